Source: an optimization exercise on an open RTL-to-GDS flow (aim: small area and a short achievable clock period). Production flows keep margins and buffers that such runs may drop.
RTL that was checked went through simulation tests only; none was proved equivalent to the original.
Runs are listed by start time; runs that overlapped did not see each other's results, and the first one shown may already differ from the original design.
Some runs may be left out. An edit can pass the tests and still lose a function that they never use.
Only the layout flow was run in runs 4 to 7, 10, 12, 13, 18, 24, 25 and 29; the RTL was not checked for function there.

## design.v

```verilog
module Correlation_32(
    input [31:0] Num_1,
    input [31:0] Num_2,
    input [31:0] Num_3,
    input [31:0] Num_4,
    input [31:0] Num_5,
    input [31:0] Num_6,
    input [31:0] Num_7,
    input [31:0] Num_8,
    input [31:0] Num_9,
    input [31:0] Num_10,
    input [31:0] Num_11,
    input [31:0] Num_12,
    input [31:0] Num_13,
    input [31:0] Num_14,
    input [31:0] Num_15,
    input [31:0] Num_16,
    input [31:0] Target_Num,
    input Clock,
    input Reset,
    output reg [3:0] Out_4
    );
	 reg [5:0] corr_memory[14:0];
	 reg [5:0] max;
	 reg [3:0] best;
	 integer i;
	 always @(*) begin
			corr_memory[0] = Correlation_Func(Num_1,Target_Num);
			corr_memory[1] = Correlation_Func(Num_2,Target_Num);
			corr_memory[2] = Correlation_Func(Num_3,Target_Num);
			corr_memory[3] = Correlation_Func(Num_4,Target_Num);
			corr_memory[4] = Correlation_Func(Num_5,Target_Num);
			corr_memory[5] = Correlation_Func(Num_6,Target_Num);
			corr_memory[6] = Correlation_Func(Num_7,Target_Num);
			corr_memory[7] = Correlation_Func(Num_8,Target_Num);
			corr_memory[8] = Correlation_Func(Num_9,Target_Num);
			corr_memory[9] = Correlation_Func(Num_10,Target_Num);
			corr_memory[10] = Correlation_Func(Num_11,Target_Num);
			corr_memory[11] = Correlation_Func(Num_12,Target_Num);
			corr_memory[12] = Correlation_Func(Num_13,Target_Num);
			corr_memory[13] = Correlation_Func(Num_14,Target_Num);
			corr_memory[14] = Correlation_Func(Num_15,Target_Num);
			max = Correlation_Func(Num_16,Target_Num);
			best = 15;
			for(i=14;i>=0;i=i-1) begin
				if(corr_memory[i]>=max) begin
					max = corr_memory[i];
					best = i;
				end
			end
	 end
	 always @(posedge Clock or posedge Reset) begin
		if(Reset) begin
			Out_4<=0;
		end
		else begin
			Out_4<=best;
		end
	 end
	 function [5:0] Correlation_Func;
		input [31:0] Num;		
		input [31:0] Target;
		reg [5:0] i;
		begin
			Correlation_Func=0;
			for (i=0;i<32;i=i+1)
				Correlation_Func=Correlation_Func+(Num[i]==Target[i]);
		end
	endfunction
endmodule
```

## run.sh

```bash
#!/bin/bash
# synth_recipe.tcl (not shown) runs the flow's synth.tcl, then flattens the netlist and writes it again
# the make line also repeats each setting of config.mk as NAME=value (left out here)
make -C /OpenROAD-flow-scripts/flow DESIGN_CONFIG=/design/flow/config.mk WORK_HOME=/design/flow/orfs CLKGATE_MAP_FILE= SYNTH_SCRIPT=/design/flow/synth_recipe.tcl finish
```

## config.mk

```make
export PLATFORM = sky130hd
export DESIGN_NAME = Correlation_32
export DESIGN_NICKNAME = Correlation_32
export VERILOG_FILES = /design/flow/design.v
export SDC_FILE = /design/flow/constraint.sdc
export NUM_CORES = 4
export LEC_CHECK = 0
export CAP_MARGIN = 20
export CORE_MARGIN = 2
export CORE_UTILIZATION = 40
export SLEW_MARGIN = 20
```

## constraint.sdc

```tcl
create_clock -name core_clock -period 50.0 [get_ports {Clock}]
set_input_delay 10.0000 -clock core_clock [delete_from_list [all_inputs] [get_ports {Clock}]]
set_output_delay 10.0000 -clock core_clock [all_outputs]
set_load 0.01 [all_outputs]
```

==> flow_summary_export.csv, run 1 <==
group,metric,value,unit
timing,max_freq,0.02262,GHz
global_route,antenna_found_initial,7,
finish,final_common_cell,"clkdlybuf4s50_1",
synth,synth_cell_type_count,110,
setup_path,start_kind,"primary input",
drt,drc_errors,0,
clock_tree,cts.htree.levels,1,
clock_tree,postCtsSetupBuffers,0,
setup_path,endpoint_kind,"flip-flop",
die,core,51200,um^2
drt,drt-total-wl,83.03,mm
finish,nets,3778,
setup_path,worst-path-buf-inv,7,
clock_tree,path_clk_slew,30,ps
synth,synth_edf_count,0,
drt,wire_per_inst,24.68,um
timing,fin_tns_setup,0,ps
global_route,grt.overflow.total,0,
clock_tree,cts_sinks,4,
clock_tree,cts_root_buf,"clkbuf_16",
synth,synth_cells,2168,
synth,yosysSeqAreaShare,0.004841,
job,max_cap_violations,0,
clock_tree,clockBufferDepth,2,
place,portBuffers,549,
setup_path,critPathCapture,"Out_4[3]",
setup_path,critPathSlowestCell,"fa_1",
setup_path,cp.depth,155,
finish,final_cell_mix,"clkdlybuf4s50_1 (549), fa_1 (384), inv_1 (365)",
drt,firstDrtPassIters,5,
global_route,busiest_layer,"met2",
clock_tree,post_cts_resized,0,
place,dp_hpwl,72.31,mm
global_route,grt_usage,0.3086,
synth,synth.ff_latch_count,4,
timing,fin_crit_sh,0.8840,
timing,setup_violations,0,
drt,antenna_left,0,
drt,drt-initial-drc-count,1088,
die,rows,83,
synth,postSynth.asyncResetShare,1.000,
die,initial_utilization,0.4039,
timing,finalCriticalPeriod,44200,ps
finish,largest_reg_flops,4,
clock_tree,hold_buffers,0,
die,ios,550,
synth,syn_nets,3262,
hold_path,worstHoldPathType,"in -> async",
global_route,use_met2,0.5217,
synth,netlist_area,20680,um^2
setup_path,cp.required,50150,ps
setup_path,cpMostUsedCell,"a21oi_1",
setup_path,startpoint,"Target_Num[15]",
timing,max_slew_margin,0.2476,
setup_path,path_class,"in -> reg",
global_route,grt_pass1_vias,18860,
global_route,grt_pass1_wl,120.0,mm
global_route,use_met3,0.05450,
synth,yosysTopAreaCellShare,0.3718,
setup_path,cp_max_fo,16,
finish,fill_cells,4684,
die,dieHeight,231.4,um
global_route,grt_start_max_net_pins,17,
finish,syn2layout_area_growth,30.80,%
die,fp.dieW,231.4,um
global_route,met1_usage,0.4168,
timing,drv_slew,0,
place,place_congestion,1.004,
clock_tree,cts_tree,"yes",
die,die_area,53530,um^2
setup_path,cpPeakStageDelay,560,ps
finish,top_regs,"Out_4 x4",
timing,tightest_slew,1119,ps
drt,vias,17270,
synth,ys.warnings.count,2,
timing,hold_viol_final,0,
timing,rsz0062_at_grt,"false",
setup_path,cp.arrival,44350,ps
drt,viasPerCell,5.135,
synth,synth.largest_area_cell,"fa_1",
finish,top_register,"Out_4",
run_status,status,"no timing/DRC/antenna violations",
synth,synth_area_leaders,"fa_1 (37%), xor2_1 (12%), xnor2_1 (12%)",
clock_tree,cts_buffers,3,
finish,final_layout_size_suffix_gt1_frac,0.05481,
synth,syn-mean-instance-area,9.538,um^2
setup_path,crit_family,"compound AO/OA/AOI/OAI gates",
synth,ys.flop_type,"dfrtp_1",
==> metrics by stage <==
step | util | instance area (um^2) | worst slack (ps) | std cells | hold slack, ps
5_1_grt | 0.5282 | 27040 | 3100 | 3363 | 10010
3_5_place_dp | 0.5267 | 26970 | 5944 | 3359 | 10230
2_1_floorplan | - | 20680 | 9369 | 2168 | 9766
3_3_place_gp | 0.5267 | 26970 | 6727 | 3359 | 10230
6_report | 0.5283 | 27050 | 5798 | 3364 | 9975
4_1_cts | 0.5282 | 27040 | 6079 | 3362 | 9991
==> per-layer routing <==
metal	routed length [um]	share of wire
met5	8	0.000096
met3	6375	0.077
met2	39430	0.47
met1	35590	0.43
met4	1626	0.020
==> cells in the mapped netlist, drive strengths merged, types with 7 or more instances <==
cell / count
a31oi: 15
o31ai: 10
a21o: 45
nand2: 62
nand4: 7
a211oi: 18
xnor2: 278
a21oi: 92
nand2b: 19
and3: 9
mux2i: 9
nor2: 52
nor2b: 17
nor3: 9
or2: 18
buf: 13
inv: 365
mux2: 19
and2: 12
o21a: 22
o21ai: 48
ha: 164
xor2: 291
clkbuf: 59
fa: 384
a221oi: 8
nand3: 15
maj3: 7
==> how the worst min path moves through the flow <==
stage                     startpoint  endpoint  slack, ps
after floorplan                Reset  Out_4[0]       9770
after global placement         Reset  Out_4[0]      10230
after detailed placement       Reset  Out_4[0]      10230
after CTS                      Reset  Out_4[0]       9990
after global routing           Reset  Out_4[0]      10010
final                          Reset  Out_4[0]       9980
==> layout make-up <==
cell class	count	area, um^2	area share
inverter	365	1370	0.05065
clock buffer	3	75.07	0.002776
timing repair buffer	583	5751	0.2126
multi-input combinational	1727	18900	0.6986
sequential	4	100.1	0.003701
tap	680	850.8	0.03146
antenna	2	5.005	0.0001850
==> cells by family after synthesis <==
kind of cell             Yosys count  share of synthesized area
XOR/XNOR                         569                     0.2410
buffers and inverters            437                    0.08138
flip-flops                         4                   0.004841
adder cells (fa/ha/maj)          555                     0.4745
AND/OR/NAND/NOR                  244                    0.06426
AO/OA/AOI/OAI                    331                     0.1186
multiplexers                      28                    0.01543
Power of run 1 is left out: the tool's default activity adds up to more than one toggle a clock period on the data nets, which glitch-free logic cannot reach.
==> run 2: changes to the inputs <==
==> design.v (replaced) <==
module Correlation_32(
    input [31:0] Num_1,
    input [31:0] Num_2,
    input [31:0] Num_3,
    input [31:0] Num_4,
    input [31:0] Num_5,
    input [31:0] Num_6,
    input [31:0] Num_7,
    input [31:0] Num_8,
    input [31:0] Num_9,
    input [31:0] Num_10,
    input [31:0] Num_11,
    input [31:0] Num_12,
    input [31:0] Num_13,
    input [31:0] Num_14,
    input [31:0] Num_15,
    input [31:0] Num_16,
    input [31:0] Target_Num,
    input Clock,
    input Reset,
    output reg [3:0] Out_4
    );
  wire [31:0] num [0:15];
  assign num[0] = Num_1;   assign num[1] = Num_2;   assign num[2] = Num_3;   assign num[3] = Num_4;
  assign num[4] = Num_5;   assign num[5] = Num_6;   assign num[6] = Num_7;   assign num[7] = Num_8;
  assign num[8] = Num_9;   assign num[9] = Num_10;  assign num[10] = Num_11; assign num[11] = Num_12;
  assign num[12] = Num_13; assign num[13] = Num_14; assign num[14] = Num_15; assign num[15] = Num_16;
  wire [5:0] d0 [0:15];
  wire [31:0] x0 = num[0] ^ Target_Num;
  wire p0_s0, p0_c0;
  wire p0_s1, p0_c1;
  wire p0_s2, p0_c2;
  wire p0_s3, p0_c3;
  wire p0_s4, p0_c4;
  wire p0_s5, p0_c5;
  wire p0_s6, p0_c6;
  wire p0_s7, p0_c7;
  wire p0_s8, p0_c8;
  wire p0_s9, p0_c9;
  wire p0_s10, p0_c10;
  wire p0_s11, p0_c11;
  wire p0_s12, p0_c12;
  wire p0_s13, p0_c13;
  wire p0_s14, p0_c14;
  wire p0_s15, p0_c15;
  wire p0_s16, p0_c16;
  wire p0_s17, p0_c17;
  wire p0_s18, p0_c18;
  wire p0_s19, p0_c19;
  wire p0_s20, p0_c20;
  wire p0_s21, p0_c21;
  wire p0_s22, p0_c22;
  wire p0_s23, p0_c23;
  wire p0_s24, p0_c24;
  wire p0_s25, p0_c25;
  wire p0_s26, p0_c26;
  wire p0_s27, p0_c27;
  wire p0_s28, p0_c28;
  wire p0_s29, p0_c29;
  wire p0_s30, p0_c30;
  corr32_fa p0_u_s0 (.a(x0[0]), .b(x0[10]), .c(x0[11]), .s(p0_s0), .co(p0_c0));
  corr32_fa p0_u_s1 (.a(x0[12]), .b(x0[13]), .c(x0[14]), .s(p0_s1), .co(p0_c1));
  corr32_fa p0_u_s2 (.a(x0[15]), .b(x0[16]), .c(x0[17]), .s(p0_s2), .co(p0_c2));
  corr32_fa p0_u_s3 (.a(x0[18]), .b(x0[19]), .c(x0[1]), .s(p0_s3), .co(p0_c3));
  corr32_fa p0_u_s4 (.a(x0[20]), .b(x0[21]), .c(x0[22]), .s(p0_s4), .co(p0_c4));
  corr32_fa p0_u_s5 (.a(x0[23]), .b(x0[24]), .c(x0[25]), .s(p0_s5), .co(p0_c5));
  corr32_fa p0_u_s6 (.a(x0[26]), .b(x0[27]), .c(x0[28]), .s(p0_s6), .co(p0_c6));
  corr32_fa p0_u_s7 (.a(x0[29]), .b(x0[2]), .c(x0[30]), .s(p0_s7), .co(p0_c7));
  corr32_fa p0_u_s8 (.a(x0[31]), .b(x0[3]), .c(x0[4]), .s(p0_s8), .co(p0_c8));
  corr32_fa p0_u_s9 (.a(x0[5]), .b(x0[6]), .c(x0[7]), .s(p0_s9), .co(p0_c9));
  corr32_fa p0_u_s10 (.a(x0[8]), .b(x0[9]), .c(p0_s0), .s(p0_s10), .co(p0_c10));
  corr32_fa p0_u_s11 (.a(p0_s1), .b(p0_s2), .c(p0_s3), .s(p0_s11), .co(p0_c11));
  corr32_fa p0_u_s12 (.a(p0_s4), .b(p0_s5), .c(p0_s6), .s(p0_s12), .co(p0_c12));
  corr32_fa p0_u_s13 (.a(p0_s7), .b(p0_s8), .c(p0_s9), .s(p0_s13), .co(p0_c13));
  corr32_fa p0_u_s14 (.a(p0_s10), .b(p0_s11), .c(p0_s12), .s(p0_s14), .co(p0_c14));
  corr32_ha p0_u_s15 (.a(p0_s13), .b(p0_s14), .s(p0_s15), .co(p0_c15));
  corr32_fa p0_u_s16 (.a(p0_c0), .b(p0_c1), .c(p0_c2), .s(p0_s16), .co(p0_c16));
  corr32_fa p0_u_s17 (.a(p0_c3), .b(p0_c4), .c(p0_c5), .s(p0_s17), .co(p0_c17));
  corr32_fa p0_u_s18 (.a(p0_c6), .b(p0_c7), .c(p0_c8), .s(p0_s18), .co(p0_c18));
  corr32_fa p0_u_s19 (.a(p0_c9), .b(p0_c10), .c(p0_c11), .s(p0_s19), .co(p0_c19));
  corr32_fa p0_u_s20 (.a(p0_c12), .b(p0_c13), .c(p0_s16), .s(p0_s20), .co(p0_c20));
  corr32_fa p0_u_s21 (.a(p0_s17), .b(p0_s18), .c(p0_c14), .s(p0_s21), .co(p0_c21));
  corr32_fa p0_u_s22 (.a(p0_s19), .b(p0_s20), .c(p0_c15), .s(p0_s22), .co(p0_c22));
  corr32_ha p0_u_s23 (.a(p0_s21), .b(p0_s22), .s(p0_s23), .co(p0_c23));
  corr32_fa p0_u_s24 (.a(p0_c16), .b(p0_c17), .c(p0_c18), .s(p0_s24), .co(p0_c24));
  corr32_fa p0_u_s25 (.a(p0_c19), .b(p0_c20), .c(p0_s24), .s(p0_s25), .co(p0_c25));
  corr32_fa p0_u_s26 (.a(p0_c21), .b(p0_s25), .c(p0_c22), .s(p0_s26), .co(p0_c26));
  corr32_ha p0_u_s27 (.a(p0_c23), .b(p0_s26), .s(p0_s27), .co(p0_c27));
  corr32_fa p0_u_s28 (.a(p0_c24), .b(p0_c25), .c(p0_c26), .s(p0_s28), .co(p0_c28));
  corr32_ha p0_u_s29 (.a(p0_c27), .b(p0_s28), .s(p0_s29), .co(p0_c29));
  corr32_ha p0_u_s30 (.a(p0_c28), .b(p0_c29), .s(p0_s30), .co(p0_c30));
  assign d0[0] = {p0_c30, p0_s30, p0_s29, p0_s27, p0_s23, p0_s15};
  wire [31:0] x1 = num[1] ^ Target_Num;
  wire p1_s0, p1_c0;
  wire p1_s1, p1_c1;
  wire p1_s2, p1_c2;
  wire p1_s3, p1_c3;
  wire p1_s4, p1_c4;
  wire p1_s5, p1_c5;
  wire p1_s6, p1_c6;
  wire p1_s7, p1_c7;
  wire p1_s8, p1_c8;
  wire p1_s9, p1_c9;
  wire p1_s10, p1_c10;
  wire p1_s11, p1_c11;
  wire p1_s12, p1_c12;
  wire p1_s13, p1_c13;
  wire p1_s14, p1_c14;
  wire p1_s15, p1_c15;
  wire p1_s16, p1_c16;
  wire p1_s17, p1_c17;
  wire p1_s18, p1_c18;
  wire p1_s19, p1_c19;
  wire p1_s20, p1_c20;
  wire p1_s21, p1_c21;
  wire p1_s22, p1_c22;
  wire p1_s23, p1_c23;
  wire p1_s24, p1_c24;
  wire p1_s25, p1_c25;
  wire p1_s26, p1_c26;
  wire p1_s27, p1_c27;
  wire p1_s28, p1_c28;
  wire p1_s29, p1_c29;
  wire p1_s30, p1_c30;
  corr32_fa p1_u_s0 (.a(x1[0]), .b(x1[10]), .c(x1[11]), .s(p1_s0), .co(p1_c0));
  corr32_fa p1_u_s1 (.a(x1[12]), .b(x1[13]), .c(x1[14]), .s(p1_s1), .co(p1_c1));
  corr32_fa p1_u_s2 (.a(x1[15]), .b(x1[16]), .c(x1[17]), .s(p1_s2), .co(p1_c2));
  corr32_fa p1_u_s3 (.a(x1[18]), .b(x1[19]), .c(x1[1]), .s(p1_s3), .co(p1_c3));
  corr32_fa p1_u_s4 (.a(x1[20]), .b(x1[21]), .c(x1[22]), .s(p1_s4), .co(p1_c4));
  corr32_fa p1_u_s5 (.a(x1[23]), .b(x1[24]), .c(x1[25]), .s(p1_s5), .co(p1_c5));
  corr32_fa p1_u_s6 (.a(x1[26]), .b(x1[27]), .c(x1[28]), .s(p1_s6), .co(p1_c6));
  corr32_fa p1_u_s7 (.a(x1[29]), .b(x1[2]), .c(x1[30]), .s(p1_s7), .co(p1_c7));
  corr32_fa p1_u_s8 (.a(x1[31]), .b(x1[3]), .c(x1[4]), .s(p1_s8), .co(p1_c8));
  corr32_fa p1_u_s9 (.a(x1[5]), .b(x1[6]), .c(x1[7]), .s(p1_s9), .co(p1_c9));
  corr32_fa p1_u_s10 (.a(x1[8]), .b(x1[9]), .c(p1_s0), .s(p1_s10), .co(p1_c10));
  corr32_fa p1_u_s11 (.a(p1_s1), .b(p1_s2), .c(p1_s3), .s(p1_s11), .co(p1_c11));
  corr32_fa p1_u_s12 (.a(p1_s4), .b(p1_s5), .c(p1_s6), .s(p1_s12), .co(p1_c12));
  corr32_fa p1_u_s13 (.a(p1_s7), .b(p1_s8), .c(p1_s9), .s(p1_s13), .co(p1_c13));
  corr32_fa p1_u_s14 (.a(p1_s10), .b(p1_s11), .c(p1_s12), .s(p1_s14), .co(p1_c14));
  corr32_ha p1_u_s15 (.a(p1_s13), .b(p1_s14), .s(p1_s15), .co(p1_c15));
  corr32_fa p1_u_s16 (.a(p1_c0), .b(p1_c1), .c(p1_c2), .s(p1_s16), .co(p1_c16));
  corr32_fa p1_u_s17 (.a(p1_c3), .b(p1_c4), .c(p1_c5), .s(p1_s17), .co(p1_c17));
  corr32_fa p1_u_s18 (.a(p1_c6), .b(p1_c7), .c(p1_c8), .s(p1_s18), .co(p1_c18));
  corr32_fa p1_u_s19 (.a(p1_c9), .b(p1_c10), .c(p1_c11), .s(p1_s19), .co(p1_c19));
  corr32_fa p1_u_s20 (.a(p1_c12), .b(p1_c13), .c(p1_s16), .s(p1_s20), .co(p1_c20));
  corr32_fa p1_u_s21 (.a(p1_s17), .b(p1_s18), .c(p1_c14), .s(p1_s21), .co(p1_c21));
  corr32_fa p1_u_s22 (.a(p1_s19), .b(p1_s20), .c(p1_c15), .s(p1_s22), .co(p1_c22));
  corr32_ha p1_u_s23 (.a(p1_s21), .b(p1_s22), .s(p1_s23), .co(p1_c23));
  corr32_fa p1_u_s24 (.a(p1_c16), .b(p1_c17), .c(p1_c18), .s(p1_s24), .co(p1_c24));
  corr32_fa p1_u_s25 (.a(p1_c19), .b(p1_c20), .c(p1_s24), .s(p1_s25), .co(p1_c25));
  corr32_fa p1_u_s26 (.a(p1_c21), .b(p1_s25), .c(p1_c22), .s(p1_s26), .co(p1_c26));
  corr32_ha p1_u_s27 (.a(p1_c23), .b(p1_s26), .s(p1_s27), .co(p1_c27));
  corr32_fa p1_u_s28 (.a(p1_c24), .b(p1_c25), .c(p1_c26), .s(p1_s28), .co(p1_c28));
  corr32_ha p1_u_s29 (.a(p1_c27), .b(p1_s28), .s(p1_s29), .co(p1_c29));
  corr32_ha p1_u_s30 (.a(p1_c28), .b(p1_c29), .s(p1_s30), .co(p1_c30));
  assign d0[1] = {p1_c30, p1_s30, p1_s29, p1_s27, p1_s23, p1_s15};
  wire [31:0] x2 = num[2] ^ Target_Num;
  wire p2_s0, p2_c0;
  wire p2_s1, p2_c1;
  wire p2_s2, p2_c2;
  wire p2_s3, p2_c3;
  wire p2_s4, p2_c4;
  wire p2_s5, p2_c5;
  wire p2_s6, p2_c6;
  wire p2_s7, p2_c7;
  wire p2_s8, p2_c8;
  wire p2_s9, p2_c9;
  wire p2_s10, p2_c10;
  wire p2_s11, p2_c11;
  wire p2_s12, p2_c12;
  wire p2_s13, p2_c13;
  wire p2_s14, p2_c14;
  wire p2_s15, p2_c15;
  wire p2_s16, p2_c16;
  wire p2_s17, p2_c17;
  wire p2_s18, p2_c18;
  wire p2_s19, p2_c19;
  wire p2_s20, p2_c20;
  wire p2_s21, p2_c21;
  wire p2_s22, p2_c22;
  wire p2_s23, p2_c23;
  wire p2_s24, p2_c24;
  wire p2_s25, p2_c25;
  wire p2_s26, p2_c26;
  wire p2_s27, p2_c27;
  wire p2_s28, p2_c28;
  wire p2_s29, p2_c29;
  wire p2_s30, p2_c30;
  corr32_fa p2_u_s0 (.a(x2[0]), .b(x2[10]), .c(x2[11]), .s(p2_s0), .co(p2_c0));
  corr32_fa p2_u_s1 (.a(x2[12]), .b(x2[13]), .c(x2[14]), .s(p2_s1), .co(p2_c1));
  corr32_fa p2_u_s2 (.a(x2[15]), .b(x2[16]), .c(x2[17]), .s(p2_s2), .co(p2_c2));
  corr32_fa p2_u_s3 (.a(x2[18]), .b(x2[19]), .c(x2[1]), .s(p2_s3), .co(p2_c3));
  corr32_fa p2_u_s4 (.a(x2[20]), .b(x2[21]), .c(x2[22]), .s(p2_s4), .co(p2_c4));
  corr32_fa p2_u_s5 (.a(x2[23]), .b(x2[24]), .c(x2[25]), .s(p2_s5), .co(p2_c5));
  corr32_fa p2_u_s6 (.a(x2[26]), .b(x2[27]), .c(x2[28]), .s(p2_s6), .co(p2_c6));
  corr32_fa p2_u_s7 (.a(x2[29]), .b(x2[2]), .c(x2[30]), .s(p2_s7), .co(p2_c7));
  corr32_fa p2_u_s8 (.a(x2[31]), .b(x2[3]), .c(x2[4]), .s(p2_s8), .co(p2_c8));
  corr32_fa p2_u_s9 (.a(x2[5]), .b(x2[6]), .c(x2[7]), .s(p2_s9), .co(p2_c9));
  corr32_fa p2_u_s10 (.a(x2[8]), .b(x2[9]), .c(p2_s0), .s(p2_s10), .co(p2_c10));
  corr32_fa p2_u_s11 (.a(p2_s1), .b(p2_s2), .c(p2_s3), .s(p2_s11), .co(p2_c11));
  corr32_fa p2_u_s12 (.a(p2_s4), .b(p2_s5), .c(p2_s6), .s(p2_s12), .co(p2_c12));
  corr32_fa p2_u_s13 (.a(p2_s7), .b(p2_s8), .c(p2_s9), .s(p2_s13), .co(p2_c13));
  corr32_fa p2_u_s14 (.a(p2_s10), .b(p2_s11), .c(p2_s12), .s(p2_s14), .co(p2_c14));
  corr32_ha p2_u_s15 (.a(p2_s13), .b(p2_s14), .s(p2_s15), .co(p2_c15));
  corr32_fa p2_u_s16 (.a(p2_c0), .b(p2_c1), .c(p2_c2), .s(p2_s16), .co(p2_c16));
  corr32_fa p2_u_s17 (.a(p2_c3), .b(p2_c4), .c(p2_c5), .s(p2_s17), .co(p2_c17));
  corr32_fa p2_u_s18 (.a(p2_c6), .b(p2_c7), .c(p2_c8), .s(p2_s18), .co(p2_c18));
  corr32_fa p2_u_s19 (.a(p2_c9), .b(p2_c10), .c(p2_c11), .s(p2_s19), .co(p2_c19));
  corr32_fa p2_u_s20 (.a(p2_c12), .b(p2_c13), .c(p2_s16), .s(p2_s20), .co(p2_c20));
  corr32_fa p2_u_s21 (.a(p2_s17), .b(p2_s18), .c(p2_c14), .s(p2_s21), .co(p2_c21));
  corr32_fa p2_u_s22 (.a(p2_s19), .b(p2_s20), .c(p2_c15), .s(p2_s22), .co(p2_c22));
  corr32_ha p2_u_s23 (.a(p2_s21), .b(p2_s22), .s(p2_s23), .co(p2_c23));
  corr32_fa p2_u_s24 (.a(p2_c16), .b(p2_c17), .c(p2_c18), .s(p2_s24), .co(p2_c24));
  corr32_fa p2_u_s25 (.a(p2_c19), .b(p2_c20), .c(p2_s24), .s(p2_s25), .co(p2_c25));
  corr32_fa p2_u_s26 (.a(p2_c21), .b(p2_s25), .c(p2_c22), .s(p2_s26), .co(p2_c26));
  corr32_ha p2_u_s27 (.a(p2_c23), .b(p2_s26), .s(p2_s27), .co(p2_c27));
  corr32_fa p2_u_s28 (.a(p2_c24), .b(p2_c25), .c(p2_c26), .s(p2_s28), .co(p2_c28));
  corr32_ha p2_u_s29 (.a(p2_c27), .b(p2_s28), .s(p2_s29), .co(p2_c29));
  corr32_ha p2_u_s30 (.a(p2_c28), .b(p2_c29), .s(p2_s30), .co(p2_c30));
  assign d0[2] = {p2_c30, p2_s30, p2_s29, p2_s27, p2_s23, p2_s15};
  wire [31:0] x3 = num[3] ^ Target_Num;
  wire p3_s0, p3_c0;
  wire p3_s1, p3_c1;
  wire p3_s2, p3_c2;
  wire p3_s3, p3_c3;
  wire p3_s4, p3_c4;
  wire p3_s5, p3_c5;
  wire p3_s6, p3_c6;
  wire p3_s7, p3_c7;
  wire p3_s8, p3_c8;
  wire p3_s9, p3_c9;
  wire p3_s10, p3_c10;
  wire p3_s11, p3_c11;
  wire p3_s12, p3_c12;
  wire p3_s13, p3_c13;
  wire p3_s14, p3_c14;
  wire p3_s15, p3_c15;
  wire p3_s16, p3_c16;
  wire p3_s17, p3_c17;
  wire p3_s18, p3_c18;
  wire p3_s19, p3_c19;
  wire p3_s20, p3_c20;
  wire p3_s21, p3_c21;
  wire p3_s22, p3_c22;
  wire p3_s23, p3_c23;
  wire p3_s24, p3_c24;
  wire p3_s25, p3_c25;
  wire p3_s26, p3_c26;
  wire p3_s27, p3_c27;
  wire p3_s28, p3_c28;
  wire p3_s29, p3_c29;
  wire p3_s30, p3_c30;
  corr32_fa p3_u_s0 (.a(x3[0]), .b(x3[10]), .c(x3[11]), .s(p3_s0), .co(p3_c0));
  corr32_fa p3_u_s1 (.a(x3[12]), .b(x3[13]), .c(x3[14]), .s(p3_s1), .co(p3_c1));
  corr32_fa p3_u_s2 (.a(x3[15]), .b(x3[16]), .c(x3[17]), .s(p3_s2), .co(p3_c2));
  corr32_fa p3_u_s3 (.a(x3[18]), .b(x3[19]), .c(x3[1]), .s(p3_s3), .co(p3_c3));
  corr32_fa p3_u_s4 (.a(x3[20]), .b(x3[21]), .c(x3[22]), .s(p3_s4), .co(p3_c4));
  corr32_fa p3_u_s5 (.a(x3[23]), .b(x3[24]), .c(x3[25]), .s(p3_s5), .co(p3_c5));
  corr32_fa p3_u_s6 (.a(x3[26]), .b(x3[27]), .c(x3[28]), .s(p3_s6), .co(p3_c6));
  corr32_fa p3_u_s7 (.a(x3[29]), .b(x3[2]), .c(x3[30]), .s(p3_s7), .co(p3_c7));
  corr32_fa p3_u_s8 (.a(x3[31]), .b(x3[3]), .c(x3[4]), .s(p3_s8), .co(p3_c8));
  corr32_fa p3_u_s9 (.a(x3[5]), .b(x3[6]), .c(x3[7]), .s(p3_s9), .co(p3_c9));
  corr32_fa p3_u_s10 (.a(x3[8]), .b(x3[9]), .c(p3_s0), .s(p3_s10), .co(p3_c10));
  corr32_fa p3_u_s11 (.a(p3_s1), .b(p3_s2), .c(p3_s3), .s(p3_s11), .co(p3_c11));
  corr32_fa p3_u_s12 (.a(p3_s4), .b(p3_s5), .c(p3_s6), .s(p3_s12), .co(p3_c12));
  corr32_fa p3_u_s13 (.a(p3_s7), .b(p3_s8), .c(p3_s9), .s(p3_s13), .co(p3_c13));
  corr32_fa p3_u_s14 (.a(p3_s10), .b(p3_s11), .c(p3_s12), .s(p3_s14), .co(p3_c14));
  corr32_ha p3_u_s15 (.a(p3_s13), .b(p3_s14), .s(p3_s15), .co(p3_c15));
  corr32_fa p3_u_s16 (.a(p3_c0), .b(p3_c1), .c(p3_c2), .s(p3_s16), .co(p3_c16));
  corr32_fa p3_u_s17 (.a(p3_c3), .b(p3_c4), .c(p3_c5), .s(p3_s17), .co(p3_c17));
  corr32_fa p3_u_s18 (.a(p3_c6), .b(p3_c7), .c(p3_c8), .s(p3_s18), .co(p3_c18));
  corr32_fa p3_u_s19 (.a(p3_c9), .b(p3_c10), .c(p3_c11), .s(p3_s19), .co(p3_c19));
  corr32_fa p3_u_s20 (.a(p3_c12), .b(p3_c13), .c(p3_s16), .s(p3_s20), .co(p3_c20));
  corr32_fa p3_u_s21 (.a(p3_s17), .b(p3_s18), .c(p3_c14), .s(p3_s21), .co(p3_c21));
  corr32_fa p3_u_s22 (.a(p3_s19), .b(p3_s20), .c(p3_c15), .s(p3_s22), .co(p3_c22));
  corr32_ha p3_u_s23 (.a(p3_s21), .b(p3_s22), .s(p3_s23), .co(p3_c23));
  corr32_fa p3_u_s24 (.a(p3_c16), .b(p3_c17), .c(p3_c18), .s(p3_s24), .co(p3_c24));
  corr32_fa p3_u_s25 (.a(p3_c19), .b(p3_c20), .c(p3_s24), .s(p3_s25), .co(p3_c25));
  corr32_fa p3_u_s26 (.a(p3_c21), .b(p3_s25), .c(p3_c22), .s(p3_s26), .co(p3_c26));
  corr32_ha p3_u_s27 (.a(p3_c23), .b(p3_s26), .s(p3_s27), .co(p3_c27));
  corr32_fa p3_u_s28 (.a(p3_c24), .b(p3_c25), .c(p3_c26), .s(p3_s28), .co(p3_c28));
  corr32_ha p3_u_s29 (.a(p3_c27), .b(p3_s28), .s(p3_s29), .co(p3_c29));
  corr32_ha p3_u_s30 (.a(p3_c28), .b(p3_c29), .s(p3_s30), .co(p3_c30));
  assign d0[3] = {p3_c30, p3_s30, p3_s29, p3_s27, p3_s23, p3_s15};
  wire [31:0] x4 = num[4] ^ Target_Num;
  wire p4_s0, p4_c0;
  wire p4_s1, p4_c1;
  wire p4_s2, p4_c2;
  wire p4_s3, p4_c3;
  wire p4_s4, p4_c4;
  wire p4_s5, p4_c5;
  wire p4_s6, p4_c6;
  wire p4_s7, p4_c7;
  wire p4_s8, p4_c8;
  wire p4_s9, p4_c9;
  wire p4_s10, p4_c10;
  wire p4_s11, p4_c11;
  wire p4_s12, p4_c12;
  wire p4_s13, p4_c13;
  wire p4_s14, p4_c14;
  wire p4_s15, p4_c15;
  wire p4_s16, p4_c16;
  wire p4_s17, p4_c17;
  wire p4_s18, p4_c18;
  wire p4_s19, p4_c19;
  wire p4_s20, p4_c20;
  wire p4_s21, p4_c21;
  wire p4_s22, p4_c22;
  wire p4_s23, p4_c23;
  wire p4_s24, p4_c24;
  wire p4_s25, p4_c25;
  wire p4_s26, p4_c26;
  wire p4_s27, p4_c27;
  wire p4_s28, p4_c28;
  wire p4_s29, p4_c29;
  wire p4_s30, p4_c30;
  corr32_fa p4_u_s0 (.a(x4[0]), .b(x4[10]), .c(x4[11]), .s(p4_s0), .co(p4_c0));
  corr32_fa p4_u_s1 (.a(x4[12]), .b(x4[13]), .c(x4[14]), .s(p4_s1), .co(p4_c1));
  corr32_fa p4_u_s2 (.a(x4[15]), .b(x4[16]), .c(x4[17]), .s(p4_s2), .co(p4_c2));
  corr32_fa p4_u_s3 (.a(x4[18]), .b(x4[19]), .c(x4[1]), .s(p4_s3), .co(p4_c3));
  corr32_fa p4_u_s4 (.a(x4[20]), .b(x4[21]), .c(x4[22]), .s(p4_s4), .co(p4_c4));
  corr32_fa p4_u_s5 (.a(x4[23]), .b(x4[24]), .c(x4[25]), .s(p4_s5), .co(p4_c5));
  corr32_fa p4_u_s6 (.a(x4[26]), .b(x4[27]), .c(x4[28]), .s(p4_s6), .co(p4_c6));
  corr32_fa p4_u_s7 (.a(x4[29]), .b(x4[2]), .c(x4[30]), .s(p4_s7), .co(p4_c7));
  corr32_fa p4_u_s8 (.a(x4[31]), .b(x4[3]), .c(x4[4]), .s(p4_s8), .co(p4_c8));
  corr32_fa p4_u_s9 (.a(x4[5]), .b(x4[6]), .c(x4[7]), .s(p4_s9), .co(p4_c9));
  corr32_fa p4_u_s10 (.a(x4[8]), .b(x4[9]), .c(p4_s0), .s(p4_s10), .co(p4_c10));
  corr32_fa p4_u_s11 (.a(p4_s1), .b(p4_s2), .c(p4_s3), .s(p4_s11), .co(p4_c11));
  corr32_fa p4_u_s12 (.a(p4_s4), .b(p4_s5), .c(p4_s6), .s(p4_s12), .co(p4_c12));
  corr32_fa p4_u_s13 (.a(p4_s7), .b(p4_s8), .c(p4_s9), .s(p4_s13), .co(p4_c13));
  corr32_fa p4_u_s14 (.a(p4_s10), .b(p4_s11), .c(p4_s12), .s(p4_s14), .co(p4_c14));
  corr32_ha p4_u_s15 (.a(p4_s13), .b(p4_s14), .s(p4_s15), .co(p4_c15));
  corr32_fa p4_u_s16 (.a(p4_c0), .b(p4_c1), .c(p4_c2), .s(p4_s16), .co(p4_c16));
  corr32_fa p4_u_s17 (.a(p4_c3), .b(p4_c4), .c(p4_c5), .s(p4_s17), .co(p4_c17));
  corr32_fa p4_u_s18 (.a(p4_c6), .b(p4_c7), .c(p4_c8), .s(p4_s18), .co(p4_c18));
  corr32_fa p4_u_s19 (.a(p4_c9), .b(p4_c10), .c(p4_c11), .s(p4_s19), .co(p4_c19));
  corr32_fa p4_u_s20 (.a(p4_c12), .b(p4_c13), .c(p4_s16), .s(p4_s20), .co(p4_c20));
  corr32_fa p4_u_s21 (.a(p4_s17), .b(p4_s18), .c(p4_c14), .s(p4_s21), .co(p4_c21));
  corr32_fa p4_u_s22 (.a(p4_s19), .b(p4_s20), .c(p4_c15), .s(p4_s22), .co(p4_c22));
  corr32_ha p4_u_s23 (.a(p4_s21), .b(p4_s22), .s(p4_s23), .co(p4_c23));
  corr32_fa p4_u_s24 (.a(p4_c16), .b(p4_c17), .c(p4_c18), .s(p4_s24), .co(p4_c24));
  corr32_fa p4_u_s25 (.a(p4_c19), .b(p4_c20), .c(p4_s24), .s(p4_s25), .co(p4_c25));
  corr32_fa p4_u_s26 (.a(p4_c21), .b(p4_s25), .c(p4_c22), .s(p4_s26), .co(p4_c26));
  corr32_ha p4_u_s27 (.a(p4_c23), .b(p4_s26), .s(p4_s27), .co(p4_c27));
  corr32_fa p4_u_s28 (.a(p4_c24), .b(p4_c25), .c(p4_c26), .s(p4_s28), .co(p4_c28));
  corr32_ha p4_u_s29 (.a(p4_c27), .b(p4_s28), .s(p4_s29), .co(p4_c29));
  corr32_ha p4_u_s30 (.a(p4_c28), .b(p4_c29), .s(p4_s30), .co(p4_c30));
  assign d0[4] = {p4_c30, p4_s30, p4_s29, p4_s27, p4_s23, p4_s15};
  wire [31:0] x5 = num[5] ^ Target_Num;
  wire p5_s0, p5_c0;
  wire p5_s1, p5_c1;
  wire p5_s2, p5_c2;
  wire p5_s3, p5_c3;
  wire p5_s4, p5_c4;
  wire p5_s5, p5_c5;
  wire p5_s6, p5_c6;
  wire p5_s7, p5_c7;
  wire p5_s8, p5_c8;
  wire p5_s9, p5_c9;
  wire p5_s10, p5_c10;
  wire p5_s11, p5_c11;
  wire p5_s12, p5_c12;
  wire p5_s13, p5_c13;
  wire p5_s14, p5_c14;
  wire p5_s15, p5_c15;
  wire p5_s16, p5_c16;
  wire p5_s17, p5_c17;
  wire p5_s18, p5_c18;
  wire p5_s19, p5_c19;
  wire p5_s20, p5_c20;
  wire p5_s21, p5_c21;
  wire p5_s22, p5_c22;
  wire p5_s23, p5_c23;
  wire p5_s24, p5_c24;
  wire p5_s25, p5_c25;
  wire p5_s26, p5_c26;
  wire p5_s27, p5_c27;
  wire p5_s28, p5_c28;
  wire p5_s29, p5_c29;
  wire p5_s30, p5_c30;
  corr32_fa p5_u_s0 (.a(x5[0]), .b(x5[10]), .c(x5[11]), .s(p5_s0), .co(p5_c0));
  corr32_fa p5_u_s1 (.a(x5[12]), .b(x5[13]), .c(x5[14]), .s(p5_s1), .co(p5_c1));
  corr32_fa p5_u_s2 (.a(x5[15]), .b(x5[16]), .c(x5[17]), .s(p5_s2), .co(p5_c2));
  corr32_fa p5_u_s3 (.a(x5[18]), .b(x5[19]), .c(x5[1]), .s(p5_s3), .co(p5_c3));
  corr32_fa p5_u_s4 (.a(x5[20]), .b(x5[21]), .c(x5[22]), .s(p5_s4), .co(p5_c4));
  corr32_fa p5_u_s5 (.a(x5[23]), .b(x5[24]), .c(x5[25]), .s(p5_s5), .co(p5_c5));
  corr32_fa p5_u_s6 (.a(x5[26]), .b(x5[27]), .c(x5[28]), .s(p5_s6), .co(p5_c6));
  corr32_fa p5_u_s7 (.a(x5[29]), .b(x5[2]), .c(x5[30]), .s(p5_s7), .co(p5_c7));
  corr32_fa p5_u_s8 (.a(x5[31]), .b(x5[3]), .c(x5[4]), .s(p5_s8), .co(p5_c8));
  corr32_fa p5_u_s9 (.a(x5[5]), .b(x5[6]), .c(x5[7]), .s(p5_s9), .co(p5_c9));
  corr32_fa p5_u_s10 (.a(x5[8]), .b(x5[9]), .c(p5_s0), .s(p5_s10), .co(p5_c10));
  corr32_fa p5_u_s11 (.a(p5_s1), .b(p5_s2), .c(p5_s3), .s(p5_s11), .co(p5_c11));
  corr32_fa p5_u_s12 (.a(p5_s4), .b(p5_s5), .c(p5_s6), .s(p5_s12), .co(p5_c12));
  corr32_fa p5_u_s13 (.a(p5_s7), .b(p5_s8), .c(p5_s9), .s(p5_s13), .co(p5_c13));
  corr32_fa p5_u_s14 (.a(p5_s10), .b(p5_s11), .c(p5_s12), .s(p5_s14), .co(p5_c14));
  corr32_ha p5_u_s15 (.a(p5_s13), .b(p5_s14), .s(p5_s15), .co(p5_c15));
  corr32_fa p5_u_s16 (.a(p5_c0), .b(p5_c1), .c(p5_c2), .s(p5_s16), .co(p5_c16));
  corr32_fa p5_u_s17 (.a(p5_c3), .b(p5_c4), .c(p5_c5), .s(p5_s17), .co(p5_c17));
  corr32_fa p5_u_s18 (.a(p5_c6), .b(p5_c7), .c(p5_c8), .s(p5_s18), .co(p5_c18));
  corr32_fa p5_u_s19 (.a(p5_c9), .b(p5_c10), .c(p5_c11), .s(p5_s19), .co(p5_c19));
  corr32_fa p5_u_s20 (.a(p5_c12), .b(p5_c13), .c(p5_s16), .s(p5_s20), .co(p5_c20));
  corr32_fa p5_u_s21 (.a(p5_s17), .b(p5_s18), .c(p5_c14), .s(p5_s21), .co(p5_c21));
  corr32_fa p5_u_s22 (.a(p5_s19), .b(p5_s20), .c(p5_c15), .s(p5_s22), .co(p5_c22));
  corr32_ha p5_u_s23 (.a(p5_s21), .b(p5_s22), .s(p5_s23), .co(p5_c23));
  corr32_fa p5_u_s24 (.a(p5_c16), .b(p5_c17), .c(p5_c18), .s(p5_s24), .co(p5_c24));
  corr32_fa p5_u_s25 (.a(p5_c19), .b(p5_c20), .c(p5_s24), .s(p5_s25), .co(p5_c25));
  corr32_fa p5_u_s26 (.a(p5_c21), .b(p5_s25), .c(p5_c22), .s(p5_s26), .co(p5_c26));
  corr32_ha p5_u_s27 (.a(p5_c23), .b(p5_s26), .s(p5_s27), .co(p5_c27));
  corr32_fa p5_u_s28 (.a(p5_c24), .b(p5_c25), .c(p5_c26), .s(p5_s28), .co(p5_c28));
  corr32_ha p5_u_s29 (.a(p5_c27), .b(p5_s28), .s(p5_s29), .co(p5_c29));
  corr32_ha p5_u_s30 (.a(p5_c28), .b(p5_c29), .s(p5_s30), .co(p5_c30));
  assign d0[5] = {p5_c30, p5_s30, p5_s29, p5_s27, p5_s23, p5_s15};
  wire [31:0] x6 = num[6] ^ Target_Num;
  wire p6_s0, p6_c0;
  wire p6_s1, p6_c1;
  wire p6_s2, p6_c2;
  wire p6_s3, p6_c3;
  wire p6_s4, p6_c4;
  wire p6_s5, p6_c5;
  wire p6_s6, p6_c6;
  wire p6_s7, p6_c7;
  wire p6_s8, p6_c8;
  wire p6_s9, p6_c9;
  wire p6_s10, p6_c10;
  wire p6_s11, p6_c11;
  wire p6_s12, p6_c12;
  wire p6_s13, p6_c13;
  wire p6_s14, p6_c14;
  wire p6_s15, p6_c15;
  wire p6_s16, p6_c16;
  wire p6_s17, p6_c17;
  wire p6_s18, p6_c18;
  wire p6_s19, p6_c19;
  wire p6_s20, p6_c20;
  wire p6_s21, p6_c21;
  wire p6_s22, p6_c22;
  wire p6_s23, p6_c23;
  wire p6_s24, p6_c24;
  wire p6_s25, p6_c25;
  wire p6_s26, p6_c26;
  wire p6_s27, p6_c27;
  wire p6_s28, p6_c28;
  wire p6_s29, p6_c29;
  wire p6_s30, p6_c30;
  corr32_fa p6_u_s0 (.a(x6[0]), .b(x6[10]), .c(x6[11]), .s(p6_s0), .co(p6_c0));
  corr32_fa p6_u_s1 (.a(x6[12]), .b(x6[13]), .c(x6[14]), .s(p6_s1), .co(p6_c1));
  corr32_fa p6_u_s2 (.a(x6[15]), .b(x6[16]), .c(x6[17]), .s(p6_s2), .co(p6_c2));
  corr32_fa p6_u_s3 (.a(x6[18]), .b(x6[19]), .c(x6[1]), .s(p6_s3), .co(p6_c3));
  corr32_fa p6_u_s4 (.a(x6[20]), .b(x6[21]), .c(x6[22]), .s(p6_s4), .co(p6_c4));
  corr32_fa p6_u_s5 (.a(x6[23]), .b(x6[24]), .c(x6[25]), .s(p6_s5), .co(p6_c5));
  corr32_fa p6_u_s6 (.a(x6[26]), .b(x6[27]), .c(x6[28]), .s(p6_s6), .co(p6_c6));
  corr32_fa p6_u_s7 (.a(x6[29]), .b(x6[2]), .c(x6[30]), .s(p6_s7), .co(p6_c7));
  corr32_fa p6_u_s8 (.a(x6[31]), .b(x6[3]), .c(x6[4]), .s(p6_s8), .co(p6_c8));
  corr32_fa p6_u_s9 (.a(x6[5]), .b(x6[6]), .c(x6[7]), .s(p6_s9), .co(p6_c9));
  corr32_fa p6_u_s10 (.a(x6[8]), .b(x6[9]), .c(p6_s0), .s(p6_s10), .co(p6_c10));
  corr32_fa p6_u_s11 (.a(p6_s1), .b(p6_s2), .c(p6_s3), .s(p6_s11), .co(p6_c11));
  corr32_fa p6_u_s12 (.a(p6_s4), .b(p6_s5), .c(p6_s6), .s(p6_s12), .co(p6_c12));
  corr32_fa p6_u_s13 (.a(p6_s7), .b(p6_s8), .c(p6_s9), .s(p6_s13), .co(p6_c13));
  corr32_fa p6_u_s14 (.a(p6_s10), .b(p6_s11), .c(p6_s12), .s(p6_s14), .co(p6_c14));
  corr32_ha p6_u_s15 (.a(p6_s13), .b(p6_s14), .s(p6_s15), .co(p6_c15));
  corr32_fa p6_u_s16 (.a(p6_c0), .b(p6_c1), .c(p6_c2), .s(p6_s16), .co(p6_c16));
  corr32_fa p6_u_s17 (.a(p6_c3), .b(p6_c4), .c(p6_c5), .s(p6_s17), .co(p6_c17));
  corr32_fa p6_u_s18 (.a(p6_c6), .b(p6_c7), .c(p6_c8), .s(p6_s18), .co(p6_c18));
  corr32_fa p6_u_s19 (.a(p6_c9), .b(p6_c10), .c(p6_c11), .s(p6_s19), .co(p6_c19));
  corr32_fa p6_u_s20 (.a(p6_c12), .b(p6_c13), .c(p6_s16), .s(p6_s20), .co(p6_c20));
  corr32_fa p6_u_s21 (.a(p6_s17), .b(p6_s18), .c(p6_c14), .s(p6_s21), .co(p6_c21));
  corr32_fa p6_u_s22 (.a(p6_s19), .b(p6_s20), .c(p6_c15), .s(p6_s22), .co(p6_c22));
  corr32_ha p6_u_s23 (.a(p6_s21), .b(p6_s22), .s(p6_s23), .co(p6_c23));
  corr32_fa p6_u_s24 (.a(p6_c16), .b(p6_c17), .c(p6_c18), .s(p6_s24), .co(p6_c24));
  corr32_fa p6_u_s25 (.a(p6_c19), .b(p6_c20), .c(p6_s24), .s(p6_s25), .co(p6_c25));
  corr32_fa p6_u_s26 (.a(p6_c21), .b(p6_s25), .c(p6_c22), .s(p6_s26), .co(p6_c26));
  corr32_ha p6_u_s27 (.a(p6_c23), .b(p6_s26), .s(p6_s27), .co(p6_c27));
  corr32_fa p6_u_s28 (.a(p6_c24), .b(p6_c25), .c(p6_c26), .s(p6_s28), .co(p6_c28));
  corr32_ha p6_u_s29 (.a(p6_c27), .b(p6_s28), .s(p6_s29), .co(p6_c29));
  corr32_ha p6_u_s30 (.a(p6_c28), .b(p6_c29), .s(p6_s30), .co(p6_c30));
  assign d0[6] = {p6_c30, p6_s30, p6_s29, p6_s27, p6_s23, p6_s15};
  wire [31:0] x7 = num[7] ^ Target_Num;
  wire p7_s0, p7_c0;
  wire p7_s1, p7_c1;
  wire p7_s2, p7_c2;
  wire p7_s3, p7_c3;
  wire p7_s4, p7_c4;
  wire p7_s5, p7_c5;
  wire p7_s6, p7_c6;
  wire p7_s7, p7_c7;
  wire p7_s8, p7_c8;
  wire p7_s9, p7_c9;
  wire p7_s10, p7_c10;
  wire p7_s11, p7_c11;
  wire p7_s12, p7_c12;
  wire p7_s13, p7_c13;
  wire p7_s14, p7_c14;
  wire p7_s15, p7_c15;
  wire p7_s16, p7_c16;
  wire p7_s17, p7_c17;
  wire p7_s18, p7_c18;
  wire p7_s19, p7_c19;
  wire p7_s20, p7_c20;
  wire p7_s21, p7_c21;
  wire p7_s22, p7_c22;
  wire p7_s23, p7_c23;
  wire p7_s24, p7_c24;
  wire p7_s25, p7_c25;
  wire p7_s26, p7_c26;
  wire p7_s27, p7_c27;
  wire p7_s28, p7_c28;
  wire p7_s29, p7_c29;
  wire p7_s30, p7_c30;
  corr32_fa p7_u_s0 (.a(x7[0]), .b(x7[10]), .c(x7[11]), .s(p7_s0), .co(p7_c0));
  corr32_fa p7_u_s1 (.a(x7[12]), .b(x7[13]), .c(x7[14]), .s(p7_s1), .co(p7_c1));
  corr32_fa p7_u_s2 (.a(x7[15]), .b(x7[16]), .c(x7[17]), .s(p7_s2), .co(p7_c2));
  corr32_fa p7_u_s3 (.a(x7[18]), .b(x7[19]), .c(x7[1]), .s(p7_s3), .co(p7_c3));
  corr32_fa p7_u_s4 (.a(x7[20]), .b(x7[21]), .c(x7[22]), .s(p7_s4), .co(p7_c4));
  corr32_fa p7_u_s5 (.a(x7[23]), .b(x7[24]), .c(x7[25]), .s(p7_s5), .co(p7_c5));
  corr32_fa p7_u_s6 (.a(x7[26]), .b(x7[27]), .c(x7[28]), .s(p7_s6), .co(p7_c6));
  corr32_fa p7_u_s7 (.a(x7[29]), .b(x7[2]), .c(x7[30]), .s(p7_s7), .co(p7_c7));
  corr32_fa p7_u_s8 (.a(x7[31]), .b(x7[3]), .c(x7[4]), .s(p7_s8), .co(p7_c8));
  corr32_fa p7_u_s9 (.a(x7[5]), .b(x7[6]), .c(x7[7]), .s(p7_s9), .co(p7_c9));
  corr32_fa p7_u_s10 (.a(x7[8]), .b(x7[9]), .c(p7_s0), .s(p7_s10), .co(p7_c10));
  corr32_fa p7_u_s11 (.a(p7_s1), .b(p7_s2), .c(p7_s3), .s(p7_s11), .co(p7_c11));
  corr32_fa p7_u_s12 (.a(p7_s4), .b(p7_s5), .c(p7_s6), .s(p7_s12), .co(p7_c12));
  corr32_fa p7_u_s13 (.a(p7_s7), .b(p7_s8), .c(p7_s9), .s(p7_s13), .co(p7_c13));
  corr32_fa p7_u_s14 (.a(p7_s10), .b(p7_s11), .c(p7_s12), .s(p7_s14), .co(p7_c14));
  corr32_ha p7_u_s15 (.a(p7_s13), .b(p7_s14), .s(p7_s15), .co(p7_c15));
  corr32_fa p7_u_s16 (.a(p7_c0), .b(p7_c1), .c(p7_c2), .s(p7_s16), .co(p7_c16));
  corr32_fa p7_u_s17 (.a(p7_c3), .b(p7_c4), .c(p7_c5), .s(p7_s17), .co(p7_c17));
  corr32_fa p7_u_s18 (.a(p7_c6), .b(p7_c7), .c(p7_c8), .s(p7_s18), .co(p7_c18));
  corr32_fa p7_u_s19 (.a(p7_c9), .b(p7_c10), .c(p7_c11), .s(p7_s19), .co(p7_c19));
  corr32_fa p7_u_s20 (.a(p7_c12), .b(p7_c13), .c(p7_s16), .s(p7_s20), .co(p7_c20));
  corr32_fa p7_u_s21 (.a(p7_s17), .b(p7_s18), .c(p7_c14), .s(p7_s21), .co(p7_c21));
  corr32_fa p7_u_s22 (.a(p7_s19), .b(p7_s20), .c(p7_c15), .s(p7_s22), .co(p7_c22));
  corr32_ha p7_u_s23 (.a(p7_s21), .b(p7_s22), .s(p7_s23), .co(p7_c23));
  corr32_fa p7_u_s24 (.a(p7_c16), .b(p7_c17), .c(p7_c18), .s(p7_s24), .co(p7_c24));
  corr32_fa p7_u_s25 (.a(p7_c19), .b(p7_c20), .c(p7_s24), .s(p7_s25), .co(p7_c25));
  corr32_fa p7_u_s26 (.a(p7_c21), .b(p7_s25), .c(p7_c22), .s(p7_s26), .co(p7_c26));
  corr32_ha p7_u_s27 (.a(p7_c23), .b(p7_s26), .s(p7_s27), .co(p7_c27));
  corr32_fa p7_u_s28 (.a(p7_c24), .b(p7_c25), .c(p7_c26), .s(p7_s28), .co(p7_c28));
  corr32_ha p7_u_s29 (.a(p7_c27), .b(p7_s28), .s(p7_s29), .co(p7_c29));
  corr32_ha p7_u_s30 (.a(p7_c28), .b(p7_c29), .s(p7_s30), .co(p7_c30));
  assign d0[7] = {p7_c30, p7_s30, p7_s29, p7_s27, p7_s23, p7_s15};
  wire [31:0] x8 = num[8] ^ Target_Num;
  wire p8_s0, p8_c0;
  wire p8_s1, p8_c1;
  wire p8_s2, p8_c2;
  wire p8_s3, p8_c3;
  wire p8_s4, p8_c4;
  wire p8_s5, p8_c5;
  wire p8_s6, p8_c6;
  wire p8_s7, p8_c7;
  wire p8_s8, p8_c8;
  wire p8_s9, p8_c9;
  wire p8_s10, p8_c10;
  wire p8_s11, p8_c11;
  wire p8_s12, p8_c12;
  wire p8_s13, p8_c13;
  wire p8_s14, p8_c14;
  wire p8_s15, p8_c15;
  wire p8_s16, p8_c16;
  wire p8_s17, p8_c17;
  wire p8_s18, p8_c18;
  wire p8_s19, p8_c19;
  wire p8_s20, p8_c20;
  wire p8_s21, p8_c21;
  wire p8_s22, p8_c22;
  wire p8_s23, p8_c23;
  wire p8_s24, p8_c24;
  wire p8_s25, p8_c25;
  wire p8_s26, p8_c26;
  wire p8_s27, p8_c27;
  wire p8_s28, p8_c28;
  wire p8_s29, p8_c29;
  wire p8_s30, p8_c30;
  corr32_fa p8_u_s0 (.a(x8[0]), .b(x8[10]), .c(x8[11]), .s(p8_s0), .co(p8_c0));
  corr32_fa p8_u_s1 (.a(x8[12]), .b(x8[13]), .c(x8[14]), .s(p8_s1), .co(p8_c1));
  corr32_fa p8_u_s2 (.a(x8[15]), .b(x8[16]), .c(x8[17]), .s(p8_s2), .co(p8_c2));
  corr32_fa p8_u_s3 (.a(x8[18]), .b(x8[19]), .c(x8[1]), .s(p8_s3), .co(p8_c3));
  corr32_fa p8_u_s4 (.a(x8[20]), .b(x8[21]), .c(x8[22]), .s(p8_s4), .co(p8_c4));
  corr32_fa p8_u_s5 (.a(x8[23]), .b(x8[24]), .c(x8[25]), .s(p8_s5), .co(p8_c5));
  corr32_fa p8_u_s6 (.a(x8[26]), .b(x8[27]), .c(x8[28]), .s(p8_s6), .co(p8_c6));
  corr32_fa p8_u_s7 (.a(x8[29]), .b(x8[2]), .c(x8[30]), .s(p8_s7), .co(p8_c7));
  corr32_fa p8_u_s8 (.a(x8[31]), .b(x8[3]), .c(x8[4]), .s(p8_s8), .co(p8_c8));
  corr32_fa p8_u_s9 (.a(x8[5]), .b(x8[6]), .c(x8[7]), .s(p8_s9), .co(p8_c9));
  corr32_fa p8_u_s10 (.a(x8[8]), .b(x8[9]), .c(p8_s0), .s(p8_s10), .co(p8_c10));
  corr32_fa p8_u_s11 (.a(p8_s1), .b(p8_s2), .c(p8_s3), .s(p8_s11), .co(p8_c11));
  corr32_fa p8_u_s12 (.a(p8_s4), .b(p8_s5), .c(p8_s6), .s(p8_s12), .co(p8_c12));
  corr32_fa p8_u_s13 (.a(p8_s7), .b(p8_s8), .c(p8_s9), .s(p8_s13), .co(p8_c13));
  corr32_fa p8_u_s14 (.a(p8_s10), .b(p8_s11), .c(p8_s12), .s(p8_s14), .co(p8_c14));
  corr32_ha p8_u_s15 (.a(p8_s13), .b(p8_s14), .s(p8_s15), .co(p8_c15));
  corr32_fa p8_u_s16 (.a(p8_c0), .b(p8_c1), .c(p8_c2), .s(p8_s16), .co(p8_c16));
  corr32_fa p8_u_s17 (.a(p8_c3), .b(p8_c4), .c(p8_c5), .s(p8_s17), .co(p8_c17));
  corr32_fa p8_u_s18 (.a(p8_c6), .b(p8_c7), .c(p8_c8), .s(p8_s18), .co(p8_c18));
  corr32_fa p8_u_s19 (.a(p8_c9), .b(p8_c10), .c(p8_c11), .s(p8_s19), .co(p8_c19));
  corr32_fa p8_u_s20 (.a(p8_c12), .b(p8_c13), .c(p8_s16), .s(p8_s20), .co(p8_c20));
  corr32_fa p8_u_s21 (.a(p8_s17), .b(p8_s18), .c(p8_c14), .s(p8_s21), .co(p8_c21));
  corr32_fa p8_u_s22 (.a(p8_s19), .b(p8_s20), .c(p8_c15), .s(p8_s22), .co(p8_c22));
  corr32_ha p8_u_s23 (.a(p8_s21), .b(p8_s22), .s(p8_s23), .co(p8_c23));
  corr32_fa p8_u_s24 (.a(p8_c16), .b(p8_c17), .c(p8_c18), .s(p8_s24), .co(p8_c24));
  corr32_fa p8_u_s25 (.a(p8_c19), .b(p8_c20), .c(p8_s24), .s(p8_s25), .co(p8_c25));
  corr32_fa p8_u_s26 (.a(p8_c21), .b(p8_s25), .c(p8_c22), .s(p8_s26), .co(p8_c26));
  corr32_ha p8_u_s27 (.a(p8_c23), .b(p8_s26), .s(p8_s27), .co(p8_c27));
  corr32_fa p8_u_s28 (.a(p8_c24), .b(p8_c25), .c(p8_c26), .s(p8_s28), .co(p8_c28));
  corr32_ha p8_u_s29 (.a(p8_c27), .b(p8_s28), .s(p8_s29), .co(p8_c29));
  corr32_ha p8_u_s30 (.a(p8_c28), .b(p8_c29), .s(p8_s30), .co(p8_c30));
  assign d0[8] = {p8_c30, p8_s30, p8_s29, p8_s27, p8_s23, p8_s15};
  wire [31:0] x9 = num[9] ^ Target_Num;
  wire p9_s0, p9_c0;
  wire p9_s1, p9_c1;
  wire p9_s2, p9_c2;
  wire p9_s3, p9_c3;
  wire p9_s4, p9_c4;
  wire p9_s5, p9_c5;
  wire p9_s6, p9_c6;
  wire p9_s7, p9_c7;
  wire p9_s8, p9_c8;
  wire p9_s9, p9_c9;
  wire p9_s10, p9_c10;
  wire p9_s11, p9_c11;
  wire p9_s12, p9_c12;
  wire p9_s13, p9_c13;
  wire p9_s14, p9_c14;
  wire p9_s15, p9_c15;
  wire p9_s16, p9_c16;
  wire p9_s17, p9_c17;
  wire p9_s18, p9_c18;
  wire p9_s19, p9_c19;
  wire p9_s20, p9_c20;
  wire p9_s21, p9_c21;
  wire p9_s22, p9_c22;
  wire p9_s23, p9_c23;
  wire p9_s24, p9_c24;
  wire p9_s25, p9_c25;
  wire p9_s26, p9_c26;
  wire p9_s27, p9_c27;
  wire p9_s28, p9_c28;
  wire p9_s29, p9_c29;
  wire p9_s30, p9_c30;
  corr32_fa p9_u_s0 (.a(x9[0]), .b(x9[10]), .c(x9[11]), .s(p9_s0), .co(p9_c0));
  corr32_fa p9_u_s1 (.a(x9[12]), .b(x9[13]), .c(x9[14]), .s(p9_s1), .co(p9_c1));
  corr32_fa p9_u_s2 (.a(x9[15]), .b(x9[16]), .c(x9[17]), .s(p9_s2), .co(p9_c2));
  corr32_fa p9_u_s3 (.a(x9[18]), .b(x9[19]), .c(x9[1]), .s(p9_s3), .co(p9_c3));
  corr32_fa p9_u_s4 (.a(x9[20]), .b(x9[21]), .c(x9[22]), .s(p9_s4), .co(p9_c4));
  corr32_fa p9_u_s5 (.a(x9[23]), .b(x9[24]), .c(x9[25]), .s(p9_s5), .co(p9_c5));
  corr32_fa p9_u_s6 (.a(x9[26]), .b(x9[27]), .c(x9[28]), .s(p9_s6), .co(p9_c6));
  corr32_fa p9_u_s7 (.a(x9[29]), .b(x9[2]), .c(x9[30]), .s(p9_s7), .co(p9_c7));
  corr32_fa p9_u_s8 (.a(x9[31]), .b(x9[3]), .c(x9[4]), .s(p9_s8), .co(p9_c8));
  corr32_fa p9_u_s9 (.a(x9[5]), .b(x9[6]), .c(x9[7]), .s(p9_s9), .co(p9_c9));
  corr32_fa p9_u_s10 (.a(x9[8]), .b(x9[9]), .c(p9_s0), .s(p9_s10), .co(p9_c10));
  corr32_fa p9_u_s11 (.a(p9_s1), .b(p9_s2), .c(p9_s3), .s(p9_s11), .co(p9_c11));
  corr32_fa p9_u_s12 (.a(p9_s4), .b(p9_s5), .c(p9_s6), .s(p9_s12), .co(p9_c12));
  corr32_fa p9_u_s13 (.a(p9_s7), .b(p9_s8), .c(p9_s9), .s(p9_s13), .co(p9_c13));
  corr32_fa p9_u_s14 (.a(p9_s10), .b(p9_s11), .c(p9_s12), .s(p9_s14), .co(p9_c14));
  corr32_ha p9_u_s15 (.a(p9_s13), .b(p9_s14), .s(p9_s15), .co(p9_c15));
  corr32_fa p9_u_s16 (.a(p9_c0), .b(p9_c1), .c(p9_c2), .s(p9_s16), .co(p9_c16));
  corr32_fa p9_u_s17 (.a(p9_c3), .b(p9_c4), .c(p9_c5), .s(p9_s17), .co(p9_c17));
  corr32_fa p9_u_s18 (.a(p9_c6), .b(p9_c7), .c(p9_c8), .s(p9_s18), .co(p9_c18));
  corr32_fa p9_u_s19 (.a(p9_c9), .b(p9_c10), .c(p9_c11), .s(p9_s19), .co(p9_c19));
  corr32_fa p9_u_s20 (.a(p9_c12), .b(p9_c13), .c(p9_s16), .s(p9_s20), .co(p9_c20));
  corr32_fa p9_u_s21 (.a(p9_s17), .b(p9_s18), .c(p9_c14), .s(p9_s21), .co(p9_c21));
  corr32_fa p9_u_s22 (.a(p9_s19), .b(p9_s20), .c(p9_c15), .s(p9_s22), .co(p9_c22));
  corr32_ha p9_u_s23 (.a(p9_s21), .b(p9_s22), .s(p9_s23), .co(p9_c23));
  corr32_fa p9_u_s24 (.a(p9_c16), .b(p9_c17), .c(p9_c18), .s(p9_s24), .co(p9_c24));
  corr32_fa p9_u_s25 (.a(p9_c19), .b(p9_c20), .c(p9_s24), .s(p9_s25), .co(p9_c25));
  corr32_fa p9_u_s26 (.a(p9_c21), .b(p9_s25), .c(p9_c22), .s(p9_s26), .co(p9_c26));
  corr32_ha p9_u_s27 (.a(p9_c23), .b(p9_s26), .s(p9_s27), .co(p9_c27));
  corr32_fa p9_u_s28 (.a(p9_c24), .b(p9_c25), .c(p9_c26), .s(p9_s28), .co(p9_c28));
  corr32_ha p9_u_s29 (.a(p9_c27), .b(p9_s28), .s(p9_s29), .co(p9_c29));
  corr32_ha p9_u_s30 (.a(p9_c28), .b(p9_c29), .s(p9_s30), .co(p9_c30));
  assign d0[9] = {p9_c30, p9_s30, p9_s29, p9_s27, p9_s23, p9_s15};
  wire [31:0] x10 = num[10] ^ Target_Num;
  wire p10_s0, p10_c0;
  wire p10_s1, p10_c1;
  wire p10_s2, p10_c2;
  wire p10_s3, p10_c3;
  wire p10_s4, p10_c4;
  wire p10_s5, p10_c5;
  wire p10_s6, p10_c6;
  wire p10_s7, p10_c7;
  wire p10_s8, p10_c8;
  wire p10_s9, p10_c9;
  wire p10_s10, p10_c10;
  wire p10_s11, p10_c11;
  wire p10_s12, p10_c12;
  wire p10_s13, p10_c13;
  wire p10_s14, p10_c14;
  wire p10_s15, p10_c15;
  wire p10_s16, p10_c16;
  wire p10_s17, p10_c17;
  wire p10_s18, p10_c18;
  wire p10_s19, p10_c19;
  wire p10_s20, p10_c20;
  wire p10_s21, p10_c21;
  wire p10_s22, p10_c22;
  wire p10_s23, p10_c23;
  wire p10_s24, p10_c24;
  wire p10_s25, p10_c25;
  wire p10_s26, p10_c26;
  wire p10_s27, p10_c27;
  wire p10_s28, p10_c28;
  wire p10_s29, p10_c29;
  wire p10_s30, p10_c30;
  corr32_fa p10_u_s0 (.a(x10[0]), .b(x10[10]), .c(x10[11]), .s(p10_s0), .co(p10_c0));
  corr32_fa p10_u_s1 (.a(x10[12]), .b(x10[13]), .c(x10[14]), .s(p10_s1), .co(p10_c1));
  corr32_fa p10_u_s2 (.a(x10[15]), .b(x10[16]), .c(x10[17]), .s(p10_s2), .co(p10_c2));
  corr32_fa p10_u_s3 (.a(x10[18]), .b(x10[19]), .c(x10[1]), .s(p10_s3), .co(p10_c3));
  corr32_fa p10_u_s4 (.a(x10[20]), .b(x10[21]), .c(x10[22]), .s(p10_s4), .co(p10_c4));
  corr32_fa p10_u_s5 (.a(x10[23]), .b(x10[24]), .c(x10[25]), .s(p10_s5), .co(p10_c5));
  corr32_fa p10_u_s6 (.a(x10[26]), .b(x10[27]), .c(x10[28]), .s(p10_s6), .co(p10_c6));
  corr32_fa p10_u_s7 (.a(x10[29]), .b(x10[2]), .c(x10[30]), .s(p10_s7), .co(p10_c7));
  corr32_fa p10_u_s8 (.a(x10[31]), .b(x10[3]), .c(x10[4]), .s(p10_s8), .co(p10_c8));
  corr32_fa p10_u_s9 (.a(x10[5]), .b(x10[6]), .c(x10[7]), .s(p10_s9), .co(p10_c9));
  corr32_fa p10_u_s10 (.a(x10[8]), .b(x10[9]), .c(p10_s0), .s(p10_s10), .co(p10_c10));
  corr32_fa p10_u_s11 (.a(p10_s1), .b(p10_s2), .c(p10_s3), .s(p10_s11), .co(p10_c11));
  corr32_fa p10_u_s12 (.a(p10_s4), .b(p10_s5), .c(p10_s6), .s(p10_s12), .co(p10_c12));
  corr32_fa p10_u_s13 (.a(p10_s7), .b(p10_s8), .c(p10_s9), .s(p10_s13), .co(p10_c13));
  corr32_fa p10_u_s14 (.a(p10_s10), .b(p10_s11), .c(p10_s12), .s(p10_s14), .co(p10_c14));
  corr32_ha p10_u_s15 (.a(p10_s13), .b(p10_s14), .s(p10_s15), .co(p10_c15));
  corr32_fa p10_u_s16 (.a(p10_c0), .b(p10_c1), .c(p10_c2), .s(p10_s16), .co(p10_c16));
  corr32_fa p10_u_s17 (.a(p10_c3), .b(p10_c4), .c(p10_c5), .s(p10_s17), .co(p10_c17));
  corr32_fa p10_u_s18 (.a(p10_c6), .b(p10_c7), .c(p10_c8), .s(p10_s18), .co(p10_c18));
  corr32_fa p10_u_s19 (.a(p10_c9), .b(p10_c10), .c(p10_c11), .s(p10_s19), .co(p10_c19));
  corr32_fa p10_u_s20 (.a(p10_c12), .b(p10_c13), .c(p10_s16), .s(p10_s20), .co(p10_c20));
  corr32_fa p10_u_s21 (.a(p10_s17), .b(p10_s18), .c(p10_c14), .s(p10_s21), .co(p10_c21));
  corr32_fa p10_u_s22 (.a(p10_s19), .b(p10_s20), .c(p10_c15), .s(p10_s22), .co(p10_c22));
  corr32_ha p10_u_s23 (.a(p10_s21), .b(p10_s22), .s(p10_s23), .co(p10_c23));
  corr32_fa p10_u_s24 (.a(p10_c16), .b(p10_c17), .c(p10_c18), .s(p10_s24), .co(p10_c24));
  corr32_fa p10_u_s25 (.a(p10_c19), .b(p10_c20), .c(p10_s24), .s(p10_s25), .co(p10_c25));
  corr32_fa p10_u_s26 (.a(p10_c21), .b(p10_s25), .c(p10_c22), .s(p10_s26), .co(p10_c26));
  corr32_ha p10_u_s27 (.a(p10_c23), .b(p10_s26), .s(p10_s27), .co(p10_c27));
  corr32_fa p10_u_s28 (.a(p10_c24), .b(p10_c25), .c(p10_c26), .s(p10_s28), .co(p10_c28));
  corr32_ha p10_u_s29 (.a(p10_c27), .b(p10_s28), .s(p10_s29), .co(p10_c29));
  corr32_ha p10_u_s30 (.a(p10_c28), .b(p10_c29), .s(p10_s30), .co(p10_c30));
  assign d0[10] = {p10_c30, p10_s30, p10_s29, p10_s27, p10_s23, p10_s15};
  wire [31:0] x11 = num[11] ^ Target_Num;
  wire p11_s0, p11_c0;
  wire p11_s1, p11_c1;
  wire p11_s2, p11_c2;
  wire p11_s3, p11_c3;
  wire p11_s4, p11_c4;
  wire p11_s5, p11_c5;
  wire p11_s6, p11_c6;
  wire p11_s7, p11_c7;
  wire p11_s8, p11_c8;
  wire p11_s9, p11_c9;
  wire p11_s10, p11_c10;
  wire p11_s11, p11_c11;
  wire p11_s12, p11_c12;
  wire p11_s13, p11_c13;
  wire p11_s14, p11_c14;
  wire p11_s15, p11_c15;
  wire p11_s16, p11_c16;
  wire p11_s17, p11_c17;
  wire p11_s18, p11_c18;
  wire p11_s19, p11_c19;
  wire p11_s20, p11_c20;
  wire p11_s21, p11_c21;
  wire p11_s22, p11_c22;
  wire p11_s23, p11_c23;
  wire p11_s24, p11_c24;
  wire p11_s25, p11_c25;
  wire p11_s26, p11_c26;
  wire p11_s27, p11_c27;
  wire p11_s28, p11_c28;
  wire p11_s29, p11_c29;
  wire p11_s30, p11_c30;
  corr32_fa p11_u_s0 (.a(x11[0]), .b(x11[10]), .c(x11[11]), .s(p11_s0), .co(p11_c0));
  corr32_fa p11_u_s1 (.a(x11[12]), .b(x11[13]), .c(x11[14]), .s(p11_s1), .co(p11_c1));
  corr32_fa p11_u_s2 (.a(x11[15]), .b(x11[16]), .c(x11[17]), .s(p11_s2), .co(p11_c2));
  corr32_fa p11_u_s3 (.a(x11[18]), .b(x11[19]), .c(x11[1]), .s(p11_s3), .co(p11_c3));
  corr32_fa p11_u_s4 (.a(x11[20]), .b(x11[21]), .c(x11[22]), .s(p11_s4), .co(p11_c4));
  corr32_fa p11_u_s5 (.a(x11[23]), .b(x11[24]), .c(x11[25]), .s(p11_s5), .co(p11_c5));
  corr32_fa p11_u_s6 (.a(x11[26]), .b(x11[27]), .c(x11[28]), .s(p11_s6), .co(p11_c6));
  corr32_fa p11_u_s7 (.a(x11[29]), .b(x11[2]), .c(x11[30]), .s(p11_s7), .co(p11_c7));
  corr32_fa p11_u_s8 (.a(x11[31]), .b(x11[3]), .c(x11[4]), .s(p11_s8), .co(p11_c8));
  corr32_fa p11_u_s9 (.a(x11[5]), .b(x11[6]), .c(x11[7]), .s(p11_s9), .co(p11_c9));
  corr32_fa p11_u_s10 (.a(x11[8]), .b(x11[9]), .c(p11_s0), .s(p11_s10), .co(p11_c10));
  corr32_fa p11_u_s11 (.a(p11_s1), .b(p11_s2), .c(p11_s3), .s(p11_s11), .co(p11_c11));
  corr32_fa p11_u_s12 (.a(p11_s4), .b(p11_s5), .c(p11_s6), .s(p11_s12), .co(p11_c12));
  corr32_fa p11_u_s13 (.a(p11_s7), .b(p11_s8), .c(p11_s9), .s(p11_s13), .co(p11_c13));
  corr32_fa p11_u_s14 (.a(p11_s10), .b(p11_s11), .c(p11_s12), .s(p11_s14), .co(p11_c14));
  corr32_ha p11_u_s15 (.a(p11_s13), .b(p11_s14), .s(p11_s15), .co(p11_c15));
  corr32_fa p11_u_s16 (.a(p11_c0), .b(p11_c1), .c(p11_c2), .s(p11_s16), .co(p11_c16));
  corr32_fa p11_u_s17 (.a(p11_c3), .b(p11_c4), .c(p11_c5), .s(p11_s17), .co(p11_c17));
  corr32_fa p11_u_s18 (.a(p11_c6), .b(p11_c7), .c(p11_c8), .s(p11_s18), .co(p11_c18));
  corr32_fa p11_u_s19 (.a(p11_c9), .b(p11_c10), .c(p11_c11), .s(p11_s19), .co(p11_c19));
  corr32_fa p11_u_s20 (.a(p11_c12), .b(p11_c13), .c(p11_s16), .s(p11_s20), .co(p11_c20));
  corr32_fa p11_u_s21 (.a(p11_s17), .b(p11_s18), .c(p11_c14), .s(p11_s21), .co(p11_c21));
  corr32_fa p11_u_s22 (.a(p11_s19), .b(p11_s20), .c(p11_c15), .s(p11_s22), .co(p11_c22));
  corr32_ha p11_u_s23 (.a(p11_s21), .b(p11_s22), .s(p11_s23), .co(p11_c23));
  corr32_fa p11_u_s24 (.a(p11_c16), .b(p11_c17), .c(p11_c18), .s(p11_s24), .co(p11_c24));
  corr32_fa p11_u_s25 (.a(p11_c19), .b(p11_c20), .c(p11_s24), .s(p11_s25), .co(p11_c25));
  corr32_fa p11_u_s26 (.a(p11_c21), .b(p11_s25), .c(p11_c22), .s(p11_s26), .co(p11_c26));
  corr32_ha p11_u_s27 (.a(p11_c23), .b(p11_s26), .s(p11_s27), .co(p11_c27));
  corr32_fa p11_u_s28 (.a(p11_c24), .b(p11_c25), .c(p11_c26), .s(p11_s28), .co(p11_c28));
  corr32_ha p11_u_s29 (.a(p11_c27), .b(p11_s28), .s(p11_s29), .co(p11_c29));
  corr32_ha p11_u_s30 (.a(p11_c28), .b(p11_c29), .s(p11_s30), .co(p11_c30));
  assign d0[11] = {p11_c30, p11_s30, p11_s29, p11_s27, p11_s23, p11_s15};
  wire [31:0] x12 = num[12] ^ Target_Num;
  wire p12_s0, p12_c0;
  wire p12_s1, p12_c1;
  wire p12_s2, p12_c2;
  wire p12_s3, p12_c3;
  wire p12_s4, p12_c4;
  wire p12_s5, p12_c5;
  wire p12_s6, p12_c6;
  wire p12_s7, p12_c7;
  wire p12_s8, p12_c8;
  wire p12_s9, p12_c9;
  wire p12_s10, p12_c10;
  wire p12_s11, p12_c11;
  wire p12_s12, p12_c12;
  wire p12_s13, p12_c13;
  wire p12_s14, p12_c14;
  wire p12_s15, p12_c15;
  wire p12_s16, p12_c16;
  wire p12_s17, p12_c17;
  wire p12_s18, p12_c18;
  wire p12_s19, p12_c19;
  wire p12_s20, p12_c20;
  wire p12_s21, p12_c21;
  wire p12_s22, p12_c22;
  wire p12_s23, p12_c23;
  wire p12_s24, p12_c24;
  wire p12_s25, p12_c25;
  wire p12_s26, p12_c26;
  wire p12_s27, p12_c27;
  wire p12_s28, p12_c28;
  wire p12_s29, p12_c29;
  wire p12_s30, p12_c30;
  corr32_fa p12_u_s0 (.a(x12[0]), .b(x12[10]), .c(x12[11]), .s(p12_s0), .co(p12_c0));
  corr32_fa p12_u_s1 (.a(x12[12]), .b(x12[13]), .c(x12[14]), .s(p12_s1), .co(p12_c1));
  corr32_fa p12_u_s2 (.a(x12[15]), .b(x12[16]), .c(x12[17]), .s(p12_s2), .co(p12_c2));
  corr32_fa p12_u_s3 (.a(x12[18]), .b(x12[19]), .c(x12[1]), .s(p12_s3), .co(p12_c3));
  corr32_fa p12_u_s4 (.a(x12[20]), .b(x12[21]), .c(x12[22]), .s(p12_s4), .co(p12_c4));
  corr32_fa p12_u_s5 (.a(x12[23]), .b(x12[24]), .c(x12[25]), .s(p12_s5), .co(p12_c5));
  corr32_fa p12_u_s6 (.a(x12[26]), .b(x12[27]), .c(x12[28]), .s(p12_s6), .co(p12_c6));
  corr32_fa p12_u_s7 (.a(x12[29]), .b(x12[2]), .c(x12[30]), .s(p12_s7), .co(p12_c7));
  corr32_fa p12_u_s8 (.a(x12[31]), .b(x12[3]), .c(x12[4]), .s(p12_s8), .co(p12_c8));
  corr32_fa p12_u_s9 (.a(x12[5]), .b(x12[6]), .c(x12[7]), .s(p12_s9), .co(p12_c9));
  corr32_fa p12_u_s10 (.a(x12[8]), .b(x12[9]), .c(p12_s0), .s(p12_s10), .co(p12_c10));
  corr32_fa p12_u_s11 (.a(p12_s1), .b(p12_s2), .c(p12_s3), .s(p12_s11), .co(p12_c11));
  corr32_fa p12_u_s12 (.a(p12_s4), .b(p12_s5), .c(p12_s6), .s(p12_s12), .co(p12_c12));
  corr32_fa p12_u_s13 (.a(p12_s7), .b(p12_s8), .c(p12_s9), .s(p12_s13), .co(p12_c13));
  corr32_fa p12_u_s14 (.a(p12_s10), .b(p12_s11), .c(p12_s12), .s(p12_s14), .co(p12_c14));
  corr32_ha p12_u_s15 (.a(p12_s13), .b(p12_s14), .s(p12_s15), .co(p12_c15));
  corr32_fa p12_u_s16 (.a(p12_c0), .b(p12_c1), .c(p12_c2), .s(p12_s16), .co(p12_c16));
  corr32_fa p12_u_s17 (.a(p12_c3), .b(p12_c4), .c(p12_c5), .s(p12_s17), .co(p12_c17));
  corr32_fa p12_u_s18 (.a(p12_c6), .b(p12_c7), .c(p12_c8), .s(p12_s18), .co(p12_c18));
  corr32_fa p12_u_s19 (.a(p12_c9), .b(p12_c10), .c(p12_c11), .s(p12_s19), .co(p12_c19));
  corr32_fa p12_u_s20 (.a(p12_c12), .b(p12_c13), .c(p12_s16), .s(p12_s20), .co(p12_c20));
  corr32_fa p12_u_s21 (.a(p12_s17), .b(p12_s18), .c(p12_c14), .s(p12_s21), .co(p12_c21));
  corr32_fa p12_u_s22 (.a(p12_s19), .b(p12_s20), .c(p12_c15), .s(p12_s22), .co(p12_c22));
  corr32_ha p12_u_s23 (.a(p12_s21), .b(p12_s22), .s(p12_s23), .co(p12_c23));
  corr32_fa p12_u_s24 (.a(p12_c16), .b(p12_c17), .c(p12_c18), .s(p12_s24), .co(p12_c24));
  corr32_fa p12_u_s25 (.a(p12_c19), .b(p12_c20), .c(p12_s24), .s(p12_s25), .co(p12_c25));
  corr32_fa p12_u_s26 (.a(p12_c21), .b(p12_s25), .c(p12_c22), .s(p12_s26), .co(p12_c26));
  corr32_ha p12_u_s27 (.a(p12_c23), .b(p12_s26), .s(p12_s27), .co(p12_c27));
  corr32_fa p12_u_s28 (.a(p12_c24), .b(p12_c25), .c(p12_c26), .s(p12_s28), .co(p12_c28));
  corr32_ha p12_u_s29 (.a(p12_c27), .b(p12_s28), .s(p12_s29), .co(p12_c29));
  corr32_ha p12_u_s30 (.a(p12_c28), .b(p12_c29), .s(p12_s30), .co(p12_c30));
  assign d0[12] = {p12_c30, p12_s30, p12_s29, p12_s27, p12_s23, p12_s15};
  wire [31:0] x13 = num[13] ^ Target_Num;
  wire p13_s0, p13_c0;
  wire p13_s1, p13_c1;
  wire p13_s2, p13_c2;
  wire p13_s3, p13_c3;
  wire p13_s4, p13_c4;
  wire p13_s5, p13_c5;
  wire p13_s6, p13_c6;
  wire p13_s7, p13_c7;
  wire p13_s8, p13_c8;
  wire p13_s9, p13_c9;
  wire p13_s10, p13_c10;
  wire p13_s11, p13_c11;
  wire p13_s12, p13_c12;
  wire p13_s13, p13_c13;
  wire p13_s14, p13_c14;
  wire p13_s15, p13_c15;
  wire p13_s16, p13_c16;
  wire p13_s17, p13_c17;
  wire p13_s18, p13_c18;
  wire p13_s19, p13_c19;
  wire p13_s20, p13_c20;
  wire p13_s21, p13_c21;
  wire p13_s22, p13_c22;
  wire p13_s23, p13_c23;
  wire p13_s24, p13_c24;
  wire p13_s25, p13_c25;
  wire p13_s26, p13_c26;
  wire p13_s27, p13_c27;
  wire p13_s28, p13_c28;
  wire p13_s29, p13_c29;
  wire p13_s30, p13_c30;
  corr32_fa p13_u_s0 (.a(x13[0]), .b(x13[10]), .c(x13[11]), .s(p13_s0), .co(p13_c0));
  corr32_fa p13_u_s1 (.a(x13[12]), .b(x13[13]), .c(x13[14]), .s(p13_s1), .co(p13_c1));
  corr32_fa p13_u_s2 (.a(x13[15]), .b(x13[16]), .c(x13[17]), .s(p13_s2), .co(p13_c2));
  corr32_fa p13_u_s3 (.a(x13[18]), .b(x13[19]), .c(x13[1]), .s(p13_s3), .co(p13_c3));
  corr32_fa p13_u_s4 (.a(x13[20]), .b(x13[21]), .c(x13[22]), .s(p13_s4), .co(p13_c4));
  corr32_fa p13_u_s5 (.a(x13[23]), .b(x13[24]), .c(x13[25]), .s(p13_s5), .co(p13_c5));
  corr32_fa p13_u_s6 (.a(x13[26]), .b(x13[27]), .c(x13[28]), .s(p13_s6), .co(p13_c6));
  corr32_fa p13_u_s7 (.a(x13[29]), .b(x13[2]), .c(x13[30]), .s(p13_s7), .co(p13_c7));
  corr32_fa p13_u_s8 (.a(x13[31]), .b(x13[3]), .c(x13[4]), .s(p13_s8), .co(p13_c8));
  corr32_fa p13_u_s9 (.a(x13[5]), .b(x13[6]), .c(x13[7]), .s(p13_s9), .co(p13_c9));
  corr32_fa p13_u_s10 (.a(x13[8]), .b(x13[9]), .c(p13_s0), .s(p13_s10), .co(p13_c10));
  corr32_fa p13_u_s11 (.a(p13_s1), .b(p13_s2), .c(p13_s3), .s(p13_s11), .co(p13_c11));
  corr32_fa p13_u_s12 (.a(p13_s4), .b(p13_s5), .c(p13_s6), .s(p13_s12), .co(p13_c12));
  corr32_fa p13_u_s13 (.a(p13_s7), .b(p13_s8), .c(p13_s9), .s(p13_s13), .co(p13_c13));
  corr32_fa p13_u_s14 (.a(p13_s10), .b(p13_s11), .c(p13_s12), .s(p13_s14), .co(p13_c14));
  corr32_ha p13_u_s15 (.a(p13_s13), .b(p13_s14), .s(p13_s15), .co(p13_c15));
  corr32_fa p13_u_s16 (.a(p13_c0), .b(p13_c1), .c(p13_c2), .s(p13_s16), .co(p13_c16));
  corr32_fa p13_u_s17 (.a(p13_c3), .b(p13_c4), .c(p13_c5), .s(p13_s17), .co(p13_c17));
  corr32_fa p13_u_s18 (.a(p13_c6), .b(p13_c7), .c(p13_c8), .s(p13_s18), .co(p13_c18));
  corr32_fa p13_u_s19 (.a(p13_c9), .b(p13_c10), .c(p13_c11), .s(p13_s19), .co(p13_c19));
  corr32_fa p13_u_s20 (.a(p13_c12), .b(p13_c13), .c(p13_s16), .s(p13_s20), .co(p13_c20));
  corr32_fa p13_u_s21 (.a(p13_s17), .b(p13_s18), .c(p13_c14), .s(p13_s21), .co(p13_c21));
  corr32_fa p13_u_s22 (.a(p13_s19), .b(p13_s20), .c(p13_c15), .s(p13_s22), .co(p13_c22));
  corr32_ha p13_u_s23 (.a(p13_s21), .b(p13_s22), .s(p13_s23), .co(p13_c23));
  corr32_fa p13_u_s24 (.a(p13_c16), .b(p13_c17), .c(p13_c18), .s(p13_s24), .co(p13_c24));
  corr32_fa p13_u_s25 (.a(p13_c19), .b(p13_c20), .c(p13_s24), .s(p13_s25), .co(p13_c25));
  corr32_fa p13_u_s26 (.a(p13_c21), .b(p13_s25), .c(p13_c22), .s(p13_s26), .co(p13_c26));
  corr32_ha p13_u_s27 (.a(p13_c23), .b(p13_s26), .s(p13_s27), .co(p13_c27));
  corr32_fa p13_u_s28 (.a(p13_c24), .b(p13_c25), .c(p13_c26), .s(p13_s28), .co(p13_c28));
  corr32_ha p13_u_s29 (.a(p13_c27), .b(p13_s28), .s(p13_s29), .co(p13_c29));
  corr32_ha p13_u_s30 (.a(p13_c28), .b(p13_c29), .s(p13_s30), .co(p13_c30));
  assign d0[13] = {p13_c30, p13_s30, p13_s29, p13_s27, p13_s23, p13_s15};
  wire [31:0] x14 = num[14] ^ Target_Num;
  wire p14_s0, p14_c0;
  wire p14_s1, p14_c1;
  wire p14_s2, p14_c2;
  wire p14_s3, p14_c3;
  wire p14_s4, p14_c4;
  wire p14_s5, p14_c5;
  wire p14_s6, p14_c6;
  wire p14_s7, p14_c7;
  wire p14_s8, p14_c8;
  wire p14_s9, p14_c9;
  wire p14_s10, p14_c10;
  wire p14_s11, p14_c11;
  wire p14_s12, p14_c12;
  wire p14_s13, p14_c13;
  wire p14_s14, p14_c14;
  wire p14_s15, p14_c15;
  wire p14_s16, p14_c16;
  wire p14_s17, p14_c17;
  wire p14_s18, p14_c18;
  wire p14_s19, p14_c19;
  wire p14_s20, p14_c20;
  wire p14_s21, p14_c21;
  wire p14_s22, p14_c22;
  wire p14_s23, p14_c23;
  wire p14_s24, p14_c24;
  wire p14_s25, p14_c25;
  wire p14_s26, p14_c26;
  wire p14_s27, p14_c27;
  wire p14_s28, p14_c28;
  wire p14_s29, p14_c29;
  wire p14_s30, p14_c30;
  corr32_fa p14_u_s0 (.a(x14[0]), .b(x14[10]), .c(x14[11]), .s(p14_s0), .co(p14_c0));
  corr32_fa p14_u_s1 (.a(x14[12]), .b(x14[13]), .c(x14[14]), .s(p14_s1), .co(p14_c1));
  corr32_fa p14_u_s2 (.a(x14[15]), .b(x14[16]), .c(x14[17]), .s(p14_s2), .co(p14_c2));
  corr32_fa p14_u_s3 (.a(x14[18]), .b(x14[19]), .c(x14[1]), .s(p14_s3), .co(p14_c3));
  corr32_fa p14_u_s4 (.a(x14[20]), .b(x14[21]), .c(x14[22]), .s(p14_s4), .co(p14_c4));
  corr32_fa p14_u_s5 (.a(x14[23]), .b(x14[24]), .c(x14[25]), .s(p14_s5), .co(p14_c5));
  corr32_fa p14_u_s6 (.a(x14[26]), .b(x14[27]), .c(x14[28]), .s(p14_s6), .co(p14_c6));
  corr32_fa p14_u_s7 (.a(x14[29]), .b(x14[2]), .c(x14[30]), .s(p14_s7), .co(p14_c7));
  corr32_fa p14_u_s8 (.a(x14[31]), .b(x14[3]), .c(x14[4]), .s(p14_s8), .co(p14_c8));
  corr32_fa p14_u_s9 (.a(x14[5]), .b(x14[6]), .c(x14[7]), .s(p14_s9), .co(p14_c9));
  corr32_fa p14_u_s10 (.a(x14[8]), .b(x14[9]), .c(p14_s0), .s(p14_s10), .co(p14_c10));
  corr32_fa p14_u_s11 (.a(p14_s1), .b(p14_s2), .c(p14_s3), .s(p14_s11), .co(p14_c11));
  corr32_fa p14_u_s12 (.a(p14_s4), .b(p14_s5), .c(p14_s6), .s(p14_s12), .co(p14_c12));
  corr32_fa p14_u_s13 (.a(p14_s7), .b(p14_s8), .c(p14_s9), .s(p14_s13), .co(p14_c13));
  corr32_fa p14_u_s14 (.a(p14_s10), .b(p14_s11), .c(p14_s12), .s(p14_s14), .co(p14_c14));
  corr32_ha p14_u_s15 (.a(p14_s13), .b(p14_s14), .s(p14_s15), .co(p14_c15));
  corr32_fa p14_u_s16 (.a(p14_c0), .b(p14_c1), .c(p14_c2), .s(p14_s16), .co(p14_c16));
  corr32_fa p14_u_s17 (.a(p14_c3), .b(p14_c4), .c(p14_c5), .s(p14_s17), .co(p14_c17));
  corr32_fa p14_u_s18 (.a(p14_c6), .b(p14_c7), .c(p14_c8), .s(p14_s18), .co(p14_c18));
  corr32_fa p14_u_s19 (.a(p14_c9), .b(p14_c10), .c(p14_c11), .s(p14_s19), .co(p14_c19));
  corr32_fa p14_u_s20 (.a(p14_c12), .b(p14_c13), .c(p14_s16), .s(p14_s20), .co(p14_c20));
  corr32_fa p14_u_s21 (.a(p14_s17), .b(p14_s18), .c(p14_c14), .s(p14_s21), .co(p14_c21));
  corr32_fa p14_u_s22 (.a(p14_s19), .b(p14_s20), .c(p14_c15), .s(p14_s22), .co(p14_c22));
  corr32_ha p14_u_s23 (.a(p14_s21), .b(p14_s22), .s(p14_s23), .co(p14_c23));
  corr32_fa p14_u_s24 (.a(p14_c16), .b(p14_c17), .c(p14_c18), .s(p14_s24), .co(p14_c24));
  corr32_fa p14_u_s25 (.a(p14_c19), .b(p14_c20), .c(p14_s24), .s(p14_s25), .co(p14_c25));
  corr32_fa p14_u_s26 (.a(p14_c21), .b(p14_s25), .c(p14_c22), .s(p14_s26), .co(p14_c26));
  corr32_ha p14_u_s27 (.a(p14_c23), .b(p14_s26), .s(p14_s27), .co(p14_c27));
  corr32_fa p14_u_s28 (.a(p14_c24), .b(p14_c25), .c(p14_c26), .s(p14_s28), .co(p14_c28));
  corr32_ha p14_u_s29 (.a(p14_c27), .b(p14_s28), .s(p14_s29), .co(p14_c29));
  corr32_ha p14_u_s30 (.a(p14_c28), .b(p14_c29), .s(p14_s30), .co(p14_c30));
  assign d0[14] = {p14_c30, p14_s30, p14_s29, p14_s27, p14_s23, p14_s15};
  wire [31:0] x15 = num[15] ^ Target_Num;
  wire p15_s0, p15_c0;
  wire p15_s1, p15_c1;
  wire p15_s2, p15_c2;
  wire p15_s3, p15_c3;
  wire p15_s4, p15_c4;
  wire p15_s5, p15_c5;
  wire p15_s6, p15_c6;
  wire p15_s7, p15_c7;
  wire p15_s8, p15_c8;
  wire p15_s9, p15_c9;
  wire p15_s10, p15_c10;
  wire p15_s11, p15_c11;
  wire p15_s12, p15_c12;
  wire p15_s13, p15_c13;
  wire p15_s14, p15_c14;
  wire p15_s15, p15_c15;
  wire p15_s16, p15_c16;
  wire p15_s17, p15_c17;
  wire p15_s18, p15_c18;
  wire p15_s19, p15_c19;
  wire p15_s20, p15_c20;
  wire p15_s21, p15_c21;
  wire p15_s22, p15_c22;
  wire p15_s23, p15_c23;
  wire p15_s24, p15_c24;
  wire p15_s25, p15_c25;
  wire p15_s26, p15_c26;
  wire p15_s27, p15_c27;
  wire p15_s28, p15_c28;
  wire p15_s29, p15_c29;
  wire p15_s30, p15_c30;
  corr32_fa p15_u_s0 (.a(x15[0]), .b(x15[10]), .c(x15[11]), .s(p15_s0), .co(p15_c0));
  corr32_fa p15_u_s1 (.a(x15[12]), .b(x15[13]), .c(x15[14]), .s(p15_s1), .co(p15_c1));
  corr32_fa p15_u_s2 (.a(x15[15]), .b(x15[16]), .c(x15[17]), .s(p15_s2), .co(p15_c2));
  corr32_fa p15_u_s3 (.a(x15[18]), .b(x15[19]), .c(x15[1]), .s(p15_s3), .co(p15_c3));
  corr32_fa p15_u_s4 (.a(x15[20]), .b(x15[21]), .c(x15[22]), .s(p15_s4), .co(p15_c4));
  corr32_fa p15_u_s5 (.a(x15[23]), .b(x15[24]), .c(x15[25]), .s(p15_s5), .co(p15_c5));
  corr32_fa p15_u_s6 (.a(x15[26]), .b(x15[27]), .c(x15[28]), .s(p15_s6), .co(p15_c6));
  corr32_fa p15_u_s7 (.a(x15[29]), .b(x15[2]), .c(x15[30]), .s(p15_s7), .co(p15_c7));
  corr32_fa p15_u_s8 (.a(x15[31]), .b(x15[3]), .c(x15[4]), .s(p15_s8), .co(p15_c8));
  corr32_fa p15_u_s9 (.a(x15[5]), .b(x15[6]), .c(x15[7]), .s(p15_s9), .co(p15_c9));
  corr32_fa p15_u_s10 (.a(x15[8]), .b(x15[9]), .c(p15_s0), .s(p15_s10), .co(p15_c10));
  corr32_fa p15_u_s11 (.a(p15_s1), .b(p15_s2), .c(p15_s3), .s(p15_s11), .co(p15_c11));
  corr32_fa p15_u_s12 (.a(p15_s4), .b(p15_s5), .c(p15_s6), .s(p15_s12), .co(p15_c12));
  corr32_fa p15_u_s13 (.a(p15_s7), .b(p15_s8), .c(p15_s9), .s(p15_s13), .co(p15_c13));
  corr32_fa p15_u_s14 (.a(p15_s10), .b(p15_s11), .c(p15_s12), .s(p15_s14), .co(p15_c14));
  corr32_ha p15_u_s15 (.a(p15_s13), .b(p15_s14), .s(p15_s15), .co(p15_c15));
  corr32_fa p15_u_s16 (.a(p15_c0), .b(p15_c1), .c(p15_c2), .s(p15_s16), .co(p15_c16));
  corr32_fa p15_u_s17 (.a(p15_c3), .b(p15_c4), .c(p15_c5), .s(p15_s17), .co(p15_c17));
  corr32_fa p15_u_s18 (.a(p15_c6), .b(p15_c7), .c(p15_c8), .s(p15_s18), .co(p15_c18));
  corr32_fa p15_u_s19 (.a(p15_c9), .b(p15_c10), .c(p15_c11), .s(p15_s19), .co(p15_c19));
  corr32_fa p15_u_s20 (.a(p15_c12), .b(p15_c13), .c(p15_s16), .s(p15_s20), .co(p15_c20));
  corr32_fa p15_u_s21 (.a(p15_s17), .b(p15_s18), .c(p15_c14), .s(p15_s21), .co(p15_c21));
  corr32_fa p15_u_s22 (.a(p15_s19), .b(p15_s20), .c(p15_c15), .s(p15_s22), .co(p15_c22));
  corr32_ha p15_u_s23 (.a(p15_s21), .b(p15_s22), .s(p15_s23), .co(p15_c23));
  corr32_fa p15_u_s24 (.a(p15_c16), .b(p15_c17), .c(p15_c18), .s(p15_s24), .co(p15_c24));
  corr32_fa p15_u_s25 (.a(p15_c19), .b(p15_c20), .c(p15_s24), .s(p15_s25), .co(p15_c25));
  corr32_fa p15_u_s26 (.a(p15_c21), .b(p15_s25), .c(p15_c22), .s(p15_s26), .co(p15_c26));
  corr32_ha p15_u_s27 (.a(p15_c23), .b(p15_s26), .s(p15_s27), .co(p15_c27));
  corr32_fa p15_u_s28 (.a(p15_c24), .b(p15_c25), .c(p15_c26), .s(p15_s28), .co(p15_c28));
  corr32_ha p15_u_s29 (.a(p15_c27), .b(p15_s28), .s(p15_s29), .co(p15_c29));
  corr32_ha p15_u_s30 (.a(p15_c28), .b(p15_c29), .s(p15_s30), .co(p15_c30));
  assign d0[15] = {p15_c30, p15_s30, p15_s29, p15_s27, p15_s23, p15_s15};
  genvar k;
  wire [5:0] d1 [0:7];
  wire       i1 [0:7];
  generate
    for (k = 0; k < 8; k = k + 1) begin : g_l1
      assign i1[k] = d0[2*k+1] < d0[2*k];
      assign d1[k] = i1[k] ? d0[2*k+1] : d0[2*k];
    end
  endgenerate
  wire [5:0] d2 [0:3];
  wire [1:0] i2 [0:3];
  generate
    for (k = 0; k < 4; k = k + 1) begin : g_l2
      wire s = d1[2*k+1] < d1[2*k];
      assign i2[k] = s ? {1'b1, i1[2*k+1]} : {1'b0, i1[2*k]};
      assign d2[k] = s ? d1[2*k+1] : d1[2*k];
    end
  endgenerate
  wire [5:0] d3 [0:1];
  wire [2:0] i3 [0:1];
  generate
    for (k = 0; k < 2; k = k + 1) begin : g_l3
      wire s = d2[2*k+1] < d2[2*k];
      assign i3[k] = s ? {1'b1, i2[2*k+1]} : {1'b0, i2[2*k]};
      assign d3[k] = s ? d2[2*k+1] : d2[2*k];
    end
  endgenerate
  wire s4 = d3[1] < d3[0];
  wire [3:0] best = s4 ? {1'b1, i3[1]} : {1'b0, i3[0]};
  always @(posedge Clock or posedge Reset) begin
    if (Reset)
      Out_4 <= 4'd0;
    else
      Out_4 <= best;
  end
endmodule
module corr32_fa(input a, input b, input c, output s, output co);
  assign s = a ^ b ^ c;
  assign co = (a & b) | (c & (a | b));
endmodule
module corr32_ha(input a, input b, output s, output co);
  assign s = a ^ b;
  assign co = a & b;
endmodule
--- a/config.mk
+++ b/config.mk
@@ -11 +11,3 @@
 export SLEW_MARGIN = 20
+export SYNTH_HIERARCHICAL = 1
+export SYNTH_MINIMUM_KEEP_SIZE = 0
==> run 2 against run 1 <==
Net effect:
- cell count shrank 26%
- area after synthesis shrank 17%
- sequential share of layout area grew 0.067 points
- synthesized cell count shrank 32%
- count of clock-buffer cells in the layout is the same
- non-clock buffer count shrank 31
- largest cell class unchanged
- highest routed layer unchanged
==> flow_summary_export.csv, run 2 <==
group,metric,value,unit
run_status,status,"no timing/DRC/antenna violations",
drt,drt-initial-drc-count,707,
finish,syn2layout_area_growth,34.21,%
place,portBuffers,549,
finish,largest_reg_flops,4,
die,ios,550,
clock_tree,postCtsSetupBuffers,0,
setup_path,cp.arrival,20310,ps
setup_path,cpPeakStageDelay,730,ps
timing,fin_crit_sh,0.4045,
setup_path,critPathSlowestCell,"buf_2",
clock_tree,clockBufferDepth,2,
global_route,grt_pass1_vias,15020,
die,rows,75,
drt,drc_errors,0,
synth,synth_cell_type_count,47,
timing,max_freq,0.04944,GHz
drt,viasPerCell,5.220,
die,initial_utilization,0.4061,
die,fp.dieW,210.6,um
drt,firstDrtPassIters,5,
finish,final_layout_size_suffix_gt1_frac,0.03482,
synth,syn-mean-instance-area,11.62,um^2
synth,syn_nets,2582,
synth,synth.ff_latch_count,4,
clock_tree,post_cts_resized,0,
finish,top_register,"Out_4",
clock_tree,cts_root_buf,"clkbuf_16",
setup_path,path_class,"in -> reg",
drt,drt-total-wl,71.13,mm
global_route,grt.overflow.total,0,
global_route,grt_pass1_wl,100.8,mm
timing,fin_tns_setup,0,ps
synth,yosys-top-cells-count,"xor2_1 (514), fa_1 (416), ha_1 (151)",
synth,ys.flop_type,"dfrtp_1",
drt,antenna_left,0,
synth,synth.largest_area_cell,"fa_1",
synth,synth_cells,1469,
synth,postSynth.asyncResetShare,1.000,
timing,hold_viol_final,0,
timing,drv_slew,0,
global_route,antenna_found_initial,7,
timing,finalCriticalPeriod,20230,ps
synth,yosysTopAreaCellShare,0.4878,
finish,fill_cells,3750,
clock_tree,cts_tree,"yes",
setup_path,cp.required,50080,ps
clock_tree,cts_sinks,4,
timing,tightest_slew,981.1,ps
timing,max_slew_margin,0.3459,
finish,final_cell_mix,"clkdlybuf4s50_1 (517), xor2_1 (514), fa_1 (416)",
finish,top_regs,"Out_4 x4",
synth,synth_area_leaders,"fa_1 (49%), xor2_1 (26%), ha_1 (11%)",
die,core,42040,um^2
finish,nets,3068,
place,place_congestion,0.9352,
global_route,grt_start_max_net_pins,17,
synth,ys.warnings.count,7,
global_route,grt_usage,0.3231,
synth,synth_edf_count,0,
synth,yosysSeqAreaShare,0.005863,
timing,rsz0062_at_grt,"false",
timing,setup_violations,0,
drt,wire_per_inst,28.52,um
drt,vias,13020,
clock_tree,cts_buffers,3,
place,dp_hpwl,59.58,mm
clock_tree,path_clk_slew,30,ps
clock_tree,cts.htree.levels,1,
clock_tree,hold_buffers,0,
die,dieHeight,210.6,um
setup_path,start_kind,"primary input",
finish,final_common_cell,"clkdlybuf4s50_1",
setup_path,cpMostUsedCell,"ha_1",
synth,netlist_area,17070,um^2
hold_path,worstHoldPathType,"in -> async",
die,die_area,44350,um^2
job,max_cap_violations,0,
synth,synth_most_common_cell,"xor2_1",
setup_path,endpoint_kind,"flip-flop",
setup_path,cp_max_fo,16,
## run 2: cell types whose count changed in the layout (fill, tap and decap cells not counted), sizes merged, moves of 26 or more
cell,before,now
inv,365,59
xnor2,278,0
xor2,291,514
a21oi,92,45
nand2,62,19
a21o,45,13
clkdlybuf4s50,549,517
fa,384,416
o21ai,48,19
mux2i,9,35
## run 2: cells by family after synthesis
kind of cell,count (synthesis),synth area share
AND/OR/NAND/NOR,79,0.02169
AO/OA/AOI/OAI,123,0.04947
buffers and inverters,130,0.02887
flip-flops,4,0.005863
adder cells (fa/ha/maj),567,0.5985
XOR/XNOR,514,0.2637
multiplexers,52,0.03195
## run 2: Yosys stat by module, one instance, submodules excluded
module | cell area [um^2] | flops+latches | cells inside
corr32_ha | 12.51 | 0 | 1
Correlation_32 | 7744 | 4 | 973
corr32_fa | 20.02 | 0 | 1
## run 2: area by class of cell
| cell class | instances | area (um^2) | share of cell area |
|---|---|---|---|
| Multi-Input combinational cell | 1335 | 16480 | 0.7192 |
| Sequential cell | 4 | 100.1 | 0.004368 |
| Antenna cell | 2 | 5.005 | 0.0002184 |
| Inverter | 59 | 221.5 | 0.009665 |
| Tap cell | 539 | 674.4 | 0.02943 |
| Clock buffer | 3 | 75.07 | 0.003276 |
| Timing Repair Buffer | 552 | 5358 | 0.2338 |
## run 2: worst max-delay path by stage
stage,depth (start not counted),startpoint,slack [ps],endpoint
finish,32,Target_Num[23],29770,Out_4[2]
global route,33,Target_Num[23],29150,Out_4[2]
CTS,32,Target_Num[14],29800,Out_4[2]
detailed placement,32,Target_Num[14],29570,Out_4[0]
global placement,32,Target_Num[23],29690,Out_4[2]
floorplan,35,Target_Num[13],30440,Out_4[2]
## run 2: worst max-delay path: cells and delay by family
family,cells,cell delay (ps)
AO/OA/AOI/OAI,12,3550
adder cells (fa/ha/maj),13,4720
multiplexers,3,900
XOR/XNOR,1,210
AND/OR/NAND/NOR,1,160
buffers and inverters,2,780
## run 2: routing by layer
| layer | global-route usage | wire length, um | vias to the layer above | share of wire |
|---|---|---|---|---|
| met1 | 0.4090 | 27700 | 6591 | 0.39 |
| met4 | 0.1105 | 2748 | 6 | 0.039 |
| met5 | 0 | 41 | - | 0.00058 |
| met2 | 0.5598 | 35360 | 643 | 0.50 |
| met3 | 0.05483 | 5280 | 115 | 0.074 |
| li1 | - | - | 5663 | - |
## run 2: metrics by stage
| step | cell area (um^2) | hold WS [ps] | utilization | setup WS [ps] | cells |
|---|---|---|---|---|---|
| 3_3_place_gp | 22830 | 10220 | 0.5431 | 29690 | 2489 |
| 5_1_grt | 22910 | 10000 | 0.5450 | 29150 | 2494 |
| 4_1_cts | 22910 | 9996 | 0.5449 | 29800 | 2492 |
| 2_1_floorplan | 17070 | 9766 | - | 30440 | 1469 |
| 6_report | 22910 | 9984 | 0.5450 | 29770 | 2494 |
| 3_5_place_dp | 22830 | 10230 | 0.5431 | 29570 | 2489 |
Power of run 2 is left out for the same reason.
==> run 3: changes to the inputs <==
==> flow/run.sh (new file) <==
#!/bin/bash
# Standard ORFS layout (standard.sh), with the port buffers made from the
# smallest buffer cell instead of the default choice.
set -euo pipefail
export BUFFER_PORTS_ARGS="-buffer_cell sky130_fd_sc_hd__buf_1"
bash standard.sh > standard.log 2>&1
==> standard.sh (new file) <==
#!/bin/bash
# synth_recipe.tcl (not shown) runs the flow's synth.tcl, then flattens the netlist and writes it again
# the make line also repeats each setting of config.mk as NAME=value (left out here)
make -C /OpenROAD-flow-scripts/flow DESIGN_CONFIG=/design/flow/config.mk WORK_HOME=/design/flow/orfs CLKGATE_MAP_FILE= SYNTH_SCRIPT=/design/flow/synth_recipe.tcl "${@:-finish}"
removed: run.sh
==> run 3 against run 2 <==
Net effect:
- still clean
- non-clock buffer count grew 17
- design area decreased by 14%
- global-route usage shrank 2.4 points
- worst setup slack worse by 68 ps
- hold slack worse by 300 ps
- sequential share of layout area up 0.069 points
==> flow_summary_export.csv, run 3 <==
group,metric,value,unit
drt,wl_met2,32.21,mm
synth,yosys-top-cells-count,"xor2_1 (514), fa_1 (416), ha_1 (151)",
finish,largest_reg_flops,4,
clock_tree,hold_buffers,0,
drt,drt-initial-drc-count,1028,
finish,finish.utilization,0.4711,
timing,rsz0062_at_grt,"false",
place,dp_hpwl,55.10,mm
synth,ys.warnings.count,7,
die,rows,75,
finish,final_common_cell,"buf_1",
finish,seqCellArea,100.1,um^2
drt,drt-total-wl,65.72,mm
drt,wl_met3,4.813,mm
synth,synth_area_leaders,"fa_1 (49%), xor2_1 (26%), ha_1 (11%)",
timing,tightest_slew,996.4,ps
hold_path,worstHoldPathType,"in -> async",
synth,yosysSeqAreaShare,0.005863,
place,dp_slack,29570,ps
setup_path,cpPeakStageDelay,710,ps
clock_tree,postCtsSetupBuffers,0,
drt,firstDrtPassIters,5,
drt,wire_per_inst,26.18,um
place,portBuffers,549,
setup_path,cpMostUsedCell,"ha_1",
timing,drv_slew,0,
die,core,42040,um^2
finish,final_layout_size_suffix_gt1_frac,0.04315,
synth,netlist_area,17070,um^2
setup_path,path_class,"in -> reg",
timing,setup_violations,0,
synth,synth_edf_count,0,
finish,fill_cells,3984,
synth,syn-mean-instance-area,11.62,um^2
global_route,grt.overflow.total,0,
clock_tree,cts_sinks,4,
finish,top_regs,"Out_4 x4",
drt,antenna_left,0,
timing,fin_tns_setup,0,ps
global_route,grt_pass1_wl,95.32,mm
clock_tree,clockBufferDepth,2,
die,ios,550,
drt,viasPerCell,5.273,
job,max_cap_violations,0,
synth,synth_cell_type_count,47,
global_route,grt_usage,0.2992,
clock_tree,cts_buffers,3,
finish,multiInputGateArea,16480,um^2
drt,vias,13240,
global_route,grt_start_max_net_pins,17,
synth,synth_cells,1469,
drt,dr.max_layer_used,"met5",
synth,postSynth.asyncResetShare,1.000,
synth,ys.flop_type,"dfrtp_1",
die,initial_utilization,0.4061,
finish,nets,3085,
synth,synth_most_common_cell,"xor2_1",
synth,yosysTopAreaCellShare,0.4878,
setup_path,cp.arrival,20380,ps
setup_path,endpoint_kind,"flip-flop",
setup_path,critPathSlowestCell,"clkbuf_2",
synth,synth.largest_area_cell,"fa_1",
finish,final_cell_mix,"buf_1 (517), xor2_1 (514), fa_1 (416)",
clock_tree,cts_root_buf,"clkbuf_16",
finish,top_register,"Out_4",
global_route,antenna_found_initial,2,
finish,syn2layout_area_growth,16.00,%
drt,wl_met1,25.44,mm
timing,final.setup.worst_slack,29700,ps
place,place_congestion,0.9870,
die,dieHeight,210.6,um
timing,max_freq,0.04927,GHz
synth,syn_nets,2582,
drt,drc_errors,0,
clock_tree,post_cts_resized,0,
timing,finalCriticalPeriod,20300,ps
setup_path,start_kind,"primary input",
setup_path,cp.required,50080,ps
die,die_area,44350,um^2
die,fp.dieW,210.6,um
timing,fin_crit_sh,0.4059,
clock_tree,cts.htree.levels,1,
global_route,grt_pass1_vias,15220,
clock_tree,cts_tree,"yes",
timing,max_slew_margin,0.3357,
clock_tree,path_clk_slew,30,ps
synth,synth.ff_latch_count,4,
timing,hold_viol_final,0,
setup_path,cp_max_fo,16,
run_status,status,"no timing/DRC/antenna violations",
-- run 3: cell counts after synthesis --
Identical to the previous run, type by type.
-- run 3: critical path: cells and delay by family --
kind            cells  cell delay [ps]
simple gates        2              250
xor+xnor            1              210
mux                 3              900
buf+inv             2              760
compound gates     12             3610
fa+ha+maj          13             4600
-- run 3: stage by stage --
stage | area, um^2 | hold slack (ps) | cells
6_report | 19800 | 9689 | 2510
5_1_grt | 19800 | 9714 | 2510
4_1_cts | 19800 | 9723 | 2509
3_5_place_dp | 19730 | 9958 | 2506
3_3_place_gp | 19730 | 9961 | 2506
2_1_floorplan | 17070 | 9766 | 1469
-- run 3: cell families after synthesis --
| group | synth area share |
|---|---|
| fa+ha+maj | 0.5985 |
| xor+xnor | 0.2637 |
| buf+inv | 0.02887 |
| compound gates | 0.04947 |
| simple gates | 0.02169 |
| mux | 0.03195 |
| flops | 0.005863 |
-- run 3: worst paths after layout --
check | to | slack, ps | depth (start not counted) | startpoint
min in group core_clock | Out_4[1] | 10750 | 1 | Out_4[1]
max in group asynchronous | Out_4[0] | 40160 | 2 | Reset
worst min-delay path | Out_4[2] | 9690 | 2 | Reset
worst max-delay path | Out_4[2] | 29700 | 33 | Target_Num[20]
-- run 3: per-module statistics from Yosys (local to each module, per instance) --
module / times used / cells / flip-flops and latches / cell area (um^2)
Correlation_32: 1 / 973 / 4 / 7744
corr32_fa: 416 / 1 / 0 / 20.02
corr32_ha: 80 / 1 / 0 / 12.51
-- run 3: layer usage --
| layer | global-route usage | vias up |
|---|---|---|
| li1 | - | 5691 |
| met1 | 0.3781 | 6695 |
| met2 | 0.5090 | 711 |
| met3 | 0.04633 | 136 |
| met4 | 0.1311 | 2 |
| met5 | 0 | - |
-- run 3: final cells by class --
cell class | instances | share of cell area
well taps | 539 | 0.03405
clock buffers | 3 | 0.003791
multi-input cells | 1335 | 0.8321
inverters | 59 | 0.01118
flip-flops and latches | 4 | 0.005054
diodes | 1 | 0.0001264
repair buffers | 569 | 0.1137
Power of run 3 is left out for the same reason.
## Run 4: large edit since run 3, in outline
design.v: 1096 -> 1092 lines; modules unchanged: 2
  Correlation_32: edited, 1088 -> 1084 lines, shown in part
==> module Correlation_32 as of run 4, first 61 of 1084 lines <==
module Correlation_32(
    input [31:0] Num_1,
    input [31:0] Num_2,
    input [31:0] Num_3,
    input [31:0] Num_4,
    input [31:0] Num_5,
    input [31:0] Num_6,
    input [31:0] Num_7,
    input [31:0] Num_8,
    input [31:0] Num_9,
    input [31:0] Num_10,
    input [31:0] Num_11,
    input [31:0] Num_12,
    input [31:0] Num_13,
    input [31:0] Num_14,
    input [31:0] Num_15,
    input [31:0] Num_16,
    input [31:0] Target_Num,
    input Clock,
    input Reset,
    output reg [3:0] Out_4
    );
  wire [31:0] num [0:15];
  assign num[0] = Num_1;   assign num[1] = Num_2;   assign num[2] = Num_3;   assign num[3] = Num_4;
  assign num[4] = Num_5;   assign num[5] = Num_6;   assign num[6] = Num_7;   assign num[7] = Num_8;
  assign num[8] = Num_9;   assign num[9] = Num_10;  assign num[10] = Num_11; assign num[11] = Num_12;
  assign num[12] = Num_13; assign num[13] = Num_14; assign num[14] = Num_15; assign num[15] = Num_16;
  wire [5:0] d0 [0:15];
  wire [31:0] x0 = num[0] ^ Target_Num;
  wire p0_s0, p0_c0;
  wire p0_s1, p0_c1;
  wire p0_s2, p0_c2;
  wire p0_s3, p0_c3;
  wire p0_s4, p0_c4;
  wire p0_s5, p0_c5;
  wire p0_s6, p0_c6;
  wire p0_s7, p0_c7;
  wire p0_s8, p0_c8;
  wire p0_s9, p0_c9;
  wire p0_s10, p0_c10;
  wire p0_s11, p0_c11;
  wire p0_s12, p0_c12;
  wire p0_s13, p0_c13;
  wire p0_s14, p0_c14;
  wire p0_s15, p0_c15;
  wire p0_s16, p0_c16;
  wire p0_s17, p0_c17;
  wire p0_s18, p0_c18;
  wire p0_s19, p0_c19;
  wire p0_s20, p0_c20;
  wire p0_s21, p0_c21;
  wire p0_s22, p0_c22;
  wire p0_s23, p0_c23;
  wire p0_s24, p0_c24;
  wire p0_s25, p0_c25;
  wire p0_s26, p0_c26;
  wire p0_s27, p0_c27;
  wire p0_s28, p0_c28;
  wire p0_s29, p0_c29;
  wire p0_s30, p0_c30;
  corr32_fa u_p0_1 (.a(x0[0]), .b(x0[10]), .c(x0[11]), .s(p0_s0), .co(p0_c0));
==> flow/run.sh (replaced) <==
#!/bin/bash
# Standard ORFS layout (standard.sh), with the port buffers made from the
# smallest buffer cell, and timing repair aiming for 0 ns of setup slack.
set -euo pipefail
export BUFFER_PORTS_ARGS="-buffer_cell sky130_fd_sc_hd__buf_1"
export SETUP_SLACK_MARGIN=0
bash standard.sh > standard.log 2>&1
==> run 4 against run 3 <==
Net effect:
- area after synthesis grew 8.8%
- cell count rose by 7.5%
- core utilization down 0.56 points
- critical path depth shrank 8
- critical endpoint is now Out_4[0]
- sequential cell count stayed put
- maximum frequency is 12% higher
- sequential share of layout area is essentially flat
- non-clock buffer count fell by 20
- wire length grew 13%
==> flow_summary_export.csv, run 4 <==
group,metric,value,unit
clock_tree,clockBufferDepth,2,
synth,netlist_area,18570,um^2
timing,setup_violations,0,
timing,max_freq,0.05512,GHz
setup_path,endpoint_kind,"flip-flop",
global_route,grt.overflow.total,0,
die,die_area,48160,um^2
synth,ys.flop_type,"dfrtp_1",
timing,fin_crit_sh,0.3628,
clock_tree,hold_buffers,0,
synth,synth_cells,1615,
drt,antenna_left,0,
synth,synth.ff_latch_count,4,
synth,synth_cell_type_count,77,
finish,fill_cells,4381,
finish,final_cell_mix,"buf_1 (517), xor2_1 (512), fa_1 (416)",
synth,synth_edf_count,0,
timing,max_slew_margin,0.2421,
synth,postSynth.asyncResetShare,1.000,
global_route,grt_pass1_wl,105.2,mm
setup_path,cp.required,50080,ps
setup_path,path_class,"in -> reg",
die,fp.dieW,219.4,um
job,max_cap_violations,0,
drt,drt-total-wl,74.50,mm
synth,yosys-top-cells-count,"xor2_1 (512), fa_1 (416), ha_1 (227)",
die,initial_utilization,0.4074,
finish,top_register,"Out_4",
synth,ys.warnings.count,7,
drt,drt-initial-drc-count,1218,
timing,hold_viol_final,0,
finish,finish.utilization,0.4654,
global_route,grt_usage,0.3074,
place,place_congestion,0.9938,
finish,final_common_cell,"buf_1",
synth,syn-mean-instance-area,11.50,um^2
setup_path,cp_max_fo,16,
drt,vias,14690,
synth,synth_area_leaders,"fa_1 (45%), xor2_1 (24%), ha_1 (15%)",
place,dp_hpwl,60.42,mm
finish,top_regs,"Out_4 x4",
clock_tree,post_cts_resized,0,
setup_path,start_kind,"primary input",
drt,viasPerCell,5.442,
clock_tree,postCtsSetupBuffers,0,
global_route,antenna_found_initial,2,
finish,syn2layout_area_growth,14.25,%
global_route,grt_start_max_net_pins,17,
timing,fin_tns_setup,0,ps
die,dieHeight,219.4,um
hold_path,worstHoldPathType,"in -> async",
die,rows,78,
clock_tree,cts_root_buf,"clkbuf_16",
synth,syn_nets,2804,
drt,drc_errors,0,
timing,drv_slew,0,
clock_tree,cts_buffers,3,
synth,synth.largest_area_cell,"fa_1",
die,ios,550,
clock_tree,cts.htree.levels,1,
clock_tree,cts_sinks,4,
synth,yosysSeqAreaShare,0.005391,
place,portBuffers,549,
drt,firstDrtPassIters,5,
timing,finalCriticalPeriod,18140,ps
timing,tightest_slew,1137,ps
finish,final_layout_size_suffix_gt1_frac,0.03337,
run_status,status,"no timing/DRC/antenna violations",
clock_tree,path_clk_slew,30,ps
synth,synth_most_common_cell,"xor2_1",
clock_tree,cts_tree,"yes",
setup_path,cp.arrival,18230,ps
finish,largest_reg_flops,4,
timing,rsz0062_at_grt,"false",
die,core,45580,um^2
finish,nets,3289,
global_route,grt_pass1_vias,16530,
synth,yosysTopAreaCellShare,0.4485,
drt,wire_per_inst,27.60,um
run 4: cell types whose count changed in the layout (fill, tap and decap cells not counted), sizes merged, moves of 8 or more:
cell	change
inv	+13
mux2	-17
a222oi	+9
nand2b	+15
ha	+76
nor2	-27
nand2	+11
buf	-20
a22o	+12
mux2i	-35
a211oi	+8
run 4: routing by layer:
| layer | GRT usage | routed length (um) | share of wire | vias up |
|---|---|---|---|---|
| li1 | - | - | - | 6333 |
| met1 | 0.3914 | 29620 | 0.40 | 7405 |
| met2 | 0.5204 | 35750 | 0.48 | 816 |
| met3 | 0.05669 | 6102 | 0.082 | 131 |
| met4 | 0.1119 | 3008 | 0.040 | 2 |
| met5 | 0 | 13 | 0.00017 | - |
run 4: area by class of cell:
class,instances,area (um^2),share of cell area
diodes,1,2.502,0.0001180
clock buffers,3,75.07,0.003539
inverters,72,270.3,0.01274
multi-input cells,1470,17910,0.8445
flip-flops and latches,4,100.1,0.004719
well taps,600,750.7,0.03539
repair buffers,549,2101,0.09903
run 4: logic make-up after synthesis:
| family | Yosys count | share of synthesized area |
|---|---|---|
| fa+ha+maj | 644 | 0.6021 |
| flops | 4 | 0.005391 |
| compound gates | 190 | 0.08020 |
| xor+xnor | 512 | 0.2415 |
| buf+inv | 141 | 0.02979 |
| simple gates | 124 | 0.04097 |
run 4: stage by stage:
stage,cell area [um^2],hold slack (ps),worst slack [ps],instances
after floorplan,18570,9766,32490,1615
after global placement,21140,9890,31910,2695
after detailed placement,21140,9890,31750,2695
after CTS,21210,9656,31940,2698
after global routing,21210,9665,31500,2699
final,21210,9647,31860,2699
run 4: Yosys stat by module, one instance, submodules excluded:
module,area [um^2],cells
Correlation_32,9238,1119
corr32_fa,20.02,1
corr32_ha,12.51,1
run 4: path summary, 6_finish.rpt:
| path | from | end |
|---|---|---|
| max | Target_Num[0] | Out_4[0] |
| min | Reset | Out_4[3] |
| max in group asynchronous | Reset | Out_4[0] |
| min in group core_clock | Out_4[2] | Out_4[2] |
run 4: critical path, cell delays in order:
cell	delay [ps]
clkbuf_2	780
xor2_1	200
fa_1	660
fa_1	480
fa_1	490
ha_1	200
fa_1	390
fa_1	400
fa_1	440
ha_1	190
ha_1	350
inv_1	90
ha_1	310
nand4_1	90
o221ai_1	170
a211oi_1	700
a222oi_1	270
nand2_1	250
ha_1	290
a21o_1	160
a21o_1	160
a221oi_1	420
a21boi_0	250
a32oi_1	290
o211ai_2	130
Power of run 4 is left out for the same reason.
==> run 5: changes to the inputs <==
==> flow/run.sh (replaced) <==
#!/bin/bash
# Standard ORFS layout (standard.sh), with the port buffers made from the
# smallest buffer cell, and timing repair aiming for 32 ns of setup slack.
set -euo pipefail
export BUFFER_PORTS_ARGS="-buffer_cell sky130_fd_sc_hd__buf_1"
export SETUP_SLACK_MARGIN=32
bash standard.sh > standard.log 2>&1
==> run 5 against run 4 <==
Net effect:
- critical path depth increased by 1
- synthesized cell count unchanged
- first-iteration DRC count decreased by 3.7%
- worst setup slack improved by 440 ps
- via count increased by 0.20%
- core utilization increased by 0.31 points
- wire length increased by 0.19%
- design area increased by 0.66%
==> flow_summary_export.csv, run 5 <==
group,metric,value,unit
run_status,status,"no timing/DRC/antenna violations",
synth,synth_area_leaders,"fa_1 (45%), xor2_1 (24%), ha_1 (15%)",
clock_tree,cts_sinks,4,
clock_tree,cts.htree.levels,1,
die,ios,550,
finish,fill_cells,4381,
synth,synth.ff_latch_count,4,
clock_tree,cts_tree,"yes",
synth,syn-mean-instance-area,11.50,um^2
synth,yosysSeqAreaShare,0.005391,
drt,vias,14720,
global_route,grt_usage,0.3077,
die,die_area,48160,um^2
synth,netlist_area,18570,um^2
finish,final_layout_size_suffix_gt1_frac,0.03575,
timing,finalCriticalPeriod,17700,ps
timing,fin_crit_sh,0.3540,
die,fp.dieW,219.4,um
die,initial_utilization,0.4074,
drt,viasPerCell,5.452,
synth,ys.flop_type,"dfrtp_1",
timing,setup_violations,0,
setup_path,cp_max_fo,16,
setup_path,cpPeakStageDelay,610,ps
finish,fin_area,21350,um^2
setup_path,cp.required,50080,ps
clock_tree,clockBufferDepth,2,
drt,drt-total-wl,74.64,mm
finish,final_cell_mix,"buf_1 (517), xor2_1 (511), fa_1 (416)",
global_route,grt.overflow.total,0,
place,portBuffers,549,
synth,synth_cells,1615,
synth,yosysTopAreaCellShare,0.4485,
drt,firstDrtPassIters,7,
synth,ys.warnings.count,7,
place,placement.cell_area,21140,um^2
global_route,grt_start_max_net_pins,17,
synth,synth.largest_area_cell,"fa_1",
timing,tightest_slew,1069,ps
finish,top_register,"Out_4",
setup_path,endpoint_kind,"flip-flop",
place,place_congestion,0.9938,
timing,rsz0062_at_grt,"false",
finish,top_regs,"Out_4 x4",
timing,hold_viol_final,0,
synth,synth_edf_count,0,
synth,synth_cell_type_count,77,
synth,postSynth.asyncResetShare,1.000,
timing,max_slew_margin,0.2872,
drt,drt-initial-drc-count,1173,
global_route,grt_pass1_wl,105.3,mm
synth,synth_most_common_cell,"xor2_1",
finish,nets,3289,
setup_path,critPathSlowestCell,"fa_1",
global_route,antenna_found_initial,2,
clock_tree,hold_buffers,0,
place,dp_hpwl,60.42,mm
die,dieHeight,219.4,um
finish,final_common_cell,"buf_1",
job,max_cap_violations,0,
clock_tree,path_clk_slew,30,ps
setup_path,start_kind,"primary input",
global_route,grt_pass1_vias,16520,
timing,final.setup.worst_slack,32300,ps
drt,wire_per_inst,27.66,um
drt,drc_errors,0,
place,dp_slack,31750,ps
die,core,45580,um^2
drt,antenna_left,0,
clock_tree,cts_buffers,3,
finish,syn2layout_area_growth,15.01,%
die,rows,78,
finish,largest_reg_flops,4,
timing,fin_tns_setup,0,ps
synth,yosys-top-cells-count,"xor2_1 (512), fa_1 (416), ha_1 (227)",
synth,syn_nets,2804,
timing,max_freq,0.05650,GHz
timing,drv_slew,0,
clock_tree,cts_root_buf,"clkbuf_16",
setup_path,cpMostUsedCell,"fa_1",
setup_path,cp.arrival,17780,ps
hold_path,worstHoldPathType,"in -> async",
setup_path,path_class,"in -> reg",
timing,whs,9648,ps
run 5: cell families after synthesis:
kind of cell	synth area share
flip-flops	0.005391
AO/OA/AOI/OAI	0.08020
XOR/XNOR	0.2415
adder cells (fa/ha/maj)	0.6021
buffers and inverters	0.02979
AND/OR/NAND/NOR	0.04097
run 5: path summary, 6_finish.rpt:
kind / start / to
hold / removal: Reset / Out_4[3]
setup / recovery: Target_Num[17] / Out_4[0]
max in group asynchronous: Reset / Out_4[0]
min in group core_clock: Out_4[1] / Out_4[1]
run 5: area by class of cell:
class                   instances  area (um^2)  share of cell area
well taps                     600        750.7             0.03516
inverters                      72        270.3             0.01266
flip-flops and latches          4        100.1            0.004688
multi-input cells            1470        17940              0.8404
diodes                          1        2.502           0.0001172
repair buffers                549         2210              0.1035
clock buffers                   3        75.07            0.003516
run 5: critical path, delay by kind of cell:
family / cells / cell delay, ps
buffers and inverters: 2 / 490
XOR/XNOR: 1 / 230
AO/OA/AOI/OAI: 10 / 2260
AND/OR/NAND/NOR: 2 / 540
adder cells (fa/ha/maj): 11 / 4170
run 5: modules after synthesis, one instance, submodules excluded:
| module | cells inside | cell area [um^2] | times used | flops+latches |
|---|---|---|---|---|
| Correlation_32 | 1119 | 9238 | 1 | 4 |
| corr32_fa | 1 | 20.02 | 416 | 0 |
| corr32_ha | 1 | 12.51 | 80 | 0 |
run 5: stage by stage:
step	std cells	utilization
after floorplan	1615	-
after global placement	2695	0.4637
after detailed placement	2695	0.4637
after CTS	2698	0.4656
after global routing	2699	0.4685
final	2699	0.4685
run 5: layer usage:
| layer | track usage | routed length, um |
|---|---|---|
| met2 | 0.5203 | 35760 |
| met5 | 0 | 13 |
| met4 | 0.1126 | 3131 |
| met3 | 0.05572 | 5900 |
| met1 | 0.3930 | 29840 |
run 5: timing repair:
action,CTS,global route
endpoints found under the setup margin,2,4
gates cloned,0,0
gates resized for setup,4,82
buffers inserted,0,0
Power of run 5 is left out for the same reason.
==> run 6: changes to the inputs <==
==> flow/run.sh (replaced) <==
#!/bin/bash
# Standard ORFS layout (standard.sh), with the port buffers made from the
# smallest buffer cell, and timing repair aiming for 34 ns of setup slack.
set -euo pipefail
export BUFFER_PORTS_ARGS="-buffer_cell sky130_fd_sc_hd__buf_1"
export SETUP_SLACK_MARGIN=34
bash standard.sh > standard.log 2>&1
==> run 6 against run 5 <==
Net effect:
- cell count is 1.9% higher
- design area is 11% higher
- global-route usage is 1.6 points higher
- synthesized cell count did not move
- area after synthesis is the same
- sequential share of layout area about the same
- critical path depth grew 4
- non-clock buffer count increased by 52
- first-iteration DRC count down 13%
==> flow_summary_export.csv, run 6 <==
group,metric,value,unit
run_status,status,"no timing/DRC/antenna violations",
clock_tree,cts_root_buf,"clkbuf_16",
drt,firstDrtPassIters,9,
drt,wl_met1,28.29,mm
timing,hold_viol_final,0,
timing,finalCriticalPeriod,17050,ps
drt,wire_per_inst,28.52,um
place,portBuffers,549,
die,rows,78,
global_route,grt_start_max_net_pins,17,
finish,final_common_cell,"buf_1",
synth,synth_cell_type_count,77,
timing,fin_tns_setup,0,ps
drt,wl_met2,39.24,mm
synth,synth_area_leaders,"fa_1 (45%), xor2_1 (24%), ha_1 (15%)",
global_route,grt_pass1_wl,110.8,mm
finish,syn2layout_area_growth,28.00,%
setup_path,cp.arrival,17140,ps
synth,synth.largest_area_cell,"fa_1",
timing,rsz0062_at_grt,"true",
finish,top_register,"Out_4",
clock_tree,clockBufferDepth,2,
setup_path,cp.required,50090,ps
synth,synth_most_common_cell,"xor2_1",
synth,yosysSeqAreaShare,0.005391,
setup_path,crit_family,"adder cells",
place,dp_hpwl,66.53,mm
synth,yosysTopAreaCellShare,0.4485,
finish,nets,3341,
global_route,antenna_found_initial,1,
timing,setup_violations,0,
die,core,45580,um^2
clock_tree,cts_buffers,3,
synth,ys.flop_type,"dfrtp_1",
setup_path,endpoint_kind,"flip-flop",
finish,final_layout_size_suffix_gt1_frac,0.1614,
drt,antenna_left,0,
setup_path,start_kind,"primary input",
global_route,grt_usage,0.3239,
drt,drt-initial-drc-count,1019,
setup_path,cpPeakStageDelay,550,ps
finish,fill_cells,4101,
finish,largest_reg_flops,4,
hold_path,worstHoldPathType,"in -> async",
die,dieHeight,219.4,um
synth,postSynth.asyncResetShare,1.000,
global_route,grt_pass1_vias,17250,
synth,syn_nets,2804,
timing,max_slew_margin,0.6273,
die,die_area,48160,um^2
clock_tree,cts_sinks,4,
synth,synth_edf_count,0,
drt,viasPerCell,5.479,
timing,max_freq,0.05864,GHz
finish,seqCellArea,100.1,um^2
die,initial_utilization,0.4074,
setup_path,path_class,"in -> reg",
setup_path,worst-path-buf-inv,6,
timing,drv_slew,0,
synth,syn-mean-instance-area,11.50,um^2
finish,multiInputGateArea,19500,um^2
synth,ys.warnings.count,7,
setup_path,critPathSlowestCell,"fa_1",
clock_tree,cts_tree,"yes",
finish,top_regs,"Out_4 x4",
clock_tree,path_clk_slew,30,ps
die,fp.dieW,219.4,um
drt,drt-total-wl,78.47,mm
drt,vias,15070,
die,ios,550,
global_route,grt.overflow.total,0,
synth,synth.ff_latch_count,4,
finish,final_cell_mix,"buf_1 (517), xor2_1 (431), fa_1 (379)",
synth,netlist_area,18570,um^2
timing,tightest_slew,554.4,ps
job,max_cap_violations,0,
timing,fin_crit_sh,0.3411,
synth,yosys-top-cells-count,"xor2_1 (512), fa_1 (416), ha_1 (227)",
drt,wl_met3,5.837,mm
clock_tree,cts.htree.levels,1,
setup_path,cp_max_fo,6,
drt,dr.max_layer_used,"met4",
drt,drc_errors,0,
place,place_congestion,0.9961,
synth,synth_cells,1615,
==> run 6: routing by layer <==
layer,global-route usage,vias to the layer above
met4,0.1856,0
met3,0.05710,184
li1,-,6377
met2,0.5606,831
met5,0,-
met1,0.3774,7680
==> run 6: worst max path at each step <==
stage / from / cells past startpoint / endpoint
floorplan: Target_Num[2] / 27 / Out_4[1]
global placement: Target_Num[26] / 24 / Out_4[1]
detailed placement: Target_Num[26] / 26 / Out_4[0]
CTS: Target_Num[11] / 28 / Out_4[0]
global route: Target_Num[27] / 29 / Out_4[0]
finish: Target_Num[27] / 30 / Out_4[0]
==> run 6: logic make-up (layout without fill, tap and decap cells) <==
logic type,count (synthesis),in the layout,synth area share
compound gates,190,190,0.08020
xor+xnor,512,512,0.2415
fa+ha+maj,644,644,0.6021
buf+inv,141,676,0.02979
flops,4,4,0.005391
other cells,0,1,0
simple gates,124,124,0.04097
==> run 6: modules after synthesis (local to each module, per instance) <==
module / cells / cell area [um^2] / flip-flops and latches
corr32_ha: 1 / 12.51 / 0
corr32_fa: 1 / 20.02 / 0
Correlation_32: 1119 / 9238 / 4
==> run 6: cell type report <==
class | count | share of cell area
multi-input combinational | 1470 | 0.8204
timing repair buffer | 601 | 0.1292
tap | 600 | 0.03159
inverter | 72 | 0.01137
sequential | 4 | 0.004212
clock buffer | 3 | 0.003159
antenna | 1 | 0.0001053
==> run 6: stage by stage <==
stage          setup WS (ps)  std cells  utilization  cell area (um^2)  hold slack (ps)
3_5_place_dp           31910       2700       0.4776             21770             9907
6_report               32950       2751       0.5214             23770             9661
4_1_cts                33060       2740       0.5129             23380             9674
3_3_place_gp           32150       2700       0.4776             21770             9896
2_1_floorplan          33300       1615            -             19810             9766
5_1_grt                32740       2751       0.5214             23770             9681
==> run 6: what timing repair did <==
item                       CTS  global route
cloned                       2             0
gates resized for setup    211            38
setup endpoints to repair    4             4
hold buffers                 0             0
setup buffers               35            10
pin swaps                   62            32
Power of run 6 is left out for the same reason.
==> run 7: changes to the inputs <==
==> flow/run.sh (replaced) <==
#!/bin/bash
# Standard ORFS layout (standard.sh), with the port buffers made from the
# smallest buffer cell, and timing repair aiming for 36 ns of setup slack.
set -euo pipefail
export BUFFER_PORTS_ARGS="-buffer_cell sky130_fd_sc_hd__buf_1"
export SETUP_SLACK_MARGIN=36
bash standard.sh > standard.log 2>&1
==> run 7 against run 6 <==
Net effect:
- wire length stayed put
- area after synthesis stayed put
- critical endpoint unchanged
- hold slack stayed put
- core utilization stayed put
- first-iteration DRC count stayed put
- cell count stayed put
- non-clock buffer count stayed put
- global-route usage stayed put
- design area stayed put
- still clean on timing, DRC and antenna
- sequential share of layout area stayed put
- largest cell class unchanged
- sequential cell count stayed put
- die area stayed put
==> flow_summary_export.csv, run 7 <==
group,metric,value,unit
run_status,status,"no timing/DRC/antenna violations",
synth,synth_edf_count,0,
drt,vias,15070,
setup_path,cp.required,50090,ps
drt,antenna_left,0,
global_route,grt.overflow.total,0,
drt,drt-total-wl,78.47,mm
setup_path,cp_max_fo,6,
setup_path,endpoint_kind,"flip-flop",
die,core,45580,um^2
setup_path,path_class,"in -> reg",
place,dp_hpwl,66.53,mm
synth,synth.largest_area_cell,"fa_1",
setup_path,critPathSlowestCell,"fa_1",
timing,fin_tns_setup,0,ps
clock_tree,clockBufferDepth,2,
synth,yosysTopAreaCellShare,0.4485,
timing,fin_crit_sh,0.3411,
finish,final_common_cell,"buf_1",
timing,rsz0062_at_grt,"true",
finish,top_regs,"Out_4 x4",
clock_tree,path_clk_slew,30,ps
finish,nets,3341,
global_route,antenna_found_initial,1,
clock_tree,cts_buffers,3,
die,fp.dieW,219.4,um
synth,yosysSeqAreaShare,0.005391,
timing,max_slew_margin,0.6273,
die,ios,550,
synth,yosys-top-cells-count,"xor2_1 (512), fa_1 (416), ha_1 (227)",
finish,syn2layout_area_growth,28.00,%
job,max_cap_violations,0,
die,initial_utilization,0.4074,
timing,finalCriticalPeriod,17050,ps
synth,syn_nets,2804,
drt,drt-initial-drc-count,1019,
place,portBuffers,549,
global_route,grt_pass1_vias,17250,
hold_path,worstHoldPathType,"in -> async",
synth,synth_area_leaders,"fa_1 (45%), xor2_1 (24%), ha_1 (15%)",
timing,whs,9661,ps
setup_path,startpoint,"Target_Num[27]",
setup_path,start_kind,"primary input",
synth,synth.ff_latch_count,4,
synth,synth_most_common_cell,"xor2_1",
finish,largest_reg_flops,4,
synth,synth_cells,1615,
synth,syn-mean-instance-area,11.50,um^2
synth,netlist_area,18570,um^2
finish,final_layout_size_suffix_gt1_frac,0.1614,
clock_tree,cts_tree,"yes",
finish,top_register,"Out_4",
synth,postSynth.asyncResetShare,1.000,
die,die_area,48160,um^2
timing,drv_slew,0,
global_route,grt_start_max_net_pins,17,
die,rows,78,
clock_tree,cts_sinks,4,
setup_path,cpPeakStageDelay,550,ps
timing,max_freq,0.05864,GHz
finish,fill_cells,4101,
timing,hold_viol_final,0,
timing,tightest_slew,554.4,ps
setup_path,crit_family,"adder cells",
drt,wire_per_inst,28.52,um
drt,firstDrtPassIters,9,
timing,setup_violations,0,
setup_path,cp.arrival,17140,ps
synth,ys.warnings.count,7,
synth,ys.flop_type,"dfrtp_1",
finish,final_cell_mix,"buf_1 (517), xor2_1 (431), fa_1 (379)",
die,dieHeight,219.4,um
place,place_congestion,0.9961,
clock_tree,cts.htree.levels,1,
clock_tree,cts_root_buf,"clkbuf_16",
synth,synth_cell_type_count,77,
setup_path,worst-path-buf-inv,6,
drt,viasPerCell,5.479,
finish,finish.utilization,0.5214,
global_route,grt_usage,0.3239,
global_route,grt_pass1_wl,110.8,mm
drt,drc_errors,0,
run 7: cell counts after synthesis:
Identical to the previous run, type by type.
run 7: layer usage:
| metal | vias up | global-route usage | routed length [um] |
|---|---|---|---|
| met5 | - | 0 | 0 |
| met4 | 0 | 0.1856 | 5098 |
| met3 | 184 | 0.05710 | 5837 |
| met2 | 831 | 0.5606 | 39240 |
| met1 | 7680 | 0.3774 | 28290 |
| li1 | 6377 | - | - |
run 7: logic make-up after synthesis:
family | Yosys count | synth area share
xor+xnor | 512 | 0.2415
flops | 4 | 0.005391
fa+ha+maj | 644 | 0.6021
simple gates | 124 | 0.04097
buf+inv | 141 | 0.02979
compound gates | 190 | 0.08020
run 7: final timing paths:
check,slack (ps),to,depth (start not counted)
setup / recovery,32950,Out_4[0],30
max in group asynchronous,40170,Out_4[3],2
min in group core_clock,10750,Out_4[2],1
hold / removal,9660,Out_4[1],2
run 7: modules after synthesis, one instance, submodules excluded:
module          cells  times used
corr32_fa           1         416
corr32_ha           1          80
Correlation_32   1119           1
run 7: cell type report:
cell class / count / area, um^2 / area share
diodes: 1 / 2.502 / 0.0001053
inverters: 72 / 270.3 / 0.01137
multi-input cells: 1470 / 19500 / 0.8204
well taps: 600 / 750.7 / 0.03159
flip-flops and latches: 4 / 100.1 / 0.004212
clock buffers: 3 / 75.07 / 0.003159
repair buffers: 601 / 3070 / 0.1292
run 7: repair_timing:
item                                    in CTS  in global routing
buffers inserted                            35                 10
pin swaps                                   62                 32
endpoints found under the setup margin       4                  4
hold buffers                                 0                  0
gates cloned                                 2                  0
resized for setup                          211                 38
run 7: stage by stage:
stage          instance area (um^2)  instances  setup slack (ps)
2_1_floorplan                 19810       1615             33300
3_3_place_gp                  21770       2700             32150
3_5_place_dp                  21770       2700             31910
4_1_cts                       23380       2740             33060
5_1_grt                       23770       2751             32740
6_report                      23770       2751             32950
Power of run 7 is left out for the same reason.
==> run 8: changes to the inputs <==
--- a/design.v
+++ b/design.v
@@ -1052,27 +1052,309 @@
   assign d0[15] = {p15_c30, p15_s30, p15_s29, p15_s27, p15_s23, p15_s15};
-  wire [5:0] d1 [0:3];
-  wire [1:0] i1 [0:3];
-  genvar g;
-  generate
-    for (g = 0; g < 4; g = g + 1) begin : g_l1
-      wire [5:0] a = d0[4*g], b = d0[4*g+1], c = d0[4*g+2], d = d0[4*g+3];
-      wire ba = b < a, ca = c < a, da = d < a, cb = c < b, db = d < b, dc = d < c;
-      wire [3:0] w;
-      assign w[0] = ~ba & ~ca & ~da;
-      assign w[1] = ba & ~cb & ~db;
-      assign w[2] = ca & cb & ~dc;
-      assign w[3] = da & db & dc;
-      assign i1[g] = {w[2] | w[3], w[1] | w[3]};
-      assign d1[g] = ({6{w[0]}} & a) | ({6{w[1]}} & b) | ({6{w[2]}} & c) | ({6{w[3]}} & d);
-    end
-  endgenerate
-  wire ba = d1[1] < d1[0], ca = d1[2] < d1[0], da = d1[3] < d1[0];
-  wire cb = d1[2] < d1[1], db = d1[3] < d1[1], dc = d1[3] < d1[2];
-  wire [3:0] w2;
-  assign w2[0] = ~ba & ~ca & ~da;
-  assign w2[1] = ba & ~cb & ~db;
-  assign w2[2] = ca & cb & ~dc;
-  assign w2[3] = da & db & dc;
-  wire [3:0] best = {w2[2] | w2[3], w2[1] | w2[3],
-                     ({2{w2[0]}} & i1[0]) | ({2{w2[1]}} & i1[1]) | ({2{w2[2]}} & i1[2]) | ({2{w2[3]}} & i1[3])};
+  wire [5:0] m0_na = ~d0[0];
+  wire [6:0] m0_c;   
+  assign m0_c[1] = d0[1][0] | m0_na[0];
+  corr32_maj u_m0_1 (.a(d0[1][1]), .b(m0_na[1]), .c(m0_c[1]), .y(m0_c[2]));
+  corr32_maj u_m0_2 (.a(d0[1][2]), .b(m0_na[2]), .c(m0_c[2]), .y(m0_c[3]));
+  corr32_maj u_m0_3 (.a(d0[1][3]), .b(m0_na[3]), .c(m0_c[3]), .y(m0_c[4]));
+  corr32_maj u_m0_4 (.a(d0[1][4]), .b(m0_na[4]), .c(m0_c[4]), .y(m0_c[5]));
+  corr32_maj u_m0_5 (.a(d0[1][5]), .b(m0_na[5]), .c(m0_c[5]), .y(m0_c[6]));
+  wire q1_0_lt10 = ~m0_c[6];
+  wire [5:0] m1_na = ~d0[0];
+  wire [6:0] m1_c;   
+  assign m1_c[1] = d0[2][0] | m1_na[0];
+  corr32_maj u_m1_1 (.a(d0[2][1]), .b(m1_na[1]), .c(m1_c[1]), .y(m1_c[2]));
+  corr32_maj u_m1_2 (.a(d0[2][2]), .b(m1_na[2]), .c(m1_c[2]), .y(m1_c[3]));
+  corr32_maj u_m1_3 (.a(d0[2][3]), .b(m1_na[3]), .c(m1_c[3]), .y(m1_c[4]));
+  corr32_maj u_m1_4 (.a(d0[2][4]), .b(m1_na[4]), .c(m1_c[4]), .y(m1_c[5]));
+  corr32_maj u_m1_5 (.a(d0[2][5]), .b(m1_na[5]), .c(m1_c[5]), .y(m1_c[6]));
+  wire q1_0_lt20 = ~m1_c[6];
+  wire [5:0] m2_na = ~d0[1];
+  wire [6:0] m2_c;   
+  assign m2_c[1] = d0[2][0] | m2_na[0];
+  corr32_maj u_m2_1 (.a(d0[2][1]), .b(m2_na[1]), .c(m2_c[1]), .y(m2_c[2]));
+  corr32_maj u_m2_2 (.a(d0[2][2]), .b(m2_na[2]), .c(m2_c[2]), .y(m2_c[3]));
+  corr32_maj u_m2_3 (.a(d0[2][3]), .b(m2_na[3]), .c(m2_c[3]), .y(m2_c[4]));
+  corr32_maj u_m2_4 (.a(d0[2][4]), .b(m2_na[4]), .c(m2_c[4]), .y(m2_c[5]));
+  corr32_maj u_m2_5 (.a(d0[2][5]), .b(m2_na[5]), .c(m2_c[5]), .y(m2_c[6]));
+  wire q1_0_lt21 = ~m2_c[6];
+  wire [5:0] m3_na = ~d0[0];
+  wire [6:0] m3_c;   
+  assign m3_c[1] = d0[3][0] | m3_na[0];
+  corr32_maj u_m3_1 (.a(d0[3][1]), .b(m3_na[1]), .c(m3_c[1]), .y(m3_c[2]));
+  corr32_maj u_m3_2 (.a(d0[3][2]), .b(m3_na[2]), .c(m3_c[2]), .y(m3_c[3]));
+  corr32_maj u_m3_3 (.a(d0[3][3]), .b(m3_na[3]), .c(m3_c[3]), .y(m3_c[4]));
+  corr32_maj u_m3_4 (.a(d0[3][4]), .b(m3_na[4]), .c(m3_c[4]), .y(m3_c[5]));
+  corr32_maj u_m3_5 (.a(d0[3][5]), .b(m3_na[5]), .c(m3_c[5]), .y(m3_c[6]));
+  wire q1_0_lt30 = ~m3_c[6];
+  wire [5:0] m4_na = ~d0[1];
+  wire [6:0] m4_c;   
+  assign m4_c[1] = d0[3][0] | m4_na[0];
+  corr32_maj u_m4_1 (.a(d0[3][1]), .b(m4_na[1]), .c(m4_c[1]), .y(m4_c[2]));
+  corr32_maj u_m4_2 (.a(d0[3][2]), .b(m4_na[2]), .c(m4_c[2]), .y(m4_c[3]));
+  corr32_maj u_m4_3 (.a(d0[3][3]), .b(m4_na[3]), .c(m4_c[3]), .y(m4_c[4]));
+  corr32_maj u_m4_4 (.a(d0[3][4]), .b(m4_na[4]), .c(m4_c[4]), .y(m4_c[5]));
+  corr32_maj u_m4_5 (.a(d0[3][5]), .b(m4_na[5]), .c(m4_c[5]), .y(m4_c[6]));
+  wire q1_0_lt31 = ~m4_c[6];
+  wire [5:0] m5_na = ~d0[2];
+  wire [6:0] m5_c;   
+  assign m5_c[1] = d0[3][0] | m5_na[0];
+  corr32_maj u_m5_1 (.a(d0[3][1]), .b(m5_na[1]), .c(m5_c[1]), .y(m5_c[2]));
+  corr32_maj u_m5_2 (.a(d0[3][2]), .b(m5_na[2]), .c(m5_c[2]), .y(m5_c[3]));
+  corr32_maj u_m5_3 (.a(d0[3][3]), .b(m5_na[3]), .c(m5_c[3]), .y(m5_c[4]));
+  corr32_maj u_m5_4 (.a(d0[3][4]), .b(m5_na[4]), .c(m5_c[4]), .y(m5_c[5]));
+  corr32_maj u_m5_5 (.a(d0[3][5]), .b(m5_na[5]), .c(m5_c[5]), .y(m5_c[6]));
+  wire q1_0_lt32 = ~m5_c[6];
+  wire q1_0_w0 = ~q1_0_lt10 & ~q1_0_lt20 & ~q1_0_lt30;
+  wire q1_0_w1 = q1_0_lt10 & ~q1_0_lt21 & ~q1_0_lt31;
+  wire q1_0_w2 = q1_0_lt20 & q1_0_lt21 & ~q1_0_lt32;
+  wire q1_0_w3 = q1_0_lt30 & q1_0_lt31 & q1_0_lt32;
+  wire i1_0_0 = (q1_0_w2 | q1_0_w3);
+  wire i1_0_1 = (q1_0_w1 | q1_0_w3);
+  wire [5:0] v1_0 = ({6{q1_0_w0}} & d0[0]) | ({6{q1_0_w1}} & d0[1]) | ({6{q1_0_w2}} & d0[2]) | ({6{q1_0_w3}} & d0[3]);
+  wire [5:0] m6_na = ~d0[4];
+  wire [6:0] m6_c;   
+  assign m6_c[1] = d0[5][0] | m6_na[0];
+  corr32_maj u_m6_1 (.a(d0[5][1]), .b(m6_na[1]), .c(m6_c[1]), .y(m6_c[2]));
+  corr32_maj u_m6_2 (.a(d0[5][2]), .b(m6_na[2]), .c(m6_c[2]), .y(m6_c[3]));
+  corr32_maj u_m6_3 (.a(d0[5][3]), .b(m6_na[3]), .c(m6_c[3]), .y(m6_c[4]));
+  corr32_maj u_m6_4 (.a(d0[5][4]), .b(m6_na[4]), .c(m6_c[4]), .y(m6_c[5]));
+  corr32_maj u_m6_5 (.a(d0[5][5]), .b(m6_na[5]), .c(m6_c[5]), .y(m6_c[6]));
+  wire q1_1_lt10 = ~m6_c[6];
+  wire [5:0] m7_na = ~d0[4];
+  wire [6:0] m7_c;   
+  assign m7_c[1] = d0[6][0] | m7_na[0];
+  corr32_maj u_m7_1 (.a(d0[6][1]), .b(m7_na[1]), .c(m7_c[1]), .y(m7_c[2]));
+  corr32_maj u_m7_2 (.a(d0[6][2]), .b(m7_na[2]), .c(m7_c[2]), .y(m7_c[3]));
+  corr32_maj u_m7_3 (.a(d0[6][3]), .b(m7_na[3]), .c(m7_c[3]), .y(m7_c[4]));
+  corr32_maj u_m7_4 (.a(d0[6][4]), .b(m7_na[4]), .c(m7_c[4]), .y(m7_c[5]));
+  corr32_maj u_m7_5 (.a(d0[6][5]), .b(m7_na[5]), .c(m7_c[5]), .y(m7_c[6]));
+  wire q1_1_lt20 = ~m7_c[6];
+  wire [5:0] m8_na = ~d0[5];
+  wire [6:0] m8_c;   
+  assign m8_c[1] = d0[6][0] | m8_na[0];
+  corr32_maj u_m8_1 (.a(d0[6][1]), .b(m8_na[1]), .c(m8_c[1]), .y(m8_c[2]));
+  corr32_maj u_m8_2 (.a(d0[6][2]), .b(m8_na[2]), .c(m8_c[2]), .y(m8_c[3]));
+  corr32_maj u_m8_3 (.a(d0[6][3]), .b(m8_na[3]), .c(m8_c[3]), .y(m8_c[4]));
+  corr32_maj u_m8_4 (.a(d0[6][4]), .b(m8_na[4]), .c(m8_c[4]), .y(m8_c[5]));
+  corr32_maj u_m8_5 (.a(d0[6][5]), .b(m8_na[5]), .c(m8_c[5]), .y(m8_c[6]));
+  wire q1_1_lt21 = ~m8_c[6];
+  wire [5:0] m9_na = ~d0[4];
+  wire [6:0] m9_c;   
+  assign m9_c[1] = d0[7][0] | m9_na[0];
+  corr32_maj u_m9_1 (.a(d0[7][1]), .b(m9_na[1]), .c(m9_c[1]), .y(m9_c[2]));
+  corr32_maj u_m9_2 (.a(d0[7][2]), .b(m9_na[2]), .c(m9_c[2]), .y(m9_c[3]));
+  corr32_maj u_m9_3 (.a(d0[7][3]), .b(m9_na[3]), .c(m9_c[3]), .y(m9_c[4]));
+  corr32_maj u_m9_4 (.a(d0[7][4]), .b(m9_na[4]), .c(m9_c[4]), .y(m9_c[5]));
+  corr32_maj u_m9_5 (.a(d0[7][5]), .b(m9_na[5]), .c(m9_c[5]), .y(m9_c[6]));
+  wire q1_1_lt30 = ~m9_c[6];
+  wire [5:0] m10_na = ~d0[5];
+  wire [6:0] m10_c;   
+  assign m10_c[1] = d0[7][0] | m10_na[0];
+  corr32_maj u_m10_1 (.a(d0[7][1]), .b(m10_na[1]), .c(m10_c[1]), .y(m10_c[2]));
+  corr32_maj u_m10_2 (.a(d0[7][2]), .b(m10_na[2]), .c(m10_c[2]), .y(m10_c[3]));
+  corr32_maj u_m10_3 (.a(d0[7][3]), .b(m10_na[3]), .c(m10_c[3]), .y(m10_c[4]));
+  corr32_maj u_m10_4 (.a(d0[7][4]), .b(m10_na[4]), .c(m10_c[4]), .y(m10_c[5]));
+  corr32_maj u_m10_5 (.a(d0[7][5]), .b(m10_na[5]), .c(m10_c[5]), .y(m10_c[6]));
+  wire q1_1_lt31 = ~m10_c[6];
+  wire [5:0] m11_na = ~d0[6];
+  wire [6:0] m11_c;   
+  assign m11_c[1] = d0[7][0] | m11_na[0];
+  corr32_maj u_m11_1 (.a(d0[7][1]), .b(m11_na[1]), .c(m11_c[1]), .y(m11_c[2]));
+  corr32_maj u_m11_2 (.a(d0[7][2]), .b(m11_na[2]), .c(m11_c[2]), .y(m11_c[3]));
+  corr32_maj u_m11_3 (.a(d0[7][3]), .b(m11_na[3]), .c(m11_c[3]), .y(m11_c[4]));
+  corr32_maj u_m11_4 (.a(d0[7][4]), .b(m11_na[4]), .c(m11_c[4]), .y(m11_c[5]));
+  corr32_maj u_m11_5 (.a(d0[7][5]), .b(m11_na[5]), .c(m11_c[5]), .y(m11_c[6]));
+  wire q1_1_lt32 = ~m11_c[6];
+  wire q1_1_w0 = ~q1_1_lt10 & ~q1_1_lt20 & ~q1_1_lt30;
+  wire q1_1_w1 = q1_1_lt10 & ~q1_1_lt21 & ~q1_1_lt31;
+  wire q1_1_w2 = q1_1_lt20 & q1_1_lt21 & ~q1_1_lt32;
+  wire q1_1_w3 = q1_1_lt30 & q1_1_lt31 & q1_1_lt32;
+  wire i1_1_0 = (q1_1_w2 | q1_1_w3);
+  wire i1_1_1 = (q1_1_w1 | q1_1_w3);
+  wire [5:0] v1_1 = ({6{q1_1_w0}} & d0[4]) | ({6{q1_1_w1}} & d0[5]) | ({6{q1_1_w2}} & d0[6]) | ({6{q1_1_w3}} & d0[7]);
+  wire [5:0] m12_na = ~d0[8];
+  wire [6:0] m12_c;   
+  assign m12_c[1] = d0[9][0] | m12_na[0];
+  corr32_maj u_m12_1 (.a(d0[9][1]), .b(m12_na[1]), .c(m12_c[1]), .y(m12_c[2]));
+  corr32_maj u_m12_2 (.a(d0[9][2]), .b(m12_na[2]), .c(m12_c[2]), .y(m12_c[3]));
+  corr32_maj u_m12_3 (.a(d0[9][3]), .b(m12_na[3]), .c(m12_c[3]), .y(m12_c[4]));
+  corr32_maj u_m12_4 (.a(d0[9][4]), .b(m12_na[4]), .c(m12_c[4]), .y(m12_c[5]));
+  corr32_maj u_m12_5 (.a(d0[9][5]), .b(m12_na[5]), .c(m12_c[5]), .y(m12_c[6]));
+  wire q1_2_lt10 = ~m12_c[6];
+  wire [5:0] m13_na = ~d0[8];
+  wire [6:0] m13_c;   
+  assign m13_c[1] = d0[10][0] | m13_na[0];
+  corr32_maj u_m13_1 (.a(d0[10][1]), .b(m13_na[1]), .c(m13_c[1]), .y(m13_c[2]));
+  corr32_maj u_m13_2 (.a(d0[10][2]), .b(m13_na[2]), .c(m13_c[2]), .y(m13_c[3]));
+  corr32_maj u_m13_3 (.a(d0[10][3]), .b(m13_na[3]), .c(m13_c[3]), .y(m13_c[4]));
+  corr32_maj u_m13_4 (.a(d0[10][4]), .b(m13_na[4]), .c(m13_c[4]), .y(m13_c[5]));
+  corr32_maj u_m13_5 (.a(d0[10][5]), .b(m13_na[5]), .c(m13_c[5]), .y(m13_c[6]));
+  wire q1_2_lt20 = ~m13_c[6];
+  wire [5:0] m14_na = ~d0[9];
+  wire [6:0] m14_c;   
+  assign m14_c[1] = d0[10][0] | m14_na[0];
+  corr32_maj u_m14_1 (.a(d0[10][1]), .b(m14_na[1]), .c(m14_c[1]), .y(m14_c[2]));
+  corr32_maj u_m14_2 (.a(d0[10][2]), .b(m14_na[2]), .c(m14_c[2]), .y(m14_c[3]));
+  corr32_maj u_m14_3 (.a(d0[10][3]), .b(m14_na[3]), .c(m14_c[3]), .y(m14_c[4]));
+  corr32_maj u_m14_4 (.a(d0[10][4]), .b(m14_na[4]), .c(m14_c[4]), .y(m14_c[5]));
+  corr32_maj u_m14_5 (.a(d0[10][5]), .b(m14_na[5]), .c(m14_c[5]), .y(m14_c[6]));
+  wire q1_2_lt21 = ~m14_c[6];
+  wire [5:0] m15_na = ~d0[8];
+  wire [6:0] m15_c;   
+  assign m15_c[1] = d0[11][0] | m15_na[0];
+  corr32_maj u_m15_1 (.a(d0[11][1]), .b(m15_na[1]), .c(m15_c[1]), .y(m15_c[2]));
+  corr32_maj u_m15_2 (.a(d0[11][2]), .b(m15_na[2]), .c(m15_c[2]), .y(m15_c[3]));
+  corr32_maj u_m15_3 (.a(d0[11][3]), .b(m15_na[3]), .c(m15_c[3]), .y(m15_c[4]));
+  corr32_maj u_m15_4 (.a(d0[11][4]), .b(m15_na[4]), .c(m15_c[4]), .y(m15_c[5]));
+  corr32_maj u_m15_5 (.a(d0[11][5]), .b(m15_na[5]), .c(m15_c[5]), .y(m15_c[6]));
+  wire q1_2_lt30 = ~m15_c[6];
+  wire [5:0] m16_na = ~d0[9];
+  wire [6:0] m16_c;   
+  assign m16_c[1] = d0[11][0] | m16_na[0];
+  corr32_maj u_m16_1 (.a(d0[11][1]), .b(m16_na[1]), .c(m16_c[1]), .y(m16_c[2]));
+  corr32_maj u_m16_2 (.a(d0[11][2]), .b(m16_na[2]), .c(m16_c[2]), .y(m16_c[3]));
+  corr32_maj u_m16_3 (.a(d0[11][3]), .b(m16_na[3]), .c(m16_c[3]), .y(m16_c[4]));
+  corr32_maj u_m16_4 (.a(d0[11][4]), .b(m16_na[4]), .c(m16_c[4]), .y(m16_c[5]));
+  corr32_maj u_m16_5 (.a(d0[11][5]), .b(m16_na[5]), .c(m16_c[5]), .y(m16_c[6]));
+  wire q1_2_lt31 = ~m16_c[6];
+  wire [5:0] m17_na = ~d0[10];
+  wire [6:0] m17_c;   
+  assign m17_c[1] = d0[11][0] | m17_na[0];
+  corr32_maj u_m17_1 (.a(d0[11][1]), .b(m17_na[1]), .c(m17_c[1]), .y(m17_c[2]));
+  corr32_maj u_m17_2 (.a(d0[11][2]), .b(m17_na[2]), .c(m17_c[2]), .y(m17_c[3]));
+  corr32_maj u_m17_3 (.a(d0[11][3]), .b(m17_na[3]), .c(m17_c[3]), .y(m17_c[4]));
+  corr32_maj u_m17_4 (.a(d0[11][4]), .b(m17_na[4]), .c(m17_c[4]), .y(m17_c[5]));
+  corr32_maj u_m17_5 (.a(d0[11][5]), .b(m17_na[5]), .c(m17_c[5]), .y(m17_c[6]));
+  wire q1_2_lt32 = ~m17_c[6];
+  wire q1_2_w0 = ~q1_2_lt10 & ~q1_2_lt20 & ~q1_2_lt30;
+  wire q1_2_w1 = q1_2_lt10 & ~q1_2_lt21 & ~q1_2_lt31;
+  wire q1_2_w2 = q1_2_lt20 & q1_2_lt21 & ~q1_2_lt32;
+  wire q1_2_w3 = q1_2_lt30 & q1_2_lt31 & q1_2_lt32;
+  wire i1_2_0 = (q1_2_w2 | q1_2_w3);
+  wire i1_2_1 = (q1_2_w1 | q1_2_w3);
+  wire [5:0] v1_2 = ({6{q1_2_w0}} & d0[8]) | ({6{q1_2_w1}} & d0[9]) | ({6{q1_2_w2}} & d0[10]) | ({6{q1_2_w3}} & d0[11]);
+  wire [5:0] m18_na = ~d0[12];
+  wire [6:0] m18_c;   
+  assign m18_c[1] = d0[13][0] | m18_na[0];
+  corr32_maj u_m18_1 (.a(d0[13][1]), .b(m18_na[1]), .c(m18_c[1]), .y(m18_c[2]));
+  corr32_maj u_m18_2 (.a(d0[13][2]), .b(m18_na[2]), .c(m18_c[2]), .y(m18_c[3]));
+  corr32_maj u_m18_3 (.a(d0[13][3]), .b(m18_na[3]), .c(m18_c[3]), .y(m18_c[4]));
+  corr32_maj u_m18_4 (.a(d0[13][4]), .b(m18_na[4]), .c(m18_c[4]), .y(m18_c[5]));
+  corr32_maj u_m18_5 (.a(d0[13][5]), .b(m18_na[5]), .c(m18_c[5]), .y(m18_c[6]));
+  wire q1_3_lt10 = ~m18_c[6];
+  wire [5:0] m19_na = ~d0[12];
+  wire [6:0] m19_c;   
+  assign m19_c[1] = d0[14][0] | m19_na[0];
+  corr32_maj u_m19_1 (.a(d0[14][1]), .b(m19_na[1]), .c(m19_c[1]), .y(m19_c[2]));
+  corr32_maj u_m19_2 (.a(d0[14][2]), .b(m19_na[2]), .c(m19_c[2]), .y(m19_c[3]));
+  corr32_maj u_m19_3 (.a(d0[14][3]), .b(m19_na[3]), .c(m19_c[3]), .y(m19_c[4]));
+  corr32_maj u_m19_4 (.a(d0[14][4]), .b(m19_na[4]), .c(m19_c[4]), .y(m19_c[5]));
+  corr32_maj u_m19_5 (.a(d0[14][5]), .b(m19_na[5]), .c(m19_c[5]), .y(m19_c[6]));
+  wire q1_3_lt20 = ~m19_c[6];
+  wire [5:0] m20_na = ~d0[13];
+  wire [6:0] m20_c;   
+  assign m20_c[1] = d0[14][0] | m20_na[0];
+  corr32_maj u_m20_1 (.a(d0[14][1]), .b(m20_na[1]), .c(m20_c[1]), .y(m20_c[2]));
+  corr32_maj u_m20_2 (.a(d0[14][2]), .b(m20_na[2]), .c(m20_c[2]), .y(m20_c[3]));
+  corr32_maj u_m20_3 (.a(d0[14][3]), .b(m20_na[3]), .c(m20_c[3]), .y(m20_c[4]));
+  corr32_maj u_m20_4 (.a(d0[14][4]), .b(m20_na[4]), .c(m20_c[4]), .y(m20_c[5]));
+  corr32_maj u_m20_5 (.a(d0[14][5]), .b(m20_na[5]), .c(m20_c[5]), .y(m20_c[6]));
+  wire q1_3_lt21 = ~m20_c[6];
+  wire [5:0] m21_na = ~d0[12];
+  wire [6:0] m21_c;   
+  assign m21_c[1] = d0[15][0] | m21_na[0];
+  corr32_maj u_m21_1 (.a(d0[15][1]), .b(m21_na[1]), .c(m21_c[1]), .y(m21_c[2]));
+  corr32_maj u_m21_2 (.a(d0[15][2]), .b(m21_na[2]), .c(m21_c[2]), .y(m21_c[3]));
+  corr32_maj u_m21_3 (.a(d0[15][3]), .b(m21_na[3]), .c(m21_c[3]), .y(m21_c[4]));
+  corr32_maj u_m21_4 (.a(d0[15][4]), .b(m21_na[4]), .c(m21_c[4]), .y(m21_c[5]));
+  corr32_maj u_m21_5 (.a(d0[15][5]), .b(m21_na[5]), .c(m21_c[5]), .y(m21_c[6]));
+  wire q1_3_lt30 = ~m21_c[6];
+  wire [5:0] m22_na = ~d0[13];
+  wire [6:0] m22_c;   
+  assign m22_c[1] = d0[15][0] | m22_na[0];
+  corr32_maj u_m22_1 (.a(d0[15][1]), .b(m22_na[1]), .c(m22_c[1]), .y(m22_c[2]));
+  corr32_maj u_m22_2 (.a(d0[15][2]), .b(m22_na[2]), .c(m22_c[2]), .y(m22_c[3]));
+  corr32_maj u_m22_3 (.a(d0[15][3]), .b(m22_na[3]), .c(m22_c[3]), .y(m22_c[4]));
+  corr32_maj u_m22_4 (.a(d0[15][4]), .b(m22_na[4]), .c(m22_c[4]), .y(m22_c[5]));
+  corr32_maj u_m22_5 (.a(d0[15][5]), .b(m22_na[5]), .c(m22_c[5]), .y(m22_c[6]));
+  wire q1_3_lt31 = ~m22_c[6];
+  wire [5:0] m23_na = ~d0[14];
+  wire [6:0] m23_c;   
+  assign m23_c[1] = d0[15][0] | m23_na[0];
+  corr32_maj u_m23_1 (.a(d0[15][1]), .b(m23_na[1]), .c(m23_c[1]), .y(m23_c[2]));
+  corr32_maj u_m23_2 (.a(d0[15][2]), .b(m23_na[2]), .c(m23_c[2]), .y(m23_c[3]));
+  corr32_maj u_m23_3 (.a(d0[15][3]), .b(m23_na[3]), .c(m23_c[3]), .y(m23_c[4]));
+  corr32_maj u_m23_4 (.a(d0[15][4]), .b(m23_na[4]), .c(m23_c[4]), .y(m23_c[5]));
+  corr32_maj u_m23_5 (.a(d0[15][5]), .b(m23_na[5]), .c(m23_c[5]), .y(m23_c[6]));
+  wire q1_3_lt32 = ~m23_c[6];
+  wire q1_3_w0 = ~q1_3_lt10 & ~q1_3_lt20 & ~q1_3_lt30;
+  wire q1_3_w1 = q1_3_lt10 & ~q1_3_lt21 & ~q1_3_lt31;
+  wire q1_3_w2 = q1_3_lt20 & q1_3_lt21 & ~q1_3_lt32;
+  wire q1_3_w3 = q1_3_lt30 & q1_3_lt31 & q1_3_lt32;
+  wire i1_3_0 = (q1_3_w2 | q1_3_w3);
+  wire i1_3_1 = (q1_3_w1 | q1_3_w3);
+  wire [5:0] v1_3 = ({6{q1_3_w0}} & d0[12]) | ({6{q1_3_w1}} & d0[13]) | ({6{q1_3_w2}} & d0[14]) | ({6{q1_3_w3}} & d0[15]);
+  wire [5:0] m24_na = ~v1_0;
+  wire [6:0] m24_c;   
+  assign m24_c[1] = v1_1[0] | m24_na[0];
+  corr32_maj u_m24_1 (.a(v1_1[1]), .b(m24_na[1]), .c(m24_c[1]), .y(m24_c[2]));
+  corr32_maj u_m24_2 (.a(v1_1[2]), .b(m24_na[2]), .c(m24_c[2]), .y(m24_c[3]));
+  corr32_maj u_m24_3 (.a(v1_1[3]), .b(m24_na[3]), .c(m24_c[3]), .y(m24_c[4]));
+  corr32_maj u_m24_4 (.a(v1_1[4]), .b(m24_na[4]), .c(m24_c[4]), .y(m24_c[5]));
+  corr32_maj u_m24_5 (.a(v1_1[5]), .b(m24_na[5]), .c(m24_c[5]), .y(m24_c[6]));
+  wire q2_0_lt10 = ~m24_c[6];
+  wire [5:0] m25_na = ~v1_0;
+  wire [6:0] m25_c;   
+  assign m25_c[1] = v1_2[0] | m25_na[0];
+  corr32_maj u_m25_1 (.a(v1_2[1]), .b(m25_na[1]), .c(m25_c[1]), .y(m25_c[2]));
+  corr32_maj u_m25_2 (.a(v1_2[2]), .b(m25_na[2]), .c(m25_c[2]), .y(m25_c[3]));
+  corr32_maj u_m25_3 (.a(v1_2[3]), .b(m25_na[3]), .c(m25_c[3]), .y(m25_c[4]));
+  corr32_maj u_m25_4 (.a(v1_2[4]), .b(m25_na[4]), .c(m25_c[4]), .y(m25_c[5]));
+  corr32_maj u_m25_5 (.a(v1_2[5]), .b(m25_na[5]), .c(m25_c[5]), .y(m25_c[6]));
+  wire q2_0_lt20 = ~m25_c[6];
+  wire [5:0] m26_na = ~v1_1;
+  wire [6:0] m26_c;   
+  assign m26_c[1] = v1_2[0] | m26_na[0];
+  corr32_maj u_m26_1 (.a(v1_2[1]), .b(m26_na[1]), .c(m26_c[1]), .y(m26_c[2]));
+  corr32_maj u_m26_2 (.a(v1_2[2]), .b(m26_na[2]), .c(m26_c[2]), .y(m26_c[3]));
+  corr32_maj u_m26_3 (.a(v1_2[3]), .b(m26_na[3]), .c(m26_c[3]), .y(m26_c[4]));
+  corr32_maj u_m26_4 (.a(v1_2[4]), .b(m26_na[4]), .c(m26_c[4]), .y(m26_c[5]));
+  corr32_maj u_m26_5 (.a(v1_2[5]), .b(m26_na[5]), .c(m26_c[5]), .y(m26_c[6]));
+  wire q2_0_lt21 = ~m26_c[6];
+  wire [5:0] m27_na = ~v1_0;
+  wire [6:0] m27_c;   
+  assign m27_c[1] = v1_3[0] | m27_na[0];
+  corr32_maj u_m27_1 (.a(v1_3[1]), .b(m27_na[1]), .c(m27_c[1]), .y(m27_c[2]));
+  corr32_maj u_m27_2 (.a(v1_3[2]), .b(m27_na[2]), .c(m27_c[2]), .y(m27_c[3]));
+  corr32_maj u_m27_3 (.a(v1_3[3]), .b(m27_na[3]), .c(m27_c[3]), .y(m27_c[4]));
+  corr32_maj u_m27_4 (.a(v1_3[4]), .b(m27_na[4]), .c(m27_c[4]), .y(m27_c[5]));
+  corr32_maj u_m27_5 (.a(v1_3[5]), .b(m27_na[5]), .c(m27_c[5]), .y(m27_c[6]));
+  wire q2_0_lt30 = ~m27_c[6];
+  wire [5:0] m28_na = ~v1_1;
+  wire [6:0] m28_c;   
+  assign m28_c[1] = v1_3[0] | m28_na[0];
+  corr32_maj u_m28_1 (.a(v1_3[1]), .b(m28_na[1]), .c(m28_c[1]), .y(m28_c[2]));
+  corr32_maj u_m28_2 (.a(v1_3[2]), .b(m28_na[2]), .c(m28_c[2]), .y(m28_c[3]));
+  corr32_maj u_m28_3 (.a(v1_3[3]), .b(m28_na[3]), .c(m28_c[3]), .y(m28_c[4]));
+  corr32_maj u_m28_4 (.a(v1_3[4]), .b(m28_na[4]), .c(m28_c[4]), .y(m28_c[5]));
+  corr32_maj u_m28_5 (.a(v1_3[5]), .b(m28_na[5]), .c(m28_c[5]), .y(m28_c[6]));
+  wire q2_0_lt31 = ~m28_c[6];
+  wire [5:0] m29_na = ~v1_2;
+  wire [6:0] m29_c;   
+  assign m29_c[1] = v1_3[0] | m29_na[0];
+  corr32_maj u_m29_1 (.a(v1_3[1]), .b(m29_na[1]), .c(m29_c[1]), .y(m29_c[2]));
+  corr32_maj u_m29_2 (.a(v1_3[2]), .b(m29_na[2]), .c(m29_c[2]), .y(m29_c[3]));
+  corr32_maj u_m29_3 (.a(v1_3[3]), .b(m29_na[3]), .c(m29_c[3]), .y(m29_c[4]));
+  corr32_maj u_m29_4 (.a(v1_3[4]), .b(m29_na[4]), .c(m29_c[4]), .y(m29_c[5]));
+  corr32_maj u_m29_5 (.a(v1_3[5]), .b(m29_na[5]), .c(m29_c[5]), .y(m29_c[6]));
+  wire q2_0_lt32 = ~m29_c[6];
+  wire q2_0_w0 = ~q2_0_lt10 & ~q2_0_lt20 & ~q2_0_lt30;
+  wire q2_0_w1 = q2_0_lt10 & ~q2_0_lt21 & ~q2_0_lt31;
+  wire q2_0_w2 = q2_0_lt20 & q2_0_lt21 & ~q2_0_lt32;
+  wire q2_0_w3 = q2_0_lt30 & q2_0_lt31 & q2_0_lt32;
+  wire i2_0_0 = (q2_0_w2 | q2_0_w3);
+  wire i2_0_1 = (q2_0_w1 | q2_0_w3);
+  wire i2_0_2 = ((q2_0_w0 & i1_0_0) | (q2_0_w1 & i1_1_0) | (q2_0_w2 & i1_2_0) | (q2_0_w3 & i1_3_0));
+  wire i2_0_3 = ((q2_0_w0 & i1_0_1) | (q2_0_w1 & i1_1_1) | (q2_0_w2 & i1_2_1) | (q2_0_w3 & i1_3_1));
+  wire [3:0] best = {i2_0_0, i2_0_1, i2_0_2, i2_0_3};
   always @(posedge Clock or posedge Reset) begin
@@ -1088,2 +1370,5 @@
 endmodule
+module corr32_maj(input a, input b, input c, output y);
+  assign y = (a & b) | (c & (a | b));
+endmodule
 module corr32_ha(input a, input b, output s, output co);
==> flow/run.sh (replaced) <==
#!/bin/bash
# Standard ORFS layout (standard.sh), with the port buffers made from the
# smallest buffer cell, and timing repair aiming for 33 ns of setup slack.
set -euo pipefail
export BUFFER_PORTS_ARGS="-buffer_cell sky130_fd_sc_hd__buf_1"
export SETUP_SLACK_MARGIN=33
bash standard.sh > standard.log 2>&1
==> run 8 against run 7 <==
Net effect:
- via count is 11% lower
- area after synthesis down 7.1%
- critical path depth decreased by 7
- wire length is 6.0% lower
- core utilization shrank 0.47 points
- non-clock buffer count decreased by 7
- hold slack better by 27 ps
- synthesized cell count fell by 12%
- design area shrank 7.0%
- cell count down 9.0%
- sequential cell count unchanged
- largest cell class unchanged
==> flow_summary_export.csv, run 8 <==
group,metric,value,unit
global_route,grt_start_max_net_pins,17,
synth,synth_edf_count,0,
clock_tree,cts_sinks,4,
finish,top_regs,"Out_4 x4",
setup_path,worstPathCellList,"clkbuf_16 -> xor2_1 -> fa_1 -> fa_1 -> fa_1 -> ha_1 -> fa_1 -> fa_2 -> ha_1 -> maj3_2 -> maj3_2 -> maj3_2 -> maj3_2 -> and4b_1 -> nor4_4 -> nand2b_1 -> maj3_2 -> maj3_2 -> maj3_2 -> maj3_2 -> maj3_2 -> nor3b_2 -> or2_2",
synth,synth.ff_latch_count,4,
clock_tree,cts.htree.levels,1,
finish,final_layout_size_suffix_gt1_frac,0.2340,
synth,netlist_area,17240,um^2
finish,largest_reg_flops,4,
clock_tree,cts_root_buf,"clkbuf_16",
timing,tightest_slew,920.8,ps
global_route,grt_pass1_vias,15390,
timing,max_slew_margin,0.3814,
synth,synth_cell_type_count,38,
clock_tree,path_clk_slew,30,ps
clock_tree,clockBufferDepth,2,
synth,yosysSeqAreaShare,0.005805,
finish,nets,3001,
global_route,grt.overflow.total,0,
finish,syn2layout_area_growth,28.23,%
finish,final_common_cell,"buf_1",
timing,max_freq,0.05765,GHz
setup_path,cpPeakStageDelay,540,ps
global_route,grt_pass1_wl,101.1,mm
clock_tree,hold_buffers,0,
finish,final_cell_mix,"buf_1 (516), xor2_1 (400), fa_1 (370)",
synth,synth.largest_area_cell,"fa_1",
setup_path,start_kind,"primary input",
die,rows,76,
setup_path,path_class,"in -> reg",
synth,ys.warnings.count,7,
setup_path,endpoint_kind,"flip-flop",
synth,postSynth.asyncResetShare,1.000,
die,die_area,44780,um^2
drt,drt-initial-drc-count,966,
clock_tree,cts_tree,"yes",
finish,top_register,"Out_4",
synth,yosys-top-cells-count,"xor2_1 (512), fa_1 (416), maj3_2 (150)",
run_status,status,"no timing/DRC/antenna violations",
place,place_congestion,0.9294,
drt,firstDrtPassIters,5,
setup_path,cp_max_fo,16,
timing,fin_tns_setup,0,ps
die,ios,550,
setup_path,cp.arrival,17440,ps
synth,synth_most_common_cell,"xor2_1",
drt,drt-total-wl,73.73,mm
die,dieHeight,211.6,um
finish,antennaDiodeCount,0,
timing,fin_crit_sh,0.3469,
drt,vias,13470,
hold_path,worstHoldPathType,"in -> async",
place,dp_hpwl,57.85,mm
drt,viasPerCell,5.381,
timing,whs,9687,ps
timing,drv_slew,0,
setup_path,cpMostUsedCell,"maj3_2",
synth,synth_cells,1429,
drt,wire_per_inst,29.46,um
die,core,42790,um^2
timing,hold_viol_final,0,
drt,antenna_left,0,
setup_path,critPathSlowestCell,"fa_1",
synth,ys.flop_type,"dfrtp_1",
synth,yosysTopAreaCellShare,0.4830,
place,portBuffers,549,
global_route,grt_usage,0.3226,
timing,setup_violations,0,
job,max_cap_violations,0,
synth,syn-mean-instance-area,12.07,um^2
global_route,antenna_found_initial,2,
die,initial_utilization,0.4030,
clock_tree,cts_buffers,3,
timing,finalCriticalPeriod,17350,ps
die,fp.dieW,211.6,um
drt,drc_errors,0,
synth,syn_nets,2471,
timing,rsz0062_at_grt,"true",
synth,synth_area_leaders,"fa_1 (48%), xor2_1 (26%), maj3_2 (9.8%)",
setup_path,cp.required,50100,ps
[run 8: changes by cell type after synthesis, sizes merged, moves of 10 or more]
| cell | previous run | this run |
|---|---|---|
| a21o | 14 | 0 |
| ha | 227 | 80 |
| maj3 | 1 | 150 |
| a2111oi | 10 | 0 |
| inv | 72 | 61 |
| clkbuf | 52 | 2 |
| buf | 17 | 67 |
| o21ai | 26 | 8 |
| a21oi | 40 | 0 |
| o211ai | 10 | 0 |
| nand2 | 30 | 9 |
[run 8: critical path: cells and delay by family]
family | cells | cell delay, ps
and+or+nand+nor | 5 | 1180
buffers and inverters | 1 | 240
adders and majority gates | 16 | 5700
xor gates and xnor gates | 1 | 280
[run 8: layout make-up]
type	count	area, um^2
Timing Repair Buffer	594	3063
Tap cell	546	683.2
Fill cell	3866	20680
Clock buffer	3	75.07
Multi-Input combinational cell	1295	17960
Sequential cell	4	100.1
Inverter	61	229.0
[run 8: modules after synthesis (local to each module, per instance)]
module | cell area, um^2 | flops+latches | copies in the design | cells inside
Correlation_32 | 6225 | 4 | 1 | 783
corr32_fa | 20.02 | 0 | 416 | 1
corr32_ha | 12.51 | 0 | 80 | 1
corr32_maj | 11.26 | 0 | 150 | 1
[run 8: cells by family (layout without fill, tap and decap cells)]
family          count (synthesis)  after routing  synth area share
flops                           4              4          0.005805
fa+ha+maj                     646            646            0.6390
buf+inv                       130            658           0.03367
compound gates                 58             58           0.02801
simple gates                   79             79           0.03345
xor+xnor                      512            512            0.2601
[run 8: repair_timing]
item,4_1_cts,5_1_grt
buffers inserted,18,13
endpoints found under the setup margin,4,4
pin swaps,61,67
gates cloned,8,4
resized for setup,175,66
[run 8: worst max-delay path by stage]
stage,startpoint,endpoint,cells past startpoint
floorplan,Target_Num[27],Out_4[2],25
global placement,Target_Num[12],Out_4[0],24
detailed placement,Target_Num[12],Out_4[0],24
CTS,Target_Num[18],Out_4[0],25
global route,Target_Num[28],Out_4[0],25
finish,Target_Num[24],Out_4[3],23
[run 8: per-stage QoR]
stage	instances	util	worst slack, ps	instance area [um^2]
2_1_floorplan	1429	-	32780	18120
3_3_place_gp	2457	0.4713	31680	20170
3_5_place_dp	2457	0.4713	31640	20170
4_1_cts	2486	0.5032	32660	21530
5_1_grt	2503	0.5167	32450	22110
6_report	2503	0.5167	32650	22110
[run 8: metal layers]
metal / vias up / wire length (um) / global-route usage
met5: - / 126 / 0
met4: 6 / 2473 / 0.1071
met3: 103 / 5728 / 0.05711
met2: 747 / 37380 / 0.5734
met1: 7066 / 28020 / 0.3962
li1: 5547 / - / -
Power of run 8 is left out for the same reason.
==> run 9: changes to the inputs <==
==> flow/run.sh (replaced) <==
#!/bin/bash
# Standard ORFS layout (standard.sh), with the port buffers made from the
# smallest buffer cell, and timing repair aiming for 32 ns of setup slack.
set -euo pipefail
export BUFFER_PORTS_ARGS="-buffer_cell sky130_fd_sc_hd__buf_1"
export SETUP_SLACK_MARGIN=32
bash standard.sh > standard.log 2>&1
==> run 9 against run 8 <==
Net effect:
- worst setup slack lost 420 ps
- cell count down 1.4%
- core utilization down 4.7 points
- die area unchanged
==> flow_summary_export.csv, run 9 <==
group,metric,value,unit
synth,ys.warnings.count,7,
clock_tree,cts_tree,"yes",
drt,viasPerCell,5.298,
synth,synth_edf_count,0,
clock_tree,cts.htree.levels,1,
place,portBuffers,549,
synth,synthSimpleGateAreaFrac,0.03345,
clock_tree,cts_sinks,4,
die,ios,550,
synth,netlist_area,17240,um^2
synth,synth_cells,1429,
setup_path,crit_family,"adder cells",
finish,instances_no_fill,2468,
synth,synth_most_common_cell,"xor2_1",
finish,final_common_cell,"buf_1",
timing,fin_crit_sh,0.3554,
synth,synth.ff_latch_count,4,
die,fp.dieW,211.6,um
drt,antenna_left,0,
synth,synth_cell_type_count,38,
setup_path,critPathSlowestCell,"fa_1",
synth,ys.flop_type,"dfrtp_1",
finish,nets,2965,
die,core,42790,um^2
place,place_congestion,1.002,
die,initial_utilization,0.4030,
synth,synthXorXnorAreaFrac,0.2601,
drt,drt-initial-drc-count,729,
timing,max_freq,0.05628,GHz
synth,yosys-top-cells-count,"xor2_1 (512), fa_1 (416), maj3_2 (150)",
global_route,grt_usage,0.3025,
setup_path,start_kind,"primary input",
synth,synth_mux_area_frac,0,
job,max_cap_violations,0,
run_status,status,"no timing/DRC/antenna violations",
setup_path,worst-path-buf-inv,3,
hold_path,worstHoldPathType,"in -> async",
timing,drv_slew,0,
place,dp_hpwl,55.29,mm
setup_path,cpPeakStageDelay,550,ps
synth,syn-mean-instance-area,12.07,um^2
synth,synth_area_leaders,"fa_1 (48%), xor2_1 (26%), maj3_2 (9.8%)",
synth,yosysSeqAreaShare,0.005805,
synth,yosysTopAreaCellShare,0.4830,
timing,finalCriticalPeriod,17770,ps
clock_tree,cts_buffers,3,
die,rows,76,
place,dp_cells,2464,
clock_tree,postCtsSetupBuffers,0,
clock_tree,path_clk_slew,30,ps
clock_tree,cts_root_buf,"clkbuf_16",
global_route,antenna_found_initial,1,
synth,syn_nets,2471,
timing,rsz0062_at_grt,"false",
setup_path,cp_max_fo,16,
synth,synthAdderAreaFrac,0.6390,
finish,top_register,"Out_4",
finish,syn2layout_area_growth,16.54,%
synth,synth_top_family_by_area,"adder cells",
global_route,grt.overflow.total,0,
drt,drc_errors,0,
drt,drt-total-wl,67.43,mm
global_route,grt_start_max_net_pins,17,
timing,fin_tns_setup,0,ps
clock_tree,hold_buffers,0,
synth,synth-compound-area-share,0.02801,
setup_path,path_class,"in -> reg",
finish,final_cell_mix,"buf_1 (517), xor2_1 (503), fa_1 (416)",
global_route,grt_pass1_vias,14870,
die,dieHeight,211.6,um
timing,max_slew_margin,0.2953,
timing,setup_violations,0,
finish,top_regs,"Out_4 x4",
setup_path,cpMostUsedCell,"maj3_2",
drt,vias,13080,
timing,hold_viol_final,0,
synth,postSynth.asyncResetShare,1.000,
finish,largest_reg_flops,4,
clock_tree,clockBufferDepth,2,
setup_path,cp.required,50100,ps
die,die_area,44780,um^2
synth,synth.largest_area_cell,"fa_1",
drt,wire_per_inst,27.32,um
setup_path,cp.arrival,17870,ps
setup_path,endpoint_kind,"flip-flop",
global_route,grt_pass1_wl,95.91,mm
finish,final_layout_size_suffix_gt1_frac,0.1150,
drt,firstDrtPassIters,5,
timing,tightest_slew,1057,ps
==> run 9: cell types whose count changed in the layout (fill, tap and decap cells not counted), sizes merged <==
| cell | delta |
|---|---|
| clkbuf | -26 |
| buf | -10 |
| diode | +1 |
==> run 9: Yosys stat by module (local to each module, per instance) <==
module / cell area, um^2 / times used / flops+latches / cells
corr32_fa: 20.02 / 416 / 0 / 1
Correlation_32: 6225 / 1 / 4 / 783
corr32_maj: 11.26 / 150 / 0 / 1
corr32_ha: 12.51 / 80 / 0 / 1
==> run 9: worst paths after layout <==
path                            end  cells past startpoint            from  slack [ps]
worst max-delay path       Out_4[2]                     25  Target_Num[19]       32230
worst min-delay path       Out_4[2]                      2           Reset        9690
max in group asynchronous  Out_4[1]                      2           Reset       40120
min in group core_clock    Out_4[0]                      1        Out_4[0]       10760
==> run 9: per-stage QoR <==
step	utilization	area [um^2]	worst slack [ps]	hold WS [ps]
2_1_floorplan	-	17240	32420	9766
3_3_place_gp	0.4614	19740	31530	9917
3_5_place_dp	0.4614	19740	31380	9919
4_1_cts	0.4651	19900	32000	9688
5_1_grt	0.4696	20100	32020	9702
6_report	0.4696	20100	32230	9691
==> run 9: metal layers <==
| metal | vias to the layer above | global-route usage | wire length, um |
|---|---|---|---|
| met4 | 0 | 0.1489 | 3959 |
| met2 | 703 | 0.4975 | 31870 |
| met1 | 6655 | 0.3830 | 26170 |
| li1 | 5572 | - | - |
| met5 | - | 0 | 0 |
| met3 | 145 | 0.05741 | 5427 |
==> run 9: kinds of logic (layout without fill, tap and decap cells) <==
| logic type | after synthesis | after routing |
|---|---|---|
| fa+ha+maj | 646 | 646 |
| flops | 4 | 4 |
| other cells | 0 | 1 |
| xor+xnor | 512 | 512 |
| compound gates | 58 | 58 |
| buf+inv | 130 | 622 |
| simple gates | 79 | 79 |
==> run 9: area by class of cell <==
| cell class | instances | area (um^2) |
|---|---|---|
| repair buffers | 558 | 2331 |
| diodes | 1 | 2.502 |
| inverters | 61 | 229.0 |
| multi-input cells | 1295 | 16670 |
| clock buffers | 3 | 75.07 |
| well taps | 546 | 683.2 |
| fillers | 4065 | 22700 |
| flip-flops and latches | 4 | 100.1 |
==> run 9: repair_timing <==
item                       4_1_cts  5_1_grt
setup endpoints to repair        4        4
resized for setup               28       63
gates cloned                     0        0
Power of run 9 is left out for the same reason.
==> run 10: changes to the inputs <==
--- a/design.v
+++ b/design.v
@@ -1297,3 +1297,4 @@
   wire [5:0] m24_na = ~v1_0;
-  wire [6:0] m24_c;   
+  wire [3:1] m24_c;   
+  wire [6:4] m24_c0, m24_c1;   
   assign m24_c[1] = v1_1[0] | m24_na[0];
@@ -1301,8 +1302,12 @@
   corr32_maj u_m24_2 (.a(v1_1[2]), .b(m24_na[2]), .c(m24_c[2]), .y(m24_c[3]));
-  corr32_maj u_m24_3 (.a(v1_1[3]), .b(m24_na[3]), .c(m24_c[3]), .y(m24_c[4]));
-  corr32_maj u_m24_4 (.a(v1_1[4]), .b(m24_na[4]), .c(m24_c[4]), .y(m24_c[5]));
-  corr32_maj u_m24_5 (.a(v1_1[5]), .b(m24_na[5]), .c(m24_c[5]), .y(m24_c[6]));
-  wire q2_0_lt10 = ~m24_c[6];
+  assign m24_c0[4] = v1_1[3] & m24_na[3];
+  assign m24_c1[4] = v1_1[3] | m24_na[3];
+  corr32_maj u_m24_4_0 (.a(v1_1[4]), .b(m24_na[4]), .c(m24_c0[4]), .y(m24_c0[5]));
+  corr32_maj u_m24_4_1 (.a(v1_1[4]), .b(m24_na[4]), .c(m24_c1[4]), .y(m24_c1[5]));
+  corr32_maj u_m24_5_0 (.a(v1_1[5]), .b(m24_na[5]), .c(m24_c0[5]), .y(m24_c0[6]));
+  corr32_maj u_m24_5_1 (.a(v1_1[5]), .b(m24_na[5]), .c(m24_c1[5]), .y(m24_c1[6]));
+  wire q2_0_lt10 = ~(m24_c[3] ? m24_c1[6] : m24_c0[6]);
   wire [5:0] m25_na = ~v1_0;
-  wire [6:0] m25_c;   
+  wire [3:1] m25_c;   
+  wire [6:4] m25_c0, m25_c1;   
   assign m25_c[1] = v1_2[0] | m25_na[0];
@@ -1310,8 +1315,12 @@
   corr32_maj u_m25_2 (.a(v1_2[2]), .b(m25_na[2]), .c(m25_c[2]), .y(m25_c[3]));
-  corr32_maj u_m25_3 (.a(v1_2[3]), .b(m25_na[3]), .c(m25_c[3]), .y(m25_c[4]));
-  corr32_maj u_m25_4 (.a(v1_2[4]), .b(m25_na[4]), .c(m25_c[4]), .y(m25_c[5]));
-  corr32_maj u_m25_5 (.a(v1_2[5]), .b(m25_na[5]), .c(m25_c[5]), .y(m25_c[6]));
-  wire q2_0_lt20 = ~m25_c[6];
+  assign m25_c0[4] = v1_2[3] & m25_na[3];
+  assign m25_c1[4] = v1_2[3] | m25_na[3];
+  corr32_maj u_m25_4_0 (.a(v1_2[4]), .b(m25_na[4]), .c(m25_c0[4]), .y(m25_c0[5]));
+  corr32_maj u_m25_4_1 (.a(v1_2[4]), .b(m25_na[4]), .c(m25_c1[4]), .y(m25_c1[5]));
+  corr32_maj u_m25_5_0 (.a(v1_2[5]), .b(m25_na[5]), .c(m25_c0[5]), .y(m25_c0[6]));
+  corr32_maj u_m25_5_1 (.a(v1_2[5]), .b(m25_na[5]), .c(m25_c1[5]), .y(m25_c1[6]));
+  wire q2_0_lt20 = ~(m25_c[3] ? m25_c1[6] : m25_c0[6]);
   wire [5:0] m26_na = ~v1_1;
-  wire [6:0] m26_c;   
+  wire [3:1] m26_c;   
+  wire [6:4] m26_c0, m26_c1;   
   assign m26_c[1] = v1_2[0] | m26_na[0];
@@ -1319,8 +1328,12 @@
   corr32_maj u_m26_2 (.a(v1_2[2]), .b(m26_na[2]), .c(m26_c[2]), .y(m26_c[3]));
-  corr32_maj u_m26_3 (.a(v1_2[3]), .b(m26_na[3]), .c(m26_c[3]), .y(m26_c[4]));
-  corr32_maj u_m26_4 (.a(v1_2[4]), .b(m26_na[4]), .c(m26_c[4]), .y(m26_c[5]));
-  corr32_maj u_m26_5 (.a(v1_2[5]), .b(m26_na[5]), .c(m26_c[5]), .y(m26_c[6]));
-  wire q2_0_lt21 = ~m26_c[6];
+  assign m26_c0[4] = v1_2[3] & m26_na[3];
+  assign m26_c1[4] = v1_2[3] | m26_na[3];
+  corr32_maj u_m26_4_0 (.a(v1_2[4]), .b(m26_na[4]), .c(m26_c0[4]), .y(m26_c0[5]));
+  corr32_maj u_m26_4_1 (.a(v1_2[4]), .b(m26_na[4]), .c(m26_c1[4]), .y(m26_c1[5]));
+  corr32_maj u_m26_5_0 (.a(v1_2[5]), .b(m26_na[5]), .c(m26_c0[5]), .y(m26_c0[6]));
+  corr32_maj u_m26_5_1 (.a(v1_2[5]), .b(m26_na[5]), .c(m26_c1[5]), .y(m26_c1[6]));
+  wire q2_0_lt21 = ~(m26_c[3] ? m26_c1[6] : m26_c0[6]);
   wire [5:0] m27_na = ~v1_0;
-  wire [6:0] m27_c;   
+  wire [3:1] m27_c;   
+  wire [6:4] m27_c0, m27_c1;   
   assign m27_c[1] = v1_3[0] | m27_na[0];
@@ -1328,8 +1341,12 @@
   corr32_maj u_m27_2 (.a(v1_3[2]), .b(m27_na[2]), .c(m27_c[2]), .y(m27_c[3]));
-  corr32_maj u_m27_3 (.a(v1_3[3]), .b(m27_na[3]), .c(m27_c[3]), .y(m27_c[4]));
-  corr32_maj u_m27_4 (.a(v1_3[4]), .b(m27_na[4]), .c(m27_c[4]), .y(m27_c[5]));
-  corr32_maj u_m27_5 (.a(v1_3[5]), .b(m27_na[5]), .c(m27_c[5]), .y(m27_c[6]));
-  wire q2_0_lt30 = ~m27_c[6];
+  assign m27_c0[4] = v1_3[3] & m27_na[3];
+  assign m27_c1[4] = v1_3[3] | m27_na[3];
+  corr32_maj u_m27_4_0 (.a(v1_3[4]), .b(m27_na[4]), .c(m27_c0[4]), .y(m27_c0[5]));
+  corr32_maj u_m27_4_1 (.a(v1_3[4]), .b(m27_na[4]), .c(m27_c1[4]), .y(m27_c1[5]));
+  corr32_maj u_m27_5_0 (.a(v1_3[5]), .b(m27_na[5]), .c(m27_c0[5]), .y(m27_c0[6]));
+  corr32_maj u_m27_5_1 (.a(v1_3[5]), .b(m27_na[5]), .c(m27_c1[5]), .y(m27_c1[6]));
+  wire q2_0_lt30 = ~(m27_c[3] ? m27_c1[6] : m27_c0[6]);
   wire [5:0] m28_na = ~v1_1;
-  wire [6:0] m28_c;   
+  wire [3:1] m28_c;   
+  wire [6:4] m28_c0, m28_c1;   
   assign m28_c[1] = v1_3[0] | m28_na[0];
@@ -1337,8 +1354,12 @@
   corr32_maj u_m28_2 (.a(v1_3[2]), .b(m28_na[2]), .c(m28_c[2]), .y(m28_c[3]));
-  corr32_maj u_m28_3 (.a(v1_3[3]), .b(m28_na[3]), .c(m28_c[3]), .y(m28_c[4]));
-  corr32_maj u_m28_4 (.a(v1_3[4]), .b(m28_na[4]), .c(m28_c[4]), .y(m28_c[5]));
-  corr32_maj u_m28_5 (.a(v1_3[5]), .b(m28_na[5]), .c(m28_c[5]), .y(m28_c[6]));
-  wire q2_0_lt31 = ~m28_c[6];
+  assign m28_c0[4] = v1_3[3] & m28_na[3];
+  assign m28_c1[4] = v1_3[3] | m28_na[3];
+  corr32_maj u_m28_4_0 (.a(v1_3[4]), .b(m28_na[4]), .c(m28_c0[4]), .y(m28_c0[5]));
+  corr32_maj u_m28_4_1 (.a(v1_3[4]), .b(m28_na[4]), .c(m28_c1[4]), .y(m28_c1[5]));
+  corr32_maj u_m28_5_0 (.a(v1_3[5]), .b(m28_na[5]), .c(m28_c0[5]), .y(m28_c0[6]));
+  corr32_maj u_m28_5_1 (.a(v1_3[5]), .b(m28_na[5]), .c(m28_c1[5]), .y(m28_c1[6]));
+  wire q2_0_lt31 = ~(m28_c[3] ? m28_c1[6] : m28_c0[6]);
   wire [5:0] m29_na = ~v1_2;
-  wire [6:0] m29_c;   
+  wire [3:1] m29_c;   
+  wire [6:4] m29_c0, m29_c1;   
   assign m29_c[1] = v1_3[0] | m29_na[0];
@@ -1346,6 +1367,9 @@
   corr32_maj u_m29_2 (.a(v1_3[2]), .b(m29_na[2]), .c(m29_c[2]), .y(m29_c[3]));
-  corr32_maj u_m29_3 (.a(v1_3[3]), .b(m29_na[3]), .c(m29_c[3]), .y(m29_c[4]));
-  corr32_maj u_m29_4 (.a(v1_3[4]), .b(m29_na[4]), .c(m29_c[4]), .y(m29_c[5]));
-  corr32_maj u_m29_5 (.a(v1_3[5]), .b(m29_na[5]), .c(m29_c[5]), .y(m29_c[6]));
-  wire q2_0_lt32 = ~m29_c[6];
+  assign m29_c0[4] = v1_3[3] & m29_na[3];
+  assign m29_c1[4] = v1_3[3] | m29_na[3];
+  corr32_maj u_m29_4_0 (.a(v1_3[4]), .b(m29_na[4]), .c(m29_c0[4]), .y(m29_c0[5]));
+  corr32_maj u_m29_4_1 (.a(v1_3[4]), .b(m29_na[4]), .c(m29_c1[4]), .y(m29_c1[5]));
+  corr32_maj u_m29_5_0 (.a(v1_3[5]), .b(m29_na[5]), .c(m29_c0[5]), .y(m29_c0[6]));
+  corr32_maj u_m29_5_1 (.a(v1_3[5]), .b(m29_na[5]), .c(m29_c1[5]), .y(m29_c1[6]));
+  wire q2_0_lt32 = ~(m29_c[3] ? m29_c1[6] : m29_c0[6]);
   wire q2_0_w0 = ~q2_0_lt10 & ~q2_0_lt20 & ~q2_0_lt30;
--- a/config.mk
+++ b/config.mk
@@ -9,3 +9,3 @@
 export CORE_MARGIN = 2
-export CORE_UTILIZATION = 40
+export CORE_UTILIZATION = 60
 export SLEW_MARGIN = 20
==> run 10 against run 9 <==
Net effect:
- still clean on timing, DRC and antenna
- via count up 4.2%
- sequential cell count is the same
- sequential share of layout area about the same
- count of clock-buffer cells in the layout unchanged
- area after synthesis rose by 1.7%
- critical path depth decreased by 3
- hold slack worse by 15 ps
- cell count is 5.2% lower
- synthesized cell count increased by 2.2%
- highest routed layer unchanged
==> flow_summary_export.csv, run 10 <==
group,metric,value,unit
global_route,grt_pass1_wl,89.32,mm
synth,synth_area_leaders,"fa_1 (47%), xor2_1 (26%), maj3_2 (10%)",
clock_tree,postCtsSetupBuffers,0,
setup_path,cp.required,50130,ps
finish,final_common_cell,"buf_1",
synth,synth.ff_latch_count,4,
finish,largest_reg_flops,4,
timing,fin_crit_sh,0.3573,
synth,yosys-top-cells-count,"xor2_1 (512), fa_1 (416), maj3_2 (156)",
synth,synth_most_common_cell,"xor2_1",
clock_tree,path_clk_slew,30,ps
finish,final_cell_mix,"buf_1 (517), xor2_1 (512), fa_1 (416)",
synth,synth_cell_type_count,42,
clock_tree,post_cts_resized,0,
setup_path,path_class,"in -> reg",
global_route,antenna_found_initial,2,
finish,syn2layout_area_growth,13.74,%
run_status,status,"no timing/DRC/antenna violations",
place,portBuffers,549,
setup_path,worstPathCellList,"clkbuf_2 -> xor2_1 -> fa_1 -> fa_1 -> fa_1 -> ha_1 -> fa_1 -> fa_1 -> fa_1 -> ha_1 -> inv_1 -> maj3_2 -> maj3_2 -> maj3_2 -> and4_1 -> nor4_2 -> nand2b_1 -> maj3_2 -> maj3_2 -> mux2_4 -> or3_4 -> o2111ai_1",
synth,postSynth.asyncResetShare,1.000,
drt,drt-total-wl,61.02,mm
global_route,grt.overflow.total,0,
clock_tree,cts_sinks,4,
finish,final_layout_size_suffix_gt1_frac,0.1100,
timing,hold_viol_final,0,
clock_tree,cts_tree,"yes",
drt,vias,13620,
setup_path,cpPeakStageDelay,640,ps
timing,max_slew_margin,0.3165,
setup_path,critPathSlowestCell,"nor4_2",
synth,synth.largest_area_cell,"fa_1",
place,place_congestion,0.9790,
setup_path,endpoint_kind,"flip-flop",
timing,setup_violations,0,
finish,top_register,"Out_4",
timing,fin_tns_setup,0,ps
drt,wire_per_inst,26.08,um
die,dieHeight,175.0,um
global_route,grt_start_max_net_pins,17,
finish,fill_cells,2196,
finish,nets,2998,
drt,drc_errors,0,
finish,multiInputGateArea,16890,um^2
place,dp_hpwl,50.37,mm
die,initial_utilization,0.6109,
hold_path,worstHoldPathType,"in -> async",
synth,yosysTopAreaCellShare,0.4750,
synth,synth_edf_count,0,
timing,rsz0062_at_grt,"false",
timing,finalCriticalPeriod,17870,ps
synth,syn_nets,2503,
drt,viasPerCell,5.821,
synth,netlist_area,17530,um^2
clock_tree,cts_buffers,3,
job,max_cap_violations,0,
global_route,grt_usage,0.4008,
die,rows,62,
die,ios,550,
clock_tree,hold_buffers,0,
drt,firstDrtPassIters,5,
die,die_area,30610,um^2
timing,tightest_slew,1025,ps
drt,antenna_left,0,
synth,syn-mean-instance-area,12.00,um^2
setup_path,cp_max_fo,16,
die,core,28700,um^2
synth,synth_cells,1461,
setup_path,cp.arrival,18000,ps
drt,drt-initial-drc-count,994,
timing,max_freq,0.05597,GHz
finish,seqCellArea,100.1,um^2
synth,ys.flop_type,"dfrtp_1",
clock_tree,clockBufferDepth,2,
finish,top_regs,"Out_4 x4",
synth,yosysSeqAreaShare,0.005709,
global_route,grt_pass1_vias,15270,
setup_path,cpMostUsedCell,"fa_1",
clock_tree,cts.htree.levels,1,
clock_tree,cts_root_buf,"clkbuf_16",
die,fp.dieW,175.0,um
setup_path,start_kind,"primary input",
timing,drv_slew,0,
synth,ys.warnings.count,7,
==> run 10: how the worst max path moves through the flow <==
stage	start	endpoint	slack (ps)	depth (start not counted)
6_report	Target_Num[1]	Out_4[1]	32130	22
5_1_grt	Target_Num[1]	Out_4[1]	32010	22
4_1_cts	Target_Num[12]	Out_4[1]	32110	22
3_5_place_dp	Target_Num[1]	Out_4[1]	31900	22
3_3_place_gp	Target_Num[0]	Out_4[0]	31970	22
2_1_floorplan	Target_Num[13]	Out_4[0]	32920	22
==> run 10: final cells by class <==
class / instances / area share
Inverter: 61 / 0.01148
Clock buffer: 3 / 0.003764
Antenna cell: 2 / 0.0002509
Multi-Input combinational cell: 1330 / 0.8471
Sequential cell: 4 / 0.005019
Timing Repair Buffer: 556 / 0.1083
Tap cell: 384 / 0.02409
==> run 10: kinds of logic (layout without fill, tap and decap cells) <==
| kind of cell | count (synthesis) | count (layout) | share of synthesized area |
|---|---|---|---|
| XOR/XNOR | 512 | 512 | 0.2557 |
| buffers and inverters | 127 | 620 | 0.03175 |
| AND/OR/NAND/NOR | 109 | 109 | 0.04460 |
| flip-flops | 4 | 4 | 0.005709 |
| adder cells (fa/ha/maj) | 652 | 652 | 0.6322 |
| multiplexers | 9 | 9 | 0.005994 |
| AO/OA/AOI/OAI | 48 | 48 | 0.02398 |
| other | 0 | 2 | 0 |
==> run 10: worst max-delay path, delay by kind of cell <==
family | cells | cell delay (ps)
fa+ha+maj | 13 | 4910
simple gates | 4 | 1400
buf+inv | 2 | 650
xor+xnor | 1 | 510
mux | 1 | 280
compound gates | 1 | 210
==> run 10: routing by layer <==
| layer | vias to the layer above | track usage | part of all wire |
|---|---|---|---|
| met5 | - | 0 | 0 |
| met4 | 0 | 0.1753 | 0.052 |
| met3 | 189 | 0.09182 | 0.096 |
| met2 | 842 | 0.6874 | 0.49 |
| met1 | 6862 | 0.4853 | 0.36 |
| li1 | 5729 | - | - |
==> run 10: modules after synthesis (local to each module, per instance) <==
module / cells / flip-flops and latches
Correlation_32: 809 / 4
corr32_maj: 1 / 0
corr32_ha: 1 / 0
corr32_fa: 1 / 0
==> run 10: per-stage QoR <==
| step | worst slack, ps | area, um^2 | instances | util | hold slack (ps) |
|---|---|---|---|---|---|
| global route | 32010 | 19940 | 2340 | 0.6949 | 9682 |
| CTS | 32110 | 19920 | 2338 | 0.6939 | 9677 |
| finish | 32130 | 19940 | 2340 | 0.6949 | 9676 |
| detailed placement | 31900 | 19840 | 2335 | 0.6912 | 9910 |
| floorplan | 32920 | 17530 | 1461 | - | 9766 |
| global placement | 31970 | 19840 | 2335 | 0.6912 | 9908 |
Power of run 10 is left out for the same reason.
==> run 11: changes to the inputs <==
--- a/design.v
+++ b/design.v
@@ -1397,2 +1397,8 @@
 endmodule
+module corr32_aoi(input a, input b, input c, output y);
+  assign y = ~((a & b) | c);
+endmodule
+module corr32_oai(input a, input b, input c, output y);
+  assign y = ~((a | b) & c);
+endmodule
 module corr32_ha(input a, input b, output s, output co);
==> flow/run.sh (replaced) <==
#!/bin/bash
# Standard ORFS layout (standard.sh), with the port buffers made from the
# smallest buffer cell, and timing repair aiming for 32.5 ns of setup slack.
set -euo pipefail
export BUFFER_PORTS_ARGS="-buffer_cell sky130_fd_sc_hd__buf_1"
export SETUP_SLACK_MARGIN=32.5
bash standard.sh > standard.log 2>&1
--- a/config.mk
+++ b/config.mk
@@ -9,3 +9,3 @@
 export CORE_MARGIN = 2
-export CORE_UTILIZATION = 60
+export CORE_UTILIZATION = 40
 export SLEW_MARGIN = 20
==> run 11 against run 10 <==
Net effect:
- core utilization down 22 points
- worst setup slack better by 540 ps
- critical endpoint unchanged
- still clean
- critical path depth unchanged
- synthesized cell count unchanged
- critical path type unchanged
==> flow_summary_export.csv, run 11 <==
group,metric,value,unit
die,dieHeight,213.4,um
synth,synthXorXnorAreaFrac,0.2557,
die,ios,550,
setup_path,endpoint_kind,"flip-flop",
job,max_cap_violations,0,
clock_tree,cts_sinks,4,
drt,drc_errors,0,
finish,final_layout_size_suffix_gt1_frac,0.1150,
timing,max_slew_margin,0.2390,
place,dp_hpwl,55.75,mm
global_route,grt.overflow.total,0,
synth,syn_nets,2503,
setup_path,cpPeakStageDelay,620,ps
synth,synth.ff_latch_count,4,
synth,synth.largest_area_cell,"fa_1",
setup_path,cp.depth,22,
synth,synth_edf_count,0,
drt,wire_per_inst,26.01,um
place,portBuffers,549,
setup_path,critPathCapture,"Out_4[1]",
synth,synth_most_common_cell,"xor2_1",
setup_path,cp.arrival,17460,ps
timing,fin_crit_sh,0.3465,
setup_path,start_kind,"primary input",
clock_tree,hold_buffers,0,
finish,syn2layout_area_growth,16.60,%
synth,netlist_area,17530,um^2
synth,yosys-top-cells-count,"xor2_1 (512), fa_1 (416), maj3_2 (156)",
setup_path,path_class,"in -> reg",
setup_path,critPathSlowestCell,"or4b_2",
timing,tightest_slew,1142,ps
timing,setup_violations,0,
synth,synth_top_family_by_area,"adder cells",
setup_path,cp_max_fo,16,
timing,max_freq,0.05771,GHz
timing,hold_viol_final,0,
finish,top_regs,"Out_4 x4",
global_route,grt_pass1_vias,15250,
finish,final_common_cell,"buf_1",
synth,syn-mean-instance-area,12.00,um^2
clock_tree,cts_tree,"yes",
synth,ys.flop_type,"dfrtp_1",
drt,drt-total-wl,65.91,mm
synth,yosysTopAreaCellShare,0.4750,
drt,firstDrtPassIters,6,
clock_tree,cts_buffers,3,
synth,synth_cells,1461,
die,fp.dieW,213.4,um
synth,synth-compound-area-share,0.02398,
timing,rsz0062_at_grt,"false",
synth,synth_cell_type_count,42,
setup_path,worst-path-buf-inv,2,
setup_path,startpoint,"Target_Num[22]",
drt,drt-initial-drc-count,806,
synth,synthSimpleGateAreaFrac,0.04460,
synth,synth_mux_area_frac,0.005994,
global_route,grt_usage,0.2891,
setup_path,crit_family,"adder cells",
global_route,grt_pass1_wl,94.30,mm
die,initial_utilization,0.4062,
synth,synthAdderAreaFrac,0.6322,
timing,fin_tns_setup,0,ps
finish,nets,2992,
clock_tree,clockBufferDepth,2,
timing,finalCriticalPeriod,17330,ps
drt,vias,13200,
setup_path,worstPathCellList,"buf_6 -> xor2_1 -> fa_1 -> fa_1 -> fa_1 -> ha_1 -> fa_1 -> fa_1 -> fa_1 -> ha_1 -> inv_1 -> maj3_2 -> maj3_2 -> maj3_2 -> or4b_2 -> nand4_1 -> nand2_1 -> maj3_2 -> maj3_2 -> mux2_4 -> or3_4 -> o2111ai_1",
global_route,grt_start_max_net_pins,17,
finish,top_register,"Out_4",
synth,postSynth.asyncResetShare,1.000,
drt,viasPerCell,5.209,
die,die_area,45530,um^2
setup_path,cpMostUsedCell,"fa_1",
hold_path,worstHoldPathType,"in -> async",
clock_tree,cts_root_buf,"clkbuf_16",
timing,drv_slew,0,
clock_tree,path_clk_slew,30,ps
drt,antenna_left,0,
setup_path,cp.required,50130,ps
global_route,antenna_found_initial,0,
run_status,status,"no timing/DRC/antenna violations",
die,core,43170,um^2
synth,yosysSeqAreaShare,0.005709,
finish,largest_reg_flops,4,
clock_tree,cts.htree.levels,1,
synth,ys.warnings.count,7,
finish,final_cell_mix,"buf_1 (517), xor2_1 (506), fa_1 (415)",
place,place_congestion,0.9583,
synth,synth_area_leaders,"fa_1 (47%), xor2_1 (26%), maj3_2 (10%)",
die,rows,76,
[run 11: cell counts after synthesis]
Identical to the previous run, type by type.
[run 11: timing repair]
item                       in CTS  in global routing
cloned                          0                  0
setup buffers                   0                  1
gates resized for setup        38                 60
pin swaps                       0                  2
setup endpoints to repair       4                  4
[run 11: metrics by stage]
step / instance area [um^2] / setup WS (ps) / utilization / hold WS, ps / cells
after floorplan: 17530 / 32920 / - / 9766 / 1461
after global placement: 20040 / 31950 / 0.4642 / 9901 / 2529
after detailed placement: 20040 / 31760 / 0.4642 / 9907 / 2529
after CTS: 20240 / 32500 / 0.4687 / 9671 / 2532
after global routing: 20440 / 32500 / 0.4735 / 9682 / 2533
final: 20440 / 32670 / 0.4736 / 9659 / 2534
[run 11: per-module statistics from Yosys (local to each module, per instance)]
module,area (um^2),copies in the design,cells inside
Correlation_32,6449,1,809
corr32_fa,20.02,416,1
corr32_ha,12.51,80,1
corr32_maj,11.26,156,1
[run 11: area by class of cell]
cell class                 instances  area, um^2
antenna                            1       2.502
clock buffer                       3       75.07
fill                            4050       22730
inverter                          61       229.0
multi-input combinational       1330       17020
sequential                         4       100.1
tap                              585       732.0
timing repair buffer             550        2282
[run 11: worst min-delay path by stage]
| stage | from | cells past startpoint | to |
|---|---|---|---|
| floorplan | Reset | 1 | Out_4[0] |
| CTS | Reset | 2 | Out_4[2] |
| finish | Reset | 2 | Out_4[2] |
| global placement | Reset | 2 | Out_4[2] |
| detailed placement | Reset | 2 | Out_4[1] |
| global route | Reset | 2 | Out_4[2] |
[run 11: cells by family (layout without fill, tap and decap cells)]
kind of cell | Yosys count | after routing
buffers and inverters | 127 | 614
multiplexers | 9 | 9
AO/OA/AOI/OAI | 48 | 48
XOR/XNOR | 512 | 512
flip-flops | 4 | 4
AND/OR/NAND/NOR | 109 | 109
other | 0 | 1
adder cells (fa/ha/maj) | 652 | 652
[run 11: metal layers]
metal / vias to the layer above / part of all wire / GRT usage
met5: - / 0 / 0
met4: 0 / 0.043 / 0.1006
met3: 132 / 0.076 / 0.04540
met2: 670 / 0.50 / 0.5123
met1: 6700 / 0.38 / 0.3581
li1: 5698 / - / -
Power of run 11 is left out for the same reason.
==> run 12: too many edits to list; what changed since run 11 <==
design.v: 1407 -> 1407 lines; modules unchanged: 5
  Correlation_32: edited, 1390 -> 1390 lines, shown in part
==> module Correlation_32 as of run 12, first 61 of 1390 lines <==
module Correlation_32(
    input [31:0] Num_1,
    input [31:0] Num_2,
    input [31:0] Num_3,
    input [31:0] Num_4,
    input [31:0] Num_5,
    input [31:0] Num_6,
    input [31:0] Num_7,
    input [31:0] Num_8,
    input [31:0] Num_9,
    input [31:0] Num_10,
    input [31:0] Num_11,
    input [31:0] Num_12,
    input [31:0] Num_13,
    input [31:0] Num_14,
    input [31:0] Num_15,
    input [31:0] Num_16,
    input [31:0] Target_Num,
    input Clock,
    input Reset,
    output reg [3:0] Out_4
    );
  wire [31:0] num [0:15];
  assign num[0] = Num_1;   assign num[1] = Num_2;   assign num[2] = Num_3;   assign num[3] = Num_4;
  assign num[4] = Num_5;   assign num[5] = Num_6;   assign num[6] = Num_7;   assign num[7] = Num_8;
  assign num[8] = Num_9;   assign num[9] = Num_10;  assign num[10] = Num_11; assign num[11] = Num_12;
  assign num[12] = Num_13; assign num[13] = Num_14; assign num[14] = Num_15; assign num[15] = Num_16;
  wire [5:0] d0 [0:15];
  wire [31:0] x0 = num[0] ^ Target_Num;
  wire p0_s0, p0_c0;
  wire p0_s1, p0_c1;
  wire p0_s2, p0_c2;
  wire p0_s3, p0_c3;
  wire p0_s4, p0_c4;
  wire p0_s5, p0_c5;
  wire p0_s6, p0_c6;
  wire p0_s7, p0_c7;
  wire p0_s8, p0_c8;
  wire p0_s9, p0_c9;
  wire p0_s10, p0_c10;
  wire p0_s11, p0_c11;
  wire p0_s12, p0_c12;
  wire p0_s13, p0_c13;
  wire p0_s14, p0_c14;
  wire p0_s15, p0_c15;
  wire p0_s16, p0_c16;
  wire p0_s17, p0_c17;
  wire p0_s18, p0_c18;
  wire p0_s19, p0_c19;
  wire p0_s20, p0_c20;
  wire p0_s21, p0_c21;
  wire p0_s22, p0_c22;
  wire p0_s23, p0_c23;
  wire p0_s24, p0_c24;
  wire p0_s25, p0_c25;
  wire p0_s26, p0_c26;
  wire p0_s27, p0_c27;
  wire p0_s28, p0_c28;
  wire p0_s29, p0_c29;
  wire p0_s30, p0_c30;
  corr32_fa u_p0_0 (.a(x0[0]), .b(x0[10]), .c(x0[11]), .s(p0_s0), .co(p0_c0));
--- a/config.mk
+++ b/config.mk
@@ -9,3 +9,3 @@
 export CORE_MARGIN = 2
-export CORE_UTILIZATION = 40
+export CORE_UTILIZATION = 70
 export SLEW_MARGIN = 20
==> run 12 against run 11 <==
Net effect:
- still clean on timing, DRC and antenna
- sequential share of layout area hardly changed
- synthesized cell count did not move
- maximum frequency decreased by 1.6%
- critical path depth unchanged
- count of clock-buffer cells in the layout is the same
- sequential cell count did not move
- via count up 12%
- cell count down 10%
- critical path type unchanged
- critical endpoint unchanged
==> flow_summary_export.csv, run 12 <==
group,metric,value,unit
timing,max_freq,0.05677,GHz
clock_tree,cts_sinks,4,
die,dieHeight,162.3,um
finish,seqCellArea,100.1,um^2
die,fp.dieW,162.3,um
die,core,24460,um^2
timing,max_slew_margin,0.2667,
synth,synthSimpleGateAreaFrac,0.04460,
drt,antenna_left,0,
global_route,grt_start_max_net_pins,17,
die,die_area,26330,um^2
finish,multiInputGateArea,16970,um^2
setup_path,endpoint_kind,"flip-flop",
clock_tree,postCtsSetupBuffers,0,
setup_path,cp_max_fo,16,
clock_tree,cts_buffers,3,
setup_path,cpMostUsedCell,"fa_1",
setup_path,critPathSlowestCell,"or4b_2",
synth,synth_cells,1461,
place,place_congestion,1.025,
synth,postSynth.asyncResetShare,1.000,
timing,hold_viol_final,0,
clock_tree,cts_tree,"yes",
finish,final_layout_size_suffix_gt1_frac,0.1124,
finish,top_register,"Out_4",
synth,synthAdderAreaFrac,0.6322,
drt,drc_errors,0,
setup_path,start_kind,"primary input",
global_route,grt_pass1_vias,15880,
synth,synth.ff_latch_count,4,
synth,synth_mux_area_frac,0.005994,
synth,ys.warnings.count,7,
synth,synthXorXnorAreaFrac,0.2557,
global_route,grt.overflow.total,0,
run_status,status,"no timing/DRC/antenna violations",
clock_tree,hold_buffers,0,
finish,final_common_cell,"buf_1",
drt,wire_per_inst,29.01,um
setup_path,cpPeakStageDelay,680,ps
timing,fin_crit_sh,0.3523,
finish,nets,2993,
drt,vias,14770,
synth,synth.largest_area_cell,"fa_1",
clock_tree,clockBufferDepth,2,
synth,syn-mean-instance-area,12.00,um^2
die,ios,550,
finish,largest_reg_flops,4,
synth,synth_most_common_cell,"xor2_1",
synth,netlist_area,17530,um^2
setup_path,path_class,"in -> reg",
setup_path,cp.arrival,17740,ps
die,rows,57,
timing,drv_slew,0,
setup_path,startpoint,"Target_Num[17]",
job,max_cap_violations,0,
synth,syn_nets,2503,
timing,tightest_slew,1100,ps
synth,yosysTopAreaCellShare,0.4750,
finish,final_cell_mix,"buf_1 (517), xor2_1 (504), fa_1 (416)",
clock_tree,cts.htree.levels,1,
synth,ys.flop_type,"dfrtp_1",
setup_path,worstPathCellList,"buf_6 -> xor2_1 -> fa_1 -> fa_1 -> fa_1 -> ha_1 -> fa_1 -> fa_1 -> fa_1 -> ha_1 -> inv_1 -> maj3_2 -> maj3_2 -> maj3_2 -> or4b_2 -> nand4_1 -> nand2_1 -> maj3_2 -> maj3_2 -> mux2_4 -> or3_4 -> o2111ai_1",
finish,top_regs,"Out_4 x4",
finish,fill_cells,1371,
timing,setup_violations,0,
clock_tree,cts_root_buf,"clkbuf_16",
global_route,antenna_found_initial,10,
synth,yosys-top-cells-count,"xor2_1 (512), fa_1 (416), maj3_2 (156)",
synth,synth_top_family_by_area,"adder cells",
drt,drt-initial-drc-count,1720,
place,portBuffers,549,
synth,synth_edf_count,0,
finish,syn2layout_area_growth,14.76,%
timing,finalCriticalPeriod,17610,ps
drt,firstDrtPassIters,8,
synth,yosysSeqAreaShare,0.005709,
timing,fin_tns_setup,0,ps
drt,drt-total-wl,66.18,mm
die,initial_utilization,0.7168,
setup_path,crit_family,"adder cells",
synth,synth_cell_type_count,42,
synth,synth-compound-area-share,0.02398,
drt,viasPerCell,6.474,
timing,rsz0062_at_grt,"false",
clock_tree,path_clk_slew,30,ps
setup_path,cp.required,50130,ps
global_route,grt_pass1_wl,90.45,mm
synth,synth_area_leaders,"fa_1 (47%), xor2_1 (26%), maj3_2 (10%)",
hold_path,worstHoldPathType,"in -> async",
place,dp_hpwl,50.73,mm
global_route,grt_usage,0.4766,
setup_path,worst-path-buf-inv,2,
-- run 12: cell count changes in the layout (fill, tap and decap cells not counted), sizes merged --
cell / change
buf: +8
diode: +7
clkbuf: -7
-- run 12: routing by layer --
metal / wire length, um / vias up / GRT usage
met2: 30240 / 1382 / 0.7708
met3: 8889 / 481 / 0.1642
met1: 20340 / 7187 / 0.5287
met5: 93 / - / 0
li1: - / 5709 / -
met4: 6627 / 9 / 0.3375
-- run 12: final cells by class --
class / instances / area share
Inverter: 61 / 0.01138
Tap cell: 324 / 0.02015
Clock buffer: 3 / 0.003731
Multi-Input combinational cell: 1330 / 0.8432
Timing Repair Buffer: 551 / 0.1156
Sequential cell: 4 / 0.004974
Antenna cell: 8 / 0.0009948
-- run 12: cells by family after synthesis --
family,Yosys count
DFF,4
AOI/OAI and AO/OA,48
xor gates and xnor gates,512
buffers and inverters,127
and+or+nand+nor,109
adders and majority gates,652
muxes,9
-- run 12: per-stage QoR --
stage / hold WS, ps / area, um^2 / worst slack (ps) / util / std cells
detailed placement: 9902 / 19720 / 31960 / 0.8061 / 2269
CTS: 9670 / 19890 / 32550 / 0.8131 / 2272
floorplan: 9766 / 17530 / 32920 / - / 1461
global route: 9693 / 20120 / 32310 / 0.8226 / 2281
global placement: 9896 / 19720 / 32090 / 0.8061 / 2269
finish: 9674 / 20120 / 32390 / 0.8226 / 2281
-- run 12: final timing paths --
path	to	slack [ps]	cells past startpoint
max in group asynchronous	Out_4[2]	40160	2
min in group core_clock	Out_4[3]	10750	1
setup / recovery	Out_4[1]	32390	22
hold / removal	Out_4[0]	9670	2
-- run 12: what timing repair did --
item                                    CTS  global route
endpoints found under the setup margin    4             4
gates cloned                              0             0
resized for setup                        33            74
-- run 12: modules after synthesis, one instance, submodules excluded --
module          cells inside  cell area, um^2
corr32_maj                 1            11.26
Correlation_32           809             6449
corr32_fa                  1            20.02
corr32_ha                  1            12.51
Power of run 12 is left out for the same reason.
==> run 13: changes to the inputs <==
==> flow/run.sh (replaced) <==
#!/bin/bash
# Standard ORFS layout (standard.sh), with the port buffers made from the
# smallest buffer cell, and timing repair aiming for 33 ns of setup slack.
set -euo pipefail
export BUFFER_PORTS_ARGS="-buffer_cell sky130_fd_sc_hd__buf_1"
export SETUP_SLACK_MARGIN=33
bash standard.sh > standard.log 2>&1
--- a/config.mk
+++ b/config.mk
@@ -7,5 +7,6 @@
 export LEC_CHECK = 0
+export ABC_AREA = 1
 export CAP_MARGIN = 20
 export CORE_MARGIN = 2
-export CORE_UTILIZATION = 70
+export CORE_UTILIZATION = 60
 export SLEW_MARGIN = 20
==> run 13 against run 12 <==
Net effect:
- still clean on timing, DRC and antenna
- die area is 23% higher
- count of clock-buffer cells in the layout did not move
- wire length grew 2.7%
- via count increased by 11%
- cell count grew 30%
- non-clock buffer count is the same
- critical path depth increased by 9
- synthesized cell count up 42%
- sequential cell count unchanged
- first-iteration DRC count is 7.0% lower
- worst setup slack better by 860 ps
- largest cell class unchanged
- highest routed layer unchanged
==> flow_summary_export.csv, run 13 <==
group,metric,value,unit
global_route,antenna_found_initial,2,
global_route,grt.overflow.total,0,
timing,hold_viol_final,0,
synth,synthSimpleGateAreaFrac,0.1119,
global_route,grt_pass1_vias,17550,
synth,synth_area_leaders,"fa_1 (45%), xor2_1 (24%), inv_1 (5.6%)",
place,dp_hpwl,56.06,mm
die,dieHeight,180.0,um
finish,final_layout_size_suffix_gt1_frac,0.04515,
clock_tree,hold_buffers,0,
place,portBuffers,549,
finish,top_register,"Out_4",
synth,synth_mux_area_frac,0,
job,max_cap_violations,0,
synth,syn_nets,3121,
drt,wire_per_inst,22.91,um
clock_tree,cts_root_buf,"clkbuf_16",
synth,yosysSeqAreaShare,0.005389,
die,core,30510,um^2
global_route,grt_usage,0.4185,
synth,ys.flop_type,"dfrtp_1",
setup_path,path_class,"in -> reg",
timing,max_slew_margin,0.3705,
synth,synth_edf_count,0,
finish,final_cell_mix,"buf_1 (517), xor2_1 (496), fa_1 (415)",
timing,drv_slew,0,
synth,ys.warnings.count,7,
setup_path,cp.required,50110,ps
die,rows,64,
finish,fin_area,21350,um^2
synth,netlist_area,18580,um^2
setup_path,endpoint_kind,"flip-flop",
synth,synth_cell_type_count,26,
finish,syn2layout_area_growth,14.91,%
drt,firstDrtPassIters,8,
synth,synth.largest_area_cell,"fa_1",
die,initial_utilization,0.6088,
timing,finalCriticalPeriod,16760,ps
synth,synthAdderAreaFrac,0.5022,
clock_tree,cts_tree,"yes",
synth,synth_top_family_by_area,"adder cells",
timing,setup_violations,0,
run_status,status,"no timing/DRC/antenna violations",
die,ios,550,
drt,drt-total-wl,67.97,mm
synth,postSynth.asyncResetShare,1.000,
die,die_area,32380,um^2
synth,yosysTopAreaCellShare,0.4483,
drt,viasPerCell,5.537,
setup_path,cpMostUsedCell,"nand2_1",
drt,drt-initial-drc-count,1599,
drt,antenna_left,0,
synth,synth_most_common_cell,"xor2_1",
global_route,grt_pass1_wl,100.8,mm
finish,top_regs,"Out_4 x4",
clock_tree,cts_buffers,3,
clock_tree,clockBufferDepth,2,
drt,vias,16430,
finish,finish.utilization,0.6996,
synth,synth-compound-area-share,0.05523,
setup_path,critPathSlowestCell,"xor2_1",
timing,final.setup.worst_slack,33240,ps
setup_path,cp_max_fo,16,
clock_tree,cts_sinks,4,
place,placement.cell_area,20690,um^2
clock_tree,cts.htree.levels,1,
global_route,grt_start_max_net_pins,17,
timing,rsz0062_at_grt,"false",
die,fp.dieW,180.0,um
timing,fin_tns_setup,0,ps
place,dp_slack,32200,ps
setup_path,start_kind,"primary input",
synth,syn-mean-instance-area,8.935,um^2
setup_path,cp.arrival,16860,ps
finish,nets,3613,
setup_path,cpPeakStageDelay,540,ps
setup_path,crit_family,"adder cells",
drt,drc_errors,0,
synth,synthXorXnorAreaFrac,0.2414,
timing,fin_crit_sh,0.3351,
timing,tightest_slew,944.3,ps
synth,synth.ff_latch_count,4,
hold_path,worstHoldPathType,"in -> async",
clock_tree,path_clk_slew,30,ps
setup_path,worst-path-buf-inv,4,
place,place_congestion,1.035,
timing,max_freq,0.05968,GHz
synth,synth_cells,2079,
finish,largest_reg_flops,4,
finish,final_common_cell,"buf_1",
synth,yosys-top-cells-count,"xor2_1 (512), fa_1 (416), inv_1 (278)",
[run 13: cell count changes after synthesis, sizes merged, moves of 13 or more]
cell	previous run	this run
nand2	14	281
inv	61	287
nor2	6	214
a21oi	0	158
maj3	156	0
nand2b	28	0
o21ai	0	13
[run 13: repair_timing]
item,CTS,global route
setup endpoints to repair,4,4
setup buffers,0,2
pin swaps,0,1
gates resized for setup,39,121
gates cloned,0,0
[run 13: worst max path at each step]
stage	start	endpoint	slack [ps]	cells past startpoint
after floorplan	Target_Num[12]	Out_4[0]	33800	32
after global placement	Target_Num[0]	Out_4[1]	32250	31
after detailed placement	Target_Num[0]	Out_4[1]	32200	31
after CTS	Target_Num[0]	Out_4[1]	33010	31
after global routing	Target_Num[15]	Out_4[0]	32960	32
final	Target_Num[8]	Out_4[1]	33240	31
[run 13: metrics by stage]
step,cells,hold WS (ps)
after floorplan,2079,9766
after global placement,2960,9862
after detailed placement,2960,9866
after CTS,2963,9628
after global routing,2965,9642
final,2967,9629
[run 13: metal layers]
| layer | GRT usage | part of all wire |
|---|---|---|
| met5 | 0 | 0.00040 |
| met2 | 0.6530 | 0.46 |
| met1 | 0.5413 | 0.37 |
| met4 | 0.2315 | 0.063 |
| met3 | 0.09826 | 0.11 |
[run 13: final cells by class]
cell class / instances / area, um^2
antenna: 2 / 5.005
inverter: 287 / 1077
tap: 396 / 495.5
multi-input combinational: 1724 / 17260
timing repair buffer: 551 / 2337
fill: 2510 / 9164
clock buffer: 3 / 75.07
sequential: 4 / 100.1
[run 13: modules after synthesis (local to each module, per instance)]
module	times used	cells inside	cell area [um^2]
corr32_ha	80	1	12.51
Correlation_32	1	959	6709
corr32_maj	156	4	16.27
corr32_fa	416	1	20.02
[run 13: cell families (layout without fill, tap and decap cells)]
family,count (synthesis),after routing
buffers and inverters,351,841
and+or+nand+nor,522,522
AOI/OAI and AO/OA,194,194
other,0,2
adders and majority gates,496,496
xor gates and xnor gates,512,512
DFF,4,4
Power of run 13 is left out for the same reason.
==> run 14: changes to the inputs <==
==> design.v: back to that of run 11 <==
==> flow/run.sh (replaced) <==
#!/bin/bash
# Standard ORFS layout (standard.sh), with the port buffers made from the
# smallest buffer cell, and timing repair aiming for 32.5 ns of setup slack.
set -euo pipefail
export BUFFER_PORTS_ARGS="-buffer_cell sky130_fd_sc_hd__buf_1"
export SETUP_SLACK_MARGIN=32.5
bash standard.sh > standard.log 2>&1
--- a/config.mk
+++ b/config.mk
@@ -7,3 +7,2 @@
 export LEC_CHECK = 0
-export ABC_AREA = 1
 export CAP_MARGIN = 20
==> run 14 against run 13 <==
Net effect:
- die area down 5.5%
- hold slack better by 46 ps
- non-clock buffer count up 5
- via count down 17%
- still clean
- largest cell class unchanged
- sequential share of layout area about the same
==> flow_summary_export.csv, run 14 <==
group,metric,value,unit
timing,finalCriticalPeriod,17340,ps
synth,postSynth.asyncResetShare,1.000,
synth,synth.largest_area_cell,"fa_1",
synth,synthAdderAreaFrac,0.6322,
finish,final_layout_size_suffix_gt1_frac,0.1131,
timing,rsz0062_at_grt,"false",
global_route,grt_usage,0.4012,
place,place_congestion,0.9790,
timing,max_freq,0.05767,GHz
timing,fin_crit_sh,0.3468,
clock_tree,clockBufferDepth,2,
die,core,28700,um^2
timing,tightest_slew,1028,ps
global_route,grt_pass1_wl,89.32,mm
drt,drc_errors,0,
place,portBuffers,549,
clock_tree,cts_root_buf,"clkbuf_16",
clock_tree,cts_sinks,4,
drt,wire_per_inst,26.30,um
die,dieHeight,175.0,um
clock_tree,cts.htree.levels,1,
finish,nets,2998,
timing,setup_violations,0,
finish,final_cell_mix,"buf_1 (517), xor2_1 (512), fa_1 (416)",
setup_path,start_kind,"primary input",
synth,ys.warnings.count,7,
global_route,antenna_found_initial,3,
timing,hold_viol_final,0,
synth,synthSimpleGateAreaFrac,0.04460,
finish,final_common_cell,"buf_1",
synth,yosysTopAreaCellShare,0.4750,
synth,synth-compound-area-share,0.02398,
synth,ys.flop_type,"dfrtp_1",
timing,fin_tns_setup,0,ps
synth,synth.ff_latch_count,4,
job,max_cap_violations,0,
setup_path,endpoint_kind,"flip-flop",
drt,drt-total-wl,61.54,mm
synth,synth_cell_type_count,42,
synth,synth_area_leaders,"fa_1 (47%), xor2_1 (26%), maj3_2 (10%)",
clock_tree,postCtsSetupBuffers,0,
synth,syn_nets,2503,
place,dp_hpwl,50.37,mm
synth,synth_cells,1461,
die,ios,550,
drt,firstDrtPassIters,5,
drt,vias,13690,
synth,synthXorXnorAreaFrac,0.2557,
die,fp.dieW,175.0,um
synth,yosys-top-cells-count,"xor2_1 (512), fa_1 (416), maj3_2 (156)",
setup_path,cp_max_fo,16,
finish,top_regs,"Out_4 x4",
run_status,status,"no timing/DRC/antenna violations",
clock_tree,hold_buffers,0,
finish,top_register,"Out_4",
synth,synth_edf_count,0,
global_route,grt.overflow.total,0,
synth,netlist_area,17530,um^2
die,rows,62,
die,die_area,30610,um^2
setup_path,startpoint,"Target_Num[1]",
drt,drt-initial-drc-count,1028,
synth,synth_mux_area_frac,0.005994,
global_route,grt_pass1_vias,15280,
finish,syn2layout_area_growth,14.66,%
clock_tree,cts_buffers,3,
drt,viasPerCell,5.850,
drt,antenna_left,0,
die,initial_utilization,0.6109,
setup_path,cp.required,50130,ps
hold_path,worstHoldPathType,"in -> async",
clock_tree,path_clk_slew,30,ps
synth,syn-mean-instance-area,12.00,um^2
finish,largest_reg_flops,4,
setup_path,path_class,"in -> reg",
synth,synth_most_common_cell,"xor2_1",
global_route,grt_start_max_net_pins,17,
synth,synth_top_family_by_area,"adder cells",
setup_path,cp.arrival,17470,ps
synth,yosysSeqAreaShare,0.005709,
timing,drv_slew,0,
timing,max_slew_margin,0.3144,
clock_tree,cts_tree,"yes",
run 14: changes by cell type after synthesis, sizes merged, moves of 11 or more:
cell    change
a221oi     +12
a22o       +12
nand3      -11
o22ai      -12
maj3      +156
inv       -226
nor2      -208
a21oi     -158
nand2     -267
nand2b     +28
o21ai      -13
run 14: critical path, cell delays in order:
cell	delay, ps
buf_4	410
xor2_1	320
fa_1	520
fa_1	530
fa_1	430
ha_1	200
fa_1	400
fa_1	410
fa_1	440
ha_1	320
inv_1	90
maj3_2	310
maj3_2	310
maj3_2	380
and4_1	240
nor4_4	470
nand2b_1	130
maj3_2	330
maj3_2	300
mux2_4	280
or3_4	390
o2111ai_1	210
run 14: per-module statistics from Yosys, one instance, submodules excluded:
| module | cell area [um^2] | flip-flops and latches |
|---|---|---|
| corr32_fa | 20.02 | 0 |
| corr32_maj | 11.26 | 0 |
| Correlation_32 | 6449 | 4 |
| corr32_ha | 12.51 | 0 |
run 14: what timing repair did:
action / 4_1_cts / 5_1_grt
pin swaps: 0 / 0
resized for setup: 26 / 39
gates cloned: 0 / 0
endpoints found under the setup margin: 4 / 4
run 14: routing by layer:
layer  GRT usage  share of wire
met4      0.1705          0.049
met1      0.4832           0.36
met5           0        0.00037
met2      0.6947           0.50
met3     0.09030          0.098
run 14: per-stage QoR:
step                      hold slack (ps)    util  cell area (um^2)  setup slack, ps  cells
after CTS                            9677  0.6966             20000            32540   2338
after global placement               9908  0.6912             19840            31970   2335
after floorplan                      9766       -             17530            32920   1461
after detailed placement             9910  0.6912             19840            31900   2335
after global routing                 9682  0.7005             20110            32500   2340
final                                9675  0.7005             20110            32660   2340
run 14: kinds of logic after synthesis:
group,count (synthesis)
flip-flops,4
AND/OR/NAND/NOR,109
buffers and inverters,127
XOR/XNOR,512
AO/OA/AOI/OAI,48
multiplexers,9
adder cells (fa/ha/maj),652
run 14: cell type report:
cell class,count,area (um^2)
Sequential cell,4,100.1
Timing Repair Buffer,556,2252
Inverter,61,229.0
Tap cell,384,480.5
Clock buffer,3,75.07
Fill cell,2174,8597
Antenna cell,2,5.005
Multi-Input combinational cell,1330,16960
run 14: final timing paths:
check,endpoint
setup / recovery,Out_4[1]
hold / removal,Out_4[0]
max in group asynchronous,Out_4[3]
min in group core_clock,Out_4[2]
Power of run 14 is left out for the same reason.
==> run 15: changes to the inputs <==
--- a/flow/run.sh
+++ b/flow/run.sh
@@ -6,2 +6,3 @@
 export SETUP_SLACK_MARGIN=32.5
+export RECOVER_POWER=100
 bash standard.sh > standard.log 2>&1
==> run 15 against run 14 <==
Net effect:
- the layout now fails its checks (capacitance limit, slew limit)
- sequential share of layout area is essentially flat
- non-clock buffer count unchanged
- maximum frequency fell by 5.5%
- core utilization is essentially flat
- hold slack about the same
- die area unchanged
- worst setup slack worse by 1000 ps
- cell count unchanged
- design area hardly changed
- global-route usage is the same
- highest routed layer unchanged
==> flow_summary_export.csv, run 15 <==
group,metric,value,unit
synth,synth.largest_area_cell,"fa_1",
global_route,grt_usage,0.4012,
finish,final_cell_mix,"buf_1 (517), xor2_1 (512), fa_1 (416)",
setup_path,worst-path-buf-inv,2,
hold_path,worstHoldPathType,"in -> async",
timing,max_slew_margin,-0.1468,
synth,ys.warnings.count,7,
setup_path,cpMostUsedCell,"fa_1",
drt,drt-initial-drc-count,1134,
clock_tree,cts_buffers,3,
finish,nets,2998,
synth,yosysTopAreaCellShare,0.4750,
timing,rsz0062_at_grt,"false",
drt,vias,13700,
clock_tree,postCtsSetupBuffers,0,
finish,top_regs,"Out_4 x4",
global_route,grt_pass1_vias,15280,
run_status,violatedChecks,"capacitance limit, slew limit",
clock_tree,cts_tree,"yes",
finish,seqCellArea,100.1,um^2
drt,antenna_left,0,
drt,firstDrtPassIters,5,
job,max_cap_violations,1,
setup_path,crit_family,"adder cells",
die,die_area,30610,um^2
setup_path,start_kind,"primary input",
synth,syn-mean-instance-area,12.00,um^2
timing,tightest_slew,1720,ps
global_route,grt_start_max_net_pins,17,
global_route,grt_pass1_wl,89.32,mm
setup_path,cp.depth,22,
clock_tree,clockBufferDepth,2,
timing,max_freq,0.05449,GHz
timing,fin_crit_sh,0.3670,
finish,final_common_cell,"buf_1",
die,fp.dieW,175.0,um
run_status,status,"complete, but fails checks",
finish,fill_cells,2176,
drt,drc_errors,0,
timing,drv_slew,17,
setup_path,cp_max_fo,16,
synth,synth.ff_latch_count,4,
die,ios,550,
synth,postSynth.asyncResetShare,1.000,
global_route,antenna_found_initial,3,
clock_tree,cts.htree.levels,1,
drt,viasPerCell,5.855,
setup_path,worstPathCellList,"clkbuf_1 -> xor2_1 -> fa_1 -> fa_1 -> fa_1 -> ha_1 -> fa_1 -> fa_1 -> fa_1 -> ha_1 -> inv_1 -> maj3_1 -> maj3_2 -> maj3_1 -> or4b_2 -> nand4_1 -> nand2_1 -> maj3_2 -> maj3_2 -> mux2_4 -> or3_1 -> o2111ai_1",
synth,yosys-top-cells-count,"xor2_1 (512), fa_1 (416), maj3_2 (156)",
clock_tree,cts_sinks,4,
place,place_congestion,0.9790,
synth,syn_nets,2503,
setup_path,cpPeakStageDelay,1210,ps
synth,synth_edf_count,0,
synth,yosysSeqAreaShare,0.005709,
die,core,28700,um^2
drt,wire_per_inst,26.27,um
die,initial_utilization,0.6109,
global_route,grt.overflow.total,0,
synth,netlist_area,17530,um^2
timing,finalCriticalPeriod,18350,ps
clock_tree,cts_root_buf,"clkbuf_16",
synth,synth_cell_type_count,42,
timing,setup_violations,0,
setup_path,cp.arrival,18480,ps
setup_path,endpoint_kind,"flip-flop",
synth,ys.flop_type,"dfrtp_1",
timing,hold_viol_final,0,
finish,multiInputGateArea,16960,um^2
clock_tree,path_clk_slew,30,ps
timing,fin_tns_setup,0,ps
finish,top_register,"Out_4",
place,portBuffers,549,
die,dieHeight,175.0,um
finish,largest_reg_flops,4,
setup_path,path_class,"in -> reg",
synth,synth_cells,1461,
setup_path,cp.required,50130,ps
finish,syn2layout_area_growth,14.60,%
synth,synth_area_leaders,"fa_1 (47%), xor2_1 (26%), maj3_2 (10%)",
die,rows,62,
place,dp_hpwl,50.37,mm
setup_path,critPathSlowestCell,"clkbuf_1",
finish,final_layout_size_suffix_gt1_frac,0.1111,
synth,synth_most_common_cell,"xor2_1",
drt,drt-total-wl,61.48,mm
-- run 15: cell count changes in the layout (fill, tap and decap cells not counted), sizes merged --
cell,delta
buf,-1
clkbuf,+1
-- run 15: cell families (layout without fill, tap and decap cells) --
logic type	Yosys count	after routing	share of synthesized area
simple gates	109	109	0.04460
mux	9	9	0.005994
xor+xnor	512	512	0.2557
buf+inv	127	620	0.03175
fa+ha+maj	652	652	0.6322
other cells	0	2	0
compound gates	48	48	0.02398
flops	4	4	0.005709
-- run 15: cell type report --
type                            instances  share of cell area
Sequential cell                         4            0.004981
Tap cell                              384             0.02391
Clock buffer                            3            0.003736
Antenna cell                            2           0.0002491
Timing Repair Buffer                  556              0.1119
Multi-Input combinational cell       1330              0.8438
Inverter                               61             0.01139
-- run 15: final timing paths --
kind	startpoint	endpoint	slack, ps
max	Target_Num[21]	Out_4[1]	31650
min	Reset	Out_4[0]	9680
max in group asynchronous	Reset	Out_4[3]	40140
min in group core_clock	Out_4[0]	Out_4[0]	10760
-- run 15: routing by layer --
metal	GRT usage	share of wire
met5	0	0.00033
met4	0.1705	0.047
met3	0.09030	0.099
met2	0.6947	0.50
met1	0.4832	0.35
-- run 15: timing repair --
action | 4_1_cts | 5_1_grt
gates resized for setup | 26 | 39
setup endpoints to repair | 4 | 4
hold buffers | 0 | 0
cloned | 0 | 0
-- run 15: metrics by stage --
| step | util | cell area (um^2) | worst slack [ps] | hold WS, ps | instances |
|---|---|---|---|---|---|
| 6_report | 0.7001 | 20090 | 31650 | 9675 | 2340 |
| 5_1_grt | 0.7001 | 20090 | 31360 | 9682 | 2340 |
| 4_1_cts | 0.6966 | 20000 | 32540 | 9677 | 2338 |
| 3_5_place_dp | 0.6912 | 19840 | 31900 | 9910 | 2335 |
| 3_3_place_gp | 0.6912 | 19840 | 31970 | 9908 | 2335 |
| 2_1_floorplan | - | 17530 | 32920 | 9766 | 1461 |
-- run 15: per-module statistics from Yosys, one instance, submodules excluded --
| module | flip-flops and latches | copies in the design | cells |
|---|---|---|---|
| Correlation_32 | 4 | 1 | 809 |
| corr32_fa | 0 | 416 | 1 |
| corr32_ha | 0 | 80 | 1 |
| corr32_maj | 0 | 156 | 1 |
Power of run 15 is left out for the same reason.
==> run 16: changes to the inputs <==
==> flow/run.sh (replaced) <==
#!/bin/bash
# Standard ORFS layout (standard.sh), with the port buffers made from the
# smallest buffer cell, every combinational cell of the synthesized netlist set to its
# smallest drive strength, and timing repair aiming for 32.5 ns of setup slack.
set -euo pipefail
export BUFFER_PORTS_ARGS="-buffer_cell sky130_fd_sc_hd__buf_1"
export SETUP_SLACK_MARGIN=32.5
export POST_SYNTH_TCL="$PWD/flow/downsize.tcl"
bash standard.sh > standard.log 2>&1
==> flow/downsize.tcl (new file) <==
# After synthesis: give every combinational cell the smallest drive strength of its
# kind (same function, smaller area); timing repair later sizes up what it needs.
set db [ord::get_db]
set n 0
foreach inst [[ord::get_db_block] getInsts] {
  set m [$inst getMaster]
  set name [$m getName]
  if {![regexp {^(sky130_fd_sc_hd__[a-z0-9]+)_([0-9]+)$} $name -> base size]} { continue }
  if {[regexp {df|dl|fa$|ha$|conb|tap|clkbuf|clkinv|clkdly|dly} $base]} { continue }
  set best ""
  set best_area 1e30
  foreach s {0 1 2} {
    set cand [$db findMaster ${base}_$s]
    if {$cand eq "NULL" || $cand eq ""} { continue }
    set a [expr {[$cand getWidth] * [$cand getHeight]}]
    if {$a < $best_area} { set best $cand; set best_area $a }
  }
  if {$best ne "" && [$best getName] ne $name && $best_area < [$m getWidth] * [$m getHeight]} {
    $inst swapMaster $best
    incr n
  }
}
puts "downsize.tcl: $n cells given a smaller drive strength"
==> run 16 against run 15 <==
Net effect:
- now clean on timing, DRC and antenna
- die area decreased by 1.8%
- count of clock-buffer cells in the layout did not move
- maximum frequency grew 5.6%
- largest cell class unchanged
- sequential cell count did not move
- first-iteration DRC count decreased by 9.1%
- synthesized cell count is the same
- worst setup slack better by 970 ps
- hold slack worse by 21 ps
- highest routed layer is now met4
- via count rose by 2.1%
- wire length up 5.5%
==> flow_summary_export.csv, run 16 <==
group,metric,value,unit
run_status,status,"no timing/DRC/antenna violations",
clock_tree,cts_buffers,3,
die,core,28010,um^2
drt,drc_errors,0,
timing,fin_tns_setup,0,ps
timing,max_slew_margin,0.4087,
setup_path,cp.required,50130,ps
timing,rsz0062_at_grt,"true",
clock_tree,cts_root_buf,"clkbuf_16",
drt,wire_per_inst,27.71,um
synth,synth_cells,1461,
die,initial_utilization,0.6142,
global_route,grt_start_max_net_pins,17,
drt,drt-initial-drc-count,1031,
finish,syn2layout_area_growth,22.16,%
clock_tree,path_clk_slew,30,ps
place,placement.cell_area,19560,um^2
clock_tree,cts.htree.levels,1,
drt,antenna_left,0,
timing,drv_slew,0,
finish,final_layout_size_suffix_gt1_frac,0.09648,
place,dp_hpwl,52.99,mm
finish,nets,3003,
place,portBuffers,549,
place,place_congestion,1.016,
finish,final_common_cell,"buf_1",
clock_tree,cts_tree,"yes",
setup_path,path_class,"in -> reg",
drt,firstDrtPassIters,5,
finish,final_cell_mix,"buf_1 (517), xor2_1 (445), fa_1 (407)",
die,rows,61,
finish,fin_area,21020,um^2
die,ios,550,
clock_tree,clockBufferDepth,2,
setup_path,endpoint_kind,"flip-flop",
setup_path,cp.arrival,17510,ps
die,dieHeight,173.3,um
clock_tree,cts_sinks,4,
drt,drt-total-wl,64.88,mm
synth,syn_nets,2503,
drt,vias,13990,
timing,max_freq,0.05755,GHz
global_route,antenna_found_initial,4,
timing,fin_crit_sh,0.3476,
setup_path,cp_max_fo,16,
global_route,grt_pass1_vias,16030,
finish,top_register,"Out_4",
global_route,grt_pass1_wl,93.49,mm
setup_path,start_kind,"primary input",
finish,top_regs,"Out_4 x4",
synth,ys.warnings.count,7,
job,max_cap_violations,0,
timing,finalCriticalPeriod,17380,ps
timing,hold_viol_final,0,
timing,tightest_slew,887.0,ps
drt,viasPerCell,5.976,
timing,setup_violations,0,
synth,syn-mean-instance-area,11.78,um^2
die,fp.dieW,173.3,um
global_route,grt.overflow.total,0,
global_route,grt_usage,0.4222,
synth,netlist_area,17200,um^2
die,die_area,30040,um^2
finish,largest_reg_flops,4,
hold_path,worstHoldPathType,"in -> async",
run 16: timing repair:
action / CTS / global route
hold endpoints to repair: 0 / 0
buffers inserted: 1 / 8
gates cloned: 0 / 1
hold buffers: 0 / 0
gates resized for setup: 79 / 164
pin swaps: 5 / 17
endpoints found under the setup margin: 4 / 4
run 16: cell type report:
cell class	instances	area (um^2)
Multi-Input combinational cell	1330	17590
Fill cell	1949	6994
Timing Repair Buffer	561	2539
Tap cell	378	473.0
Inverter	61	229.0
Sequential cell	4	100.1
Clock buffer	3	75.07
Antenna cell	4	10.01
run 16: worst paths after layout:
path,startpoint,to,slack (ps),depth (start not counted)
max in group asynchronous,Reset,Out_4[0],40180,2
min in group core_clock,Out_4[2],Out_4[2],10720,1
min,Reset,Out_4[2],9650,2
max,Target_Num[13],Out_4[0],32620,21
run 16: worst max-delay path, cell delays in order:
cell	delay, ps
clkbuf_16	210
xor2_1	240
fa_1	490
fa_2	660
fa_1	440
ha_1	200
fa_1	390
fa_1	390
fa_1	450
ha_1	360
maj3_1	360
maj3_1	360
maj3_2	360
or4b_2	690
nand4_1	140
nand2_1	70
maj3_1	350
maj3_1	380
mux2_4	320
or3_4	420
o2111ai_2	200
run 16: through the flow:
| step | hold WS (ps) | std cells | worst slack [ps] | utilization |
|---|---|---|---|---|
| 6_report | 9655 | 2341 | 32620 | 0.7503 |
| 5_1_grt | 9655 | 2341 | 32450 | 0.7503 |
| 4_1_cts | 9646 | 2328 | 32490 | 0.7156 |
| 3_5_place_dp | 9880 | 2324 | 31560 | 0.6984 |
| 3_3_place_gp | 9870 | 2324 | 31620 | 0.6984 |
| 2_1_floorplan | 9766 | 1461 | 32500 | - |
run 16: per-layer routing:
metal	wire length [um]	vias up	global-route usage
met5	0	-	0
met4	5311	0	0.2747
li1	-	5688	-
met1	21410	7092	0.4797
met3	5570	281	0.07785
met2	32590	928	0.7322
Power of run 16 is left out for the same reason.
==> run 17: changes to the inputs <==
==> flow/run.sh (replaced) <==
#!/bin/bash
# Standard ORFS layout (standard.sh), with the port buffers made from the
# smallest buffer cell, and timing repair aiming for 32.5 ns of setup slack.
set -euo pipefail
export BUFFER_PORTS_ARGS="-buffer_cell sky130_fd_sc_hd__buf_1"
export SETUP_SLACK_MARGIN=32.5
bash standard.sh > standard.log 2>&1
--- a/config.mk
+++ b/config.mk
@@ -9,3 +9,3 @@
 export CORE_MARGIN = 2
-export CORE_UTILIZATION = 60
+export CORE_UTILIZATION = 80
 export SLEW_MARGIN = 20
removed: flow/downsize.tcl
==> run 17 against run 16 <==
Net effect:
- the flow now stops in I/O pin placement (3_2_place_iop)
- synthesized cell count stayed put
- area after synthesis is 1.9% higher
==> flow_summary_export.csv, run 17 <==
group,metric,value,unit
run_status,status,"stopped before the end",
run_status,stop_stage,"I/O pin placement (3_2_place_iop)",
run_status,error_line,"[ERROR PPL-0024] Number of IO pins (550) exceeds maximum number of available positions (542). Increase the die perimeter from 608.18um to 748.00um.",
die,rows,54,
synth,synth_cells,1461,
synth,postSynth.asyncResetShare,1.000,
synth,synth_edf_count,0,
synth,syn_nets,2503,
synth,yosysSeqAreaShare,0.005709,
synth,yosysTopAreaCellShare,0.4750,
synth,synth_cell_type_count,42,
synth,syn-mean-instance-area,12.00,um^2
synth,ys.flop_type,"dfrtp_1",
synth,netlist_area,17530,um^2
die,dieHeight,152.0,um
synth,synth_area_leaders,"fa_1 (47%), xor2_1 (26%), maj3_2 (10%)",
synth,synth.ff_latch_count,4,
die,initial_utilization,0.8085,
synth,ys.warnings.count,7,
synth,synth_most_common_cell,"xor2_1",
die,fp.dieW,152.0,um
synth,yosys-top-cells-count,"xor2_1 (512), fa_1 (416), maj3_2 (156)",
synth,synth.largest_area_cell,"fa_1",
==> run 17: cell families after synthesis <==
| kind of cell | synth area share |
|---|---|
| AO/OA/AOI/OAI | 0.02398 |
| adder cells (fa/ha/maj) | 0.6322 |
| buffers and inverters | 0.03175 |
| multiplexers | 0.005994 |
| XOR/XNOR | 0.2557 |
| AND/OR/NAND/NOR | 0.04460 |
| flip-flops | 0.005709 |
==> run 17: per-module statistics from Yosys, one instance, submodules excluded <==
module	area (um^2)	cells
corr32_fa	20.02	1
corr32_maj	11.26	1
Correlation_32	6449	809
corr32_ha	12.51	1
## Run 18: large edit since run 17, in outline
design.v: 1407 -> 1455 lines; modules unchanged: 5
  Correlation_32: edited, 1390 -> 1438 lines, shown in part
==> module Correlation_32 as of run 18, first 61 of 1438 lines <==
module Correlation_32(
    input [31:0] Num_1,
    input [31:0] Num_2,
    input [31:0] Num_3,
    input [31:0] Num_4,
    input [31:0] Num_5,
    input [31:0] Num_6,
    input [31:0] Num_7,
    input [31:0] Num_8,
    input [31:0] Num_9,
    input [31:0] Num_10,
    input [31:0] Num_11,
    input [31:0] Num_12,
    input [31:0] Num_13,
    input [31:0] Num_14,
    input [31:0] Num_15,
    input [31:0] Num_16,
    input [31:0] Target_Num,
    input Clock,
    input Reset,
    output reg [3:0] Out_4
    );
  wire [31:0] num [0:15];
  assign num[0] = Num_1;   assign num[1] = Num_2;   assign num[2] = Num_3;   assign num[3] = Num_4;
  assign num[4] = Num_5;   assign num[5] = Num_6;   assign num[6] = Num_7;   assign num[7] = Num_8;
  assign num[8] = Num_9;   assign num[9] = Num_10;  assign num[10] = Num_11; assign num[11] = Num_12;
  assign num[12] = Num_13; assign num[13] = Num_14; assign num[14] = Num_15; assign num[15] = Num_16;
  wire [5:0] d0 [0:15];
  wire [31:0] x0 = num[0] ^ Target_Num;
  wire p0_s0, p0_c0;
  wire p0_s1, p0_c1;
  wire p0_s2, p0_c2;
  wire p0_s3, p0_c3;
  wire p0_s4, p0_c4;
  wire p0_s5, p0_c5;
  wire p0_s6, p0_c6;
  wire p0_s7, p0_c7;
  wire p0_s8, p0_c8;
  wire p0_s9, p0_c9;
  wire p0_s10, p0_c10;
  wire p0_s11, p0_c11;
  wire p0_s12, p0_c12;
  wire p0_s13, p0_c13;
  wire p0_s14, p0_c14;
  wire p0_s15, p0_c15;
  wire p0_s16, p0_c16;
  wire p0_s17, p0_c17;
  wire p0_s18, p0_c18;
  wire p0_s19, p0_c19;
  wire p0_s20, p0_c20;
  wire p0_s21, p0_c21;
  wire p0_s22, p0_c22;
  wire p0_s23, p0_c23;
  wire p0_s24, p0_c24;
  wire p0_s25, p0_c25;
  wire p0_s26, p0_c26;
  wire p0_s27, p0_c27;
  wire p0_s28, p0_c28;
  wire p0_s29, p0_c29;
  wire p0_s30, p0_c30;
  corr32_fa u_p0_0 (.a(x0[0]), .b(x0[10]), .c(x0[11]), .s(p0_s0), .co(p0_c0));
==> flow/run.sh (replaced) <==
#!/bin/bash
# Standard ORFS layout (standard.sh), with the port buffers made from the
# smallest buffer cell, and timing repair aiming for 33 ns of setup slack.
set -euo pipefail
export BUFFER_PORTS_ARGS="-buffer_cell sky130_fd_sc_hd__buf_1"
export SETUP_SLACK_MARGIN=33
bash standard.sh > standard.log 2>&1
--- a/config.mk
+++ b/config.mk
@@ -9,3 +9,3 @@
 export CORE_MARGIN = 2
-export CORE_UTILIZATION = 80
+export CORE_UTILIZATION = 60
 export SLEW_MARGIN = 20
==> run 18 against run 17 <==
Net effect:
- now clean on timing, DRC and antenna
- synthesized cell count grew 7.7%
- area after synthesis increased by 2.8%
==> flow_summary_export.csv, run 18 <==
group,metric,value,unit
run_status,status,"no timing/DRC/antenna violations",
clock_tree,cts_buffers,3,
timing,hold_viol_final,0,
timing,max_slew_margin,0.3560,
timing,rsz0062_at_grt,"false",
clock_tree,hold_buffers,0,
place,portBuffers,549,
synth,yosys-top-cells-count,"xor2_1 (512), fa_1 (416), nand2b_1 (100)",
setup_path,worstPathCellList,"buf_6 -> xor2_1 -> fa_2 -> fa_1 -> fa_1 -> ha_1 -> fa_1 -> fa_1 -> fa_1 -> ha_1 -> ha_1 -> nor2b_1 -> o21ai_1 -> a21oi_4 -> buf_4 -> nor4bb_4 -> nor4_4 -> nor2b_1 -> maj3_2 -> maj3_2 -> mux2_4 -> or3_4 -> o2111ai_1",
global_route,grt_usage,0.4262,
drt,antenna_left,0,
timing,fin_tns_setup,0,ps
setup_path,cp.required,50130,ps
setup_path,cpMostUsedCell,"fa_1",
synth,synth_area_leaders,"fa_1 (46%), xor2_1 (25%), ha_1 (5.6%)",
place,placement.cell_area,20280,um^2
place,place_congestion,1.058,
hold_path,worstHoldPathType,"in -> async",
timing,fin_crit_sh,0.3367,
die,fp.dieW,177.4,um
synth,yosysSeqAreaShare,0.005551,
finish,final_cell_mix,"buf_1 (516), xor2_1 (505), fa_1 (415)",
finish,top_register,"Out_4",
synth,synth_edf_count,0,
clock_tree,cts_sinks,4,
global_route,grt_pass1_vias,15800,
finish,top_regs,"Out_4 x4",
finish,fin_area,20800,um^2
synth,yosysTopAreaCellShare,0.4618,
synth,synth_cell_type_count,43,
timing,drv_slew,0,
synth,synth_most_common_cell,"xor2_1",
finish,syn2layout_area_growth,15.33,%
setup_path,start_kind,"primary input",
finish,largest_reg_flops,4,
global_route,grt_pass1_wl,95.56,mm
synth,netlist_area,18030,um^2
timing,tightest_slew,966.1,ps
place,dp_hpwl,54.85,mm
drt,viasPerCell,5.891,
clock_tree,cts_root_buf,"clkbuf_16",
global_route,grt_start_max_net_pins,17,
job,max_cap_violations,0,
setup_path,cp.arrival,16970,ps
setup_path,endpoint_kind,"flip-flop",
timing,max_freq,0.05940,GHz
clock_tree,clockBufferDepth,2,
die,core,29640,um^2
die,dieHeight,177.4,um
global_route,grt.overflow.total,0,
synth,ys.warnings.count,7,
finish,fill_cells,2286,
synth,synth.largest_area_cell,"fa_1",
finish,final_layout_size_suffix_gt1_frac,0.1018,
die,ios,550,
clock_tree,cts.htree.levels,1,
finish,nets,3106,
finish,final_common_cell,"buf_1",
place,dp_slack,32370,ps
die,die_area,31460,um^2
synth,syn_nets,2615,
synth,ys.flop_type,"dfrtp_1",
drt,drt-initial-drc-count,1052,
drt,wire_per_inst,27.20,um
timing,finalCriticalPeriod,16840,ps
synth,postSynth.asyncResetShare,1.000,
clock_tree,path_clk_slew,30,ps
timing,setup_violations,0,
drt,drt-total-wl,66.75,mm
drt,firstDrtPassIters,5,
synth,synth.ff_latch_count,4,
clock_tree,cts_tree,"yes",
drt,drc_errors,0,
die,initial_utilization,0.6085,
timing,final.setup.worst_slack,33160,ps
setup_path,cp_max_fo,16,
setup_path,cpPeakStageDelay,730,ps
synth,synth_cells,1573,
drt,vias,14460,
setup_path,path_class,"in -> reg",
die,rows,63,
synth,syn-mean-instance-area,11.46,um^2
setup_path,critPathSlowestCell,"fa_2",
global_route,antenna_found_initial,3,
## run 18: cell families after synthesis
group,after synthesis,share of synthesized area
fa+ha+maj,580,0.5698
mux,9,0.005828
flops,4,0.005551
xor+xnor,512,0.2487
buf+inv,95,0.02421
simple gates,253,0.09269
compound gates,120,0.05329
## run 18: cell type report
| class | instances | area, um^2 | area share |
|---|---|---|---|
| Multi-Input combinational cell | 1474 | 17680 | 0.8499 |
| Tap cell | 390 | 488.0 | 0.02346 |
| Antenna cell | 2 | 5.005 | 0.0002406 |
| Timing Repair Buffer | 556 | 2360 | 0.1135 |
| Sequential cell | 4 | 100.1 | 0.004813 |
| Clock buffer | 3 | 75.07 | 0.003609 |
| Inverter | 25 | 93.84 | 0.004512 |
## run 18: metrics by stage
stage	hold WS, ps	utilization	instances
global placement	9884	0.6842	2442
global route	9690	0.7017	2454
floorplan	9766	-	1573
CTS	9666	0.6906	2445
finish	9665	0.7017	2454
detailed placement	9899	0.6842	2442
## run 18: worst max-delay path: cells and delay by family
| family | cells | cell delay (ps) |
|---|---|---|
| fa+ha+maj | 11 | 4320 |
| compound gates | 3 | 540 |
| buf+inv | 2 | 420 |
| simple gates | 5 | 1160 |
| xor+xnor | 1 | 160 |
| mux | 1 | 300 |
## run 18: per-layer routing
layer	global-route usage	routed length, um	vias to the layer above
li1	-	-	6075
met1	0.5257	24000	7224
met2	0.6856	31910	952
met3	0.1163	6861	204
met4	0.2271	3960	2
met5	0	10	-
## run 18: worst max path at each step
| stage | startpoint | to | slack, ps | cells past startpoint |
|---|---|---|---|---|
| floorplan | Target_Num[13] | Out_4[0] | 33320 | 23 |
| global placement | Target_Num[13] | Out_4[1] | 32510 | 22 |
| detailed placement | Target_Num[12] | Out_4[0] | 32370 | 22 |
| CTS | Target_Num[19] | Out_4[0] | 33020 | 22 |
| global route | Target_Num[10] | Out_4[0] | 32970 | 22 |
| finish | Target_Num[1] | Out_4[0] | 33160 | 23 |
## run 18: what timing repair did
| action | in CTS | in global routing |
|---|---|---|
| pin swaps | 0 | 3 |
| gates resized for setup | 36 | 92 |
| setup endpoints to repair | 4 | 4 |
| buffers inserted | 0 | 7 |
## run 18: per-module statistics from Yosys, one instance, submodules excluded
module | cell area [um^2] | cells inside | flops+latches
Correlation_32 | 7218 | 921 | 4
corr32_ha | 12.51 | 1 | 0
corr32_oai | 5.005 | 1 | 0
corr32_aoi | 8.758 | 1 | 0
corr32_fa | 20.02 | 1 | 0
corr32_maj | 11.26 | 1 | 0
Power of run 18 is left out for the same reason.
==> run 19: changes to the inputs <==
==> design.v: back to that of run 11 <==
==> flow/run.sh (replaced) <==
#!/bin/bash
# Standard ORFS layout (standard.sh), with the port buffers made from the
# smallest buffer cell, and timing repair aiming for 32.5 ns of setup slack.
set -euo pipefail
export BUFFER_PORTS_ARGS="-buffer_cell sky130_fd_sc_hd__buf_1"
export SETUP_SLACK_MARGIN=32.5
bash standard.sh > standard.log 2>&1
--- a/config.mk
+++ b/config.mk
@@ -8,4 +8,6 @@
 export CAP_MARGIN = 20
+export CORE_ASPECT_RATIO = 0.3
 export CORE_MARGIN = 2
-export CORE_UTILIZATION = 60
+export CORE_UTILIZATION = 75
+export CTS_BUF_LIST = sky130_fd_sc_hd__clkbuf_2
 export SLEW_MARGIN = 20
==> run 19 against run 18 <==
Net effect:
- still clean on timing, DRC and antenna
- core utilization increased by 19 points
- worst setup slack got worse by 660 ps
- sequential share of layout area about the same
- critical endpoint unchanged
==> flow_summary_export.csv, run 19 <==
group,metric,value,unit
clock_tree,cts_root_buf,"clkbuf_2",
setup_path,critPathSlowestCell,"or4b_2",
finish,final_cell_mix,"buf_1 (517), xor2_1 (500), fa_1 (415)",
clock_tree,cts_sinks,4,
hold_path,worstHoldPathType,"in -> async",
die,core,22750,um^2
setup_path,worst-path-buf-inv,2,
global_route,use_met2,0.7930,
finish,syn2layout_area_growth,15.23,%
drt,drc_errors,0,
setup_path,endpoint_kind,"flip-flop",
synth,netlist_area,17530,um^2
synth,synth_area_leaders,"fa_1 (47%), xor2_1 (26%), maj3_2 (10%)",
place,dp_hpwl,56.70,mm
timing,setup_violations,0,
die,ios,550,
setup_path,cp.required,50110,ps
die,initial_utilization,0.7708,
timing,fin_crit_sh,0.3499,
timing,hold_viol_final,0,
finish,top_regs,"Out_4 x4",
setup_path,start_kind,"primary input",
timing,drv_slew,0,
setup_path,worstPathCellList,"buf_8 -> xor2_1 -> fa_1 -> fa_1 -> fa_1 -> ha_1 -> fa_1 -> fa_1 -> fa_1 -> ha_1 -> inv_1 -> maj3_2 -> maj3_2 -> maj3_2 -> or4b_2 -> nand4_1 -> nand2_1 -> maj3_2 -> maj3_2 -> mux2_4 -> or3_4 -> o2111ai_1",
drt,wire_per_inst,31.39,um
finish,final_layout_size_suffix_gt1_frac,0.1196,
global_route,met1_usage,0.6864,
setup_path,cp_max_fo,16,
place,portBuffers,549,
global_route,grt_pass1_vias,16560,
drt,drt-initial-drc-count,2063,
drt,drt-total-wl,71.20,mm
synth,syn-mean-instance-area,12.00,um^2
timing,finalCriticalPeriod,17490,ps
clock_tree,cts_buffers,3,
die,fp.dieW,283.2,um
setup_path,cp.arrival,17610,ps
synth,postSynth.asyncResetShare,1.000,
synth,yosysTopAreaCellShare,0.4750,
setup_path,cpMostUsedCell,"fa_1",
synth,synth_cell_type_count,42,
finish,antennaDiodeCount,0,
synth,synth.largest_area_cell,"fa_1",
clock_tree,path_clk_slew,60,ps
synth,synth_edf_count,0,
clock_tree,clockBufferDepth,2,
clock_tree,cts_tree,"yes",
place,place_congestion,1.123,
synth,yosysSeqAreaShare,0.005709,
timing,max_slew_margin,0.3168,
finish,nets,2992,
drt,vias,15600,
synth,yosys-top-cells-count,"xor2_1 (512), fa_1 (416), maj3_2 (156)",
die,rows,30,
global_route,grt_usage,0.5568,
drt,antenna_left,0,
synth,synth_cells,1461,
synth,synth.ff_latch_count,4,
synth,ys.flop_type,"dfrtp_1",
die,die_area,24850,um^2
finish,largest_reg_flops,4,
drt,viasPerCell,6.879,
synth,syn_nets,2503,
clock_tree,cts.htree.levels,1,
global_route,busiest_layer,"met2",
timing,tightest_slew,1025,ps
synth,synth_most_common_cell,"xor2_1",
finish,fill_cells,999,
timing,rsz0062_at_grt,"false",
finish,finish.utilization,0.8882,
synth,ys.warnings.count,7,
job,max_cap_violations,0,
die,dieHeight,87.75,um
setup_path,cpPeakStageDelay,680,ps
global_route,use_met3,0.2880,
setup_path,path_class,"in -> reg",
global_route,grt_pass1_wl,98.51,mm
global_route,grt.overflow.total,0,
run_status,status,"no timing/DRC/antenna violations",
finish,final_common_cell,"buf_1",
global_route,antenna_found_initial,0,
setup_path,crit_family,"adder cells",
global_route,grt_start_max_net_pins,17,
drt,firstDrtPassIters,8,
finish,top_register,"Out_4",
timing,fin_tns_setup,0,ps
timing,max_freq,0.05716,GHz
run 19: cell types whose count changed after synthesis, sizes merged:
cell    before  now
buf         65   64
maj3        84  156
a21oi       48    0
nand2b     100   28
inv         25   61
clkbuf       5    2
o21ai       24    0
nor2b       74    2
run 19: area by class of cell:
type                       instances  area (um^2)  area share
multi-input combinational       1330        17070      0.8451
tap                              320        400.4     0.01982
clock buffer                       3        15.01   0.0007431
timing repair buffer             550         2386      0.1181
sequential                         4        100.1    0.004954
inverter                          61        229.0     0.01133
run 19: worst max path at each step:
stage / start / endpoint / slack (ps) / cells past startpoint
finish: Target_Num[28] / Out_4[0] / 32510 / 22
global placement: Target_Num[12] / Out_4[0] / 32010 / 20
global route: Target_Num[15] / Out_4[0] / 32360 / 21
CTS: Target_Num[13] / Out_4[0] / 32500 / 22
detailed placement: Target_Num[21] / Out_4[0] / 31760 / 21
floorplan: Target_Num[13] / Out_4[0] / 32920 / 22
run 19: metrics by stage:
step                      instances  hold slack, ps  area (um^2)  worst slack (ps)
final                          2268            9646        20200             32510
after global placement         2264            9864        19710             32010
after global routing           2268            9645        20200             32360
after CTS                      2267            9633        19880             32500
after detailed placement       2264            9875        19710             31760
after floorplan                1461            9766        17530             32920
run 19: cells by family after synthesis:
logic type | after synthesis | share of synthesized area
buffers and inverters | 127 | 0.03175
AND/OR/NAND/NOR | 109 | 0.04460
adder cells (fa/ha/maj) | 652 | 0.6322
XOR/XNOR | 512 | 0.2557
flip-flops | 4 | 0.005709
AO/OA/AOI/OAI | 48 | 0.02398
multiplexers | 9 | 0.005994
run 19: per-layer routing:
metal | vias up | wire length, um
li1 | 5705 | -
met1 | 7500 | 22710
met5 | - | 56
met3 | 531 | 13780
met4 | 2 | 5860
met2 | 1864 | 28800
run 19: modules after synthesis (local to each module, per instance):
module / cells inside / cell area, um^2 / flip-flops and latches
Correlation_32: 809 / 6449 / 4
corr32_ha: 1 / 12.51 / 0
corr32_maj: 1 / 11.26 / 0
corr32_fa: 1 / 20.02 / 0
run 19: what timing repair did:
action                                  in CTS  in global routing
gates resized for setup                     44                 89
pin swaps                                    0                  4
endpoints found under the setup margin       4                  4
buffers inserted                             0                  1
hold buffers                                 0                  0
Power of run 19 is left out for the same reason.
==> run 20: changes to the inputs <==
--- a/config.mk
+++ b/config.mk
@@ -8,6 +8,6 @@
 export CAP_MARGIN = 20
-export CORE_ASPECT_RATIO = 0.3
 export CORE_MARGIN = 2
-export CORE_UTILIZATION = 75
+export CORE_UTILIZATION = 60
 export CTS_BUF_LIST = sky130_fd_sc_hd__clkbuf_2
+export PLACE_DENSITY = 0.85
 export SLEW_MARGIN = 20
==> run 20 against run 19 <==
Net effect:
- worst setup slack gained 120 ps
- via count is 9.1% lower
- non-clock buffer count increased by 2
- critical endpoint is now Out_4[1]
==> flow_summary_export.csv, run 20 <==
group,metric,value,unit
drt,antenna_left,0,
finish,final_cell_mix,"buf_1 (517), xor2_1 (506), fa_1 (416)",
synth,synth.ff_latch_count,4,
finish,nets,2994,
finish,final_layout_size_suffix_gt1_frac,0.1123,
place,place_congestion,1.006,
clock_tree,cts_root_buf,"clkbuf_2",
hold_path,worstHoldPathType,"in -> async",
die,core,28700,um^2
global_route,grt_pass1_wl,93.18,mm
synth,synth_edf_count,0,
clock_tree,cts_sinks,4,
global_route,grt_pass1_vias,16040,
timing,final.setup.worst_slack,32620,ps
global_route,antenna_found_initial,1,
timing,fin_crit_sh,0.3476,
setup_path,path_class,"in -> reg",
synth,ys.flop_type,"dfrtp_1",
global_route,grt.overflow.total,0,
global_route,grt_usage,0.4188,
timing,max_slew_margin,0.3361,
setup_path,endpoint_kind,"flip-flop",
drt,firstDrtPassIters,7,
die,initial_utilization,0.6109,
clock_tree,cts.htree.levels,1,
place,dp_hpwl,51.41,mm
synth,synth_most_common_cell,"xor2_1",
clock_tree,cts_tree,"yes",
timing,drv_slew,0,
setup_path,start_kind,"primary input",
timing,fin_tns_setup,0,ps
die,die_area,30610,um^2
clock_tree,cts_buffers,3,
job,max_cap_violations,0,
drt,vias,14180,
timing,setup_violations,0,
setup_path,cpMostUsedCell,"fa_1",
setup_path,worstPathCellList,"buf_8 -> xor2_1 -> fa_1 -> fa_1 -> fa_1 -> ha_1 -> fa_1 -> fa_1 -> fa_1 -> ha_1 -> maj3_2 -> maj3_2 -> maj3_2 -> or4b_2 -> nand4_1 -> nand2_1 -> maj3_2 -> maj3_2 -> mux2_4 -> or3_4 -> o2111ai_1",
synth,synth_cells,1461,
synth,syn-mean-instance-area,12.00,um^2
synth,ys.warnings.count,7,
finish,syn2layout_area_growth,14.75,%
synth,syn_nets,2503,
place,portBuffers,549,
finish,fill_cells,2103,
setup_path,cp.required,50110,ps
die,ios,550,
timing,hold_viol_final,0,
setup_path,cp_max_fo,16,
synth,postSynth.asyncResetShare,1.000,
synth,yosys-top-cells-count,"xor2_1 (512), fa_1 (416), maj3_2 (156)",
timing,max_freq,0.05754,GHz
synth,synth_cell_type_count,42,
finish,final_common_cell,"buf_1",
clock_tree,hold_buffers,0,
place,dp_slack,31950,ps
timing,finalCriticalPeriod,17380,ps
synth,synth_area_leaders,"fa_1 (47%), xor2_1 (26%), maj3_2 (10%)",
synth,netlist_area,17530,um^2
die,dieHeight,175.0,um
drt,drt-initial-drc-count,1220,
synth,synth.largest_area_cell,"fa_1",
die,rows,62,
die,fp.dieW,175.0,um
drt,drc_errors,0,
synth,yosysSeqAreaShare,0.005709,
global_route,grt_start_max_net_pins,17,
place,placement.cell_area,19800,um^2
finish,largest_reg_flops,4,
finish,top_regs,"Out_4 x4",
timing,rsz0062_at_grt,"false",
finish,fin_area,20120,um^2
drt,drt-total-wl,64.19,mm
clock_tree,path_clk_slew,40,ps
synth,yosysTopAreaCellShare,0.4750,
finish,top_register,"Out_4",
run_status,status,"no timing/DRC/antenna violations",
setup_path,critPathSlowestCell,"or4b_2",
drt,wire_per_inst,27.49,um
setup_path,cp.arrival,17480,ps
timing,tightest_slew,995.8,ps
drt,viasPerCell,6.072,
setup_path,cpPeakStageDelay,670,ps
clock_tree,clockBufferDepth,2,
## run 20: cell counts after synthesis
Identical to the previous run, type by type.
## run 20: kinds of logic after synthesis
family                   after synthesis  synth area share
AO/OA/AOI/OAI                         48           0.02398
XOR/XNOR                             512            0.2557
adder cells (fa/ha/maj)              652            0.6322
buffers and inverters                127           0.03175
flip-flops                             4          0.005709
multiplexers                           9          0.005994
AND/OR/NAND/NOR                      109           0.04460
## run 20: how the worst max path moves through the flow
stage                   start        to  slack (ps)  cells after the start
6_report       Target_Num[22]  Out_4[1]       32620                     21
5_1_grt        Target_Num[13]  Out_4[1]       32440                     21
4_1_cts        Target_Num[12]  Out_4[1]       32560                     22
3_5_place_dp   Target_Num[12]  Out_4[1]       31950                     21
3_3_place_gp   Target_Num[20]  Out_4[1]       32120                     21
2_1_floorplan  Target_Num[13]  Out_4[0]       32920                     22
## run 20: final cells by class
class                      count  area [um^2]  share of cell area
inverter                      61        229.0             0.01138
clock buffer                   3        15.01           0.0007462
tap                          384        480.5             0.02388
antenna                        1        2.502           0.0001244
multi-input combinational   1330        16960              0.8427
sequential                     4        100.1            0.004975
timing repair buffer         552         2337              0.1162
## run 20: modules after synthesis (local to each module, per instance)
module          cell area (um^2)  flops+latches  cells  copies in the design
corr32_maj                 11.26              0      1                   156
corr32_ha                  12.51              0      1                    80
Correlation_32              6449              4    809                     1
corr32_fa                  20.02              0      1                   416
## run 20: repair_timing
| action | 4_1_cts | 5_1_grt |
|---|---|---|
| buffers inserted | 0 | 0 |
| gates cloned | 0 | 0 |
| gates resized for setup | 33 | 72 |
| setup endpoints to repair | 4 | 4 |
## run 20: worst max-delay path, delay by kind of cell
family	cells	cell delay, ps
simple gates	4	1330
compound gates	1	220
xor+xnor	1	350
buf+inv	1	270
mux	1	310
fa+ha+maj	13	4980
## run 20: metal layers
layer / up-vias / GRT usage / part of all wire
met5: - / 0 / 0
met4: 0 / 0.2757 / 0.086
met3: 331 / 0.1175 / 0.12
met2: 1102 / 0.6744 / 0.46
met1: 7030 / 0.4928 / 0.33
li1: 5716 / - / -
## run 20: through the flow
stage	utilization	hold WS [ps]	std cells
after global placement	0.6899	9894	2330
after detailed placement	0.6899	9896	2330
after global routing	0.7010	9682	2335
after floorplan	-	9766	1461
after CTS	0.6939	9671	2333
final	0.7010	9685	2335
Power of run 20 is left out for the same reason.
==> run 21: changes to the inputs <==
--- a/config.mk
+++ b/config.mk
@@ -11,3 +11,2 @@
 export CTS_BUF_LIST = sky130_fd_sc_hd__clkbuf_2
-export PLACE_DENSITY = 0.85
 export SLEW_MARGIN = 20
==> run 21 against run 20 <==
Net effect:
- still clean on timing, DRC and antenna
- first-iteration DRC count shrank 11%
- wire length shrank 4.3%
- via count shrank 3.3%
- area after synthesis is the same
- non-clock buffer count grew 4
==> flow_summary_export.csv, run 21 <==
group,metric,value,unit
drt,drc_errors,0,
global_route,grt.overflow.total,0,
synth,netlist_area,17530,um^2
timing,drv_slew,0,
clock_tree,cts_sinks,4,
setup_path,crit_family,"adder cells",
finish,largest_reg_flops,4,
clock_tree,cts_tree,"yes",
setup_path,start_kind,"primary input",
setup_path,critPathSlowestCell,"fa_1",
synth,synth_cells,1461,
clock_tree,path_clk_slew,50,ps
setup_path,cp.depth,22,
synth,synth.largest_area_cell,"fa_1",
timing,rsz0062_at_grt,"false",
place,portBuffers,549,
finish,fin_area,20030,um^2
synth,yosysTopAreaCellShare,0.4750,
job,max_cap_violations,0,
finish,fill_cells,2185,
clock_tree,clockBufferDepth,2,
global_route,grt_pass1_wl,89.27,mm
clock_tree,cts_buffers,3,
die,core,28700,um^2
finish,final_layout_size_suffix_gt1_frac,0.1126,
die,die_area,30610,um^2
global_route,grt_usage,0.4006,
timing,max_slew_margin,0.3241,
die,dieHeight,175.0,um
timing,tightest_slew,1014,ps
synth,synth_cell_type_count,42,
setup_path,cp.arrival,17460,ps
hold_path,worstHoldPathType,"in -> async",
synth,syn-mean-instance-area,12.00,um^2
timing,finalCriticalPeriod,17340,ps
synth,ys.flop_type,"dfrtp_1",
finish,top_regs,"Out_4 x4",
finish,finish.utilization,0.6979,
drt,vias,13720,
place,dp_hpwl,50.37,mm
synth,ys.warnings.count,7,
synth,syn_nets,2503,
timing,setup_violations,0,
drt,antenna_left,0,
die,initial_utilization,0.6109,
timing,fin_crit_sh,0.3467,
finish,nets,2998,
place,placement.cell_area,19840,um^2
die,rows,62,
finish,multiInputGateArea,16950,um^2
setup_path,worstPathCellList,"clkbuf_4 -> xor2_1 -> fa_1 -> fa_1 -> fa_1 -> ha_1 -> fa_1 -> fa_1 -> fa_1 -> ha_1 -> inv_1 -> maj3_2 -> maj3_2 -> maj3_2 -> or4b_2 -> nand4_1 -> nand2_1 -> maj3_2 -> maj3_2 -> mux2_4 -> or3_4 -> o2111ai_1",
global_route,grt_start_max_net_pins,17,
clock_tree,cts_root_buf,"clkbuf_2",
synth,synth_edf_count,0,
synth,yosys-top-cells-count,"xor2_1 (512), fa_1 (416), maj3_2 (156)",
drt,drt-initial-drc-count,1082,
global_route,antenna_found_initial,4,
place,place_congestion,0.9790,
setup_path,cpMostUsedCell,"fa_1",
synth,synth_most_common_cell,"xor2_1",
synth,synth.ff_latch_count,4,
setup_path,path_class,"in -> reg",
setup_path,cpPeakStageDelay,640,ps
finish,seqCellArea,100.1,um^2
setup_path,endpoint_kind,"flip-flop",
clock_tree,cts.htree.levels,1,
drt,drt-total-wl,61.43,mm
drt,viasPerCell,5.860,
timing,max_freq,0.05769,GHz
timing,hold_viol_final,0,
synth,postSynth.asyncResetShare,1.000,
drt,firstDrtPassIters,6,
die,ios,550,
run_status,status,"no timing/DRC/antenna violations",
finish,syn2layout_area_growth,14.24,%
setup_path,cp_max_fo,16,
timing,fin_tns_setup,0,ps
setup_path,cp.required,50120,ps
finish,final_common_cell,"buf_1",
finish,final_cell_mix,"buf_1 (517), xor2_1 (512), fa_1 (416)",
synth,synth_area_leaders,"fa_1 (47%), xor2_1 (26%), maj3_2 (10%)",
finish,top_register,"Out_4",
drt,wire_per_inst,26.24,um
setup_path,worst-path-buf-inv,2,
global_route,grt_pass1_vias,15260,
die,fp.dieW,175.0,um
synth,yosysSeqAreaShare,0.005709,
run 21: cell count changes in the layout (fill, tap and decap cells not counted), moves of 2 or more:
cell	previous run	this run
nor4_4	1	3
clkbuf_2	7	12
nor4_2	3	1
buf_4	0	13
xor2_1	506	512
buf_6	13	10
diode_2	1	3
clkbuf_4	4	7
buf_8	13	0
xor2_2	6	0
run 21: cells by family after synthesis:
family,Yosys count,share of synthesized area
adder cells (fa/ha/maj),652,0.6322
XOR/XNOR,512,0.2557
buffers and inverters,127,0.03175
AND/OR/NAND/NOR,109,0.04460
AO/OA/AOI/OAI,48,0.02398
multiplexers,9,0.005994
flip-flops,4,0.005709
run 21: final cells by class:
| cell class | instances | share of cell area |
|---|---|---|
| antenna | 3 | 0.0003748 |
| clock buffer | 3 | 0.0007495 |
| inverter | 61 | 0.01143 |
| multi-input combinational | 1330 | 0.8462 |
| sequential | 4 | 0.004997 |
| tap | 384 | 0.02399 |
| timing repair buffer | 556 | 0.1122 |
run 21: worst max path at each step:
stage | slack [ps] | startpoint | end
final | 32660 | Target_Num[26] | Out_4[1]
after global routing | 32500 | Target_Num[27] | Out_4[1]
after CTS | 32530 | Target_Num[4] | Out_4[1]
after detailed placement | 31900 | Target_Num[1] | Out_4[1]
after global placement | 31970 | Target_Num[0] | Out_4[0]
after floorplan | 32920 | Target_Num[13] | Out_4[0]
run 21: layer usage:
metal,global-route usage,up-vias,wire length (um)
met5,0,-,4
met4,0.1705,2,3076
met3,0.08768,172,6273
met2,0.6919,882,30350
met1,0.4857,6930,21720
li1,-,5732,-
run 21: Yosys stat by module, one instance, submodules excluded:
module | cells | flip-flops and latches
Correlation_32 | 809 | 4
corr32_fa | 1 | 0
corr32_ha | 1 | 0
corr32_maj | 1 | 0
run 21: stage by stage:
stage          hold slack [ps]  std cells  setup WS [ps]
6_report                  9686       2341          32660
5_1_grt                   9681       2341          32500
4_1_cts                   9680       2338          32530
3_5_place_dp              9910       2335          31900
3_3_place_gp              9908       2335          31970
2_1_floorplan             9766       1461          32920
run 21: what timing repair did:
| item | 4_1_cts | 5_1_grt |
|---|---|---|
| setup buffers | 0 | 0 |
| hold buffers | 0 | 0 |
| gates resized for setup | 26 | 36 |
| endpoints found under the setup margin | 4 | 4 |
Power of run 21 is left out for the same reason.
==> run 22: changes to the inputs <==
==> flow/run.sh (replaced) <==
#!/bin/bash
# Standard ORFS layout (standard.sh), with the port buffers made from the
# smallest buffer cell, and timing repair aiming for 32.7 ns of setup slack.
set -euo pipefail
export BUFFER_PORTS_ARGS="-buffer_cell sky130_fd_sc_hd__buf_1"
export SETUP_SLACK_MARGIN=32.7
bash standard.sh > standard.log 2>&1
==> run 22 against run 21 <==
Net effect:
- maximum frequency increased by 0.68%
- sequential share of layout area about the same
- synthesized cell count unchanged
- core utilization increased by 1.5 points
- global-route usage increased by 0.10 points
- design area increased by 2.2%
- highest routed layer unchanged
==> flow_summary_export.csv, run 22 <==
group,metric,value,unit
setup_path,path_class,"in -> reg",
clock_tree,clockBufferDepth,2,
clock_tree,cts_sinks,4,
job,max_cap_violations,0,
place,portBuffers,549,
finish,final_layout_size_suffix_gt1_frac,0.1270,
finish,final_common_cell,"buf_1",
clock_tree,path_clk_slew,50,ps
global_route,antenna_found_initial,5,
setup_path,endpoint_kind,"flip-flop",
synth,syn-mean-instance-area,12.00,um^2
clock_tree,cts_buffers,3,
synth,synth_cells,1461,
synth,synth_edf_count,0,
global_route,grt_start_max_net_pins,17,
finish,final_cell_mix,"buf_1 (517), xor2_1 (494), fa_1 (416)",
global_route,grt_usage,0.4017,
clock_tree,cts_tree,"yes",
synth,synth.largest_area_cell,"fa_1",
global_route,grt_pass1_wl,89.51,mm
drt,antenna_left,0,
synth,ys.flop_type,"dfrtp_1",
die,ios,550,
drt,vias,13870,
synth,postSynth.asyncResetShare,1.000,
synth,synth_most_common_cell,"xor2_1",
synth,synth.ff_latch_count,4,
finish,largest_reg_flops,4,
global_route,grt_pass1_vias,15320,
die,core,28700,um^2
synth,synth_cell_type_count,42,
drt,viasPerCell,5.905,
die,die_area,30610,um^2
hold_path,worstHoldPathType,"in -> async",
place,dp_hpwl,50.37,mm
timing,hold_viol_final,0,
timing,max_slew_margin,0.3111,
timing,tightest_slew,1033,ps
setup_path,start_kind,"primary input",
timing,fin_crit_sh,0.3444,
timing,setup_violations,0,
finish,top_regs,"Out_4 x4",
timing,fin_tns_setup,0,ps
die,dieHeight,175.0,um
synth,syn_nets,2503,
drt,drt-initial-drc-count,1144,
clock_tree,cts.htree.levels,1,
global_route,grt.overflow.total,0,
synth,synth_area_leaders,"fa_1 (47%), xor2_1 (26%), maj3_2 (10%)",
timing,rsz0062_at_grt,"false",
timing,drv_slew,0,
synth,netlist_area,17530,um^2
synth,yosysSeqAreaShare,0.005709,
drt,drt-total-wl,62.42,mm
setup_path,cp_max_fo,16,
drt,firstDrtPassIters,5,
die,rows,62,
setup_path,cp.arrival,17340,ps
synth,yosysTopAreaCellShare,0.4750,
drt,drc_errors,0,
synth,ys.warnings.count,7,
clock_tree,cts_root_buf,"clkbuf_2",
place,place_congestion,0.9790,
die,fp.dieW,175.0,um
run_status,status,"no timing/DRC/antenna violations",
setup_path,cp.required,50120,ps
timing,max_freq,0.05808,GHz
die,initial_utilization,0.6109,
finish,top_register,"Out_4",
synth,yosys-top-cells-count,"xor2_1 (512), fa_1 (416), maj3_2 (156)",
finish,fill_cells,2111,
finish,nets,3004,
timing,finalCriticalPeriod,17220,ps
drt,wire_per_inst,26.59,um
finish,syn2layout_area_growth,16.74,%
[run 22: cell counts after synthesis]
Identical to the previous run, type by type.
[run 22: cells by family (layout without fill, tap and decap cells)]
logic type,Yosys count,in the layout,synth area share
mux,9,9,0.005994
simple gates,109,109,0.04460
xor+xnor,512,512,0.2557
compound gates,48,48,0.02398
other cells,0,4,0
fa+ha+maj,652,652,0.6322
flops,4,4,0.005709
buf+inv,127,626,0.03175
[run 22: area by class of cell]
cell class | instances | area (um^2) | area share
repair buffers | 562 | 2502 | 0.1222
inverters | 61 | 229.0 | 0.01119
well taps | 384 | 480.5 | 0.02347
flip-flops and latches | 4 | 100.1 | 0.004890
multi-input cells | 1330 | 17130 | 0.8370
diodes | 4 | 10.01 | 0.0004890
clock buffers | 3 | 15.01 | 0.0007335
[run 22: layer usage]
metal	share of wire	wire [um]	up-vias	global-route usage
li1	-	-	5728	-
met1	0.35	21890	6996	0.4909
met2	0.50	30970	951	0.6887
met3	0.10	6440	189	0.08681
met4	0.050	3102	2	0.1736
met5	0.00029	18	-	0
[run 22: timing repair]
action,in CTS,in global routing
hold buffers,0,0
resized for setup,50,78
endpoints found under the setup margin,4,4
pin swaps,0,3
setup buffers,0,6
[run 22: worst max-delay path: stages]
cell and delay, ps:
buf_8 240, xor2_1 290, fa_1 500, fa_1 600, fa_1 430, ha_1 210
fa_1 370, fa_1 390, fa_1 470, ha_1 370, maj3_2 320, maj3_2 310
maj3_2 360, or4b_2 670, nand4_1 140, nand2_1 80, maj3_2 310, maj3_2 320
mux2_4 310, or3_4 410, o2111ai_1 210
[run 22: Yosys stat by module, one instance, submodules excluded]
module,flip-flops and latches,times used
Correlation_32,4,1
corr32_maj,0,156
corr32_ha,0,80
corr32_fa,0,416
[run 22: final timing paths]
kind	start	end	cells after the start
setup / recovery	Target_Num[14]	Out_4[1]	21
hold / removal	Reset	Out_4[0]	2
min in group core_clock	Out_4[2]	Out_4[2]	1
max in group asynchronous	Reset	Out_4[2]	2
[run 22: per-stage QoR]
step	setup WS (ps)	utilization	instance area, um^2	hold slack (ps)	cells
after detailed placement	31900	0.6912	19840	9910	2335
after global routing	32670	0.7132	20470	9682	2348
after CTS	32720	0.6996	20080	9680	2338
after global placement	31970	0.6912	19840	9908	2335
final	32780	0.7132	20470	9692	2348
after floorplan	32920	-	17530	9766	1461
Power of run 22 is left out for the same reason.
==> run 23: changes to the inputs <==
==> flow/run.sh (replaced) <==
#!/bin/bash
# Standard ORFS layout (standard.sh), with the port buffers made from the
# smallest buffer cell, and timing repair aiming for 32.5 ns of setup slack.
set -euo pipefail
export BUFFER_PORTS_ARGS="-buffer_cell sky130_fd_sc_hd__buf_1"
export SETUP_SLACK_MARGIN=32.5
bash standard.sh > standard.log 2>&1
--- a/config.mk
+++ b/config.mk
@@ -9,3 +9,3 @@
 export CORE_MARGIN = 2
-export CORE_UTILIZATION = 60
+export CORE_UTILIZATION = 65
 export CTS_BUF_LIST = sky130_fd_sc_hd__clkbuf_2
==> run 23 against run 22 <==
Net effect:
- still clean on timing, DRC and antenna
- sequential cell count stayed put
- cell count shrank 1.9%
- hold slack got worse by 29 ps
- count of clock-buffer cells in the layout unchanged
- via count fell by 0.13%
- maximum frequency fell by 0.68%
- design area is 2.0% lower
- global-route usage increased by 3.8 points
- critical path type unchanged
- critical endpoint unchanged
- largest cell class unchanged
- highest routed layer unchanged
==> flow_summary_export.csv, run 23 <==
group,metric,value,unit
place,dp_hpwl,50.88,mm
clock_tree,hold_buffers,0,
global_route,grt.overflow.total,0,
die,initial_utilization,0.6561,
synth,synth.largest_area_cell,"fa_1",
clock_tree,path_clk_slew,50,ps
die,core,26730,um^2
die,ios,550,
synth,synth_area_leaders,"fa_1 (47%), xor2_1 (26%), maj3_2 (10%)",
global_route,grt_start_max_net_pins,17,
drt,vias,13850,
clock_tree,cts_root_buf,"clkbuf_2",
clock_tree,clockBufferDepth,2,
setup_path,cpMostUsedCell,"fa_1",
synth,syn-mean-instance-area,12.00,um^2
drt,drt-initial-drc-count,1119,
timing,setup_violations,0,
timing,max_freq,0.05769,GHz
die,dieHeight,168.2,um
drt,firstDrtPassIters,5,
global_route,grt_usage,0.4394,
drt,viasPerCell,6.013,
global_route,antenna_found_initial,6,
synth,synth_edf_count,0,
timing,tightest_slew,976.0,ps
synth,yosysSeqAreaShare,0.005709,
finish,top_register,"Out_4",
setup_path,cp.arrival,17440,ps
clock_tree,cts_sinks,4,
setup_path,path_class,"in -> reg",
job,max_cap_violations,0,
timing,max_slew_margin,0.3493,
finish,nets,3000,
timing,drv_slew,0,
global_route,grt_pass1_vias,15490,
drt,antenna_left,0,
synth,ys.warnings.count,7,
setup_path,start_kind,"primary input",
finish,largest_reg_flops,4,
finish,final_common_cell,"buf_1",
global_route,grt_pass1_wl,90.29,mm
clock_tree,cts.htree.levels,1,
die,die_area,28310,um^2
finish,final_cell_mix,"buf_1 (517), xor2_1 (510), fa_1 (416)",
setup_path,cpPeakStageDelay,640,ps
synth,postSynth.asyncResetShare,1.000,
synth,yosys-top-cells-count,"xor2_1 (512), fa_1 (416), maj3_2 (156)",
synth,synth_cells,1461,
finish,final_layout_size_suffix_gt1_frac,0.1140,
setup_path,cp_max_fo,16,
run_status,status,"no timing/DRC/antenna violations",
synth,syn_nets,2503,
setup_path,critPathSlowestCell,"or4b_2",
clock_tree,cts_tree,"yes",
timing,fin_tns_setup,0,ps
drt,drt-total-wl,61.51,mm
die,fp.dieW,168.2,um
setup_path,worstPathCellList,"clkbuf_2 -> buf_8 -> xor2_1 -> fa_1 -> fa_1 -> fa_1 -> ha_1 -> fa_1 -> fa_1 -> fa_1 -> ha_1 -> inv_1 -> maj3_2 -> maj3_2 -> maj3_2 -> or4b_2 -> nand4_1 -> nand2_1 -> maj3_2 -> maj3_2 -> mux2_4 -> or3_4 -> o2111ai_1",
synth,synth.ff_latch_count,4,
die,rows,60,
drt,drc_errors,0,
timing,fin_crit_sh,0.3467,
setup_path,endpoint_kind,"flip-flop",
place,place_congestion,1.018,
finish,top_regs,"Out_4 x4",
timing,rsz0062_at_grt,"false",
clock_tree,postCtsSetupBuffers,0,
synth,yosysTopAreaCellShare,0.4750,
synth,netlist_area,17530,um^2
timing,hold_viol_final,0,
drt,wire_per_inst,26.71,um
synth,synth_most_common_cell,"xor2_1",
synth,synth_cell_type_count,42,
clock_tree,cts_buffers,3,
synth,ys.flop_type,"dfrtp_1",
finish,syn2layout_area_growth,14.37,%
timing,finalCriticalPeriod,17340,ps
setup_path,cp.required,50100,ps
place,portBuffers,549,
hold_path,worstHoldPathType,"in -> async",
run 23: cell counts after synthesis:
Identical to the previous run, type by type.
run 23: cell families (layout without fill, tap and decap cells):
group | count (synthesis) | after routing | synth area share
AND/OR/NAND/NOR | 109 | 109 | 0.04460
flip-flops | 4 | 4 | 0.005709
buffers and inverters | 127 | 622 | 0.03175
other | 0 | 6 | 0
AO/OA/AOI/OAI | 48 | 48 | 0.02398
adder cells (fa/ha/maj) | 652 | 652 | 0.6322
multiplexers | 9 | 9 | 0.005994
XOR/XNOR | 512 | 512 | 0.2557
run 23: final timing paths:
path	startpoint	slack, ps	cells after the start	end
worst min-delay path	Reset	9660	2	Out_4[3]
worst max-delay path	Target_Num[16]	32660	23	Out_4[1]
min in group core_clock	Out_4[1]	10730	1	Out_4[1]
max in group asynchronous	Reset	40160	2	Out_4[1]
run 23: modules after synthesis (local to each module, per instance):
module | cells inside | area, um^2 | copies in the design
Correlation_32 | 809 | 6449 | 1
corr32_fa | 1 | 20.02 | 416
corr32_ha | 1 | 12.51 | 80
corr32_maj | 1 | 11.26 | 156
run 23: what timing repair did:
action | in CTS | in global routing
resized for setup | 24 | 53
pin swaps | 0 | 1
setup endpoints to repair | 4 | 4
run 23: area by class of cell:
cell class | count | area, um^2
Multi-Input combinational cell | 1330 | 16970
Fill cell | 1911 | 6671
Timing Repair Buffer | 558 | 2300
Tap cell | 341 | 426.7
Inverter | 61 | 229.0
Sequential cell | 4 | 100.1
Clock buffer | 3 | 15.01
Antenna cell | 6 | 15.01
run 23: critical path: cells and delay by family:
family / cells / cell delay (ps)
xor gates and xnor gates: 1 / 290
buffers and inverters: 3 / 420
and+or+nand+nor: 4 / 1280
AOI/OAI and AO/OA: 1 / 220
adders and majority gates: 13 / 4880
muxes: 1 / 320
run 23: per-stage QoR:
step	cell area, um^2	instances	worst slack, ps	utilization	hold slack, ps
2_1_floorplan	17530	1461	32920	-	9766
3_3_place_gp	19800	2294	32010	0.7409	9892
3_5_place_dp	19800	2294	31970	0.7409	9885
4_1_cts	19890	2297	32500	0.7442	9665
5_1_grt	20050	2302	32490	0.7503	9662
6_report	20050	2303	32660	0.7504	9663
run 23: routing by layer:
metal  global-route usage  share of wire  up-vias
met4               0.2534          0.067        2
met2               0.7116           0.47      962
li1                     -              -     5733
met3               0.1399           0.12      222
met5                    0        0.00021        -
met1               0.5191           0.34     6929
Power of run 23 is left out for the same reason.
==> run 24: too many edits to list; what changed since run 23 <==
design.v: 1407 -> 1752 lines; modules unchanged: 5
  Correlation_32: edited, 1390 -> 1726 lines, shown in part
  corr32_nand2: new, 3 lines
  corr32_nand3: new, 3 lines
  corr32_nand4: new, 3 lines
==> module Correlation_32 as of run 24, first 61 of 1726 lines <==
module Correlation_32(
    input [31:0] Num_1,
    input [31:0] Num_2,
    input [31:0] Num_3,
    input [31:0] Num_4,
    input [31:0] Num_5,
    input [31:0] Num_6,
    input [31:0] Num_7,
    input [31:0] Num_8,
    input [31:0] Num_9,
    input [31:0] Num_10,
    input [31:0] Num_11,
    input [31:0] Num_12,
    input [31:0] Num_13,
    input [31:0] Num_14,
    input [31:0] Num_15,
    input [31:0] Num_16,
    input [31:0] Target_Num,
    input Clock,
    input Reset,
    output reg [3:0] Out_4
    );
  wire [31:0] num [0:15];
  assign num[0] = Num_1;   assign num[1] = Num_2;   assign num[2] = Num_3;   assign num[3] = Num_4;
  assign num[4] = Num_5;   assign num[5] = Num_6;   assign num[6] = Num_7;   assign num[7] = Num_8;
  assign num[8] = Num_9;   assign num[9] = Num_10;  assign num[10] = Num_11; assign num[11] = Num_12;
  assign num[12] = Num_13; assign num[13] = Num_14; assign num[14] = Num_15; assign num[15] = Num_16;
  wire [5:0] d0 [0:15];
  wire [31:0] x0 = num[0] ^ Target_Num;
  wire p0_s0, p0_c0;
  wire p0_s1, p0_c1;
  wire p0_s2, p0_c2;
  wire p0_s3, p0_c3;
  wire p0_s4, p0_c4;
  wire p0_s5, p0_c5;
  wire p0_s6, p0_c6;
  wire p0_s7, p0_c7;
  wire p0_s8, p0_c8;
  wire p0_s9, p0_c9;
  wire p0_s10, p0_c10;
  wire p0_s11, p0_c11;
  wire p0_s12, p0_c12;
  wire p0_s13, p0_c13;
  wire p0_s14, p0_c14;
  wire p0_s15, p0_c15;
  wire p0_s16, p0_c16;
  wire p0_s17, p0_c17;
  wire p0_s18, p0_c18;
  wire p0_s19, p0_c19;
  wire p0_s20, p0_c20;
  wire p0_s21, p0_c21;
  wire p0_s22, p0_c22;
  wire p0_s23, p0_c23;
  wire p0_s24, p0_c24;
  wire p0_s25, p0_c25;
  wire p0_s26, p0_c26;
  wire p0_s27, p0_c27;
  wire p0_s28, p0_c28;
  wire p0_s29, p0_c29;
  wire p0_s30, p0_c30;
  corr32_fa u_p0_0 (.a(x0[0]), .b(x0[10]), .c(x0[11]), .s(p0_s0), .co(p0_c0));
==> module corr32_nand2 as of run 24 <==
module corr32_nand2(input a, input b, output y);
  assign y = ~(a & b);
endmodule
==> module corr32_nand3 as of run 24 <==
module corr32_nand3(input a, input b, input c, output y);
  assign y = ~(a & b & c);
endmodule
==> module corr32_nand4 as of run 24 <==
module corr32_nand4(input a, input b, input c, input d, output y);
  assign y = ~(a & b & c & d);
endmodule
--- a/config.mk
+++ b/config.mk
@@ -9,3 +9,3 @@
 export CORE_MARGIN = 2
-export CORE_UTILIZATION = 65
+export CORE_UTILIZATION = 60
 export CTS_BUF_LIST = sky130_fd_sc_hd__clkbuf_2
==> run 24 against run 23 <==
Net effect:
- still clean on timing, DRC and antenna
- synthesized cell count is 5.1% higher
- cell count up 4.6%
- core utilization fell by 5.8 points
- non-clock buffer count is 9 lower
- critical path type unchanged
==> flow_summary_export.csv, run 24 <==
group,metric,value,unit
finish,final_common_cell,"buf_1",
drt,drt-initial-drc-count,1125,
timing,hold_viol_final,0,
finish,final_cell_mix,"buf_1 (517), xor2_1 (509), fa_1 (416)",
clock_tree,path_clk_slew,50,ps
setup_path,critPathSlowestCell,"clkbuf_2",
synth,syn-mean-instance-area,11.55,um^2
drt,firstDrtPassIters,7,
die,core,28940,um^2
synth,synth.largest_area_cell,"fa_1",
setup_path,start_kind,"primary input",
synth,synth_area_leaders,"fa_1 (47%), xor2_1 (25%), maj3_2 (9.9%)",
finish,instances_no_fill,2410,
place,place_congestion,0.9941,
synth,syn_nets,2578,
timing,fin_tns_setup,0,ps
place,portBuffers,549,
setup_path,endpoint_kind,"flip-flop",
finish,largest_reg_flops,4,
drt,wire_per_inst,27.77,um
clock_tree,cts_tree,"yes",
synth,synth_edf_count,0,
setup_path,cp_max_fo,16,
clock_tree,cts.htree.levels,1,
clock_tree,clockBufferDepth,2,
timing,max_freq,0.05781,GHz
setup_path,cp.required,50080,ps
job,max_cap_violations,0,
global_route,grt_usage,0.4395,
synth,netlist_area,17730,um^2
global_route,grt_pass1_vias,16280,
setup_path,cpMostUsedCell,"fa_1",
drt,antenna_left,0,
setup_path,worstPathCellList,"clkbuf_2 -> xor2_1 -> fa_1 -> fa_1 -> fa_1 -> ha_1 -> fa_1 -> fa_1 -> fa_1 -> ha_1 -> inv_1 -> maj3_2 -> maj3_2 -> maj3_2 -> inv_1 -> nand4_1 -> nand4_1 -> nand2b_1 -> maj3_2 -> maj3_2 -> mux2_4 -> nand2_1 -> o22ai_1 -> a221o_1",
finish,syn2layout_area_growth,12.93,%
finish,top_regs,"Out_4 x4",
die,fp.dieW,175.9,um
synth,synth_most_common_cell,"xor2_1",
drt,wl_met2,31.36,mm
setup_path,path_class,"in -> reg",
global_route,antenna_found_initial,2,
timing,max_slew_margin,0.2758,
synth,postSynth.asyncResetShare,1.000,
place,dp_hpwl,54.32,mm
global_route,grt.overflow.total,0,
synth,yosysTopAreaCellShare,0.4696,
timing,finalCriticalPeriod,17300,ps
drt,wl_met1,22.51,mm
die,die_area,30950,um^2
die,rows,62,
clock_tree,hold_buffers,0,
global_route,grt_start_max_net_pins,17,
place,dp_cells,2405,
synth,yosysSeqAreaShare,0.005645,
timing,drv_slew,0,
timing,fin_crit_sh,0.3459,
drt,viasPerCell,6.024,
global_route,grt_pass1_wl,97.36,mm
setup_path,cpPeakStageDelay,630,ps
synth,ys.flop_type,"dfrtp_1",
hold_path,worstHoldPathType,"in -> async",
timing,setup_violations,0,
finish,top_register,"Out_4",
synth,synth_cell_type_count,21,
die,ios,550,
clock_tree,cts_root_buf,"clkbuf_2",
clock_tree,cts_sinks,4,
timing,rsz0062_at_grt,"false",
clock_tree,cts_buffers,3,
timing,whs,9676,ps
run_status,status,"no timing/DRC/antenna violations",
finish,final_layout_size_suffix_gt1_frac,0.1003,
setup_path,cp.arrival,17380,ps
synth,ys.warnings.count,7,
die,initial_utilization,0.6129,
synth,synth_cells,1536,
drt,drc_errors,0,
drt,wl_met3,6.936,mm
drt,drt-total-wl,66.93,mm
die,dieHeight,175.9,um
drt,vias,14520,
finish,nets,3068,
synth,synth.ff_latch_count,4,
drt,dr.max_layer_used,"met4",
finish,fill_cells,2207,
timing,tightest_slew,1086,ps
synth,yosys-top-cells-count,"xor2_1 (512), fa_1 (416), maj3_2 (156)",
run 24: Yosys stat by module (local to each module, per instance):
| module | times used | flip-flops and latches | cell area (um^2) |
|---|---|---|---|
| Correlation_32 | 1 | 4 | 5787 |
| corr32_fa | 416 | 0 | 20.02 |
| corr32_ha | 80 | 0 | 12.51 |
| corr32_maj | 156 | 0 | 11.26 |
| corr32_nand2 | 8 | 0 | 3.754 |
| corr32_nand3 | 16 | 0 | 5.005 |
| corr32_nand4 | 120 | 0 | 6.256 |
run 24: cell families (layout without fill, tap and decap cells):
| kind of cell | after synthesis | after routing | share of synthesized area |
|---|---|---|---|
| buf+inv | 161 | 649 | 0.04184 |
| compound gates | 5 | 5 | 0.002258 |
| other cells | 0 | 2 | 0 |
| flops | 4 | 4 | 0.005645 |
| fa+ha+maj | 652 | 652 | 0.6251 |
| xor+xnor | 512 | 512 | 0.2529 |
| simple gates | 195 | 195 | 0.06661 |
| mux | 7 | 7 | 0.005645 |
run 24: area by class of cell:
cell class	count	area (um^2)	share of cell area
Tap cell	384	480.5	0.02399
Inverter	97	364.1	0.01818
Sequential cell	4	100.1	0.004998
Antenna cell	2	5.005	0.0002499
Multi-Input combinational cell	1371	16910	0.8446
Timing Repair Buffer	549	2148	0.1073
Clock buffer	3	15.01	0.0007497
run 24: critical path, delay by kind of cell:
family          cells  cell delay [ps]
buf+inv             3              920
xor+xnor            1              320
fa+ha+maj          13             4860
simple gates        4              610
mux                 1              280
compound gates      2              370
run 24: per-stage QoR:
| step | setup slack, ps | instance area, um^2 | utilization |
|---|---|---|---|
| after CTS | 32560 | 19950 | 0.6895 |
| after detailed placement | 32320 | 19940 | 0.6890 |
| after floorplan | 33210 | 17730 | - |
| after global placement | 32430 | 19940 | 0.6890 |
| final | 32700 | 20030 | 0.6921 |
| after global routing | 32500 | 20030 | 0.6921 |
run 24: repair_timing:
item	CTS	global route
setup endpoints to repair	0	4
buffers inserted	0	0
resized for setup	0	48
run 24: worst paths after layout:
path                                start        to  slack (ps)
min in group core_clock          Out_4[2]  Out_4[2]       10740
setup / recovery           Target_Num[28]  Out_4[1]       32700
hold / removal                      Reset  Out_4[2]        9680
max in group asynchronous           Reset  Out_4[1]       40130
run 24: metal layers:
metal / GRT usage / vias up
li1: - / 5946
met1: 0.5079 / 7190
met3: 0.1067 / 286
met4: 0.3299 / 0
met5: 0 / -
met2: 0.7115 / 1095
Power of run 24 is left out for the same reason.
==> run 25: changes to the inputs <==
==> flow/run.sh (replaced) <==
#!/bin/bash
# Standard ORFS layout (standard.sh), with the port buffers made from the
# smallest buffer cell, and timing repair aiming for 32.8 ns of setup slack.
set -euo pipefail
export BUFFER_PORTS_ARGS="-buffer_cell sky130_fd_sc_hd__buf_1"
export SETUP_SLACK_MARGIN=32.8
bash standard.sh > standard.log 2>&1
==> run 25 against run 24 <==
Net effect:
- hold slack lost 1.6 ps
- die area did not move
- sequential cell count unchanged
- core utilization grew 0.40 points
- critical path depth fell by 1
- area after synthesis unchanged
- cell count barely moved
- first-iteration DRC count increased by 4.8%
- design area is 0.57% higher
- count of clock-buffer cells in the layout did not move
- wire length about the same
- maximum frequency increased by 1.5%
- critical endpoint unchanged
==> flow_summary_export.csv, run 25 <==
group,metric,value,unit
finish,fill_cells,2176,
clock_tree,cts_root_buf,"clkbuf_2",
timing,hold_viol_final,0,
die,die_area,30950,um^2
global_route,use_met2,0.7116,
global_route,grt.overflow.total,0,
global_route,grt_pass1_vias,16380,
finish,final_common_cell,"buf_1",
finish,top_regs,"Out_4 x4",
global_route,met1_usage,0.5086,
synth,ys.flop_type,"dfrtp_1",
synth,synth_cell_type_count,21,
drt,wire_per_inst,27.74,um
clock_tree,clockBufferDepth,2,
clock_tree,path_clk_slew,50,ps
setup_path,path_class,"in -> reg",
place,dp_hpwl,54.32,mm
timing,drv_slew,0,
global_route,antenna_found_initial,4,
die,ios,550,
finish,seqCellArea,100.1,um^2
finish,largest_reg_flops,4,
clock_tree,cts_sinks,4,
clock_tree,postCtsSetupBuffers,0,
hold_path,worstHoldPathType,"in -> async",
synth,yosysTopAreaCellShare,0.4696,
finish,finish.utilization,0.6961,
place,portBuffers,549,
setup_path,cp.required,50080,ps
synth,synth_edf_count,0,
global_route,busiest_layer,"met2",
setup_path,cp.arrival,17130,ps
drt,drt-initial-drc-count,1179,
setup_path,start_kind,"primary input",
synth,ys.warnings.count,7,
global_route,grt_pass1_wl,97.58,mm
synth,yosysSeqAreaShare,0.005645,
finish,final_cell_mix,"buf_1 (517), xor2_1 (508), fa_1 (416)",
clock_tree,cts.htree.levels,1,
clock_tree,cts_tree,"yes",
setup_path,endpoint_kind,"flip-flop",
global_route,grt_start_max_net_pins,17,
setup_path,cp_max_fo,16,
finish,multiInputGateArea,16920,um^2
timing,max_freq,0.05865,GHz
drt,antenna_left,0,
drt,firstDrtPassIters,5,
die,dieHeight,175.9,um
clock_tree,hold_buffers,0,
synth,synth_most_common_cell,"xor2_1",
drt,drt-total-wl,66.91,mm
timing,final.setup.worst_slack,32950,ps
timing,tightest_slew,957.6,ps
timing,rsz0062_at_grt,"false",
die,core,28940,um^2
synth,synth.largest_area_cell,"fa_1",
place,dp_slack,32320,ps
clock_tree,cts_buffers,3,
finish,top_register,"Out_4",
die,initial_utilization,0.6129,
timing,finalCriticalPeriod,17050,ps
job,max_cap_violations,0,
synth,yosys-top-cells-count,"xor2_1 (512), fa_1 (416), maj3_2 (156)",
synth,netlist_area,17730,um^2
synth,synth.ff_latch_count,4,
timing,max_slew_margin,0.3616,
die,fp.dieW,175.9,um
global_route,use_met3,0.1119,
synth,syn_nets,2578,
synth,synth_area_leaders,"fa_1 (47%), xor2_1 (25%), maj3_2 (9.9%)",
die,rows,62,
run_status,status,"no timing/DRC/antenna violations",
finish,nets,3068,
synth,synth_cells,1536,
drt,vias,14540,
synth,postSynth.asyncResetShare,1.000,
global_route,grt_usage,0.4405,
timing,fin_crit_sh,0.3410,
drt,drc_errors,0,
timing,fin_tns_setup,0,ps
finish,syn2layout_area_growth,13.58,%
finish,final_layout_size_suffix_gt1_frac,0.1008,
drt,viasPerCell,6.029,
synth,syn-mean-instance-area,11.55,um^2
place,place_congestion,0.9941,
timing,setup_violations,0,
-- run 25: what timing repair did --
item,4_1_cts,5_1_grt
gates resized for setup,26,64
pin swaps,0,2
setup endpoints to repair,4,4
gates cloned,0,0
-- run 25: worst paths after layout --
check | startpoint | end | slack, ps | cells after the start
hold / removal | Reset | Out_4[2] | 9670 | 2
max in group asynchronous | Reset | Out_4[1] | 40140 | 2
min in group core_clock | Out_4[2] | Out_4[2] | 10740 | 1
setup / recovery | Target_Num[9] | Out_4[1] | 32950 | 23
-- run 25: per-stage QoR --
stage          cells  hold slack (ps)  area (um^2)
2_1_floorplan   1536             9766        17730
3_3_place_gp    2405             9892        19940
3_5_place_dp    2405             9896        19940
4_1_cts         2408             9668        20020
5_1_grt         2412             9676        20140
6_report        2412             9674        20140
-- run 25: worst max-delay path: stages --
cell and delay, ps:
buf_2 710, xor2_1 390, fa_1 530, fa_1 500, ha_1 210, fa_1 380
fa_1 390, fa_1 450, ha_1 420, inv_1 70, maj3_2 310, maj3_2 310
maj3_2 380, inv_1 220, nand4_1 130, nand4_1 250, nand2b_1 110, maj3_2 320
maj3_2 300, mux2_4 280, nand2_1 90, o22ai_1 100, a221o_1 270
-- run 25: per-module statistics from Yosys (local to each module, per instance) --
module / cell area [um^2] / cells
corr32_nand4: 6.256 / 1
corr32_maj: 11.26 / 1
Correlation_32: 5787 / 740
corr32_nand2: 3.754 / 1
corr32_ha: 12.51 / 1
corr32_nand3: 5.005 / 1
corr32_fa: 20.02 / 1
-- run 25: layout make-up --
cell class	count	area share
clock buffers	3	0.0007454
inverters	97	0.01808
flip-flops and latches	4	0.004970
well taps	384	0.02385
diodes	4	0.0004970
multi-input cells	1371	0.8401
repair buffers	549	0.1118
-- run 25: metal layers --
metal	share of wire	vias to the layer above
li1	-	5951
met1	0.34	7206
met2	0.47	1102
met3	0.10	284
met4	0.087	0
met5	0	-
-- run 25: kinds of logic (layout without fill, tap and decap cells) --
kind of cell,Yosys count,in the layout,share of synthesized area
AOI/OAI and AO/OA,5,5,0.002258
xor gates and xnor gates,512,512,0.2529
adders and majority gates,652,652,0.6251
buffers and inverters,161,649,0.04184
DFF,4,4,0.005645
muxes,7,7,0.005645
other,0,4,0
and+or+nand+nor,195,195,0.06661
Power of run 25 is left out for the same reason.
==> run 26: changes to the inputs <==
--- a/design.v
+++ b/design.v
@@ -1632,80 +1632,62 @@
   wire [5:0] v1_3 = {q1_3_v5, q1_3_v4, q1_3_v3, q1_3_v2, q1_3_v1, q1_3_v0};
-  wire [5:0] m24_na = ~v1_0;
-  wire [3:1] m24_c;   
-  wire [6:4] m24_c0, m24_c1;   
-  assign m24_c[1] = v1_1[0] | m24_na[0];
-  corr32_maj u_m24_1 (.a(v1_1[1]), .b(m24_na[1]), .c(m24_c[1]), .y(m24_c[2]));
-  corr32_maj u_m24_2 (.a(v1_1[2]), .b(m24_na[2]), .c(m24_c[2]), .y(m24_c[3]));
-  assign m24_c0[4] = v1_1[3] & m24_na[3];
-  assign m24_c1[4] = v1_1[3] | m24_na[3];
-  corr32_maj u_m24_4_0 (.a(v1_1[4]), .b(m24_na[4]), .c(m24_c0[4]), .y(m24_c0[5]));
-  corr32_maj u_m24_4_1 (.a(v1_1[4]), .b(m24_na[4]), .c(m24_c1[4]), .y(m24_c1[5]));
-  corr32_maj u_m24_5_0 (.a(v1_1[5]), .b(m24_na[5]), .c(m24_c0[5]), .y(m24_c0[6]));
-  corr32_maj u_m24_5_1 (.a(v1_1[5]), .b(m24_na[5]), .c(m24_c1[5]), .y(m24_c1[6]));
-  wire q2_0_lt10 = ~(m24_c[3] ? m24_c1[6] : m24_c0[6]);
-  wire [5:0] m25_na = ~v1_0;
-  wire [3:1] m25_c;   
-  wire [6:4] m25_c0, m25_c1;   
-  assign m25_c[1] = v1_2[0] | m25_na[0];
-  corr32_maj u_m25_1 (.a(v1_2[1]), .b(m25_na[1]), .c(m25_c[1]), .y(m25_c[2]));
-  corr32_maj u_m25_2 (.a(v1_2[2]), .b(m25_na[2]), .c(m25_c[2]), .y(m25_c[3]));
-  assign m25_c0[4] = v1_2[3] & m25_na[3];
-  assign m25_c1[4] = v1_2[3] | m25_na[3];
-  corr32_maj u_m25_4_0 (.a(v1_2[4]), .b(m25_na[4]), .c(m25_c0[4]), .y(m25_c0[5]));
-  corr32_maj u_m25_4_1 (.a(v1_2[4]), .b(m25_na[4]), .c(m25_c1[4]), .y(m25_c1[5]));
-  corr32_maj u_m25_5_0 (.a(v1_2[5]), .b(m25_na[5]), .c(m25_c0[5]), .y(m25_c0[6]));
-  corr32_maj u_m25_5_1 (.a(v1_2[5]), .b(m25_na[5]), .c(m25_c1[5]), .y(m25_c1[6]));
-  wire q2_0_lt20 = ~(m25_c[3] ? m25_c1[6] : m25_c0[6]);
-  wire [5:0] m26_na = ~v1_1;
-  wire [3:1] m26_c;   
-  wire [6:4] m26_c0, m26_c1;   
-  assign m26_c[1] = v1_2[0] | m26_na[0];
-  corr32_maj u_m26_1 (.a(v1_2[1]), .b(m26_na[1]), .c(m26_c[1]), .y(m26_c[2]));
-  corr32_maj u_m26_2 (.a(v1_2[2]), .b(m26_na[2]), .c(m26_c[2]), .y(m26_c[3]));
-  assign m26_c0[4] = v1_2[3] & m26_na[3];
-  assign m26_c1[4] = v1_2[3] | m26_na[3];
-  corr32_maj u_m26_4_0 (.a(v1_2[4]), .b(m26_na[4]), .c(m26_c0[4]), .y(m26_c0[5]));
-  corr32_maj u_m26_4_1 (.a(v1_2[4]), .b(m26_na[4]), .c(m26_c1[4]), .y(m26_c1[5]));
-  corr32_maj u_m26_5_0 (.a(v1_2[5]), .b(m26_na[5]), .c(m26_c0[5]), .y(m26_c0[6]));
-  corr32_maj u_m26_5_1 (.a(v1_2[5]), .b(m26_na[5]), .c(m26_c1[5]), .y(m26_c1[6]));
-  wire q2_0_lt21 = ~(m26_c[3] ? m26_c1[6] : m26_c0[6]);
-  wire [5:0] m27_na = ~v1_0;
-  wire [3:1] m27_c;   
-  wire [6:4] m27_c0, m27_c1;   
-  assign m27_c[1] = v1_3[0] | m27_na[0];
-  corr32_maj u_m27_1 (.a(v1_3[1]), .b(m27_na[1]), .c(m27_c[1]), .y(m27_c[2]));
-  corr32_maj u_m27_2 (.a(v1_3[2]), .b(m27_na[2]), .c(m27_c[2]), .y(m27_c[3]));
-  assign m27_c0[4] = v1_3[3] & m27_na[3];
-  assign m27_c1[4] = v1_3[3] | m27_na[3];
-  corr32_maj u_m27_4_0 (.a(v1_3[4]), .b(m27_na[4]), .c(m27_c0[4]), .y(m27_c0[5]));
-  corr32_maj u_m27_4_1 (.a(v1_3[4]), .b(m27_na[4]), .c(m27_c1[4]), .y(m27_c1[5]));
-  corr32_maj u_m27_5_0 (.a(v1_3[5]), .b(m27_na[5]), .c(m27_c0[5]), .y(m27_c0[6]));
-  corr32_maj u_m27_5_1 (.a(v1_3[5]), .b(m27_na[5]), .c(m27_c1[5]), .y(m27_c1[6]));
-  wire q2_0_lt30 = ~(m27_c[3] ? m27_c1[6] : m27_c0[6]);
-  wire [5:0] m28_na = ~v1_1;
-  wire [3:1] m28_c;   
-  wire [6:4] m28_c0, m28_c1;   
-  assign m28_c[1] = v1_3[0] | m28_na[0];
-  corr32_maj u_m28_1 (.a(v1_3[1]), .b(m28_na[1]), .c(m28_c[1]), .y(m28_c[2]));
-  corr32_maj u_m28_2 (.a(v1_3[2]), .b(m28_na[2]), .c(m28_c[2]), .y(m28_c[3]));
-  assign m28_c0[4] = v1_3[3] & m28_na[3];
-  assign m28_c1[4] = v1_3[3] | m28_na[3];
-  corr32_maj u_m28_4_0 (.a(v1_3[4]), .b(m28_na[4]), .c(m28_c0[4]), .y(m28_c0[5]));
-  corr32_maj u_m28_4_1 (.a(v1_3[4]), .b(m28_na[4]), .c(m28_c1[4]), .y(m28_c1[5]));
-  corr32_maj u_m28_5_0 (.a(v1_3[5]), .b(m28_na[5]), .c(m28_c0[5]), .y(m28_c0[6]));
-  corr32_maj u_m28_5_1 (.a(v1_3[5]), .b(m28_na[5]), .c(m28_c1[5]), .y(m28_c1[6]));
-  wire q2_0_lt31 = ~(m28_c[3] ? m28_c1[6] : m28_c0[6]);
-  wire [5:0] m29_na = ~v1_2;
-  wire [3:1] m29_c;   
-  wire [6:4] m29_c0, m29_c1;   
-  assign m29_c[1] = v1_3[0] | m29_na[0];
-  corr32_maj u_m29_1 (.a(v1_3[1]), .b(m29_na[1]), .c(m29_c[1]), .y(m29_c[2]));
-  corr32_maj u_m29_2 (.a(v1_3[2]), .b(m29_na[2]), .c(m29_c[2]), .y(m29_c[3]));
-  assign m29_c0[4] = v1_3[3] & m29_na[3];
-  assign m29_c1[4] = v1_3[3] | m29_na[3];
-  corr32_maj u_m29_4_0 (.a(v1_3[4]), .b(m29_na[4]), .c(m29_c0[4]), .y(m29_c0[5]));
-  corr32_maj u_m29_4_1 (.a(v1_3[4]), .b(m29_na[4]), .c(m29_c1[4]), .y(m29_c1[5]));
-  corr32_maj u_m29_5_0 (.a(v1_3[5]), .b(m29_na[5]), .c(m29_c0[5]), .y(m29_c0[6]));
-  corr32_maj u_m29_5_1 (.a(v1_3[5]), .b(m29_na[5]), .c(m29_c1[5]), .y(m29_c1[6]));
-  wire q2_0_lt32 = ~(m29_c[3] ? m29_c1[6] : m29_c0[6]);
+  wire [5:0] m24_g = v1_1 & ~v1_0;
+  wire [5:0] m24_p = v1_1 | ~v1_0;
+  wire [6:1] m24_c;   
+  assign m24_c[1] = m24_p[0];
+  corr32_aoi u_m24_1 (.a(m24_p[1]), .b(m24_c[1]), .c(m24_g[1]), .y(m24_c[2]));
+  corr32_oai u_m24_2 (.a(~m24_p[2]), .b(m24_c[2]), .c(~m24_g[2]), .y(m24_c[3]));
+  corr32_aoi u_m24_3 (.a(m24_p[3]), .b(m24_c[3]), .c(m24_g[3]), .y(m24_c[4]));
+  corr32_oai u_m24_4 (.a(~m24_p[4]), .b(m24_c[4]), .c(~m24_g[4]), .y(m24_c[5]));
+  corr32_aoi u_m24_5 (.a(m24_p[5]), .b(m24_c[5]), .c(m24_g[5]), .y(m24_c[6]));
+  wire q2_0_lt10 = m24_c[6];
+  wire [5:0] m25_g = v1_2 & ~v1_0;
+  wire [5:0] m25_p = v1_2 | ~v1_0;
+  wire [6:1] m25_c;   
+  assign m25_c[1] = m25_p[0];
+  corr32_aoi u_m25_1 (.a(m25_p[1]), .b(m25_c[1]), .c(m25_g[1]), .y(m25_c[2]));
+  corr32_oai u_m25_2 (.a(~m25_p[2]), .b(m25_c[2]), .c(~m25_g[2]), .y(m25_c[3]));
+  corr32_aoi u_m25_3 (.a(m25_p[3]), .b(m25_c[3]), .c(m25_g[3]), .y(m25_c[4]));
+  corr32_oai u_m25_4 (.a(~m25_p[4]), .b(m25_c[4]), .c(~m25_g[4]), .y(m25_c[5]));
+  corr32_aoi u_m25_5 (.a(m25_p[5]), .b(m25_c[5]), .c(m25_g[5]), .y(m25_c[6]));
+  wire q2_0_lt20 = m25_c[6];
+  wire [5:0] m26_g = v1_2 & ~v1_1;
+  wire [5:0] m26_p = v1_2 | ~v1_1;
+  wire [6:1] m26_c;   
+  assign m26_c[1] = m26_p[0];
+  corr32_aoi u_m26_1 (.a(m26_p[1]), .b(m26_c[1]), .c(m26_g[1]), .y(m26_c[2]));
+  corr32_oai u_m26_2 (.a(~m26_p[2]), .b(m26_c[2]), .c(~m26_g[2]), .y(m26_c[3]));
+  corr32_aoi u_m26_3 (.a(m26_p[3]), .b(m26_c[3]), .c(m26_g[3]), .y(m26_c[4]));
+  corr32_oai u_m26_4 (.a(~m26_p[4]), .b(m26_c[4]), .c(~m26_g[4]), .y(m26_c[5]));
+  corr32_aoi u_m26_5 (.a(m26_p[5]), .b(m26_c[5]), .c(m26_g[5]), .y(m26_c[6]));
+  wire q2_0_lt21 = m26_c[6];
+  wire [5:0] m27_g = v1_3 & ~v1_0;
+  wire [5:0] m27_p = v1_3 | ~v1_0;
+  wire [6:1] m27_c;   
+  assign m27_c[1] = m27_p[0];
+  corr32_aoi u_m27_1 (.a(m27_p[1]), .b(m27_c[1]), .c(m27_g[1]), .y(m27_c[2]));
+  corr32_oai u_m27_2 (.a(~m27_p[2]), .b(m27_c[2]), .c(~m27_g[2]), .y(m27_c[3]));
+  corr32_aoi u_m27_3 (.a(m27_p[3]), .b(m27_c[3]), .c(m27_g[3]), .y(m27_c[4]));
+  corr32_oai u_m27_4 (.a(~m27_p[4]), .b(m27_c[4]), .c(~m27_g[4]), .y(m27_c[5]));
+  corr32_aoi u_m27_5 (.a(m27_p[5]), .b(m27_c[5]), .c(m27_g[5]), .y(m27_c[6]));
+  wire q2_0_lt30 = m27_c[6];
+  wire [5:0] m28_g = v1_3 & ~v1_1;
+  wire [5:0] m28_p = v1_3 | ~v1_1;
+  wire [6:1] m28_c;   
+  assign m28_c[1] = m28_p[0];
+  corr32_aoi u_m28_1 (.a(m28_p[1]), .b(m28_c[1]), .c(m28_g[1]), .y(m28_c[2]));
+  corr32_oai u_m28_2 (.a(~m28_p[2]), .b(m28_c[2]), .c(~m28_g[2]), .y(m28_c[3]));
+  corr32_aoi u_m28_3 (.a(m28_p[3]), .b(m28_c[3]), .c(m28_g[3]), .y(m28_c[4]));
+  corr32_oai u_m28_4 (.a(~m28_p[4]), .b(m28_c[4]), .c(~m28_g[4]), .y(m28_c[5]));
+  corr32_aoi u_m28_5 (.a(m28_p[5]), .b(m28_c[5]), .c(m28_g[5]), .y(m28_c[6]));
+  wire q2_0_lt31 = m28_c[6];
+  wire [5:0] m29_g = v1_3 & ~v1_2;
+  wire [5:0] m29_p = v1_3 | ~v1_2;
+  wire [6:1] m29_c;   
+  assign m29_c[1] = m29_p[0];
+  corr32_aoi u_m29_1 (.a(m29_p[1]), .b(m29_c[1]), .c(m29_g[1]), .y(m29_c[2]));
+  corr32_oai u_m29_2 (.a(~m29_p[2]), .b(m29_c[2]), .c(~m29_g[2]), .y(m29_c[3]));
+  corr32_aoi u_m29_3 (.a(m29_p[3]), .b(m29_c[3]), .c(m29_g[3]), .y(m29_c[4]));
+  corr32_oai u_m29_4 (.a(~m29_p[4]), .b(m29_c[4]), .c(~m29_g[4]), .y(m29_c[5]));
+  corr32_aoi u_m29_5 (.a(m29_p[5]), .b(m29_c[5]), .c(m29_g[5]), .y(m29_c[6]));
+  wire q2_0_lt32 = m29_c[6];
   wire q2_0_w0 = ~q2_0_lt10 & ~q2_0_lt20 & ~q2_0_lt30;
==> flow/run.sh (replaced) <==
#!/bin/bash
# Standard ORFS layout (standard.sh), with the port buffers made from the
# smallest buffer cell, and timing repair aiming for 33.2 ns of setup slack.
set -euo pipefail
export BUFFER_PORTS_ARGS="-buffer_cell sky130_fd_sc_hd__buf_1"
export SETUP_SLACK_MARGIN=33.2
bash standard.sh > standard.log 2>&1
==> run 26 against run 25 <==
Net effect:
- worst setup slack improved by 360 ps
- first-iteration DRC count up 7.4%
- critical path type unchanged
- wire length is 7.1% higher
- synthesized cell count rose by 1.4%
- critical path depth up 1
- still clean on timing, DRC and antenna
- area after synthesis fell by 0.16%
- global-route usage increased by 0.44 points
- sequential cell count unchanged
- maximum frequency rose by 2.1%
==> flow_summary_export.csv, run 26 <==
group,metric,value,unit
drt,drt-total-wl,71.66,mm
timing,max_slew_margin,0.6156,
setup_path,cp.arrival,16790,ps
synth,synth.ff_latch_count,4,
global_route,busiest_layer,"met2",
setup_path,start_kind,"primary input",
timing,drv_slew,0,
finish,largest_reg_flops,4,
synth,ys.flop_type,"dfrtp_1",
drt,drc_errors,0,
finish,nets,3115,
global_route,met1_usage,0.5131,
place,placement.cell_area,19910,um^2
setup_path,cp_max_fo,16,
global_route,antenna_found_initial,3,
global_route,grt_start_max_net_pins,17,
synth,synth.largest_area_cell,"fa_1",
global_route,grt_pass1_wl,99.04,mm
timing,fin_crit_sh,0.3339,
finish,top_regs,"Out_4 x4",
synth,yosys-top-cells-count,"xor2_1 (512), fa_1 (416), maj3_2 (120), nand4_1 (120), inv_1 (85)",
finish,final_common_cell,"buf_1",
die,die_area,30900,um^2
synth,netlist_area,17710,um^2
setup_path,path_class,"in -> reg",
setup_path,startpoint,"Target_Num[14]",
place,place_congestion,0.9662,
finish,instances_no_fill,2459,
finish,top_register,"Out_4",
synth,synth_edf_count,0,
finish,final_cell_mix,"buf_1 (515), xor2_1 (429), fa_1 (404)",
die,core,28860,um^2
synth,synth_area_leaders,"fa_1 (47%), xor2_1 (25%), maj3_2 (7.6%)",
die,ios,550,
synth,synth_top_family_by_area,"adder cells",
synth,synth_mux_area_frac,0,
die,initial_utilization,0.6136,
clock_tree,clockBufferDepth,2,
timing,finalCriticalPeriod,16690,ps
synth,synth_most_common_cell,"xor2_1",
synth,synthAdderAreaFrac,0.6032,
job,max_cap_violations,0,
clock_tree,cts_tree,"yes",
synth,synth_cells,1558,
global_route,grt_usage,0.4449,
global_route,grt_pass1_vias,16740,
synth,postSynth.asyncResetShare,1.000,
timing,hold_viol_final,0,
clock_tree,cts_sinks,4,
finish,final_layout_size_suffix_gt1_frac,0.1622,
synth,synthSimpleGateAreaFrac,0.08240,
die,dieHeight,175.8,um
synth,synthXorXnorAreaFrac,0.2533,
synth,yosysTopAreaCellShare,0.4704,
drt,antenna_left,0,
clock_tree,cts_root_buf,"clkbuf_2",
place,dp_hpwl,53.89,mm
synth,yosysSeqAreaShare,0.005653,
drt,vias,15130,
setup_path,cp.required,50100,ps
clock_tree,cts_buffers,3,
run_status,status,"no timing/DRC/antenna violations",
synth,synth_cell_type_count,21,
timing,setup_violations,0,
synth,syn_nets,2600,
die,rows,62,
timing,max_freq,0.05990,GHz
place,dp_cells,2430,
hold_path,worstHoldPathType,"in -> async",
clock_tree,path_clk_slew,50,ps
timing,fin_tns_setup,0,ps
timing,tightest_slew,576.6,ps
drt,firstDrtPassIters,8,
global_route,grt.overflow.total,0,
finish,syn2layout_area_growth,21.28,%
place,portBuffers,549,
drt,drt-initial-drc-count,1266,
timing,rsz0062_at_grt,"false",
synth,synth-compound-area-share,0.01484,
drt,viasPerCell,6.151,
global_route,use_met3,0.1087,
clock_tree,cts.htree.levels,1,
synth,ys.warnings.count,7,
setup_path,endpoint_kind,"flip-flop",
drt,wire_per_inst,29.14,um
clock_tree,hold_buffers,0,
finish,fin_area,21470,um^2
synth,syn-mean-instance-area,11.36,um^2
die,fp.dieW,175.8,um
global_route,use_met2,0.7110,
==> run 26: cell types whose count changed after synthesis, moves of 2 or more <==
cell / delta
maj3_2: -36
nand2b_1: +24
nor2b_1: +24
a21oi_2: +18
inv_1: -12
o21ai_1: +12
buf_2: -9
buf_4: +9
mux2_4: -6
nand2_1: -3
a32o_1: +2
nor2_1: +2
o22ai_1: -2
==> run 26: cells by family after synthesis <==
group,Yosys count
simple gates,242
flops,4
buf+inv,149
fa+ha+maj,616
xor+xnor,512
compound gates,35
==> run 26: per-layer routing <==
metal  wire length [um]  vias up
li1                   -     5999
met1              23580     7500
met2              32660     1239
met3               7697      388
met4               7732        0
met5                  0        -
==> run 26: final timing paths <==
kind / end / slack, ps / cells after the start
max: Out_4[0] / 33310 / 24
min: Out_4[2] / 9650 / 2
max in group asynchronous: Out_4[0] / 40160 / 2
min in group core_clock: Out_4[2] / 10690 / 1
==> run 26: cell type report <==
type / instances / area, um^2
multi-input cells: 1405 / 17820
fillers: 1971 / 7383
repair buffers: 574 / 2709
well taps: 384 / 480.5
inverters: 85 / 337.8
flip-flops and latches: 4 / 100.1
clock buffers: 3 / 15.01
diodes: 4 / 10.01
==> run 26: repair_timing <==
action	CTS	global route
gates resized for setup	53	216
gates cloned	0	1
endpoints found under the setup margin	4	4
pin swaps	2	51
buffers inserted	0	21
endpoints found under the hold margin	0	0
==> run 26: Yosys stat by module, one instance, submodules excluded <==
module / area [um^2] / times used / flip-flops and latches / cells
corr32_nand2: 3.754 / 8 / 0 / 1
corr32_nand4: 6.256 / 120 / 0 / 1
Correlation_32: 5947 / 1 / 4 / 768
corr32_aoi: 8.758 / 18 / 0 / 1
corr32_ha: 12.51 / 80 / 0 / 1
corr32_oai: 5.005 / 12 / 0 / 1
corr32_fa: 20.02 / 416 / 0 / 1
corr32_nand3: 5.005 / 16 / 0 / 1
corr32_maj: 11.26 / 120 / 0 / 1
==> run 26: metrics by stage <==
step / worst slack (ps) / utilization / hold WS [ps]
5_1_grt: 33130 / 0.7441 / 9663
3_5_place_dp: 32520 / 0.6899 / 9883
4_1_cts: 33230 / 0.6987 / 9651
6_report: 33310 / 0.7441 / 9655
2_1_floorplan: 33450 / - / 9766
3_3_place_gp: 32610 / 0.6899 / 9887
==> run 26: critical path, stage by stage <==
cell	delay (ps)
buf_12	210
xor2_2	380
fa_1	540
fa_1	600
fa_1	440
ha_1	200
fa_1	370
fa_1	390
fa_1	450
ha_1	360
maj3_2	320
maj3_2	310
maj3_2	380
nand4_1	150
nand4_1	260
nand2b_4	230
a21oi_2	120
o21ai_1	90
a21oi_2	110
o21ai_1	90
a21oi_2	170
nor2_2	70
a32o_1	270
a221o_1	250
Power of run 26 is left out for the same reason.
==> run 27: changes to the inputs <==
==> flow/run.sh (replaced) <==
#!/bin/bash
# Standard ORFS layout (standard.sh), with the port buffers made from the
# smallest buffer cell, and timing repair aiming for 32.9 ns of setup slack.
set -euo pipefail
export BUFFER_PORTS_ARGS="-buffer_cell sky130_fd_sc_hd__buf_1"
export SETUP_SLACK_MARGIN=32.9
bash standard.sh > standard.log 2>&1
==> run 27 against run 26 <==
Net effect:
- largest cell class unchanged
- critical path type unchanged
- still clean on timing, DRC and antenna
- maximum frequency decreased by 1.0%
- via count decreased by 3.5%
- cell count decreased by 0.85%
- worst setup slack got worse by 170 ps
- die area unchanged
- highest routed layer unchanged
- wire length decreased by 6.1%
==> flow_summary_export.csv, run 27 <==
group,metric,value,unit
finish,top_register,"Out_4",
timing,tightest_slew,1010,ps
drt,dr.max_layer_used,"met4",
synth,synth_most_common_cell,"xor2_1",
timing,hold_viol_final,0,
drt,drc_errors,0,
timing,max_slew_margin,0.3267,
timing,setup_violations,0,
die,fp.dieW,175.8,um
job,max_cap_violations,0,
setup_path,cp_max_fo,16,
synth,syn_nets,2600,
synth,synth_mux_area_frac,0,
synth,synthAdderAreaFrac,0.6032,
drt,wl_met1,22.53,mm
drt,drt-total-wl,67.31,mm
finish,final_common_cell,"buf_1",
timing,finalCriticalPeriod,16860,ps
place,portBuffers,549,
run_status,status,"no timing/DRC/antenna violations",
clock_tree,cts_sinks,4,
drt,viasPerCell,5.987,
finish,largest_reg_flops,4,
synth,synth-compound-area-share,0.01484,
die,die_area,30900,um^2
die,core,28860,um^2
synth,synth.largest_area_cell,"fa_1",
clock_tree,postCtsSetupBuffers,0,
drt,wire_per_inst,27.61,um
drt,antenna_left,0,
die,ios,550,
synth,synthSimpleGateAreaFrac,0.08240,
setup_path,endpoint_kind,"flip-flop",
setup_path,path_class,"in -> reg",
clock_tree,cts_tree,"yes",
clock_tree,cts.htree.levels,1,
timing,rsz0062_at_grt,"false",
timing,max_freq,0.05930,GHz
timing,fin_crit_sh,0.3373,
global_route,grt_pass1_wl,98.12,mm
setup_path,cp.arrival,16960,ps
synth,yosysSeqAreaShare,0.005653,
clock_tree,path_clk_slew,50,ps
synth,netlist_area,17710,um^2
finish,final_cell_mix,"buf_1 (517), xor2_1 (508), fa_1 (416)",
drt,firstDrtPassIters,5,
global_route,grt_pass1_vias,16640,
finish,final_layout_size_suffix_gt1_frac,0.08931,
global_route,grt_usage,0.4402,
die,initial_utilization,0.6136,
drt,drt-initial-drc-count,1075,
synth,synthXorXnorAreaFrac,0.2533,
clock_tree,cts_buffers,3,
synth,yosys-top-cells-count,"xor2_1 (512), fa_1 (416), maj3_2 (120), nand4_1 (120), inv_1 (85)",
die,rows,62,
clock_tree,clockBufferDepth,2,
synth,ys.warnings.count,7,
synth,postSynth.asyncResetShare,1.000,
finish,nets,3093,
drt,vias,14600,
die,dieHeight,175.8,um
synth,ys.flop_type,"dfrtp_1",
drt,wl_met3,6.728,mm
global_route,antenna_found_initial,5,
synth,synth_edf_count,0,
timing,fin_tns_setup,0,ps
drt,wl_met2,31.22,mm
synth,synth_area_leaders,"fa_1 (47%), xor2_1 (25%), maj3_2 (7.6%)",
place,place_congestion,0.9662,
synth,yosysTopAreaCellShare,0.4704,
finish,syn2layout_area_growth,13.70,%
setup_path,cp.required,50100,ps
setup_path,start_kind,"primary input",
synth,synth.ff_latch_count,4,
global_route,grt_start_max_net_pins,17,
hold_path,worstHoldPathType,"in -> async",
place,dp_hpwl,53.89,mm
timing,drv_slew,0,
synth,synth_cells,1558,
synth,syn-mean-instance-area,11.36,um^2
clock_tree,cts_root_buf,"clkbuf_2",
finish,top_regs,"Out_4 x4",
global_route,grt.overflow.total,0,
synth,synth_top_family_by_area,"adder cells",
synth,synth_cell_type_count,21,
clock_tree,hold_buffers,0,
[run 27: cell counts after synthesis]
No cell type changed its count.
[run 27: how the worst max path moves through the flow]
stage / from / to / slack [ps]
2_1_floorplan: Target_Num[13] / Out_4[0] / 33450
3_3_place_gp: Target_Num[0] / Out_4[0] / 32610
3_5_place_dp: Target_Num[13] / Out_4[0] / 32520
4_1_cts: Target_Num[3] / Out_4[0] / 32940
5_1_grt: Target_Num[12] / Out_4[0] / 32910
6_report: Target_Num[19] / Out_4[0] / 33140
[run 27: layer usage]
metal | vias to the layer above | global-route usage
li1 | 6017 | -
met1 | 7235 | 0.5092
met2 | 1028 | 0.7057
met3 | 316 | 0.1045
met4 | 0 | 0.3468
met5 | - | 0
[run 27: critical path: stages]
cell     delay [ps]
buf_6           270
xor2_1          300
fa_1            490
fa_1            530
fa_1            450
ha_1            210
fa_1            380
fa_1            390
fa_1            450
ha_1            370
inv_1            90
maj3_2          320
maj3_2          310
maj3_2          380
inv_1           190
nand4_1         120
nand4_1         240
nor2b_1         200
a21oi_2          40
o21ai_1         160
a21oi_2          70
o21ai_1         160
a21oi_2          90
and3_1          210
a32o_1          220
a221o_1         250
[run 27: modules after synthesis (local to each module, per instance)]
module | cell area [um^2] | times used | flops+latches
Correlation_32 | 5947 | 1 | 4
corr32_fa | 20.02 | 416 | 0
corr32_ha | 12.51 | 80 | 0
corr32_maj | 11.26 | 120 | 0
corr32_aoi | 8.758 | 18 | 0
corr32_nand4 | 6.256 | 120 | 0
corr32_nand3 | 5.005 | 16 | 0
corr32_oai | 5.005 | 12 | 0
corr32_nand2 | 3.754 | 8 | 0
[run 27: through the flow]
stage               utilization  setup WS, ps  area [um^2]  instances  hold slack, ps
floorplan                     -         33450        17710       1558            9766
global placement         0.6899         32610        19910       2430            9887
detailed placement       0.6899         32520        19910       2430            9883
CTS                      0.6929         32940        19990       2433            9651
global route             0.6976         32910        20130       2438            9663
finish                   0.6976         33140        20130       2438            9652
[run 27: cells by family (layout without fill, tap and decap cells)]
group,count (synthesis),after routing
fa+ha+maj,616,616
xor+xnor,512,512
simple gates,242,242
buf+inv,149,640
compound gates,35,35
flops,4,4
other cells,0,5
[run 27: timing repair]
action	4_1_cts	5_1_grt
gates resized for setup	24	67
gates cloned	0	0
setup endpoints to repair	2	3
pin swaps	0	1
[run 27: layout make-up]
cell class,instances,area [um^2]
clock buffers,3,15.01
flip-flops and latches,4,100.1
repair buffers,552,2285
multi-input cells,1405,16920
well taps,384,480.5
fillers,2184,8726
inverters,85,322.8
diodes,5,12.51
Power of run 27 is left out for the same reason.
==> run 28: changes to the inputs <==
==> flow/run.sh (replaced) <==
#!/bin/bash
# Standard ORFS layout (standard.sh), with the port buffers made from the
# smallest buffer cell, and timing repair aiming for 32.7 ns of setup slack.
set -euo pipefail
export BUFFER_PORTS_ARGS="-buffer_cell sky130_fd_sc_hd__buf_1"
export SETUP_SLACK_MARGIN=32.7
bash standard.sh > standard.log 2>&1
==> run 28 against run 27 <==
Net effect:
- worst setup slack got worse by 170 ps
- sequential share of layout area barely moved
- first-iteration DRC count rose by 19%
- maximum frequency fell by 1.0%
- wire length fell by 0.40%
- hold slack improved by 2.2 ps
- highest routed layer unchanged
- design area fell by 0.57%
- cell count barely moved
- critical endpoint unchanged
- still clean
- synthesized cell count did not move
- core utilization fell by 0.40 points
==> flow_summary_export.csv, run 28 <==
group,metric,value,unit
clock_tree,cts.htree.levels,1,
synth,yosys-top-cells-count,"xor2_1 (512), fa_1 (416), maj3_2 (120), nand4_1 (120), inv_1 (85)",
global_route,grt_usage,0.4409,
synth,synth_cells,1558,
die,die_area,30900,um^2
finish,top_regs,"Out_4 x4",
synth,synth_area_leaders,"fa_1 (47%), xor2_1 (25%), maj3_2 (7.6%)",
synth,ys.warnings.count,7,
clock_tree,cts_buffers,3,
clock_tree,hold_buffers,0,
timing,drv_slew,0,
die,core,28860,um^2
place,place_congestion,0.9662,
finish,final_cell_mix,"buf_1 (517), xor2_1 (511), fa_1 (416)",
run_status,status,"no timing/DRC/antenna violations",
place,portBuffers,549,
drt,drt-initial-drc-count,1279,
die,fp.dieW,175.8,um
drt,viasPerCell,6.026,
setup_path,path_class,"in -> reg",
drt,vias,14690,
finish,top_register,"Out_4",
place,placement.cell_area,19910,um^2
hold_path,worstHoldPathType,"in -> async",
setup_path,start_kind,"primary input",
synth,syn_nets,2600,
job,max_cap_violations,0,
synth,ys.flop_type,"dfrtp_1",
drt,antenna_left,0,
timing,setup_violations,0,
timing,fin_crit_sh,0.3407,
synth,yosysSeqAreaShare,0.005653,
die,ios,550,
synth,synth.ff_latch_count,4,
setup_path,cpPeakStageDelay,510,ps
synth,postSynth.asyncResetShare,1.000,
clock_tree,cts_tree,"yes",
synth,synth_most_common_cell,"xor2_1",
global_route,grt.overflow.total,0,
synth,synth_cell_type_count,21,
setup_path,cp.required,50100,ps
timing,finalCriticalPeriod,17040,ps
timing,hold_viol_final,0,
die,initial_utilization,0.6136,
synth,synth.largest_area_cell,"fa_1",
finish,fin_area,20020,um^2
synth,synth_edf_count,0,
global_route,grt_pass1_wl,98.16,mm
finish,largest_reg_flops,4,
setup_path,cp_max_fo,16,
setup_path,cpMostUsedCell,"fa_1",
clock_tree,cts_root_buf,"clkbuf_2",
finish,syn2layout_area_growth,13.05,%
place,dp_hpwl,53.89,mm
die,dieHeight,175.8,um
timing,tightest_slew,1045,ps
clock_tree,cts_sinks,4,
finish,final_layout_size_suffix_gt1_frac,0.08638,
setup_path,critPathSlowestCell,"fa_1",
timing,rsz0062_at_grt,"false",
synth,syn-mean-instance-area,11.36,um^2
setup_path,cp.arrival,17130,ps
global_route,grt_pass1_vias,16650,
finish,final_common_cell,"buf_1",
setup_path,endpoint_kind,"flip-flop",
drt,wire_per_inst,27.51,um
drt,firstDrtPassIters,5,
timing,max_freq,0.05870,GHz
synth,netlist_area,17710,um^2
timing,fin_tns_setup,0,ps
timing,max_slew_margin,0.3033,
drt,drt-total-wl,67.04,mm
clock_tree,clockBufferDepth,2,
clock_tree,path_clk_slew,50,ps
finish,nets,3093,
global_route,grt_start_max_net_pins,17,
drt,drc_errors,0,
global_route,antenna_found_initial,3,
die,rows,62,
synth,yosysTopAreaCellShare,0.4704,
run 28: stage by stage:
step / setup WS, ps / instances / util / hold slack [ps]
global placement: 32610 / 2430 / 0.6899 / 9887
detailed placement: 32520 / 2430 / 0.6899 / 9883
finish: 32960 / 2437 / 0.6936 / 9654
CTS: 32740 / 2433 / 0.6904 / 9651
global route: 32710 / 2436 / 0.6935 / 9663
floorplan: 33450 / 1558 / - / 9766
run 28: per-module statistics from Yosys (local to each module, per instance):
module	cells	flip-flops and latches
corr32_fa	1	0
corr32_nand4	1	0
corr32_nand3	1	0
corr32_aoi	1	0
corr32_maj	1	0
Correlation_32	768	4
corr32_nand2	1	0
corr32_oai	1	0
corr32_ha	1	0
run 28: cell families after synthesis:
family	share of synthesized area
xor gates and xnor gates	0.2533
and+or+nand+nor	0.08240
adders and majority gates	0.6032
AOI/OAI and AO/OA	0.01484
buffers and inverters	0.04063
DFF	0.005654
run 28: critical path: cells and delay by family:
kind,cells,cell delay (ps)
AOI/OAI and AO/OA,7,980
xor gates and xnor gates,1,300
adders and majority gates,11,4280
buffers and inverters,3,740
and+or+nand+nor,4,810
run 28: cell type report:
cell class,instances,area [um^2]
multi-input cells,1405,16890
fillers,2215,8841
repair buffers,552,2198
well taps,384,480.5
inverters,85,319.1
flip-flops and latches,4,100.1
clock buffers,3,15.01
diodes,4,10.01
run 28: per-layer routing:
layer | vias up | global-route usage | share of wire
li1 | 6027 | - | -
met1 | 7208 | 0.5082 | 0.34
met2 | 1120 | 0.7023 | 0.46
met3 | 331 | 0.1082 | 0.10
met4 | 0 | 0.3554 | 0.098
met5 | - | 0 | 0
run 28: worst paths after layout:
path / slack, ps / startpoint / endpoint / cells past startpoint
min in group core_clock: 10680 / Out_4[2] / Out_4[2] / 1
hold / removal: 9650 / Reset / Out_4[2] / 2
setup / recovery: 32960 / Target_Num[10] / Out_4[0] / 26
max in group asynchronous: 40170 / Reset / Out_4[0] / 2
run 28: timing repair:
action	CTS	global route
gates resized for setup	0	63
setup endpoints to repair	0	3
buffers inserted	0	0
Power of run 28 is left out for the same reason.
==> run 29: changes to the inputs <==
--- a/design.v
+++ b/design.v
@@ -1053,3 +1053,5 @@
   wire [5:0] m0_na = ~d0[0];
-  wire [6:0] m0_c;   
+  wire [5:3] m0_g = d0[1][5:3] & m0_na[5:3];
+  wire [5:3] m0_p = d0[1][5:3] | m0_na[5:3];
+  wire [6:1] m0_c;   
   assign m0_c[1] = d0[1][0] | m0_na[0];
@@ -1057,8 +1059,10 @@
   corr32_maj u_m0_2 (.a(d0[1][2]), .b(m0_na[2]), .c(m0_c[2]), .y(m0_c[3]));
-  corr32_maj u_m0_3 (.a(d0[1][3]), .b(m0_na[3]), .c(m0_c[3]), .y(m0_c[4]));
-  corr32_maj u_m0_4 (.a(d0[1][4]), .b(m0_na[4]), .c(m0_c[4]), .y(m0_c[5]));
-  corr32_maj u_m0_5 (.a(d0[1][5]), .b(m0_na[5]), .c(m0_c[5]), .y(m0_c[6]));
-  wire q1_0_lt10 = ~m0_c[6];
+  corr32_aoi u_m0_3 (.a(m0_p[3]), .b(m0_c[3]), .c(m0_g[3]), .y(m0_c[4]));
+  corr32_oai u_m0_4 (.a(~m0_p[4]), .b(m0_c[4]), .c(~m0_g[4]), .y(m0_c[5]));
+  corr32_aoi u_m0_5 (.a(m0_p[5]), .b(m0_c[5]), .c(m0_g[5]), .y(m0_c[6]));
+  wire q1_0_lt10 = m0_c[6];
   wire [5:0] m1_na = ~d0[0];
-  wire [6:0] m1_c;   
+  wire [5:3] m1_g = d0[2][5:3] & m1_na[5:3];
+  wire [5:3] m1_p = d0[2][5:3] | m1_na[5:3];
+  wire [6:1] m1_c;   
   assign m1_c[1] = d0[2][0] | m1_na[0];
@@ -1066,8 +1070,10 @@
   corr32_maj u_m1_2 (.a(d0[2][2]), .b(m1_na[2]), .c(m1_c[2]), .y(m1_c[3]));
-  corr32_maj u_m1_3 (.a(d0[2][3]), .b(m1_na[3]), .c(m1_c[3]), .y(m1_c[4]));
-  corr32_maj u_m1_4 (.a(d0[2][4]), .b(m1_na[4]), .c(m1_c[4]), .y(m1_c[5]));
-  corr32_maj u_m1_5 (.a(d0[2][5]), .b(m1_na[5]), .c(m1_c[5]), .y(m1_c[6]));
-  wire q1_0_lt20 = ~m1_c[6];
+  corr32_aoi u_m1_3 (.a(m1_p[3]), .b(m1_c[3]), .c(m1_g[3]), .y(m1_c[4]));
+  corr32_oai u_m1_4 (.a(~m1_p[4]), .b(m1_c[4]), .c(~m1_g[4]), .y(m1_c[5]));
+  corr32_aoi u_m1_5 (.a(m1_p[5]), .b(m1_c[5]), .c(m1_g[5]), .y(m1_c[6]));
+  wire q1_0_lt20 = m1_c[6];
   wire [5:0] m2_na = ~d0[1];
-  wire [6:0] m2_c;   
+  wire [5:3] m2_g = d0[2][5:3] & m2_na[5:3];
+  wire [5:3] m2_p = d0[2][5:3] | m2_na[5:3];
+  wire [6:1] m2_c;   
   assign m2_c[1] = d0[2][0] | m2_na[0];
@@ -1075,8 +1081,10 @@
   corr32_maj u_m2_2 (.a(d0[2][2]), .b(m2_na[2]), .c(m2_c[2]), .y(m2_c[3]));
-  corr32_maj u_m2_3 (.a(d0[2][3]), .b(m2_na[3]), .c(m2_c[3]), .y(m2_c[4]));
-  corr32_maj u_m2_4 (.a(d0[2][4]), .b(m2_na[4]), .c(m2_c[4]), .y(m2_c[5]));
-  corr32_maj u_m2_5 (.a(d0[2][5]), .b(m2_na[5]), .c(m2_c[5]), .y(m2_c[6]));
-  wire q1_0_lt21 = ~m2_c[6];
+  corr32_aoi u_m2_3 (.a(m2_p[3]), .b(m2_c[3]), .c(m2_g[3]), .y(m2_c[4]));
+  corr32_oai u_m2_4 (.a(~m2_p[4]), .b(m2_c[4]), .c(~m2_g[4]), .y(m2_c[5]));
+  corr32_aoi u_m2_5 (.a(m2_p[5]), .b(m2_c[5]), .c(m2_g[5]), .y(m2_c[6]));
+  wire q1_0_lt21 = m2_c[6];
   wire [5:0] m3_na = ~d0[0];
-  wire [6:0] m3_c;   
+  wire [5:3] m3_g = d0[3][5:3] & m3_na[5:3];
+  wire [5:3] m3_p = d0[3][5:3] | m3_na[5:3];
+  wire [6:1] m3_c;   
   assign m3_c[1] = d0[3][0] | m3_na[0];
@@ -1084,8 +1092,10 @@
   corr32_maj u_m3_2 (.a(d0[3][2]), .b(m3_na[2]), .c(m3_c[2]), .y(m3_c[3]));
-  corr32_maj u_m3_3 (.a(d0[3][3]), .b(m3_na[3]), .c(m3_c[3]), .y(m3_c[4]));
-  corr32_maj u_m3_4 (.a(d0[3][4]), .b(m3_na[4]), .c(m3_c[4]), .y(m3_c[5]));
-  corr32_maj u_m3_5 (.a(d0[3][5]), .b(m3_na[5]), .c(m3_c[5]), .y(m3_c[6]));
-  wire q1_0_lt30 = ~m3_c[6];
+  corr32_aoi u_m3_3 (.a(m3_p[3]), .b(m3_c[3]), .c(m3_g[3]), .y(m3_c[4]));
+  corr32_oai u_m3_4 (.a(~m3_p[4]), .b(m3_c[4]), .c(~m3_g[4]), .y(m3_c[5]));
+  corr32_aoi u_m3_5 (.a(m3_p[5]), .b(m3_c[5]), .c(m3_g[5]), .y(m3_c[6]));
+  wire q1_0_lt30 = m3_c[6];
   wire [5:0] m4_na = ~d0[1];
-  wire [6:0] m4_c;   
+  wire [5:3] m4_g = d0[3][5:3] & m4_na[5:3];
+  wire [5:3] m4_p = d0[3][5:3] | m4_na[5:3];
+  wire [6:1] m4_c;   
   assign m4_c[1] = d0[3][0] | m4_na[0];
@@ -1093,8 +1103,10 @@
   corr32_maj u_m4_2 (.a(d0[3][2]), .b(m4_na[2]), .c(m4_c[2]), .y(m4_c[3]));
-  corr32_maj u_m4_3 (.a(d0[3][3]), .b(m4_na[3]), .c(m4_c[3]), .y(m4_c[4]));
-  corr32_maj u_m4_4 (.a(d0[3][4]), .b(m4_na[4]), .c(m4_c[4]), .y(m4_c[5]));
-  corr32_maj u_m4_5 (.a(d0[3][5]), .b(m4_na[5]), .c(m4_c[5]), .y(m4_c[6]));
-  wire q1_0_lt31 = ~m4_c[6];
+  corr32_aoi u_m4_3 (.a(m4_p[3]), .b(m4_c[3]), .c(m4_g[3]), .y(m4_c[4]));
+  corr32_oai u_m4_4 (.a(~m4_p[4]), .b(m4_c[4]), .c(~m4_g[4]), .y(m4_c[5]));
+  corr32_aoi u_m4_5 (.a(m4_p[5]), .b(m4_c[5]), .c(m4_g[5]), .y(m4_c[6]));
+  wire q1_0_lt31 = m4_c[6];
   wire [5:0] m5_na = ~d0[2];
-  wire [6:0] m5_c;   
+  wire [5:3] m5_g = d0[3][5:3] & m5_na[5:3];
+  wire [5:3] m5_p = d0[3][5:3] | m5_na[5:3];
+  wire [6:1] m5_c;   
   assign m5_c[1] = d0[3][0] | m5_na[0];
@@ -1102,6 +1114,6 @@
   corr32_maj u_m5_2 (.a(d0[3][2]), .b(m5_na[2]), .c(m5_c[2]), .y(m5_c[3]));
-  corr32_maj u_m5_3 (.a(d0[3][3]), .b(m5_na[3]), .c(m5_c[3]), .y(m5_c[4]));
-  corr32_maj u_m5_4 (.a(d0[3][4]), .b(m5_na[4]), .c(m5_c[4]), .y(m5_c[5]));
-  corr32_maj u_m5_5 (.a(d0[3][5]), .b(m5_na[5]), .c(m5_c[5]), .y(m5_c[6]));
-  wire q1_0_lt32 = ~m5_c[6];
+  corr32_aoi u_m5_3 (.a(m5_p[3]), .b(m5_c[3]), .c(m5_g[3]), .y(m5_c[4]));
+  corr32_oai u_m5_4 (.a(~m5_p[4]), .b(m5_c[4]), .c(~m5_g[4]), .y(m5_c[5]));
+  corr32_aoi u_m5_5 (.a(m5_p[5]), .b(m5_c[5]), .c(m5_g[5]), .y(m5_c[6]));
+  wire q1_0_lt32 = m5_c[6];
   wire q1_0_w0 = ~q1_0_lt10 & ~q1_0_lt20 & ~q1_0_lt30;
@@ -1198,3 +1210,5 @@
   wire [5:0] m6_na = ~d0[4];
-  wire [6:0] m6_c;   
+  wire [5:3] m6_g = d0[5][5:3] & m6_na[5:3];
+  wire [5:3] m6_p = d0[5][5:3] | m6_na[5:3];
+  wire [6:1] m6_c;   
   assign m6_c[1] = d0[5][0] | m6_na[0];
@@ -1202,8 +1216,10 @@
   corr32_maj u_m6_2 (.a(d0[5][2]), .b(m6_na[2]), .c(m6_c[2]), .y(m6_c[3]));
-  corr32_maj u_m6_3 (.a(d0[5][3]), .b(m6_na[3]), .c(m6_c[3]), .y(m6_c[4]));
-  corr32_maj u_m6_4 (.a(d0[5][4]), .b(m6_na[4]), .c(m6_c[4]), .y(m6_c[5]));
-  corr32_maj u_m6_5 (.a(d0[5][5]), .b(m6_na[5]), .c(m6_c[5]), .y(m6_c[6]));
-  wire q1_1_lt10 = ~m6_c[6];
+  corr32_aoi u_m6_3 (.a(m6_p[3]), .b(m6_c[3]), .c(m6_g[3]), .y(m6_c[4]));
+  corr32_oai u_m6_4 (.a(~m6_p[4]), .b(m6_c[4]), .c(~m6_g[4]), .y(m6_c[5]));
+  corr32_aoi u_m6_5 (.a(m6_p[5]), .b(m6_c[5]), .c(m6_g[5]), .y(m6_c[6]));
+  wire q1_1_lt10 = m6_c[6];
   wire [5:0] m7_na = ~d0[4];
-  wire [6:0] m7_c;   
+  wire [5:3] m7_g = d0[6][5:3] & m7_na[5:3];
+  wire [5:3] m7_p = d0[6][5:3] | m7_na[5:3];
+  wire [6:1] m7_c;   
   assign m7_c[1] = d0[6][0] | m7_na[0];
@@ -1211,8 +1227,10 @@
   corr32_maj u_m7_2 (.a(d0[6][2]), .b(m7_na[2]), .c(m7_c[2]), .y(m7_c[3]));
-  corr32_maj u_m7_3 (.a(d0[6][3]), .b(m7_na[3]), .c(m7_c[3]), .y(m7_c[4]));
-  corr32_maj u_m7_4 (.a(d0[6][4]), .b(m7_na[4]), .c(m7_c[4]), .y(m7_c[5]));
-  corr32_maj u_m7_5 (.a(d0[6][5]), .b(m7_na[5]), .c(m7_c[5]), .y(m7_c[6]));
-  wire q1_1_lt20 = ~m7_c[6];
+  corr32_aoi u_m7_3 (.a(m7_p[3]), .b(m7_c[3]), .c(m7_g[3]), .y(m7_c[4]));
+  corr32_oai u_m7_4 (.a(~m7_p[4]), .b(m7_c[4]), .c(~m7_g[4]), .y(m7_c[5]));
+  corr32_aoi u_m7_5 (.a(m7_p[5]), .b(m7_c[5]), .c(m7_g[5]), .y(m7_c[6]));
+  wire q1_1_lt20 = m7_c[6];
   wire [5:0] m8_na = ~d0[5];
-  wire [6:0] m8_c;   
+  wire [5:3] m8_g = d0[6][5:3] & m8_na[5:3];
+  wire [5:3] m8_p = d0[6][5:3] | m8_na[5:3];
+  wire [6:1] m8_c;   
   assign m8_c[1] = d0[6][0] | m8_na[0];
@@ -1220,8 +1238,10 @@
   corr32_maj u_m8_2 (.a(d0[6][2]), .b(m8_na[2]), .c(m8_c[2]), .y(m8_c[3]));
-  corr32_maj u_m8_3 (.a(d0[6][3]), .b(m8_na[3]), .c(m8_c[3]), .y(m8_c[4]));
-  corr32_maj u_m8_4 (.a(d0[6][4]), .b(m8_na[4]), .c(m8_c[4]), .y(m8_c[5]));
-  corr32_maj u_m8_5 (.a(d0[6][5]), .b(m8_na[5]), .c(m8_c[5]), .y(m8_c[6]));
-  wire q1_1_lt21 = ~m8_c[6];
+  corr32_aoi u_m8_3 (.a(m8_p[3]), .b(m8_c[3]), .c(m8_g[3]), .y(m8_c[4]));
+  corr32_oai u_m8_4 (.a(~m8_p[4]), .b(m8_c[4]), .c(~m8_g[4]), .y(m8_c[5]));
+  corr32_aoi u_m8_5 (.a(m8_p[5]), .b(m8_c[5]), .c(m8_g[5]), .y(m8_c[6]));
+  wire q1_1_lt21 = m8_c[6];
   wire [5:0] m9_na = ~d0[4];
-  wire [6:0] m9_c;   
+  wire [5:3] m9_g = d0[7][5:3] & m9_na[5:3];
+  wire [5:3] m9_p = d0[7][5:3] | m9_na[5:3];
+  wire [6:1] m9_c;   
   assign m9_c[1] = d0[7][0] | m9_na[0];
@@ -1229,8 +1249,10 @@
   corr32_maj u_m9_2 (.a(d0[7][2]), .b(m9_na[2]), .c(m9_c[2]), .y(m9_c[3]));
-  corr32_maj u_m9_3 (.a(d0[7][3]), .b(m9_na[3]), .c(m9_c[3]), .y(m9_c[4]));
-  corr32_maj u_m9_4 (.a(d0[7][4]), .b(m9_na[4]), .c(m9_c[4]), .y(m9_c[5]));
-  corr32_maj u_m9_5 (.a(d0[7][5]), .b(m9_na[5]), .c(m9_c[5]), .y(m9_c[6]));
-  wire q1_1_lt30 = ~m9_c[6];
+  corr32_aoi u_m9_3 (.a(m9_p[3]), .b(m9_c[3]), .c(m9_g[3]), .y(m9_c[4]));
+  corr32_oai u_m9_4 (.a(~m9_p[4]), .b(m9_c[4]), .c(~m9_g[4]), .y(m9_c[5]));
+  corr32_aoi u_m9_5 (.a(m9_p[5]), .b(m9_c[5]), .c(m9_g[5]), .y(m9_c[6]));
+  wire q1_1_lt30 = m9_c[6];
   wire [5:0] m10_na = ~d0[5];
-  wire [6:0] m10_c;   
+  wire [5:3] m10_g = d0[7][5:3] & m10_na[5:3];
+  wire [5:3] m10_p = d0[7][5:3] | m10_na[5:3];
+  wire [6:1] m10_c;   
   assign m10_c[1] = d0[7][0] | m10_na[0];
@@ -1238,8 +1260,10 @@
   corr32_maj u_m10_2 (.a(d0[7][2]), .b(m10_na[2]), .c(m10_c[2]), .y(m10_c[3]));
-  corr32_maj u_m10_3 (.a(d0[7][3]), .b(m10_na[3]), .c(m10_c[3]), .y(m10_c[4]));
-  corr32_maj u_m10_4 (.a(d0[7][4]), .b(m10_na[4]), .c(m10_c[4]), .y(m10_c[5]));
-  corr32_maj u_m10_5 (.a(d0[7][5]), .b(m10_na[5]), .c(m10_c[5]), .y(m10_c[6]));
-  wire q1_1_lt31 = ~m10_c[6];
+  corr32_aoi u_m10_3 (.a(m10_p[3]), .b(m10_c[3]), .c(m10_g[3]), .y(m10_c[4]));
+  corr32_oai u_m10_4 (.a(~m10_p[4]), .b(m10_c[4]), .c(~m10_g[4]), .y(m10_c[5]));
+  corr32_aoi u_m10_5 (.a(m10_p[5]), .b(m10_c[5]), .c(m10_g[5]), .y(m10_c[6]));
+  wire q1_1_lt31 = m10_c[6];
   wire [5:0] m11_na = ~d0[6];
-  wire [6:0] m11_c;   
+  wire [5:3] m11_g = d0[7][5:3] & m11_na[5:3];
+  wire [5:3] m11_p = d0[7][5:3] | m11_na[5:3];
+  wire [6:1] m11_c;   
   assign m11_c[1] = d0[7][0] | m11_na[0];
@@ -1247,6 +1271,6 @@
   corr32_maj u_m11_2 (.a(d0[7][2]), .b(m11_na[2]), .c(m11_c[2]), .y(m11_c[3]));
-  corr32_maj u_m11_3 (.a(d0[7][3]), .b(m11_na[3]), .c(m11_c[3]), .y(m11_c[4]));
-  corr32_maj u_m11_4 (.a(d0[7][4]), .b(m11_na[4]), .c(m11_c[4]), .y(m11_c[5]));
-  corr32_maj u_m11_5 (.a(d0[7][5]), .b(m11_na[5]), .c(m11_c[5]), .y(m11_c[6]));
-  wire q1_1_lt32 = ~m11_c[6];
+  corr32_aoi u_m11_3 (.a(m11_p[3]), .b(m11_c[3]), .c(m11_g[3]), .y(m11_c[4]));
+  corr32_oai u_m11_4 (.a(~m11_p[4]), .b(m11_c[4]), .c(~m11_g[4]), .y(m11_c[5]));
+  corr32_aoi u_m11_5 (.a(m11_p[5]), .b(m11_c[5]), .c(m11_g[5]), .y(m11_c[6]));
+  wire q1_1_lt32 = m11_c[6];
   wire q1_1_w0 = ~q1_1_lt10 & ~q1_1_lt20 & ~q1_1_lt30;
@@ -1343,3 +1367,5 @@
   wire [5:0] m12_na = ~d0[8];
-  wire [6:0] m12_c;   
+  wire [5:3] m12_g = d0[9][5:3] & m12_na[5:3];
+  wire [5:3] m12_p = d0[9][5:3] | m12_na[5:3];
+  wire [6:1] m12_c;   
   assign m12_c[1] = d0[9][0] | m12_na[0];
@@ -1347,8 +1373,10 @@
   corr32_maj u_m12_2 (.a(d0[9][2]), .b(m12_na[2]), .c(m12_c[2]), .y(m12_c[3]));
-  corr32_maj u_m12_3 (.a(d0[9][3]), .b(m12_na[3]), .c(m12_c[3]), .y(m12_c[4]));
-  corr32_maj u_m12_4 (.a(d0[9][4]), .b(m12_na[4]), .c(m12_c[4]), .y(m12_c[5]));
-  corr32_maj u_m12_5 (.a(d0[9][5]), .b(m12_na[5]), .c(m12_c[5]), .y(m12_c[6]));
-  wire q1_2_lt10 = ~m12_c[6];
+  corr32_aoi u_m12_3 (.a(m12_p[3]), .b(m12_c[3]), .c(m12_g[3]), .y(m12_c[4]));
+  corr32_oai u_m12_4 (.a(~m12_p[4]), .b(m12_c[4]), .c(~m12_g[4]), .y(m12_c[5]));
+  corr32_aoi u_m12_5 (.a(m12_p[5]), .b(m12_c[5]), .c(m12_g[5]), .y(m12_c[6]));
+  wire q1_2_lt10 = m12_c[6];
   wire [5:0] m13_na = ~d0[8];
-  wire [6:0] m13_c;   
+  wire [5:3] m13_g = d0[10][5:3] & m13_na[5:3];
+  wire [5:3] m13_p = d0[10][5:3] | m13_na[5:3];
+  wire [6:1] m13_c;   
   assign m13_c[1] = d0[10][0] | m13_na[0];
@@ -1356,8 +1384,10 @@
   corr32_maj u_m13_2 (.a(d0[10][2]), .b(m13_na[2]), .c(m13_c[2]), .y(m13_c[3]));
-  corr32_maj u_m13_3 (.a(d0[10][3]), .b(m13_na[3]), .c(m13_c[3]), .y(m13_c[4]));
-  corr32_maj u_m13_4 (.a(d0[10][4]), .b(m13_na[4]), .c(m13_c[4]), .y(m13_c[5]));
-  corr32_maj u_m13_5 (.a(d0[10][5]), .b(m13_na[5]), .c(m13_c[5]), .y(m13_c[6]));
-  wire q1_2_lt20 = ~m13_c[6];
+  corr32_aoi u_m13_3 (.a(m13_p[3]), .b(m13_c[3]), .c(m13_g[3]), .y(m13_c[4]));
+  corr32_oai u_m13_4 (.a(~m13_p[4]), .b(m13_c[4]), .c(~m13_g[4]), .y(m13_c[5]));
+  corr32_aoi u_m13_5 (.a(m13_p[5]), .b(m13_c[5]), .c(m13_g[5]), .y(m13_c[6]));
+  wire q1_2_lt20 = m13_c[6];
   wire [5:0] m14_na = ~d0[9];
-  wire [6:0] m14_c;   
+  wire [5:3] m14_g = d0[10][5:3] & m14_na[5:3];
+  wire [5:3] m14_p = d0[10][5:3] | m14_na[5:3];
+  wire [6:1] m14_c;   
   assign m14_c[1] = d0[10][0] | m14_na[0];
@@ -1365,8 +1395,10 @@
   corr32_maj u_m14_2 (.a(d0[10][2]), .b(m14_na[2]), .c(m14_c[2]), .y(m14_c[3]));
-  corr32_maj u_m14_3 (.a(d0[10][3]), .b(m14_na[3]), .c(m14_c[3]), .y(m14_c[4]));
-  corr32_maj u_m14_4 (.a(d0[10][4]), .b(m14_na[4]), .c(m14_c[4]), .y(m14_c[5]));
-  corr32_maj u_m14_5 (.a(d0[10][5]), .b(m14_na[5]), .c(m14_c[5]), .y(m14_c[6]));
-  wire q1_2_lt21 = ~m14_c[6];
+  corr32_aoi u_m14_3 (.a(m14_p[3]), .b(m14_c[3]), .c(m14_g[3]), .y(m14_c[4]));
+  corr32_oai u_m14_4 (.a(~m14_p[4]), .b(m14_c[4]), .c(~m14_g[4]), .y(m14_c[5]));
+  corr32_aoi u_m14_5 (.a(m14_p[5]), .b(m14_c[5]), .c(m14_g[5]), .y(m14_c[6]));
+  wire q1_2_lt21 = m14_c[6];
   wire [5:0] m15_na = ~d0[8];
-  wire [6:0] m15_c;   
+  wire [5:3] m15_g = d0[11][5:3] & m15_na[5:3];
+  wire [5:3] m15_p = d0[11][5:3] | m15_na[5:3];
+  wire [6:1] m15_c;   
   assign m15_c[1] = d0[11][0] | m15_na[0];
@@ -1374,8 +1406,10 @@
   corr32_maj u_m15_2 (.a(d0[11][2]), .b(m15_na[2]), .c(m15_c[2]), .y(m15_c[3]));
-  corr32_maj u_m15_3 (.a(d0[11][3]), .b(m15_na[3]), .c(m15_c[3]), .y(m15_c[4]));
-  corr32_maj u_m15_4 (.a(d0[11][4]), .b(m15_na[4]), .c(m15_c[4]), .y(m15_c[5]));
-  corr32_maj u_m15_5 (.a(d0[11][5]), .b(m15_na[5]), .c(m15_c[5]), .y(m15_c[6]));
-  wire q1_2_lt30 = ~m15_c[6];
+  corr32_aoi u_m15_3 (.a(m15_p[3]), .b(m15_c[3]), .c(m15_g[3]), .y(m15_c[4]));
+  corr32_oai u_m15_4 (.a(~m15_p[4]), .b(m15_c[4]), .c(~m15_g[4]), .y(m15_c[5]));
+  corr32_aoi u_m15_5 (.a(m15_p[5]), .b(m15_c[5]), .c(m15_g[5]), .y(m15_c[6]));
+  wire q1_2_lt30 = m15_c[6];
   wire [5:0] m16_na = ~d0[9];
-  wire [6:0] m16_c;   
+  wire [5:3] m16_g = d0[11][5:3] & m16_na[5:3];
+  wire [5:3] m16_p = d0[11][5:3] | m16_na[5:3];
+  wire [6:1] m16_c;   
   assign m16_c[1] = d0[11][0] | m16_na[0];
@@ -1383,8 +1417,10 @@
   corr32_maj u_m16_2 (.a(d0[11][2]), .b(m16_na[2]), .c(m16_c[2]), .y(m16_c[3]));
-  corr32_maj u_m16_3 (.a(d0[11][3]), .b(m16_na[3]), .c(m16_c[3]), .y(m16_c[4]));
-  corr32_maj u_m16_4 (.a(d0[11][4]), .b(m16_na[4]), .c(m16_c[4]), .y(m16_c[5]));
-  corr32_maj u_m16_5 (.a(d0[11][5]), .b(m16_na[5]), .c(m16_c[5]), .y(m16_c[6]));
-  wire q1_2_lt31 = ~m16_c[6];
+  corr32_aoi u_m16_3 (.a(m16_p[3]), .b(m16_c[3]), .c(m16_g[3]), .y(m16_c[4]));
+  corr32_oai u_m16_4 (.a(~m16_p[4]), .b(m16_c[4]), .c(~m16_g[4]), .y(m16_c[5]));
+  corr32_aoi u_m16_5 (.a(m16_p[5]), .b(m16_c[5]), .c(m16_g[5]), .y(m16_c[6]));
+  wire q1_2_lt31 = m16_c[6];
   wire [5:0] m17_na = ~d0[10];
-  wire [6:0] m17_c;   
+  wire [5:3] m17_g = d0[11][5:3] & m17_na[5:3];
+  wire [5:3] m17_p = d0[11][5:3] | m17_na[5:3];
+  wire [6:1] m17_c;   
   assign m17_c[1] = d0[11][0] | m17_na[0];
@@ -1392,6 +1428,6 @@
   corr32_maj u_m17_2 (.a(d0[11][2]), .b(m17_na[2]), .c(m17_c[2]), .y(m17_c[3]));
-  corr32_maj u_m17_3 (.a(d0[11][3]), .b(m17_na[3]), .c(m17_c[3]), .y(m17_c[4]));
-  corr32_maj u_m17_4 (.a(d0[11][4]), .b(m17_na[4]), .c(m17_c[4]), .y(m17_c[5]));
-  corr32_maj u_m17_5 (.a(d0[11][5]), .b(m17_na[5]), .c(m17_c[5]), .y(m17_c[6]));
-  wire q1_2_lt32 = ~m17_c[6];
+  corr32_aoi u_m17_3 (.a(m17_p[3]), .b(m17_c[3]), .c(m17_g[3]), .y(m17_c[4]));
+  corr32_oai u_m17_4 (.a(~m17_p[4]), .b(m17_c[4]), .c(~m17_g[4]), .y(m17_c[5]));
+  corr32_aoi u_m17_5 (.a(m17_p[5]), .b(m17_c[5]), .c(m17_g[5]), .y(m17_c[6]));
+  wire q1_2_lt32 = m17_c[6];
   wire q1_2_w0 = ~q1_2_lt10 & ~q1_2_lt20 & ~q1_2_lt30;
@@ -1488,3 +1524,5 @@
   wire [5:0] m18_na = ~d0[12];
-  wire [6:0] m18_c;   
+  wire [5:3] m18_g = d0[13][5:3] & m18_na[5:3];
+  wire [5:3] m18_p = d0[13][5:3] | m18_na[5:3];
+  wire [6:1] m18_c;   
   assign m18_c[1] = d0[13][0] | m18_na[0];
@@ -1492,8 +1530,10 @@
   corr32_maj u_m18_2 (.a(d0[13][2]), .b(m18_na[2]), .c(m18_c[2]), .y(m18_c[3]));
-  corr32_maj u_m18_3 (.a(d0[13][3]), .b(m18_na[3]), .c(m18_c[3]), .y(m18_c[4]));
-  corr32_maj u_m18_4 (.a(d0[13][4]), .b(m18_na[4]), .c(m18_c[4]), .y(m18_c[5]));
-  corr32_maj u_m18_5 (.a(d0[13][5]), .b(m18_na[5]), .c(m18_c[5]), .y(m18_c[6]));
-  wire q1_3_lt10 = ~m18_c[6];
+  corr32_aoi u_m18_3 (.a(m18_p[3]), .b(m18_c[3]), .c(m18_g[3]), .y(m18_c[4]));
+  corr32_oai u_m18_4 (.a(~m18_p[4]), .b(m18_c[4]), .c(~m18_g[4]), .y(m18_c[5]));
+  corr32_aoi u_m18_5 (.a(m18_p[5]), .b(m18_c[5]), .c(m18_g[5]), .y(m18_c[6]));
+  wire q1_3_lt10 = m18_c[6];
   wire [5:0] m19_na = ~d0[12];
-  wire [6:0] m19_c;   
+  wire [5:3] m19_g = d0[14][5:3] & m19_na[5:3];
+  wire [5:3] m19_p = d0[14][5:3] | m19_na[5:3];
+  wire [6:1] m19_c;   
   assign m19_c[1] = d0[14][0] | m19_na[0];
@@ -1501,8 +1541,10 @@
   corr32_maj u_m19_2 (.a(d0[14][2]), .b(m19_na[2]), .c(m19_c[2]), .y(m19_c[3]));
-  corr32_maj u_m19_3 (.a(d0[14][3]), .b(m19_na[3]), .c(m19_c[3]), .y(m19_c[4]));
-  corr32_maj u_m19_4 (.a(d0[14][4]), .b(m19_na[4]), .c(m19_c[4]), .y(m19_c[5]));
-  corr32_maj u_m19_5 (.a(d0[14][5]), .b(m19_na[5]), .c(m19_c[5]), .y(m19_c[6]));
-  wire q1_3_lt20 = ~m19_c[6];
+  corr32_aoi u_m19_3 (.a(m19_p[3]), .b(m19_c[3]), .c(m19_g[3]), .y(m19_c[4]));
+  corr32_oai u_m19_4 (.a(~m19_p[4]), .b(m19_c[4]), .c(~m19_g[4]), .y(m19_c[5]));
+  corr32_aoi u_m19_5 (.a(m19_p[5]), .b(m19_c[5]), .c(m19_g[5]), .y(m19_c[6]));
+  wire q1_3_lt20 = m19_c[6];
   wire [5:0] m20_na = ~d0[13];
-  wire [6:0] m20_c;   
+  wire [5:3] m20_g = d0[14][5:3] & m20_na[5:3];
+  wire [5:3] m20_p = d0[14][5:3] | m20_na[5:3];
+  wire [6:1] m20_c;   
   assign m20_c[1] = d0[14][0] | m20_na[0];
@@ -1510,8 +1552,10 @@
   corr32_maj u_m20_2 (.a(d0[14][2]), .b(m20_na[2]), .c(m20_c[2]), .y(m20_c[3]));
-  corr32_maj u_m20_3 (.a(d0[14][3]), .b(m20_na[3]), .c(m20_c[3]), .y(m20_c[4]));
-  corr32_maj u_m20_4 (.a(d0[14][4]), .b(m20_na[4]), .c(m20_c[4]), .y(m20_c[5]));
-  corr32_maj u_m20_5 (.a(d0[14][5]), .b(m20_na[5]), .c(m20_c[5]), .y(m20_c[6]));
-  wire q1_3_lt21 = ~m20_c[6];
+  corr32_aoi u_m20_3 (.a(m20_p[3]), .b(m20_c[3]), .c(m20_g[3]), .y(m20_c[4]));
+  corr32_oai u_m20_4 (.a(~m20_p[4]), .b(m20_c[4]), .c(~m20_g[4]), .y(m20_c[5]));
+  corr32_aoi u_m20_5 (.a(m20_p[5]), .b(m20_c[5]), .c(m20_g[5]), .y(m20_c[6]));
+  wire q1_3_lt21 = m20_c[6];
   wire [5:0] m21_na = ~d0[12];
-  wire [6:0] m21_c;   
+  wire [5:3] m21_g = d0[15][5:3] & m21_na[5:3];
+  wire [5:3] m21_p = d0[15][5:3] | m21_na[5:3];
+  wire [6:1] m21_c;   
   assign m21_c[1] = d0[15][0] | m21_na[0];
@@ -1519,8 +1563,10 @@
   corr32_maj u_m21_2 (.a(d0[15][2]), .b(m21_na[2]), .c(m21_c[2]), .y(m21_c[3]));
-  corr32_maj u_m21_3 (.a(d0[15][3]), .b(m21_na[3]), .c(m21_c[3]), .y(m21_c[4]));
-  corr32_maj u_m21_4 (.a(d0[15][4]), .b(m21_na[4]), .c(m21_c[4]), .y(m21_c[5]));
-  corr32_maj u_m21_5 (.a(d0[15][5]), .b(m21_na[5]), .c(m21_c[5]), .y(m21_c[6]));
-  wire q1_3_lt30 = ~m21_c[6];
+  corr32_aoi u_m21_3 (.a(m21_p[3]), .b(m21_c[3]), .c(m21_g[3]), .y(m21_c[4]));
+  corr32_oai u_m21_4 (.a(~m21_p[4]), .b(m21_c[4]), .c(~m21_g[4]), .y(m21_c[5]));
+  corr32_aoi u_m21_5 (.a(m21_p[5]), .b(m21_c[5]), .c(m21_g[5]), .y(m21_c[6]));
+  wire q1_3_lt30 = m21_c[6];
   wire [5:0] m22_na = ~d0[13];
-  wire [6:0] m22_c;   
+  wire [5:3] m22_g = d0[15][5:3] & m22_na[5:3];
+  wire [5:3] m22_p = d0[15][5:3] | m22_na[5:3];
+  wire [6:1] m22_c;   
   assign m22_c[1] = d0[15][0] | m22_na[0];
@@ -1528,8 +1574,10 @@
   corr32_maj u_m22_2 (.a(d0[15][2]), .b(m22_na[2]), .c(m22_c[2]), .y(m22_c[3]));
-  corr32_maj u_m22_3 (.a(d0[15][3]), .b(m22_na[3]), .c(m22_c[3]), .y(m22_c[4]));
-  corr32_maj u_m22_4 (.a(d0[15][4]), .b(m22_na[4]), .c(m22_c[4]), .y(m22_c[5]));
-  corr32_maj u_m22_5 (.a(d0[15][5]), .b(m22_na[5]), .c(m22_c[5]), .y(m22_c[6]));
-  wire q1_3_lt31 = ~m22_c[6];
+  corr32_aoi u_m22_3 (.a(m22_p[3]), .b(m22_c[3]), .c(m22_g[3]), .y(m22_c[4]));
+  corr32_oai u_m22_4 (.a(~m22_p[4]), .b(m22_c[4]), .c(~m22_g[4]), .y(m22_c[5]));
+  corr32_aoi u_m22_5 (.a(m22_p[5]), .b(m22_c[5]), .c(m22_g[5]), .y(m22_c[6]));
+  wire q1_3_lt31 = m22_c[6];
   wire [5:0] m23_na = ~d0[14];
-  wire [6:0] m23_c;   
+  wire [5:3] m23_g = d0[15][5:3] & m23_na[5:3];
+  wire [5:3] m23_p = d0[15][5:3] | m23_na[5:3];
+  wire [6:1] m23_c;   
   assign m23_c[1] = d0[15][0] | m23_na[0];
@@ -1537,6 +1585,6 @@
   corr32_maj u_m23_2 (.a(d0[15][2]), .b(m23_na[2]), .c(m23_c[2]), .y(m23_c[3]));
-  corr32_maj u_m23_3 (.a(d0[15][3]), .b(m23_na[3]), .c(m23_c[3]), .y(m23_c[4]));
-  corr32_maj u_m23_4 (.a(d0[15][4]), .b(m23_na[4]), .c(m23_c[4]), .y(m23_c[5]));
-  corr32_maj u_m23_5 (.a(d0[15][5]), .b(m23_na[5]), .c(m23_c[5]), .y(m23_c[6]));
-  wire q1_3_lt32 = ~m23_c[6];
+  corr32_aoi u_m23_3 (.a(m23_p[3]), .b(m23_c[3]), .c(m23_g[3]), .y(m23_c[4]));
+  corr32_oai u_m23_4 (.a(~m23_p[4]), .b(m23_c[4]), .c(~m23_g[4]), .y(m23_c[5]));
+  corr32_aoi u_m23_5 (.a(m23_p[5]), .b(m23_c[5]), .c(m23_g[5]), .y(m23_c[6]));
+  wire q1_3_lt32 = m23_c[6];
   wire q1_3_w0 = ~q1_3_lt10 & ~q1_3_lt20 & ~q1_3_lt30;
==> flow/run.sh (replaced) <==
#!/bin/bash
# Standard ORFS layout (standard.sh), with the port buffers made from the
# smallest buffer cell, and timing repair aiming for 33.2 ns of setup slack.
set -euo pipefail
export BUFFER_PORTS_ARGS="-buffer_cell sky130_fd_sc_hd__buf_1"
export SETUP_SLACK_MARGIN=33.2
bash standard.sh > standard.log 2>&1
==> run 29 against run 28 <==
Net effect:
- maximum frequency grew 3.0%
- wire length grew 1.4%
- synthesized cell count grew 6.9%
- still clean
- via count grew 3.3%
- core utilization grew 1.4 points
==> flow_summary_export.csv, run 29 <==
group,metric,value,unit
global_route,grt_usage,0.4294,
die,rows,63,
timing,finalCriticalPeriod,16550,ps
clock_tree,clockBufferDepth,2,
synth,synth_edf_count,0,
die,ios,550,
synth,syn-mean-instance-area,10.93,um^2
synth,yosysSeqAreaShare,0.005499,
die,initial_utilization,0.6125,
synth,netlist_area,18200,um^2
synth,postSynth.asyncResetShare,1.000,
finish,largest_reg_flops,4,
drt,viasPerCell,5.923,
synth,ys.flop_type,"dfrtp_1",
synth,synth_mux_area_frac,0,
die,dieHeight,178.2,um
timing,max_freq,0.06044,GHz
synth,synthSimpleGateAreaFrac,0.1296,
drt,dr.max_layer_used,"met4",
global_route,grt_start_max_net_pins,17,
setup_path,cp.arrival,16630,ps
synth,yosysTopAreaCellShare,0.4576,
run_status,status,"no timing/DRC/antenna violations",
clock_tree,cts_root_buf,"clkbuf_2",
global_route,grt_pass1_vias,16480,
setup_path,cpMostUsedCell,"fa_1",
synth,synthXorXnorAreaFrac,0.2464,
timing,max_slew_margin,0.3846,
timing,hold_viol_final,0,
drt,vias,15180,
setup_path,crit_family,"adder cells",
clock_tree,cts.htree.levels,1,
die,die_area,31740,um^2
clock_tree,cts_sinks,4,
global_route,grt_pass1_wl,97.32,mm
synth,synth_cells,1666,
job,max_cap_violations,0,
finish,final_common_cell,"buf_1",
setup_path,endpoint_kind,"flip-flop",
setup_path,worst-path-buf-inv,2,
finish,final_layout_size_suffix_gt1_frac,0.08441,
synth,synth_area_leaders,"fa_1 (46%), xor2_1 (25%), ha_1 (5.5%)",
finish,top_regs,"Out_4 x4",
place,place_congestion,0.9891,
setup_path,cp.required,50090,ps
drt,drc_errors,0,
timing,tightest_slew,923.2,ps
die,fp.dieW,178.2,um
finish,top_register,"Out_4",
finish,final_cell_mix,"buf_1 (517), xor2_1 (496), fa_1 (416)",
place,portBuffers,549,
timing,fin_crit_sh,0.3309,
die,core,29720,um^2
synth,synth_cell_type_count,21,
finish,syn2layout_area_growth,15.59,%
clock_tree,cts_tree,"yes",
setup_path,cpPeakStageDelay,530,ps
setup_path,start_kind,"primary input",
drt,wl_met2,32.29,mm
hold_path,worstHoldPathType,"in -> async",
drt,wire_per_inst,26.53,um
drt,wl_met3,7.431,mm
synth,synth.ff_latch_count,4,
synth,synth-compound-area-share,0.04413,
finish,fill_cells,2285,
synth,synthAdderAreaFrac,0.5422,
timing,setup_violations,0,
timing,fin_tns_setup,0,ps
clock_tree,cts_buffers,3,
synth,ys.warnings.count,7,
synth,synth_top_family_by_area,"adder cells",
finish,fin_area,21040,um^2
setup_path,path_class,"in -> reg",
synth,syn_nets,2708,
clock_tree,path_clk_slew,50,ps
setup_path,cp_max_fo,16,
drt,firstDrtPassIters,5,
global_route,grt.overflow.total,0,
timing,rsz0062_at_grt,"false",
global_route,antenna_found_initial,4,
place,placement.cell_area,20400,um^2
place,dp_hpwl,53.54,mm
synth,synth_most_common_cell,"xor2_1",
drt,wl_met1,23.42,mm
drt,drt-total-wl,67.97,mm
synth,synth.largest_area_cell,"fa_1",
timing,drv_slew,0,
drt,antenna_left,0,
finish,nets,3212,
drt,drt-initial-drc-count,1067,
synth,yosys-top-cells-count,"xor2_1 (512), fa_1 (416), nand2b_1 (132)",
setup_path,critPathSlowestCell,"fa_1",
-- run 29: cell count changes after synthesis, sizes merged --
cell    before  now
a21oi       18   66
inv         85   49
maj3       120   48
nand2b      60  132
nor2b       30  102
o21ai       13   37
-- run 29: worst paths after layout --
path / startpoint / endpoint / slack [ps] / depth (start not counted)
min: Reset / Out_4[0] / 9670 / 2
max: Target_Num[27] / Out_4[1] / 33450 / 26
min in group core_clock: Out_4[3] / Out_4[3] / 10700 / 1
max in group asynchronous: Reset / Out_4[2] / 40170 / 2
-- run 29: repair_timing --
item | in CTS | in global routing
pin swaps | 0 | 7
endpoints found under the setup margin | 2 | 4
hold buffers | 0 | 0
setup buffers | 0 | 13
resized for setup | 36 | 99
cloned | 0 | 0
-- run 29: routing by layer --
layer | vias to the layer above | GRT usage
met1 | 7516 | 0.5032
li1 | 6395 | -
met4 | 0 | 0.2530
met5 | - | 0
met2 | 1012 | 0.7049
met3 | 252 | 0.1230
-- run 29: per-stage QoR --
stage	hold slack, ps	util	setup slack [ps]	std cells
global route	9678	0.7080	33190	2562
CTS	9658	0.6908	33210	2545
detailed placement	9890	0.6864	32610	2542
floorplan	9766	-	33760	1666
global placement	9886	0.6864	32670	2542
finish	9666	0.7080	33450	2562
-- run 29: kinds of logic (layout without fill, tap and decap cells) --
kind of cell,count (synthesis),after routing
xor gates and xnor gates,512,512
adders and majority gates,544,544
other,0,4
AOI/OAI and AO/OA,107,107
DFF,4,4
buffers and inverters,113,615
and+or+nand+nor,386,386
-- run 29: cell type report --
type                    instances  area (um^2)  share of cell area
inverters                      49        183.9            0.008742
well taps                     390        488.0             0.02319
flip-flops and latches          4        100.1            0.004758
diodes                          4        10.01           0.0004758
multi-input cells            1549        17800              0.8463
clock buffers                   3        15.01           0.0007136
repair buffers                563         2437              0.1158
-- run 29: Yosys stat by module (local to each module, per instance) --
module / area, um^2 / cells / flops+latches / times used
corr32_maj: 11.26 / 1 / 0 / 48
corr32_aoi: 8.758 / 1 / 0 / 66
corr32_ha: 12.51 / 1 / 0 / 80
corr32_oai: 5.005 / 1 / 0 / 36
corr32_nand2: 3.754 / 1 / 0 / 8
Correlation_32: 6713 / 876 / 4 / 1
corr32_fa: 20.02 / 1 / 0 / 416
corr32_nand4: 6.256 / 1 / 0 / 120
corr32_nand3: 5.005 / 1 / 0 / 16
Power of run 29 is left out for the same reason.
==> run 30: changes to the inputs <==
==> design.v: back to that of run 26 <==
==> flow/run.sh (replaced) <==
#!/bin/bash
# Standard ORFS layout (standard.sh), with the port buffers made from the
# smallest buffer cell, and timing repair aiming for 32.9 ns of setup slack.
set -euo pipefail
export BUFFER_PORTS_ARGS="-buffer_cell sky130_fd_sc_hd__buf_1"
export SETUP_SLACK_MARGIN=32.9
bash standard.sh > standard.log 2>&1
--- a/config.mk
+++ b/config.mk
@@ -9,3 +9,3 @@
 export CORE_MARGIN = 2
-export CORE_UTILIZATION = 60
+export CORE_UTILIZATION = 55
 export CTS_BUF_LIST = sky130_fd_sc_hd__clkbuf_2
==> run 30 against run 29 <==
Net effect:
- still clean on timing, DRC and antenna
- area after synthesis down 2.7%
- die area is 6.0% higher
- core utilization decreased by 7.2 points
==> flow_summary_export.csv, run 30 <==
group,metric,value,unit
drt,drt-total-wl,67.47,mm
place,dp_slack,32560,ps
place,dp_hpwl,55.41,mm
clock_tree,path_clk_slew,80,ps
synth,synth.ff_latch_count,4,
clock_tree,hold_buffers,0,
timing,fin_crit_sh,0.3375,
setup_path,cp.required,50100,ps
synth,synthAdderAreaFrac,0.6032,
synth,syn-mean-instance-area,11.36,um^2
clock_tree,cts_sinks,4,
finish,final_common_cell,"buf_1",
global_route,antenna_found_initial,11,
synth,synth_edf_count,0,
synth,netlist_area,17710,um^2
drt,viasPerCell,5.765,
clock_tree,postCtsSetupBuffers,0,
setup_path,cpPeakStageDelay,510,ps
drt,antenna_left,0,
timing,hold_viol_final,0,
job,max_cap_violations,0,
clock_tree,cts_root_buf,"clkbuf_2",
hold_path,worstHoldPathType,"in -> async",
synth,syn_nets,2600,
die,fp.dieW,183.4,um
finish,fill_cells,2672,
finish,final_layout_size_suffix_gt1_frac,0.08602,
synth,synth_area_leaders,"fa_1 (47%), xor2_1 (25%), maj3_2 (7.6%)",
finish,syn2layout_area_growth,13.72,%
timing,finalCriticalPeriod,16880,ps
setup_path,worst-path-buf-inv,3,
die,initial_utilization,0.5597,
drt,drt-initial-drc-count,842,
timing,tightest_slew,946.5,ps
setup_path,cp.arrival,16970,ps
timing,drv_slew,0,
setup_path,cpMostUsedCell,"fa_1",
setup_path,cp_max_fo,16,
global_route,grt_pass1_wl,98.03,mm
setup_path,endpoint_kind,"flip-flop",
setup_path,start_kind,"primary input",
clock_tree,clockBufferDepth,2,
clock_tree,cts.htree.levels,1,
finish,finish.utilization,0.6364,
die,dieHeight,183.4,um
finish,largest_reg_flops,4,
global_route,grt.overflow.total,0,
synth,postSynth.asyncResetShare,1.000,
drt,wire_per_inst,27.42,um
finish,multiInputGateArea,16910,um^2
synth,synth_mux_area_frac,0,
finish,top_regs,"Out_4 x4",
drt,drc_errors,0,
synth,yosysTopAreaCellShare,0.4704,
synth,synth_most_common_cell,"xor2_1",
timing,rsz0062_at_grt,"false",
synth,synth_cell_type_count,21,
place,portBuffers,549,
drt,firstDrtPassIters,7,
run_status,status,"no timing/DRC/antenna violations",
synth,ys.warnings.count,7,
place,place_congestion,1.013,
setup_path,crit_family,"adder cells",
timing,max_slew_margin,0.3690,
global_route,grt_usage,0.4088,
finish,seqCellArea,100.1,um^2
die,ios,550,
synth,yosys-top-cells-count,"xor2_1 (512), fa_1 (416), maj3_2 (120), nand4_1 (120), inv_1 (85)",
setup_path,critPathSlowestCell,"fa_1",
setup_path,path_class,"in -> reg",
drt,vias,14180,
timing,setup_violations,0,
timing,max_freq,0.05926,GHz
synth,yosysSeqAreaShare,0.005653,
timing,fin_tns_setup,0,ps
synth,synth_top_family_by_area,"adder cells",
finish,nets,3090,
global_route,grt_start_max_net_pins,17,
clock_tree,cts_buffers,3,
finish,fin_area,20130,um^2
place,placement.cell_area,19910,um^2
synth,synth.largest_area_cell,"fa_1",
synth,synth_cells,1558,
die,core,31640,um^2
clock_tree,cts_tree,"yes",
global_route,grt_pass1_vias,16030,
finish,final_cell_mix,"buf_1 (517), xor2_1 (509), fa_1 (416)",
synth,ys.flop_type,"dfrtp_1",
synth,synthSimpleGateAreaFrac,0.08240,
die,rows,65,
synth,synth-compound-area-share,0.01484,
finish,top_register,"Out_4",
die,die_area,33640,um^2
timing,final.setup.worst_slack,33120,ps
synth,synthXorXnorAreaFrac,0.2533,
run 30: cell types whose count changed in the layout (fill, tap and decap cells not counted), moves of 24 or more:
cell | before | now
inv_1 | 49 | 85
o21ai_1 | 36 | 12
nand2b_1 | 132 | 60
a21oi_2 | 45 | 18
maj3_2 | 48 | 120
nor2b_1 | 102 | 30
run 30: metrics by stage:
step	hold slack [ps]	std cells
finish	9654	2460
global route	9652	2459
detailed placement	9907	2445
global placement	9896	2445
CTS	9644	2448
floorplan	9766	1558
run 30: timing repair:
action                                  4_1_cts  5_1_grt
endpoints found under the hold margin         0        0
endpoints found under the setup margin        2        3
gates resized for setup                      13       87
pin swaps                                     0        0
run 30: metal layers:
metal  track usage  up-vias  share of wire
met3       0.07607      225          0.081
met4        0.3021        0          0.083
li1              -     6030              -
met1        0.4755     7078           0.35
met2        0.6780      849           0.49
met5             0        -              0
run 30: per-module statistics from Yosys (local to each module, per instance):
module          times used  area (um^2)  cells inside  flip-flops and latches
corr32_nand3            16        5.005             1                       0
corr32_nand2             8        3.754             1                       0
corr32_nand4           120        6.256             1                       0
corr32_maj             120        11.26             1                       0
corr32_oai              12        5.005             1                       0
corr32_aoi              18        8.758             1                       0
corr32_fa              416        20.02             1                       0
corr32_ha               80        12.51             1                       0
Correlation_32           1         5947           768                       4
run 30: worst paths after layout:
path                                from       end  slack (ps)  cells past startpoint
max                        Target_Num[5]  Out_4[1]       33120                     25
max in group asynchronous          Reset  Out_4[0]       40120                      2
min in group core_clock         Out_4[2]  Out_4[2]       10710                      1
min                                Reset  Out_4[2]        9650                      2
run 30: final cells by class:
class | count | area share
clock buffers | 3 | 0.0007457
well taps | 402 | 0.02498
repair buffers | 549 | 0.1122
multi-input cells | 1405 | 0.8398
inverters | 85 | 0.01585
diodes | 12 | 0.001491
flip-flops and latches | 4 | 0.004971
run 30: kinds of logic (layout without fill, tap and decap cells):
logic type,count (synthesis),after routing
XOR/XNOR,512,512
adder cells (fa/ha/maj),616,616
AO/OA/AOI/OAI,35,35
AND/OR/NAND/NOR,242,242
other,0,12
flip-flops,4,4
buffers and inverters,149,637
Power of run 30 is left out for the same reason.

afterwards: timing with drivers on the ports:
Ports are ideal in the flow. The routed layouts listed here were re-timed in OpenROAD. Step 1 sets driving cells, clkbuf_16 on the clock port and buf_2 on the other inputs (assumed; they add their load-dependent delay and slew). Step 2 also shifts input and output timing later by t, the mid clock arrival at the registers, as if the neighbouring blocks saw the same clock. a / b / c = ideal / step 1 / step 2; a / b = the first two.
| run | t (ns) | slack for setup (ns) | worst setup path after step 2 | worst data-port slew with drivers (ns) |
|---|---|---|---|---|
| run 1 | 0.261 | 5.798 / 5.805 / 5.544 | input to register | 0.13 |
| run 2 | 0.260 | 29.773 / 29.786 / 29.526 | input to register | 0.11 |
| run 3 | 0.264 | 29.705 / 29.721 / 29.457 | input to register | 0.14 |
| run 4 | 0.263 | 31.858 / 31.875 / 31.612 | input to register | 0.16 |
| run 5 | 0.264 | 32.301 / 32.246 / 31.982 | input to register | 0.15 |
| run 6 | 0.258 | 32.946 / 32.951 / 32.694 | input to register | 0.11 |
| run 7 | 0.258 | 32.946 / 32.951 / 32.694 | input to register | 0.11 |
| run 8 | 0.270 | 32.654 / 32.534 / 32.264 | input to register | 0.21 |
| run 9 | 0.274 | 32.230 / 32.260 / 31.986 | input to register | 0.13 |
| run 10 | 0.261 | 32.134 / 32.152 / 31.891 | input to register | 0.10 |
| run 11 | 0.264 | 32.673 / 32.667 / 32.403 | input to register | 0.11 |
| run 12 | 0.263 | 32.386 / 32.374 / 32.111 | input to register | 0.22 |
| run 13 | 0.251 | 33.243 / 33.245 / 32.994 | input to register | 0.09 |
| run 14 | 0.264 | 32.661 / 32.658 / 32.394 | input to register | 0.11 |
| run 15 | 0.263 | 31.650 / 31.641 / 31.378 | input to register | 0.11 |
| run 16 | 0.250 | 32.622 / 32.585 / 32.335 | input to register | 0.13 |
| run 18 | 0.260 | 33.164 / 33.161 / 32.902 | input to register | 0.14 |
| run 19 | 0.230 | 32.505 / 32.471 / 32.240 | input to register | 0.08 |
| run 20 | 0.228 | 32.622 / 32.600 / 32.372 | input to register | 0.12 |
| run 21 | 0.241 | 32.665 / 32.666 / 32.425 | input to register | 0.11 |
| run 22 | 0.240 | 32.782 / 32.756 / 32.515 | input to register | 0.10 |
| run 23 | 0.232 | 32.665 / 32.663 / 32.431 | input to register | 0.09 |
| run 24 | 0.234 | 32.703 / 32.709 / 32.474 | input to register | 0.12 |
| run 25 | 0.233 | 32.950 / 32.947 / 32.714 | input to register | 0.13 |
| run 26 | 0.237 | 33.306 / 33.248 / 33.011 | input to register | 0.20 |
| run 27 | 0.236 | 33.137 / 33.106 / 32.870 | input to register | 0.14 |
| run 28 | 0.235 | 32.963 / 32.959 / 32.724 | input to register | 0.15 |
| run 29 | 0.225 | 33.454 / 33.434 / 33.210 | input to register | 0.14 |
| run 30 | 0.246 | 33.125 / 33.116 / 32.869 | input to register | 0.14 |
For run 8, which loses most, drivers alone change the setup slack by -0.120 ns; drivers and shift together by -0.390 ns.
